From an optimization exercise on the open Yosys and OpenROAD flow, aimed at small area and a short achievable clock period; shortcuts taken in it are not production practice. At most, simulation tests tie the RTL to the original design; equivalence was not proved. Runs are listed by start time; runs that overlapped did not see each other's results, and the first one shown may already differ from the original design. Some runs may be left out. An edit can pass the tests and still lose a function that they never use. For runs 2 to 16, only the layout was checked, not whether the RTL still works. No activity file was given, so power comes from the tool's default toggle rates.

**config.mk**
```make
export PLATFORM = sky130hd
export DESIGN_NAME = Radix_2_div
export DESIGN_NICKNAME = Radix_2_div
export VERILOG_FILES = /design/flow/design.v
export SDC_FILE = /design/flow/constraint.sdc
export NUM_CORES = 4
export LEC_CHECK = 0
export CAP_MARGIN = 20
export CORE_MARGIN = 2
export CORE_UTILIZATION = 40
export SLEW_MARGIN = 20
```
**constraint.sdc**
```tcl
create_clock -name core_clock -period 4.0 [get_ports {clock}]
set_input_delay 0.8000 -clock core_clock [delete_from_list [all_inputs] [get_ports {clock}]]
set_output_delay 0.8000 -clock core_clock [all_outputs]
set_load 0.01 [all_outputs]
```
**design.v**
```verilog
`timescale 1ns/1ps
module Radix_2_div #(
parameter[3:0]	DSIZE	= 15,
parameter[3:0]	PSIZE	= 15
)(
	input				clock,
	input				rst,
	input [DSIZE-1:0]	divisor,
	input [DSIZE-1:0]	dividend,
	output[PSIZE-1:0]	quotient,
	output[3:0]			quoexp
);
localparam integer W = DSIZE + 1;	 
localparam integer P = PSIZE;
reg	[(P+1)*W-1:0]	divisor_r2;
reg	[(P+1)*W-1:0]	dividend_r2;
reg	[(P+1)*4-1:0]	divisor_exp;
reg	[P*P-1:0]		LQ;
reg	[P*P-1:0]		UQ;
reg	[3:0]		norm_exp;
reg	[W-1:0]		norm_div;
integer			NN;
always@(*)begin
	norm_exp	= {4{1'b1}};
	norm_div	= {{(W-1){1'b0}},1'b1} << (DSIZE-1);
	for(NN=0;NN<DSIZE;NN=NN+1)begin
		if(divisor[NN])begin
			norm_exp	= DSIZE-1-NN;
			norm_div	= {1'b0,divisor} << (DSIZE-1-NN);
		end
	end
end
always@(posedge clock,posedge rst)begin
	if(rst)begin
		divisor_exp[P*4 +: 4]	<= {4{1'b0}};
		divisor_r2[P*W +: W] 	<= {{(W-1){1'b0}},1'b1} << (DSIZE-1);
	end else begin
		divisor_exp[P*4 +: 4]	<= norm_exp;
		divisor_r2[P*W +: W]	<= norm_div;
	end
end
always@(posedge clock,posedge rst)begin
	if(rst)	dividend_r2[P*W +: W]	<= {W{1'b0}};
	else 	dividend_r2[P*W +: W]	<= {1'b0,dividend};
end
genvar II;
generate
for(II=1;II<=P;II=II+1)begin:GEN_TRANS
	wire	[W-1:0]	Z	= dividend_r2[II*W +: W];
	wire	[W-1:0]	D	= divisor_r2[II*W +: W];
	wire			pos	= (Z[W-1:W-2] == 2'b01);
	wire			neg	= (Z[W-1:W-2] == 2'b10);
	wire	[W-1:0]	S	= pos ? ((Z-D)<<1) : neg ? ((Z+D)<<1) : (Z<<1);
	always@(posedge clock,posedge rst)begin
		if(rst)	begin
			dividend_r2[(II-1)*W +: W]	<= {W{1'b0}};
			divisor_exp[(II-1)*4 +: 4]	<= {4{1'b0}};
			divisor_r2[(II-1)*W +: W]	<= {W{1'b0}};
			LQ[(II-1)*P+II-1]			<= 1'b0;
			UQ[(II-1)*P+II-1]			<= 1'b0;
		end else begin
			dividend_r2[(II-1)*W +: W]	<= S;
			divisor_exp[(II-1)*4 +: 4]	<= divisor_exp[II*4 +: 4];
			divisor_r2[(II-1)*W +: W]	<= divisor_r2[II*W +: W];
			LQ[(II-1)*P+II-1]			<= neg;
			UQ[(II-1)*P+II-1]			<= pos | neg;
		end
	end
	if(II < P)begin:GEN_SHIFT
		always@(posedge clock,posedge rst)begin
			if(rst)begin
				LQ[(II-1)*P+II +: P-II]	<= {(P-II){1'b0}};
				UQ[(II-1)*P+II +: P-II]	<= {(P-II){1'b0}};
			end else begin
				LQ[(II-1)*P+II +: P-II]	<= LQ[II*P+II +: P-II];
				UQ[(II-1)*P+II +: P-II]	<= UQ[II*P+II +: P-II];
			end
		end
	end
end
endgenerate
reg [P-1:0]	Qu;
always@(posedge clock,posedge rst)begin
	if(rst)		Qu	<= {P{1'b0}};
	else		Qu	<=  UQ[P-1:0] - {LQ[P-1:0]<<1};
end
reg	[3:0]	exp;
always@(posedge clock,posedge rst)begin
	if(rst)		exp	<= {4{1'b0}};
	else		exp	<= divisor_exp[3:0];
end
assign	quoexp		= exp;
assign	quotient	= Qu;
endmodule
```
**run.sh**
```bash
#!/bin/bash
# synth_recipe.tcl (not shown) runs the flow's synth.tcl, then flattens the netlist and writes it again
# the make line also repeats each setting of config.mk as NAME=value (left out here)
make -C /OpenROAD-flow-scripts/flow DESIGN_CONFIG=/design/flow/config.mk WORK_HOME=/design/flow/orfs CLKGATE_MAP_FILE= SYNTH_SCRIPT=/design/flow/synth_recipe.tcl finish
```
==> metrics.cfg, run 1 <==
[floorplanning]
initial_utilization_pct = 40.26
die_y_um = 318.3
ioPinCount = 51
dieArea_mm2 = 0.1013
num_rows = 115
core-area_mm2 = 0.09813
die_x_um = 318.3

[global_route]
grt_pass1_wl_um = 147100
grt_max_degree = 90
grt_pass1_vias = 28347
grtUsageTotal_pct = 17.42
antenna_found_initial = 2
grt-ovfl-total = 0

[sta]
slew_violations = 0
hold_violations = 0
skew_ns = 0.03569
rsz0062_at_grt = false
max_freq_mhz = 328.7
setup_tns_ns = 0
hold_ws_ns = 0.3307
slew_headroom_pct = 26.21
tightest_slew_ns = 1.105
period_minus_slack_ns = 3.042
period_share_pct = 76.06
setup_viol = 0

[route]
wl_per_cell_um = 16.40
avgViaCountPerCell = 5.392
wirelength_um = 87640
drtAntennaViolNets = 0
drt-initial-drc-count = 2113
drt_first_pass_iters = 6
num_vias = 28819
drc = 0

[pwr]
switching_share_pct = 40.96
vdd_drop_max_mv = 0.3490
clkPwrFrac_pct = 21.3
combPwrFrac_pct = 47.7
power_density_mw_per_mm2 = 808.9
totalPowerFinal_mw = 35.90
p_leak_nw = 20.49
seq_power_share_pct = 31.0
internal_power_mw = 21.19
power.switching_mw = 14.71

[layout]
post-route-util_pct = 45.22
nFillCells = 9256
final_layout_size_suffix_gt1_share_pct = 7.025
finalInstanceArea_mm2 = 0.04438
area_delta_synth_final_pct = 12.32
nNetsFinal = 4442

[synth]
syn-mean-instance-area_um2 = 9.977
yosys.area.top_type = dfrtp_1
synth.cell_area_mm2 = 0.03951
synth_flop_cell = dfrtp_1
yosysUniqueCellTypes = 91
async_flop_share_pct = 100.0
synthTopCellsByArea = dfrtp_1 46%, ha_1 12%, a21oi_1 4.6%
yosysWarnings = 1
synth_commonest_cells = 729 x dfrtp_1, 441 x inv_1, 392 x ha_1
synth_nets = 4410
synth_edf_count = 0
synth_cells = 3960
yosysTopAreaCellShare_pct = 46.17
ys_ff_latch = 729
yosysMostFrequentCell = dfrtp_1
seq_area_frac_synth_pct = 46.17

[clocking]
cts_resized = 0
cts_tree = yes
root_buffer = clkbuf_16
cts_hold_buf = 0
cts_max_level = 3
insertion_delay_ns = 0.66
cts_sinks = 729
clockBufferDepth = 3
clk_transition_reported_paths_ns = 0.06
postCtsSetupBuffers = 0
numCtsBuffers = 80

[status]
status = no timing/DRC/antenna violations

[critical_path]
critPathLaunchType = flop
critical_path_arrival_ns = 3.64
crit_fanout = 4
end_kind = flop
critPathKind = flop to flop
crit_required_ns = 4.60

[worst_hold_path]
hp-class = flop to flop

[placed_design]
dpl.hpwl_um = 64610
post_dp_cell_area_mm2 = 0.04156
routabilityCongestion = 0.8671
portBuffers = 50

[job]
cap_violations = 0

-- cell type report --
type / count / area, um2 / area share (%)
clock inverter: 45 / 614.3 / 1.384
inverter: 445 / 1674 / 3.772
multi-input combinational: 2629 / 19000 / 42.82
antenna: 1 / 2.502 / 0.005639
sequential: 729 / 18240 / 41.11
timing repair buffer: 107 / 1028 / 2.318
tap: 1287 / 1610 / 3.629
clock buffer: 102 / 2205 / 4.968
-- cells by family (layout without fill, tap and decap cells) --
group                      Yosys count  in the layout  synth area share [%]
buffers and inverters              602            699                 5.735
and+or+nand+nor                    867            867                 10.64
AOI/OAI and AO/OA                 1248           1248                 21.45
other                                1              2              0.009491
DFF                                729            729                 46.17
xor gates and xnor gates            54             54                 1.197
adders and majority gates          418            418                 13.73
muxes                               41             41                 1.064
-- routing by layer --
layer / global-route usage (%) / routed length (um) / vias up
met5: 0 / 0 / -
met1: 24.58 / 40890 / 13910
met3: 2.423 / 4064 / 122
met4: 4.381 / 1761 / 0
li1: - / - / 14072
met2: 28.23 / 40920 / 715
-- through the flow --
stage               setup slack (ns)  cells
floorplan                     -6.788   3960
global placement              0.9555   5197
detailed placement            0.9372   5197
CTS                            1.057   5344
global route                  0.7730   5344
finish                        0.9576   5345
-- path summary, 6_finish.rpt --
kind,startpoint,cells after the start,slack [ns],to
max,GEN_TRANS[9].D[1]$_DFF_PP0_,12,0.96,GEN_TRANS[8].Z[14]$_DFF_PP0_
max in group asynchronous,rst,4,2.32,GEN_TRANS[14].Z[8]$_DFF_PP0_
max reg2reg,GEN_TRANS[9].D[1]$_DFF_PP0_,12,0.96,GEN_TRANS[8].Z[14]$_DFF_PP0_
min reg2reg,LQ[101]$_DFF_PP0_,0,0.33,LQ[86]$_DFF_PP0_
min in group asynchronous,rst,2,0.62,UQ[102]$_DFF_PP0_
min,LQ[101]$_DFF_PP0_,0,0.33,LQ[86]$_DFF_PP0_
-- worst max-delay path, stage by stage (launching register included) --
cell and delay [ns]:
dfrtp_1 0.39, ha_1 0.20, inv_1 0.06, fa_1 0.42, o21ba_2 0.22, o21bai_1 0.21, a21oi_1 0.13, o21ai_0 0.17
o21ai_0 0.28, o32ai_1 0.26, nor2_1 0.08, o311ai_0 0.39, a22o_1 0.20
-- state kept, by name (all words and copies together) (netlist names) --
name	cells
GEN_TRANS.Z	212
GEN_TRANS.D	209
UQ	120
LQ	105
divisor_exp	64
Qu	15
exp	4
-- layout by cell type, fill, tap and decap left out, types with 24 or more instances in the layout --
cell type        synthesis  routed
xor2_1                  24      24
nand2b_1                76      76
nand3_1                 62      62
o22ai_1                143     143
a211oi_1                27      27
and2_1                  24      24
a21o_1                  53      53
nor3_1                  82      82
buf_4                    1      49
o211ai_1                37      37
o21bai_1                65      65
a22o_1                  35      35
nor2_1                 256     256
xnor2_1                 30      30
ha_1                   392     392
inv_1                  441     440
mux2i_1                 33      33
clkdlybuf4s50_1          0      50
a21oi_1                364     364
o31ai_1                 24      24
clkbuf_16                0      80
a221oi_1                28      28
a22oi_1                 44      44
or3_1                   38      38
dfrtp_1                729     729
nand2_1                179     179
o22a_1                  42      42
nor2b_1                 72      72
fa_1                    26      26
o21ai_0                158     158
-- power by group through the flow --
stage               Clock (mW)  Sequential (mW)  Combinational [mW]
floorplan                    0             10.8                13.0
global placement             0             11.3                16.7
detailed placement           0             11.3                16.8
CTS                       7.89             11.2                16.9
global route              8.22             11.4                19.2
finish                    7.64             11.1                17.1
==> run 2: changes to the inputs <==
==> design.v (replaced) <==
`timescale 1ns/1ps
module Radix_2_div #(
parameter[3:0]	DSIZE	= 15,
parameter[3:0]	PSIZE	= 15
)(
	input				clock,
	input				rst,
	input [DSIZE-1:0]	divisor,
	input [DSIZE-1:0]	dividend,
	output[PSIZE-1:0]	quotient,
	output[3:0]			quoexp
);
localparam [15:0] FOLD = 16'b0010_0100_1001_0000;
function integer pend;	 
	input integer t;
	integer k;
	begin
		pend = 1;
		for (k = 2; k <= t; k = k + 1)
			pend = FOLD[k] ? 1 : pend + 1;
	end
endfunction
reg	[14:0]	n1, d1;
always @(posedge clock) begin
	n1	<= dividend;
	d1	<= divisor;
end
wire [15:0]	y0 = {d1, 1'b0};
wire		s3 = ~|y0[15:8];
wire [15:0]	y1 = s3 ? {y0[7:0], 8'b0} : y0;
wire		s2 = ~|y1[15:12];
wire [15:0]	y2 = s2 ? {y1[11:0], 4'b0} : y1;
wire		s1 = ~|y2[15:14];
wire [15:0]	y3 = s1 ? {y2[13:0], 2'b0} : y2;
wire		s0 = ~y3[15];
wire [15:0]	y4 = s0 ? {y3[14:0], 1'b0} : y3;
reg	[14*15-1:0]	Zf;	 
reg	[14*14-1:0]	Df;	 
reg	[15*4-1:0]	Ef;	 
reg	[15*15-1:0]	Bf;	 
reg	[15*15-1:0]	Lf;	 
reg	[1:0]		Ztop;	 
always @(posedge clock) begin
	Zf[0 +: 15]	<= n1;
	Df[0 +: 14]	<= y4[14:1];
	Ef[0 +: 4]	<= {s3, s2, s1, s0};
end
genvar t;
generate
for (t = 1; t <= 14; t = t + 1) begin: STEP
	wire [15:0]	Z	= (t == 1) ? {1'b0, Zf[0 +: 15]} : {Zf[(t-1)*15 +: 15], 1'b0};
	wire		pos	= ~Z[15] &  Z[14];
	wire		neg	=  Z[15] & ~Z[14];
	wire [14:0]	Dx	= {1'b1, Df[(t-1)*14 +: 14]};
	wire [14:0]	op	= ({15{pos}} & ~Dx) | ({15{neg}} & Dx);
	wire [14:0]	S	= Z[14:0] + op + {14'b0, pos};
	always @(posedge clock) begin
		Ef[t*4 +: 4]	<= Ef[(t-1)*4 +: 4];
	end
	if (t < 14) begin: KEEPZ
		always @(posedge clock) begin
			Zf[t*15 +: 15]	<= S;
			Df[t*14 +: 14]	<= Df[(t-1)*14 +: 14];
		end
	end else begin: LASTZ
		always @(posedge clock) Ztop <= S[14:13];
	end
	if (t == 1) begin: QFIRST
		always @(posedge clock) begin
			Bf[15 +: 1]	<= pos | neg;
			Lf[15 +: 1]	<= neg;
		end
	end else if (FOLD[t]) begin: QFOLD
		localparam integer P = pend(t-1);
		wire [t-2:0]	Bp	= Bf[(t-1)*15 +: t-1];
		wire [P-1:0]	Lp	= Lf[(t-1)*15 +: P];
		wire [t-2:0]	Bn	= Bp - {Lp, 1'b0};
		always @(posedge clock) begin
			Bf[t*15 +: t]	<= {Bn, pos | neg};
			Lf[t*15 +: 1]	<= neg;
		end
	end else begin: QSHIFT
		localparam integer P = pend(t-1);
		always @(posedge clock) begin
			Bf[t*15 +: t]		<= {Bf[(t-1)*15 +: t-1], pos | neg};
			Lf[t*15 +: P+1]	<= {Lf[(t-1)*15 +: P], neg};
		end
	end
end
endgenerate
localparam integer PL = pend(14);
wire		pos0	= ~Ztop[1] &  Ztop[0];
wire		neg0	=  Ztop[1] & ~Ztop[0];
wire [14:0]	Qfin	= {Bf[14*15 +: 14], pos0 | neg0} - {Lf[14*15 +: PL], neg0, 1'b0};
reg	[4:0]	cnt;
always @(posedge clock, posedge rst) begin
	if (rst)			cnt	<= 5'd0;
	else if (!cnt[4])	cnt	<= cnt + 5'd1;
end
reg	[14:0]	Qu;
reg	[3:0]	exp;
always @(posedge clock, posedge rst) begin
	if (rst) begin
		Qu	<= 15'd0;
		exp	<= 4'd0;
	end else begin
		Qu	<= cnt[4] ? Qfin : 15'd0;
		exp	<= cnt[4] ? Ef[14*4 +: 4] : 4'd0;
	end
end
assign	quotient	= Qu;
assign	quoexp		= exp;
endmodule
==> metrics.cfg, run 2 <==
[clocking]
cts_resized = 0
root_buffer = clkbuf_16
cts_sinks = 651
cts_tree = yes
clockBufferDepth = 3
cts_hold_buf = 0
clk_transition_reported_paths_ns = 0.06
numCtsBuffers = 68
cts_max_level = 3
postCtsSetupBuffers = 0
insertion_delay_ns = 0.59

[critical_path]
crit_chain = inv_1 -> ha_1 -> mux2_2 -> ha_1 -> fa_1 -> a211oi_1 -> o211ai_1 -> a41oi_1 -> o21ai_0 -> a21oi_1 -> xor2_1
r2r-start = Zf[193]$_DFF_P_
reg2reg_setup_slack_ns = 0.77
crit_path_frequent_cell = ha_1
cpPeakStageDelay_ns = 0.45
critPathKind = flop to flop
critical_path_arrival_ns = 3.75
end_kind = flop
rr_worst_depth = 11
crit_fanout = 15
critPathLaunchType = flop
slowest_stage = fa_1
r2r-end = Zf[209]$_DFF_P_
crit_required_ns = 4.52

[pwr]
p_leak_nw = 13.29
totalPowerFinal_mw = 29.16
power_density_mw_per_mm2 = 986.1
vdd_drop_max_mv = 0.4941

[sta]
setup_tns_ns = 0
slew_headroom_pct = 43.10
slew_violations = 0
tightest_slew_ns = 0.8526
setup_viol = 0
hold_violations = 0
hold_ws_ns = 0.3052
skew_ns = 0.02521
max_freq_mhz = 310.1
period_share_pct = 80.63
fin_ws_ns = 0.7749
period_minus_slack_ns = 3.225
rsz0062_at_grt = false

[worst_hold_path]
min_delay_path_depth = 0
hp-class = flop to flop
holdPathEnd = Bf[222]$_DFF_P_
worstHoldStart = Bf[206]$_DFF_P_

[layout]
finalInstanceArea_mm2 = 0.02957
largest_reg_flops = 210
nNetsFinal = 2639
layout_commonest_cell = dfxtp_1
area_delta_synth_final_pct = 14.23
layout_common_cells = 627 x dfxtp_1, 272 x ha_1, 182 x mux2_2
antenna_cells = 0
post-route-util_pct = 46.03
final_layout_size_suffix_gt1_share_pct = 13.16
instances_no_fill = 3226
nFillCells = 5877

[global_route]
grt_pass1_wl_um = 82280
grt-ovfl-total = 0
grt_pass1_vias = 16262
antenna_found_initial = 1
grt_max_degree = 25
grtUsageTotal_pct = 15.23

[synth]
async_flop_share_pct = 3.687
synth_edf_count = 0
synthTopCellsByArea = dfxtp_1 48%, ha_1 13%, mux2_2 7.9%
synth.cell_area_mm2 = 0.02588
yosysWarnings = 1
yosysUniqueCellTypes = 58
synth_flop_cell = dfxtp_1
synth_cells = 2231
synth_nets = 2553
yosys.area.top_type = dfxtp_1
yosysTopAreaCellShare_pct = 48.49
yosysMostFrequentCell = dfxtp_1
seq_area_frac_synth_pct = 50.81
ys_ff_latch = 651
syn-mean-instance-area_um2 = 11.60
synth_commonest_cells = 627 x dfxtp_1, 272 x ha_1, 182 x mux2_2

[floorplanning]
initial_utilization_pct = 40.30
num_rows = 93
die_x_um = 258.4
die_y_um = 258.4
ioPinCount = 51
dieArea_mm2 = 0.06676
core-area_mm2 = 0.06423

[route]
drt-initial-drc-count = 564
num_vias = 15752
drtAntennaViolNets = 0
drc = 0
drt_first_pass_iters = 7
wirelength_um = 50390
wl_per_cell_um = 15.62
avgViaCountPerCell = 4.883

[job]
cap_violations = 0

[placed_design]
portBuffers = 50
dp_cells = 3102
preCtsSetupSlack_ns = 0.8214
routabilityCongestion = 0.8389
dpl.hpwl_um = 38690
post_dp_cell_area_mm2 = 0.02732

[status]
status = no timing/DRC/antenna violations

## run 2: changes by cell type in the layout (fill, tap and decap cells not counted), moves of 63 or more
| cell | change |
|---|---|
| a21oi_1 | -232 |
| dfrtp_1 | -705 |
| dfxtp_1 | +627 |
| ha_1 | -120 |
| inv_1 | -359 |
| mux2_2 | +174 |
| nand2_1 | -136 |
| nor2_1 | -158 |
| o21ai_0 | -63 |
| o22ai_1 | -142 |
| xnor2_1 | +101 |
## run 2: layer usage
metal	vias to the layer above	routed length, um	GRT usage [%]
met2	239	24990	27.41
li1	8075	-	-
met3	96	1679	2.836
met1	7342	22480	18.30
met5	-	0	0
met4	0	1243	4.785
## run 2: report_power, final
group	internal [mW]	switching, mW
sequential	8.80	1.04
clock	3.67	2.54
combinational	6.13	6.98
## run 2: cell families after synthesis
family	count (synthesis)	share of synthesized area [%]
adders and majority gates	290	14.54
DFF	651	50.81
buffers and inverters	118	1.769
muxes	201	8.653
and+or+nand+nor	318	6.091
AOI/OAI and AO/OA	456	11.47
xor gates and xnor gates	197	6.666
## run 2: how the worst max path moves through the flow
stage / slack [ns] / from / endpoint / depth (start not counted)
2_1_floorplan: 1.08 / Zf[193]$_DFF_P_ / Zf[209]$_DFF_P_ / 12
3_3_place_gp: 0.94 / Zf[193]$_DFF_P_ / Zf[209]$_DFF_P_ / 11
3_5_place_dp: 0.82 / Zf[193]$_DFF_P_ / Zf[209]$_DFF_P_ / 11
4_1_cts: 0.79 / Zf[193]$_DFF_P_ / Zf[209]$_DFF_P_ / 11
5_1_grt: 0.48 / Zf[193]$_DFF_P_ / Zf[209]$_DFF_P_ / 11
6_report: 0.77 / Zf[193]$_DFF_P_ / Zf[209]$_DFF_P_ / 11
## run 2: worst max-delay path, delay by kind of cell (launching register included)
| family | cells | cell delay, ns |
|---|---|---|
| multiplexers | 1 | 0.33 |
| adder cells (fa/ha/maj) | 3 | 1.03 |
| flip-flops | 1 | 0.35 |
| AO/OA/AOI/OAI | 5 | 1.23 |
| XOR/XNOR | 1 | 0.15 |
| buffers and inverters | 1 | 0.07 |
## run 2: cell type report
type	instances	area, um2	area share [%]
clock buffer	96	1971	6.665
sequential	651	13150	44.48
multi-input combinational	1462	12270	41.51
inverter	82	307.8	1.041
tap	855	1070	3.618
timing repair buffer	52	515.5	1.743
clock inverter	28	277.8	0.9394
==> run 3: changes to the inputs <==
--- a/config.mk
+++ b/config.mk
@@ -8,4 +8,5 @@
 export CAP_MARGIN = 20
 export CORE_MARGIN = 2
 export CORE_UTILIZATION = 40
+export SETUP_SLACK_MARGIN = 1.8
 export SLEW_MARGIN = 20
==> metrics.cfg, run 3 <==
[status]
status = no timing/DRC/antenna violations

[placed_design]
portBuffers = 50
routabilityCongestion = 0.8441
dpl.hpwl_um = 36870

[route]
drt-initial-drc-count = 669
wl_per_cell_um = 16.18
drt_first_pass_iters = 6
drtAntennaViolNets = 0
num_vias = 16788
avgViaCountPerCell = 4.907
wirelength_um = 55360
drc = 0

[layout]
largest_reg_flops = 210
layout_common_cells = 597 x dfxtp_1, 157 x ha_1, 153 x buf_4
post-route-util_pct = 53.01
nNetsFinal = 2836
antenna_cells = 0
final_layout_size_suffix_gt1_share_pct = 34.22
area_delta_synth_final_pct = 31.56
layout_commonest_cell = dfxtp_1

[pwr]
clkPwrFrac_pct = 18.9
power.switching_mw = 12.50
p_leak_nw = 14.68
switching_share_pct = 36.25
internal_power_mw = 21.99
power_density_mw_per_mm2 = 1013
combPwrFrac_pct = 51.8
vdd_drop_max_mv = 0.5867
seq_power_share_pct = 29.3

[sta]
period_share_pct = 67.03
setup_viol = 0
setup_tns_ns = 0
max_freq_mhz = 373.0
slew_violations = 0
period_minus_slack_ns = 2.681
hold_violations = 0
skew_ns = 0.02010
rsz0062_at_grt = true
slew_headroom_pct = 45.03
tightest_slew_ns = 0.8236

[global_route]
antenna_found_initial = 0
grt_max_degree = 25
grt-ovfl-total = 0
grt_pass1_wl_um = 87570
grtUsageTotal_pct = 16.18
grt_pass1_vias = 17408

[worst_hold_path]
hp-class = flop to flop

[clocking]
numCtsBuffers = 68
clockBufferDepth = 3
cts_tree = yes
cts_max_level = 3
cts_sinks = 651
insertion_delay_ns = 0.60
clk_transition_reported_paths_ns = 0.06
root_buffer = clkbuf_16

[synth]
synth_xor_area_share_pct = 6.666
yosysWarnings = 1
synthTopCellsByArea = dfxtp_1 48%, ha_1 13%, mux2_2 7.9%
synth_nets = 2553
yosysTopAreaCellShare_pct = 48.49
seq_area_frac_synth_pct = 50.81
synth_cells = 2231
yosysUniqueCellTypes = 58
synthAdderAreaFrac_pct = 14.54
synth_simple_gate_area_share_pct = 6.091
syn-mean-instance-area_um2 = 11.60
synth_flop_cell = dfxtp_1
synth_compound_area_share_pct = 11.47
synth_top_family_by_area = adder cells
ys_ff_latch = 651
synth_edf_count = 0
yosys.area.top_type = dfxtp_1
synthMuxAreaShare_pct = 8.653
async_flop_share_pct = 3.687
synth_commonest_cells = 627 x dfxtp_1, 272 x ha_1, 182 x mux2_2
yosysMostFrequentCell = dfxtp_1
synth.cell_area_mm2 = 0.02588

[floorplanning]
core-area_mm2 = 0.06423
die_x_um = 258.4
dieArea_mm2 = 0.06676
initial_utilization_pct = 40.30
die_y_um = 258.4
num_rows = 93
ioPinCount = 51

[critical_path]
critPathLaunchType = flop
end_kind = flop
crit_required_ns = 4.51
critical_path_arrival_ns = 3.20
critPathKind = flop to flop
crit_fanout = 5

[job]
cap_violations = 0

## run 3: cell count changes in the layout (fill, tap and decap cells not counted), moves of 26 or more
| cell | change |
|---|---|
| o21ai_2 | +27 |
| ha_1 | -115 |
| buf_6 | +38 |
| mux2_4 | +48 |
| o21ai_0 | -53 |
| a21oi_2 | +44 |
| ha_4 | +104 |
| dfxtp_1 | -30 |
| buf_4 | +151 |
| a21oi_1 | -45 |
| mux2_2 | -48 |
| inv_1 | -26 |
## run 3: logic make-up (layout without fill, tap and decap cells)
| logic type | Yosys count | in the layout |
|---|---|---|
| and+or+nand+nor | 318 | 318 |
| buffers and inverters | 118 | 452 |
| xor gates and xnor gates | 197 | 197 |
| muxes | 201 | 201 |
| AOI/OAI and AO/OA | 456 | 457 |
| DFF | 651 | 651 |
| adders and majority gates | 290 | 290 |
## run 3: timing repair
item	in CTS	in global routing
gates resized for setup	215	191
pin swaps	169	156
endpoints found under the setup margin	136	137
cloned	1	0
buffers inserted	137	59
hold buffers	0	0
## run 3: power by group through the flow
stage          combinational [mW]  clock [mW]  sequential [mW]
3_5_place_dp                 13.9           0             10.1
3_3_place_gp                 13.7           0             10.1
4_1_cts                      15.9        6.68             10.1
2_1_floorplan                11.4           0             9.70
6_report                     17.9        6.51             10.1
5_1_grt                      19.6        6.95             10.3
## run 3: worst max-delay path: stages, from the launching register on
cell,delay [ns]
dfxtp_2,0.36
inv_2,0.06
ha_4,0.19
mux2_4,0.28
ha_4,0.17
fa_2,0.34
a211oi_2,0.23
o211ai_1,0.20
a41oi_2,0.33
o21ai_1,0.11
a21oi_1,0.18
xor2_1,0.15
## run 3: stage by stage
step	setup WS (ns)	instances	hold WS [ns]	total power, mW	cell area [um2]
after floorplan	1.498	2231	0.3095	21.06	27030
after global placement	1.341	3102	0.3105	23.77	28190
after detailed placement	1.308	3102	0.3121	24.02	28190
after CTS	1.357	3362	0.3164	32.67	32590
after global routing	1.225	3421	0.3267	36.92	34050
final	1.319	3421	0.3194	34.50	34050
## run 3: final timing paths
| path | start | end | slack (ns) | cells past startpoint |
|---|---|---|---|---|
| min reg2reg | Lf[76]$_DFF_P_ | STEP[7].genblk2.QFOLD.Lp[2]$_DFF_P_ | 0.32 | 0 |
| max in group asynchronous | rst | cnt[4]$_DFF_PP0_ | 2.81 | 2 |
| max | Zf[163]$_DFF_P_ | Zf[179]$_DFF_P_ | 1.32 | 11 |
| max reg2reg | Zf[163]$_DFF_P_ | Zf[179]$_DFF_P_ | 1.32 | 11 |
| min | Lf[76]$_DFF_P_ | STEP[7].genblk2.QFOLD.Lp[2]$_DFF_P_ | 0.32 | 0 |
| min in group asynchronous | rst | exp[1]$_DFF_PP0_ | 0.68 | 2 |
## run 3: area by class of cell
type                    count  area [um2]
inverters                  82       325.3
well taps                 855        1070
fillers                  5422       30180
flip-flops and latches    651       13210
clock inverters            24       335.3
multi-input cells        1463       14940
repair buffers            248        2158
clock buffers              98        2019
## run 3: routing by layer
layer  share of wire, %  vias up  GRT usage [%]
met4                2.4        0          5.700
met5                  0        -              0
met1                 43     7988          19.30
met2                 51      236          29.34
li1                   -     8465              -
met3                2.9       99          2.572
==> run 4: changes to the inputs <==
--- a/design.v
+++ b/design.v
@@ -18,6 +18,30 @@
 		pend = 1;
 		for (k = 2; k <= t; k = k + 1)
 			pend = FOLD[k] ? 1 : pend + 1;
+	end
+endfunction
+function [14:0] add15;
+	input [14:0] a, b;
+	input cin;
+	reg [14:0] g, p, G, P, Gn, Pn;
+	integer i, l;
+	begin
+		g = a & b;
+		p = a ^ b;
+		G = g;
+		P = p;
+		G[0] = g[0] | (p[0] & cin);
+		P[0] = 1'b0;
+		for (l = 1; l < 16; l = l * 2) begin
+			Gn = G; Pn = P;
+			for (i = 0; i < 15; i = i + 1)
+				if (i & l) begin
+					Gn[i] = G[i] | (P[i] & G[(i & ~(l-1)) - 1]);
+					Pn[i] = P[i] & P[(i & ~(l-1)) - 1];
+				end
+			G = Gn; P = Pn;
+		end
+		add15 = p ^ {G[13:0], cin};
 	end
 endfunction
 reg	[14:0]	n1, d1;
@@ -53,7 +77,7 @@
 	wire		neg	=  Z[15] & ~Z[14];
 	wire [14:0]	Dx	= {1'b1, Df[(t-1)*14 +: 14]};
 	wire [14:0]	op	= ({15{pos}} & ~Dx) | ({15{neg}} & Dx);
-	wire [14:0]	S	= Z[14:0] + op + {14'b0, pos};
+	wire [14:0]	S	= add15(Z[14:0], op, pos);
 	always @(posedge clock) begin
 		Ef[t*4 +: 4]	<= Ef[(t-1)*4 +: 4];
 	end
==> metrics.cfg, run 4 <==
[critical_path]
end_kind = flop
crit_fanout = 10
crit_required_ns = 4.54
critPathKind = flop to flop
cpPeakStageDelay_ns = 0.45
crit_path_frequent_cell = ha_4
critPathLaunchType = flop
slowest_stage = fa_2
crit_chain = inv_4 -> ha_4 -> buf_4 -> mux2_2 -> ha_4 -> a21oi_1 -> nand2_2 -> or2_4 -> a21o_1 -> a21oi_2 -> fa_2 -> inv_1
critical_path_arrival_ns = 3.37

[floorplanning]
core-area_mm2 = 0.06171
ioPinCount = 51
initial_utilization_pct = 40.54
die_x_um = 254.1
dieArea_mm2 = 0.06455
die_y_um = 254.1
num_rows = 91

[sta]
setup_tns_ns = 0
slew_headroom_pct = 43.63
rsz0062_at_grt = true
period_minus_slack_ns = 2.824
max_freq_mhz = 354.1
tightest_slew_ns = 0.8446
hold_violations = 0
slew_violations = 0
setup_viol = 0
skew_ns = 0.02626
period_share_pct = 70.60

[global_route]
grt_pass1_vias = 16651
grt_pass1_wl_um = 82680
grt-ovfl-total = 0
antenna_found_initial = 0
grtUsageTotal_pct = 16.08
grt_max_degree = 25

[synth]
synth.cell_area_mm2 = 0.02502
synthTopCellsByArea = dfxtp_1 50%, ha_1 12%, mux2_2 7.7%
synth_edf_count = 0
seq_area_frac_synth_pct = 52.58
yosysUniqueCellTypes = 62
synth_flop_cell = dfxtp_1
synth_cells = 2090
async_flop_share_pct = 3.687
yosysWarnings = 1
ys_ff_latch = 651
yosysMostFrequentCell = dfxtp_1
syn-mean-instance-area_um2 = 11.97
synth_nets = 2414
yosys.area.top_type = dfxtp_1
synth_commonest_cells = 627 x dfxtp_1, 235 x ha_1, 203 x inv_1
yosysTopAreaCellShare_pct = 50.18

[layout]
nFillCells = 4996
antenna_cells = 0
largest_reg_flops = 210
layout_common_cells = 596 x dfxtp_1, 168 x buf_4, 157 x inv_1
final_layout_size_suffix_gt1_share_pct = 39.66
area_delta_synth_final_pct = 36.16
nNetsFinal = 2770
layout_commonest_cell = dfxtp_1

[clocking]
cts_tree = yes
root_buffer = clkbuf_16
cts_max_level = 3
clk_transition_reported_paths_ns = 0.06
numCtsBuffers = 69
insertion_delay_ns = 0.60
clockBufferDepth = 3
cts_sinks = 651

[worst_hold_path]
hp-class = flop to flop

[job]
cap_violations = 0

[pwr]
clkPwrFrac_pct = 20.2
internal_power_mw = 22.57
power.switching_mw = 11.82
switching_share_pct = 34.37
seq_power_share_pct = 29.1
p_leak_nw = 15.06
combPwrFrac_pct = 50.8
totalPowerFinal_mw = 34.39
vdd_drop_max_mv = 0.3693
power_density_mw_per_mm2 = 1010

[status]
status = no timing/DRC/antenna violations

[route]
wirelength_um = 51450
drc = 0
drt-initial-drc-count = 558
drt_first_pass_iters = 5
wl_per_cell_um = 15.42
num_vias = 15799
drtAntennaViolNets = 0
avgViaCountPerCell = 4.736

[placed_design]
portBuffers = 50
dpl.hpwl_um = 32610
routabilityCongestion = 0.8265

run 4: power by group through the flow:
stage                     clock (mW)  sequential (mW)  combinational [mW]
after floorplan                    0             9.77                10.1
after global placement             0             10.0                12.3
after detailed placement           0             10.1                12.6
after CTS                       7.11             10.0                15.9
after global routing            7.37             10.2                19.2
final                           6.93             10.0                17.5
run 4: kinds of logic (layout without fill, tap and decap cells):
group / after synthesis / after routing / synth area share (%)
AOI/OAI and AO/OA: 236 / 237 / 6.492
xor gates and xnor gates: 159 / 159 / 5.567
adders and majority gates: 292 / 292 / 16.32
buffers and inverters: 237 / 645 / 3.646
DFF: 651 / 651 / 52.58
muxes: 201 / 201 / 8.913
and+or+nand+nor: 314 / 314 / 6.487
run 4: final cells by class:
cell class	instances	area, um2	area share (%)
Timing Repair Buffer	318	2856	8.386
Tap cell	837	1047	3.075
Inverter	203	779.5	2.289
Multi-Input combinational cell	1203	13640	40.05
Clock buffer	90	1968	5.778
Clock inverter	34	556.8	1.635
Sequential cell	651	13210	38.79
run 4: final timing paths:
path	cells after the start	slack [ns]	startpoint	to
setup / recovery	12	1.18	Zf[29]$_DFF_P_	Zf[38]$_DFF_P_
max in group asynchronous	2	2.79	rst	exp[3]$_DFF_PP0_
hold reg to reg	0	0.32	n1[7]$_DFF_P_	Zf[7]$_DFF_P_
min in group asynchronous	2	0.68	rst	cnt[4]$_DFF_PP0_
hold / removal	0	0.32	n1[7]$_DFF_P_	Zf[7]$_DFF_P_
setup reg to reg	12	1.18	Zf[29]$_DFF_P_	Zf[38]$_DFF_P_
run 4: through the flow:
step	cell area [um2]	hold slack [ns]	setup slack, ns	cells	util, %
floorplan	26480	0.3095	1.284	2090	-
global placement	27670	0.3099	1.209	2943	44.83
detailed placement	27670	0.3121	1.130	2943	44.83
CTS	32880	0.3197	1.162	3269	53.28
global route	34060	0.3224	1.091	3336	55.19
finish	34060	0.3212	1.176	3336	55.19
run 4: what timing repair did:
action                                  CTS  global route
endpoints found under the setup margin  168           152
cloned                                    3             0
gates resized for setup                 273           140
setup buffers                           199            67
hold buffers                              0             0
pin swaps                               168           115
run 4: worst max-delay path, delay by kind of cell (launching register included):
kind	cells	cell delay, ns
compound gates	3	0.57
fa+ha+maj	3	0.87
buf+inv	3	0.27
flops	1	0.37
mux	1	0.29
simple gates	2	0.39
run 4: per-layer routing:
layer / share of wire [%] / wire [um] / vias to the layer above / GRT usage (%)
met5: 0 / 0 / - / 0
li1: - / - / 7798 / -
met3: 3.1 / 1594 / 122 / 3.011
met4: 3.4 / 1754 / 0 / 6.504
met1: 41 / 21160 / 7647 / 17.99
met2: 52 / 26950 / 232 / 29.82
==> run 5: changes to the inputs <==
--- a/design.v
+++ b/design.v
@@ -20,28 +20,33 @@
 			pend = FOLD[k] ? 1 : pend + 1;
 	end
 endfunction
-function [14:0] add15;
-	input [14:0] a, b;
-	input cin;
-	reg [14:0] g, p, G, P, Gn, Pn;
+function [14:0] srt_step;
+	input [15:0] z;
+	input [13:0] d;
+	reg pos, neg;
+	reg [14:0] dx, x, g, p;
+	reg [15:0] G, P, Gn, Pn;	 
 	integer i, l;
 	begin
-		g = a & b;
-		p = a ^ b;
-		G = g;
-		P = p;
-		G[0] = g[0] | (p[0] & cin);
-		P[0] = 1'b0;
+		pos = ~z[15] &  z[14];
+		neg =  z[15] & ~z[14];
+		dx = {1'b1, d};
+		x = z[14:0] ^ dx;
+		for (i = 0; i < 15; i = i + 1) begin
+			g[i] = z[i] & (pos ? ~dx[i] : neg & dx[i]);
+			p[i] = pos ? ~x[i] : (neg ? x[i] : z[i]);
+		end
+		G = {g, pos};
+		P = {p, 1'b0};
 		for (l = 1; l < 16; l = l * 2) begin
 			Gn = G; Pn = P;
-			for (i = 0; i < 15; i = i + 1)
-				if (i & l) begin
-					Gn[i] = G[i] | (P[i] & G[(i & ~(l-1)) - 1]);
-					Pn[i] = P[i] & P[(i & ~(l-1)) - 1];
-				end
+			for (i = l; i < 16; i = i + 1) begin
+				Gn[i] = G[i] | (P[i] & G[i-l]);
+				Pn[i] = P[i] & P[i-l];
+			end
 			G = Gn; P = Pn;
 		end
-		add15 = p ^ {G[13:0], cin};
+		srt_step = p ^ G[14:0];
 	end
 endfunction
 reg	[14:0]	n1, d1;
@@ -73,11 +78,9 @@
 generate
 for (t = 1; t <= 14; t = t + 1) begin: STEP
 	wire [15:0]	Z	= (t == 1) ? {1'b0, Zf[0 +: 15]} : {Zf[(t-1)*15 +: 15], 1'b0};
+	wire [14:0]	S	= srt_step(Z, Df[(t-1)*14 +: 14]);
 	wire		pos	= ~Z[15] &  Z[14];
 	wire		neg	=  Z[15] & ~Z[14];
-	wire [14:0]	Dx	= {1'b1, Df[(t-1)*14 +: 14]};
-	wire [14:0]	op	= ({15{pos}} & ~Dx) | ({15{neg}} & Dx);
-	wire [14:0]	S	= add15(Z[14:0], op, pos);
 	always @(posedge clock) begin
 		Ef[t*4 +: 4]	<= Ef[(t-1)*4 +: 4];
 	end
--- a/config.mk
+++ b/config.mk
@@ -8,5 +8,5 @@
 export CAP_MARGIN = 20
 export CORE_MARGIN = 2
 export CORE_UTILIZATION = 40
-export SETUP_SLACK_MARGIN = 1.8
+export SETUP_SLACK_MARGIN = 2.0
 export SLEW_MARGIN = 20
==> metrics.cfg, run 5 <==
[global_route]
grtUsageTotal_pct = 18.25
grt_pass1_wl_um = 125900
grt_max_degree = 25
grt-ovfl-total = 0
antenna_found_initial = 0
grt_pass1_vias = 24770

[synth]
yosysTopAreaCellShare_pct = 39.11
seq_area_frac_synth_pct = 40.99
synth_nets = 3554
yosysWarnings = 1
synth_commonest_cells = 627 x dfxtp_1, 262 x xnor2_1, 214 x inv_1
yosysMostFrequentCell = dfxtp_1
synth_flop_cell = dfxtp_1
synth.cell_area_mm2 = 0.03209
synthTopCellsByArea = dfxtp_1 39%, xnor2_1 7.2%, maj3_1 5.1%
syn-mean-instance-area_um2 = 9.264
yosys.area.top_type = dfxtp_1
synth_cells = 3464
synth_edf_count = 0
async_flop_share_pct = 3.687
yosysUniqueCellTypes = 96
ys_ff_latch = 651

[placed_design]
post_dp_cell_area_mm2 = 0.03447
routabilityCongestion = 0.8471
portBuffers = 50
preCtsSetupSlack_ns = 0.7918
dpl.hpwl_um = 49090

[layout]
post-route-util_pct = 54.14
finalInstanceArea_mm2 = 0.04291
final_layout_size_suffix_gt1_share_pct = 29.02
nFillCells = 6708
layout_common_cells = 564 x dfxtp_1, 254 x buf_4, 233 x xnor2_1
nNetsFinal = 3879
largest_reg_flops = 210
layout_commonest_cell = dfxtp_1
area_delta_synth_final_pct = 33.70

[critical_path]
critPathKind = flop to flop
crit_fanout = 5
critical_path_arrival_ns = 3.27
crit_required_ns = 4.49
critPathLaunchType = flop
end_kind = flop

[pwr]
seq_power_share_pct = 29.3
internal_power_mw = 22.87
clkPwrFrac_pct = 17.3
p_leak_nw = 17.09
vdd_drop_max_mv = 0.3750
totalPowerFinal_mw = 37.89
power.switching_mw = 15.02
combPwrFrac_pct = 53.3
switching_share_pct = 39.63
power_density_mw_per_mm2 = 883.1

[clocking]
numCtsBuffers = 68
clockBufferDepth = 3
cts_sinks = 651
clk_transition_reported_paths_ns = 0.06
root_buffer = clkbuf_16
cts_max_level = 3
insertion_delay_ns = 0.62
cts_tree = yes

[route]
route.met2.wl_um = 39050
wirelength_um = 79430
num_vias = 25678
avgViaCountPerCell = 5.248
drc = 0
drt-initial-drc-count = 1350
drtAntennaViolNets = 0
wl_met3_um = 2406
drt_first_pass_iters = 6
wl_per_cell_um = 16.23
top_layer_used = met4
met1_length_um = 36420

[floorplanning]
die_y_um = 287.2
dieArea_mm2 = 0.08251
num_rows = 103
ioPinCount = 51
initial_utilization_pct = 40.49
die_x_um = 287.2
core-area_mm2 = 0.07926

[sta]
rsz0062_at_grt = true
period_minus_slack_ns = 2.781
tightest_slew_ns = 0.7393
hold_violations = 0
fin_ws_ns = 1.219
period_share_pct = 69.53
slew_violations = 0
max_freq_mhz = 359.6
slew_headroom_pct = 50.19
setup_viol = 0
setup_tns_ns = 0
skew_ns = 0.02799

[status]
status = no timing/DRC/antenna violations

[job]
cap_violations = 0

[worst_hold_path]
hp-class = flop to flop

[run 5: cell types whose count changed after synthesis, sizes merged, moves of 87 or more]
cell and change:
o21ai +180, nand2b +100, mux2i +87, nor2b +94, xnor2 +181, nand2 +92
maj3 +167, ha -181, mux2 -155, clkbuf +122
[run 5: power groups by stage]
stage / Sequential [mW] / Clock (mW) / Combinational, mW
floorplan: 9.90 / 0 / 12.9
global placement: 11.1 / 0 / 14.7
detailed placement: 11.1 / 0 / 14.8
CTS: 11.1 / 6.72 / 18.4
global route: 11.4 / 7.00 / 21.9
finish: 11.1 / 6.57 / 20.2
[run 5: worst paths after layout]
| path | start | end | slack [ns] | cells after the start |
|---|---|---|---|---|
| setup / recovery | Zf[43]$_DFF_P_ | Zf[59]$_DFF_P_ | 1.22 | 10 |
| hold / removal | Ef[53]$_DFF_P_ | Ef[57]$_DFF_P_ | 0.31 | 0 |
| setup reg to reg | Zf[43]$_DFF_P_ | Zf[59]$_DFF_P_ | 1.22 | 10 |
| hold reg to reg | Ef[53]$_DFF_P_ | Ef[57]$_DFF_P_ | 0.31 | 0 |
| max in group asynchronous | rst | Qu[8]$_DFF_PP0_ | 3.05 | 2 |
| min in group asynchronous | rst | Qu[2]$_DFF_PP0_ | 0.55 | 2 |
[run 5: cell families after synthesis]
kind of cell             after synthesis  share of synthesized area [%]
flip-flops                           651                          40.99
buffers and inverters                412                          4.928
XOR/XNOR                             388                          10.82
adder cells (fa/ha/maj)              225                          7.583
AO/OA/AOI/OAI                        823                          17.42
multiplexers                         133                          4.211
AND/OR/NAND/NOR                      832                          14.05
[run 5: what timing repair did]
item,CTS,global route
setup buffers,279,93
setup endpoints to repair,199,156
gates cloned,10,1
hold buffers,0,0
pin swaps,217,174
gates resized for setup,487,258
[run 5: cell type report]
type	instances	area [um2]	share of cell area (%)
Tap cell	1050	1314	3.062
Clock inverter	26	374.1	0.8719
Multi-Input combinational cell	2408	21050	49.06
Inverter	221	873.3	2.035
Antenna cell	1	2.502	0.005832
Sequential cell	651	13290	30.97
Timing Repair Buffer	438	3998	9.317
Clock buffer	97	2002	4.666
Timing Repair inverter	1	8.758	0.02041
[run 5: through the flow]
| stage | hold slack, ns | std cells |
|---|---|---|
| global placement | 0.3101 | 4386 |
| detailed placement | 0.3121 | 4386 |
| floorplan | 0.3095 | 3464 |
| finish | 0.3055 | 4893 |
| CTS | 0.3075 | 4798 |
| global route | 0.3142 | 4892 |
[run 5: critical path, stage by stage (launching register included)]
cell	delay, ns
dfxtp_2	0.36
inv_2	0.06
ha_4	0.17
and3b_1	0.19
or3_4	0.38
a221o_1	0.39
a21oi_2	0.24
o31ai_4	0.10
a211o_1	0.34
maj3_2	0.32
xnor2_1	0.13
[run 5: metal layers]
metal | vias up | track usage (%)
met1 | 12381 | 24.05
met2 | 386 | 31.45
li1 | 12804 | -
met5 | - | 0
met4 | 0 | 4.414
met3 | 107 | 2.484
==> run 6: changes to the inputs <==
--- a/design.v
+++ b/design.v
@@ -40,10 +40,11 @@
 		P = {p, 1'b0};
 		for (l = 1; l < 16; l = l * 2) begin
 			Gn = G; Pn = P;
-			for (i = l; i < 16; i = i + 1) begin
-				Gn[i] = G[i] | (P[i] & G[i-l]);
-				Pn[i] = P[i] & P[i-l];
-			end
+			for (i = 0; i < 16; i = i + 1)
+				if (i & l) begin
+					Gn[i] = G[i] | (P[i] & G[(i & ~(l-1)) - 1]);
+					Pn[i] = P[i] & P[(i & ~(l-1)) - 1];
+				end
 			G = Gn; P = Pn;
 		end
 		srt_step = p ^ G[14:0];
==> metrics.cfg, run 6 <==
[critical_path]
rr_worst_depth = 12
crit_path_start = Zf[29]$_DFF_P_
critical_path_arrival_ns = 3.51
critPathBufInv = 1
r2r-start = Zf[29]$_DFF_P_
reg2reg_setup_slack_ns = 0.97
crit_required_ns = 4.48
crit_fanout = 4
critPathKind = flop to flop
end_kind = flop
cpPeakStageDelay_ns = 0.36
slowest_stage = dfxtp_2
crit_family = adder cells
crit_path_frequent_cell = maj3_2
crit_chain = inv_2 -> ha_4 -> nor3b_4 -> a311oi_2 -> maj3_2 -> o31ai_4 -> maj3_2 -> maj3_2 -> a211oi_4 -> o31ai_4 -> maj3_2 -> xor2_1
critPathLaunchType = flop
r2r-end = Zf[42]$_DFF_P_

[sta]
slew_violations = 0
period_minus_slack_ns = 3.027
slew_headroom_pct = 41.83
tightest_slew_ns = 0.8716
setup_viol = 0
skew_ns = 0.02482
period_share_pct = 75.68
max_freq_mhz = 330.4
setup_tns_ns = 0
hold_violations = 0
rsz0062_at_grt = true

[pwr]
power_density_mw_per_mm2 = 895.2
vdd_drop_max_mv = 0.3141
p_leak_nw = 14.94

[synth]
synth_edf_count = 0
yosys.area.top_type = dfxtp_1
synth_commonest_cells = 627 x dfxtp_1, 253 x xnor2_1, 192 x inv_1
yosysTopAreaCellShare_pct = 46.04
async_flop_share_pct = 3.687
synth.cell_area_mm2 = 0.02726
yosysUniqueCellTypes = 79
ys_ff_latch = 651
synth_nets = 2834
yosysWarnings = 1
yosysMostFrequentCell = dfxtp_1
synth_flop_cell = dfxtp_1
syn-mean-instance-area_um2 = 10.08
synthTopCellsByArea = dfxtp_1 46%, xnor2_1 8.1%, ha_1 4.3%
synth_cells = 2705
seq_area_frac_synth_pct = 48.24

[route]
drtAntennaViolNets = 0
num_vias = 19618
wirelength_um = 60120
drt_first_pass_iters = 5
drt-initial-drc-count = 866
wl_per_cell_um = 15.30
avgViaCountPerCell = 4.992
drc = 0

[status]
status = no timing/DRC/antenna violations

[clocking]
cts_max_level = 3
cts_sinks = 651
clk_transition_reported_paths_ns = 0.06
cts_hold_buf = 0
cts_tree = yes
numCtsBuffers = 69
clockBufferDepth = 3
root_buffer = clkbuf_16
insertion_delay_ns = 0.61

[floorplanning]
core-area_mm2 = 0.06728
die_x_um = 265.1
dieArea_mm2 = 0.07027
die_y_um = 265.1
num_rows = 95
ioPinCount = 51
initial_utilization_pct = 40.53

[placed_design]
portBuffers = 50
routabilityCongestion = 0.8586
dpl.hpwl_um = 39240

[worst_hold_path]
holdPathEnd = Ef[55]$_DFF_P_
worstHoldStart = Ef[51]$_DFF_P_
hp-class = flop to flop
min_delay_path_depth = 0

[global_route]
grt_max_degree = 25
grtUsageTotal_pct = 16.51
grt_pass1_vias = 19893
grt_pass1_wl_um = 96230
antenna_found_initial = 1
grt-ovfl-total = 0

[layout]
post-route-util_pct = 53.29
final_layout_size_suffix_gt1_share_pct = 29.64
layout_commonest_cell = dfxtp_1
largest_reg_flops = 210
area_delta_synth_final_pct = 31.49
nNetsFinal = 3132
layout_common_cells = 575 x dfxtp_1, 228 x xnor2_1, 184 x buf_4
antenna_cells = 0

[job]
cap_violations = 0

==> run 6: cell families after synthesis <==
logic type | after synthesis | share of synthesized area, %
flip-flops | 651 | 48.24
multiplexers | 127 | 4.718
buffers and inverters | 284 | 3.969
XOR/XNOR | 336 | 11.23
AO/OA/AOI/OAI | 465 | 11.25
AND/OR/NAND/NOR | 654 | 12.62
adder cells (fa/ha/maj) | 188 | 7.967
==> run 6: worst max-delay path by stage <==
stage	end	slack [ns]	cells past startpoint
after floorplan	Zf[57]$_DFF_P_	1.07	13
after global placement	Zf[207]$_DFF_P_	0.41	12
after detailed placement	Zf[207]$_DFF_P_	0.29	12
after CTS	Zf[42]$_DFF_P_	1.04	12
after global routing	Zf[42]$_DFF_P_	0.89	12
final	Zf[42]$_DFF_P_	0.97	12
==> run 6: final cells by class <==
cell class              count  area, um2
repair buffers            315       2788
multi-input cells        1771      15590
flip-flops and latches    651      13250
clock buffers              94       1972
clock inverters            31      405.4
fillers                  5681      31430
well taps                 873       1092
inverters                 195      753.2
==> run 6: routing by layer <==
layer / wire length, um / global-route usage (%) / vias up
met5: 13 / 0 / -
met1: 24630 / 18.71 / 9438
li1: - / - / 9775
met2: 31820 / 30.82 / 274
met3: 1664 / 2.740 / 129
met4: 1988 / 6.306 / 2
==> run 6: what timing repair did <==
item | CTS | global route
setup endpoints to repair | 181 | 157
cloned | 2 | 0
pin swaps | 187 | 138
buffers inserted | 182 | 69
resized for setup | 327 | 222
==> run 6: power breakdown <==
group	leakage [nW]	internal (mW)	total [mW]	switching, mW
clock network	1.18	3.95	6.58	2.63
logic	8.20	7.89	15.0	7.14
registers	5.56	8.75	10.5	1.73
total	14.9	20.6	32.1	11.5
==> run 6: per-stage QoR <==
stage	area, um2	hold slack [ns]	total power [mW]	instances	setup slack [ns]
after floorplan	28250	0.3095	19.41	2705	1.068
after global routing	35850	0.3219	34.22	3930	0.8907
after CTS	34290	0.3174	30.70	3861	1.042
after global placement	29460	0.3095	21.68	3552	0.4140
final	35850	0.3201	32.10	3930	0.9730
after detailed placement	29460	0.3121	22.01	3552	0.2922
==> run 7: changes to the inputs <==
--- a/design.v
+++ b/design.v
@@ -21,17 +21,15 @@
 	end
 endfunction
 function [14:0] srt_step;
-	input [15:0] z;
+	input [14:0] z;
+	input pos, neg;
 	input [13:0] d;
-	reg pos, neg;
 	reg [14:0] dx, x, g, p;
 	reg [15:0] G, P, Gn, Pn;	 
 	integer i, l;
 	begin
-		pos = ~z[15] &  z[14];
-		neg =  z[15] & ~z[14];
 		dx = {1'b1, d};
-		x = z[14:0] ^ dx;
+		x = z ^ dx;
 		for (i = 0; i < 15; i = i + 1) begin
 			g[i] = z[i] & (pos ? ~dx[i] : neg & dx[i]);
 			p[i] = pos ? ~x[i] : (neg ? x[i] : z[i]);
@@ -40,11 +38,10 @@
 		P = {p, 1'b0};
 		for (l = 1; l < 16; l = l * 2) begin
 			Gn = G; Pn = P;
-			for (i = 0; i < 16; i = i + 1)
-				if (i & l) begin
-					Gn[i] = G[i] | (P[i] & G[(i & ~(l-1)) - 1]);
-					Pn[i] = P[i] & P[(i & ~(l-1)) - 1];
-				end
+			for (i = l; i < 16; i = i + 1) begin
+				Gn[i] = G[i] | (P[i] & G[i-l]);
+				Pn[i] = P[i] & P[i-l];
+			end
 			G = Gn; P = Pn;
 		end
 		srt_step = p ^ G[14:0];
@@ -65,33 +62,36 @@
 wire		s0 = ~y3[15];
 wire [15:0]	y4 = s0 ? {y3[14:0], 1'b0} : y3;
 reg	[14*15-1:0]	Zf;	 
+reg	[14:0]		Pf, Nf;	 
 reg	[14*14-1:0]	Df;	 
 reg	[15*4-1:0]	Ef;	 
 reg	[15*15-1:0]	Bf;	 
 reg	[15*15-1:0]	Lf;	 
-reg	[1:0]		Ztop;	 
 always @(posedge clock) begin
 	Zf[0 +: 15]	<= n1;
+	Pf[0]		<= n1[14];
+	Nf[0]		<= 1'b0;
 	Df[0 +: 14]	<= y4[14:1];
 	Ef[0 +: 4]	<= {s3, s2, s1, s0};
 end
 genvar t;
 generate
 for (t = 1; t <= 14; t = t + 1) begin: STEP
-	wire [15:0]	Z	= (t == 1) ? {1'b0, Zf[0 +: 15]} : {Zf[(t-1)*15 +: 15], 1'b0};
-	wire [14:0]	S	= srt_step(Z, Df[(t-1)*14 +: 14]);
-	wire		pos	= ~Z[15] &  Z[14];
-	wire		neg	=  Z[15] & ~Z[14];
+	wire [14:0]	Z	= (t == 1) ? Zf[0 +: 15] : {Zf[(t-1)*15 +: 14], 1'b0};
+	wire		pos	= Pf[t-1];
+	wire		neg	= Nf[t-1];
+	wire [14:0]	S	= srt_step(Z, pos, neg, Df[(t-1)*14 +: 14]);
 	always @(posedge clock) begin
 		Ef[t*4 +: 4]	<= Ef[(t-1)*4 +: 4];
+		Pf[t]			<= ~S[14] &  S[13];
+		Nf[t]			<=  S[14] & ~S[13];
 	end
 	if (t < 14) begin: KEEPZ
 		always @(posedge clock) begin
-			Zf[t*15 +: 15]	<= S;
+			Zf[t*15 +: 14]	<= S[13:0];
 			Df[t*14 +: 14]	<= Df[(t-1)*14 +: 14];
 		end
 	end else begin: LASTZ
-		always @(posedge clock) Ztop <= S[14:13];
 	end
 	if (t == 1) begin: QFIRST
 		always @(posedge clock) begin
@@ -117,8 +117,8 @@
 end
 endgenerate
 localparam integer PL = pend(14);
-wire		pos0	= ~Ztop[1] &  Ztop[0];
-wire		neg0	=  Ztop[1] & ~Ztop[0];
+wire		pos0	= Pf[14];
+wire		neg0	= Nf[14];
 wire [14:0]	Qfin	= {Bf[14*15 +: 14], pos0 | neg0} - {Lf[14*15 +: PL], neg0, 1'b0};
 reg	[4:0]	cnt;
 always @(posedge clock, posedge rst) begin
--- a/config.mk
+++ b/config.mk
@@ -8,5 +8,4 @@
 export CAP_MARGIN = 20
 export CORE_MARGIN = 2
 export CORE_UTILIZATION = 40
-export SETUP_SLACK_MARGIN = 2.0
 export SLEW_MARGIN = 20
==> metrics.cfg, run 7 <==
[floorplanning]
die_x_um = 297.2
dieArea_mm2 = 0.08832
core-area_mm2 = 0.08515
die_y_um = 297.2
num_rows = 107
ioPinCount = 51
initial_utilization_pct = 40.38

[placed_design]
routabilityCongestion = 0.8348
portBuffers = 50
dpl.hpwl_um = 54040
dp_cells = 4774

[critical_path]
crit_path_frequent_cell = a222oi_1
crit_chain = or2_1 -> and3_1 -> a222oi_1 -> inv_1 -> maj3_2 -> a222oi_1 -> o21ai_1 -> a222oi_1 -> xnor2_1
critPathKind = flop to flop
rr_worst_depth = 9
r2r-end = STEP[11].Z[11]$_DFF_P_
reg2reg_setup_slack_ns = 0.66
r2r-start = Pf[9]$_DFF_P_
slowest_stage = a222oi_1
critPathLaunchType = flop
cpPeakStageDelay_ns = 0.66
crit_required_ns = 4.48
critical_path_arrival_ns = 3.82
end_kind = flop
crit_fanout = 19

[synth]
async_flop_share_pct = 3.614
yosys.area.top_type = dfxtp_1
synth.cell_area_mm2 = 0.03438
syn-mean-instance-area_um2 = 9.003
yosysWarnings = 1
yosysMostFrequentCell = dfxtp_1
synth_cells = 3819
yosysTopAreaCellShare_pct = 37.26
synth_nets = 3869
yosysUniqueCellTypes = 76
ys_ff_latch = 664
synth_flop_cell = dfxtp_1
synth_commonest_cells = 640 x dfxtp_1, 329 x xnor2_1, 280 x o21ai_0
synth_edf_count = 0
seq_area_frac_synth_pct = 39.01
synthTopCellsByArea = dfxtp_1 37%, xnor2_1 8.4%, maj3_1 4.5%

[layout]
layout_commonest_cell = dfxtp_1
largest_reg_flops = 197
layout_common_cells = 640 x dfxtp_1, 329 x xnor2_1, 280 x o21ai_0
antenna_cells = 0
nNetsFinal = 3756
instances_no_fill = 4909
final_layout_size_suffix_gt1_share_pct = 6.375
area_delta_synth_final_pct = 11.26

[route]
drc = 0
avgViaCountPerCell = 5.336
wl_per_cell_um = 15.24
drt-initial-drc-count = 1841
num_vias = 26194
drtAntennaViolNets = 0
wirelength_um = 74820
drt_first_pass_iters = 8

[sta]
tightest_slew_ns = 0.9367
max_freq_mhz = 299.6
slew_violations = 0
setup_viol = 0
period_minus_slack_ns = 3.338
period_share_pct = 83.45
setup_tns_ns = 0
slew_headroom_pct = 37.43
rsz0062_at_grt = false
hold_violations = 0
skew_ns = 0.02848

[clocking]
cts_tree = yes
cts_max_level = 3
insertion_delay_ns = 0.62
root_buffer = clkbuf_16
cts_hold_buf = 0
postCtsSetupBuffers = 0
clk_transition_reported_paths_ns = 0.06
cts_resized = 0
cts_sinks = 664
clockBufferDepth = 3
numCtsBuffers = 73

[worst_hold_path]
holdPathEnd = STEP[7].genblk2.QFOLD.Bp[5]$_DFF_P_
min_delay_path_depth = 0
hp-class = flop to flop
worstHoldStart = Bf[79]$_DFF_P_

[global_route]
grt_pass1_wl_um = 124200
antenna_found_initial = 0
grt_max_degree = 32
grt_pass1_vias = 24581
grtUsageTotal_pct = 16.41
grt-ovfl-total = 0

[pwr]
vdd_drop_max_mv = 0.3706
power_density_mw_per_mm2 = 845.1
p_leak_nw = 14.41

[status]
status = no timing/DRC/antenna violations

[job]
cap_violations = 0

-- run 7: final cells by class --
type	instances	area, um2
clock buffer	101	2072
clock inverter	33	548.0
fill	8283	46890
inverter	162	608.1
multi-input combinational	2698	19230
sequential	664	13410
tap	1144	1431
timing repair buffer	107	948.4
-- run 7: worst max-delay path, delay by kind of cell, from the launching register on --
family	cells	cell delay [ns]
buf+inv	1	0.11
compound gates	4	1.60
simple gates	2	0.54
fa+ha+maj	1	0.34
xor+xnor	1	0.12
flops	1	0.51
-- run 7: kinds of logic after synthesis --
family                   share of synthesized area (%)
flip-flops                                       39.01
adder cells (fa/ha/maj)                          5.808
buffers and inverters                            5.062
XOR/XNOR                                         11.96
AO/OA/AOI/OAI                                    17.88
multiplexers                                     4.152
AND/OR/NAND/NOR                                  16.13
-- run 7: power breakdown --
group | switching [mW] | internal [mW]
Sequential | 2.89 | 8.81
Clock | 2.82 | 4.28
Combinational | 6.73 | 6.80
Total | 12.4 | 19.9
-- run 7: metal layers --
metal  routed length (um)  part of all wire, %  vias up  GRT usage (%)
met2                35130                   47      447          27.74
met4                 1615                  2.2        0          4.666
li1                     -                    -    13340              -
met1                35630                   48    12302          21.80
met3                 2443                  3.3      105          2.264
met5                    0                    0        -              0
-- run 7: stage by stage --
step / hold WS, ns / cell area, um2 / power, mW / setup WS (ns) / util, %
2_1_floorplan: 0.3096 / 34380 / 22.10 / 1.222 / -
3_3_place_gp: 0.3097 / 35600 / 25.28 / 0.7412 / 41.82
3_5_place_dp: 0.3121 / 35600 / 25.32 / 0.6996 / 41.82
4_1_cts: 0.3121 / 38220 / 32.58 / 0.6930 / 44.89
5_1_grt: 0.3199 / 38250 / 34.71 / 0.3580 / 44.93
6_report: 0.3166 / 38250 / 32.33 / 0.6619 / 44.93
-- run 7: worst max-delay path by stage --
stage | start | to | cells past startpoint
finish | Pf[9]$_DFF_P_ | STEP[11].Z[11]$_DFF_P_ | 9
global route | Nf[10]$_DFF_P_ | STEP[12].Z[11]$_DFF_P_ | 9
CTS | Nf[10]$_DFF_P_ | STEP[12].Z[11]$_DFF_P_ | 9
detailed placement | Nf[10]$_DFF_P_ | STEP[12].Z[11]$_DFF_P_ | 9
global placement | Nf[10]$_DFF_P_ | STEP[12].Z[11]$_DFF_P_ | 9
floorplan | Df[127]$_DFF_P_ | STEP[11].Z[11]$_DFF_P_ | 9
==> run 8: changes to the inputs <==
--- a/design.v
+++ b/design.v
@@ -38,10 +38,11 @@
 		P = {p, 1'b0};
 		for (l = 1; l < 16; l = l * 2) begin
 			Gn = G; Pn = P;
-			for (i = l; i < 16; i = i + 1) begin
-				Gn[i] = G[i] | (P[i] & G[i-l]);
-				Pn[i] = P[i] & P[i-l];
-			end
+			for (i = 0; i < 16; i = i + 1)
+				if (i & l) begin
+					Gn[i] = G[i] | (P[i] & G[(i & ~(l-1)) - 1]);
+					Pn[i] = P[i] & P[(i & ~(l-1)) - 1];
+				end
 			G = Gn; P = Pn;
 		end
 		srt_step = p ^ G[14:0];
==> metrics.cfg, run 8 <==
[sta]
slew_headroom_pct = 39.00
setup_tns_ns = 0
hold_violations = 0
rsz0062_at_grt = false
slew_violations = 0
setup_viol = 0
skew_ns = 0.01401
period_share_pct = 87.53
tightest_slew_ns = 0.9140
max_freq_mhz = 285.6
period_minus_slack_ns = 3.501

[placed_design]
portBuffers = 50
dp_cells = 3988
post_dp_cell_area_mm2 = 0.03061
routabilityCongestion = 0.8316
dpl.hpwl_um = 43640

[floorplanning]
core-area_mm2 = 0.07173
dieArea_mm2 = 0.07488
num_rows = 98
initial_utilization_pct = 40.54
die_x_um = 273.6
die_y_um = 273.6
ioPinCount = 51

[clocking]
cts_tree = yes
insertion_delay_ns = 0.61
cts_resized = 0
clk_transition_reported_paths_ns = 0.06
numCtsBuffers = 72
root_buffer = clkbuf_16
cts_hold_buf = 0
postCtsSetupBuffers = 0
clockBufferDepth = 3
cts_max_level = 3
cts_sinks = 664

[layout]
layout_common_cells = 640 x dfxtp_1, 285 x xnor2_1, 213 x nand2_1
largest_reg_flops = 197
antenna_cells = 0
area_delta_synth_final_pct = 14.01
instances_no_fill = 4120
finalInstanceArea_mm2 = 0.03316
post-route-util_pct = 46.22
nFillCells = 6714
final_layout_size_suffix_gt1_share_pct = 7.129
layout_commonest_cell = dfxtp_1
nNetsFinal = 3201

[synth]
yosysTopAreaCellShare_pct = 44.05
synth_cells = 3060
yosysUniqueCellTypes = 91
async_flop_share_pct = 3.614
yosys.area.top_type = dfxtp_1
syn-mean-instance-area_um2 = 9.504
synthTopCellsByArea = dfxtp_1 44%, xnor2_1 8.6%, mux2i_1 4.7%
synthAdderAreaFrac_pct = 4.973
synth_simple_gate_area_share_pct = 14.63
yosysWarnings = 1
ys_ff_latch = 664
synth_commonest_cells = 640 x dfxtp_1, 285 x xnor2_1, 213 x nand2_1
synth.cell_area_mm2 = 0.02908
seq_area_frac_synth_pct = 46.12
synth_compound_area_share_pct = 14.06
synth_top_family_by_area = simple AND/OR/NAND/NOR gates
synth_edf_count = 0
synth_nets = 3149
yosysMostFrequentCell = dfxtp_1
synth_xor_area_share_pct = 10.30
synth_flop_cell = dfxtp_1
synthMuxAreaShare_pct = 5.533

[route]
drc = 0
num_vias = 20732
avgViaCountPerCell = 5.032
wirelength_um = 59540
drt_first_pass_iters = 5
drt-initial-drc-count = 1083
drtAntennaViolNets = 0
wl_per_cell_um = 14.45

[pwr]
p_leak_nw = 13.71
power_density_mw_per_mm2 = 881.9
vdd_drop_max_mv = 0.3653
totalPowerFinal_mw = 29.24

[critical_path]
crit_fanout = 16
r2r-start = Pf[2]$_DFF_P_
slowest_stage = dfxtp_1
critPathBufInv = 0
r2r-end = Nf[3]$_DFF_P_
crit_required_ns = 4.50
reg2reg_setup_slack_ns = 0.50
end_kind = flop
critPathKind = flop to flop
critPathLaunchType = flop
critical_path_arrival_ns = 4.00
crit_family = compound AO/OA/AOI/OAI gates
crit_chain = and4b_1 -> a311oi_1 -> maj3_1 -> o31ai_1 -> maj3_2 -> o211ai_1 -> a41oi_1 -> o31ai_2 -> xnor2_1 -> a21oi_1 -> a21bo_1
rr_worst_depth = 11
cpPeakStageDelay_ns = 0.66

[global_route]
grtUsageTotal_pct = 15.78
grt_max_degree = 26
antenna_found_initial = 0
grt_pass1_vias = 19809
grt-ovfl-total = 0
grt_pass1_wl_um = 97980

[worst_hold_path]
min_delay_path_depth = 0
worstHoldStart = Ef[4]$_DFF_P_
holdPathEnd = Ef[8]$_DFF_P_
hp-class = flop to flop

[status]
status = no timing/DRC/antenna violations

[job]
cap_violations = 0

run 8: cell count changes after synthesis, moves of 42 or more:
cell      before  now
nor2_1       115  157
xnor2_1      329  285
o31ai_1       52    9
o22ai_1       19   61
a22oi_1       69   26
o21ai_0      280  121
inv_1        160  202
maj3_1       156   68
nor2b_1      125   75
and2_1       106   64
clkbuf_1     252   90
nand3_1      121   43
run 8: final cells by class:
type	instances	area, um2	share of cell area (%)
Clock buffer	107	2125	6.408
Clock inverter	25	421.7	1.272
Inverter	205	769.5	2.321
Multi-Input combinational cell	2073	14390	43.41
Sequential cell	664	13410	40.45
Tap cell	950	1189	3.585
Timing Repair Buffer	96	845.8	2.551
run 8: how the worst max path moves through the flow:
stage	from	to	slack (ns)	cells after the start
after floorplan	Nf[4]$_DFF_P_	Nf[5]$_DFF_P_	0.86	13
after global placement	Nf[11]$_DFF_P_	Nf[12]$_DFF_P_	0.59	11
after detailed placement	Pf[2]$_DFF_P_	Nf[3]$_DFF_P_	0.57	11
after CTS	Pf[2]$_DFF_P_	Nf[3]$_DFF_P_	0.54	11
after global routing	Pf[2]$_DFF_P_	Nf[3]$_DFF_P_	0.19	11
final	Pf[2]$_DFF_P_	Nf[3]$_DFF_P_	0.50	11
run 8: cells by family (layout without fill, tap and decap cells):
kind of cell             Yosys count  after routing
AO/OA/AOI/OAI                    628            628
multiplexers                     155            155
XOR/XNOR                         337            337
adder cells (fa/ha/maj)          127            127
flip-flops                       664            664
AND/OR/NAND/NOR                  826            826
buffers and inverters            323            433
run 8: stage by stage:
stage          worst slack [ns]  hold WS, ns
2_1_floorplan            0.8644       0.3096
3_3_place_gp             0.5854       0.3097
3_5_place_dp             0.5669       0.3121
4_1_cts                  0.5397       0.3247
5_1_grt                  0.1908       0.3242
6_report                 0.4987       0.3232
run 8: metal layers:
| layer | vias to the layer above | part of all wire (%) | global-route usage, % |
|---|---|---|---|
| li1 | 10651 | - | - |
| met1 | 9686 | 46 | 19.63 |
| met2 | 282 | 48 | 27.37 |
| met3 | 113 | 3.0 | 2.588 |
| met4 | 0 | 2.9 | 5.766 |
| met5 | - | 0 | 0 |
run 8: worst register-to-register path: cells and delay by family, from the launching register on:
| family | cells | cell delay [ns] |
|---|---|---|
| compound gates | 7 | 1.65 |
| xor+xnor | 1 | 0.20 |
| flops | 1 | 0.66 |
| fa+ha+maj | 2 | 0.62 |
| simple gates | 1 | 0.26 |
run 8: power by group:
part	switching [mW]	internal, mW
logic	5.71	5.56
clock network	2.68	4.29
registers	2.18	8.82
==> run 9: changes to the inputs <==
--- a/design.v
+++ b/design.v
@@ -24,28 +24,13 @@
 	input [14:0] z;
 	input pos, neg;
 	input [13:0] d;
-	reg [14:0] dx, x, g, p;
-	reg [15:0] G, P, Gn, Pn;	 
-	integer i, l;
+	reg [14:0] dx, op;
+	reg [15:0] s;
 	begin
 		dx = {1'b1, d};
-		x = z ^ dx;
-		for (i = 0; i < 15; i = i + 1) begin
-			g[i] = z[i] & (pos ? ~dx[i] : neg & dx[i]);
-			p[i] = pos ? ~x[i] : (neg ? x[i] : z[i]);
-		end
-		G = {g, pos};
-		P = {p, 1'b0};
-		for (l = 1; l < 16; l = l * 2) begin
-			Gn = G; Pn = P;
-			for (i = 0; i < 16; i = i + 1)
-				if (i & l) begin
-					Gn[i] = G[i] | (P[i] & G[(i & ~(l-1)) - 1]);
-					Pn[i] = P[i] & P[(i & ~(l-1)) - 1];
-				end
-			G = Gn; P = Pn;
-		end
-		srt_step = p ^ G[14:0];
+		op = ({15{pos}} & ~dx) | ({15{neg}} & dx);
+		s = {z, 1'b1} + {op, pos};
+		srt_step = s[15:1];
 	end
 endfunction
 reg	[14:0]	n1, d1;
==> metrics.cfg, run 9 <==
[status]
status = no timing/DRC/antenna violations

[sta]
max_freq_mhz = 342.2
slew_violations = 0
period_share_pct = 73.07
fin_ws_ns = 1.077
tightest_slew_ns = 0.8785
hold_violations = 0
period_minus_slack_ns = 2.923
setup_viol = 0
rsz0062_at_grt = false
slew_headroom_pct = 40.99
skew_ns = 0.01151
setup_tns_ns = 0

[layout]
antenna_cells = 0
post-route-util_pct = 46.41
finalInstanceArea_mm2 = 0.02986
largest_reg_flops = 197
nNetsFinal = 2648
layout_common_cells = 640 x dfxtp_1, 209 x ha_1, 184 x mux2_2
final_layout_size_suffix_gt1_share_pct = 13.72
instances_no_fill = 3312
area_delta_synth_final_pct = 14.74
layout_commonest_cell = dfxtp_1

[synth]
synthMuxAreaShare_pct = 8.807
synth_commonest_cells = 640 x dfxtp_1, 209 x ha_1, 184 x mux2_2
synth.cell_area_mm2 = 0.02603
yosysWarnings = 1
yosys.area.top_type = dfxtp_1
synth_compound_area_share_pct = 12.21
synthAdderAreaFrac_pct = 10.43
ys_ff_latch = 664
synth_flop_cell = dfxtp_1
synth_nets = 2562
synthTopCellsByArea = dfxtp_1 49%, ha_1 10%, mux2_2 8.0%
synth_edf_count = 0
seq_area_frac_synth_pct = 51.53
yosysTopAreaCellShare_pct = 49.23
yosysUniqueCellTypes = 80
synth_xor_area_share_pct = 6.831
syn-mean-instance-area_um2 = 11.24
synth_simple_gate_area_share_pct = 8.605
synth_cells = 2316
yosysMostFrequentCell = dfxtp_1
synth_top_family_by_area = compound AO/OA/AOI/OAI gates
async_flop_share_pct = 3.614

[clocking]
cts_resized = 0
numCtsBuffers = 69
insertion_delay_ns = 0.60
cts_tree = yes
cts_hold_buf = 0
cts_max_level = 3
cts_sinks = 664
root_buffer = clkbuf_16
clockBufferDepth = 3
clk_transition_reported_paths_ns = 0.06
postCtsSetupBuffers = 0

[floorplanning]
die_x_um = 259.1
core-area_mm2 = 0.06435
ioPinCount = 51
num_rows = 93
initial_utilization_pct = 40.45
die_y_um = 259.1
dieArea_mm2 = 0.06713

[critical_path]
rr_worst_depth = 9
critical_path_arrival_ns = 3.45
crit_path_frequent_cell = o21ai_1
end_kind = flop
crit_chain = mux2_2 -> ha_1 -> a21oi_1 -> o21ai_1 -> a2111oi_1 -> o21ai_1 -> and2_1 -> o211a_1 -> nor3_1
critPathLaunchType = flop
slowest_stage = dfxtp_1
reg2reg_setup_slack_ns = 1.08
crit_fanout = 18
cpPeakStageDelay_ns = 0.67
critPathKind = flop to flop
crit_required_ns = 4.53

[placed_design]
portBuffers = 50
dp_cells = 3186
dpl.hpwl_um = 34470
routabilityCongestion = 0.8269
post_dp_cell_area_mm2 = 0.02743
preCtsSetupSlack_ns = 1.079

[route]
drt_first_pass_iters = 5
num_vias = 16404
wirelength_um = 46520
avgViaCountPerCell = 4.953
drc = 0
drt-initial-drc-count = 616
wl_per_cell_um = 14.05
drtAntennaViolNets = 0

[global_route]
antenna_found_initial = 0
grt_pass1_vias = 16868
grt_max_degree = 25
grt_pass1_wl_um = 79160
grt-ovfl-total = 0
grtUsageTotal_pct = 14.10

[pwr]
seq_power_share_pct = 34.9
clkPwrFrac_pct = 22.9
combPwrFrac_pct = 42.2
internal_power_mw = 18.84
vdd_drop_max_mv = 0.3862
power_density_mw_per_mm2 = 974.7
switching_share_pct = 35.27
power.switching_mw = 10.27
p_leak_nw = 13.20

[worst_hold_path]
min_delay_path_depth = 0
hp-class = flop to flop

[job]
cap_violations = 0

==> run 9: metal layers <==
| layer | GRT usage, % | share of wire [%] | vias to the layer above |
|---|---|---|---|
| li1 | - | - | 8416 |
| met1 | 15.87 | 43 | 7642 |
| met2 | 26.15 | 51 | 238 |
| met3 | 2.646 | 3.1 | 108 |
| met4 | 5.411 | 3.0 | 0 |
| met5 | 0 | 0 | - |
==> run 9: cell type report <==
type	count	area, um2
clock buffer	90	1937
clock inverter	36	485.5
fill	5797	34480
inverter	65	249.0
multi-input combinational	1552	12210
sequential	664	13410
tap	855	1070
timing repair buffer	50	500.5
==> run 9: critical path, delay by kind of cell (launching register included) <==
family | cells | cell delay, ns
AOI/OAI and AO/OA | 5 | 1.26
adders and majority gates | 1 | 0.26
DFF | 1 | 0.67
muxes | 1 | 0.26
and+or+nand+nor | 2 | 0.38
==> run 9: path summary, 6_finish.rpt <==
| path | start | to |
|---|---|---|
| max | Nf[4]$_DFF_P_ | Pf[5]$_DFF_P_ |
| min | Ef[33]$_DFF_P_ | Ef[37]$_DFF_P_ |
| max reg2reg | Nf[4]$_DFF_P_ | Pf[5]$_DFF_P_ |
| min reg2reg | Ef[33]$_DFF_P_ | Ef[37]$_DFF_P_ |
| max in group asynchronous | rst | Qu[12]$_DFF_PP0_ |
| min in group asynchronous | rst | Qu[0]$_DFF_PP0_ |
==> run 9: kinds of logic after synthesis <==
group                    count (synthesis)
AO/OA/AOI/OAI                          489
XOR/XNOR                               203
adder cells (fa/ha/maj)                214
buffers and inverters                  100
flip-flops                             664
multiplexers                           205
AND/OR/NAND/NOR                        441
==> run 9: metrics by stage <==
step / total power [mW] / hold WS (ns)
5_1_grt: 31.44 / 0.3225
2_1_floorplan: 19.83 / 0.3096
3_5_place_dp: 22.53 / 0.3121
6_report: 29.11 / 0.3165
3_3_place_gp: 22.28 / 0.3097
4_1_cts: 29.40 / 0.3101
==> run 9: power by group through the flow <==
| stage | registers, mW | clock network (mW) | logic [mW] |
|---|---|---|---|
| after floorplan | 9.77 | 0 | 10.1 |
| after global placement | 10.3 | 0 | 12.0 |
| after detailed placement | 10.3 | 0 | 12.2 |
| after CTS | 10.2 | 6.89 | 12.3 |
| after global routing | 10.4 | 7.15 | 13.9 |
| final | 10.2 | 6.68 | 12.3 |
==> run 10: changes to the inputs <==
--- a/config.mk
+++ b/config.mk
@@ -8,4 +8,5 @@
 export CAP_MARGIN = 20
 export CORE_MARGIN = 2
 export CORE_UTILIZATION = 40
+export SETUP_SLACK_MARGIN = 0.8
 export SLEW_MARGIN = 20
==> metrics.cfg, run 10 <==
[job]
cap_violations = 0

[layout]
finalInstanceArea_mm2 = 0.02986
nNetsFinal = 2648
largest_reg_flops = 197
final_layout_size_suffix_gt1_share_pct = 13.72
layout_common_cells = 640 x dfxtp_1, 209 x ha_1, 184 x mux2_2
nFillCells = 5797
post-route-util_pct = 46.41
area_delta_synth_final_pct = 14.74
layout_commonest_cell = dfxtp_1
antenna_cells = 0
instances_no_fill = 3312

[synth]
seq_area_frac_synth_pct = 51.53
synth_compound_area_share_pct = 12.21
yosysUniqueCellTypes = 80
synth_commonest_cells = 640 x dfxtp_1, 209 x ha_1, 184 x mux2_2
syn-mean-instance-area_um2 = 11.24
synth_flop_cell = dfxtp_1
yosysMostFrequentCell = dfxtp_1
yosysTopAreaCellShare_pct = 49.23
synthAdderAreaFrac_pct = 10.43
synth_simple_gate_area_share_pct = 8.605
yosysWarnings = 1
synth_edf_count = 0
async_flop_share_pct = 3.614
ys_ff_latch = 664
synth_nets = 2562
yosys.area.top_type = dfxtp_1
synth_top_family_by_area = compound AO/OA/AOI/OAI gates
synthTopCellsByArea = dfxtp_1 49%, ha_1 10%, mux2_2 8.0%
synth.cell_area_mm2 = 0.02603
synth_xor_area_share_pct = 6.831
synth_cells = 2316
synthMuxAreaShare_pct = 8.807

[pwr]
power_density_mw_per_mm2 = 974.7
totalPowerFinal_mw = 29.11
clkPwrFrac_pct = 22.9
p_leak_nw = 13.20
seq_power_share_pct = 34.9
vdd_drop_max_mv = 0.3862
combPwrFrac_pct = 42.2
internal_power_mw = 18.84
power.switching_mw = 10.27
switching_share_pct = 35.27

[clocking]
cts_max_level = 3
clockBufferDepth = 3
cts_tree = yes
root_buffer = clkbuf_16
cts_sinks = 664
postCtsSetupBuffers = 0
insertion_delay_ns = 0.60
cts_resized = 0
numCtsBuffers = 69
clk_transition_reported_paths_ns = 0.06
cts_hold_buf = 0

[floorplanning]
initial_utilization_pct = 40.45
die_y_um = 259.1
die_x_um = 259.1
core-area_mm2 = 0.06435
ioPinCount = 51
num_rows = 93
dieArea_mm2 = 0.06713

[global_route]
grt_max_degree = 25
antenna_found_initial = 0
grt_pass1_vias = 16868
grtUsageTotal_pct = 14.10
grt-ovfl-total = 0
grt_pass1_wl_um = 79160

[route]
drt_first_pass_iters = 5
drt-initial-drc-count = 616
drc = 0
wirelength_um = 46520
num_vias = 16404
avgViaCountPerCell = 4.953
drtAntennaViolNets = 0
wl_per_cell_um = 14.05

[critical_path]
crit_required_ns = 4.53
end_kind = flop
rr_worst_depth = 9
reg2reg_setup_slack_ns = 1.08
r2r-start = Nf[4]$_DFF_P_
critPathKind = flop to flop
critPathLaunchType = flop
critical_path_arrival_ns = 3.45
crit_fanout = 18
r2r-end = Pf[5]$_DFF_P_

[sta]
slew_headroom_pct = 40.99
max_freq_mhz = 342.2
slew_violations = 0
fin_ws_ns = 1.077
period_minus_slack_ns = 2.923
rsz0062_at_grt = false
setup_viol = 0
tightest_slew_ns = 0.8785
setup_tns_ns = 0
hold_ws_ns = 0.3165
hold_violations = 0
skew_ns = 0.01151
period_share_pct = 73.07

[worst_hold_path]
holdPathEnd = Ef[37]$_DFF_P_
min_delay_path_depth = 0
hp-class = flop to flop
worstHoldStart = Ef[33]$_DFF_P_

[placed_design]
portBuffers = 50
routabilityCongestion = 0.8269
preCtsSetupSlack_ns = 1.079
post_dp_cell_area_mm2 = 0.02743
dp_cells = 3186
dpl.hpwl_um = 34470

[status]
status = no timing/DRC/antenna violations

-- run 10: cell counts after synthesis --
Identical to the previous run, type by type.
-- run 10: logic make-up after synthesis --
logic type      Yosys count
flops                   664
compound gates          489
simple gates            441
fa+ha+maj               214
mux                     205
xor+xnor                203
buf+inv                 100
-- run 10: power groups by stage --
stage                     clock [mW]  combinational, mW  sequential (mW)
after global routing            7.15               13.9             10.4
after detailed placement           0               12.2             10.3
after CTS                       6.89               12.3             10.2
after floorplan                    0               10.1             9.77
after global placement             0               12.0             10.3
final                           6.68               12.3             10.2
-- run 10: critical path, stage by stage (launching register included) --
cell and delay [ns]:
dfxtp_1 0.67, mux2_2 0.26, ha_1 0.26, a21oi_1 0.22, o21ai_1 0.12, a2111oi_1 0.51, o21ai_1 0.15, and2_1 0.20
o211a_1 0.26, nor3_1 0.18
-- run 10: final cells by class --
type	count	area, um2	share of cell area [%]
flip-flops and latches	664	13410	44.91
multi-input cells	1552	12210	40.88
clock buffers	90	1937	6.486
well taps	855	1070	3.582
repair buffers	50	500.5	1.676
clock inverters	36	485.5	1.626
inverters	65	249.0	0.8338
-- run 10: how the worst max path moves through the flow --
stage | startpoint | endpoint | slack (ns)
after floorplan | Pf[11]$_DFF_P_ | Nf[12]$_DFF_P_ | 1.50
after global placement | STEP[1].Z[14]$_DFF_P_ | Pf[1]$_DFF_P_ | 1.08
after detailed placement | Nf[13]$_DFF_P_ | Pf[14]$_DFF_P_ | 1.08
after CTS | Nf[13]$_DFF_P_ | Pf[14]$_DFF_P_ | 1.06
after global routing | Nf[4]$_DFF_P_ | Pf[5]$_DFF_P_ | 0.81
final | Nf[4]$_DFF_P_ | Pf[5]$_DFF_P_ | 1.08
-- run 10: routing by layer --
| layer | wire [um] | part of all wire [%] | GRT usage (%) | up-vias |
|---|---|---|---|---|
| li1 | - | - | - | 8416 |
| met3 | 1440 | 3.1 | 2.646 | 108 |
| met5 | 0 | 0 | 0 | - |
| met4 | 1418 | 3.0 | 5.411 | 0 |
| met1 | 20080 | 43 | 15.87 | 7642 |
| met2 | 23580 | 51 | 26.15 | 238 |
==> run 11: changes to the inputs <==
--- a/config.mk
+++ b/config.mk
@@ -8,5 +8,5 @@
 export CAP_MARGIN = 20
 export CORE_MARGIN = 2
 export CORE_UTILIZATION = 40
-export SETUP_SLACK_MARGIN = 0.8
+export SETUP_SLACK_MARGIN = 1.3
 export SLEW_MARGIN = 20
==> metrics.cfg, run 11 <==
[synth]
yosysTopAreaCellShare_pct = 49.23
yosysUniqueCellTypes = 80
synthTopCellsByArea = dfxtp_1 49%, ha_1 10%, mux2_2 8.0%
synth_flop_cell = dfxtp_1
yosys.area.top_type = dfxtp_1
async_flop_share_pct = 3.614
synth_compound_area_share_pct = 12.21
yosysMostFrequentCell = dfxtp_1
synth_xor_area_share_pct = 6.831
synth_cells = 2316
syn-mean-instance-area_um2 = 11.24
synth.cell_area_mm2 = 0.02603
synth_simple_gate_area_share_pct = 8.605
synth_commonest_cells = 640 x dfxtp_1, 209 x ha_1, 184 x mux2_2
synthAdderAreaFrac_pct = 10.43
synthMuxAreaShare_pct = 8.807
synth_nets = 2562
seq_area_frac_synth_pct = 51.53
synth_edf_count = 0
yosysWarnings = 1
synth_top_family_by_area = compound AO/OA/AOI/OAI gates
ys_ff_latch = 664

[layout]
final_layout_size_suffix_gt1_share_pct = 16.44
layout_common_cells = 613 x dfxtp_1, 208 x ha_1, 184 x mux2_2
largest_reg_flops = 197
nNetsFinal = 2661
antenna_cells = 0
area_delta_synth_final_pct = 15.97
layout_commonest_cell = dfxtp_1
finalInstanceArea_mm2 = 0.03018
post-route-util_pct = 46.91
nFillCells = 5779

[placed_design]
routabilityCongestion = 0.8269
dpl.hpwl_um = 34470
portBuffers = 50
post_dp_cell_area_mm2 = 0.02743

[clocking]
clk_transition_reported_paths_ns = 0.06
clockBufferDepth = 3
cts_tree = yes
cts_max_level = 3
root_buffer = clkbuf_16
numCtsBuffers = 69
cts_sinks = 664
insertion_delay_ns = 0.60

[pwr]
p_leak_nw = 13.30
vdd_drop_max_mv = 0.3862
power_density_mw_per_mm2 = 974.7

[sta]
period_share_pct = 64.88
setup_viol = 0
hold_violations = 0
setup_tns_ns = 0
rsz0062_at_grt = true
skew_ns = 0.01042
hold_ws_ns = 0.3163
period_minus_slack_ns = 2.595
slew_headroom_pct = 43.09
slew_violations = 0
tightest_slew_ns = 0.8528
max_freq_mhz = 385.4

[route]
wl_per_cell_um = 14.13
drc = 0
drt-initial-drc-count = 611
route.met2.wl_um = 23920
avgViaCountPerCell = 4.955
num_vias = 16476
met1_length_um = 20160
top_layer_used = met4
drt_first_pass_iters = 5
wl_met3_um = 1437
wirelength_um = 46970
drtAntennaViolNets = 0

[critical_path]
crit_fanout = 18
crit_required_ns = 4.53
critical_path_arrival_ns = 3.12
crit_family = compound AO/OA/AOI/OAI gates
critPathKind = flop to flop
critPathLaunchType = flop
slowest_stage = dfxtp_2
end_kind = flop
critPathBufInv = 0
cpPeakStageDelay_ns = 0.42
crit_path_frequent_cell = a21o_1
crit_chain = mux2_2 -> ha_1 -> a21o_1 -> a21oi_2 -> o221ai_2 -> a221o_1 -> a21o_1 -> a21oi_1 -> xnor2_1

[global_route]
grt_pass1_wl_um = 79320
antenna_found_initial = 0
grt-ovfl-total = 0
grt_pass1_vias = 16891
grtUsageTotal_pct = 14.12
grt_max_degree = 25

[job]
cap_violations = 0

[floorplanning]
dieArea_mm2 = 0.06713
die_y_um = 259.1
initial_utilization_pct = 40.45
die_x_um = 259.1
ioPinCount = 51
num_rows = 93
core-area_mm2 = 0.06435

[worst_hold_path]
hp-class = flop to flop

[status]
status = no timing/DRC/antenna violations

[run 11: stage by stage]
step	total power [mW]	worst slack (ns)	instances
6_report	29.42	1.405	3325
5_1_grt	31.75	1.232	3325
4_1_cts	29.45	1.239	3312
3_5_place_dp	22.53	1.079	3186
3_3_place_gp	22.28	1.081	3186
2_1_floorplan	19.83	1.496	2316
[run 11: where the power goes]
| part | internal [mW] | total (mW) | switching (mW) |
|---|---|---|---|
| combinational | 5.99 | 12.5 | 6.55 |
| sequential | 8.97 | 10.2 | 1.23 |
| clock | 4.05 | 6.68 | 2.63 |
| total | 19.0 | 29.4 | 10.4 |
[run 11: layout make-up]
| type | count | area (um2) | share of cell area (%) |
|---|---|---|---|
| Clock inverter | 36 | 485.5 | 1.608 |
| Multi-Input combinational cell | 1552 | 12360 | 40.93 |
| Inverter | 65 | 249.0 | 0.8249 |
| Sequential cell | 664 | 13460 | 44.61 |
| Timing Repair Buffer | 63 | 623.1 | 2.064 |
| Clock buffer | 90 | 1937 | 6.417 |
| Tap cell | 855 | 1070 | 3.544 |
[run 11: worst reg2reg max path, cell delays in order (launching register included)]
cell and delay (ns):
dfxtp_2 0.42, mux2_2 0.31, ha_1 0.34, a21o_1 0.19
a21oi_2 0.20, o221ai_2 0.19, a221o_1 0.39, a21o_1 0.19
a21oi_1 0.17, xnor2_1 0.13
[run 11: logic make-up after synthesis]
group                    Yosys count
AO/OA/AOI/OAI                    489
XOR/XNOR                         203
adder cells (fa/ha/maj)          214
buffers and inverters            100
flip-flops                       664
multiplexers                     205
AND/OR/NAND/NOR                  441
[run 11: final timing paths]
path,startpoint,end,slack [ns],cells after the start
max in group asynchronous,rst,Qu[12]$_DFF_PP0_,2.79,2
min in group asynchronous,rst,Qu[0]$_DFF_PP0_,0.68,2
max reg2reg,Nf[1]$_DFF_P_,STEP[3].Z[13]$_DFF_P_,1.40,9
min,Ef[33]$_DFF_P_,Ef[37]$_DFF_P_,0.32,0
max,Nf[1]$_DFF_P_,STEP[3].Z[13]$_DFF_P_,1.40,9
min reg2reg,Ef[33]$_DFF_P_,Ef[37]$_DFF_P_,0.32,0
[run 11: per-layer routing]
| layer | global-route usage [%] | vias to the layer above |
|---|---|---|
| li1 | - | 8435 |
| met1 | 15.89 | 7693 |
| met2 | 26.19 | 235 |
| met3 | 2.656 | 113 |
| met4 | 5.475 | 0 |
| met5 | 0 | - |
[run 11: what timing repair did]
item,CTS,global route
hold buffers,0,0
endpoints found under the setup margin,42,48
setup buffers,0,13
gates resized for setup,31,38
pin swaps,0,9
==> run 12: changes to the inputs <==
--- a/config.mk
+++ b/config.mk
@@ -8,5 +8,5 @@
 export CAP_MARGIN = 20
 export CORE_MARGIN = 2
 export CORE_UTILIZATION = 40
-export SETUP_SLACK_MARGIN = 1.3
+export SETUP_SLACK_MARGIN = 1.7
 export SLEW_MARGIN = 20
==> metrics.cfg, run 12 <==
[status]
status = no timing/DRC/antenna violations

[synth]
synth_edf_count = 0
synth_simple_gate_area_share_pct = 8.605
async_flop_share_pct = 3.614
synthMuxAreaShare_pct = 8.807
yosys.area.top_type = dfxtp_1
synth_compound_area_share_pct = 12.21
yosysMostFrequentCell = dfxtp_1
synth_flop_cell = dfxtp_1
yosysTopAreaCellShare_pct = 49.23
yosysUniqueCellTypes = 80
seq_area_frac_synth_pct = 51.53
synth_nets = 2562
synth_commonest_cells = 640 x dfxtp_1, 209 x ha_1, 184 x mux2_2
synth_cells = 2316
synth.cell_area_mm2 = 0.02603
synthAdderAreaFrac_pct = 10.43
yosysWarnings = 1
ys_ff_latch = 664
synth_xor_area_share_pct = 6.831
syn-mean-instance-area_um2 = 11.24
synth_top_family_by_area = compound AO/OA/AOI/OAI gates
synthTopCellsByArea = dfxtp_1 49%, ha_1 10%, mux2_2 8.0%

[critical_path]
crit_fanout = 7
end_kind = flop
critPathKind = flop to flop
crit_required_ns = 4.51
critical_path_arrival_ns = 2.89
critPathLaunchType = flop

[clocking]
numCtsBuffers = 70
cts_max_level = 3
cts_tree = yes
root_buffer = clkbuf_16
clockBufferDepth = 3
insertion_delay_ns = 0.62
cts_sinks = 664
clk_transition_reported_paths_ns = 0.06
cts_hold_buf = 0

[floorplanning]
core-area_mm2 = 0.06435
initial_utilization_pct = 40.45
die_y_um = 259.1
num_rows = 93
ioPinCount = 51
die_x_um = 259.1
dieArea_mm2 = 0.06713

[pwr]
combPwrFrac_pct = 49.5
internal_power_mw = 21.45
power_density_mw_per_mm2 = 1006
clkPwrFrac_pct = 19.8
power.switching_mw = 12.26
seq_power_share_pct = 30.7
vdd_drop_max_mv = 0.4264
p_leak_nw = 14.31
switching_share_pct = 36.37

[layout]
final_layout_size_suffix_gt1_share_pct = 31.80
antenna_cells = 0
layout_commonest_cell = dfxtp_1
layout_common_cells = 581 x dfxtp_1, 157 x mux2_2, 125 x buf_4
area_delta_synth_final_pct = 28.78
largest_reg_flops = 197
nNetsFinal = 2798

[sta]
hold_violations = 0
fin_ws_ns = 1.619
hold_ws_ns = 0.3177
slew_violations = 0
tightest_slew_ns = 0.8557
skew_ns = 0.03429
setup_viol = 0
period_share_pct = 59.53
max_freq_mhz = 420.0
slew_headroom_pct = 42.89
rsz0062_at_grt = true
period_minus_slack_ns = 2.381
setup_tns_ns = 0

[worst_hold_path]
hp-class = flop to flop

[placed_design]
preCtsSetupSlack_ns = 1.115
portBuffers = 50
dpl.hpwl_um = 35380
routabilityCongestion = 0.8072

[route]
wirelength_um = 54440
num_vias = 17437
avgViaCountPerCell = 5.032
drt-initial-drc-count = 568
drt_first_pass_iters = 6
drc = 0
wl_per_cell_um = 15.71
drtAntennaViolNets = 0

[global_route]
grtUsageTotal_pct = 15.09
grt-ovfl-total = 0
grt_max_degree = 25
antenna_found_initial = 0
grt_pass1_vias = 17394
grt_pass1_wl_um = 83640

[job]
cap_violations = 0

==> run 12: cell counts after synthesis <==
Identical to the previous run, type by type.
==> run 12: cell families (layout without fill, tap and decap cells) <==
kind of cell               after synthesis  count (layout)
DFF                                    664             664
AOI/OAI and AO/OA                      489             489
and+or+nand+nor                        441             441
adders and majority gates              214             214
muxes                                  205             205
xor gates and xnor gates               203             203
buffers and inverters                  100             394
==> run 12: worst paths after layout <==
| check | start | endpoint | slack [ns] | cells after the start |
|---|---|---|---|---|
| setup / recovery | Pf[13]$_DFF_P_ | Nf[14]$_DFF_P_ | 1.62 | 9 |
| hold / removal | Bf[79]$_DFF_P_ | STEP[7].genblk2.QFOLD.Bp[5]$_DFF_P_ | 0.32 | 0 |
| setup reg to reg | Pf[13]$_DFF_P_ | Nf[14]$_DFF_P_ | 1.62 | 9 |
| hold reg to reg | Bf[79]$_DFF_P_ | STEP[7].genblk2.QFOLD.Bp[5]$_DFF_P_ | 0.32 | 0 |
| max in group asynchronous | rst | cnt[1]$_DFFE_PP0N_ | 2.79 | 2 |
| min in group asynchronous | rst | Qu[0]$_DFF_PP0_ | 0.67 | 2 |
==> run 12: layer usage <==
layer / up-vias / global-route usage (%) / share of wire (%)
met5: - / 0 / 0
met4: 0 / 6.230 / 3.0
met3: 105 / 2.470 / 3.3
met2: 282 / 27.44 / 51
met1: 8340 / 17.51 / 42
li1: 8710 / - / -
==> run 12: repair_timing <==
action	in CTS	in global routing
setup buffers	65	84
endpoints found under the setup margin	124	68
pin swaps	67	112
cloned	0	0
gates resized for setup	251	264
==> run 12: worst max-delay path, cell delays in order, from the launching register on <==
cell and delay [ns]:
dfxtp_4 0.38, mux2_4 0.29, ha_4 0.22, a21o_1 0.16, a21o_1 0.18, a21oi_2 0.17
o21ai_2 0.08, or3_1 0.37, mux2_4 0.28, o211a_1 0.13
==> run 12: through the flow <==
| step | power, mW | instance area (um2) | util [%] | instances |
|---|---|---|---|---|
| after detailed placement | 22.88 | 27710 | 43.06 | 3186 |
| after floorplan | 20.13 | 26350 | - | 2316 |
| final | 33.71 | 33520 | 52.09 | 3465 |
| after CTS | 31.40 | 31760 | 49.36 | 3381 |
| after global placement | 22.63 | 27710 | 43.06 | 3186 |
| after global routing | 36.09 | 33520 | 52.09 | 3465 |
==> run 12: final cells by class <==
class / count / area (um2)
fill: 5395 / 30830
inverter: 65 / 251.5
tap: 855 / 1070
multi-input combinational: 1552 / 14500
sequential: 664 / 13550
clock buffer: 93 / 1968
timing repair buffer: 199 / 1683
clock inverter: 37 / 493.0
==> run 12: power by group through the flow <==
| stage | Combinational (mW) | Clock, mW | Sequential, mW |
|---|---|---|---|
| 6_report | 16.7 | 6.69 | 10.3 |
| 2_1_floorplan | 10.3 | 0 | 9.80 |
| 3_5_place_dp | 12.5 | 0 | 10.4 |
| 3_3_place_gp | 12.3 | 0 | 10.4 |
| 5_1_grt | 18.4 | 7.15 | 10.6 |
| 4_1_cts | 14.2 | 6.86 | 10.4 |
==> run 13: changes to the inputs <==
--- a/config.mk
+++ b/config.mk
@@ -8,5 +8,5 @@
 export CAP_MARGIN = 20
 export CORE_MARGIN = 2
 export CORE_UTILIZATION = 40
-export SETUP_SLACK_MARGIN = 1.7
+export SETUP_SLACK_MARGIN = 2.1
 export SLEW_MARGIN = 20
==> metrics.cfg, run 13 <==
[route]
drt_first_pass_iters = 4
drtAntennaViolNets = 0
avgViaCountPerCell = 5.022
drt-initial-drc-count = 627
wl_per_cell_um = 15.91
num_vias = 18185
wirelength_um = 57600
drc = 0

[synth]
yosysUniqueCellTypes = 80
syn-mean-instance-area_um2 = 11.24
yosysTopAreaCellShare_pct = 49.23
synth_edf_count = 0
synth_commonest_cells = 640 x dfxtp_1, 209 x ha_1, 184 x mux2_2
synth_nets = 2562
synthTopCellsByArea = dfxtp_1 49%, ha_1 10%, mux2_2 8.0%
seq_area_frac_synth_pct = 51.53
synth_cells = 2316
synth.cell_area_mm2 = 0.02603
synth_flop_cell = dfxtp_1
yosys.area.top_type = dfxtp_1
ys_ff_latch = 664
async_flop_share_pct = 3.614
yosysMostFrequentCell = dfxtp_1
yosysWarnings = 1

[global_route]
grt_pass1_wl_um = 91000
grt-ovfl-total = 0
antenna_found_initial = 0
grt_max_degree = 25
grt_pass1_vias = 18913
grtUsageTotal_pct = 16.45

[placed_design]
routabilityCongestion = 0.8205
dpl.hpwl_um = 34910
portBuffers = 50

[sta]
slew_headroom_pct = 39.11
period_minus_slack_ns = 2.407
max_freq_mhz = 415.5
skew_ns = 0.04887
period_share_pct = 60.18
slew_violations = 0
tightest_slew_ns = 0.9123
hold_violations = 0
rsz0062_at_grt = true
setup_viol = 0
setup_tns_ns = 0

[floorplanning]
ioPinCount = 51
num_rows = 93
initial_utilization_pct = 40.45
dieArea_mm2 = 0.06713
core-area_mm2 = 0.06435
die_y_um = 259.1
die_x_um = 259.1

[critical_path]
critPathKind = flop to flop
end_kind = flop
critical_path_arrival_ns = 2.91
crit_fanout = 7
critPathLaunchType = flop
crit_chain = buf_6 -> nor2b_4 -> ha_4 -> or3_4 -> o221a_4 -> a2111oi_4 -> or2_4 -> o311ai_4 -> and3_1
critPathBufInv = 1
slowest_stage = or3_4
crit_family = simple AND/OR/NAND/NOR gates
crit_required_ns = 4.50
cpPeakStageDelay_ns = 0.39

[clocking]
clockBufferDepth = 3
cts_tree = yes
clk_transition_reported_paths_ns = 0.06
numCtsBuffers = 70
cts_sinks = 664
insertion_delay_ns = 0.62
cts_max_level = 3
root_buffer = clkbuf_16

[layout]
layout_common_cells = 572 x dfxtp_1, 208 x buf_4, 135 x mux2_2
area_delta_synth_final_pct = 41.80
largest_reg_flops = 197
final_layout_size_suffix_gt1_share_pct = 44.11
layout_commonest_cell = dfxtp_1
antenna_cells = 0
nNetsFinal = 2955
nFillCells = 5073

[status]
status = no timing/DRC/antenna violations

[pwr]
p_leak_nw = 15.46
power_density_mw_per_mm2 = 1026
vdd_drop_max_mv = 0.4564
totalPowerFinal_mw = 37.88

[job]
cap_violations = 0

[worst_hold_path]
hp-class = flop to flop

-- run 13: layer usage --
| metal | GRT usage (%) | share of wire, % |
|---|---|---|
| met5 | 0 | 0 |
| met4 | 7.402 | 3.8 |
| met3 | 2.802 | 2.8 |
| met2 | 31.82 | 54 |
| met1 | 17.21 | 39 |
-- run 13: final timing paths --
path | end | slack (ns) | cells past startpoint | start
min reg2reg | Bf[79]$_DFF_P_ | 0.32 | 0 | Bf[63]$_DFF_P_
min | Bf[79]$_DFF_P_ | 0.32 | 0 | Bf[63]$_DFF_P_
max | Pf[1]$_DFF_P_ | 1.59 | 9 | STEP[1].Z[14]$_DFF_P_
min in group asynchronous | exp[1]$_DFF_PP0_ | 0.69 | 2 | rst
max in group asynchronous | Qu[0]$_DFF_PP0_ | 2.74 | 2 | rst
max reg2reg | Pf[1]$_DFF_P_ | 1.59 | 9 | STEP[1].Z[14]$_DFF_P_
-- run 13: area by class of cell --
cell class                      count  area, um2  share of cell area, %
Clock buffer                       98       2027                  5.492
Multi-Input combinational cell   1552      16440                  44.55
Timing Repair Buffer              355       3139                  8.506
Timing Repair inverter              1      8.758                0.02373
Inverter                           65      256.5                 0.6950
Clock inverter                     31      391.6                  1.061
Tap cell                          855       1070                  2.899
Sequential cell                   664      13570                  36.78
-- run 13: logic make-up (layout without fill, tap and decap cells) --
group                      after synthesis  in the layout  share of synthesized area [%]
AOI/OAI and AO/OA                      489            489                          12.21
xor gates and xnor gates               203            203                          6.831
adders and majority gates              214            214                          10.43
buffers and inverters                  100            550                          1.586
DFF                                    664            664                          51.53
muxes                                  205            205                          8.807
and+or+nand+nor                        441            441                          8.605
-- run 13: repair_timing --
item                                    4_1_cts  5_1_grt
pin swaps                                   168      179
setup buffers                               202      103
cloned                                        0        1
hold buffers                                  0        0
gates resized for setup                     447      290
endpoints found under the setup margin      161      182
-- run 13: power breakdown --
| part | total (mW) | switching (mW) | internal, mW | leakage [nW] |
|---|---|---|---|---|
| Clock | 6.60 | 2.68 | 3.92 | 1.19 |
| Combinational | 20.8 | 9.62 | 11.2 | 8.57 |
| Sequential | 10.5 | 1.44 | 9.02 | 5.69 |
-- run 13: metrics by stage --
| stage | instance area (um2) | std cells | hold WS (ns) | util [%] | worst slack, ns |
|---|---|---|---|---|---|
| 3_3_place_gp | 29060 | 3186 | 0.3099 | 45.16 | 1.249 |
| 6_report | 36910 | 3621 | 0.3194 | 57.36 | 1.593 |
| 2_1_floorplan | 27910 | 2316 | 0.3089 | - | 1.704 |
| 4_1_cts | 34750 | 3517 | 0.3215 | 54.01 | 1.588 |
| 3_5_place_dp | 29060 | 3186 | 0.3121 | 45.16 | 1.198 |
| 5_1_grt | 36910 | 3621 | 0.3217 | 57.36 | 1.522 |
==> run 14: changes to the inputs <==
--- a/config.mk
+++ b/config.mk
@@ -8,5 +8,6 @@
 export CAP_MARGIN = 20
 export CORE_MARGIN = 2
 export CORE_UTILIZATION = 40
-export SETUP_SLACK_MARGIN = 2.1
+export CTS_BUF_LIST = sky130_fd_sc_hd__clkbuf_4
+export SETUP_SLACK_MARGIN = 1.4
 export SLEW_MARGIN = 20
==> metrics.cfg, run 14 <==
[layout]
layout_common_cells = 609 x dfxtp_1, 222 x clkbuf_4, 200 x ha_1
final_layout_size_suffix_gt1_share_pct = 22.31
largest_reg_flops = 197
nNetsFinal = 2760
post-route-util_pct = 46.69
layout_commonest_cell = dfxtp_1
area_delta_synth_final_pct = 15.44

[synth]
synth.cell_area_mm2 = 0.02603
yosysTopAreaCellShare_pct = 49.23
yosysUniqueCellTypes = 80
synthTopCellsByArea = dfxtp_1 49%, ha_1 10%, mux2_2 8.0%
synth_flop_cell = dfxtp_1
seq_area_frac_synth_pct = 51.53
yosysMostFrequentCell = dfxtp_1
async_flop_share_pct = 3.614
synth_nets = 2562
yosysWarnings = 1
synth_cells = 2316
syn-mean-instance-area_um2 = 11.24
yosys.area.top_type = dfxtp_1
ys_ff_latch = 664
synth_commonest_cells = 640 x dfxtp_1, 209 x ha_1, 184 x mux2_2
synth_edf_count = 0

[worst_hold_path]
holdPathEnd = n1[10]$_DFF_P_
min_delay_path_depth = 1
worstHoldStart = dividend[10]
hp-class = primary input to flop

[pwr]
p_leak_nw = 13.37
power_density_mw_per_mm2 = 944.4
vdd_drop_max_mv = 0.3228

[critical_path]
crit_required_ns = 4.91
critical_path_arrival_ns = 3.44
critPathKind = flop to flop
r2r-start = Nf[13]$_DFF_P_
reg2reg_setup_slack_ns = 1.47
critPathLaunchType = flop
rr_worst_depth = 9
crit_fanout = 17
end_kind = flop
r2r-end = Pf[14]$_DFF_P_

[route]
met1_length_um = 19950
drc = 0
wl_met3_um = 1975
drt-initial-drc-count = 643
avgViaCountPerCell = 4.927
route.met2.wl_um = 24710
drt_first_pass_iters = 5
wirelength_um = 48030
wl_per_cell_um = 13.79
num_vias = 17161
top_layer_used = met4
drtAntennaViolNets = 0

[placed_design]
dpl.hpwl_um = 34470
portBuffers = 50
routabilityCongestion = 0.8269

[sta]
setup_viol = 0
skew_ns = 0.05485
slew_headroom_pct = 42.79
max_freq_mhz = 394.6
setup_tns_ns = 0
rsz0062_at_grt = true
period_minus_slack_ns = 2.534
hold_violations = 0
tightest_slew_ns = 0.8572
period_share_pct = 63.35
slew_violations = 0

[global_route]
grt_pass1_vias = 17817
grtUsageTotal_pct = 14.51
grt_max_degree = 25
grt-ovfl-total = 0
antenna_found_initial = 2
grt_pass1_wl_um = 80830

[clocking]
root_buffer = clkbuf_4
clockBufferDepth = 3
insertion_delay_ns = 1.00
cts_hold_buf = 0
cts_max_level = 4
numCtsBuffers = 164
cts_sinks = 664
cts_tree = yes
clk_transition_reported_paths_ns = 0.07

[floorplanning]
core-area_mm2 = 0.06435
num_rows = 93
ioPinCount = 51
die_y_um = 259.1
dieArea_mm2 = 0.06713
initial_utilization_pct = 40.45
die_x_um = 259.1

[status]
status = no timing/DRC/antenna violations

[job]
cap_violations = 0

-- run 14: cell counts after synthesis --
No cell type changed its count.
-- run 14: how the worst max path moves through the flow --
stage	from	endpoint	slack, ns	depth (start not counted)
floorplan	Pf[11]$_DFF_P_	Nf[12]$_DFF_P_	1.50	10
global placement	STEP[1].Z[14]$_DFF_P_	Pf[1]$_DFF_P_	1.08	9
detailed placement	Nf[13]$_DFF_P_	Pf[14]$_DFF_P_	1.08	9
CTS	Nf[1]$_DFF_P_	STEP[3].Z[13]$_DFF_P_	1.37	9
global route	Nf[1]$_DFF_P_	STEP[3].Z[13]$_DFF_P_	1.38	8
finish	Nf[13]$_DFF_P_	Pf[14]$_DFF_P_	1.47	9
-- run 14: cells by family after synthesis --
group	after synthesis	synth area share (%)
adder cells (fa/ha/maj)	214	10.43
multiplexers	205	8.807
AND/OR/NAND/NOR	441	8.605
AO/OA/AOI/OAI	489	12.21
buffers and inverters	100	1.586
flip-flops	664	51.53
XOR/XNOR	203	6.831
-- run 14: cell type report --
cell class              count  area [um2]
fillers                  5916       34300
flip-flops and latches    664       13480
multi-input cells        1552       12630
clock buffers             222        1667
well taps                 855        1070
repair buffers             67       633.1
clock inverters            52       294.0
inverters                  65       249.0
diodes                      6       15.01
-- run 14: power breakdown --
| group | total, mW | internal, mW | switching (mW) |
|---|---|---|---|
| Sequential | 10.2 | 8.98 | 1.24 |
| Clock | 5.26 | 2.66 | 2.60 |
| Combinational | 12.9 | 6.14 | 6.77 |
| Total | 28.4 | 17.8 | 10.6 |
-- run 14: worst max-delay path, stage by stage (launching register included) --
cell	delay [ns]
dfxtp_4	0.41
mux2_2	0.28
ha_1	0.31
a21o_1	0.17
a21o_1	0.18
a21oi_2	0.14
o21ai_1	0.12
or3_1	0.36
mux2_2	0.30
a211oi_2	0.21
-- run 14: through the flow --
stage                     power [mW]  hold slack, ns  instance area, um2  instances  worst slack, ns
after floorplan                19.83          0.3096               26030       2316            1.496
after global placement         22.28          0.3097               27430       3186            1.081
after detailed placement       22.53          0.3121               27430       3186            1.079
after CTS                      28.12          0.1054               29510       3461            1.374
after global routing           30.83          0.1260               30050       3483            1.378
final                          28.37          0.2446               30050       3483            1.466
-- run 14: repair_timing --
item	4_1_cts	5_1_grt
setup endpoints to repair	81	51
pin swaps	3	22
resized for setup	70	79
endpoints found under the hold margin	0	0
buffers inserted	1	16
-- run 14: routing by layer --
metal | up-vias | global-route usage, %
met5 | - | 0
met4 | 0 | 7.771
met3 | 108 | 3.681
met2 | 302 | 26.24
met1 | 8019 | 15.45
li1 | 8732 | -
==> run 15: changes to the inputs <==
--- a/config.mk
+++ b/config.mk
@@ -8,6 +8,6 @@
 export CAP_MARGIN = 20
 export CORE_MARGIN = 2
 export CORE_UTILIZATION = 40
-export CTS_BUF_LIST = sky130_fd_sc_hd__clkbuf_4
+export CTS_BUF_LIST = sky130_fd_sc_hd__clkbuf_8
 export SETUP_SLACK_MARGIN = 1.4
 export SLEW_MARGIN = 20
==> metrics.cfg, run 15 <==
[status]
status = no timing/DRC/antenna violations

[job]
cap_violations = 0

[sta]
setup_tns_ns = 0
slew_violations = 0
hold_violations = 0
slew_headroom_pct = 43.02
fin_ws_ns = 1.476
period_minus_slack_ns = 2.524
tightest_slew_ns = 0.8538
period_share_pct = 63.11
max_freq_mhz = 396.1
hold_ws_ns = 0.3088
skew_ns = 0.03288
rsz0062_at_grt = true
setup_viol = 0

[synth]
yosysUniqueCellTypes = 80
synth_cells = 2316
synth_flop_cell = dfxtp_1
synth_commonest_cells = 640 x dfxtp_1, 209 x ha_1, 184 x mux2_2
yosysTopAreaCellShare_pct = 49.23
yosys.area.top_type = dfxtp_1
yosysMostFrequentCell = dfxtp_1
synthTopCellsByArea = dfxtp_1 49%, ha_1 10%, mux2_2 8.0%
synth_edf_count = 0
yosysWarnings = 1
async_flop_share_pct = 3.614
syn-mean-instance-area_um2 = 11.24
ys_ff_latch = 664
synth.cell_area_mm2 = 0.02603
synth_nets = 2562
seq_area_frac_synth_pct = 51.53

[pwr]
vdd_drop_max_mv = 0.3833
totalPowerFinal_mw = 29.02
p_leak_nw = 13.45
combPwrFrac_pct = 44.5
internal_power_mw = 18.45
switching_share_pct = 36.43
seq_power_share_pct = 35.2
power_density_mw_per_mm2 = 957.3
power.switching_mw = 10.57
clkPwrFrac_pct = 20.4

[clocking]
clockBufferDepth = 3
cts_hold_buf = 0
numCtsBuffers = 105
insertion_delay_ns = 0.69
root_buffer = clkbuf_8
cts_max_level = 3
cts_tree = yes
clk_transition_reported_paths_ns = 0.07
cts_sinks = 664

[layout]
area_delta_synth_final_pct = 16.48
nNetsFinal = 2701
layout_common_cells = 613 x dfxtp_1, 204 x ha_1, 184 x mux2_2
post-route-util_pct = 47.11
finalInstanceArea_mm2 = 0.03032
layout_commonest_cell = dfxtp_1
instances_no_fill = 3396
final_layout_size_suffix_gt1_share_pct = 19.42
largest_reg_flops = 197

[global_route]
grt_pass1_vias = 17262
met2_usage_pct = 26.15
grt_pass1_wl_um = 79920
grt-ovfl-total = 0
met3_usage_pct = 3.095
grtUsageMet1_pct = 15.73
grtUsageTotal_pct = 14.17
top_usage_layer = met2
antenna_found_initial = 1
grt_max_degree = 25

[critical_path]
critPathLaunchType = flop
end_kind = flop
critical_path_arrival_ns = 3.11
crit_required_ns = 4.58
crit_fanout = 19
critPathKind = flop to flop

[route]
drc = 0
num_vias = 16716
drt-initial-drc-count = 540
drtAntennaViolNets = 0
avgViaCountPerCell = 4.922
drt_first_pass_iters = 5
wirelength_um = 47630
wl_per_cell_um = 14.03

[placed_design]
dpl.hpwl_um = 34470
portBuffers = 50
dp_cells = 3186
preCtsSetupSlack_ns = 1.079
routabilityCongestion = 0.8269
post_dp_cell_area_mm2 = 0.02743

[floorplanning]
core-area_mm2 = 0.06435
die_x_um = 259.1
die_y_um = 259.1
num_rows = 93
ioPinCount = 51
initial_utilization_pct = 40.45
dieArea_mm2 = 0.06713

[worst_hold_path]
hp-class = flop to flop

## run 15: worst max-delay path: stages, from the launching register on
cell and delay [ns]:
dfxtp_4 0.41, nor2b_1 0.17, fa_1 0.40, a21o_1 0.18, a21oi_2 0.23, o21ai_2 0.12
a2111oi_4 0.41, or2_4 0.22, o311ai_4 0.12, and3_1 0.17
## run 15: what timing repair did
action	in CTS	in global routing
pin swaps	3	18
setup endpoints to repair	64	56
setup buffers	1	16
resized for setup	45	73
## run 15: layout make-up
type	count	area, um2
diodes	2	5.005
fillers	5768	34030
repair buffers	67	653.1
clock buffers	131	1803
multi-input cells	1552	12610
clock inverters	60	449.2
well taps	855	1070
inverters	65	249.0
flip-flops and latches	664	13470
## run 15: power groups by stage
stage	Sequential, mW	Combinational [mW]	Clock (mW)
6_report	10.2	12.9	5.91
5_1_grt	10.5	14.5	6.42
4_1_cts	10.2	12.4	6.13
3_5_place_dp	10.3	12.2	0
3_3_place_gp	10.3	12.0	0
2_1_floorplan	9.77	10.1	0
## run 15: logic make-up (layout without fill, tap and decap cells)
| group | count (synthesis) | in the layout | share of synthesized area [%] |
|---|---|---|---|
| other | 0 | 2 | 0 |
| adders and majority gates | 214 | 214 | 10.43 |
| muxes | 205 | 205 | 8.807 |
| xor gates and xnor gates | 203 | 203 | 6.831 |
| DFF | 664 | 664 | 51.53 |
| and+or+nand+nor | 441 | 441 | 8.605 |
| AOI/OAI and AO/OA | 489 | 489 | 12.21 |
| buffers and inverters | 100 | 323 | 1.586 |
## run 15: final timing paths
| kind | from | end | slack [ns] | depth (start not counted) |
|---|---|---|---|---|
| max in group asynchronous | rst | Qu[14]$_DFF_PP0_ | 2.87 | 2 |
| min in group asynchronous | rst | Qu[2]$_DFF_PP0_ | 0.59 | 2 |
| setup / recovery | STEP[1].Z[14]$_DFF_P_ | Pf[1]$_DFF_P_ | 1.48 | 9 |
| setup reg to reg | STEP[1].Z[14]$_DFF_P_ | Pf[1]$_DFF_P_ | 1.48 | 9 |
| hold / removal | Bf[165]$_DFF_P_ | STEP[13].genblk2.QFOLD.Bp[1]$_DFF_P_ | 0.31 | 0 |
| hold reg to reg | Bf[165]$_DFF_P_ | STEP[13].genblk2.QFOLD.Bp[1]$_DFF_P_ | 0.31 | 0 |
## run 15: routing by layer
metal / vias to the layer above / wire length [um]
met5: - / 0
met2: 259 / 24240
li1: 8526 / -
met1: 7813 / 20290
met3: 118 / 1661
met4: 0 / 1437
==> run 16: changes to the inputs <==
--- a/config.mk
+++ b/config.mk
@@ -9,5 +9,7 @@
 export CORE_MARGIN = 2
 export CORE_UTILIZATION = 40
 export CTS_BUF_LIST = sky130_fd_sc_hd__clkbuf_8
+export CTS_CLUSTER_DIAMETER = 60
+export CTS_CLUSTER_SIZE = 16
 export SETUP_SLACK_MARGIN = 1.4
 export SLEW_MARGIN = 20
==> metrics.cfg, run 16 <==
[global_route]
met2_usage_pct = 26.01
grt_pass1_wl_um = 78040
grt_pass1_vias = 16714
grt-ovfl-total = 0
grtUsageMet1_pct = 15.68
grtUsageTotal_pct = 13.79
antenna_found_initial = 1
top_usage_layer = met2
met3_usage_pct = 2.431
grt_max_degree = 25

[floorplanning]
num_rows = 93
dieArea_mm2 = 0.06713
core-area_mm2 = 0.06435
die_x_um = 259.1
die_y_um = 259.1
ioPinCount = 51
initial_utilization_pct = 40.45

[critical_path]
crit_path_start = Nf[13]$_DFF_P_
end_kind = flop
cpPeakStageDelay_ns = 0.39
crit_chain = mux2_2 -> ha_1 -> a21o_1 -> a21o_1 -> a21oi_2 -> o21ai_1 -> or3_1 -> mux2_2 -> a211oi_2
crit_required_ns = 4.59
r2r-start = Nf[13]$_DFF_P_
critical_path_arrival_ns = 3.12
crit_fanout = 9
critPathKind = flop to flop
slowest_stage = dfxtp_4
critPathLaunchType = flop

[placed_design]
preCtsSetupSlack_ns = 1.079
dpl.hpwl_um = 34470
routabilityCongestion = 0.8269
portBuffers = 50
post_dp_cell_area_mm2 = 0.02743

[layout]
nNetsFinal = 2658
layout_commonest_cell = dfxtp_1
finalInstanceArea_mm2 = 0.02913
layout_common_cells = 609 x dfxtp_1, 201 x ha_1, 184 x mux2_2
final_layout_size_suffix_gt1_share_pct = 17.11
area_delta_synth_final_pct = 11.90
largest_reg_flops = 197

[synth]
synth_commonest_cells = 640 x dfxtp_1, 209 x ha_1, 184 x mux2_2
yosysUniqueCellTypes = 80
syn-mean-instance-area_um2 = 11.24
seq_area_frac_synth_pct = 51.53
synth_simple_gate_area_share_pct = 8.605
synthMuxAreaShare_pct = 8.807
synth_xor_area_share_pct = 6.831
async_flop_share_pct = 3.614
yosys.area.top_type = dfxtp_1
synth_compound_area_share_pct = 12.21
synthTopCellsByArea = dfxtp_1 49%, ha_1 10%, mux2_2 8.0%
synth_edf_count = 0
yosysTopAreaCellShare_pct = 49.23
ys_ff_latch = 664
synth_cells = 2316
synth_top_family_by_area = compound AO/OA/AOI/OAI gates
yosysWarnings = 1
synth.cell_area_mm2 = 0.02603
synthAdderAreaFrac_pct = 10.43
synth_nets = 2562
yosysMostFrequentCell = dfxtp_1
synth_flop_cell = dfxtp_1

[pwr]
clkPwrFrac_pct = 13.5
internal_power_mw = 16.66
seq_power_share_pct = 38.0
p_leak_nw = 12.72
power.switching_mw = 10.14
switching_share_pct = 37.84
combPwrFrac_pct = 48.5
vdd_drop_max_mv = 0.3355
power_density_mw_per_mm2 = 920.0

[sta]
max_freq_mhz = 395.8
rsz0062_at_grt = true
hold_violations = 0
skew_ns = 0.03333
period_share_pct = 63.16
slew_violations = 0
tightest_slew_ns = 0.8545
setup_tns_ns = 0
setup_viol = 0
hold_ws_ns = 0.3211
slew_headroom_pct = 42.97
period_minus_slack_ns = 2.527
fin_ws_ns = 1.473

[route]
wirelength_um = 47120
wl_per_cell_um = 14.33
drt_first_pass_iters = 5
avgViaCountPerCell = 4.973
drt-initial-drc-count = 664
num_vias = 16355
drc = 0
drtAntennaViolNets = 0

[worst_hold_path]
hp-class = flop to flop
worstHoldStart = n1[7]$_DFF_P_

[job]
cap_violations = 0

[clocking]
cts_sinks = 664
numCtsBuffers = 52
clockBufferDepth = 3
root_buffer = clkbuf_8
cts_tree = yes
insertion_delay_ns = 0.68
clk_transition_reported_paths_ns = 0.10
cts_max_level = 2

[status]
status = no timing/DRC/antenna violations

## run 16: cell counts after synthesis
Identical to the previous run, type by type.
## run 16: power groups by stage
stage | registers, mW | logic [mW] | clock network, mW
after global placement | 10.3 | 12.0 | 0
after CTS | 10.2 | 12.4 | 3.79
final | 10.2 | 13.0 | 3.62
after detailed placement | 10.3 | 12.2 | 0
after global routing | 10.5 | 14.6 | 4.03
after floorplan | 9.77 | 10.1 | 0
## run 16: per-stage QoR
stage	std cells	util, %	total power, mW
after floorplan	2316	-	19.83
after global routing	3288	45.26	29.05
after detailed placement	3186	42.63	22.53
final	3289	45.26	26.80
after CTS	3261	44.38	26.43
after global placement	3186	42.63	22.28
## run 16: cell families (layout without fill, tap and decap cells)
kind of cell    after synthesis  after routing
other cells                   0              2
compound gates              489            489
simple gates                441            441
xor+xnor                    203            203
flops                       664            664
mux                         205            205
fa+ha+maj                   214            214
buf+inv                     100            216
## run 16: routing by layer
layer	vias to the layer above	part of all wire, %
li1	8374	-
met2	201	51
met3	96	3.1
met4	0	2.7
met5	-	0
met1	7684	43
## run 16: repair_timing
action	4_1_cts	5_1_grt
hold buffers	0	0
pin swaps	3	26
setup buffers	1	26
endpoints found under the setup margin	63	53
gates resized for setup	51	78
## run 16: critical path, delay by kind of cell, from the launching register on
family / cells / cell delay (ns)
AOI/OAI and AO/OA: 5 / 0.81
adders and majority gates: 1 / 0.31
DFF: 1 / 0.39
muxes: 2 / 0.57
and+or+nand+nor: 1 / 0.36
## run 16: worst paths after layout
check                      depth (start not counted)  slack, ns              endpoint
max                                                9       1.47        Pf[14]$_DFF_P_
min reg2reg                                        0       0.32  STEP[1].Z[7]$_DFF_P_
min in group asynchronous                          2       0.60       Qu[0]$_DFF_PP0_
max in group asynchronous                          2       2.87      Qu[14]$_DFF_PP0_
max reg2reg                                        9       1.47        Pf[14]$_DFF_P_
min                                                0       0.32  STEP[1].Z[7]$_DFF_P_
## run 16: layout make-up
cell class	count	area, um2
Fill cell	5884	35220
Sequential cell	664	13490
Multi-Input combinational cell	1552	12610
Tap cell	855	1070
Clock buffer	53	729.5
Timing Repair Buffer	77	715.7
Clock inverter	21	249.0
Inverter	65	249.0
Antenna cell	2	5.005
==> run 17: changes to the inputs <==
--- a/design.v
+++ b/design.v
@@ -38,15 +38,14 @@
 	n1	<= dividend;
 	d1	<= divisor;
 end
-wire [15:0]	y0 = {d1, 1'b0};
-wire		s3 = ~|y0[15:8];
-wire [15:0]	y1 = s3 ? {y0[7:0], 8'b0} : y0;
-wire		s2 = ~|y1[15:12];
-wire [15:0]	y2 = s2 ? {y1[11:0], 4'b0} : y1;
-wire		s1 = ~|y2[15:14];
-wire [15:0]	y3 = s1 ? {y2[13:0], 2'b0} : y2;
-wire		s0 = ~y3[15];
-wire [15:0]	y4 = s0 ? {y3[14:0], 1'b0} : y3;
+reg	[3:0]	ne;
+integer		k;
+always @(*) begin
+	ne = 4'd15;
+	for (k = 0; k < 15; k = k + 1)
+		if (d1[k]) ne = 14 - k;
+end
+wire [14:0]	nd = d1 << ne;
 reg	[14*15-1:0]	Zf;	 
 reg	[14:0]		Pf, Nf;	 
 reg	[14*14-1:0]	Df;	 
@@ -57,8 +56,8 @@
 	Zf[0 +: 15]	<= n1;
 	Pf[0]		<= n1[14];
 	Nf[0]		<= 1'b0;
-	Df[0 +: 14]	<= y4[14:1];
-	Ef[0 +: 4]	<= {s3, s2, s1, s0};
+	Df[0 +: 14]	<= nd[13:0];
+	Ef[0 +: 4]	<= ne;
 end
 genvar t;
 generate
==> config.mk (replaced) <==
export PLATFORM = sky130hd
export DESIGN_NAME = Radix_2_div
export DESIGN_NICKNAME = Radix_2_div
export VERILOG_FILES = /design/flow/design.v
export SDC_FILE = /design/flow/constraint.sdc
export NUM_CORES = 4
export LEC_CHECK = 0
export ABC_AREA = 1
export CAP_MARGIN = 20
export CORE_MARGIN = 2
export CORE_UTILIZATION = 40
export CTS_BUF_LIST = sky130_fd_sc_hd__clkbuf_4
export SETUP_SLACK_MARGIN = 1.4
export SLEW_MARGIN = 20
==> metrics.cfg, run 17 <==
[status]
status = no timing/DRC/antenna violations

[critical_path]
slowest_stage = dfxtp_2
crit_path_frequent_cell = nand2_1
crit_chain = clkinvlp_4 -> o21ai_0 -> ha_1 -> a21oi_1 -> nand2_1 -> nand2_1 -> nand2_1 -> a21oi_4 -> o21ai_1 -> nand3_1 -> nand2_1 -> nand3_1 -> nand2_1 -> xor2_1
rr_worst_depth = 14
crit_required_ns = 4.80
cp.depth = 14
critPathKind = flop to flop
cpPeakStageDelay_ns = 0.40
critPathLaunchType = flop
crit_family = compound AO/OA/AOI/OAI gates
critical_path_arrival_ns = 3.22
end_kind = flop
crit_fanout = 7
r2r-end = STEP[11].Z[12]$_DFF_P_
r2r-start = Pf[9]$_DFF_P_
reg2reg_setup_slack_ns = 1.58
critPathBufInv = 1

[synth]
synthTopCellsByArea = dfxtp_1 51%, ha_1 10%, nand2_1 7.8%
synth.cell_area_mm2 = 0.02523
yosysWarnings = 1
synth_nets = 2898
synth_commonest_cells = 640 x dfxtp_1, 525 x nand2_1, 209 x ha_1
yosysMostFrequentCell = dfxtp_1
yosysUniqueCellTypes = 47
synth_flop_cell = dfxtp_1
synth_cells = 2652
synth_edf_count = 0
yosys.area.top_type = dfxtp_1
syn-mean-instance-area_um2 = 9.512
async_flop_share_pct = 3.614
yosysTopAreaCellShare_pct = 50.79
ys_ff_latch = 664
seq_area_frac_synth_pct = 53.17

[sta]
period_minus_slack_ns = 2.420
period_share_pct = 60.50
slew_violations = 0
tightest_slew_ns = 0.8850
skew_ns = 0.04922
hold_violations = 0
fin_ws_ns = 1.580
rsz0062_at_grt = true
setup_tns_ns = 0
setup_viol = 0
max_freq_mhz = 413.3
slew_headroom_pct = 40.63

[pwr]
totalPowerFinal_mw = 27.30
p_leak_nw = 13.73
vdd_drop_max_mv = 0.3680
power_density_mw_per_mm2 = 938.0

[clocking]
cts_sinks = 664
numCtsBuffers = 169
clk_transition_reported_paths_ns = 0.06
cts_tree = yes
clockBufferDepth = 3
insertion_delay_ns = 0.94
root_buffer = clkbuf_4
cts_max_level = 4

[layout]
nNetsFinal = 3106
nFillCells = 6001
largest_reg_flops = 197
layout_common_cells = 617 x dfxtp_1, 525 x nand2_1, 233 x clkbuf_4
post-route-util_pct = 46.39
area_delta_synth_final_pct = 15.36
layout_commonest_cell = dfxtp_1
final_layout_size_suffix_gt1_share_pct = 13.51

[job]
cap_violations = 0

[worst_hold_path]
hp-class = primary input to asynchronous set/reset pin

[floorplanning]
core-area_mm2 = 0.06274
num_rows = 92
die_x_um = 255.1
ioPinCount = 51
die_y_um = 255.1
initial_utilization_pct = 40.21
dieArea_mm2 = 0.06509

[placed_design]
preCtsSetupSlack_ns = 1.148
routabilityCongestion = 0.9075
dpl.hpwl_um = 36630
portBuffers = 50

[route]
route.met2.wl_um = 24570
avgViaCountPerCell = 4.655
drc = 0
drt-initial-drc-count = 728
num_vias = 17772
met1_length_um = 20390
wl_met3_um = 1733
drtAntennaViolNets = 0
top_layer_used = met4
wirelength_um = 48290
drt_first_pass_iters = 5
wl_per_cell_um = 12.65

[global_route]
grt_pass1_vias = 17899
grtUsageTotal_pct = 15.40
grt_pass1_wl_um = 81130
grt_max_degree = 25
grt-ovfl-total = 0
antenna_found_initial = 2

-- run 17: changes by cell type after synthesis, moves of 45 or more --
cell     before  now
nand2_1     106  525
mux2_2      184    0
inv_1        62  205
o21ai_0      63  201
nand3_1      33  122
xor2_1       91  150
a21o_1       62    4
xnor2_1     112   67
-- run 17: cells by family after synthesis --
logic type,Yosys count,synth area share (%)
AOI/OAI and AO/OA,515,11.92
adders and majority gates,214,10.76
DFF,664,53.17
xor gates and xnor gates,217,7.534
and+or+nand+nor,782,12.70
buffers and inverters,260,3.913
-- run 17: power by group --
group          switching, mW  leakage [nW]  total [mW]  internal [mW]
clock network           2.51          1.26        5.63           3.12
registers               1.21          5.68        10.2           9.01
logic                   6.71          6.79        11.5           4.74
-- run 17: what timing repair did --
item | 4_1_cts | 5_1_grt
hold buffers | 0 | 0
resized for setup | 26 | 51
pin swaps | 0 | 1
endpoints found under the setup margin | 27 | 56
buffers inserted | 4 | 19
cloned | 0 | 0
-- run 17: worst max path at each step --
stage / slack (ns) / start / end
after detailed placement: 1.15 / STEP[1].Z[14]$_DFF_P_ / STEP[2].Z[12]$_DFF_P_
after global placement: 1.26 / STEP[1].Z[14]$_DFF_P_ / STEP[2].Z[12]$_DFF_P_
after floorplan: 1.72 / Nf[11]$_DFF_P_ / STEP[13].Z[12]$_DFF_P_
after global routing: 1.34 / STEP[1].Z[14]$_DFF_P_ / STEP[2].Z[12]$_DFF_P_
final: 1.58 / Pf[9]$_DFF_P_ / STEP[11].Z[12]$_DFF_P_
after CTS: 1.36 / STEP[1].Z[14]$_DFF_P_ / STEP[2].Z[12]$_DFF_P_
-- run 17: layout make-up --
cell class                      count  area, um2  area share (%)
Multi-Input combinational cell   1728      10910           37.48
Timing Repair Buffer               73      661.9           2.274
Inverter                          224      892.1           3.065
Sequential cell                   664      13440           46.20
Antenna cell                        4      10.01         0.03440
Clock inverter                     46      377.9           1.298
Tap cell                          846       1059           3.637
Clock buffer                      233       1749           6.011
-- run 17: through the flow --
stage / instances / instance area (um2) / hold WS [ns]
after global routing: 3818 / 29100 / 0.1945
final: 3818 / 29100 / 0.2473
after CTS: 3795 / 28800 / 0.1355
after floorplan: 2652 / 25230 / 0.3096
after global placement: 3512 / 26640 / 0.3100
after detailed placement: 3512 / 26640 / 0.3121
-- run 17: per-layer routing --
metal / GRT usage, % / vias to the layer above
li1: - / 9290
met4: 8.672 / 0
met3: 3.763 / 120
met2: 27.80 / 304
met5: 0 / -
met1: 16.39 / 8058
==> run 18: changes to the inputs <==
--- a/config.mk
+++ b/config.mk
@@ -9,6 +9,8 @@
 export CAP_MARGIN = 20
 export CORE_MARGIN = 2
 export CORE_UTILIZATION = 40
-export CTS_BUF_LIST = sky130_fd_sc_hd__clkbuf_4
-export SETUP_SLACK_MARGIN = 1.4
+export CTS_BUF_LIST = sky130_fd_sc_hd__clkbuf_8
+export CTS_CLUSTER_DIAMETER = 60
+export CTS_CLUSTER_SIZE = 16
+export SETUP_SLACK_MARGIN = 1.8
 export SLEW_MARGIN = 20
==> metrics.cfg, run 18 <==
[layout]
finalInstanceArea_mm2 = 0.03133
nNetsFinal = 3223
area_delta_synth_final_pct = 24.18
largest_reg_flops = 197
layout_common_cells = 608 x dfxtp_1, 487 x nand2_1, 238 x buf_4
nFillCells = 5566
layout_commonest_cell = dfxtp_1
final_layout_size_suffix_gt1_share_pct = 24.54

[clocking]
clockBufferDepth = 3
numCtsBuffers = 50
cts_sinks = 664
root_buffer = clkbuf_8
insertion_delay_ns = 0.68
cts_max_level = 2
cts_hold_buf = 0
cts_tree = yes
clk_transition_reported_paths_ns = 0.10

[floorplanning]
die_x_um = 255.1
dieArea_mm2 = 0.06509
die_y_um = 255.1
core-area_mm2 = 0.06274
num_rows = 92
initial_utilization_pct = 40.21
ioPinCount = 51

[critical_path]
crit_required_ns = 4.58
cpPeakStageDelay_ns = 0.40
crit_chain = clkinvlp_4 -> o21ai_2 -> ha_4 -> a21oi_2 -> a21boi_4 -> o21ai_2 -> a21boi_2 -> o21ai_2 -> nand3_2 -> nand2_1 -> nand2_1 -> nand2_2 -> nand2_1 -> inv_1
end_kind = flop
critical_path_arrival_ns = 2.84
slowest_stage = dfxtp_4
crit_fanout = 5
critPathLaunchType = flop
critPathKind = flop to flop

[global_route]
grt_pass1_wl_um = 80950
grt_pass1_vias = 17459
grt-ovfl-total = 0
grtUsageTotal_pct = 15.15
grt_max_degree = 25
antenna_found_initial = 1

[synth]
yosysMostFrequentCell = dfxtp_1
syn-mean-instance-area_um2 = 9.512
ys_ff_latch = 664
synthTopCellsByArea = dfxtp_1 51%, ha_1 10%, nand2_1 7.8%
yosys.area.top_type = dfxtp_1
yosysUniqueCellTypes = 47
synth_nets = 2898
seq_area_frac_synth_pct = 53.17
synth_edf_count = 0
async_flop_share_pct = 3.614
yosysTopAreaCellShare_pct = 50.79
synth.cell_area_mm2 = 0.02523
yosysWarnings = 1
synth_commonest_cells = 640 x dfxtp_1, 525 x nand2_1, 209 x ha_1
synth_flop_cell = dfxtp_1
synth_cells = 2652

[sta]
period_minus_slack_ns = 2.257
skew_ns = 0.03038
rsz0062_at_grt = true
setup_viol = 0
hold_violations = 0
slew_violations = 0
setup_tns_ns = 0
fin_ws_ns = 1.743
max_freq_mhz = 443.1
slew_headroom_pct = 41.13
tightest_slew_ns = 0.8777
period_share_pct = 56.42

[status]
status = no timing/DRC/antenna violations

[placed_design]
dpl.hpwl_um = 36730
post_dp_cell_area_mm2 = 0.02664
portBuffers = 50
routabilityCongestion = 0.8630
preCtsSetupSlack_ns = 1.215

[pwr]
power_density_mw_per_mm2 = 939.8
vdd_drop_max_mv = 0.3140
p_leak_nw = 14.37

[route]
top_layer_used = met4
wirelength_um = 53750
drc = 0
drt-initial-drc-count = 669
avgViaCountPerCell = 4.768
wl_per_cell_um = 13.98
met1_length_um = 21950
drtAntennaViolNets = 0
route.met2.wl_um = 28260
num_vias = 18329
drt_first_pass_iters = 5
wl_met3_um = 1691

[worst_hold_path]
hp-class = flop to flop

[job]
cap_violations = 0

run 18: changes by cell type in the layout (fill, tap and decap cells not counted), sizes merged, moves of 6 or more:
cell / before / now
buf: 23 / 253
inv: 212 / 220
bufinv: 7 / 1
clkbuf: 233 / 58
dlygate4sd2: 19 / 13
clkinv: 36 / 6
run 18: logic make-up (layout without fill, tap and decap cells):
logic type               after synthesis  after routing  share of synthesized area [%]
AO/OA/AOI/OAI                        515            515                          11.92
XOR/XNOR                             217            217                          7.534
adder cells (fa/ha/maj)              214            214                          10.76
buffers and inverters                260            603                          3.913
flip-flops                           664            664                          53.17
other                                  0              3                              0
AND/OR/NAND/NOR                      782            782                          12.70
run 18: critical path, delay by kind of cell, from the launching register on:
family / cells / cell delay (ns)
compound gates: 6 / 1.00
simple gates: 5 / 0.33
flops: 1 / 0.40
buf+inv: 2 / 0.19
fa+ha+maj: 1 / 0.24
run 18: layout make-up:
type / instances / area, um2 / share of cell area (%)
repair inverters: 2 / 13.76 / 0.04393
repair buffers: 307 / 2484 / 7.928
inverters: 224 / 915.9 / 2.924
multi-input cells: 1728 / 12460 / 39.78
clock buffers: 53 / 729.5 / 2.329
flip-flops and latches: 664 / 13520 / 43.16
clock inverters: 17 / 136.4 / 0.4354
diodes: 3 / 7.507 / 0.02396
well taps: 846 / 1059 / 3.379
run 18: final timing paths:
check | from | depth (start not counted) | slack, ns | end
max in group asynchronous | rst | 2 | 3.07 | Qu[4]$_DFF_PP0_
max reg2reg | Pf[3]$_DFF_P_ | 14 | 1.74 | Pf[4]$_DFF_P_
max | Pf[3]$_DFF_P_ | 14 | 1.74 | Pf[4]$_DFF_P_
min in group asynchronous | rst | 2 | 0.50 | Qu[10]$_DFF_PP0_
min | Ef[35]$_DFF_P_ | 0 | 0.32 | Ef[39]$_DFF_P_
min reg2reg | Ef[35]$_DFF_P_ | 0 | 0.32 | Ef[39]$_DFF_P_
run 18: routing by layer:
metal  up-vias  global-route usage, %
met2       278                  28.17
met4         0                  6.182
met3       117                  2.298
met5         -                      0
li1       9390                      -
met1      8544                  17.25
run 18: power breakdown:
group          internal (mW)  total, mW  switching (mW)
clock network           1.30       3.38            2.08
logic                   7.41       15.8            8.38
registers               9.03       10.3            1.24
run 18: through the flow:
stage	hold slack (ns)	instances	util, %	total power, mW
CTS	0.3305	3660	45.33	25.97
global placement	0.3102	3512	42.47	21.29
global route	0.3292	3844	49.93	31.71
detailed placement	0.3121	3512	42.47	21.57
floorplan	0.3096	2652	-	18.81
finish	0.3201	3844	49.93	29.44
run 18: what timing repair did:
item	in CTS	in global routing
cloned	1	3
resized for setup	160	392
endpoints found under the setup margin	127	95
pin swaps	63	251
buffers inserted	77	178
==> run 19: changes to the inputs <==
--- a/config.mk
+++ b/config.mk
@@ -12,5 +12,5 @@
 export CTS_BUF_LIST = sky130_fd_sc_hd__clkbuf_8
 export CTS_CLUSTER_DIAMETER = 60
 export CTS_CLUSTER_SIZE = 16
-export SETUP_SLACK_MARGIN = 1.8
+export SETUP_SLACK_MARGIN = 2.0
 export SLEW_MARGIN = 20
==> metrics.cfg, run 19 <==
[route]
drtAntennaViolNets = 0
wl_per_cell_um = 15.24
drt-initial-drc-count = 771
num_vias = 19451
avgViaCountPerCell = 4.841
wirelength_um = 61240
drc = 0
drt_first_pass_iters = 5

[floorplanning]
num_rows = 92
core-area_mm2 = 0.06274
initial_utilization_pct = 40.21
die_x_um = 255.1
die_y_um = 255.1
dieArea_mm2 = 0.06509
ioPinCount = 51

[synth]
synth.cell_area_mm2 = 0.02523
yosysTopAreaCellShare_pct = 50.79
yosysMostFrequentCell = dfxtp_1
yosys.area.top_type = dfxtp_1
yosysUniqueCellTypes = 47
synth_cells = 2652
synthMuxAreaShare_pct = 0
seq_area_frac_synth_pct = 53.17
synth_nets = 2898
synthTopCellsByArea = dfxtp_1 51%, ha_1 10%, nand2_1 7.8%
synth_edf_count = 0
synth_top_family_by_area = simple AND/OR/NAND/NOR gates
syn-mean-instance-area_um2 = 9.512
synth_xor_area_share_pct = 7.534
async_flop_share_pct = 3.614
synth_commonest_cells = 640 x dfxtp_1, 525 x nand2_1, 209 x ha_1
synth_simple_gate_area_share_pct = 12.70
yosysWarnings = 1
synthAdderAreaFrac_pct = 10.76
synth_flop_cell = dfxtp_1
ys_ff_latch = 664
synth_compound_area_share_pct = 11.92

[clocking]
cts_tree = yes
clockBufferDepth = 3
clk_transition_reported_paths_ns = 0.11
root_buffer = clkbuf_8
cts_max_level = 2
cts_hold_buf = 0
insertion_delay_ns = 0.72
numCtsBuffers = 52
cts_sinks = 664

[pwr]
seq_power_share_pct = 30.9
power.switching_mw = 13.53
power_density_mw_per_mm2 = 980.5
p_leak_nw = 15.58
combPwrFrac_pct = 58.4
vdd_drop_max_mv = 0.3838
switching_share_pct = 40.03
clkPwrFrac_pct = 10.7
internal_power_mw = 20.28

[sta]
slew_headroom_pct = 38.56
setup_tns_ns = 0
period_minus_slack_ns = 2.209
slew_violations = 0
skew_ns = 0.06414
fin_ws_ns = 1.791
rsz0062_at_grt = true
hold_violations = 0
hold_ws_ns = 0.3094
tightest_slew_ns = 0.9160
period_share_pct = 55.22
setup_viol = 0
max_freq_mhz = 452.8

[layout]
instances_no_fill = 4018
final_layout_size_suffix_gt1_share_pct = 37.95
largest_reg_flops = 197
area_delta_synth_final_pct = 36.71
layout_commonest_cell = dfxtp_1
finalInstanceArea_mm2 = 0.03449
nFillCells = 5100
nNetsFinal = 3391
register_area_mm2 = 0.01354
layout_common_cells = 593 x dfxtp_1, 409 x nand2_1, 344 x buf_4
multi_input_area_mm2 = 0.01400

[critical_path]
end_kind = flop
crit_path_frequent_cell = o21ai_2
slowest_stage = dfxtp_4
crit_chain = buf_6 -> nand2_4 -> o21ai_4 -> ha_4 -> nand2_1 -> o21a_1 -> o21ai_2 -> a21boi_2 -> o21ai_2 -> nand2_2 -> o21ai_2 -> xor2_2 -> nand2_1 -> inv_2
critPathKind = flop to flop
critical_path_arrival_ns = 2.87
critPathLaunchType = flop
crit_required_ns = 4.66
critPathBufInv = 2
cpPeakStageDelay_ns = 0.42
crit_fanout = 8
crit_family = compound AO/OA/AOI/OAI gates

[job]
cap_violations = 0

[placed_design]
preCtsSetupSlack_ns = 1.501
dp_cells = 3512
portBuffers = 50
dpl.hpwl_um = 37440
post_dp_cell_area_mm2 = 0.02671
routabilityCongestion = 0.8573

[status]
status = no timing/DRC/antenna violations

[global_route]
grt-ovfl-total = 0
grt_max_degree = 25
grtUsageTotal_pct = 16.41
grt_pass1_vias = 18319
grt_pass1_wl_um = 86800
antenna_found_initial = 1

[worst_hold_path]
hp-class = flop to flop

## run 19: cell count changes in the layout (fill, tap and decap cells not counted), sizes merged
cell and change:
clkinv +4, bufinv +1, nand2 +1, clkdlybuf4s15 -5
diode -1, buf +186, clkbuf -3, clkinvlp -4
inv +8, dlygate4sd2 -13
## run 19: power groups by stage
stage	logic [mW]	registers, mW	clock network (mW)
2_1_floorplan	9.10	9.83	0
4_1_cts	14.3	10.3	3.77
6_report	19.7	10.4	3.62
3_3_place_gp	11.1	10.4	0
5_1_grt	21.4	10.7	4.04
3_5_place_dp	11.3	10.4	0
## run 19: metal layers
layer / part of all wire (%) / global-route usage, %
met3: 3.3 / 2.736
met5: 0 / 0
met1: 40 / 18.67
met4: 4.0 / 6.516
met2: 53 / 30.40
## run 19: cell type report
type	instances	share of cell area, %
multi-input combinational	1729	40.59
sequential	664	39.26
clock buffer	55	2.195
timing repair buffer	470	11.36
clock inverter	24	0.6567
tap	846	3.069
antenna	2	0.01451
inverter	224	2.786
timing repair inverter	4	0.07256
## run 19: cells by family (layout without fill, tap and decap cells)
| kind of cell | after synthesis | count (layout) |
|---|---|---|
| AND/OR/NAND/NOR | 782 | 783 |
| AO/OA/AOI/OAI | 515 | 515 |
| other | 0 | 2 |
| XOR/XNOR | 217 | 217 |
| flip-flops | 664 | 664 |
| buffers and inverters | 260 | 777 |
| adder cells (fa/ha/maj) | 214 | 214 |
## run 19: timing repair
item / 4_1_cts / 5_1_grt
setup buffers: 229 / 188
endpoints found under the setup margin: 150 / 142
cloned: 3 / 5
gates resized for setup: 362 / 671
pin swaps: 181 / 379
## run 19: stage by stage
stage	power (mW)	utilization, %
final	33.81	54.97
after global routing	36.12	54.97
after CTS	28.35	48.24
after detailed placement	21.70	42.57
after global placement	21.49	42.57
after floorplan	18.93	-
## run 19: final timing paths
path / depth (start not counted) / startpoint / to / slack, ns
worst max-delay path: 14 / Nf[11]$_DFF_P_ / Pf[12]$_DFF_P_ / 1.79
worst min-delay path: 0 / Bf[75]$_DFF_P_ / STEP[7].genblk2.QFOLD.Bp[1]$_DFF_P_ / 0.31
worst max register to register: 14 / Nf[11]$_DFF_P_ / Pf[12]$_DFF_P_ / 1.79
worst min register to register: 0 / Bf[75]$_DFF_P_ / STEP[7].genblk2.QFOLD.Bp[1]$_DFF_P_ / 0.31
max in group asynchronous: 2 / rst / Qu[11]$_DFF_PP0_ / 3.06
min in group asynchronous: 2 / rst / Qu[9]$_DFF_PP0_ / 0.48
==> run 20: changes to the inputs <==
--- a/config.mk
+++ b/config.mk
@@ -12,5 +12,5 @@
 export CTS_BUF_LIST = sky130_fd_sc_hd__clkbuf_8
 export CTS_CLUSTER_DIAMETER = 60
 export CTS_CLUSTER_SIZE = 16
-export SETUP_SLACK_MARGIN = 2.0
+export SETUP_SLACK_MARGIN = 1.6
 export SLEW_MARGIN = 20
==> metrics.cfg, run 20 <==
[global_route]
grt_pass1_wl_um = 79430
antenna_found_initial = 1
grtUsageTotal_pct = 14.86
grt_max_degree = 25
grt-ovfl-total = 0
grt_pass1_vias = 16861

[worst_hold_path]
min_delay_path_depth = 0
worstHoldStart = Ef[48]$_DFF_P_
hp-class = flop to flop
holdPathEnd = Ef[52]$_DFF_P_

[route]
drc = 0
wirelength_um = 48600
drtAntennaViolNets = 0
avgViaCountPerCell = 4.721
drt_first_pass_iters = 5
drt-initial-drc-count = 820
num_vias = 17241
wl_per_cell_um = 13.31

[synth]
synth_flop_cell = dfxtp_1
yosysWarnings = 1
yosysUniqueCellTypes = 47
synth_nets = 2898
synth_cells = 2652
async_flop_share_pct = 3.614
synth_commonest_cells = 640 x dfxtp_1, 525 x nand2_1, 209 x ha_1
seq_area_frac_synth_pct = 53.17
yosysMostFrequentCell = dfxtp_1
synth.cell_area_mm2 = 0.02523
yosysTopAreaCellShare_pct = 50.79
ys_ff_latch = 664
yosys.area.top_type = dfxtp_1
synth_edf_count = 0
synthTopCellsByArea = dfxtp_1 51%, ha_1 10%, nand2_1 7.8%
syn-mean-instance-area_um2 = 9.512

[status]
status = no timing/DRC/antenna violations

[layout]
layout_common_cells = 611 x dfxtp_1, 523 x nand2_1, 205 x ha_1
nFillCells = 5937
largest_reg_flops = 197
nNetsFinal = 3034
layout_commonest_cell = dfxtp_1
final_layout_size_suffix_gt1_share_pct = 11.12
instances_no_fill = 3652
area_delta_synth_final_pct = 13.23

[placed_design]
dp_cells = 3512
routabilityCongestion = 0.9075
dpl.hpwl_um = 36630
portBuffers = 50

[pwr]
p_leak_nw = 13.29
totalPowerFinal_mw = 25.98
switching_share_pct = 39.70
internal_power_mw = 15.67
combPwrFrac_pct = 47.7
clkPwrFrac_pct = 12.9
power_density_mw_per_mm2 = 909.7
power.switching_mw = 10.32
seq_power_share_pct = 39.4
vdd_drop_max_mv = 0.3355

[clocking]
cts_sinks = 664
insertion_delay_ns = 0.66
cts_hold_buf = 0
numCtsBuffers = 49
root_buffer = clkbuf_8
clk_transition_reported_paths_ns = 0.10
cts_tree = yes
cts_max_level = 2
clockBufferDepth = 3

[sta]
period_minus_slack_ns = 2.380
tightest_slew_ns = 0.9054
setup_tns_ns = 0
slew_violations = 0
max_freq_mhz = 420.2
slew_headroom_pct = 39.27
period_share_pct = 59.49
hold_violations = 0
skew_ns = 0.03248
hold_ws_ns = 0.3213
rsz0062_at_grt = true
setup_viol = 0

[job]
cap_violations = 0

[critical_path]
r2r-end = Qu[13]$_DFF_PP0_
end_kind = flop
crit_fanout = 3
rr_worst_depth = 10
critPathLaunchType = flop
reg2reg_setup_slack_ns = 1.62
r2r-start = Bf[210]$_DFF_P_
critical_path_arrival_ns = 2.89
crit_required_ns = 4.51
crit_path_start = Bf[210]$_DFF_P_
critPathKind = flop to flop

[floorplanning]
die_x_um = 255.1
num_rows = 92
dieArea_mm2 = 0.06509
core-area_mm2 = 0.06274
die_y_um = 255.1
ioPinCount = 51
initial_utilization_pct = 40.21

## run 20: cell counts after synthesis
No cell type changed its count.
## run 20: power groups by stage
stage,combinational [mW],clock [mW],sequential [mW]
2_1_floorplan,8.99,0,9.81
6_report,12.4,3.34,10.2
3_3_place_gp,11.0,0,10.3
4_1_cts,11.4,3.53,10.3
5_1_grt,14.0,3.77,10.5
3_5_place_dp,11.2,0,10.4
## run 20: worst max-delay path, cell delays in order (launching register included)
cell,delay (ns)
dfxtp_2,0.33
inv_2,0.06
ha_4,0.14
inv_2,0.04
fa_2,0.36
a211o_1,0.35
nor3_4,0.25
nand3_2,0.12
or3_1,0.37
xor2_1,0.17
nor2_1,0.06
## run 20: how the worst max path moves through the flow
stage,depth (start not counted),to,slack [ns]
after floorplan,15,STEP[13].Z[12]$_DFF_P_,1.72
after global placement,15,STEP[2].Z[12]$_DFF_P_,1.26
after detailed placement,15,STEP[2].Z[12]$_DFF_P_,1.15
after CTS,15,STEP[2].Z[12]$_DFF_P_,1.52
after global routing,13,Pf[7]$_DFF_P_,1.49
final,10,Qu[13]$_DFF_PP0_,1.62
## run 20: final cells by class
cell class	count	area, um2	area share (%)
clock inverter	13	93.84	0.3285
sequential	664	13500	47.28
timing repair inverter	1	7.507	0.02628
antenna	1	2.502	0.008761
multi-input combinational	1728	11210	39.24
clock buffer	55	757.0	2.650
tap	846	1059	3.706
timing repair buffer	120	1036	3.627
inverter	224	895.9	3.136
## run 20: what timing repair did
action | in CTS | in global routing
pin swaps | 0 | 54
setup buffers | 15 | 55
gates resized for setup | 53 | 144
cloned | 0 | 1
endpoints found under the setup margin | 68 | 83
## run 20: per-stage QoR
stage	setup WS, ns	cell area (um2)	utilization, %
2_1_floorplan	1.724	25230	-
3_3_place_gp	1.255	26640	42.46
3_5_place_dp	1.148	26640	42.46
4_1_cts	1.517	27700	44.15
5_1_grt	1.492	28560	45.53
6_report	1.620	28560	45.53
## run 20: cells by family (layout without fill, tap and decap cells)
logic type,count (synthesis),after routing,synth area share [%]
adders and majority gates,214,214,10.76
AOI/OAI and AO/OA,515,515,11.92
other,0,1,0
xor gates and xnor gates,217,217,7.534
buffers and inverters,260,413,3.913
DFF,664,664,53.17
and+or+nand+nor,782,782,12.70
## run 20: metal layers
metal  wire length [um]  vias to the layer above  track usage, %  share of wire, %
met5                  0                        -               0                 0
met1              20610                     7907           16.96                42
met2              24880                      232           27.82                51
met3               1594                       92           2.370               3.3
li1                   -                     9010               -                 -
met4               1504                        0           5.313               3.1
==> run 21: changes to the inputs <==
--- a/config.mk
+++ b/config.mk
@@ -8,9 +8,10 @@
 export ABC_AREA = 1
 export CAP_MARGIN = 20
 export CORE_MARGIN = 2
-export CORE_UTILIZATION = 40
+export CORE_UTILIZATION = 55
 export CTS_BUF_LIST = sky130_fd_sc_hd__clkbuf_8
 export CTS_CLUSTER_DIAMETER = 60
 export CTS_CLUSTER_SIZE = 16
+export PLACE_DENSITY = 0.6
 export SETUP_SLACK_MARGIN = 1.6
 export SLEW_MARGIN = 20
==> metrics.cfg, run 21 <==
[status]
status = no timing/DRC/antenna violations

[layout]
antenna_cells = 0
multi_input_area_mm2 = 0.01141
layout_commonest_cell = dfxtp_1
finalInstanceArea_mm2 = 0.02866
area_delta_synth_final_pct = 13.59
nFillCells = 3810
nNetsFinal = 3053
final_layout_size_suffix_gt1_share_pct = 13.30
instances_no_fill = 3427
largest_reg_flops = 197
register_area_mm2 = 0.01350
layout_common_cells = 611 x dfxtp_1, 519 x nand2_1, 201 x ha_1

[clocking]
clockBufferDepth = 3
cts_tree = yes
cts_max_level = 2
cts_hold_buf = 0
root_buffer = clkbuf_8
clk_transition_reported_paths_ns = 0.09
cts_sinks = 664
insertion_delay_ns = 0.67
numCtsBuffers = 51

[synth]
async_flop_share_pct = 3.614
synthTopCellsByArea = dfxtp_1 51%, ha_1 10%, nand2_1 7.8%
synth_flop_cell = dfxtp_1
seq_area_frac_synth_pct = 53.17
yosysWarnings = 1
synth_cells = 2652
yosys.area.top_type = dfxtp_1
syn-mean-instance-area_um2 = 9.512
ys_ff_latch = 664
synth.cell_area_mm2 = 0.02523
yosysUniqueCellTypes = 47
yosysMostFrequentCell = dfxtp_1
synth_edf_count = 0
synth_commonest_cells = 640 x dfxtp_1, 525 x nand2_1, 209 x ha_1
synth_nets = 2898
yosysTopAreaCellShare_pct = 50.79

[floorplanning]
initial_utilization_pct = 55.71
num_rows = 78
die_x_um = 218.2
dieArea_mm2 = 0.04760
ioPinCount = 51
die_y_um = 218.2
core-area_mm2 = 0.04528

[sta]
skew_ns = 0.02463
slew_headroom_pct = 40.95
rsz0062_at_grt = true
period_minus_slack_ns = 2.365
setup_viol = 0
setup_tns_ns = 0
slew_violations = 0
tightest_slew_ns = 0.8848
hold_violations = 0
hold_ws_ns = 0.3287
fin_ws_ns = 1.635
period_share_pct = 59.12
max_freq_mhz = 422.8

[global_route]
antenna_found_initial = 0
grt_pass1_vias = 17009
grtUsageTotal_pct = 19.89
grt_max_degree = 25
grt_pass1_wl_um = 77700
grt-ovfl-total = 0

[route]
wirelength_um = 47420
wl_per_cell_um = 13.84
avgViaCountPerCell = 5.013
drt_first_pass_iters = 5
drtAntennaViolNets = 0
drt-initial-drc-count = 684
drc = 0
num_vias = 17178

[pwr]
p_leak_nw = 13.46
power_density_mw_per_mm2 = 929.4
vdd_drop_max_mv = 0.5280

[critical_path]
crit_path_frequent_cell = inv_2
critical_path_arrival_ns = 2.94
crit_chain = inv_2 -> ha_4 -> inv_2 -> fa_2 -> a211o_1 -> nor3_4 -> nand3_2 -> or3_4 -> xor2_1 -> nor2_1
cpPeakStageDelay_ns = 0.38
critPathLaunchType = flop
reg2reg_setup_slack_ns = 1.64
critPathKind = flop to flop
crit_fanout = 3
r2r-end = Qu[13]$_DFF_PP0_
crit_required_ns = 4.58
crit_family = simple AND/OR/NAND/NOR gates
rr_worst_depth = 10
end_kind = flop
slowest_stage = or3_4
critPathBufInv = 2
r2r-start = Bf[210]$_DFF_P_

[worst_hold_path]
holdPathEnd = Bf[214]$_DFF_P_
min_delay_path_depth = 0
worstHoldStart = Bf[198]$_DFF_P_
hp-class = flop to flop

[placed_design]
portBuffers = 50
routabilityCongestion = 0.8207
dpl.hpwl_um = 35300
post_dp_cell_area_mm2 = 0.02633
preCtsSetupSlack_ns = 1.161
dp_cells = 3266

[job]
cap_violations = 0

## run 21: cell count changes in the layout (fill, tap and decap cells not counted), moves of 4 or more
cell             before  now
a21oi_1             172  158
a21oi_2              12   26
buf_4                68   86
clkdlybuf4s50_1      39   34
dlygate4sd2_1         9   14
ha_1                205  201
ha_4                  2    6
nand2_1             523  519
nand2_2              13   18
o21ai_0             169  157
o21ai_2              34   45
## run 21: power breakdown
group          internal (mW)  leakage (nW)  switching, mW
registers               9.02          5.69           1.16
logic                   5.67          7.27           7.25
clock network           1.43         0.499           2.09
## run 21: stage by stage
step | utilization [%] | power [mW]
after floorplan | - | 18.80
after global placement | 58.15 | 21.32
after detailed placement | 58.15 | 21.54
after CTS | 60.91 | 25.45
after global routing | 63.28 | 28.92
final | 63.28 | 26.63
## run 21: cell type report
cell class / instances / area share (%)
timing repair inverter: 1 / 0.01746
clock buffer: 56 / 2.690
tap: 600 / 2.620
multi-input combinational: 1728 / 39.82
clock inverter: 17 / 0.6287
timing repair buffer: 137 / 3.995
sequential: 664 / 47.12
inverter: 224 / 3.113
## run 21: kinds of logic after synthesis
logic type	share of synthesized area (%)
AO/OA/AOI/OAI	11.92
XOR/XNOR	7.534
AND/OR/NAND/NOR	12.70
flip-flops	53.17
adder cells (fa/ha/maj)	10.76
buffers and inverters	3.913
## run 21: worst max path at each step
stage                                from                      to  slack, ns  depth (start not counted)
after detailed placement   Pf[12]$_DFF_P_  STEP[14].Z[13]$_DFF_P_       1.16                         10
final                     Bf[210]$_DFF_P_        Qu[13]$_DFF_PP0_       1.64                         10
after CTS                  Pf[12]$_DFF_P_  STEP[14].Z[13]$_DFF_P_       1.59                         10
after global placement     Pf[12]$_DFF_P_  STEP[14].Z[13]$_DFF_P_       1.17                         10
after floorplan            Nf[11]$_DFF_P_  STEP[13].Z[12]$_DFF_P_       1.72                         15
after global routing      Bf[210]$_DFF_P_        Qu[13]$_DFF_PP0_       1.48                         10
## run 21: timing repair
action,CTS,global route
endpoints found under the setup margin,82,76
gates cloned,0,1
gates resized for setup,73,178
setup buffers,20,67
pin swaps,4,84
## run 21: metal layers
layer | vias up | routed length [um] | GRT usage (%)
met5 | - | 0 | 0
met4 | 0 | 1129 | 6.576
met3 | 80 | 1349 | 3.312
met2 | 183 | 24880 | 38.03
met1 | 7882 | 20060 | 22.17
li1 | 9033 | - | -
==> run 22: changes to the inputs <==
--- a/config.mk
+++ b/config.mk
@@ -8,10 +8,9 @@
 export ABC_AREA = 1
 export CAP_MARGIN = 20
 export CORE_MARGIN = 2
-export CORE_UTILIZATION = 55
+export CORE_UTILIZATION = 40
 export CTS_BUF_LIST = sky130_fd_sc_hd__clkbuf_8
 export CTS_CLUSTER_DIAMETER = 60
 export CTS_CLUSTER_SIZE = 16
-export PLACE_DENSITY = 0.6
-export SETUP_SLACK_MARGIN = 1.6
+export SETUP_SLACK_MARGIN = 1.5
 export SLEW_MARGIN = 20
==> metrics.cfg, run 22 <==
[status]
status = no timing/DRC/antenna violations

[pwr]
power_density_mw_per_mm2 = 902.2
vdd_drop_max_mv = 0.3231
p_leak_nw = 13.01

[sta]
fin_ws_ns = 1.635
setup_tns_ns = 0
slew_headroom_pct = 39.38
period_minus_slack_ns = 2.365
tightest_slew_ns = 0.9037
hold_ws_ns = 0.3211
rsz0062_at_grt = true
slew_violations = 0
skew_ns = 0.03472
hold_violations = 0
max_freq_mhz = 422.9
setup_viol = 0
period_share_pct = 59.12

[route]
drt-initial-drc-count = 782
num_vias = 17064
drtAntennaViolNets = 0
wl_per_cell_um = 13.23
wirelength_um = 47810
avgViaCountPerCell = 4.723
drc = 0
drt_first_pass_iters = 5

[critical_path]
crit_fanout = 1
critPathKind = flop to output port
critPathBufInv = 1
critPathLaunchType = flop
crit_chain = clkdlybuf4s50_1
crit_required_ns = 3.20
end_kind = output port
cpPeakStageDelay_ns = 0.54
slowest_stage = clkdlybuf4s50_1
crit_family = buffers and inverters
critical_path_arrival_ns = 1.56

[floorplanning]
num_rows = 92
initial_utilization_pct = 40.21
dieArea_mm2 = 0.06509
die_x_um = 255.1
ioPinCount = 51
die_y_um = 255.1
core-area_mm2 = 0.06274

[layout]
nNetsFinal = 2995
area_delta_synth_final_pct = 11.36
multi_input_area_mm2 = 0.01105
largest_reg_flops = 197
register_area_mm2 = 0.01348
instances_no_fill = 3613
final_layout_size_suffix_gt1_share_pct = 8.749
nFillCells = 5978
layout_common_cells = 615 x dfxtp_1, 525 x nand2_1, 208 x ha_1
layout_commonest_cell = dfxtp_1

[clocking]
root_buffer = clkbuf_8
insertion_delay_ns = 0.66
clk_transition_reported_paths_ns = 0.10
clockBufferDepth = 3
numCtsBuffers = 49
cts_tree = yes
cts_sinks = 664
cts_max_level = 2

[synth]
synth_nets = 2898
synth.cell_area_mm2 = 0.02523
synth_edf_count = 0
yosysMostFrequentCell = dfxtp_1
yosysTopAreaCellShare_pct = 50.79
syn-mean-instance-area_um2 = 9.512
synth_commonest_cells = 640 x dfxtp_1, 525 x nand2_1, 209 x ha_1
synth_cells = 2652
synth_flop_cell = dfxtp_1
synthMuxAreaShare_pct = 0
synth_xor_area_share_pct = 7.534
yosysWarnings = 1
async_flop_share_pct = 3.614
yosys.area.top_type = dfxtp_1
synth_top_family_by_area = simple AND/OR/NAND/NOR gates
seq_area_frac_synth_pct = 53.17
synth_compound_area_share_pct = 11.92
synth_simple_gate_area_share_pct = 12.70
synthTopCellsByArea = dfxtp_1 51%, ha_1 10%, nand2_1 7.8%
yosysUniqueCellTypes = 47
synthAdderAreaFrac_pct = 10.76
ys_ff_latch = 664

[worst_hold_path]
hp-class = flop to flop

[placed_design]
portBuffers = 50
dp_cells = 3512
preCtsSetupSlack_ns = 1.148
routabilityCongestion = 0.9075
dpl.hpwl_um = 36630

[global_route]
grt_pass1_vias = 16842
grtUsageTotal_pct = 14.83
grt_pass1_wl_um = 79270
antenna_found_initial = 1
grt-ovfl-total = 0
grt_max_degree = 25

[job]
cap_violations = 0

## run 22: worst paths after layout
path / startpoint / to / slack (ns) / cells after the start
worst max-delay path: Qu[3]$_DFF_PP0_ / quotient[3] / 1.64 / 1
worst min-delay path: Ef[48]$_DFF_P_ / Ef[52]$_DFF_P_ / 0.32 / 0
worst max register to register: Nf[8]$_DFF_P_ / STEP[10].Z[12]$_DFF_P_ / 1.64 / 14
worst min register to register: Ef[48]$_DFF_P_ / Ef[52]$_DFF_P_ / 0.32 / 0
max in group asynchronous: rst / Qu[9]$_DFF_PP0_ / 3.03 / 2
min in group asynchronous: rst / Qu[5]$_DFF_PP0_ / 0.52 / 2
## run 22: kinds of logic after synthesis
| family | after synthesis |
|---|---|
| adder cells (fa/ha/maj) | 214 |
| buffers and inverters | 260 |
| AND/OR/NAND/NOR | 782 |
| XOR/XNOR | 217 |
| AO/OA/AOI/OAI | 515 |
| flip-flops | 664 |
## run 22: area by class of cell
| cell class | count | area share (%) |
|---|---|---|
| sequential | 664 | 47.98 |
| multi-input combinational | 1728 | 39.32 |
| tap | 846 | 3.768 |
| inverter | 224 | 3.171 |
| timing repair buffer | 82 | 2.726 |
| clock buffer | 55 | 2.695 |
| clock inverter | 13 | 0.3340 |
| antenna | 1 | 0.008907 |
## run 22: where the power goes
part	switching (mW)	total (mW)	internal [mW]
clock	2.03	3.34	1.31
combinational	6.84	11.8	4.93
sequential	1.22	10.2	9.01
total	10.1	25.3	15.3
## run 22: timing repair
item | in CTS | in global routing
gates resized for setup | 26 | 83
endpoints found under the hold margin | 0 | 0
endpoints found under the setup margin | 31 | 64
hold buffers | 0 | 0
buffers inserted | 12 | 20
pin swaps | 0 | 11
## run 22: worst reg2reg max path, stage by stage (launching register included)
cell and delay [ns]:
dfxtp_2 0.52, inv_2 0.07, nand2_1 0.12, o21a_1 0.14, ha_1 0.18, nand3_1 0.08
nand2_1 0.10, inv_1 0.05, o21a_1 0.22, o21bai_1 0.18, a21oi_2 0.09, o21ai_1 0.21
nand3_1 0.09, nand2_1 0.09, xor2_1 0.17
## run 22: metrics by stage
step	area (um2)	total power, mW	util (%)
after floorplan	25230	18.80	-
after global placement	26640	21.32	42.46
after detailed placement	26640	21.60	42.46
after CTS	27650	25.17	44.07
after global routing	28090	27.68	44.78
final	28090	25.35	44.78
## run 22: layer usage
metal  up-vias  wire length (um)  track usage [%]
met5         -                 0                0
met2       240             24210            27.75
met1      7800             20540            16.91
li1       8926                 -                -
met3        98              1517            2.370
met4         0              1537            5.397
==> run 23: changes to the inputs <==
--- a/config.mk
+++ b/config.mk
@@ -12,5 +12,6 @@
 export CTS_BUF_LIST = sky130_fd_sc_hd__clkbuf_8
 export CTS_CLUSTER_DIAMETER = 60
 export CTS_CLUSTER_SIZE = 16
-export SETUP_SLACK_MARGIN = 1.5
+export PLACE_DENSITY = 0.9
+export SETUP_SLACK_MARGIN = 1.6
 export SLEW_MARGIN = 20
==> metrics.cfg, run 23 <==
[synth]
ys_ff_latch = 664
synth.cell_area_mm2 = 0.02523
syn-mean-instance-area_um2 = 9.512
synth_flop_cell = dfxtp_1
yosysMostFrequentCell = dfxtp_1
synth_nets = 2898
async_flop_share_pct = 3.614
synthTopCellsByArea = dfxtp_1 51%, ha_1 10%, nand2_1 7.8%
seq_area_frac_synth_pct = 53.17
synth_commonest_cells = 640 x dfxtp_1, 525 x nand2_1, 209 x ha_1
yosysUniqueCellTypes = 47
yosysTopAreaCellShare_pct = 50.79
synth_cells = 2652
yosysWarnings = 1
synth_edf_count = 0
yosys.area.top_type = dfxtp_1

[floorplanning]
initial_utilization_pct = 40.21
dieArea_mm2 = 0.06509
num_rows = 92
die_x_um = 255.1
ioPinCount = 51
die_y_um = 255.1
core-area_mm2 = 0.06274

[sta]
setup_tns_ns = 0
tightest_slew_ns = 0.9552
skew_ns = 0.06051
hold_ws_ns = 0.3159
setup_viol = 0
slew_violations = 0
period_share_pct = 61.94
rsz0062_at_grt = true
hold_violations = 0
max_freq_mhz = 403.6
slew_headroom_pct = 36.25
period_minus_slack_ns = 2.477

[critical_path]
crit_required_ns = 4.56
critPathLaunchType = flop
crit_fanout = 7
critPathKind = flop to flop
end_kind = flop
critical_path_arrival_ns = 3.04

[layout]
largest_reg_flops = 197
layout_commonest_cell = dfxtp_1
nNetsFinal = 3026
multi_input_area_mm2 = 0.01138
register_area_mm2 = 0.01351
layout_common_cells = 611 x dfxtp_1, 516 x nand2_1, 201 x ha_1
nFillCells = 5411
final_layout_size_suffix_gt1_share_pct = 12.01
area_delta_synth_final_pct = 13.65
antenna_cells = 0

[clocking]
root_buffer = clkbuf_8
clockBufferDepth = 3
clk_transition_reported_paths_ns = 0.10
insertion_delay_ns = 0.67
cts_hold_buf = 0
cts_tree = yes
cts_sinks = 664
cts_max_level = 2
numCtsBuffers = 49

[route]
drt-initial-drc-count = 975
num_vias = 17893
drtAntennaViolNets = 0
wirelength_um = 47940
avgViaCountPerCell = 4.921
drt_first_pass_iters = 6
wl_per_cell_um = 13.19
drc = 0

[placed_design]
routabilityCongestion = 0.8687
dpl.hpwl_um = 32030
portBuffers = 50

[pwr]
p_leak_nw = 13.26
power_density_mw_per_mm2 = 917.1
vdd_drop_max_mv = 0.3643

[global_route]
grt_pass1_vias = 17688
antenna_found_initial = 0
grt-ovfl-total = 0
grt_max_degree = 25
grt_pass1_wl_um = 74710
grtUsageTotal_pct = 13.58

[status]
status = no timing/DRC/antenna violations

[job]
cap_violations = 0

[worst_hold_path]
hp-class = flop to flop

[run 23: cell counts after synthesis]
Identical to the previous run, type by type.
[run 23: layout make-up]
cell class                      instances  area share [%]
Sequential cell                       664           47.12
Multi-Input combinational cell       1728           39.68
Tap cell                              846           3.692
Timing Repair Buffer                  112           3.522
Inverter                              224           3.142
Clock buffer                           51           2.448
Clock inverter                         10          0.3709
Timing Repair inverter                  1         0.02618
[run 23: logic make-up after synthesis]
logic type               Yosys count  share of synthesized area [%]
AND/OR/NAND/NOR                  782                          12.70
flip-flops                       664                          53.17
AO/OA/AOI/OAI                    515                          11.92
buffers and inverters            260                          3.913
XOR/XNOR                         217                          7.534
adder cells (fa/ha/maj)          214                          10.76
[run 23: path summary, 6_finish.rpt]
check,endpoint,startpoint,depth (start not counted),slack (ns)
setup / recovery,STEP[12].Z[12]$_DFF_P_,Pf[10]$_DFF_P_,14,1.52
hold / removal,STEP[1].Z[7]$_DFF_P_,n1[7]$_DFF_P_,0,0.32
setup reg to reg,STEP[12].Z[12]$_DFF_P_,Pf[10]$_DFF_P_,14,1.52
hold reg to reg,STEP[1].Z[7]$_DFF_P_,n1[7]$_DFF_P_,0,0.32
max in group asynchronous,Qu[14]$_DFF_PP0_,rst,2,2.70
min in group asynchronous,Qu[0]$_DFF_PP0_,rst,2,0.65
[run 23: where the power goes]
part           internal (mW)  switching, mW
logic                   5.43           7.42
registers               9.03           1.14
clock network           1.25           2.03
[run 23: metal layers]
layer / routed length [um] / vias to the layer above / share of wire, % / global-route usage [%]
met5: 0 / - / 0 / 0
met4: 2115 / 0 / 4.4 / 6.299
met3: 1826 / 164 / 3.8 / 2.349
met2: 26070 / 447 / 54 / 27.80
met1: 17930 / 8287 / 37 / 12.87
li1: - / 8995 / - / -
[run 23: critical path: stages, from the launching register on]
cell	delay [ns]
dfxtp_4	0.42
clkinvlp_4	0.21
o21ai_2	0.16
ha_1	0.31
a21oi_1	0.20
nand2_1	0.11
nand2_1	0.08
nand2_1	0.09
a21oi_4	0.18
o21ai_1	0.13
nand3_1	0.12
nand2_1	0.09
nand3_1	0.07
nand2_1	0.06
xor2_1	0.14
[run 23: repair_timing]
action	4_1_cts	5_1_grt
cloned	1	0
buffers inserted	14	48
resized for setup	50	197
pin swaps	1	69
setup endpoints to repair	59	85
[run 23: per-stage QoR]
stage	area [um2]	setup slack [ns]	std cells	util, %	power (mW)
3_5_place_dp	26640	1.244	3512	42.46	21.25
6_report	28670	1.523	3636	45.70	26.29
5_1_grt	28670	1.435	3636	45.70	28.34
2_1_floorplan	25230	1.724	2652	-	18.80
3_3_place_gp	26640	1.294	3512	42.46	20.68
4_1_cts	27670	1.565	3588	44.11	24.74
==> run 24: changes to the inputs <==
--- a/config.mk
+++ b/config.mk
@@ -8,10 +8,10 @@
 export ABC_AREA = 1
 export CAP_MARGIN = 20
 export CORE_MARGIN = 2
-export CORE_UTILIZATION = 40
+export CORE_UTILIZATION = 60
 export CTS_BUF_LIST = sky130_fd_sc_hd__clkbuf_8
 export CTS_CLUSTER_DIAMETER = 60
 export CTS_CLUSTER_SIZE = 16
-export PLACE_DENSITY = 0.9
+export PLACE_DENSITY = 0.85
 export SETUP_SLACK_MARGIN = 1.6
 export SLEW_MARGIN = 20
==> metrics.cfg, run 24 <==
[sta]
setup_viol = 0
period_minus_slack_ns = 2.464
hold_violations = 0
rsz0062_at_grt = true
slew_headroom_pct = 43.21
skew_ns = 0.03887
period_share_pct = 61.60
tightest_slew_ns = 0.8509
slew_violations = 0
setup_tns_ns = 0
max_freq_mhz = 405.8

[synth]
synth_flop_cell = dfxtp_1
synth_compound_area_share_pct = 11.92
synth_commonest_cells = 640 x dfxtp_1, 525 x nand2_1, 209 x ha_1
yosysUniqueCellTypes = 47
synth_top_family_by_area = simple AND/OR/NAND/NOR gates
synth.cell_area_mm2 = 0.02523
ys_ff_latch = 664
synth_simple_gate_area_share_pct = 12.70
yosys.area.top_type = dfxtp_1
synth_cells = 2652
yosysMostFrequentCell = dfxtp_1
synth_edf_count = 0
synthTopCellsByArea = dfxtp_1 51%, ha_1 10%, nand2_1 7.8%
synth_nets = 2898
async_flop_share_pct = 3.614
yosysTopAreaCellShare_pct = 50.79
synth_xor_area_share_pct = 7.534
syn-mean-instance-area_um2 = 9.512
seq_area_frac_synth_pct = 53.17
synthMuxAreaShare_pct = 0
synthAdderAreaFrac_pct = 10.76
yosysWarnings = 1

[floorplanning]
dieArea_mm2 = 0.04370
initial_utilization_pct = 60.41
die_x_um = 209.0
ioPinCount = 51
die_y_um = 209.0
num_rows = 75
core-area_mm2 = 0.04176

[global_route]
grt_pass1_vias = 17915
grt-ovfl-total = 0
grtUsageTotal_pct = 21.33
antenna_found_initial = 0
grt_pass1_wl_um = 78740
grt_max_degree = 25

[pwr]
combPwrFrac_pct = 49.1
internal_power_mw = 15.74
vdd_drop_max_mv = 0.5537
switching_share_pct = 40.36
totalPowerFinal_mw = 26.39
p_leak_nw = 13.23
power.switching_mw = 10.65
seq_power_share_pct = 38.6
power_density_mw_per_mm2 = 935.8
clkPwrFrac_pct = 12.2

[placed_design]
post_dp_cell_area_mm2 = 0.02626
routabilityCongestion = 0.9037
dpl.hpwl_um = 34960
portBuffers = 50

[clocking]
numCtsBuffers = 48
cts_sinks = 664
cts_tree = yes
cts_hold_buf = 0
root_buffer = clkbuf_8
cts_max_level = 2
clk_transition_reported_paths_ns = 0.10
clockBufferDepth = 3
insertion_delay_ns = 0.62

[route]
drc = 0
top_layer_used = met4
drt-initial-drc-count = 1105
wirelength_um = 50260
wl_per_cell_um = 15.07
met1_length_um = 20070
num_vias = 18113
drtAntennaViolNets = 0
avgViaCountPerCell = 5.430
wl_met3_um = 1849
route.met2.wl_um = 26530
drt_first_pass_iters = 6

[layout]
largest_reg_flops = 197
final_layout_size_suffix_gt1_share_pct = 11.62
layout_commonest_cell = dfxtp_1
finalInstanceArea_mm2 = 0.02820
antenna_cells = 0
nNetsFinal = 3031
multi_input_area_mm2 = 0.01132
nFillCells = 2910
area_delta_synth_final_pct = 11.80
layout_common_cells = 612 x dfxtp_1, 522 x nand2_1, 200 x ha_1
register_area_mm2 = 0.01350

[critical_path]
critPathLaunchType = flop
crit_fanout = 5
end_kind = flop
critPathKind = flop to flop
crit_required_ns = 4.52
critical_path_arrival_ns = 2.98

[status]
status = no timing/DRC/antenna violations

[job]
cap_violations = 0

[worst_hold_path]
hp-class = flop to flop

==> run 24: cell counts after synthesis <==
Identical to the previous run, type by type.
==> run 24: power by group through the flow <==
stage | clock, mW | combinational, mW | sequential (mW)
2_1_floorplan | 0 | 8.99 | 9.81
3_3_place_gp | 0 | 10.6 | 10.2
3_5_place_dp | 0 | 11.2 | 10.3
4_1_cts | 3.28 | 11.5 | 10.2
5_1_grt | 3.55 | 14.4 | 10.4
6_report | 3.23 | 13.0 | 10.2
==> run 24: cells by family (layout without fill, tap and decap cells) <==
family | after synthesis | in the layout
adder cells (fa/ha/maj) | 214 | 214
flip-flops | 664 | 664
AO/OA/AOI/OAI | 515 | 515
buffers and inverters | 260 | 405
XOR/XNOR | 217 | 217
AND/OR/NAND/NOR | 782 | 782
==> run 24: layout make-up <==
class / count / share of cell area (%)
Multi-Input combinational cell: 1728 / 40.12
Clock inverter: 10 / 0.2795
Inverter: 224 / 3.185
Clock buffer: 52 / 2.538
Timing Repair Buffer: 118 / 3.598
Timing Repair inverter: 1 / 0.01775
Tap cell: 539 / 2.391
Sequential cell: 664 / 47.87
==> run 24: metrics by stage <==
stage,cells,setup slack (ns),util [%],hold WS [ns]
detailed placement,3205,1.180,62.87,0.3121
floorplan,2652,1.724,-,0.3096
finish,3336,1.536,67.54,0.3179
global placement,3205,1.375,62.87,0.3104
CTS,3278,1.527,65.26,0.3229
global route,3336,1.463,67.54,0.3317
==> run 24: repair_timing <==
item	4_1_cts	5_1_grt
cloned	0	1
pin swaps	1	64
gates resized for setup	55	158
setup buffers	11	57
setup endpoints to repair	66	71
==> run 24: path summary, 6_finish.rpt <==
| kind | start | endpoint | slack [ns] | depth (start not counted) |
|---|---|---|---|---|
| min | n1[11]$_DFF_P_ | STEP[1].Z[11]$_DFF_P_ | 0.32 | 0 |
| min in group asynchronous | rst | Qu[6]$_DFF_PP0_ | 0.67 | 2 |
| min reg2reg | n1[11]$_DFF_P_ | STEP[1].Z[11]$_DFF_P_ | 0.32 | 0 |
| max reg2reg | Pf[12]$_DFF_P_ | STEP[14].Z[13]$_DFF_P_ | 1.54 | 10 |
| max in group asynchronous | rst | Qu[9]$_DFF_PP0_ | 2.80 | 2 |
| max | Pf[12]$_DFF_P_ | STEP[14].Z[13]$_DFF_P_ | 1.54 | 10 |
==> run 24: per-layer routing <==
layer | up-vias | track usage, %
met4 | 0 | 8.079
li1 | 8999 | -
met1 | 8517 | 23.65
met3 | 161 | 2.976
met5 | - | 0
met2 | 436 | 41.02
==> run 24: critical path, stage by stage, from the launching register on <==
cell and delay, ns:
dfxtp_4 0.41, clkinvlp_4 0.16, o21ai_2 0.16, ha_1 0.30, a21oi_1 0.17, a21boi_2 0.25
o21ai_2 0.10, a21boi_2 0.22, o21ai_2 0.10, a21oi_1 0.18, xor2_1 0.29
==> run 25: changes to the inputs <==
--- a/config.mk
+++ b/config.mk
@@ -6,12 +6,12 @@
 export NUM_CORES = 4
 export LEC_CHECK = 0
 export ABC_AREA = 1
-export CAP_MARGIN = 20
+export CAP_MARGIN = 0
 export CORE_MARGIN = 2
-export CORE_UTILIZATION = 60
+export CORE_UTILIZATION = 40
 export CTS_BUF_LIST = sky130_fd_sc_hd__clkbuf_8
 export CTS_CLUSTER_DIAMETER = 60
 export CTS_CLUSTER_SIZE = 16
-export PLACE_DENSITY = 0.85
+export PLACE_DENSITY = 0.75
 export SETUP_SLACK_MARGIN = 1.6
-export SLEW_MARGIN = 20
+export SLEW_MARGIN = 0
==> metrics.cfg, run 25 <==
[synth]
synth_cells = 2652
synthTopCellsByArea = dfxtp_1 51%, ha_1 10%, nand2_1 7.8%
seq_area_frac_synth_pct = 53.17
synth_flop_cell = dfxtp_1
synth.cell_area_mm2 = 0.02523
yosysMostFrequentCell = dfxtp_1
async_flop_share_pct = 3.614
yosysUniqueCellTypes = 47
synth_commonest_cells = 640 x dfxtp_1, 525 x nand2_1, 209 x ha_1
syn-mean-instance-area_um2 = 9.512
yosysWarnings = 1
synth_edf_count = 0
ys_ff_latch = 664
synth_nets = 2898
yosysTopAreaCellShare_pct = 50.79
yosys.area.top_type = dfxtp_1

[sta]
tightest_slew_ns = 0.9590
setup_viol = 0
slew_violations = 0
hold_violations = 0
max_freq_mhz = 433.5
fin_ws_ns = 1.693
setup_tns_ns = 0
rsz0062_at_grt = true
slew_headroom_pct = 36.00
period_share_pct = 57.67
skew_ns = 0.04820
period_minus_slack_ns = 2.307

[critical_path]
crit_fanout = 3
crit_family = simple AND/OR/NAND/NOR gates
crit_chain = ha_2 -> inv_1 -> fa_2 -> a211o_1 -> nor3_4 -> nand3_2 -> or3_4 -> xor2_1 -> nor2_1
end_kind = flop
critPathLaunchType = flop
critPathKind = flop to flop
critPathBufInv = 1
slowest_stage = dfxtp_2
cpPeakStageDelay_ns = 0.39
critical_path_arrival_ns = 2.77
crit_required_ns = 4.46

[placed_design]
preCtsSetupSlack_ns = 1.285
portBuffers = 50
routabilityCongestion = 0.8625
post_dp_cell_area_mm2 = 0.02664
dpl.hpwl_um = 33150
dp_cells = 3512

[clocking]
cts_hold_buf = 0
numCtsBuffers = 48
root_buffer = clkbuf_8
cts_sinks = 664
insertion_delay_ns = 0.63
cts_tree = yes
clk_transition_reported_paths_ns = 0.10
cts_max_level = 2
clockBufferDepth = 3

[global_route]
grt_max_degree = 25
grt-ovfl-total = 0
grt_pass1_wl_um = 72880
antenna_found_initial = 1
grtUsageTotal_pct = 13.46
grt_pass1_vias = 16173

[route]
drc = 0
wirelength_um = 44600
wl_per_cell_um = 12.30
num_vias = 16827
drt_first_pass_iters = 5
drtAntennaViolNets = 0
avgViaCountPerCell = 4.641
drt-initial-drc-count = 854

[layout]
multi_input_area_mm2 = 0.01109
post-route-util_pct = 44.99
finalInstanceArea_mm2 = 0.02822
register_area_mm2 = 0.01350
layout_common_cells = 612 x dfxtp_1, 521 x nand2_1, 205 x ha_1
instances_no_fill = 3626
area_delta_synth_final_pct = 11.88
largest_reg_flops = 197
nNetsFinal = 3016
final_layout_size_suffix_gt1_share_pct = 9.968
nFillCells = 5880
layout_commonest_cell = dfxtp_1

[floorplanning]
die_x_um = 255.1
ioPinCount = 51
die_y_um = 255.1
dieArea_mm2 = 0.06509
num_rows = 92
core-area_mm2 = 0.06274
initial_utilization_pct = 40.21

[job]
cap_violations = 0

[pwr]
power_density_mw_per_mm2 = 893.1
vdd_drop_max_mv = 0.4510
p_leak_nw = 13.09

[worst_hold_path]
hp-class = flop to flop

[status]
status = no timing/DRC/antenna violations

[run 25: final cells by class]
| cell class | instances | area share, % |
|---|---|---|
| tap | 846 | 3.750 |
| sequential | 664 | 47.82 |
| timing repair inverter | 1 | 0.01773 |
| timing repair buffer | 103 | 3.218 |
| clock inverter | 8 | 0.2438 |
| clock buffer | 51 | 2.487 |
| multi-input combinational | 1728 | 39.30 |
| inverter | 224 | 3.152 |
| antenna | 1 | 0.008866 |
[run 25: worst paths after layout]
check	from	end	slack, ns	cells after the start
max	Nf[14]$_DFF_P_	Qu[13]$_DFF_PP0_	1.69	9
min	Ef[26]$_DFF_P_	Ef[30]$_DFF_P_	0.32	0
max reg2reg	Nf[14]$_DFF_P_	Qu[13]$_DFF_PP0_	1.69	9
min reg2reg	Ef[26]$_DFF_P_	Ef[30]$_DFF_P_	0.32	0
max in group asynchronous	rst	Qu[13]$_DFF_PP0_	2.69	2
min in group asynchronous	rst	Qu[0]$_DFF_PP0_	0.69	2
[run 25: stage by stage]
step / hold WS [ns] / total power [mW]
4_1_cts: 0.3268 / 24.60
2_1_floorplan: 0.3096 / 18.80
3_3_place_gp: 0.3100 / 20.98
6_report: 0.3177 / 25.21
3_5_place_dp: 0.3121 / 21.28
5_1_grt: 0.3307 / 27.42
[run 25: timing repair]
item                                    in CTS  in global routing
gates cloned                                 0                  1
pin swaps                                    2                 36
setup buffers                               11                 42
resized for setup                           38                112
endpoints found under the setup margin      55                 72
[run 25: logic make-up after synthesis]
group | count (synthesis) | share of synthesized area [%]
XOR/XNOR | 217 | 7.534
adder cells (fa/ha/maj) | 214 | 10.76
AO/OA/AOI/OAI | 515 | 11.92
flip-flops | 664 | 53.17
buffers and inverters | 260 | 3.913
AND/OR/NAND/NOR | 782 | 12.70
[run 25: report_power, final]
group          leakage (nW)  internal [mW]  switching [mW]  total (mW)
Combinational          7.00           5.12            6.73        11.9
Sequential             5.69           9.02            1.17        10.2
Clock                 0.407           1.22            1.94        3.16
Total                  13.1           15.4            9.84        25.2
[run 25: per-layer routing]
| layer | vias to the layer above | part of all wire [%] | GRT usage [%] |
|---|---|---|---|
| li1 | 8945 | - | - |
| met1 | 7590 | 44 | 15.84 |
| met2 | 213 | 51 | 24.98 |
| met3 | 79 | 2.9 | 1.973 |
| met4 | 0 | 2.4 | 4.311 |
| met5 | - | 0 | 0 |
==> run 26: changes to the inputs <==
--- a/config.mk
+++ b/config.mk
@@ -6,7 +6,7 @@
 export NUM_CORES = 4
 export LEC_CHECK = 0
 export ABC_AREA = 1
-export CAP_MARGIN = 0
+export CAP_MARGIN = 20
 export CORE_MARGIN = 2
 export CORE_UTILIZATION = 40
 export CTS_BUF_LIST = sky130_fd_sc_hd__clkbuf_8
@@ -14,4 +14,4 @@
 export CTS_CLUSTER_SIZE = 16
 export PLACE_DENSITY = 0.75
 export SETUP_SLACK_MARGIN = 1.6
-export SLEW_MARGIN = 0
+export SLEW_MARGIN = 20
==> metrics.cfg, run 26 <==
[sta]
slew_violations = 0
max_freq_mhz = 434.1
rsz0062_at_grt = true
period_minus_slack_ns = 2.304
slew_headroom_pct = 38.79
skew_ns = 0.04826
tightest_slew_ns = 0.9125
setup_viol = 0
period_share_pct = 57.60
hold_ws_ns = 0.3182
setup_tns_ns = 0
hold_violations = 0

[global_route]
grtUsageMet1_pct = 15.84
grt_max_degree = 25
grtUsageTotal_pct = 13.46
grt-ovfl-total = 0
antenna_found_initial = 1
grt_pass1_wl_um = 72880
met3_usage_pct = 1.973
grt_pass1_vias = 16173
top_usage_layer = met2
met2_usage_pct = 24.98

[pwr]
switching_share_pct = 39.06
power_density_mw_per_mm2 = 893.1
p_leak_nw = 13.09
internal_power_mw = 15.36
totalPowerFinal_mw = 25.21
power.switching_mw = 9.845
clkPwrFrac_pct = 12.6
combPwrFrac_pct = 47.0
seq_power_share_pct = 40.4
vdd_drop_max_mv = 0.4511

[floorplanning]
die_x_um = 255.1
dieArea_mm2 = 0.06509
core-area_mm2 = 0.06274
ioPinCount = 51
die_y_um = 255.1
initial_utilization_pct = 40.21
num_rows = 92

[layout]
layout_common_cells = 612 x dfxtp_1, 521 x nand2_1, 205 x ha_1
largest_reg_flops = 197
layout_commonest_cell = dfxtp_1
nNetsFinal = 3016
area_delta_synth_final_pct = 11.88
instances_no_fill = 3626
post-route-util_pct = 44.99
final_layout_size_suffix_gt1_share_pct = 9.968

[synth]
yosysTopAreaCellShare_pct = 50.79
yosys.area.top_type = dfxtp_1
synth_cells = 2652
async_flop_share_pct = 3.614
yosysUniqueCellTypes = 47
seq_area_frac_synth_pct = 53.17
synth_edf_count = 0
synth.cell_area_mm2 = 0.02523
yosysWarnings = 1
synth_flop_cell = dfxtp_1
yosysMostFrequentCell = dfxtp_1
synth_nets = 2898
synth_commonest_cells = 640 x dfxtp_1, 525 x nand2_1, 209 x ha_1
ys_ff_latch = 664
syn-mean-instance-area_um2 = 9.512
synthTopCellsByArea = dfxtp_1 51%, ha_1 10%, nand2_1 7.8%

[critical_path]
critPathLaunchType = flop
crit_family = simple AND/OR/NAND/NOR gates
crit_required_ns = 4.46
slowest_stage = dfxtp_2
crit_fanout = 3
critical_path_arrival_ns = 2.77
crit_chain = ha_2 -> inv_1 -> fa_2 -> a211o_1 -> nor3_4 -> nand3_2 -> or3_4 -> xor2_1 -> nor2_1
critPathKind = flop to flop
cpPeakStageDelay_ns = 0.39
end_kind = flop
critPathBufInv = 1

[placed_design]
portBuffers = 50
routabilityCongestion = 0.8625
dp_cells = 3512
dpl.hpwl_um = 33150

[clocking]
root_buffer = clkbuf_8
clockBufferDepth = 3
clk_transition_reported_paths_ns = 0.10
cts_max_level = 2
numCtsBuffers = 48
cts_tree = yes
cts_sinks = 664
insertion_delay_ns = 0.63

[status]
status = no timing/DRC/antenna violations

[job]
cap_violations = 0

[route]
drtAntennaViolNets = 0
wirelength_um = 44590
wl_per_cell_um = 12.30
drt-initial-drc-count = 854
drc = 0
drt_first_pass_iters = 7
num_vias = 16833
avgViaCountPerCell = 4.642

[worst_hold_path]
hp-class = flop to flop

==> run 26: power groups by stage <==
| stage | Sequential, mW | Combinational (mW) | Clock [mW] |
|---|---|---|---|
| detailed placement | 10.3 | 11.0 | 0 |
| finish | 10.2 | 11.9 | 3.16 |
| global route | 10.4 | 13.5 | 3.53 |
| global placement | 10.3 | 10.7 | 0 |
| floorplan | 9.81 | 8.99 | 0 |
| CTS | 10.2 | 11.1 | 3.28 |
==> run 26: stage by stage <==
stage | setup slack [ns] | cell area [um2]
CTS | 1.536 | 27560
global placement | 1.351 | 26640
finish | 1.696 | 28220
detailed placement | 1.285 | 26640
floorplan | 1.724 | 25230
global route | 1.538 | 28220
==> run 26: cells by family after synthesis <==
| group | Yosys count | share of synthesized area (%) |
|---|---|---|
| and+or+nand+nor | 782 | 12.70 |
| DFF | 664 | 53.17 |
| AOI/OAI and AO/OA | 515 | 11.92 |
| buffers and inverters | 260 | 3.913 |
| xor gates and xnor gates | 217 | 7.534 |
| adders and majority gates | 214 | 10.76 |
==> run 26: metal layers <==
metal / vias up / wire length [um]
li1: 8946 / -
met1: 7592 / 19530
met2: 216 / 22690
met3: 79 / 1290
met4: 0 / 1075
met5: - / 0
==> run 26: worst paths after layout <==
kind	start	end	slack, ns	cells past startpoint
setup / recovery	Nf[14]$_DFF_P_	Qu[13]$_DFF_PP0_	1.70	9
max in group asynchronous	rst	Qu[13]$_DFF_PP0_	2.98	2
min in group asynchronous	rst	Qu[0]$_DFF_PP0_	0.56	2
hold / removal	Ef[26]$_DFF_P_	Ef[30]$_DFF_P_	0.32	0
hold reg to reg	Ef[26]$_DFF_P_	Ef[30]$_DFF_P_	0.32	0
setup reg to reg	Nf[14]$_DFF_P_	Qu[13]$_DFF_PP0_	1.70	9
==> run 26: timing repair <==
| action | CTS | global route |
|---|---|---|
| hold buffers | 0 | 0 |
| pin swaps | 2 | 36 |
| gates cloned | 0 | 1 |
| resized for setup | 38 | 112 |
| setup buffers | 11 | 42 |
| setup endpoints to repair | 55 | 72 |
==> run 26: final cells by class <==
class / instances / area [um2]
Multi-Input combinational cell: 1728 / 11090
Timing Repair Buffer: 103 / 908.4
Tap cell: 846 / 1059
Inverter: 224 / 889.6
Timing Repair inverter: 1 / 5.005
Antenna cell: 1 / 2.502
Fill cell: 5880 / 34510
Clock inverter: 8 / 68.82
Sequential cell: 664 / 13500
Clock buffer: 51 / 701.9
==> run 27: changes to the inputs <==
--- a/config.mk
+++ b/config.mk
@@ -13,5 +13,5 @@
 export CTS_CLUSTER_DIAMETER = 60
 export CTS_CLUSTER_SIZE = 16
 export PLACE_DENSITY = 0.75
-export SETUP_SLACK_MARGIN = 1.6
+export SETUP_SLACK_MARGIN = 1.7
 export SLEW_MARGIN = 20
==> metrics.cfg, run 27 <==
[status]
status = no timing/DRC/antenna violations

[floorplanning]
die_y_um = 255.1
core-area_mm2 = 0.06274
ioPinCount = 51
initial_utilization_pct = 40.21
dieArea_mm2 = 0.06509
num_rows = 92
die_x_um = 255.1

[synth]
synth_commonest_cells = 640 x dfxtp_1, 525 x nand2_1, 209 x ha_1
yosys.area.top_type = dfxtp_1
synthMuxAreaShare_pct = 0
synth_nets = 2898
synth_compound_area_share_pct = 11.92
synth_edf_count = 0
yosysUniqueCellTypes = 47
synth_simple_gate_area_share_pct = 12.70
synthTopCellsByArea = dfxtp_1 51%, ha_1 10%, nand2_1 7.8%
synth_cells = 2652
synth.cell_area_mm2 = 0.02523
synth_flop_cell = dfxtp_1
yosysWarnings = 1
yosysMostFrequentCell = dfxtp_1
async_flop_share_pct = 3.614
synth_top_family_by_area = simple AND/OR/NAND/NOR gates
syn-mean-instance-area_um2 = 9.512
seq_area_frac_synth_pct = 53.17
synthAdderAreaFrac_pct = 10.76
synth_xor_area_share_pct = 7.534
ys_ff_latch = 664
yosysTopAreaCellShare_pct = 50.79

[layout]
finalInstanceArea_mm2 = 0.02909
largest_reg_flops = 197
area_delta_synth_final_pct = 15.30
nNetsFinal = 3088
layout_common_cells = 612 x dfxtp_1, 510 x nand2_1, 200 x ha_1
layout_commonest_cell = dfxtp_1
final_layout_size_suffix_gt1_share_pct = 14.14

[sta]
setup_viol = 0
period_minus_slack_ns = 2.244
rsz0062_at_grt = true
tightest_slew_ns = 0.9234
period_share_pct = 56.09
setup_tns_ns = 0
max_freq_mhz = 445.7
slew_headroom_pct = 38.06
slew_violations = 0
skew_ns = 0.04981
hold_violations = 0

[global_route]
grt_pass1_vias = 16278
antenna_found_initial = 1
grtUsageTotal_pct = 13.54
grt-ovfl-total = 0
grt_pass1_wl_um = 73310
grt_max_degree = 25

[clocking]
cts_max_level = 2
cts_tree = yes
clockBufferDepth = 3
clk_transition_reported_paths_ns = 0.09
cts_hold_buf = 0
cts_sinks = 664
insertion_delay_ns = 0.63
root_buffer = clkbuf_8
numCtsBuffers = 48

[critical_path]
crit_fanout = 8
r2r-end = Pf[5]$_DFF_P_
end_kind = flop
critPathLaunchType = flop
rr_worst_depth = 14
crit_required_ns = 4.51
reg2reg_setup_slack_ns = 1.76
critPathKind = flop to flop
r2r-start = Pf[4]$_DFF_P_
critical_path_arrival_ns = 2.75

[route]
drt_first_pass_iters = 5
drtAntennaViolNets = 0
drc = 0
avgViaCountPerCell = 4.681
num_vias = 17316
drt-initial-drc-count = 810
wirelength_um = 46820
wl_per_cell_um = 12.66

[job]
cap_violations = 0

[placed_design]
portBuffers = 50
post_dp_cell_area_mm2 = 0.02664
routabilityCongestion = 0.8625
dpl.hpwl_um = 33150

[pwr]
seq_power_share_pct = 38.6
combPwrFrac_pct = 49.3
internal_power_mw = 15.98
power.switching_mw = 10.32
vdd_drop_max_mv = 0.4633
p_leak_nw = 13.57
power_density_mw_per_mm2 = 904.2
clkPwrFrac_pct = 12.1
switching_share_pct = 39.23

[worst_hold_path]
holdPathEnd = Ef[30]$_DFF_P_
worstHoldStart = Ef[26]$_DFF_P_
hp-class = flop to flop
min_delay_path_depth = 0

## run 27: cell counts after synthesis
No cell type changed its count.
## run 27: metal layers
layer / share of wire [%] / GRT usage [%]
met1: 43 / 15.90
met2: 52 / 25.09
met3: 2.7 / 1.963
met4: 2.7 / 4.578
met5: 0 / 0
## run 27: metrics by stage
stage | setup slack [ns] | cells | hold slack, ns | utilization, % | power [mW]
floorplan | 1.724 | 2652 | 0.3096 | - | 18.80
global placement | 1.351 | 3512 | 0.3100 | 42.46 | 20.98
detailed placement | 1.285 | 3512 | 0.3121 | 42.46 | 21.28
CTS | 1.674 | 3592 | 0.3268 | 44.15 | 24.72
global route | 1.600 | 3699 | 0.3309 | 46.36 | 28.48
finish | 1.756 | 3699 | 0.3135 | 46.36 | 26.30
## run 27: cells by family after synthesis
group           Yosys count
compound gates          515
buf+inv                 260
xor+xnor                217
flops                   664
fa+ha+maj               214
simple gates            782
## run 27: worst max path at each step
stage                                        end  slack, ns                  start
after CTS                  STEP[2].Z[12]$_DFF_P_       1.67  STEP[1].Z[14]$_DFF_P_
after global routing       STEP[5].Z[12]$_DFF_P_       1.60          Pf[3]$_DFF_P_
after detailed placement   STEP[2].Z[12]$_DFF_P_       1.29  STEP[1].Z[14]$_DFF_P_
after floorplan           STEP[13].Z[12]$_DFF_P_       1.72         Nf[11]$_DFF_P_
final                              Pf[5]$_DFF_P_       1.76          Pf[4]$_DFF_P_
after global placement     STEP[2].Z[12]$_DFF_P_       1.35  STEP[1].Z[14]$_DFF_P_
## run 27: critical path, stage by stage, from the launching register on
cell and delay [ns]:
dfxtp_4 0.36, clkinvlp_4 0.20, o21ai_2 0.23, ha_4 0.24
a21oi_2 0.11, a21boi_4 0.19, o21ai_2 0.09, a21boi_2 0.20
o21ai_2 0.11, nand3_1 0.11, nand2_1 0.06, nand2_1 0.07
nand2_2 0.07, nand2_2 0.07, inv_1 0.04
## run 27: area by class of cell
class	count	area, um2
fill	5759	33650
sequential	664	13510
multi-input combinational	1728	11370
timing repair buffer	175	1450
tap	846	1059
inverter	224	914.6
clock buffer	51	701.9
clock inverter	8	68.82
timing repair inverter	1	7.507
antenna	2	5.005
## run 27: power groups by stage
stage	combinational [mW]	sequential [mW]	clock, mW
floorplan	8.99	9.81	0
global placement	10.7	10.3	0
detailed placement	11.0	10.3	0
CTS	11.2	10.2	3.28
global route	14.6	10.4	3.53
finish	13.0	10.2	3.17
## run 27: repair_timing
action | in CTS | in global routing
endpoints found under the setup margin | 94 | 86
buffers inserted | 21 | 104
cloned | 0 | 1
pin swaps | 9 | 86
gates resized for setup | 87 | 181
==> run 28: changes to the inputs <==
--- a/design.v
+++ b/design.v
@@ -24,13 +24,28 @@
 	input [14:0] z;
 	input pos, neg;
 	input [13:0] d;
-	reg [14:0] dx, op;
-	reg [15:0] s;
+	reg [14:0] dx, x, g, p;
+	reg [15:0] G, P, Gn, Pn;	 
+	integer i, l;
 	begin
 		dx = {1'b1, d};
-		op = ({15{pos}} & ~dx) | ({15{neg}} & dx);
-		s = {z, 1'b1} + {op, pos};
-		srt_step = s[15:1];
+		x = z ^ dx;
+		for (i = 0; i < 15; i = i + 1) begin
+			g[i] = z[i] & (pos ? ~dx[i] : neg & dx[i]);
+			p[i] = pos ? ~x[i] : (neg ? x[i] : z[i]);
+		end
+		G = {g, pos};
+		P = {p, 1'b0};
+		for (l = 1; l < 16; l = l * 2) begin
+			Gn = G; Pn = P;
+			for (i = 0; i < 16; i = i + 1)
+				if (i & l) begin
+					Gn[i] = G[i] | (P[i] & G[(i & ~(l-1)) - 1]);
+					Pn[i] = P[i] & P[(i & ~(l-1)) - 1];
+				end
+			G = Gn; P = Pn;
+		end
+		srt_step = p ^ G[14:0];
 	end
 endfunction
 reg	[14:0]	n1, d1;
--- a/config.mk
+++ b/config.mk
@@ -13,5 +13,5 @@
 export CTS_CLUSTER_DIAMETER = 60
 export CTS_CLUSTER_SIZE = 16
 export PLACE_DENSITY = 0.75
-export SETUP_SLACK_MARGIN = 1.7
+export SETUP_SLACK_MARGIN = 1.6
 export SLEW_MARGIN = 20
==> metrics.cfg, run 28 <==
[status]
status = no timing/DRC/antenna violations

[sta]
period_minus_slack_ns = 2.318
rsz0062_at_grt = true
hold_ws_ns = 0.3212
slew_violations = 0
fin_ws_ns = 1.682
hold_violations = 0
slew_headroom_pct = 39.86
tightest_slew_ns = 0.9012
max_freq_mhz = 431.4
setup_tns_ns = 0
period_share_pct = 57.95
skew_ns = 0.05797
setup_viol = 0

[critical_path]
crit_fanout = 3
r2r-end = Qu[13]$_DFF_PP0_
critical_path_arrival_ns = 2.85
crit_chain = ha_1 -> inv_1 -> fa_2 -> a211o_1 -> nor3_4 -> nand3_2 -> or3_1 -> xor2_1 -> nor2_1
crit_family = simple AND/OR/NAND/NOR gates
slowest_stage = dfxtp_1
critPathBufInv = 1
cpPeakStageDelay_ns = 0.38
crit_required_ns = 4.53
end_kind = flop
reg2reg_setup_slack_ns = 1.68
critPathLaunchType = flop
r2r-start = Nf[14]$_DFF_P_
critPathKind = flop to flop
rr_worst_depth = 9

[floorplanning]
core-area_mm2 = 0.06446
dieArea_mm2 = 0.06732
num_rows = 93
initial_utilization_pct = 40.50
ioPinCount = 51
die_y_um = 259.5
die_x_um = 259.5

[synth]
syn-mean-instance-area_um2 = 8.032
synthTopCellsByArea = dfxtp_1 49%, nand2_1 13%, inv_1 6.6%
synth_flop_cell = dfxtp_1
yosysWarnings = 1
synth_nets = 3339
ys_ff_latch = 664
synth_commonest_cells = 871 x nand2_1, 640 x dfxtp_1, 458 x inv_1
seq_area_frac_synth_pct = 51.38
yosys.area.top_type = dfxtp_1
yosysMostFrequentCell = nand2_1
synth_cells = 3250
yosysUniqueCellTypes = 49
synth.cell_area_mm2 = 0.02611
async_flop_share_pct = 3.614
synth_edf_count = 0
yosysTopAreaCellShare_pct = 49.08

[route]
avgViaCountPerCell = 4.512
drt-initial-drc-count = 936
wirelength_um = 46410
wl_per_cell_um = 11.08
drc = 0
drt_first_pass_iters = 7
drtAntennaViolNets = 0
num_vias = 18904

[layout]
final_layout_size_suffix_gt1_share_pct = 7.531
instances_no_fill = 4190
nNetsFinal = 3410
largest_reg_flops = 197
area_delta_synth_final_pct = 9.567
layout_commonest_cell = nand2_1
layout_common_cells = 860 x nand2_1, 625 x dfxtp_1, 461 x inv_1

[worst_hold_path]
min_delay_path_depth = 0
holdPathEnd = Df[172]$_DFF_P_
hp-class = flop to flop
worstHoldStart = Df[158]$_DFF_P_

[clocking]
cts_tree = yes
insertion_delay_ns = 0.66
cts_sinks = 664
cts_max_level = 2
numCtsBuffers = 49
clk_transition_reported_paths_ns = 0.10
clockBufferDepth = 3
root_buffer = clkbuf_8

[pwr]
p_leak_nw = 14.44
vdd_drop_max_mv = 0.4328
power_density_mw_per_mm2 = 838.9

[placed_design]
routabilityCongestion = 0.8394
dp_cells = 4117
portBuffers = 50
dpl.hpwl_um = 35300
preCtsSetupSlack_ns = 1.388

[global_route]
grt_pass1_vias = 17686
grt_max_degree = 25
antenna_found_initial = 1
grt_pass1_wl_um = 78440
grt-ovfl-total = 0
grtUsageTotal_pct = 13.88

[job]
cap_violations = 0

-- run 28: kinds of logic after synthesis --
kind of cell    share of synthesized area, %
flops                                  51.38
fa+ha+maj                              2.847
compound gates                         9.016
simple gates                           22.76
mux                                  0.03835
buf+inv                                7.817
xor+xnor                               6.140
-- run 28: area by class of cell --
cell class,instances,area [um2]
Tap cell,855,1070
Antenna cell,2,5.005
Clock buffer,52,715.7
Multi-Input combinational cell,2069,10870
Timing Repair Buffer,63,600.6
Clock inverter,11,85.08
Inverter,474,1805
Sequential cell,664,13450
Fill cell,6229,35860
-- run 28: timing repair --
| action | in CTS | in global routing |
|---|---|---|
| hold buffers | 0 | 0 |
| setup buffers | 0 | 8 |
| pin swaps | 0 | 8 |
| resized for setup | 21 | 79 |
| setup endpoints to repair | 57 | 114 |
-- run 28: worst max path at each step --
stage	cells past startpoint	to	startpoint
CTS	9	Qu[13]$_DFF_PP0_	Nf[14]$_DFF_P_
global placement	11	STEP[3].Z[11]$_DFF_P_	Pf[1]$_DFF_P_
finish	9	Qu[13]$_DFF_PP0_	Nf[14]$_DFF_P_
floorplan	10	Qu[13]$_DFF_PP0_	Bf[210]$_DFF_P_
detailed placement	11	STEP[4].Z[13]$_DFF_P_	Pf[2]$_DFF_P_
global route	17	Pf[7]$_DFF_P_	Pf[6]$_DFF_P_
-- run 28: layer usage --
layer | vias up | GRT usage (%) | routed length [um]
li1 | 10177 | - | -
met1 | 8360 | 15.78 | 19980
met2 | 268 | 25.84 | 23250
met3 | 99 | 2.304 | 1737
met4 | 0 | 5.156 | 1446
met5 | - | 0 | 0
-- run 28: through the flow --
| step | utilization, % | area [um2] | power, mW |
|---|---|---|---|
| after floorplan | - | 26110 | 18.29 |
| after global placement | 42.59 | 27450 | 20.32 |
| after detailed placement | 42.59 | 27450 | 20.59 |
| after CTS | 43.88 | 28280 | 23.90 |
| after global routing | 44.37 | 28600 | 26.36 |
| final | 44.37 | 28600 | 24.00 |
-- run 28: power breakdown --
group          internal [mW]  leakage (nW)  switching (mW)  total (mW)
Clock                   1.20         0.422            2.04        3.24
Combinational           4.29          8.34            6.45        10.7
Sequential              8.88          5.68            1.13        10.0
Total                   14.4          14.4            9.63        24.0
-- run 28: worst register-to-register path, delay by kind of cell (launching register included) --
family / cells / cell delay, ns
flip-flops: 1 / 0.38
buffers and inverters: 1 / 0.07
adder cells (fa/ha/maj): 2 / 0.55
XOR/XNOR: 1 / 0.16
AND/OR/NAND/NOR: 4 / 0.73
AO/OA/AOI/OAI: 1 / 0.32
==> run 29: changes to the inputs <==
--- a/design.v
+++ b/design.v
@@ -24,28 +24,13 @@
 	input [14:0] z;
 	input pos, neg;
 	input [13:0] d;
-	reg [14:0] dx, x, g, p;
-	reg [15:0] G, P, Gn, Pn;	 
-	integer i, l;
+	reg [14:0] dx, op;
+	reg [15:0] s;
 	begin
 		dx = {1'b1, d};
-		x = z ^ dx;
-		for (i = 0; i < 15; i = i + 1) begin
-			g[i] = z[i] & (pos ? ~dx[i] : neg & dx[i]);
-			p[i] = pos ? ~x[i] : (neg ? x[i] : z[i]);
-		end
-		G = {g, pos};
-		P = {p, 1'b0};
-		for (l = 1; l < 16; l = l * 2) begin
-			Gn = G; Pn = P;
-			for (i = 0; i < 16; i = i + 1)
-				if (i & l) begin
-					Gn[i] = G[i] | (P[i] & G[(i & ~(l-1)) - 1]);
-					Pn[i] = P[i] & P[(i & ~(l-1)) - 1];
-				end
-			G = Gn; P = Pn;
-		end
-		srt_step = p ^ G[14:0];
+		op = ({15{pos}} & ~dx) | ({15{neg}} & dx);
+		s = {z, 1'b1} + {op, pos};
+		srt_step = s[15:1];
 	end
 endfunction
 reg	[14:0]	n1, d1;
--- a/config.mk
+++ b/config.mk
@@ -9,9 +9,9 @@
 export CAP_MARGIN = 20
 export CORE_MARGIN = 2
 export CORE_UTILIZATION = 40
-export CTS_BUF_LIST = sky130_fd_sc_hd__clkbuf_8
+export CTS_BUF_LIST = sky130_fd_sc_hd__clkbuf_8 sky130_fd_sc_hd__clkbuf_16
 export CTS_CLUSTER_DIAMETER = 60
 export CTS_CLUSTER_SIZE = 16
 export PLACE_DENSITY = 0.75
-export SETUP_SLACK_MARGIN = 1.6
+export SETUP_SLACK_MARGIN = 1.8
 export SLEW_MARGIN = 20
==> metrics.cfg, run 29 <==
[synth]
synth_edf_count = 0
synth_commonest_cells = 640 x dfxtp_1, 525 x nand2_1, 209 x ha_1
ys_ff_latch = 664
async_flop_share_pct = 3.614
yosysTopAreaCellShare_pct = 50.79
synth_cells = 2652
yosys.area.top_type = dfxtp_1
yosysUniqueCellTypes = 47
synth_nets = 2898
yosysMostFrequentCell = dfxtp_1
synth.cell_area_mm2 = 0.02523
synthTopCellsByArea = dfxtp_1 51%, ha_1 10%, nand2_1 7.8%
seq_area_frac_synth_pct = 53.17
yosysWarnings = 1
syn-mean-instance-area_um2 = 9.512
synth_flop_cell = dfxtp_1

[floorplanning]
core-area_mm2 = 0.06274
die_y_um = 255.1
num_rows = 92
dieArea_mm2 = 0.06509
ioPinCount = 51
die_x_um = 255.1
initial_utilization_pct = 40.21

[sta]
setup_tns_ns = 0
hold_violations = 0
tightest_slew_ns = 0.6079
slew_headroom_pct = 59.47
fin_ws_ns = 1.669
skew_ns = 0.02482
rsz0062_at_grt = true
setup_viol = 0
period_minus_slack_ns = 2.331
max_freq_mhz = 429.0
slew_violations = 0
period_share_pct = 58.28

[global_route]
grt_pass1_vias = 16614
grt_pass1_wl_um = 74640
grt-ovfl-total = 0
grtUsageTotal_pct = 13.77
antenna_found_initial = 0
grt_max_degree = 25

[pwr]
power.switching_mw = 11.58
internal_power_mw = 18.35
power_density_mw_per_mm2 = 958.6
p_leak_nw = 14.34
combPwrFrac_pct = 51.2
vdd_drop_max_mv = 0.5385
seq_power_share_pct = 34.3
switching_share_pct = 38.69
clkPwrFrac_pct = 14.5

[clocking]
numCtsBuffers = 47
cts_hold_buf = 0
cts_tree = yes
insertion_delay_ns = 0.57
cts_sinks = 664
clockBufferDepth = 3
cts_max_level = 2
clk_transition_reported_paths_ns = 0.07
root_buffer = clkbuf_16

[status]
status = no timing/DRC/antenna violations

[layout]
layout_commonest_cell = dfxtp_1
final_layout_size_suffix_gt1_share_pct = 21.30
finalInstanceArea_mm2 = 0.03122
nNetsFinal = 3172
largest_reg_flops = 197
antenna_cells = 0
layout_common_cells = 612 x dfxtp_1, 494 x nand2_1, 193 x inv_1
area_delta_synth_final_pct = 23.78

[critical_path]
crit_required_ns = 4.46
slowest_stage = dfxtp_4
reg2reg_setup_slack_ns = 1.67
crit_path_start = Pf[9]$_DFF_P_
setup.worst_path.end = Pf[10]$_DFF_P_
end_kind = flop
critPathKind = flop to flop
r2r-end = Pf[10]$_DFF_P_
crit_fanout = 7
crit_path_frequent_cell = o21ai_2
rr_worst_depth = 12
r2r-start = Pf[9]$_DFF_P_
cpPeakStageDelay_ns = 0.37
critPathLaunchType = flop
crit_chain = clkinvlp_4 -> o21ai_1 -> ha_1 -> a21oi_1 -> o21a_1 -> o21ai_4 -> a21boi_4 -> o21ai_2 -> nand2_1 -> o21ai_2 -> xor2_2 -> and2_1
critical_path_arrival_ns = 2.79

[worst_hold_path]
hp-class = flop to flop
min_delay_path_depth = 0
worstHoldStart = Ef[27]$_DFF_P_

[route]
drt-initial-drc-count = 877
drtAntennaViolNets = 0
wl_per_cell_um = 13.69
drt_first_pass_iters = 5
num_vias = 18103
wirelength_um = 51740
drc = 0
avgViaCountPerCell = 4.789

[placed_design]
dpl.hpwl_um = 32790
portBuffers = 50
preCtsSetupSlack_ns = 1.281
routabilityCongestion = 0.8553
post_dp_cell_area_mm2 = 0.02664

[job]
cap_violations = 0

[run 29: how the worst min path moves through the flow]
stage / endpoint / slack [ns]
2_1_floorplan: Bf[106]$_DFF_P_ / 0.31
3_3_place_gp: Bf[127]$_DFF_P_ / 0.31
3_5_place_dp: Bf[106]$_DFF_P_ / 0.31
4_1_cts: Ef[29]$_DFF_P_ / 0.32
5_1_grt: Ef[29]$_DFF_P_ / 0.32
6_report: Ef[31]$_DFF_P_ / 0.31
[run 29: worst max-delay path: cells and delay by family, from the launching register on]
family,cells,cell delay [ns]
compound gates,7,0.99
xor+xnor,1,0.17
fa+ha+maj,1,0.29
buf+inv,1,0.15
flops,1,0.37
simple gates,2,0.26
[run 29: power groups by stage]
stage          combinational (mW)  clock [mW]  sequential [mW]
3_3_place_gp                 10.7           0             10.3
2_1_floorplan                9.00           0             9.81
3_5_place_dp                 10.9           0             10.3
4_1_cts                      11.9        4.42             10.2
6_report                     15.3        4.34             10.3
5_1_grt                      16.9        4.72             10.5
[run 29: cell type report]
cell class / instances / area (um2)
tap: 846 / 1059
sequential: 664 / 13520
clock inverter: 8 / 57.56
timing repair buffer: 259 / 2156
inverter: 224 / 927.1
multi-input combinational: 1728 / 12270
fill: 5348 / 31510
clock buffer: 49 / 1226
timing repair inverter: 2 / 13.76
[run 29: logic make-up (layout without fill, tap and decap cells)]
kind of cell             count (synthesis)  after routing  share of synthesized area, %
XOR/XNOR                               217            217                         7.534
buffers and inverters                  260            542                         3.913
flip-flops                             664            664                         53.17
AND/OR/NAND/NOR                        782            782                         12.70
AO/OA/AOI/OAI                          515            515                         11.92
adder cells (fa/ha/maj)                214            214                         10.76
[run 29: per-stage QoR]
| stage | power [mW] | cells | utilization, % | hold slack [ns] |
|---|---|---|---|---|
| finish | 29.93 | 3780 | 49.77 | 0.3116 |
| global route | 32.09 | 3780 | 49.77 | 0.3195 |
| CTS | 26.56 | 3629 | 45.78 | 0.3160 |
| detailed placement | 21.25 | 3512 | 42.47 | 0.3121 |
| global placement | 20.98 | 3512 | 42.47 | 0.3100 |
| floorplan | 18.81 | 2652 | - | 0.3096 |
[run 29: routing by layer]
layer	vias to the layer above	wire, um	track usage (%)
li1	9273	-	-
met1	8436	21130	15.57
met2	279	27350	25.80
met3	115	1627	2.207
met4	0	1637	5.230
met5	-	0	0
[run 29: timing repair]
item	CTS	global route
endpoints found under the setup margin	116	92
hold endpoints to repair	0	0
pin swaps	53	185
gates resized for setup	153	328
gates cloned	1	2
buffers inserted	59	148
==> run 30: changes to the inputs <==
--- a/config.mk
+++ b/config.mk
@@ -9,9 +9,9 @@
 export CAP_MARGIN = 20
 export CORE_MARGIN = 2
 export CORE_UTILIZATION = 40
-export CTS_BUF_LIST = sky130_fd_sc_hd__clkbuf_8 sky130_fd_sc_hd__clkbuf_16
+export CTS_BUF_LIST = sky130_fd_sc_hd__clkbuf_8
 export CTS_CLUSTER_DIAMETER = 60
 export CTS_CLUSTER_SIZE = 16
 export PLACE_DENSITY = 0.75
-export SETUP_SLACK_MARGIN = 1.8
+export SETUP_SLACK_MARGIN = 1.65
 export SLEW_MARGIN = 20
==> metrics.cfg, run 30 <==
[clocking]
clk_transition_reported_paths_ns = 0.09
insertion_delay_ns = 0.63
numCtsBuffers = 48
clockBufferDepth = 3
cts_tree = yes
cts_sinks = 664
root_buffer = clkbuf_8
cts_max_level = 2
cts_hold_buf = 0

[sta]
slew_headroom_pct = 39.13
skew_ns = 0.04951
setup_viol = 0
max_freq_mhz = 438.2
tightest_slew_ns = 0.9075
setup_tns_ns = 0
slew_violations = 0
fin_ws_ns = 1.718
rsz0062_at_grt = true
hold_violations = 0
period_minus_slack_ns = 2.282
hold_ws_ns = 0.3158
period_share_pct = 57.05

[synth]
yosysUniqueCellTypes = 47
async_flop_share_pct = 3.614
yosysWarnings = 1
synth_cells = 2652
yosysTopAreaCellShare_pct = 50.79
synth.cell_area_mm2 = 0.02523
yosys.area.top_type = dfxtp_1
synth_flop_cell = dfxtp_1
syn-mean-instance-area_um2 = 9.512
synth_edf_count = 0
seq_area_frac_synth_pct = 53.17
ys_ff_latch = 664
synthTopCellsByArea = dfxtp_1 51%, ha_1 10%, nand2_1 7.8%
synth_commonest_cells = 640 x dfxtp_1, 525 x nand2_1, 209 x ha_1
synth_nets = 2898
yosysMostFrequentCell = dfxtp_1

[critical_path]
crit_required_ns = 4.54
end_kind = flop
r2r-start = STEP[1].Z[14]$_DFF_P_
setup.worst_path.end = STEP[2].Z[12]$_DFF_P_
critPathLaunchType = flop
critical_path_arrival_ns = 2.82
reg2reg_setup_slack_ns = 1.72
critPathKind = flop to flop
rr_worst_depth = 15
crit_fanout = 7
crit_path_start = STEP[1].Z[14]$_DFF_P_
r2r-end = STEP[2].Z[12]$_DFF_P_

[placed_design]
preCtsSetupSlack_ns = 1.285
dpl.hpwl_um = 33150
routabilityCongestion = 0.8625
portBuffers = 50

[floorplanning]
ioPinCount = 51
initial_utilization_pct = 40.21
die_x_um = 255.1
dieArea_mm2 = 0.06509
core-area_mm2 = 0.06274
die_y_um = 255.1
num_rows = 92

[global_route]
grt_pass1_wl_um = 73170
grt_max_degree = 25
grt-ovfl-total = 0
grt_pass1_vias = 16227
antenna_found_initial = 1
grtUsageTotal_pct = 13.51

[layout]
layout_commonest_cell = dfxtp_1
nNetsFinal = 3050
nFillCells = 5822
area_delta_synth_final_pct = 13.59
post-route-util_pct = 45.68
layout_common_cells = 611 x dfxtp_1, 518 x nand2_1, 203 x ha_1
register_area_mm2 = 0.01351
largest_reg_flops = 197
final_layout_size_suffix_gt1_share_pct = 11.84
multi_input_area_mm2 = 0.01121

[worst_hold_path]
hp-class = flop to flop

[pwr]
clkPwrFrac_pct = 12.3
power_density_mw_per_mm2 = 897.9
switching_share_pct = 39.08
power.switching_mw = 10.05
combPwrFrac_pct = 48.1
seq_power_share_pct = 39.6
p_leak_nw = 13.38
vdd_drop_max_mv = 0.4816
internal_power_mw = 15.67

[route]
drc = 0
avgViaCountPerCell = 4.643
wirelength_um = 45530
wl_per_cell_um = 12.44
num_vias = 16992
drt_first_pass_iters = 5
drt-initial-drc-count = 813
drtAntennaViolNets = 0

[status]
status = no timing/DRC/antenna violations

[job]
cap_violations = 0

run 30: what timing repair did:
| item | in CTS | in global routing |
|---|---|---|
| resized for setup | 57 | 151 |
| gates cloned | 0 | 1 |
| setup buffers | 16 | 71 |
| pin swaps | 4 | 61 |
| setup endpoints to repair | 66 | 89 |
run 30: critical path: stages, from the launching register on:
cell	delay [ns]
dfxtp_2	0.38
clkinv_4	0.09
nor2_2	0.13
inv_1	0.08
fa_1	0.41
inv_1	0.07
a21o_1	0.10
a21oi_1	0.09
o21ai_2	0.19
nand3_1	0.09
nand2_1	0.10
nand3_1	0.09
nand2_1	0.10
nand3_1	0.07
nand2_1	0.08
xor2_1	0.13
run 30: cells by family after synthesis:
logic type                 after synthesis  share of synthesized area (%)
xor gates and xnor gates               217                          7.534
buffers and inverters                  260                          3.913
AOI/OAI and AO/OA                      515                          11.92
and+or+nand+nor                        782                          12.70
DFF                                    664                          53.17
adders and majority gates              214                          10.76
run 30: cell type report:
class / instances / share of cell area (%)
Sequential cell: 664 / 47.15
Multi-Input combinational cell: 1728 / 39.12
Timing Repair Buffer: 137 / 4.166
Tap cell: 846 / 3.694
Inverter: 224 / 3.148
Clock buffer: 51 / 2.450
Clock inverter: 8 / 0.2402
Timing Repair inverter: 1 / 0.01747
Antenna cell: 1 / 0.008733
run 30: how the worst min path moves through the flow:
stage | from | to | cells past startpoint
floorplan | STEP[7].genblk2.QFOLD.Bp[0]$_DFF_P_ | Bf[106]$_DFF_P_ | 0
global placement | Ef[52]$_DFF_P_ | Ef[56]$_DFF_P_ | 0
detailed placement | Bf[61]$_DFF_P_ | Bf[77]$_DFF_P_ | 0
CTS | Bf[169]$_DFF_P_ | STEP[13].genblk2.QFOLD.Bp[5]$_DFF_P_ | 0
global route | Bf[195]$_DFF_P_ | Bf[211]$_DFF_P_ | 0
finish | Ef[26]$_DFF_P_ | Ef[30]$_DFF_P_ | 0
run 30: metal layers:
| layer | GRT usage [%] | share of wire (%) | vias up |
|---|---|---|---|
| met1 | 15.89 | 43 | 7687 |
| met5 | 0 | 0 | - |
| met2 | 25.12 | 51 | 214 |
| met4 | 4.294 | 2.4 | 0 |
| li1 | - | - | 9008 |
| met3 | 1.963 | 2.7 | 83 |
run 30: power groups by stage:
stage          logic (mW)  registers (mW)  clock network (mW)
2_1_floorplan        8.99            9.81                   0
3_3_place_gp         10.7            10.3                   0
3_5_place_dp         11.0            10.3                   0
4_1_cts              11.2            10.2                3.28
5_1_grt              14.0            10.4                3.54
6_report             12.4            10.2                3.17
run 30: per-stage QoR:
step                total power [mW]  area, um2  cells
floorplan                      18.80      25230   2652
global placement               20.98      26640   3512
detailed placement             21.28      26640   3512
CTS                            24.66      27630   3587
global route                   27.94      28660   3660
finish                         25.73      28660   3660
==> run 31: changes to the inputs <==
--- a/design.v
+++ b/design.v
@@ -24,13 +24,28 @@
 	input [14:0] z;
 	input pos, neg;
 	input [13:0] d;
-	reg [14:0] dx, op;
-	reg [15:0] s;
+	reg [14:0] dx, x, g, p;
+	reg [15:0] G, P, Gn, Pn;	 
+	integer i, l;
 	begin
 		dx = {1'b1, d};
-		op = ({15{pos}} & ~dx) | ({15{neg}} & dx);
-		s = {z, 1'b1} + {op, pos};
-		srt_step = s[15:1];
+		x = z ^ dx;
+		for (i = 0; i < 15; i = i + 1) begin
+			g[i] = z[i] & (pos ? ~dx[i] : neg & dx[i]);
+			p[i] = pos ? ~x[i] : (neg ? x[i] : z[i]);
+		end
+		G = {g, pos};
+		P = {p, 1'b0};
+		for (l = 1; l < 16; l = l * 2) begin
+			Gn = G; Pn = P;
+			for (i = 0; i < 16; i = i + 1)
+				if (i & l) begin
+					Gn[i] = G[i] | (P[i] & G[(i & ~(l-1)) - 1]);
+					Pn[i] = P[i] & P[(i & ~(l-1)) - 1];
+				end
+			G = Gn; P = Pn;
+		end
+		srt_step = p ^ G[14:0];
 	end
 endfunction
 reg	[14:0]	n1, d1;
--- a/config.mk
+++ b/config.mk
@@ -13,5 +13,5 @@
 export CTS_CLUSTER_DIAMETER = 60
 export CTS_CLUSTER_SIZE = 16
 export PLACE_DENSITY = 0.75
-export SETUP_SLACK_MARGIN = 1.65
+export SETUP_SLACK_MARGIN = 1.85
 export SLEW_MARGIN = 20
==> metrics.cfg, run 31 <==
[route]
drt_first_pass_iters = 6
drt-initial-drc-count = 960
wirelength_um = 51070
avgViaCountPerCell = 4.580
drc = 0
route.met2.wl_um = 26520
wl_per_cell_um = 11.95
drtAntennaViolNets = 0
wl_met3_um = 1697
met1_length_um = 21130
top_layer_used = met4
num_vias = 19567

[sta]
skew_ns = 0.04568
period_share_pct = 54.75
max_freq_mhz = 456.6
slew_violations = 0
tightest_slew_ns = 0.8965
period_minus_slack_ns = 2.190
fin_ws_ns = 1.810
hold_violations = 0
setup_tns_ns = 0
slew_headroom_pct = 40.16
rsz0062_at_grt = true
hold_ws_ns = 0.3217
setup_viol = 0

[layout]
final_layout_size_suffix_gt1_share_pct = 13.67
largest_reg_flops = 197
layout_commonest_cell = nand2_1
finalInstanceArea_mm2 = 0.02999
instances_no_fill = 4272
layout_common_cells = 820 x nand2_1, 611 x dfxtp_1, 455 x inv_1
post-route-util_pct = 46.52
area_delta_synth_final_pct = 14.87
nNetsFinal = 3492

[synth]
synth_edf_count = 0
yosysUniqueCellTypes = 49
yosysWarnings = 1
async_flop_share_pct = 3.614
synthTopCellsByArea = dfxtp_1 49%, nand2_1 13%, inv_1 6.6%
syn-mean-instance-area_um2 = 8.032
ys_ff_latch = 664
synth_commonest_cells = 871 x nand2_1, 640 x dfxtp_1, 458 x inv_1
yosys.area.top_type = dfxtp_1
yosysTopAreaCellShare_pct = 49.08
seq_area_frac_synth_pct = 51.38
yosysMostFrequentCell = nand2_1
synth_cells = 3250
synth_flop_cell = dfxtp_1
synth.cell_area_mm2 = 0.02611
synth_nets = 3339

[clocking]
cts_sinks = 664
cts_hold_buf = 0
clk_transition_reported_paths_ns = 0.10
numCtsBuffers = 50
cts_tree = yes
clockBufferDepth = 3
insertion_delay_ns = 0.66
cts_max_level = 2
root_buffer = clkbuf_8

[placed_design]
portBuffers = 50
dpl.hpwl_um = 37110
post_dp_cell_area_mm2 = 0.02745
routabilityCongestion = 0.8564
dp_cells = 4116
preCtsSetupSlack_ns = 1.354

[floorplanning]
num_rows = 93
dieArea_mm2 = 0.06732
ioPinCount = 51
die_y_um = 259.5
initial_utilization_pct = 40.50
die_x_um = 259.5
core-area_mm2 = 0.06446

[global_route]
grt_pass1_vias = 17984
grtUsageTotal_pct = 14.48
grt_pass1_wl_um = 81120
grt-ovfl-total = 0
antenna_found_initial = 1
grt_max_degree = 25

[critical_path]
crit_family = simple AND/OR/NAND/NOR gates
end_kind = flop
crit_path_frequent_cell = inv_2
critPathLaunchType = flop
slowest_stage = fa_2
crit_fanout = 2
critPathKind = flop to flop
crit_chain = inv_2 -> ha_2 -> inv_2 -> fa_2 -> a211o_1 -> nor3_4 -> nand3_2 -> or3_1 -> xor2_1 -> nor2_1
critPathBufInv = 2
critical_path_arrival_ns = 2.72
cpPeakStageDelay_ns = 0.34
crit_required_ns = 4.53

[pwr]
p_leak_nw = 14.93
totalPowerFinal_mw = 25.51
power_density_mw_per_mm2 = 850.6
vdd_drop_max_mv = 0.4767

[status]
status = no timing/DRC/antenna violations

[worst_hold_path]
hp-class = flop to flop

[job]
cap_violations = 0

[run 31: path summary, 6_finish.rpt]
kind                                       from                     to  slack [ns]  cells past startpoint
worst min register to register   n1[13]$_DFF_P_  STEP[1].Z[13]$_DFF_P_        0.32                      0
max in group asynchronous                   rst        Qu[6]$_DFF_PP0_        2.80                      2
min in group asynchronous                   rst        Qu[3]$_DFF_PP0_        0.63                      2
worst min-delay path             n1[13]$_DFF_P_  STEP[1].Z[13]$_DFF_P_        0.32                      0
worst max register to register  Bf[210]$_DFF_P_       Qu[13]$_DFF_PP0_        1.81                     10
worst max-delay path            Bf[210]$_DFF_P_       Qu[13]$_DFF_PP0_        1.81                     10
[run 31: timing repair]
item                                    CTS  global route
gates resized for setup                 117           244
pin swaps                                 6            66
cloned                                    1             5
endpoints found under the setup margin  181           125
setup buffers                            11            73
[run 31: layout make-up]
class / instances / area [um2]
fillers: 6104 / 34480
inverters: 474 / 1887
clock buffers: 51 / 701.9
repair inverters: 2 / 12.51
multi-input cells: 2072 / 11480
clock inverters: 14 / 135.1
diodes: 1 / 2.502
well taps: 855 / 1070
flip-flops and latches: 664 / 13510
repair buffers: 139 / 1194
[run 31: cells by family (layout without fill, tap and decap cells)]
| kind of cell | Yosys count | in the layout | share of synthesized area, % |
|---|---|---|---|
| AOI/OAI and AO/OA | 418 | 418 | 9.016 |
| xor gates and xnor gates | 183 | 183 | 6.140 |
| adders and majority gates | 57 | 57 | 2.847 |
| buffers and inverters | 517 | 680 | 7.817 |
| DFF | 664 | 664 | 51.38 |
| muxes | 1 | 1 | 0.03835 |
| other | 0 | 1 | 0 |
| and+or+nand+nor | 1410 | 1413 | 22.76 |
[run 31: power breakdown]
| group | internal (mW) | total, mW | leakage [nW] | switching (mW) |
|---|---|---|---|---|
| clock network | 1.26 | 3.34 | 0.445 | 2.08 |
| logic | 4.91 | 12.1 | 8.80 | 7.16 |
| registers | 8.91 | 10.1 | 5.68 | 1.19 |
| total | 15.1 | 25.5 | 14.9 | 10.4 |
[run 31: layer usage]
| metal | vias to the layer above | GRT usage, % |
|---|---|---|
| li1 | 10372 | - |
| met4 | 0 | 5.013 |
| met5 | - | 0 |
| met3 | 119 | 2.148 |
| met1 | 8770 | 16.12 |
| met2 | 306 | 27.75 |
==> run 32: changes to the inputs <==
--- a/config.mk
+++ b/config.mk
@@ -13,5 +13,5 @@
 export CTS_CLUSTER_DIAMETER = 60
 export CTS_CLUSTER_SIZE = 16
 export PLACE_DENSITY = 0.75
-export SETUP_SLACK_MARGIN = 1.85
+export SETUP_SLACK_MARGIN = 1.95
 export SLEW_MARGIN = 20
==> metrics.cfg, run 32 <==
[sta]
max_freq_mhz = 466.9
tightest_slew_ns = 0.9078
hold_ws_ns = 0.3208
period_share_pct = 53.54
setup_tns_ns = 0
skew_ns = 0.03045
setup_viol = 0
period_minus_slack_ns = 2.142
hold_violations = 0
slew_violations = 0
fin_ws_ns = 1.858
rsz0062_at_grt = true
slew_headroom_pct = 39.41

[pwr]
p_leak_nw = 15.52
seq_power_share_pct = 36.6
totalPowerFinal_mw = 27.38
power.switching_mw = 11.41
power_density_mw_per_mm2 = 859.5
combPwrFrac_pct = 52.0
clkPwrFrac_pct = 11.3
switching_share_pct = 41.66
vdd_drop_max_mv = 0.3830
internal_power_mw = 15.97

[critical_path]
critPathKind = flop to flop
r2r-start = Pf[8]$_DFF_P_
crit_required_ns = 4.57
critical_path_arrival_ns = 2.72
crit_fanout = 8
end_kind = flop
r2r-end = Nf[9]$_DFF_P_
rr_worst_depth = 13
reg2reg_setup_slack_ns = 1.86
critPathLaunchType = flop

[clocking]
cts_hold_buf = 0
cts_tree = yes
numCtsBuffers = 47
root_buffer = clkbuf_8
insertion_delay_ns = 0.64
clockBufferDepth = 3
cts_sinks = 664
cts_max_level = 2
clk_transition_reported_paths_ns = 0.10

[global_route]
grt-ovfl-total = 0
grtUsageTotal_pct = 13.61
grt_pass1_wl_um = 77590
antenna_found_initial = 1
grt_pass1_vias = 18059
grt_max_degree = 25

[worst_hold_path]
worstHoldStart = Ef[38]$_DFF_P_
holdPathEnd = Ef[42]$_DFF_P_
min_delay_path_depth = 0
hp-class = flop to flop

[synth]
yosysMostFrequentCell = nand2_1
synth_nets = 3339
yosysWarnings = 1
yosysUniqueCellTypes = 49
syn-mean-instance-area_um2 = 8.032
yosysTopAreaCellShare_pct = 49.08
yosys.area.top_type = dfxtp_1
synth.cell_area_mm2 = 0.02611
async_flop_share_pct = 3.614
synthTopCellsByArea = dfxtp_1 49%, nand2_1 13%, inv_1 6.6%
synth_flop_cell = dfxtp_1
synth_commonest_cells = 871 x nand2_1, 640 x dfxtp_1, 458 x inv_1
synth_cells = 3250
synth_edf_count = 0
ys_ff_latch = 664
seq_area_frac_synth_pct = 51.38

[layout]
area_delta_synth_final_pct = 22.04
layout_common_cells = 713 x nand2_1, 609 x dfxtp_1, 443 x inv_1
finalInstanceArea_mm2 = 0.03186
final_layout_size_suffix_gt1_share_pct = 23.11
largest_reg_flops = 197
layout_commonest_cell = nand2_1
post-route-util_pct = 49.42
nNetsFinal = 3562
instances_no_fill = 4340

[floorplanning]
ioPinCount = 51
die_x_um = 259.5
num_rows = 93
dieArea_mm2 = 0.06732
die_y_um = 259.5
initial_utilization_pct = 40.50
core-area_mm2 = 0.06446

[route]
avgViaCountPerCell = 4.656
drtAntennaViolNets = 0
drc = 0
wl_per_cell_um = 12.18
num_vias = 20205
drt_first_pass_iters = 7
wirelength_um = 52850
drt-initial-drc-count = 1020

[placed_design]
dp_cells = 4121
preCtsSetupSlack_ns = 1.425
routabilityCongestion = 0.8429
post_dp_cell_area_mm2 = 0.02749
portBuffers = 50
dpl.hpwl_um = 33230

[job]
cap_violations = 0

[status]
status = no timing/DRC/antenna violations

-- run 32: how the worst max path moves through the flow --
stage,start,end,slack (ns),cells after the start
finish,Pf[8]$_DFF_P_,Nf[9]$_DFF_P_,1.86,13
detailed placement,Pf[13]$_DFF_P_,Nf[14]$_DFF_P_,1.43,13
floorplan,Bf[210]$_DFF_P_,Qu[13]$_DFF_PP0_,1.88,10
global placement,Pf[13]$_DFF_P_,Nf[14]$_DFF_P_,1.48,13
CTS,Bf[210]$_DFF_P_,Qu[13]$_DFF_PP0_,1.87,10
global route,Pf[7]$_DFF_P_,STEP[9].Z[13]$_DFF_P_,1.69,17
-- run 32: critical path: stages (launching register included) --
cell	delay [ns]
dfxtp_4	0.42
inv_8	0.09
buf_12	0.12
o21ai_1	0.09
o211ai_1	0.19
nand2_1	0.17
nor2_2	0.17
nand3_2	0.12
nand2_4	0.13
nand3_2	0.10
nand2_2	0.10
xor2_2	0.19
nand2_2	0.10
inv_2	0.08
-- run 32: cell type report --
cell class | count | area [um2]
repair inverters | 5 | 37.54
clock buffers | 49 | 674.4
diodes | 1 | 2.502
inverters | 474 | 1922
repair buffers | 201 | 1780
multi-input cells | 2080 | 12800
fillers | 5700 | 32610
clock inverters | 11 | 63.81
flip-flops and latches | 664 | 13510
well taps | 855 | 1070
-- run 32: power by group through the flow --
stage / clock network [mW] / registers [mW] / logic [mW]
5_1_grt: 3.46 / 10.3 / 15.9
4_1_cts: 3.20 / 9.94 / 11.1
6_report: 3.10 / 10.0 / 14.2
3_3_place_gp: 0 / 9.97 / 10.2
3_5_place_dp: 0 / 10.0 / 10.4
2_1_floorplan: 0 / 9.70 / 8.60
-- run 32: repair_timing --
action,CTS,global route
pin swaps,34,193
setup endpoints to repair,186,137
buffers inserted,37,101
cloned,3,17
resized for setup,244,584
-- run 32: cells by family (layout without fill, tap and decap cells) --
family | count (synthesis) | count (layout) | synth area share (%)
AO/OA/AOI/OAI | 418 | 418 | 9.016
XOR/XNOR | 183 | 183 | 6.140
adder cells (fa/ha/maj) | 57 | 57 | 2.847
buffers and inverters | 517 | 740 | 7.817
flip-flops | 664 | 664 | 51.38
multiplexers | 1 | 1 | 0.03835
other | 0 | 1 | 0
AND/OR/NAND/NOR | 1410 | 1421 | 22.76
-- run 32: routing by layer --
metal | wire (um) | global-route usage (%)
met1 | 20520 | 14.47
met2 | 28680 | 26.77
met3 | 1683 | 1.933
met4 | 1975 | 5.109
met5 | 0 | 0
==> run 33: changes to the inputs <==
--- a/config.mk
+++ b/config.mk
@@ -13,5 +13,5 @@
 export CTS_CLUSTER_DIAMETER = 60
 export CTS_CLUSTER_SIZE = 16
 export PLACE_DENSITY = 0.75
-export SETUP_SLACK_MARGIN = 1.95
+export SETUP_SLACK_MARGIN = 1.75
 export SLEW_MARGIN = 20
==> metrics.cfg, run 33 <==
[critical_path]
end_kind = flop
crit_fanout = 3
critPathLaunchType = flop
slowest_stage = fa_2
crit_required_ns = 4.50
critical_path_arrival_ns = 2.71
critPathKind = flop to flop
cpPeakStageDelay_ns = 0.34
crit_chain = inv_2 -> ha_4 -> inv_1 -> fa_2 -> a211o_1 -> nor3_4 -> nand3_2 -> or3_4 -> xor2_1 -> nor2_1

[route]
drt_first_pass_iters = 5
num_vias = 18949
drt-initial-drc-count = 924
drc = 0
drtAntennaViolNets = 0
wirelength_um = 46300
avgViaCountPerCell = 4.508
wl_per_cell_um = 11.02

[floorplanning]
initial_utilization_pct = 40.50
ioPinCount = 51
num_rows = 93
core-area_mm2 = 0.06446
die_x_um = 259.5
dieArea_mm2 = 0.06732
die_y_um = 259.5

[clocking]
numCtsBuffers = 48
cts_max_level = 2
cts_sinks = 664
cts_hold_buf = 0
clockBufferDepth = 3
clk_transition_reported_paths_ns = 0.10
root_buffer = clkbuf_8
insertion_delay_ns = 0.68
cts_tree = yes

[placed_design]
dpl.hpwl_um = 34940
portBuffers = 50
routabilityCongestion = 0.8346
dp_cells = 4115

[global_route]
grt_max_degree = 25
grt_pass1_vias = 17589
antenna_found_initial = 1
grt_pass1_wl_um = 78000
grtUsageTotal_pct = 13.80
grt-ovfl-total = 0

[pwr]
power.switching_mw = 9.669
vdd_drop_max_mv = 0.4328
power_density_mw_per_mm2 = 833.9
internal_power_mw = 14.44
switching_share_pct = 40.10
clkPwrFrac_pct = 12.8
totalPowerFinal_mw = 24.11
combPwrFrac_pct = 45.6
p_leak_nw = 14.55
seq_power_share_pct = 41.6

[synth]
yosysTopAreaCellShare_pct = 49.08
seq_area_frac_synth_pct = 51.38
yosysUniqueCellTypes = 49
yosysWarnings = 1
synth_nets = 3339
synthTopCellsByArea = dfxtp_1 49%, nand2_1 13%, inv_1 6.6%
yosys.area.top_type = dfxtp_1
synth_edf_count = 0
async_flop_share_pct = 3.614
yosysMostFrequentCell = nand2_1
synth_commonest_cells = 871 x nand2_1, 640 x dfxtp_1, 458 x inv_1
synth_cells = 3250
syn-mean-instance-area_um2 = 8.032
synth_flop_cell = dfxtp_1
synth.cell_area_mm2 = 0.02611
ys_ff_latch = 664

[layout]
layout_commonest_cell = nand2_1
nFillCells = 6178
area_delta_synth_final_pct = 10.75
multi_input_area_mm2 = 0.01108
largest_reg_flops = 197
register_area_mm2 = 0.01348
instances_no_fill = 4203
final_layout_size_suffix_gt1_share_pct = 9.262
layout_common_cells = 849 x nand2_1, 613 x dfxtp_1, 460 x inv_1
nNetsFinal = 3426

[sta]
setup_tns_ns = 0
period_minus_slack_ns = 2.204
max_freq_mhz = 453.7
slew_violations = 0
skew_ns = 0.07703
setup_viol = 0
slew_headroom_pct = 60.59
hold_ws_ns = 0.3080
period_share_pct = 55.10
rsz0062_at_grt = true
tightest_slew_ns = 0.5911
hold_violations = 0

[job]
cap_violations = 0

[status]
status = no timing/DRC/antenna violations

[worst_hold_path]
hp-class = flop to flop

run 33: cell counts after synthesis:
Identical to the previous run, type by type.
run 33: area by class of cell:
cell class,instances,share of cell area [%]
diodes,1,0.008656
clock buffers,49,2.333
clock inverters,11,0.2294
inverters,474,6.336
multi-input cells,2069,38.32
flip-flops and latches,664,46.62
well taps,855,3.700
repair buffers,80,2.454
run 33: final timing paths:
| kind | startpoint | endpoint | slack (ns) | cells past startpoint |
|---|---|---|---|---|
| setup / recovery | Bf[210]$_DFF_P_ | Qu[13]$_DFF_PP0_ | 1.80 | 10 |
| hold / removal | Bf[122]$_DFF_P_ | STEP[10].genblk2.QFOLD.Bp[3]$_DFF_P_ | 0.31 | 0 |
| setup reg to reg | Bf[210]$_DFF_P_ | Qu[13]$_DFF_PP0_ | 1.80 | 10 |
| hold reg to reg | Bf[122]$_DFF_P_ | STEP[10].genblk2.QFOLD.Bp[3]$_DFF_P_ | 0.31 | 0 |
| max in group asynchronous | rst | Qu[14]$_DFF_PP0_ | 3.07 | 2 |
| min in group asynchronous | rst | Qu[11]$_DFF_PP0_ | 0.53 | 2 |
run 33: worst max-delay path, delay by kind of cell (launching register included):
kind                     cells  cell delay (ns)
buffers and inverters        2             0.12
AND/OR/NAND/NOR              4             0.66
adder cells (fa/ha/maj)      2             0.47
AO/OA/AOI/OAI                1             0.34
flip-flops                   1             0.32
XOR/XNOR                     1             0.13
run 33: power groups by stage:
stage	registers, mW	clock network, mW	logic (mW)
2_1_floorplan	9.70	0	8.60
3_3_place_gp	10.1	0	10.1
3_5_place_dp	10.2	0	10.4
4_1_cts	10.0	3.22	10.5
5_1_grt	10.3	3.47	12.8
6_report	10.0	3.10	11.0
run 33: repair_timing:
action	in CTS	in global routing
pin swaps	2	14
gates resized for setup	55	131
setup buffers	2	25
setup endpoints to repair	147	119
run 33: cell families after synthesis:
kind of cell | share of synthesized area, %
simple gates | 22.76
flops | 51.38
buf+inv | 7.817
compound gates | 9.016
xor+xnor | 6.140
fa+ha+maj | 2.847
mux | 0.03835
run 33: stage by stage:
stage | util (%) | worst slack [ns] | instance area, um2
floorplan | - | 1.841 | 26110
global placement | 42.57 | 1.388 | 27440
detailed placement | 42.57 | 1.325 | 27440
CTS | 43.87 | 1.713 | 28280
global route | 44.85 | 1.668 | 28910
finish | 44.85 | 1.796 | 28910
run 33: routing by layer:
layer  GRT usage [%]  up-vias  wire [um]
li1                -    10210          -
met5               0        -          0
met3           2.216       85       1669
met2           25.52      268      23020
met4           5.412        0       1535
met1           15.79     8386      20070
==> run 34: changes to the inputs <==
--- a/design.v
+++ b/design.v
@@ -10,7 +10,7 @@
 	output[PSIZE-1:0]	quotient,
 	output[3:0]			quoexp
 );
-localparam [15:0] FOLD = 16'b0010_0100_1001_0000;
+localparam [15:0] FOLD = 16'b0100_1001_0010_0000;
 function integer pend;	 
 	input integer t;
 	integer k;
==> metrics.cfg, run 34 <==
[pwr]
seq_power_share_pct = 41.6
internal_power_mw = 14.34
clkPwrFrac_pct = 13.0
power.switching_mw = 9.662
combPwrFrac_pct = 45.4
vdd_drop_max_mv = 0.3184
switching_share_pct = 40.25
power_density_mw_per_mm2 = 830.2
p_leak_nw = 14.56

[floorplanning]
initial_utilization_pct = 40.59
core-area_mm2 = 0.06470
num_rows = 93
die_y_um = 260.2
ioPinCount = 51
dieArea_mm2 = 0.06771
die_x_um = 260.2

[layout]
register_area_mm2 = 0.01349
area_delta_synth_final_pct = 10.13
nNetsFinal = 3436
layout_common_cells = 877 x nand2_1, 615 x dfxtp_1, 460 x inv_1
nFillCells = 6201
final_layout_size_suffix_gt1_share_pct = 8.696
post-route-util_pct = 44.70
largest_reg_flops = 197
layout_commonest_cell = nand2_1
multi_input_area_mm2 = 0.01107

[synth]
seq_area_frac_synth_pct = 51.16
synth_cells = 3263
synth_commonest_cells = 890 x nand2_1, 641 x dfxtp_1, 453 x inv_1
ys_ff_latch = 665
yosysUniqueCellTypes = 50
synth_flop_cell = dfxtp_1
synthTopCellsByArea = dfxtp_1 49%, nand2_1 13%, inv_1 6.5%
yosysMostFrequentCell = nand2_1
synth_nets = 3352
synth.cell_area_mm2 = 0.02626
async_flop_share_pct = 3.609
synth_edf_count = 0
syn-mean-instance-area_um2 = 8.047
yosysTopAreaCellShare_pct = 48.87
yosysWarnings = 1
yosys.area.top_type = dfxtp_1

[sta]
skew_ns = 0.02319
setup_tns_ns = 0
slew_headroom_pct = 40.45
tightest_slew_ns = 0.8923
period_share_pct = 53.01
max_freq_mhz = 471.6
slew_violations = 0
period_minus_slack_ns = 2.121
rsz0062_at_grt = true
hold_ws_ns = 0.3243
setup_viol = 0
hold_violations = 0

[route]
drt-initial-drc-count = 780
drc = 0
drtAntennaViolNets = 0
num_vias = 18961
wirelength_um = 46820
wl_per_cell_um = 11.11
drt_first_pass_iters = 8
avgViaCountPerCell = 4.500

[status]
status = no timing/DRC/antenna violations

[critical_path]
critPathKind = flop to flop
crit_required_ns = 4.51
crit_fanout = 13
critical_path_arrival_ns = 2.63
end_kind = flop
critPathLaunchType = flop

[placed_design]
portBuffers = 50
routabilityCongestion = 0.8616
dpl.hpwl_um = 35930

[clocking]
root_buffer = clkbuf_8
insertion_delay_ns = 0.63
numCtsBuffers = 47
clk_transition_reported_paths_ns = 0.11
clockBufferDepth = 3
cts_tree = yes
cts_max_level = 2
cts_sinks = 665

[global_route]
antenna_found_initial = 1
grt_max_degree = 25
grt_pass1_vias = 17898
grtUsageTotal_pct = 13.82
grt-ovfl-total = 0
grt_pass1_wl_um = 78540

[job]
cap_violations = 0

[worst_hold_path]
hp-class = flop to flop

==> run 34: path summary, 6_finish.rpt <==
path,startpoint,end,slack (ns),cells after the start
max,Nf[2]$_DFF_P_,STEP[4].Z[9]$_DFF_P_,1.88,12
min reg2reg,n1[0]$_DFF_P_,STEP[1].Z[0]$_DFF_P_,0.32,0
min in group asynchronous,rst,Qu[1]$_DFF_PP0_,0.66,2
min,n1[0]$_DFF_P_,STEP[1].Z[0]$_DFF_P_,0.32,0
max reg2reg,Nf[2]$_DFF_P_,STEP[4].Z[9]$_DFF_P_,1.88,12
max in group asynchronous,rst,exp[3]$_DFF_PP0_,2.78,2
==> run 34: power groups by stage <==
stage	logic (mW)	clock network [mW]	registers, mW
global placement	10.2	0	10.1
floorplan	8.61	0	9.69
detailed placement	10.5	0	10.1
finish	10.9	3.11	9.99
global route	12.6	3.49	10.2
CTS	10.5	3.23	9.98
==> run 34: area by class of cell <==
type,count,share of cell area [%]
Clock buffer,50,2.380
Tap cell,855,3.700
Timing Repair inverter,1,0.03029
Antenna cell,1,0.008654
Clock inverter,10,0.1904
Multi-Input combinational cell,2076,38.29
Inverter,482,6.426
Sequential cell,665,46.66
Timing Repair Buffer,74,2.311
==> run 34: metrics by stage <==
stage	total power [mW]	setup WS, ns	instances	cell area [um2]
finish	24.01	1.879	4214	28920
global route	26.37	1.716	4214	28920
CTS	23.74	1.736	4193	28400
detailed placement	20.61	1.443	4133	27610
global placement	20.27	1.527	4133	27610
floorplan	18.30	2.048	3263	26260
==> run 34: routing by layer <==
metal  track usage (%)  wire (um)
met1             15.15      19930
met2             26.37      23690
met3             1.998       1409
met4             5.714       1790
met5                 0          0
==> run 34: kinds of logic after synthesis <==
kind of cell	Yosys count	synth area share (%)
AO/OA/AOI/OAI	407	8.968
XOR/XNOR	172	5.737
AND/OR/NAND/NOR	1439	23.36
buffers and inverters	522	7.881
adder cells (fa/ha/maj)	57	2.859
flip-flops	665	51.16
multiplexers	1	0.03812
==> run 34: critical path, stage by stage, from the launching register on <==
cell	delay, ns
dfxtp_2	0.44
nand2_8	0.12
nand2_1	0.07
o21ai_0	0.09
or2_2	0.31
nand2_2	0.09
o21ai_1	0.08
a21oi_1	0.20
nand2_2	0.13
ha_1	0.20
inv_1	0.05
nand2_1	0.08
xnor2_2	0.15
==> run 34: what timing repair did <==
action | CTS | global route
setup buffers | 0 | 19
hold buffers | 0 | 0
resized for setup | 47 | 108
gates cloned | 0 | 1
pin swaps | 2 | 18
setup endpoints to repair | 118 | 121
==> run 35: changes to the inputs <==
--- a/config.mk
+++ b/config.mk
@@ -13,5 +13,5 @@
 export CTS_CLUSTER_DIAMETER = 60
 export CTS_CLUSTER_SIZE = 16
 export PLACE_DENSITY = 0.75
-export SETUP_SLACK_MARGIN = 1.75
+export SETUP_SLACK_MARGIN = 1.8
 export SLEW_MARGIN = 20
==> metrics.cfg, run 35 <==
[synth]
synth.cell_area_mm2 = 0.02626
async_flop_share_pct = 3.609
yosysTopAreaCellShare_pct = 48.87
yosys.area.top_type = dfxtp_1
seq_area_frac_synth_pct = 51.16
synth_flop_cell = dfxtp_1
synth_nets = 3352
yosysMostFrequentCell = nand2_1
synth_cells = 3263
yosysUniqueCellTypes = 50
synth_commonest_cells = 890 x nand2_1, 641 x dfxtp_1, 453 x inv_1
synthTopCellsByArea = dfxtp_1 49%, nand2_1 13%, inv_1 6.5%
ys_ff_latch = 665
yosysWarnings = 1
syn-mean-instance-area_um2 = 8.047
synth_edf_count = 0

[sta]
fin_ws_ns = 1.867
rsz0062_at_grt = true
setup_tns_ns = 0
slew_headroom_pct = 40.43
skew_ns = 0.02304
setup_viol = 0
hold_violations = 0
hold_ws_ns = 0.3238
period_share_pct = 53.33
tightest_slew_ns = 0.8926
period_minus_slack_ns = 2.133
slew_violations = 0
max_freq_mhz = 468.8

[placed_design]
dp_cells = 4133
routabilityCongestion = 0.8616
dpl.hpwl_um = 35930
portBuffers = 50
post_dp_cell_area_mm2 = 0.02761
preCtsSetupSlack_ns = 1.443

[critical_path]
critPathKind = flop to flop
critical_path_arrival_ns = 2.66
crit_required_ns = 4.52
cp.depth = 18
slowest_stage = dfxtp_1
critPathLaunchType = flop
end_kind = flop
crit_chain = buf_6 -> inv_6 -> nand2_8 -> buf_4 -> nand2_1 -> o21ai_1 -> nor2_1 -> inv_2 -> nand2_2 -> nor2_2 -> nand3_1 -> nand2_2 -> a21boi_2 -> nand2_1 -> nand2_1 -> nand2_2 -> nand2_1 -> inv_1
cpPeakStageDelay_ns = 0.32
crit_fanout = 10
crit_path_frequent_cell = nand2_1
critPathBufInv = 5
crit_family = simple AND/OR/NAND/NOR gates
rr_worst_depth = 18

[route]
drc = 0
wl_per_cell_um = 11.26
num_vias = 19161
wirelength_um = 47630
drtAntennaViolNets = 0
drt_first_pass_iters = 5
drt-initial-drc-count = 910
avgViaCountPerCell = 4.529

[global_route]
grt_max_degree = 25
top_usage_layer = met2
grtUsageMet1_pct = 15.16
met3_usage_pct = 2.027
grt_pass1_wl_um = 78580
grt-ovfl-total = 0
grt_pass1_vias = 17888
met2_usage_pct = 26.36
grtUsageTotal_pct = 13.83
antenna_found_initial = 1

[floorplanning]
core-area_mm2 = 0.06470
ioPinCount = 51
initial_utilization_pct = 40.59
die_y_um = 260.2
dieArea_mm2 = 0.06771
die_x_um = 260.2
num_rows = 93

[layout]
finalInstanceArea_mm2 = 0.02928
instances_no_fill = 4231
post-route-util_pct = 45.26
final_layout_size_suffix_gt1_share_pct = 10.25
largest_reg_flops = 197
area_delta_synth_final_pct = 11.52
layout_commonest_cell = nand2_1
layout_common_cells = 865 x nand2_1, 615 x dfxtp_1, 460 x inv_1
nNetsFinal = 3453

[clocking]
numCtsBuffers = 47
cts_sinks = 665
clk_transition_reported_paths_ns = 0.10
cts_hold_buf = 0
clockBufferDepth = 3
root_buffer = clkbuf_8
insertion_delay_ns = 0.63
cts_tree = yes
cts_max_level = 2

[pwr]
p_leak_nw = 14.71
power_density_mw_per_mm2 = 832.7
totalPowerFinal_mw = 24.38
vdd_drop_max_mv = 0.3174

[worst_hold_path]
hp-class = flop to flop
min_delay_path_depth = 0

[status]
status = no timing/DRC/antenna violations

[job]
cap_violations = 0

## run 35: cell counts after synthesis
No cell type changed its count.
## run 35: layout make-up
| type | count | area (um2) |
|---|---|---|
| inverter | 482 | 1866 |
| sequential | 665 | 13500 |
| timing repair inverter | 1 | 8.758 |
| fill | 6152 | 35410 |
| clock inverter | 10 | 55.05 |
| antenna | 1 | 2.502 |
| tap | 855 | 1070 |
| multi-input combinational | 2076 | 11280 |
| clock buffer | 50 | 688.2 |
| timing repair buffer | 91 | 813.3 |
## run 35: worst reg2reg max path, delay by kind of cell (launching register included)
| family | cells | cell delay, ns |
|---|---|---|
| flip-flops | 1 | 0.32 |
| buffers and inverters | 5 | 0.50 |
| AO/OA/AOI/OAI | 2 | 0.28 |
| AND/OR/NAND/NOR | 11 | 0.94 |
## run 35: repair_timing
action | 4_1_cts | 5_1_grt
pin swaps | 4 | 37
buffers inserted | 1 | 35
resized for setup | 63 | 152
setup endpoints to repair | 144 | 122
hold endpoints to repair | 0 | 0
gates cloned | 0 | 1
## run 35: path summary, 6_finish.rpt
path                                 start                              endpoint  slack (ns)
max                          Pf[7]$_DFF_P_                         Nf[8]$_DFF_P_        1.87
min                        Bf[135]$_DFF_P_  STEP[11].genblk2.QFOLD.Bp[1]$_DFF_P_        0.32
max reg2reg                  Pf[7]$_DFF_P_                         Nf[8]$_DFF_P_        1.87
min reg2reg                Bf[135]$_DFF_P_  STEP[11].genblk2.QFOLD.Bp[1]$_DFF_P_        0.32
max in group asynchronous              rst                      exp[3]$_DFF_PP0_        2.79
min in group asynchronous              rst                       Qu[1]$_DFF_PP0_        0.66
## run 35: cell families (layout without fill, tap and decap cells)
group	Yosys count	in the layout	synth area share, %
simple gates	1439	1439	23.36
flops	665	665	51.16
buf+inv	522	634	7.881
compound gates	407	407	8.968
xor+xnor	172	172	5.737
other cells	0	1	0
fa+ha+maj	57	57	2.859
mux	1	1	0.03812
## run 35: layer usage
metal	vias to the layer above	share of wire (%)
met5	-	0
met4	0	4.0
met3	124	2.9
met2	248	51
met1	8503	42
li1	10286	-
## run 35: where the power goes
part	switching, mW	internal, mW	total (mW)
Clock	1.97	1.14	3.11
Sequential	1.11	8.89	10.0
Combinational	6.79	4.49	11.3
Total	9.87	14.5	24.4
==> run 36: changes to the inputs <==
--- a/config.mk
+++ b/config.mk
@@ -13,5 +13,5 @@
 export CTS_CLUSTER_DIAMETER = 60
 export CTS_CLUSTER_SIZE = 16
 export PLACE_DENSITY = 0.75
-export SETUP_SLACK_MARGIN = 1.8
+export SETUP_SLACK_MARGIN = 1.7
 export SLEW_MARGIN = 20
==> metrics.cfg, run 36 <==
[status]
status = no timing/DRC/antenna violations

[sta]
max_freq_mhz = 463.7
setup_viol = 0
setup_tns_ns = 0
skew_ns = 0.02126
period_share_pct = 53.91
slew_violations = 0
period_minus_slack_ns = 2.156
slew_headroom_pct = 40.45
tightest_slew_ns = 0.8923
hold_violations = 0
rsz0062_at_grt = false
hold_ws_ns = 0.3212

[placed_design]
routabilityCongestion = 0.8616
dpl.hpwl_um = 35930
dp_cells = 4133
portBuffers = 50

[clocking]
root_buffer = clkbuf_8
cts_tree = yes
clockBufferDepth = 3
cts_sinks = 665
numCtsBuffers = 47
clk_transition_reported_paths_ns = 0.10
cts_max_level = 2
insertion_delay_ns = 0.63

[critical_path]
critical_path_arrival_ns = 2.68
crit_chain = buf_6 -> inv_6 -> nand2_8 -> nand2_1 -> o21ai_1 -> or2_2 -> nand2_2 -> o21ai_1 -> a21oi_1 -> nand2_2 -> ha_2 -> inv_1 -> nand2_1 -> xnor2_1
r2r-start = Pf[7]$_DFF_P_
cp.depth = 14
end_kind = flop
slowest_stage = dfxtp_1
r2r-end = STEP[9].Z[9]$_DFF_P_
crit_family = simple AND/OR/NAND/NOR gates
crit_fanout = 14
critPathKind = flop to flop
reg2reg_setup_slack_ns = 1.84
critPathBufInv = 3
cpPeakStageDelay_ns = 0.32
crit_required_ns = 4.53
critPathLaunchType = flop
rr_worst_depth = 14

[synth]
syn-mean-instance-area_um2 = 8.047
synthTopCellsByArea = dfxtp_1 49%, nand2_1 13%, inv_1 6.5%
seq_area_frac_synth_pct = 51.16
async_flop_share_pct = 3.609
yosysMostFrequentCell = nand2_1
yosysUniqueCellTypes = 50
synth_cells = 3263
yosys.area.top_type = dfxtp_1
synth.cell_area_mm2 = 0.02626
yosysWarnings = 1
synth_edf_count = 0
synth_commonest_cells = 890 x nand2_1, 641 x dfxtp_1, 453 x inv_1
yosysTopAreaCellShare_pct = 48.87
synth_flop_cell = dfxtp_1
synth_nets = 3352
ys_ff_latch = 665

[layout]
largest_reg_flops = 197
nNetsFinal = 3425
area_delta_synth_final_pct = 9.320
layout_commonest_cell = nand2_1
instances_no_fill = 4203
layout_common_cells = 880 x nand2_1, 621 x dfxtp_1, 460 x inv_1
final_layout_size_suffix_gt1_share_pct = 7.708

[route]
avgViaCountPerCell = 4.484
wirelength_um = 46180
drt-initial-drc-count = 827
drc = 0
wl_per_cell_um = 10.99
num_vias = 18847
drtAntennaViolNets = 0
drt_first_pass_iters = 5

[floorplanning]
initial_utilization_pct = 40.59
die_y_um = 260.2
dieArea_mm2 = 0.06771
die_x_um = 260.2
num_rows = 93
core-area_mm2 = 0.06470
ioPinCount = 51

[worst_hold_path]
worstHoldStart = Ef[46]$_DFF_P_
hp-class = flop to flop
holdPathEnd = Ef[50]$_DFF_P_
min_delay_path_depth = 0

[pwr]
vdd_drop_max_mv = 0.3166
p_leak_nw = 14.51
power.switching_mw = 9.548
switching_share_pct = 40.12
power_density_mw_per_mm2 = 829.1
combPwrFrac_pct = 45.0
internal_power_mw = 14.25
seq_power_share_pct = 42.0
totalPowerFinal_mw = 23.80
clkPwrFrac_pct = 13.1

[global_route]
antenna_found_initial = 1
grt_pass1_wl_um = 78390
grt_pass1_vias = 17859
grt_max_degree = 25
grtUsageTotal_pct = 13.79
grt-ovfl-total = 0

[job]
cap_violations = 0

[run 36: changes by cell type in the layout (fill, tap and decap cells not counted), moves of 5 or more]
cell,previous run,this run
nand2_2,35,24
nand2_1,865,880
nand2_8,8,3
dfxtp_1,615,621
nor2_1,205,215
nor2_2,14,5
a21oi_1,64,75
buf_4,35,11
a21oi_2,25,16
[run 36: kinds of logic (layout without fill, tap and decap cells)]
family | count (synthesis) | count (layout) | share of synthesized area, %
and+or+nand+nor | 1439 | 1439 | 23.36
buffers and inverters | 522 | 606 | 7.881
muxes | 1 | 1 | 0.03812
xor gates and xnor gates | 172 | 172 | 5.737
other | 0 | 1 | 0
AOI/OAI and AO/OA | 407 | 407 | 8.968
DFF | 665 | 665 | 51.16
adders and majority gates | 57 | 57 | 2.859
[run 36: layout make-up]
class                           instances  area [um2]
Tap cell                              855        1070
Inverter                              482        1842
Multi-Input combinational cell       2076       10970
Fill cell                            6241       35990
Timing Repair Buffer                   64       593.1
Clock inverter                         10       55.05
Sequential cell                       665       13490
Antenna cell                            1       2.502
Clock buffer                           50       688.2
[run 36: through the flow]
step                      cell area [um2]  utilization [%]  worst slack [ns]
final                               28710            44.37             1.844
after global routing                28710            44.37             1.681
after CTS                           28360            43.84             1.705
after detailed placement            27610            42.67             1.443
after global placement              27610            42.67             1.527
after floorplan                     26260                -             2.048
[run 36: how the worst max path moves through the flow]
stage	startpoint	end
final	Pf[7]$_DFF_P_	STEP[9].Z[9]$_DFF_P_
after global routing	Pf[7]$_DFF_P_	STEP[9].Z[9]$_DFF_P_
after floorplan	STEP[1].Z[14]$_DFF_P_	STEP[2].Z[9]$_DFF_P_
after CTS	Pf[4]$_DFF_P_	STEP[6].Z[9]$_DFF_P_
after detailed placement	Pf[5]$_DFF_P_	Pf[6]$_DFF_P_
after global placement	Pf[5]$_DFF_P_	Pf[6]$_DFF_P_
[run 36: power by group through the flow]
stage          clock (mW)  combinational [mW]  sequential (mW)
2_1_floorplan           0                8.61             9.69
3_3_place_gp            0                10.2             10.1
3_5_place_dp            0                10.5             10.1
4_1_cts              3.23                10.5             9.97
5_1_grt              3.48                12.5             10.2
6_report             3.11                10.7             9.98
[run 36: routing by layer]
layer / wire (um) / vias to the layer above / track usage, %
met5: 0 / - / 0
met4: 1769 / 0 / 5.762
met3: 1295 / 121 / 1.998
met2: 23270 / 214 / 26.30
met1: 19850 / 8285 / 15.12
li1: - / 10227 / -
[run 36: repair_timing]
action | CTS | global route
pin swaps | 0 | 10
gates cloned | 0 | 0
buffers inserted | 0 | 9
endpoints found under the setup margin | 95 | 112
gates resized for setup | 38 | 79
hold buffers | 0 | 0
==> run 37: changes to the inputs <==
--- a/config.mk
+++ b/config.mk
@@ -12,6 +12,6 @@
 export CTS_BUF_LIST = sky130_fd_sc_hd__clkbuf_8
 export CTS_CLUSTER_DIAMETER = 60
 export CTS_CLUSTER_SIZE = 16
-export PLACE_DENSITY = 0.75
-export SETUP_SLACK_MARGIN = 1.7
+export PLACE_DENSITY = 0.65
+export SETUP_SLACK_MARGIN = 1.75
 export SLEW_MARGIN = 20
==> metrics.cfg, run 37 <==
[clocking]
cts_tree = yes
cts_sinks = 665
clk_transition_reported_paths_ns = 0.09
numCtsBuffers = 51
root_buffer = clkbuf_8
insertion_delay_ns = 0.67
clockBufferDepth = 3
cts_max_level = 2

[critical_path]
rr_worst_depth = 14
r2r-start = Pf[8]$_DFF_P_
reg2reg_setup_slack_ns = 1.87
critPathKind = flop to output port
critPathLaunchType = flop
crit_family = flip-flops
slowest_stage = dfrtp_1
cpPeakStageDelay_ns = 0.39
crit_fanout = 1
critical_path_arrival_ns = 1.36
crit_chain = dlygate4sd2_1
setup.worst_path.end = quotient[8]
end_kind = output port
cp.depth = 1
r2r-end = STEP[10].Z[9]$_DFF_P_
critPathBufInv = 1
crit_required_ns = 3.20
crit_path_start = Qu[8]$_DFF_PP0_

[layout]
post-route-util_pct = 45.62
finalInstanceArea_mm2 = 0.02951
nNetsFinal = 3459
layout_commonest_cell = nand2_1
layout_common_cells = 862 x nand2_1, 617 x dfxtp_1, 457 x inv_1
largest_reg_flops = 197
nFillCells = 6305
final_layout_size_suffix_gt1_share_pct = 10.36
instances_no_fill = 4245
area_delta_synth_final_pct = 12.40

[floorplanning]
dieArea_mm2 = 0.06771
die_x_um = 260.2
num_rows = 93
core-area_mm2 = 0.06470
initial_utilization_pct = 40.59
ioPinCount = 51
die_y_um = 260.2

[synth]
synth.cell_area_mm2 = 0.02626
synth_cells = 3263
synth_nets = 3352
synth_flop_cell = dfxtp_1
syn-mean-instance-area_um2 = 8.047
async_flop_share_pct = 3.609
yosysWarnings = 1
yosysTopAreaCellShare_pct = 48.87
synth_edf_count = 0
yosysMostFrequentCell = nand2_1
yosys.area.top_type = dfxtp_1
synthTopCellsByArea = dfxtp_1 49%, nand2_1 13%, inv_1 6.5%
ys_ff_latch = 665
yosysUniqueCellTypes = 50
seq_area_frac_synth_pct = 51.16
synth_commonest_cells = 890 x nand2_1, 641 x dfxtp_1, 453 x inv_1

[placed_design]
dpl.hpwl_um = 35590
dp_cells = 4137
post_dp_cell_area_mm2 = 0.02764
portBuffers = 50
routabilityCongestion = 0.8263
preCtsSetupSlack_ns = 1.459

[global_route]
antenna_found_initial = 1
grt_pass1_vias = 17371
grt-ovfl-total = 0
grt_max_degree = 25
grtUsageTotal_pct = 13.71
grt_pass1_wl_um = 77640

[sta]
period_minus_slack_ns = 2.161
skew_ns = 0.04223
tightest_slew_ns = 0.8820
hold_violations = 0
slew_headroom_pct = 41.13
max_freq_mhz = 462.8
setup_viol = 0
period_share_pct = 54.01
rsz0062_at_grt = true
setup_tns_ns = 0
slew_violations = 0
fin_ws_ns = 1.839
hold_ws_ns = 0.3252

[route]
wl_per_cell_um = 11.11
drt-initial-drc-count = 771
wirelength_um = 47150
avgViaCountPerCell = 4.502
drt_first_pass_iters = 5
drc = 0
drtAntennaViolNets = 0
num_vias = 19112

[pwr]
p_leak_nw = 14.82
totalPowerFinal_mw = 24.73
vdd_drop_max_mv = 0.3416
power_density_mw_per_mm2 = 838.0

[worst_hold_path]
hp-class = flop to flop
min_delay_path_depth = 0

[status]
status = no timing/DRC/antenna violations

[job]
cap_violations = 0

## run 37: worst register-to-register path: stages (launching register included)
cell and delay, ns:
dfxtp_4 0.37, buf_6 0.14, inv_6 0.08, nand2_8 0.09, nand2_1 0.07, o21ai_0 0.09, or2_2 0.30, nand2_2 0.09
o21ai_1 0.08, a21oi_1 0.17, nand2_2 0.12, ha_1 0.21, inv_1 0.05, nand2_1 0.05, xnor2_1 0.12
## run 37: area by class of cell
cell class,instances,area [um2],area share [%]
Antenna cell,1,2.502,0.008479
Clock buffer,55,757.0,2.565
Clock inverter,17,197.7,0.6698
Inverter,482,1901,6.440
Multi-Input combinational cell,2079,11280,38.23
Sequential cell,665,13490,45.70
Tap cell,855,1070,3.625
Timing Repair Buffer,91,815.8,2.764
## run 37: worst min-delay path by stage
| stage | start | end | slack, ns |
|---|---|---|---|
| finish | Bf[78]$_DFF_P_ | Bf[94]$_DFF_P_ | 0.33 |
| global route | Bf[90]$_DFF_P_ | STEP[8].genblk2.QFOLD.Bp[1]$_DFF_P_ | 0.32 |
| CTS | Df[88]$_DFF_P_ | Df[102]$_DFF_P_ | 0.32 |
| detailed placement | Bf[169]$_DFF_P_ | Bf[185]$_DFF_P_ | 0.31 |
| global placement | Ef[41]$_DFF_P_ | Ef[45]$_DFF_P_ | 0.31 |
| floorplan | STEP[8].genblk2.QFOLD.Bp[0]$_DFF_P_ | Bf[121]$_DFF_P_ | 0.31 |
## run 37: kinds of logic after synthesis
kind of cell    after synthesis  share of synthesized area [%]
flops                       665                          51.16
simple gates               1439                          23.36
buf+inv                     522                          7.881
mux                           1                        0.03812
compound gates              407                          8.968
fa+ha+maj                    57                          2.859
xor+xnor                    172                          5.737
## run 37: power breakdown
group / leakage (nW) / internal (mW) / switching (mW)
Sequential: 5.69 / 8.88 / 1.09
Combinational: 8.62 / 4.49 / 6.70
Clock: 0.505 / 1.48 / 2.09
Total: 14.8 / 14.9 / 9.88
## run 37: timing repair
item                       in CTS  in global routing
pin swaps                       1                 34
hold buffers                    0                  0
buffers inserted                0                 29
gates cloned                    0                  6
resized for setup              51                161
setup endpoints to repair     105                119
## run 37: metal layers
metal  vias up  part of all wire (%)  global-route usage [%]
met4         0                   2.4                   4.016
met5         -                     0                       0
met3        76                   3.1                   2.320
met2       188                    49                   24.99
li1      10306                     -                       -
met1      8542                    45                   16.42
==> run 38: changes to the inputs <==
--- a/config.mk
+++ b/config.mk
@@ -8,10 +8,10 @@
 export ABC_AREA = 1
 export CAP_MARGIN = 20
 export CORE_MARGIN = 2
-export CORE_UTILIZATION = 40
+export CORE_UTILIZATION = 50
 export CTS_BUF_LIST = sky130_fd_sc_hd__clkbuf_8
 export CTS_CLUSTER_DIAMETER = 60
 export CTS_CLUSTER_SIZE = 16
-export PLACE_DENSITY = 0.65
+export PLACE_DENSITY = 0.75
 export SETUP_SLACK_MARGIN = 1.75
 export SLEW_MARGIN = 20
==> metrics.cfg, run 38 <==
[synth]
synthAdderAreaFrac_pct = 2.859
synth_commonest_cells = 890 x nand2_1, 641 x dfxtp_1, 453 x inv_1
synth.cell_area_mm2 = 0.02626
seq_area_frac_synth_pct = 51.16
synthMuxAreaShare_pct = 0.03812
synth_flop_cell = dfxtp_1
yosysTopAreaCellShare_pct = 48.87
yosysWarnings = 1
synth_cells = 3263
yosysMostFrequentCell = nand2_1
yosys.area.top_type = dfxtp_1
ys_ff_latch = 665
synth_compound_area_share_pct = 8.968
synth_nets = 3352
yosysUniqueCellTypes = 50
synthTopCellsByArea = dfxtp_1 49%, nand2_1 13%, inv_1 6.5%
async_flop_share_pct = 3.609
synth_edf_count = 0
synth_xor_area_share_pct = 5.737
syn-mean-instance-area_um2 = 8.047
synth_simple_gate_area_share_pct = 23.36
synth_top_family_by_area = simple AND/OR/NAND/NOR gates

[sta]
slew_violations = 0
hold_ws_ns = 0.3136
setup_viol = 0
fin_ws_ns = 1.842
tightest_slew_ns = 0.8474
hold_violations = 0
period_minus_slack_ns = 2.158
skew_ns = 0.04174
rsz0062_at_grt = true
slew_headroom_pct = 43.44
setup_tns_ns = 0
period_share_pct = 53.94
max_freq_mhz = 463.5

[layout]
largest_reg_flops = 197
multi_input_area_mm2 = 0.01130
nFillCells = 4520
post-route-util_pct = 56.70
final_layout_size_suffix_gt1_share_pct = 10.48
register_area_mm2 = 0.01348
layout_common_cells = 857 x nand2_1, 618 x dfxtp_1, 455 x inv_1
finalInstanceArea_mm2 = 0.02926
layout_commonest_cell = nand2_1
nNetsFinal = 3462
instances_no_fill = 4069
area_delta_synth_final_pct = 11.45

[critical_path]
slowest_stage = dfrtp_1
critPathBufInv = 1
critPathLaunchType = flop
r2r-end = Pf[11]$_DFF_P_
critPathKind = flop to output port
critical_path_arrival_ns = 1.36
crit_fanout = 1
crit_chain = dlygate4sd2_1
end_kind = output port
cpPeakStageDelay_ns = 0.38
crit_required_ns = 3.20
crit_family = flip-flops
r2r-start = Pf[10]$_DFF_P_
rr_worst_depth = 17
reg2reg_setup_slack_ns = 1.85

[placed_design]
dp_cells = 3960
preCtsSetupSlack_ns = 1.404
post_dp_cell_area_mm2 = 0.02740
portBuffers = 50
routabilityCongestion = 0.8417
dpl.hpwl_um = 34370

[pwr]
vdd_drop_max_mv = 0.3117
clkPwrFrac_pct = 14.1
switching_share_pct = 40.24
totalPowerFinal_mw = 24.62
combPwrFrac_pct = 45.4
power_density_mw_per_mm2 = 841.4
internal_power_mw = 14.71
seq_power_share_pct = 40.5
power.switching_mw = 9.907
p_leak_nw = 14.79

[clocking]
cts_tree = yes
clockBufferDepth = 3
numCtsBuffers = 51
clk_transition_reported_paths_ns = 0.11
root_buffer = clkbuf_8
cts_sinks = 665
insertion_delay_ns = 0.68
cts_max_level = 2
cts_hold_buf = 0

[floorplanning]
dieArea_mm2 = 0.05436
ioPinCount = 51
initial_utilization_pct = 50.87
num_rows = 83
die_x_um = 233.2
die_y_um = 233.2
core-area_mm2 = 0.05161

[global_route]
grt_pass1_wl_um = 76770
antenna_found_initial = 1
grt_max_degree = 25
grtUsageTotal_pct = 16.93
grt_pass1_vias = 17588
grt-ovfl-total = 0

[route]
wirelength_um = 46660
drtAntennaViolNets = 0
drt_first_pass_iters = 5
drt-initial-drc-count = 991
wl_per_cell_um = 11.47
num_vias = 19250
avgViaCountPerCell = 4.731
drc = 0

[worst_hold_path]
hp-class = flop to flop
min_delay_path_depth = 0
worstHoldStart = n1[0]$_DFF_P_
holdPathEnd = STEP[1].Z[0]$_DFF_P_

[job]
cap_violations = 0

[status]
status = no timing/DRC/antenna violations

[run 38: logic make-up after synthesis]
family,after synthesis
xor gates and xnor gates,172
adders and majority gates,57
and+or+nand+nor,1439
AOI/OAI and AO/OA,407
buffers and inverters,522
DFF,665
muxes,1
[run 38: repair_timing]
item,in CTS,in global routing
buffers inserted,0,34
pin swaps,0,32
endpoints found under the hold margin,0,0
resized for setup,58,150
setup endpoints to repair,123,116
gates cloned,0,6
[run 38: power by group through the flow]
stage	combinational (mW)	clock, mW	sequential [mW]
finish	11.2	3.46	9.97
global route	12.9	3.83	10.2
CTS	10.5	3.58	9.95
detailed placement	10.4	0	10.1
global placement	10.2	0	10.0
floorplan	8.61	0	9.69
[run 38: layout make-up]
| type | instances | area share [%] |
|---|---|---|
| Timing Repair inverter | 1 | 0.02993 |
| Multi-Input combinational cell | 2079 | 38.62 |
| Inverter | 482 | 6.456 |
| Clock buffer | 53 | 2.493 |
| Antenna cell | 1 | 0.008551 |
| Timing Repair Buffer | 93 | 2.831 |
| Tap cell | 680 | 2.907 |
| Clock inverter | 15 | 0.5815 |
| Sequential cell | 665 | 46.07 |
[run 38: layer usage]
layer	part of all wire (%)	track usage [%]	vias to the layer above	wire (um)
met5	0	0	-	0
met4	3.3	6.330	0	1532
met3	3.2	2.917	104	1483
met2	50	30.86	258	23230
met1	44	19.72	8567	20410
li1	-	-	10321	-
[run 38: worst max path at each step]
stage	start	end	slack, ns	depth (start not counted)
6_report	Qu[1]$_DFF_PP0_	quotient[1]	1.84	1
4_1_cts	Qu[7]$_DFF_PP0_	quotient[7]	1.76	1
2_1_floorplan	STEP[1].Z[14]$_DFF_P_	STEP[2].Z[9]$_DFF_P_	2.05	13
3_3_place_gp	Pf[9]$_DFF_P_	STEP[11].Z[9]$_DFF_P_	1.56	13
3_5_place_dp	Pf[4]$_DFF_P_	STEP[6].Z[9]$_DFF_P_	1.40	13
5_1_grt	Pf[10]$_DFF_P_	STEP[12].Z[11]$_DFF_P_	1.67	17
==> run 39: changes to the inputs <==
--- a/config.mk
+++ b/config.mk
@@ -8,10 +8,10 @@
 export ABC_AREA = 1
 export CAP_MARGIN = 20
 export CORE_MARGIN = 2
-export CORE_UTILIZATION = 50
+export CORE_UTILIZATION = 40
 export CTS_BUF_LIST = sky130_fd_sc_hd__clkbuf_8
-export CTS_CLUSTER_DIAMETER = 60
-export CTS_CLUSTER_SIZE = 16
+export CTS_CLUSTER_DIAMETER = 70
+export CTS_CLUSTER_SIZE = 20
 export PLACE_DENSITY = 0.75
 export SETUP_SLACK_MARGIN = 1.75
 export SLEW_MARGIN = 20
==> metrics.cfg, run 39 <==
[clocking]
cts_max_level = 2
insertion_delay_ns = 0.62
cts_sinks = 665
clockBufferDepth = 3
cts_tree = yes
root_buffer = clkbuf_8
clk_transition_reported_paths_ns = 0.11
numCtsBuffers = 39
cts_hold_buf = 0

[floorplanning]
die_y_um = 260.2
ioPinCount = 51
dieArea_mm2 = 0.06771
num_rows = 93
core-area_mm2 = 0.06470
die_x_um = 260.2
initial_utilization_pct = 40.59

[synth]
synth_xor_area_share_pct = 5.737
syn-mean-instance-area_um2 = 8.047
synth_flop_cell = dfxtp_1
synthAdderAreaFrac_pct = 2.859
yosysTopAreaCellShare_pct = 48.87
synth_commonest_cells = 890 x nand2_1, 641 x dfxtp_1, 453 x inv_1
synth_compound_area_share_pct = 8.968
yosys.area.top_type = dfxtp_1
synth_simple_gate_area_share_pct = 23.36
synth_cells = 3263
synth_edf_count = 0
synth_nets = 3352
async_flop_share_pct = 3.609
synthTopCellsByArea = dfxtp_1 49%, nand2_1 13%, inv_1 6.5%
yosysWarnings = 1
yosysMostFrequentCell = nand2_1
seq_area_frac_synth_pct = 51.16
ys_ff_latch = 665
synth_top_family_by_area = simple AND/OR/NAND/NOR gates
synthMuxAreaShare_pct = 0.03812
yosysUniqueCellTypes = 50
synth.cell_area_mm2 = 0.02626

[placed_design]
routabilityCongestion = 0.8616
portBuffers = 50
dp_cells = 4133
post_dp_cell_area_mm2 = 0.02761
dpl.hpwl_um = 35930

[sta]
max_freq_mhz = 470.3
skew_ns = 0.02146
hold_violations = 0
slew_violations = 0
tightest_slew_ns = 0.8865
slew_headroom_pct = 40.84
rsz0062_at_grt = true
setup_tns_ns = 0
period_share_pct = 53.16
period_minus_slack_ns = 2.126
setup_viol = 0

[route]
drt-initial-drc-count = 856
wirelength_um = 46420
route.met2.wl_um = 23730
num_vias = 18890
drc = 0
drtAntennaViolNets = 0
top_layer_used = met4
drt_first_pass_iters = 8
avgViaCountPerCell = 4.490
wl_met3_um = 1310
met1_length_um = 19800
wl_per_cell_um = 11.03

[pwr]
clkPwrFrac_pct = 12.1
power_density_mw_per_mm2 = 823.8
vdd_drop_max_mv = 0.4133
switching_share_pct = 40.34
seq_power_share_pct = 42.0
power.switching_mw = 9.559
combPwrFrac_pct = 45.9
p_leak_nw = 14.49
internal_power_mw = 14.14

[layout]
nNetsFinal = 3428
layout_commonest_cell = nand2_1
area_delta_synth_final_pct = 9.544
instances_no_fill = 4207
final_layout_size_suffix_gt1_share_pct = 8.358
layout_common_cells = 878 x nand2_1, 615 x dfxtp_1, 459 x inv_1
largest_reg_flops = 197
nFillCells = 6253
finalInstanceArea_mm2 = 0.02876

[status]
status = no timing/DRC/antenna violations

[critical_path]
reg2reg_setup_slack_ns = 1.87
end_kind = flop
crit_fanout = 14
critPathKind = flop to flop
critPathLaunchType = flop
critical_path_arrival_ns = 2.63
crit_required_ns = 4.51

[global_route]
antenna_found_initial = 1
grt_pass1_vias = 17786
grtUsageTotal_pct = 13.67
grt-ovfl-total = 0
grt_max_degree = 25
grt_pass1_wl_um = 77850

[worst_hold_path]
hp-class = flop to flop

[job]
cap_violations = 0

## run 39: cell counts after synthesis
No cell type changed its count.
## run 39: worst paths after layout
kind                                start              endpoint  cells after the start
max in group asynchronous             rst      exp[3]$_DFF_PP0_                      2
min in group asynchronous             rst    cnt[0]$_DFFE_PP0N_                      2
min                        Ef[44]$_DFF_P_        Ef[48]$_DFF_P_                      0
min reg2reg                Ef[44]$_DFF_P_        Ef[48]$_DFF_P_                      0
max                         Pf[7]$_DFF_P_  STEP[9].Z[9]$_DFF_P_                     14
max reg2reg                 Pf[7]$_DFF_P_  STEP[9].Z[9]$_DFF_P_                     14
## run 39: layout make-up
class                      count  area (um2)  area share (%)
antenna                        2       5.005         0.01740
inverter                     482        1853           6.442
clock inverter                11       56.30          0.1957
clock buffer                  41       564.3           1.962
multi-input combinational   2076       11050           38.42
timing repair inverter         1       8.758         0.03045
tap                          855        1070           3.719
timing repair buffer          74       665.6           2.314
sequential                   665       13490           46.90
## run 39: power by group through the flow
stage,sequential [mW],clock (mW),combinational (mW)
3_5_place_dp,10.1,0,10.5
4_1_cts,9.98,2.98,10.5
5_1_grt,10.2,3.23,12.6
3_3_place_gp,10.1,0,10.2
6_report,9.96,2.87,10.9
2_1_floorplan,9.69,0,8.61
## run 39: cells by family (layout without fill, tap and decap cells)
group / Yosys count / in the layout
DFF: 665 / 665
AOI/OAI and AO/OA: 407 / 407
other: 0 / 2
and+or+nand+nor: 1439 / 1439
buffers and inverters: 522 / 609
adders and majority gates: 57 / 57
xor gates and xnor gates: 172 / 172
muxes: 1 / 1
## run 39: metrics by stage
step	hold WS [ns]	power [mW]	setup WS, ns	utilization [%]
floorplan	0.3096	18.30	2.048	-
global placement	0.3098	20.27	1.527	42.67
detailed placement	0.3121	20.61	1.443	42.67
CTS	0.3287	23.47	1.756	43.72
global route	0.3360	26.06	1.667	44.46
finish	0.3286	23.70	1.874	44.46
## run 39: repair_timing
action                                  4_1_cts  5_1_grt
resized for setup                            49       95
cloned                                        0        1
pin swaps                                     2       12
hold endpoints to repair                      0        0
endpoints found under the setup margin      117      116
setup buffers                                 0       19
## run 39: critical path, stage by stage (launching register included)
cell and delay (ns):
dfxtp_1 0.32, buf_6 0.15, inv_6 0.09, nand2_8 0.09
nand2_1 0.07, o21ai_1 0.07, or2_2 0.31, nand2_2 0.11
o21ai_2 0.08, a21oi_2 0.19, nand2_4 0.11, ha_1 0.21
inv_1 0.05, nand2_1 0.05, xnor2_1 0.12
## run 39: routing by layer
metal / vias up / global-route usage [%]
met3: 94 / 1.910
met5: - / 0
met1: 8341 / 15.15
li1: 10235 / -
met2: 220 / 26.15
met4: 0 / 5.190

==> what the ideal ports hide <==
The flow's constraints put no driver on any port. The routed layouts listed below were extracted and timed again, unchanged, in two steps.
Step 1 assumes that a clkbuf_16 drives the clock port and a buf_2 every other input.
Step 2 adds t to the input delays and takes it off the output delays; t is the mean of the earliest and latest rising clock arrival at the registers after step 1. Input paths then give back, and output paths get back, about the clock's delay inside the block.
a / b / c = ideal / step 1 / step 2; a / b = the first two.
run | shift t [ns] | setup WS [ns] | worst setup path at the end | clock arrival spread, ns
run 1 | 0.703 | 0.958 / 0.958 / 0.923 | input to register | 0.038 / 0.038
run 2 | 0.643 | 0.775 / 0.775 / 0.775 | register to register | 0.028 / 0.029
run 3 | 0.653 | 1.319 / 1.319 / 1.319 | register to register | 0.023 / 0.024
run 4 | 0.645 | 1.176 / 1.176 / 1.176 | register to register | 0.028 / 0.029
run 5 | 0.660 | 1.219 / 1.219 / 1.219 | register to register | 0.031 / 0.032
run 6 | 0.655 | 0.973 / 0.973 / 0.973 | register to register | 0.026 / 0.026
run 7 | 0.669 | 0.662 / 0.662 / 0.662 | register to register | 0.030 / 0.030
run 8 | 0.657 | 0.499 / 0.499 / 0.499 | register to register | 0.019 / 0.019
run 9 | 0.655 | 1.077 / 1.077 / 1.077 | register to register | 0.013 / 0.013
run 10 | 0.655 | 1.077 / 1.077 / 1.077 | register to register | 0.013 / 0.013
run 11 | 0.653 | 1.405 / 1.405 / 1.405 | register to register | 0.012 / 0.011
run 12 | 0.661 | 1.619 / 1.619 / 1.619 | register to register | 0.034 / 0.035
run 13 | 0.657 | 1.593 / 1.593 / 1.593 | register to register | 0.051 / 0.050
run 14 | 1.028 | 1.466 / 1.466 / 1.466 | register to register | 0.060 / 0.060
run 15 | 0.729 | 1.476 / 1.476 / 1.476 | register to register | 0.036 / 0.036
run 16 | 0.712 | 1.473 / 1.473 / 1.473 | register to register | 0.034 / 0.033
run 17 | 0.976 | 1.580 / 1.535 / 1.580 | register to register | 0.056 / 0.055
run 18 | 0.716 | 1.743 / 1.743 / 1.743 | register to register | 0.040 / 0.040
run 19 | 0.734 | 1.791 / 1.791 / 1.791 | register to register | 0.080 / 0.079
run 20 | 0.700 | 1.620 / 1.620 / 1.620 | register to register | 0.037 / 0.036
run 21 | 0.716 | 1.635 / 1.635 / 1.635 | register to register | 0.027 / 0.027
run 22 | 0.704 | 1.635 / 1.579 / 1.642 | register to register | 0.037 / 0.037
run 23 | 0.696 | 1.523 / 1.523 / 1.523 | register to register | 0.072 / 0.072
run 24 | 0.655 | 1.536 / 1.536 / 1.536 | register to register | 0.046 / 0.047
run 25 | 0.659 | 1.693 / 1.647 / 1.693 | register to register | 0.052 / 0.053
run 26 | 0.659 | 1.696 / 1.647 / 1.696 | register to register | 0.052 / 0.053
run 27 | 0.657 | 1.756 / 1.756 / 1.756 | register to register | 0.053 / 0.053
run 28 | 0.688 | 1.682 / 1.637 / 1.682 | register to register | 0.064 / 0.064
run 29 | 0.619 | 1.669 / 1.669 / 1.669 | register to register | 0.033 / 0.033
run 30 | 0.659 | 1.718 / 1.661 / 1.718 | register to register | 0.053 / 0.053
run 31 | 0.695 | 1.810 / 1.810 / 1.810 | register to register | 0.049 / 0.049
run 32 | 0.683 | 1.858 / 1.858 / 1.858 | register to register | 0.037 / 0.036
run 33 | 0.697 | 1.796 / 1.796 / 1.796 | register to register | 0.078 / 0.078
run 34 | 0.675 | 1.879 / 1.842 / 1.879 | register to register | 0.030 / 0.030
run 35 | 0.677 | 1.867 / 1.835 / 1.867 | register to register | 0.031 / 0.031
run 36 | 0.675 | 1.844 / 1.839 / 1.844 | register to register | 0.032 / 0.032
run 37 | 0.707 | 1.839 / 1.784 / 1.868 | register to register | 0.052 / 0.052
run 38 | 0.718 | 1.842 / 1.788 / 1.851 | register to register | 0.042 / 0.043
run 39 | 0.659 | 1.874 / 1.858 / 1.874 | register to register | 0.031 / 0.031
After both steps every run listed still meets setup and hold. The setup slack of run 1, which loses most, moves by 0.000 ns with the drivers and by -0.035 ns with both steps.
